This is an optimization exercise on Yosys and OpenROAD, whose aim is small area and a short achievable clock period, not a production implementation.
At most, simulation tests tie the RTL to the original design; equivalence was not proved.
Order is by start time. A run may have started before the one above it ended, and the first run may already hold edits.
Not every run is shown, and edits may drop behaviour that the tests do not exercise.
Function not checked in runs 9, 15 to 17, 21 to 30, 33, 36, 37, 42, 51, 52, 57 and 58: the RTL went through the layout flow alone.
Power figures rest on the tool's default switching activity, not on a simulated workload.

$ cat flow/config.mk
export PLATFORM = sky130hd
export DESIGN_NAME = desiredDrive_reg
export DESIGN_NICKNAME = desiredDrive_reg
export VERILOG_FILES = /design/flow/design.v
export SDC_FILE = /design/flow/constraint.sdc
export NUM_CORES = 4
export LEC_CHECK = 0
export CAP_MARGIN = 20
export CORE_MARGIN = 2
export CORE_UTILIZATION = 40
export SLEW_MARGIN = 20
$ cat flow/constraint.sdc
create_clock -name core_clock -period 13.0 [get_ports {clk}]
set_input_delay 2.6000 -clock core_clock [delete_from_list [all_inputs] [get_ports {clk}]]
set_output_delay 2.6000 -clock core_clock [all_outputs]
set_load 0.01 [all_outputs]
$ cat flow/design.v
module incline_sat(
    input [12:0] incline,
    output [9:0] incline_sat
);
assign incline_sat = (~incline[12] && |incline[12:9]) ? 10'h1FF : 
                    (incline[12] && ~(&incline[12:9])) ? 10'h200 : incline[9:0];
endmodule
module desiredDrive(
    input [11:0] avg_torque,
    input [4:0] cadence,
    input not_pedaling,
    input [12:0] incline,
    input [2:0] scale,
    output [11:0] target_curr
);
localparam TORQUE_MIN = 12'h380;
localparam TOO_SMALL = 5'h05;
logic [9:0] inc_sat;
incline_sat i1( .incline(incline), .incline_sat(inc_sat));
logic [10:0] incline_factor;
assign incline_factor = {inc_sat[9], inc_sat[9:0]} + 11'd256;
logic [8:0] incline_factor_limit;
assign incline_factor_limit = (incline_factor[10] == 1'b1) ? 9'h000 : (incline_factor[9]) ? 9'h1FF : incline_factor[8:0];
logic [5:0] cadence_factor;
assign cadence_factor = (|cadence[4:1]) ? ({1'b0, cadence} + 6'd32) : 6'h00;
logic [12:0]torque_off;
assign torque_off = {1'b0, avg_torque} - {1'b0, TORQUE_MIN};
logic [12:0] torque_pos;
assign torque_pos = (torque_off[12] == 1'b1) ? 12'h000 : torque_off[11:0];
logic [30:0]assist_prod;
assign assist_prod = not_pedaling ? 30'h00000000 : (torque_pos * incline_factor_limit * cadence_factor * scale);
assign target_curr = (|assist_prod[29:27]) ? 12'hFFF : assist_prod[26:15];
endmodule
module desiredDrive_reg(
    input clk, rst_n,
    input [11:0] avg_torque,
    input [4:0] cadence,
    input not_pedaling,
    input [12:0] incline,
    input [2:0] scale,
    output logic [11:0] target_curr
);
logic [11:0] avg_torque_r;
logic [4:0] cadence_r;
logic not_pedaling_r;
logic [12:0] incline_r;
logic [2:0] scale_r;
logic [11:0] target_curr_nxt;
always_ff @(posedge clk, negedge rst_n) begin
    if (!rst_n) begin
        avg_torque_r <= 12'h000;
        cadence_r <= 5'h00;
        not_pedaling_r <= 1'b0;
        incline_r <= 13'h0000;
        scale_r <= 3'h0;
    end
    else begin
        avg_torque_r <= avg_torque;
        cadence_r <= cadence;
        not_pedaling_r <= not_pedaling;
        incline_r <= incline;
        scale_r <= scale;
    end
end
desiredDrive iDD(.avg_torque(avg_torque_r), .cadence(cadence_r), .not_pedaling(not_pedaling_r),
                 .incline(incline_r), .scale(scale_r), .target_curr(target_curr_nxt));
always_ff @(posedge clk, negedge rst_n) begin
    if (!rst_n)
        target_curr <= 12'h000;
    else
        target_curr <= target_curr_nxt;
end
endmodule
$ cat flow/run.sh
#!/bin/bash
# synth_recipe.tcl (not shown) runs the flow's synth.tcl, then flattens the netlist and writes it again
# the make line also repeats each setting of config.mk as NAME=value (left out here)
make -C /OpenROAD-flow-scripts/flow DESIGN_CONFIG=/design/flow/config.mk WORK_HOME=/design/flow/orfs CLKGATE_MAP_FILE= SYNTH_SCRIPT=/design/flow/synth_recipe.tcl finish
==> summary.md, run 1 <==
| Metric | Value |
|---|---|
| Initial antenna violation count | `0` |
| Crit path time final | `12.11 ns` |
| First-pass GRT wire length | `44500 um` |
| Final HPWL from detailed placement | `20400 um` |
| CP endpoint kind | `flip-flop` |
| Crit path kind | `reg2reg` |
| CTS Root Cell | `clkbuf_16` |
| Worst r2r path cells | `49` |
| Fin crit share | `0.931` |
| Gr usage total | `0.188` |
| Initial Util | `0.409` |
| CP startpoint kind | `flip-flop` |
| Share of cells above drive strength 1 | `0.0376` |
| Final WL | `25000 um` |
| Synth warn | `1` |
| Per-cell routed wire length | `14.5 um` |
| Worst Max-Slew Pin Slew | `0.954 ns` |
| Synth Instances | `1324` |
| Nets | `1675` |
| Crit path required time | `13.18 ns` |
| Pre-antenna DRT Iters | `5` |
| H-tree depth | `2` |
| Pins Over Slew Limit | `0` |
| Global route overflow | `0` |
| Yosys reg bits | `46` |
| Final setup viols | `0` |
| DR vias | `8770` |
| Flop-to-flop setup slack | `0.89 ns` |
| Hold Path End | `target_curr[4]` |
| Number of enable flip-flop cells after synthesis | `0` |
| Critical path's most frequent cell | `fa_1` |
| Final Hold Viols | `0` |
| CTS Buffer Depth | `2` |
| Worst r2r dst | `target_curr[6]` |
| Setup Skew | `0.0172 ns` |
| Max cap viols | `0` |
| Synth area leader | `fa_1` |
| Largest net degree at the start of global routing | `47` |
| Max incr delay on CP | `0.54 ns` |
| Detail Route Antenna Nets | `0` |
| Io pins | `48` |
| Antenna diode count | `0` |
| CTS Buf Count | `5` |
| P&R area growth vs syn | `9.58%` |
| Routability Congestion | `0.860` |
| Vias per inst | `5.07` |
| Worst slew margin relative to its limit | `0.364` |
| Status | `no timing/DRC/antenna violations` |
| CP Max Fanout | `12` |
| # hold bufs at CTS | `0` |
| Residual DRC | `0` |
| RSZ-0062 raised after global routing | `no` |
| Core ar. | `27100 sq um` |
| Port Buffer Count | `47` |
| Syn Area/Cell | `8.38 sq um` |
| Seq/Total Area, Yosys | `0.104` |
| Hold Path Cell Cnt | `1` |
| Max stage delay cell, worst path | `a21oi_1` |
| Synth area leaders | `fa_1 (31%), ha_1 (12%), dfrtp_1 (10%)` |
| Min-delay worst type | `reg2reg` |
| WP data arrival | `12.29 ns` |
| Reg clk slew, reported paths | `0.09 ns` |
| Highest clock rate | `82.6 MHz` |
| DR iter-0 viols | `541` |
| Sinks on the clock net | `46` |
| Setup TNS | `0 ns` |
| Die W | `171 um` |
| Worst R2R Start | `incline_r[11]` |
| Hold_sp | `not_pedaling_r` |
| Rows | `60` |
| Syn Std Cell Area | `11100 sq um` |
| DIE AREA | `29100 sq um` |
| Syn_nets | `1643` |
| Synth top area share | `0.314` |
| Synth Flop Type | `dfrtp_1` |
| Latest clock arrival within the worst-skew pair | `0.32 ns` |
| Die height | `171 um` |
| CTS tree | `built` |
| Post-synth ARST share | `1.00` |
| Netlist cell types | `65` |
| Number of global-route vias before repair | `9185` |
[state kept, by name, summed over array words and instances (netlist names)]
signal and count:
incline_r 13, avg_torque_r 12, target_curr 12, cadence_r 5, scale_r 3, not_pedaling_r 1
[cell usage in the layout, fill, tap and decap left out, drive strengths merged, types with 5 or more instances in the layout]
master         instances
ha                   109
dfrtp                 46
nor3b                  7
and2                  60
nand4                  6
a31oi                  8
mux2i                  5
fa                   174
buf                   17
xor2                  19
nand2b                 9
nand3                 40
nand2                201
nor2b                 13
clkbuf                 5
nor3                  19
inv                  252
a211oi                11
nor2                  81
or2                    7
o2111ai                6
o21ai                 32
a21oi                 51
xnor2                 26
a21o                  31
and3                  13
clkdlybuf4s50         46
[area by class of cell]
| cell class | count | area (sq um) |
|---|---|---|
| fill | 2686 | 14900 |
| clock buffer | 5 | 125 |
| tap | 372 | 465 |
| inverter | 249 | 935 |
| multi-input combinational | 991 | 8870 |
| sequential | 46 | 1150 |
| timing repair buffer | 63 | 586 |
| clock inverter | 3 | 26.3 |
[critical path, delay by kind of cell (launching register included)]
family | cells | cell delay (ns)
flops | 1 | 0.42
fa+ha+maj | 12 | 5.33
simple gates | 8 | 1.20
buf+inv | 10 | 0.87
compound gates | 17 | 3.85
xor+xnor | 2 | 0.34
[stage by stage]
step           utilization  std cells  hold slack [ns]  setup WS, ns  instance area (sq um)
2_1_floorplan            -       1324            0.501          1.58                  11100
3_5_place_dp         0.442       1719            0.757         0.692                  12000
3_3_place_gp         0.442       1719            0.744         0.871                  12000
5_1_grt              0.449       1729            0.820        0.0646                  12200
6_report             0.449       1729            0.770         0.894                  12200
4_1_cts              0.447       1727            0.781         0.607                  12100
[worst max-delay path by stage]
stage	to	start	cells after the start	slack, ns
6_report	target_curr[6]	incline_r[11]	49	0.89
5_1_grt	target_curr[1]	incline_r[11]	52	0.06
4_1_cts	target_curr[9]	incline_r[11]	47	0.61
3_5_place_dp	target_curr[9]	incline_r[11]	47	0.69
3_3_place_gp	target_curr[2]	incline_r[11]	48	0.87
2_1_floorplan	target_curr[10]	incline_r[11]	49	1.58
[routing by layer]
metal | wire length, um | vias to the layer above | track usage
li1 | - | 4267 | -
met1 | 12000 | 4318 | 0.264
met3 | 1220 | 19 | 0.0310
met4 | 259 | 0 | 0.0334
met2 | 11500 | 166 | 0.309
met5 | 0 | - | 0
[what timing repair did]
item                       CTS  global route
setup endpoints to repair    0            12
setup buffers                0             2
gates resized for setup      0             7
[cell families (layout without fill, tap and decap cells)]
group	count (synthesis)	count (layout)	share of synthesized area
XOR/XNOR	45	45	0.0355
AO/OA/AOI/OAI	180	180	0.115
AND/OR/NAND/NOR	477	477	0.205
buffers and inverters	287	320	0.0985
flip-flops	46	46	0.104
adder cells (fa/ha/maj)	283	283	0.437
multiplexers	6	6	0.00553
[synthesized netlist by cell type (19+ instances only)]
library cell	instances
a21o_1	30
a21oi_1	51
and2_1	60
clkbuf_1	35
dfrtp_1	46
fa_1	174
ha_1	109
inv_1	249
nand2_1	201
nand3_1	40
nor2_1	81
nor3_1	19
o21ai_0	32
xnor2_1	26
xor2_1	19
Power of run 1 is not shown: default switching activity piles up to over one toggle a cycle in this logic, so the estimate is an artifact.
==> run 2: too many edits to list; what changed since run 1 <==
flow/design.v: 73 -> 662 lines; modules unchanged: 1
  mul15x15: new, 594 lines, shown in part
  desiredDrive: edited, 26 -> 29 lines, not shown
  desiredDrive_reg: edited, 40 -> 32 lines, not shown
==> module mul15x15 as of run 2, first 43 of 594 lines <==
module mul15x15(input [14:0] a, input [14:0] b, output [29:0] y);
    wire p0_0 = a[0] & b[0];
    wire p0_1 = a[0] & b[1];
    wire p0_2 = a[0] & b[2];
    wire p0_3 = a[0] & b[3];
    wire p0_4 = a[0] & b[4];
    wire p0_5 = a[0] & b[5];
    wire p0_6 = a[0] & b[6];
    wire p0_7 = a[0] & b[7];
    wire p0_8 = a[0] & b[8];
    wire p0_9 = a[0] & b[9];
    wire p0_10 = a[0] & b[10];
    wire p0_11 = a[0] & b[11];
    wire p0_12 = a[0] & b[12];
    wire p0_13 = a[0] & b[13];
    wire p0_14 = a[0] & b[14];
    wire p1_0 = a[1] & b[0];
    wire p1_1 = a[1] & b[1];
    wire p1_2 = a[1] & b[2];
    wire p1_3 = a[1] & b[3];
    wire p1_4 = a[1] & b[4];
    wire p1_5 = a[1] & b[5];
    wire p1_6 = a[1] & b[6];
    wire p1_7 = a[1] & b[7];
    wire p1_8 = a[1] & b[8];
    wire p1_9 = a[1] & b[9];
    wire p1_10 = a[1] & b[10];
    wire p1_11 = a[1] & b[11];
    wire p1_12 = a[1] & b[12];
    wire p1_13 = a[1] & b[13];
    wire p1_14 = a[1] & b[14];
    wire p2_0 = a[2] & b[0];
    wire p2_1 = a[2] & b[1];
    wire p2_2 = a[2] & b[2];
    wire p2_3 = a[2] & b[3];
    wire p2_4 = a[2] & b[4];
    wire p2_5 = a[2] & b[5];
    wire p2_6 = a[2] & b[6];
    wire p2_7 = a[2] & b[7];
    wire p2_8 = a[2] & b[8];
    wire p2_9 = a[2] & b[9];
    wire p2_10 = a[2] & b[10];
    wire p2_11 = a[2] & b[11];
==> summary.md, run 2 <==
| Metric | Value |
|---|---|
| Reg clk slew, reported paths | `0.06 ns` |
| Latest clock arrival within the worst-skew pair | `0.30 ns` |
| Largest net degree at the start of global routing | `43` |
| Max cap viols | `0` |
| Status | `no timing/DRC/antenna violations` |
| Synth warn | `1` |
| Met3 wire length | `1100 um` |
| Min-delay worst type | `reg2reg` |
| Worst r2r path cells | `18` |
| Largest regs | `ic_r (15), ts_r (15), target_curr (12)` |
| Crit path kind | `in2reg` |
| Seq/Total Area, Yosys | `0.102` |
| Post_cts resized | `0` |
| P&R area growth vs syn | `8.81%` |
| Met1 Routed Length | `10600 um` |
| Crit path required time | `13.22 ns` |
| Routability Congestion | `0.828` |
| CP startpoint kind | `input port` |
| Metal2 WL | `10700 um` |
| Final setup viols | `0` |
| Synth top area share | `0.405` |
| Final Hold Viols | `0` |
| Netlist cell types | `44` |
| Setup TNS | `0 ns` |
| Most common cell after layout, fill and taps aside | `inv_1` |
| Residual DRC | `0` |
| CP endpoint kind | `flip-flop` |
| Core ar. | `25200 sq um` |
| Die height | `164 um` |
| Synth Instances | `1170` |
| RSZ-0062 raised after global routing | `no` |
| Antenna diode count | `0` |
| Crit path time final | `7.60 ns` |
| CTS Buf Count | `5` |
| Number of global-route vias before repair | `7962` |
| Initial antenna violation count | `0` |
| Setup Skew | `0.00304 ns` |
| Syn_nets | `1494` |
| Synth area leaders | `fa_1 (41%), dfrtp_1 (10%), ha_1 (9.7%)` |
| Top routing layer in use | `met4` |
| Syn Area/Cell | `8.79 sq um` |
| CTS tree | `built` |
| Pins Over Slew Limit | `0` |
| Synth cell count leaders | `inv_1 (260), fa_1 (208), nand2_1 (162)` |
| Detail Route Antenna Nets | `0` |
| DR iter-0 viols | `339` |
| H-tree depth | `2` |
| # hold bufs at CTS | `0` |
| Nets | `1506` |
| Hold_sp | `ts_r[14]` |
| Gr usage total | `0.185` |
| Flop-to-flop setup slack | `6.79 ns` |
| Synth area leader | `fa_1` |
| Most common cell in the netlist | `inv_1` |
| Worst Max-Slew Pin Slew | `0.711 ns` |
| Worst R2R Start | `ic_r[12]` |
| Global route overflow | `0` |
| Rows | `58` |
| Per-cell routed wire length | `15.0 um` |
| CTS Root Cell | `clkbuf_16` |
| Worst slew margin relative to its limit | `0.519` |
| Fin crit share | `0.584` |
| CP startpoint | `incline[12]` |
| Commonest cells after routing, fill and taps aside | `inv_1 (260), fa_1 (208), nand2_1 (162), and2_1 (147), ha_1 (80)` |
| DIE AREA | `27000 sq um` |
| Final WL | `22700 um` |
| # Post-CTS Setup Buffers | `0` |
| DR vias | `7325` |
| Number of enable flip-flop cells after synthesis | `0` |
| CP Max Fanout | `11` |
| Synth Flop Type | `dfrtp_1` |
| Port Buffer Count | `47` |
| Io pins | `48` |
| CTS Buffer Depth | `2` |
| Vias per inst | `4.84` |
| First-pass GRT wire length | `39400 um` |
| Pre-antenna DRT Iters | `4` |
| Sinks on the clock net | `42` |
| Die W | `164 um` |
| Syn Std Cell Area | `10300 sq um` |
| Share of cells above drive strength 1 | `0.0135` |
| Highest clock rate | `132 MHz` |
| Initial Util | `0.408` |
| Post-synth ARST share | `1.00` |
| Final HPWL from detailed placement | `17900 um` |
| Hold Path Cell Cnt | `4` |
| Yosys reg bits | `42` |
| WP data arrival | `7.82 ns` |
## run 2: cell families after synthesis
family                     share of synthesized area
muxes                                        0.00110
and+or+nand+nor                                0.197
DFF                                            0.102
adders and majority gates                      0.502
xor gates and xnor gates                      0.0264
buffers and inverters                          0.111
AOI/OAI and AO/OA                             0.0600
## run 2: worst max-delay path, stage by stage
cell	delay, ns
clkdlybuf4s50_1	0.68
nand2_1	0.09
a21oi_1	0.18
ha_1	0.25
o21ai_1	0.26
a21oi_1	0.08
nor2_1	0.32
and2_1	0.21
fa_1	0.43
inv_1	0.09
fa_1	0.40
fa_1	0.48
inv_1	0.04
ha_1	0.31
a21o_1	0.20
a21oi_1	0.21
o21bai_1	0.09
a21oi_1	0.23
o21ai_0	0.17
a21o_1	0.20
a21oi_1	0.17
xnor2_1	0.13
## run 2: final cells by class
class / instances / area [sq um]
repair buffers: 48 / 485
well taps: 330 / 413
clock buffers: 6 / 129
flip-flops and latches: 42 / 1050
clock inverters: 2 / 37.5
fillers: 2489 / 14000
multi-input cells: 825 / 8090
inverters: 260 / 976
## run 2: metal layers
| layer | vias to the layer above | GRT usage |
|---|---|---|
| li1 | 3520 | - |
| met1 | 3625 | 0.253 |
| met2 | 163 | 0.314 |
| met3 | 17 | 0.0222 |
| met4 | 0 | 0.0455 |
| met5 | - | 0 |
## run 2: path summary, 6_finish.rpt
path / to
setup / recovery: ic_r[13]
hold / removal: target_curr[7]
setup reg to reg: target_curr[3]
hold reg to reg: target_curr[7]
max in group asynchronous: ic_r[6]
min in group asynchronous: target_curr[0]
## run 2: through the flow
| step | hold slack [ns] | area, sq um | instances | setup WS, ns | util |
|---|---|---|---|---|---|
| global route | 1.33 | 11200 | 1513 | 4.87 | 0.444 |
| CTS | 1.32 | 11200 | 1512 | 5.35 | 0.443 |
| finish | 1.23 | 11200 | 1513 | 5.40 | 0.444 |
| floorplan | 0.752 | 10300 | 1170 | 5.95 | - |
| global placement | 1.31 | 11000 | 1504 | 5.20 | 0.437 |
| detailed placement | 1.32 | 11000 | 1504 | 5.04 | 0.437 |
Power of run 2 is not shown: the default activity estimate is doubtful for this run.
==> run 3: changes to the inputs <==
==> flow/flow/run.sh (new file) <==
#!/bin/bash
# Layout flow: the standard flow, except that Yosys's generic "synth -run fine:"
# step skips its early ABC pass (-noabc), so that extract_fa sees the RTL's full
# adders as written (without the input/output inversions the early ABC pass puts
# around them). Everything else (dfflibmap, the final ABC mapping, flatten,
# renaming, floorplan .. finish) is the standard flow unchanged.
set -euo pipefail
HERE=$(pwd)
# ORFS's synth.tcl with the one change
sed 's/synth -top \$::env(DESIGN_NAME) -run fine: {\*}\$synth_full_args/synth -top $::env(DESIGN_NAME) -run fine: -noabc {*}$synth_full_args/' \
    "$FLOW_HOME/scripts/synth.tcl" > "$HERE/synth_noabc.tcl"
grep -q -- '-run fine: -noabc' "$HERE/synth_noabc.tcl"
# The standard flow's synthesis wrapper, sourcing the changed synth.tcl
sed "s#source \$::env(SCRIPTS_DIR)/synth.tcl#source $HERE/synth_noabc.tcl#" synth_recipe.tcl > "$HERE/flow_synth.tcl"
grep -q "source $HERE/synth_noabc.tcl" "$HERE/flow_synth.tcl"
# standard.sh, pointed at that wrapper
sed "s#SYNTH_SCRIPT=[^ ]*#SYNTH_SCRIPT=$HERE/flow_synth.tcl#" standard.sh > "$HERE/flow_standard.sh"
grep -q "SYNTH_SCRIPT=$HERE/flow_synth.tcl" "$HERE/flow_standard.sh"
bash "$HERE/flow_standard.sh" finish > "$HERE/flow_make.log" 2>&1
==> flow/standard.sh (new file) <==
#!/bin/bash
# synth_recipe.tcl (not shown) runs the flow's synth.tcl, then flattens the netlist and writes it again
# the make line also repeats each setting of config.mk as NAME=value (left out here)
make -C /OpenROAD-flow-scripts/flow DESIGN_CONFIG=/design/flow/config.mk WORK_HOME=/design/flow/orfs CLKGATE_MAP_FILE= SYNTH_SCRIPT=/design/flow/synth_recipe.tcl "${@:-finish}"
removed: flow/run.sh
==> summary.md, run 3 <==
| Metric | Value |
|---|---|
| Status | `no timing/DRC/antenna violations` |
| CTS Root Cell | `clkbuf_16` |
| Crit path kind | `in2reg` |
| Fin crit share | `0.585` |
| Commonest cells after routing, fill and taps aside | `and2_1 (263), fa_1 (208), ha_1 (80), nor2_1 (55), a21oi_1 (48)` |
| # hold bufs at CTS | `0` |
| Die height | `160 um` |
| CP endpoint kind | `flip-flop` |
| Hold Path Cell Cnt | `4` |
| CTS Buffer Depth | `2` |
| Sinks on the clock net | `42` |
| Number of global-route vias before repair | `7191` |
| DR iter-0 viols | `283` |
| Pre-antenna DRT Iters | `5` |
| Highest clock rate | `131 MHz` |
| Post_cts resized | `0` |
| Max cap viols | `0` |
| Residual DRC | `0` |
| Global route overflow | `0` |
| Number of enable flip-flop cells after synthesis | `0` |
| Io pins | `48` |
| Synth area leader | `fa_1` |
| Port Buffer Count | `47` |
| Synth warn | `1` |
| Synth area leaders | `fa_1 (43%), and2_1 (17%), dfrtp_1 (11%)` |
| Setup TNS | `0 ns` |
| Syn Std Cell Area | `9790 sq um` |
| Largest regs | `ic_r (15), ts_r (15), target_curr (12)` |
| Gr usage total | `0.181` |
| Rows | `57` |
| H-tree depth | `2` |
| Die W | `160 um` |
| CP Max Fanout | `8` |
| Yosys reg bits | `42` |
| Worst Max-Slew Pin Slew | `0.940 ns` |
| Reg clk slew, reported paths | `0.06 ns` |
| Final Hold Viols | `0` |
| Setup Skew | `0.00920 ns` |
| Latest clock arrival within the worst-skew pair | `0.30 ns` |
| Synth Instances | `937` |
| Crit path required time | `13.22 ns` |
| Worst r2r path cells | `14` |
| # Post-CTS Setup Buffers | `0` |
| CP startpoint kind | `input port` |
| First-pass GRT wire length | `37200 um` |
| Worst slew margin relative to its limit | `0.374` |
| Final WL | `22100 um` |
| Worst R2R Start | `ts_r[2]` |
| Largest net degree at the start of global routing | `43` |
| Vias per inst | `5.20` |
| DIE AREA | `25700 sq um` |
| Netlist cell types | `52` |
| Synth top area share | `0.426` |
| Seq/Total Area, Yosys | `0.107` |
| Per-cell routed wire length | `17.3 um` |
| Most common cell in the netlist | `and2_1` |
| Min-delay worst type | `reg2reg` |
| Flop-to-flop setup slack | `6.55 ns` |
| Initial Util | `0.405` |
| Synth cell count leaders | `and2_1 (263), fa_1 (208), ha_1 (80)` |
| DR vias | `6637` |
| Final HPWL from detailed placement | `17400 um` |
| Share of cells above drive strength 1 | `0.0273` |
| Hold_sp | `ic_r[14]` |
| Initial antenna violation count | `0` |
| RSZ-0062 raised after global routing | `no` |
| Nets | `1275` |
| P&R area growth vs syn | `9.22%` |
| Syn Area/Cell | `10.4 sq um` |
| Routability Congestion | `0.792` |
| Synth Flop Type | `dfrtp_1` |
| Fin Hold WS | `1.39 ns` |
| Worst r2r dst | `target_curr[6]` |
| Antenna diode count | `0` |
| WP data arrival | `7.83 ns` |
| Pins Over Slew Limit | `0` |
| Crit path time final | `7.61 ns` |
| Final setup viols | `0` |
| Hold Path End | `target_curr[10]` |
| Core ar. | `24200 sq um` |
| Syn_nets | `1261` |
| Post-synth ARST share | `1.00` |
| CTS tree | `built` |
| Most common cell after layout, fill and taps aside | `and2_1` |
| CTS Buf Count | `5` |
| Detail Route Antenna Nets | `0` |
-- run 3: critical path, cell delays in order --
cell and delay (ns):
clkdlybuf4s50_1 0.45, nor3_1 0.20, nor2_1 0.05, a21oi_1 0.18, ha_1 0.16, inv_1 0.04
nor2_1 0.39, a21oi_1 0.27, and2_1 0.25, fa_1 0.58, fa_1 0.45, fa_1 0.48
ha_1 0.33, a21o_1 0.19, a21oi_1 0.21, o21bai_1 0.09, a21oi_1 0.21, o21ai_0 0.18
a21o_1 0.20, a21oi_1 0.18, xnor2_1 0.14
-- run 3: kinds of logic (layout without fill, tap and decap cells) --
logic type,count (synthesis),after routing,synth area share
xor+xnor,33,33,0.0295
simple gates,428,428,0.246
buf+inv,51,66,0.0208
flops,42,42,0.107
mux,2,2,0.00294
compound gates,93,93,0.0651
fa+ha+maj,288,288,0.528
-- run 3: area by class of cell --
class / instances / area (sq um)
clock inverters: 3 / 68.8
well taps: 324 / 405
inverters: 11 / 41.3
repair buffers: 47 / 465
multi-input cells: 844 / 8530
fillers: 2320 / 13500
clock buffers: 5 / 125
flip-flops and latches: 42 / 1050
-- run 3: per-layer routing --
| layer | share of wire | track usage |
|---|---|---|
| met4 | 0.011 | 0.0348 |
| met2 | 0.48 | 0.298 |
| met3 | 0.039 | 0.0279 |
| met1 | 0.47 | 0.257 |
| met5 | 0 | 0 |
-- run 3: through the flow --
step | worst slack [ns] | util | std cells | cell area, sq um
after CTS | 5.41 | 0.442 | 1276 | 10700
final | 5.39 | 0.442 | 1276 | 10700
after floorplan | 6.05 | - | 937 | 9790
after global placement | 5.24 | 0.434 | 1268 | 10500
after detailed placement | 5.11 | 0.434 | 1268 | 10500
after global routing | 4.94 | 0.442 | 1276 | 10700
-- run 3: how the worst max path moves through the flow --
stage,startpoint,to,slack (ns)
global route,incline[10],ic_r[13],4.94
detailed placement,incline[10],ic_r[13],5.11
global placement,incline[10],ic_r[13],5.24
floorplan,incline[10],ic_r[13],6.05
finish,incline[10],ic_r[13],5.39
CTS,incline[10],ic_r[13],5.41
Power of run 3 is not shown: the default activity estimate is doubtful for this run.
## Run 4: large edit since run 3, in outline
flow/design.v: 662 -> 1235 lines; modules unchanged: 1
  desiredDrive: edited, 29 -> 392 lines, not shown
  desiredDrive_reg: edited, 32 -> 836 lines, not shown
  removed: mul15x15
==> summary.md, run 4 <==
| Metric | Value |
|---|---|
| Gr usage total | `0.196` |
| Synth area leaders | `fa_1 (45%), and2_1 (18%), ha_1 (10%)` |
| WP data arrival | `7.18 ns` |
| Fraction of area in multi-input gates | `0.801` |
| Fin crit share | `0.536` |
| Max incr delay on CP | `0.52 ns` |
| Share of cells above drive strength 1 | `0.0193` |
| Global route overflow | `0` |
| Final HPWL from detailed placement | `17000 um` |
| Number of global-route vias before repair | `7041` |
| Signal buffers | `48` |
| CP endpoint kind | `flip-flop` |
| Io pins | `48` |
| Syn Area/Cell | `10.9 sq um` |
| Die height | `157 um` |
| CTS Root Cell | `clkbuf_16` |
| Synth warn | `1` |
| Crit-path cells | `clkdlybuf4s50_1 > nor4_1 > nor2_1 > or2_0 > and2_1 > fa_1 > fa_1 > fa_1 > ha_1 > o21ai_0 > a21oi_1 > o41a_1 > a41o_1 > o31ai_2 > xnor2_1` |
| Synth top area share | `0.454` |
| Nets | `1200` |
| Per-cell routed wire length | `18.1 um` |
| Latest clock arrival within the worst-skew pair | `0.28 ns` |
| Pleak | `5.19 nW` |
| Sinks on the clock net | `42` |
| Synth Flop Type | `dfrtp_1` |
| Worst Max-Slew Pin Slew | `1.02 ns` |
| Crit path kind | `in2reg` |
| Commonest cells after routing, fill and taps aside | `and2_1 (270), fa_1 (211), ha_1 (75), clkdlybuf4s50_1 (47), nor2_1 (33)` |
| Final setup viols | `0` |
| Netlist cell types | `50` |
| Syn Std Cell Area | `9310 sq um` |
| Critical path's top delay family | `adder cells` |
| First-pass GRT wire length | `37100 um` |
| P&R area growth vs syn | `9.77%` |
| Min-delay worst type | `reg2reg` |
| # Post-CTS Setup Buffers | `0` |
| Multi-input logic area | `8190 sq um` |
| Post_cts resized | `0` |
| H-tree depth | `2` |
| Synth Instances | `855` |
| Register Area | `976 sq um` |
| Die W | `157 um` |
| CP Max Fanout | `8` |
| DIE AREA | `24500 sq um` |
| Highest clock rate | `144 MHz` |
| Critical path's most frequent cell | `fa_1` |
| Most common cell in the netlist | `and2_1` |
| Detail Route Antenna Nets | `0` |
| Initial Util | `0.409` |
| Sequential cell count | `42` |
| Power per cell area | `138 nW/um^2` |
| RSZ-0062 raised after global routing | `no` |
| Most common cell after layout, fill and taps aside | `and2_1` |
| Seq/Total Area, Yosys | `0.105` |
| Post-synth ARST share | `0.643` |
| Pins Over Slew Limit | `0` |
| Yosys reg bits | `42` |
| Reg clk slew, reported paths | `0.06 ns` |
| Max stage delay cell, worst path | `fa_1` |
| Antenna diode count | `0` |
| Largest cell class by area | `multi-input gates` |
| Synth area leader | `fa_1` |
| # Taps | `313` |
| CTS Buf Count | `5` |
| Status | `no timing/DRC/antenna violations` |
| Largest regs | `ic_r (15), ts_r (15), target_curr (12)` |
| Final Hold Viols | `0` |
| Clock buffer count | `7` |
| Max cap viols | `0` |
| FILL cells | `2190` |
| Pre-antenna DRT Iters | `4` |
| Largest net degree at the start of global routing | `28` |
| Peak VDD IR | `0.0939 mV` |
| Non-clock buffer share | `0.0468` |
| Number of enable flip-flop cells after synthesis | `0` |
| CP Buf/Inv Count | `1` |
| Fin util | `0.449` |
| CTS Buffer Depth | `2` |
| Port Buffer Count | `47` |
| DR iter-0 viols | `234` |
| Inverter count | `10` |
| Initial antenna violation count | `0` |
| Setup TNS | `0 ns` |
| Final WL | `21600 um` |
| Multi-input gates | `771` |
| Residual DRC | `0` |
| Core ar. | `22800 sq um` |
| CP startpoint kind | `input port` |
| Crit path required time | `13.22 ns` |
| Synth cell count leaders | `and2_1 (270), fa_1 (211), ha_1 (75)` |
| Crit path time final | `6.96 ns` |
| Worst slew margin relative to its limit | `0.322` |
| Fraction of area in registers | `0.0955` |
| # hold bufs at CTS | `0` |
| Rows | `55` |
| CTS tree | `built` |
| Vias per inst | `5.14` |
| Syn_nets | `1177` |
| DR vias | `6128` |
| Clock network area share | `0.0144` |
| Setup Skew | `0.00396 ns` |
| Routability Congestion | `0.804` |
==> run 4: cell count changes in the layout (fill, tap and decap cells not counted), sizes merged, moves of 7 or more <==
cell and delta:
or2 +7, a21o -7, dfrtp -15, dfxtp +15, nand3 -7, a21oi -30
and3 +24, nand4 -14, nand2 -18, nor2 -22
==> run 4: cells by family (layout without fill, tap and decap cells) <==
family / count (synthesis) / in the layout / synth area share
xor gates and xnor gates: 25 / 25 / 0.0235
buffers and inverters: 42 / 66 / 0.0169
and+or+nand+nor: 394 / 394 / 0.248
adders and majority gates: 286 / 286 / 0.554
DFF: 42 / 42 / 0.105
AOI/OAI and AO/OA: 66 / 66 / 0.0521
==> run 4: worst min-delay path, delay by kind of cell (launching register included) <==
family	cells	cell delay (ns)
AND/OR/NAND/NOR	4	0.46
flip-flops	1	0.65
adder cells (fa/ha/maj)	1	0.12
==> run 4: metrics by stage <==
stage	cell area (sq um)	cells	setup WS (ns)	hold WS [ns]	power [mW]
3_5_place_dp	10100	1184	5.73	1.25	1.29
6_report	10200	1192	6.04	1.26	1.41
5_1_grt	10200	1192	5.68	1.39	1.59
4_1_cts	10200	1192	6.01	1.27	1.43
3_3_place_gp	10100	1184	5.79	1.25	1.28
2_1_floorplan	9310	855	6.49	0.951	0.957
==> run 4: final timing paths <==
kind,startpoint,end,slack (ns),cells past startpoint
setup / recovery,incline[8],ic_r[13],6.04,15
hold / removal,ts_r[14],target_curr[11],1.26,5
setup reg to reg,ic_r[14],target_curr[3],7.01,15
hold reg to reg,ts_r[14],target_curr[11],1.26,5
max in group asynchronous,rst_n,ts_r[1],10.00,2
min in group asynchronous,rst_n,target_curr[5],2.71,2
==> run 4: report_power, final <==
group / internal, mW / total (mW) / switching [mW]
Combinational: 0.450 / 0.981 / 0.531
Clock: 0.0762 / 0.126 / 0.0497
Sequential: 0.179 / 0.307 / 0.129
==> run 4: layer usage <==
layer / global-route usage / up-vias / wire length [um]
met1: 0.272 / 3219 / 10100
met2: 0.340 / 79 / 10700
met3: 0.0202 / 16 / 610
met5: 0 / - / 0
met4: 0.0358 / 0 / 265
li1: - / 2814 / -
==> run 5: changes to the inputs <==
--- a/flow/flow/run.sh
+++ b/flow/flow/run.sh
@@ -16,4 +16,4 @@
 # standard.sh, pointed at that wrapper
 sed "s#SYNTH_SCRIPT=[^ ]*#SYNTH_SCRIPT=$HERE/flow_synth.tcl#" standard.sh > "$HERE/flow_standard.sh"
 grep -q "SYNTH_SCRIPT=$HERE/flow_synth.tcl" "$HERE/flow_standard.sh"
-bash "$HERE/flow_standard.sh" finish > "$HERE/flow_make.log" 2>&1
+bash "$HERE/flow_standard.sh" SETUP_SLACK_MARGIN=6.5 finish > "$HERE/flow_make.log" 2>&1
==> summary.md, run 5 <==
| Metric | Value |
|---|---|
| Yosys reg bits | `42` |
| Worst R2R Start | `ic_r[13]` |
| Status | `no timing/DRC/antenna violations` |
| Worst Max-Slew Pin Slew | `0.845 ns` |
| CTS Buffer Depth | `2` |
| Highest clock rate | `158 MHz` |
| CTS tree | `built` |
| Gr usage total | `0.194` |
| Cell Area, Placed | `10100 sq um` |
| Placed cell count | `1185` |
| Nets | `1208` |
| Worst r2r path cells | `15` |
| Io pins | `48` |
| Routability Congestion | `0.815` |
| Syn Area/Cell | `10.9 sq um` |
| Crit path time final | `6.34 ns` |
| Multi-input logic area | `8260 sq um` |
| Antenna diode count | `0` |
| Sinks on the clock net | `42` |
| Most common cell after layout, fill and taps aside | `and2_1` |
| CP startpoint kind | `input port` |
| Worst r2r dst | `target_curr[4]` |
| Rows | `55` |
| Crit path required time | `13.22 ns` |
| Non-filler cells, final | `1200` |
| Max incr delay on CP | `0.57 ns` |
| H-tree depth | `2` |
| Vias per inst | `5.18` |
| Power per cell area | `138 nW/um^2` |
| Number of global-route vias before repair | `7166` |
| Fin crit share | `0.487` |
| Min-delay worst type | `reg2reg` |
| Fin util | `0.454` |
| Setup TNS | `0 ns` |
| Per-cell routed wire length | `17.9 um` |
| Synth warn | `1` |
| Latest clock arrival within the worst-skew pair | `0.29 ns` |
| CTS Root Cell | `clkbuf_16` |
| Crit-path cells | `clkdlybuf4s15_1 > nor4_2 > nor2_2 > or2_4 > and2_4 > fa_1 > fa_1 > fa_1 > ha_4 > o21ai_2 > a21oi_2 > o41a_1 > a41o_1 > o31ai_4 > xnor2_1` |
| DIE AREA | `24500 sq um` |
| Core ar. | `22800 sq um` |
| Initial antenna violation count | `0` |
| Worst slew margin relative to its limit | `0.433` |
| FILL cells | `2167` |
| Synth Instances | `855` |
| First-pass GRT wire length | `37200 um` |
| Top routing layer in use | `met4` |
| Die height | `157 um` |
| Crit path kind | `in2reg` |
| Post-synth ARST share | `0.643` |
| Synth area leader | `fa_1` |
| Synth cell count leaders | `and2_1 (270), fa_1 (211), ha_1 (75)` |
| RSZ-0062 raised after global routing | `no` |
| Critical path's most frequent cell | `fa_1` |
| Number of enable flip-flop cells after synthesis | `0` |
| # hold bufs at CTS | `0` |
| Final setup viols | `0` |
| DR iter-0 viols | `245` |
| Pins Over Slew Limit | `0` |
| Pleak | `5.25 nW` |
| Most common cell in the netlist | `and2_1` |
| Finished Cell Area | `10300 sq um` |
| Global route overflow | `0` |
| Netlist cell types | `50` |
| Register Area | `976 sq um` |
| Commonest cells after routing, fill and taps aside | `and2_1 (268), fa_1 (209), ha_1 (72), clkdlybuf4s50_1 (42), nor2_1 (32)` |
| Synth top area share | `0.454` |
| Final Hold Viols | `0` |
| Met1 Routed Length | `9750 um` |
| Final HPWL from detailed placement | `17000 um` |
| Synth area leaders | `fa_1 (45%), and2_1 (18%), ha_1 (10%)` |
| Initial Util | `0.409` |
| Syn_nets | `1177` |
| CP endpoint kind | `flip-flop` |
| CP Max Fanout | `6` |
| Peak VDD IR | `0.0857 mV` |
| WP data arrival | `6.55 ns` |
| Largest net degree at the start of global routing | `28` |
| Hold Path End | `target_curr[11]` |
| Syn Std Cell Area | `9310 sq um` |
| Reg clk slew, reported paths | `0.07 ns` |
| Setup Skew | `0.0111 ns` |
| Residual DRC | `0` |
| Hold_sp | `ic_r[14]` |
| Flop-to-flop setup slack | `6.89 ns` |
| Largest regs | `ic_r (15), ts_r (15), target_curr (12)` |
| CTS Buf Count | `5` |
| Pre-antenna DRT Iters | `4` |
| Die W | `157 um` |
| P&R area growth vs syn | `11.0%` |
| DR vias | `6211` |
| Met3 wire length | `690 um` |
| Max cap viols | `0` |
| Metal2 WL | `10700 um` |
| Port Buffer Count | `47` |
| Seq/Total Area, Yosys | `0.105` |
| Max stage delay cell, worst path | `fa_1` |
| Share of cells above drive strength 1 | `0.0519` |
| Final WL | `21500 um` |
| Hold Path Cell Cnt | `5` |
| Synth Flop Type | `dfrtp_1` |
| Detail Route Antenna Nets | `0` |
-- run 5: cell counts after synthesis --
Identical to the previous run, type by type.
-- run 5: metal layers --
layer | track usage | up-vias
li1 | - | 2840
met1 | 0.266 | 3245
met2 | 0.338 | 105
met3 | 0.0172 | 21
met4 | 0.0389 | 0
met5 | 0 | -
-- run 5: cell type report --
cell class / instances / area share
flip-flops and latches: 42 / 0.0944
repair buffers: 56 / 0.0508
clock inverters: 3 / 0.00182
multi-input cells: 771 / 0.799
inverters: 10 / 0.00363
clock buffers: 5 / 0.0121
well taps: 313 / 0.0379
-- run 5: power breakdown --
group | internal, mW | switching [mW]
combinational | 0.463 | 0.530
sequential | 0.179 | 0.123
clock | 0.0713 | 0.0555
-- run 5: stage by stage --
stage          hold WS [ns]  setup slack, ns  total power, mW
3_3_place_gp           1.25             5.76             1.27
5_1_grt                1.33             6.49             1.60
6_report               1.23             6.66             1.42
4_1_cts                1.26             6.52             1.43
2_1_floorplan         0.951             6.51            0.957
3_5_place_dp           1.25             5.71             1.28
-- run 5: worst max path at each step --
stage	startpoint	endpoint	cells past startpoint
final	incline[11]	ic_r[13]	15
after global routing	incline[8]	ic_r[13]	15
after CTS	incline[11]	ic_r[13]	15
after detailed placement	incline[8]	ic_r[13]	15
after global placement	incline[8]	ic_r[13]	15
after floorplan	incline[8]	ic_r[13]	14
-- run 5: logic make-up (layout without fill, tap and decap cells) --
kind of cell,after synthesis,after routing,share of synthesized area
compound gates,66,66,0.0521
simple gates,394,394,0.248
flops,42,42,0.105
xor+xnor,25,25,0.0235
buf+inv,42,74,0.0169
fa+ha+maj,286,286,0.554
-- run 5: timing repair --
item / 4_1_cts / 5_1_grt
pin swaps: 13 / 17
setup buffers: 5 / 2
setup endpoints to repair: 7 / 5
resized for setup: 20 / 16
-- run 5: critical path, delay by kind of cell --
kind	cells	cell delay, ns
xor gates and xnor gates	1	0.14
and+or+nand+nor	4	0.78
AOI/OAI and AO/OA	5	1.06
adders and majority gates	4	1.77
buffers and inverters	1	0.19
==> run 6: changes to the inputs <==
--- a/flow/flow/run.sh
+++ b/flow/flow/run.sh
@@ -16,4 +16,4 @@
 # standard.sh, pointed at that wrapper
 sed "s#SYNTH_SCRIPT=[^ ]*#SYNTH_SCRIPT=$HERE/flow_synth.tcl#" standard.sh > "$HERE/flow_standard.sh"
 grep -q "SYNTH_SCRIPT=$HERE/flow_synth.tcl" "$HERE/flow_standard.sh"
-bash "$HERE/flow_standard.sh" SETUP_SLACK_MARGIN=6.5 finish > "$HERE/flow_make.log" 2>&1
+bash "$HERE/flow_standard.sh" SETUP_SLACK_MARGIN=7.5 finish > "$HERE/flow_make.log" 2>&1
==> summary.md, run 6 <==
| Metric | Value |
|---|---|
| Reg clk slew, reported paths | `0.07 ns` |
| Share of cells above drive strength 1 | `0.141` |
| Final HPWL from detailed placement | `16300 um` |
| Post-synth ARST share | `0.643` |
| WP depth | `15` |
| Seq/Total Area, Yosys | `0.105` |
| CP startpoint kind | `input port` |
| Per-cell routed wire length | `17.7 um` |
| Worst slew margin relative to its limit | `0.588` |
| Netlist cell types | `50` |
| Finished Cell Area | `10900 sq um` |
| Min-delay worst type | `reg2reg` |
| CTS Buffer Depth | `2` |
| CP Max Fanout | `8` |
| Core ar. | `22800 sq um` |
| WP data arrival | `6.33 ns` |
| Initial Util | `0.409` |
| Latest clock arrival within the worst-skew pair | `0.30 ns` |
| Setup Skew | `0.00812 ns` |
| Sinks on the clock net | `42` |
| Antenna diode count | `0` |
| Syn_nets | `1177` |
| CTS tree | `built` |
| Final WL | `21700 um` |
| Syn Std Cell Area | `9310 sq um` |
| Crit path required time | `13.19 ns` |
| Die height | `157 um` |
| Final setup viols | `0` |
| Yosys reg bits | `42` |
| Setup TNS | `0 ns` |
| Pins Over Slew Limit | `0` |
| Synth top area share | `0.454` |
| First-pass GRT wire length | `37200 um` |
| Syn Area/Cell | `10.9 sq um` |
| Synth Instances | `855` |
| Critical path's top delay family | `adder cells` |
| Largest regs | `ic_r (15), ts_r (15), target_curr (12)` |
| Synth warn | `1` |
| DIE AREA | `24500 sq um` |
| Most common cell in the netlist | `and2_1` |
| CP Buf/Inv Count | `2` |
| # hold bufs at CTS | `0` |
| Worst Max-Slew Pin Slew | `0.612 ns` |
| Synth area leaders | `fa_1 (45%), and2_1 (18%), ha_1 (10%)` |
| Vias per inst | `5.17` |
| Max stage delay cell, worst path | `fa_1` |
| Nets | `1236` |
| Number of global-route vias before repair | `7206` |
| Max incr delay on CP | `0.55 ns` |
| Critical path's most frequent cell | `fa_1` |
| Pre-antenna DRT Iters | `4` |
| FILL cells | `2105` |
| Most common cell after layout, fill and taps aside | `and2_1` |
| Crit-path cells | `buf_6 > nor4_4 > nor2_4 > or2_4 > and2_4 > fa_1 > fa_1 > fa_1 > ha_4 > o21ai_2 > a21oi_2 > o41a_1 > buf_4 > fa_2 > xor2_1` |
| Fin util | `0.478` |
| Number of enable flip-flop cells after synthesis | `0` |
| Detail Route Antenna Nets | `0` |
| DR vias | `6345` |
| Status | `no timing/DRC/antenna violations` |
| P&R area growth vs syn | `17.0%` |
| Flop-to-flop setup slack | `7.54 ns` |
| Fin crit share | `0.473` |
| Pleak | `5.44 nW` |
| Crit path time final | `6.14 ns` |
| Multi-input logic area | `8540 sq um` |
| Crit path kind | `in2reg` |
| Io pins | `48` |
| Global route overflow | `0` |
| Cell Area, Placed | `10100 sq um` |
| Register Area | `1010 sq um` |
| Largest net degree at the start of global routing | `28` |
| Residual DRC | `0` |
| Worst r2r path cells | `15` |
| Peak VDD IR | `0.104 mV` |
| DR iter-0 viols | `174` |
| Commonest cells after routing, fill and taps aside | `and2_1 (268), fa_1 (208), ha_1 (68), clkdlybuf4s50_1 (32), buf_4 (28)` |
| Synth Flop Type | `dfrtp_1` |
| Hold Path Cell Cnt | `5` |
| Fin Hold WS | `0.999 ns` |
| Die W | `157 um` |
| Highest clock rate | `163 MHz` |
| Routability Congestion | `0.820` |
| CP endpoint kind | `flip-flop` |
| CTS Root Cell | `clkbuf_16` |
| Final Hold Viols | `0` |
| Initial antenna violation count | `0` |
| Synth area leader | `fa_1` |
| Port Buffer Count | `47` |
| Power per cell area | `137 nW/um^2` |
| RSZ-0062 raised after global routing | `yes` |
| Max cap viols | `0` |
| Gr usage total | `0.198` |
| H-tree depth | `2` |
| Synth cell count leaders | `and2_1 (270), fa_1 (211), ha_1 (75)` |
| Rows | `55` |
| CTS Buf Count | `5` |
[run 6: cells by family (layout without fill, tap and decap cells)]
kind of cell    Yosys count  count (layout)  share of synthesized area
compound gates           66              67                     0.0521
xor+xnor                 25              25                     0.0235
fa+ha+maj               286             286                      0.554
buf+inv                  42             101                     0.0169
flops                    42              42                      0.105
simple gates            394             394                      0.248
[run 6: final timing paths]
kind / start / endpoint
worst min register to register: ic_r[14] / target_curr[11]
worst max-delay path: incline[10] / ic_r[9]
min in group asynchronous: rst_n / target_curr[0]
worst min-delay path: ic_r[14] / target_curr[11]
max in group asynchronous: rst_n / ts_r[0]
worst max register to register: ts_r[7] / target_curr[2]
[run 6: final cells by class]
type / count / share of cell area
multi-input combinational: 772 / 0.783
sequential: 42 / 0.0924
timing repair buffer: 83 / 0.0702
tap: 313 / 0.0359
clock buffer: 7 / 0.0141
inverter: 10 / 0.00344
clock inverter: 1 / 0.000574
[run 6: report_power, final]
| group | internal, mW | leakage (nW) | total [mW] | switching, mW |
|---|---|---|---|---|
| Sequential | 0.185 | 0.468 | 0.307 | 0.121 |
| Combinational | 0.505 | 4.90 | 1.04 | 0.535 |
| Clock | 0.0833 | 0.0796 | 0.142 | 0.0590 |
| Total | 0.773 | 5.44 | 1.49 | 0.715 |
[run 6: metal layers]
metal  up-vias  part of all wire  GRT usage
met2       101              0.49      0.341
met3        36             0.027     0.0197
met4         0             0.040     0.0826
met1      3313              0.44      0.255
li1       2895                 -          -
met5         -                 0          0
[run 6: what timing repair did]
item                       4_1_cts  5_1_grt
resized for setup               99       50
setup buffers                   25        9
setup endpoints to repair       34       29
pin swaps                       34       22
cloned                           2        0
[run 6: per-stage QoR]
stage                     setup slack (ns)  instances  total power, mW
final                                 6.86       1228             1.49
after CTS                             6.73       1219             1.44
after global routing                  6.75       1228             1.66
after global placement                6.01       1184             1.23
after floorplan                       6.73        855            0.960
after detailed placement              5.96       1184             1.24
==> run 7: changes to the inputs <==
--- a/flow/flow/run.sh
+++ b/flow/flow/run.sh
@@ -16,4 +16,4 @@
 # standard.sh, pointed at that wrapper
 sed "s#SYNTH_SCRIPT=[^ ]*#SYNTH_SCRIPT=$HERE/flow_synth.tcl#" standard.sh > "$HERE/flow_standard.sh"
 grep -q "SYNTH_SCRIPT=$HERE/flow_synth.tcl" "$HERE/flow_standard.sh"
-bash "$HERE/flow_standard.sh" SETUP_SLACK_MARGIN=7.5 finish > "$HERE/flow_make.log" 2>&1
+bash "$HERE/flow_standard.sh" SETUP_SLACK_MARGIN=7 finish > "$HERE/flow_make.log" 2>&1
==> summary.md, run 7 <==
| Metric | Value |
|---|---|
| Status | `no timing/DRC/antenna violations` |
| Worst r2r path cells | `15` |
| Synth area leader | `fa_1` |
| Pins Over Slew Limit | `0` |
| Setup Skew | `0.00562 ns` |
| CTS Buffer Depth | `2` |
| Hold Path End | `target_curr[11]` |
| Most common cell after layout, fill and taps aside | `and2_1` |
| Share of cells above drive strength 1 | `0.0793` |
| Initial antenna violation count | `1` |
| Peak VDD IR | `0.0717 mV` |
| Worst R2R Start | `ic_r[13]` |
| Largest net degree at the start of global routing | `28` |
| RSZ-0062 raised after global routing | `yes` |
| Synth Instances | `855` |
| Synth warn | `1` |
| Final Hold Viols | `0` |
| CP endpoint kind | `flip-flop` |
| Nets | `1216` |
| Flop-to-flop setup slack | `6.97 ns` |
| Pre-antenna DRT Iters | `5` |
| Per-cell routed wire length | `17.7 um` |
| Crit path kind | `in2reg` |
| Mux share of post-synthesis cell area | `0` |
| Rows | `55` |
| Most common cell in the netlist | `and2_1` |
| Reg clk slew, reported paths | `0.06 ns` |
| Crit path time final | `6.16 ns` |
| Syn Std Cell Area | `9310 sq um` |
| Synth top area share | `0.454` |
| Hold Path Cell Cnt | `5` |
| Number of global-route vias before repair | `7144` |
| CP Buf/Inv Count | `1` |
| First-pass GRT wire length | `36800 um` |
| CTS tree | `built` |
| Crit-path cells | `buf_8 > nor4_4 > nor2_4 > or2_4 > and2_4 > fa_1 > fa_1 > fa_1 > ha_4 > o21ai_2 > a21oi_2 > o41a_1 > a41o_1 > o31ai_4 > xnor2_1` |
| Crit path required time | `13.18 ns` |
| Critical path's most frequent cell | `fa_1` |
| DR vias | `6213` |
| Vias per inst | `5.14` |
| Commonest cells after routing, fill and taps aside | `and2_1 (268), fa_1 (209), ha_1 (70), clkdlybuf4s50_1 (33), nor2_1 (31)` |
| CP startpoint kind | `input port` |
| Fin util | `0.462` |
| Final WL | `21400 um` |
| DR iter-0 viols | `192` |
| Max incr delay on CP | `0.54 ns` |
| CTS Root Cell | `clkbuf_16` |
| Final HPWL from detailed placement | `16800 um` |
| Synth Flop Type | `dfrtp_1` |
| P&R area growth vs syn | `13.0%` |
| Port Buffer Count | `47` |
| Max cap viols | `0` |
| Antenna diode count | `0` |
| Worst slew margin relative to its limit | `0.453` |
| Max stage delay cell, worst path | `fa_1` |
| Die W | `157 um` |
| Latest clock arrival within the worst-skew pair | `0.30 ns` |
| Fin crit share | `0.474` |
| Syn_nets | `1177` |
| Detail Route Antenna Nets | `0` |
| Synth area leaders | `fa_1 (45%), and2_1 (18%), ha_1 (10%)` |
| Yosys reg bits | `42` |
| Pleak | `5.32 nW` |
| Combinational family with the most area after synthesis | `adder cells` |
| DIE AREA | `24500 sq um` |
| Sinks on the clock net | `42` |
| Xor-xnor portion of the synthesized cell area | `0.0235` |
| Syn Area/Cell | `10.9 sq um` |
| Core ar. | `22800 sq um` |
| H-tree depth | `2` |
| WP data arrival | `6.35 ns` |
| CP Max Fanout | `8` |
| Initial Util | `0.409` |
| FILL cells | `2146` |
| Final setup viols | `0` |
| Post-synth ARST share | `0.643` |
| Routability Congestion | `0.819` |
| CP startpoint | `incline[10]` |
| Global route overflow | `0` |
| Netlist cell types | `50` |
| Compound-Gate Fraction of Synth Area | `0.0521` |
| CTS Buf Count | `5` |
| Simple-gate area share of the yosys netlist | `0.248` |
| Die height | `157 um` |
| Synth cell count leaders | `and2_1 (270), fa_1 (211), ha_1 (75)` |
| Tot Pwr | `1.43 mW` |
| Largest regs | `ic_r (15), ts_r (15), target_curr (12)` |
| Setup TNS | `0 ns` |
| Hold_sp | `ts_r[14]` |
| Io pins | `48` |
| Critical path's top delay family | `adder cells` |
| Residual DRC | `0` |
| Gr usage total | `0.195` |
| Seq/Total Area, Yosys | `0.105` |
| Number of enable flip-flop cells after synthesis | `0` |
| Worst r2r dst | `target_curr[3]` |
| Highest clock rate | `162 MHz` |
| Min-delay worst type | `reg2reg` |
| Worst Max-Slew Pin Slew | `0.812 ns` |
| Post-Synth Adder-Cell Area | `0.554` |
| Power per cell area | `136 nW/um^2` |
==> run 7: stage by stage <==
step                      hold WS [ns]  setup WS, ns  instances  area [sq um]
after floorplan                  0.951          6.73        855          9350
after global placement            1.23          6.04       1185         10100
after detailed placement          1.20          5.96       1185         10100
after CTS                         1.22          6.67       1208         10500
after global routing              1.36          6.68       1208         10500
final                             1.23          6.84       1208         10500
==> run 7: layout make-up <==
| class | instances | area [sq um] | area share |
|---|---|---|---|
| clock inverters | 3 | 16.3 | 0.00155 |
| inverters | 10 | 37.5 | 0.00357 |
| multi-input cells | 771 | 8390 | 0.797 |
| clock buffers | 5 | 125 | 0.0119 |
| flip-flops and latches | 42 | 981 | 0.0932 |
| well taps | 313 | 392 | 0.0372 |
| repair buffers | 64 | 581 | 0.0552 |
==> run 7: cells by family after synthesis <==
| family | count (synthesis) |
|---|---|
| AO/OA/AOI/OAI | 66 |
| XOR/XNOR | 25 |
| adder cells (fa/ha/maj) | 286 |
| buffers and inverters | 42 |
| flip-flops | 42 |
| AND/OR/NAND/NOR | 394 |
==> run 7: worst max-delay path by stage <==
stage                    end  slack, ns  cells after the start
floorplan           ic_r[13]       6.73                     14
global placement    ic_r[13]       6.04                     15
detailed placement  ic_r[13]       5.96                     13
CTS                 ic_r[13]       6.67                     15
finish              ic_r[13]       6.84                     15
global route        ic_r[13]       6.68                     15
==> run 7: layer usage <==
metal / track usage / share of wire / vias up
met1: 0.265 / 0.46 / 3219
met2: 0.329 / 0.48 / 112
met3: 0.0296 / 0.041 / 23
met4: 0.0463 / 0.015 / 0
met5: 0 / 0 / -
li1: - / - / 2859
==> run 7: timing repair <==
item | CTS | global route
pin swaps | 22 | 12
buffers inserted | 14 | 0
hold buffers | 0 | 0
endpoints found under the setup margin | 24 | 24
resized for setup | 52 | 22
gates cloned | 1 | 0
==> run 7: power breakdown <==
part	leakage, nW	switching [mW]	internal (mW)
combinational	4.78	0.545	0.462
sequential	0.474	0.123	0.179
clock	0.0672	0.0523	0.0701
total	5.32	0.721	0.711
==> run 8: changes to the inputs <==
--- a/flow/flow/run.sh
+++ b/flow/flow/run.sh
@@ -16,4 +16,4 @@
 # standard.sh, pointed at that wrapper
 sed "s#SYNTH_SCRIPT=[^ ]*#SYNTH_SCRIPT=$HERE/flow_synth.tcl#" standard.sh > "$HERE/flow_standard.sh"
 grep -q "SYNTH_SCRIPT=$HERE/flow_synth.tcl" "$HERE/flow_standard.sh"
-bash "$HERE/flow_standard.sh" SETUP_SLACK_MARGIN=7 finish > "$HERE/flow_make.log" 2>&1
+bash "$HERE/flow_standard.sh" SETUP_SLACK_MARGIN=6.5 "BUFFER_PORTS_ARGS=-buffer_cell sky130_fd_sc_hd__buf_2" finish > "$HERE/flow_make.log" 2>&1
==> summary.md, run 8 <==
| Metric | Value |
|---|---|
| Status | `no timing/DRC/antenna violations` |
| Sw frac | `0.507` |
| Flop-to-flop setup slack | `6.88 ns` |
| CTS tree | `built` |
| Synth area leaders | `fa_1 (45%), and2_1 (18%), ha_1 (10%)` |
| Sequential power share | `0.216` |
| Hold_sp | `ts_r[14]` |
| CTS Root Cell | `clkbuf_16` |
| RSZ-0062 raised after global routing | `no` |
| Crit path kind | `in2reg` |
| Met2 GRT Util | `0.329` |
| Post-synth ARST share | `0.643` |
| Initial antenna violation count | `0` |
| Number of enable flip-flop cells after synthesis | `0` |
| Crit path time final | `6.34 ns` |
| Finished Cell Area | `10100 sq um` |
| Met3 wire length | `815 um` |
| Max incr delay on CP | `0.56 ns` |
| Max stage delay cell, worst path | `fa_1` |
| Initial Util | `0.409` |
| Peak VDD IR | `0.0942 mV` |
| Residual DRC | `0` |
| Nets | `1203` |
| Sinks on the clock net | `42` |
| CTS Buffer Depth | `2` |
| Netlist cell types | `50` |
| Setup Skew | `0.00583 ns` |
| Synth warn | `1` |
| Worst R2R Start | `ic_r[13]` |
| Final setup viols | `0` |
| Comb power frac | `0.694` |
| Clock power frac | `0.090` |
| Per-cell routed wire length | `17.8 um` |
| Syn Area/Cell | `10.9 sq um` |
| Antenna diode count | `0` |
| Syn_nets | `1177` |
| Die W | `157 um` |
| Detail Route Antenna Nets | `0` |
| Most common cell in the netlist | `and2_1` |
| Largest regs | `ic_r (15), ts_r (15), target_curr (12)` |
| Internal | `0.690 mW` |
| Port Buffer Count | `47` |
| Grt met3 use | `0.0241` |
| Hold Path End | `target_curr[11]` |
| Largest net degree at the start of global routing | `28` |
| Pre-antenna DRT Iters | `4` |
| Commonest cells after routing, fill and taps aside | `and2_1 (270), fa_1 (210), ha_1 (73), buf_2 (47), nor2_1 (32)` |
| Final Hold Viols | `0` |
| Io pins | `48` |
| Seq/Total Area, Yosys | `0.105` |
| Top routing layer in use | `met4` |
| Min-delay worst type | `reg2reg` |
| Final HPWL from detailed placement | `16900 um` |
| Max cap viols | `0` |
| DR vias | `6145` |
| DIE AREA | `24500 sq um` |
| Critical path's most frequent cell | `fa_1` |
| Synth cell count leaders | `and2_1 (270), fa_1 (211), ha_1 (75)` |
| Cell Area, Placed | `9830 sq um` |
| CP Buf/Inv Count | `1` |
| Critical path's top delay family | `adder cells` |
| Pins Over Slew Limit | `0` |
| Pre-CTS setup slack | `6.04 ns` |
| Crit-path cells | `buf_2 > nor4_4 > nor2_4 > or2_4 > and2_1 > fa_1 > fa_1 > fa_1 > ha_1 > o41a_1 > a41o_1 > o31ai_4 > o21bai_1` |
| Reg clk slew, reported paths | `0.06 ns` |
| P&R area growth vs syn | `8.15%` |
| Die height | `157 um` |
| Worst Max-Slew Pin Slew | `0.788 ns` |
| Worst r2r path cells | `15` |
| Highest clock rate | `158 MHz` |
| Syn Std Cell Area | `9310 sq um` |
| CTS Buf Count | `5` |
| First-pass GRT wire length | `36300 um` |
| WP data arrival | `6.52 ns` |
| Synth Flop Type | `dfrtp_1` |
| Setup TNS | `0 ns` |
| CP endpoint kind | `flip-flop` |
| Vias per inst | `5.14` |
| Pleak | `5.23 nW` |
| Metal2 WL | `10500 um` |
| Worst slew margin relative to its limit | `0.471` |
| Met1 Routed Length | `9680 um` |
| Synth Instances | `855` |
| Worst r2r dst | `target_curr[3]` |
| H-tree depth | `2` |
| Gr usage total | `0.191` |
| Fin crit share | `0.488` |
| Routability Congestion | `0.782` |
| Rows | `55` |
| Share of cells above drive strength 1 | `0.0907` |
| Synth area leader | `fa_1` |
| GRT Max-Usage Layer | `met2` |
| Hold Path Cell Cnt | `5` |
| Crit path required time | `13.17 ns` |
| Final setup margin | `6.66 ns` |
| Number of global-route vias before repair | `6735` |
| Most common cell after layout, fill and taps aside | `and2_1` |
| Final WL | `21200 um` |
| Tot Pwr | `1.40 mW` |
| Global route overflow | `0` |
| M1 GR Usage | `0.265` |
| Synth top area share | `0.454` |
| Latest clock arrival within the worst-skew pair | `0.29 ns` |
| Yosys reg bits | `42` |
| Core ar. | `22800 sq um` |
| DR iter-0 viols | `245` |
| P_sw | `0.709 mW` |
| CP startpoint kind | `input port` |
| # hold bufs at CTS | `0` |
| CP Max Fanout | `8` |
| Power per cell area | `139 nW/um^2` |
## run 8: cell counts after synthesis
Identical to the previous run, type by type.
## run 8: power groups by stage
stage	registers, mW	logic [mW]	clock network, mW
global placement	0.307	0.948	0
global route	0.312	1.12	0.136
floorplan	0.213	0.744	0
detailed placement	0.305	0.954	0
CTS	0.303	0.968	0.131
finish	0.302	0.971	0.126
## run 8: logic make-up after synthesis
family                   synth area share
AO/OA/AOI/OAI                      0.0521
buffers and inverters              0.0169
adder cells (fa/ha/maj)             0.554
AND/OR/NAND/NOR                     0.248
flip-flops                          0.105
XOR/XNOR                           0.0235
## run 8: repair_timing
action / 4_1_cts / 5_1_grt
pin swaps: 8 / 13
resized for setup: 5 / 16
buffers inserted: 2 / 1
endpoints found under the setup margin: 4 / 5
## run 8: final cells by class
class                   count  area, sq um
fillers                  2173        12700
multi-input cells         771         8260
flip-flops and latches     42          976
well taps                 313          392
repair buffers             51          265
clock buffers               5          125
inverters                  10         37.5
clock inverters             3         18.8
## run 8: worst reg2reg max path: stages (launching register included)
cell      delay, ns
dfxtp_1        0.67
and2_1         0.24
fa_1           0.43
fa_1           0.54
fa_1           0.44
fa_1           0.40
fa_1           0.53
fa_1           0.41
ha_1           0.33
nor2_1         0.06
a311oi_1       0.67
o41ai_1        0.21
a31o_2         0.33
o21ai_2        0.30
a31oi_4        0.19
o21ai_0        0.23
## run 8: worst max-delay path by stage
stage | startpoint | endpoint | slack [ns] | depth (start not counted)
6_report | incline[8] | ic_r[14] | 6.66 | 13
5_1_grt | incline[8] | ic_r[14] | 6.50 | 13
4_1_cts | incline[9] | ic_r[13] | 6.52 | 15
3_5_place_dp | incline[8] | ic_r[13] | 6.04 | 15
3_3_place_gp | incline[8] | ic_r[13] | 6.11 | 15
2_1_floorplan | incline[8] | ic_r[13] | 6.51 | 14
## run 8: stage by stage
stage | cells | utilization | hold WS, ns
global route | 1195 | 0.442 | 1.35
floorplan | 855 | - | 0.951
CTS | 1194 | 0.439 | 1.25
global placement | 1184 | 0.431 | 1.26
finish | 1195 | 0.442 | 1.25
detailed placement | 1184 | 0.431 | 1.24
==> run 9: too many edits to list; what changed since run 8 <==
flow/design.v: 1235 -> 1235 lines; modules unchanged: 1
  desiredDrive: edited, 392 -> 392 lines, not shown
  desiredDrive_reg: edited, 836 -> 836 lines, not shown
==> flow/flow/run.sh (replaced) <==
#!/bin/bash
# Layout flow: the standard flow (standard.sh), with these changes:
#  - synthesis: Yosys's generic "synth -run fine:" step skips its early ABC
#    pass (-noabc), so that extract_fa sees the RTL's full adders as written
#    (without the input/output inversions that pass puts around them), and
#    extract_fa looks for full adders only (EXTRACT_FA_ARGS); the rest of
#    synthesis (dfflibmap, the final ABC mapping, flatten, renaming) is as in
#    the standard flow's synthesis;
#  - the port buffers are PORT_BUF cells;
#  - ORFS's timing repair aims for SETUP_SLACK_MARGIN ns of setup slack.
# The SDC, the clock period and every other step are the standard flow's.
set -euo pipefail
HERE=$(pwd)
EXTRACT_FA_ARGS="-fa"
SETUP_MARGIN=6.5
PORT_BUF=sky130_fd_sc_hd__buf_2
# ORFS's synth.tcl with the changes
sed -e 's/synth -top \$::env(DESIGN_NAME) -run fine: {\*}\$synth_full_args/synth -top $::env(DESIGN_NAME) -run fine: -noabc {*}$synth_full_args/' \
    -e "s/extract_fa {\*}\[dont_use_extract_fa_args\]/extract_fa $EXTRACT_FA_ARGS/" \
    "$FLOW_HOME/scripts/synth.tcl" > "$HERE/synth_changed.tcl"
grep -q -- '-run fine: -noabc' "$HERE/synth_changed.tcl"
grep -q -- "^ *extract_fa $EXTRACT_FA_ARGS\$" "$HERE/synth_changed.tcl"
# The standard flow's synthesis wrapper, sourcing the changed synth.tcl
sed "s#source \$::env(SCRIPTS_DIR)/synth.tcl#source $HERE/synth_changed.tcl#" synth_recipe.tcl > "$HERE/flow_synth.tcl"
grep -q "source $HERE/synth_changed.tcl" "$HERE/flow_synth.tcl"
# standard.sh, pointed at that wrapper
sed "s#SYNTH_SCRIPT=[^ ]*#SYNTH_SCRIPT=$HERE/flow_synth.tcl#" standard.sh > "$HERE/flow_standard.sh"
grep -q "SYNTH_SCRIPT=$HERE/flow_synth.tcl" "$HERE/flow_standard.sh"
bash "$HERE/flow_standard.sh" SETUP_SLACK_MARGIN=$SETUP_MARGIN \
    "BUFFER_PORTS_ARGS=-buffer_cell $PORT_BUF" finish > "$HERE/flow_make.log" 2>&1
==> summary.md, run 9 <==
| Metric | Value |
|---|---|
| Largest net degree at the start of global routing | `28` |
| Cell Area, Placed | `9630 sq um` |
| Synth top area share | `0.457` |
| Pre-CTS setup slack | `5.53 ns` |
| Die W | `156 um` |
| Commonest cells after routing, fill and taps aside | `nand2_1 (305), fa_1 (210), inv_1 (53), xnor2_1 (48), buf_2 (44)` |
| Crit path kind | `in2reg` |
| WP data arrival | `6.72 ns` |
| Max incr delay on CP | `0.56 ns` |
| CTS Root Cell | `clkbuf_16` |
| CTS Buf Count | `5` |
| Status | `no timing/DRC/antenna violations` |
| Flop-to-flop setup slack | `6.89 ns` |
| Syn Area/Cell | `9.02 sq um` |
| Die height | `156 um` |
| Latest clock arrival within the worst-skew pair | `0.31 ns` |
| DR iter-0 viols | `412` |
| Final setup viols | `0` |
| Critical path's most frequent cell | `fa_1` |
| Residual DRC | `0` |
| Core ar. | `22600 sq um` |
| CP Max Fanout | `6` |
| DR vias | `7289` |
| Fin Hold WS | `1.05 ns` |
| CP endpoint kind | `flip-flop` |
| CTS Buffer Depth | `2` |
| Most common cell in the netlist | `nand2_1` |
| Worst slew margin relative to its limit | `0.447` |
| Share of cells above drive strength 1 | `0.118` |
| Most common cell after layout, fill and taps aside | `nand2_1` |
| Rows | `55` |
| Synth cell count leaders | `nand2_1 (310), fa_1 (211), clkbuf_1 (64)` |
| P&R area growth vs syn | `9.17%` |
| Number of global-route vias before repair | `8001` |
| Worst r2r dst | `target_curr[6]` |
| Finished Cell Area | `10100 sq um` |
| Crit-path cells | `buf_8 > nor4_4 > or2_4 > nand2b_4 > nand2_2 > fa_1 > fa_1 > inv_2 > fa_1 > xor2_1 > nand2_1 > a211o_1 > o211ai_1 > buf_4 > a21oi_4 > o41ai_4 > nand2_1 > maj3_2 > xnor2_1` |
| Nets | `1282` |
| Global route overflow | `0` |
| Netlist cell types | `63` |
| Worst r2r path cells | `17` |
| Vias per inst | `5.52` |
| Non-filler cells, final | `1321` |
| Final Hold Viols | `0` |
| Per-cell routed wire length | `17.0 um` |
| Crit path time final | `6.52 ns` |
| Setup Skew | `0.0134 ns` |
| Peak VDD IR | `0.0982 mV` |
| Syn Std Cell Area | `9250 sq um` |
| Max cap viols | `0` |
| CP startpoint | `incline[10]` |
| Synth Flop Type | `dfrtp_1` |
| Synth Instances | `1025` |
| CP Buf/Inv Count | `3` |
| Yosys reg bits | `42` |
| H-tree depth | `2` |
| Post-synth ARST share | `0.643` |
| Sinks on the clock net | `42` |
| CP Capture Point | `ic_r[12]` |
| Pleak | `3.05 nW` |
| Hold_sp | `ic_r[14]` |
| Critical path's top delay family | `adder cells` |
| Final HPWL from detailed placement | `17000 um` |
| Fin crit share | `0.501` |
| First-pass GRT wire length | `39300 um` |
| Initial Util | `0.408` |
| Pins Over Slew Limit | `0` |
| Gr usage total | `0.203` |
| Pre-antenna DRT Iters | `4` |
| WP depth | `19` |
| Fin util | `0.446` |
| Highest clock rate | `153 MHz` |
| Antenna diode count | `0` |
| Number of enable flip-flop cells after synthesis | `0` |
| Final setup margin | `6.48 ns` |
| Tot Pwr | `1.65 mW` |
| DIE AREA | `24300 sq um` |
| Worst Max-Slew Pin Slew | `0.828 ns` |
| Crit path required time | `13.20 ns` |
| Placed cell count | `1290` |
| Initial antenna violation count | `0` |
| Seq/Total Area, Yosys | `0.106` |
| Final WL | `22500 um` |
| Detail Route Antenna Nets | `0` |
| Synth area leaders | `fa_1 (46%), nand2_1 (13%), dfrtp_1 (7.3%)` |
| CP startpoint kind | `input port` |
| Min-delay worst type | `reg2reg` |
| CTS tree | `built` |
| Synth area leader | `fa_1` |
| Power per cell area | `163 nW/um^2` |
| Reg clk slew, reported paths | `0.07 ns` |
| Max stage delay cell, worst path | `fa_1` |
| Syn_nets | `1272` |
| RSZ-0062 raised after global routing | `yes` |
| Setup TNS | `0 ns` |
| Routability Congestion | `0.833` |
| Worst R2R Start | `ic_r[14]` |
| Synth warn | `1` |
| Port Buffer Count | `47` |
| Io pins | `48` |
| Largest regs | `ic_r (15), ts_r (15), target_curr (12)` |
-- run 9: cell types whose count changed in the layout (fill, tap and decap cells not counted), sizes merged, moves of 15 or more --
cell	delta
xnor2	+36
ha	-75
xor2	+22
o21ai	+15
nand2	+283
and3	-16
nand3	+15
inv	+43
buf	+19
and2	-257
-- run 9: area by class of cell --
class / instances / area, sq um
repair buffers: 71 / 438
multi-input cells: 861 / 7970
clock inverters: 3 / 21.3
inverters: 54 / 203
fillers: 2175 / 12500
flip-flops and latches: 42 / 978
well taps: 285 / 357
clock buffers: 5 / 125
-- run 9: repair_timing --
| item | in CTS | in global routing |
|---|---|---|
| endpoints found under the setup margin | 12 | 18 |
| hold endpoints to repair | 0 | 0 |
| gates resized for setup | 13 | 25 |
| setup buffers | 17 | 6 |
| hold buffers | 0 | 0 |
| pin swaps | 14 | 9 |
-- run 9: how the worst min path moves through the flow --
stage / slack, ns / endpoint / cells past startpoint
after floorplan: 0.55 / target_curr[11] / 2
after global placement: 1.05 / target_curr[11] / 2
after detailed placement: 1.05 / target_curr[11] / 2
after CTS: 1.06 / target_curr[11] / 2
after global routing: 1.15 / target_curr[11] / 2
final: 1.05 / target_curr[11] / 2
-- run 9: logic make-up (layout without fill, tap and decap cells) --
kind of cell	Yosys count	count (layout)	synth area share
mux	1	1	0.00108
simple gates	438	438	0.202
flops	42	42	0.106
fa+ha+maj	225	225	0.472
compound gates	114	114	0.0899
buf+inv	122	133	0.0507
xor+xnor	83	83	0.0786
-- run 9: report_power, final --
| part | internal [mW] | switching, mW | total (mW) | leakage [nW] |
|---|---|---|---|---|
| combinational | 0.540 | 0.650 | 1.19 | 2.51 |
| sequential | 0.182 | 0.146 | 0.328 | 0.472 |
| clock | 0.0713 | 0.0605 | 0.132 | 0.0698 |
-- run 9: routing by layer --
layer	GRT usage	up-vias	wire, um
li1	-	3294	-
met1	0.256	3747	9290
met2	0.359	202	11500
met3	0.0264	46	1010
met4	0.0699	0	670
met5	0	-	0
==> run 10: changes to the inputs <==
==> flow/design.v: back to that of run 4 <==
--- a/flow/flow/run.sh
+++ b/flow/flow/run.sh
@@ -11,9 +11,9 @@
 # The SDC, the clock period and every other step are the standard flow's.
 set -euo pipefail
 HERE=$(pwd)
-EXTRACT_FA_ARGS="-fa"
+EXTRACT_FA_ARGS=""
 SETUP_MARGIN=6.5
-PORT_BUF=sky130_fd_sc_hd__buf_2
+PORT_BUF=sky130_fd_sc_hd__buf_1
 # ORFS's synth.tcl with the changes
 sed -e 's/synth -top \$::env(DESIGN_NAME) -run fine: {\*}\$synth_full_args/synth -top $::env(DESIGN_NAME) -run fine: -noabc {*}$synth_full_args/' \
     -e "s/extract_fa {\*}\[dont_use_extract_fa_args\]/extract_fa $EXTRACT_FA_ARGS/" \
==> summary.md, run 10 <==
| Metric | Value |
|---|---|
| CTS Buf Count | `5` |
| Gr usage total | `0.191` |
| Status | `no timing/DRC/antenna violations` |
| Sinks on the clock net | `42` |
| Fin crit share | `0.490` |
| Crit path time final | `6.37 ns` |
| Rows | `55` |
| Final Hold Viols | `0` |
| Multi-input logic area | `8250 sq um` |
| Max stage delay cell, worst path | `fa_1` |
| Max cap viols | `0` |
| Highest clock rate | `157 MHz` |
| Crit-path cells | `buf_6 > nor4_4 > nor2_4 > or2_4 > and2_4 > fa_1 > fa_1 > fa_1 > ha_4 > o21ai_2 > a21oi_2 > o41a_1 > a41o_1 > o31ai_4 > xnor2_1` |
| Synth area leader | `fa_1` |
| Worst slew margin relative to its limit | `0.548` |
| Tot Pwr | `1.41 mW` |
| Yosys reg bits | `42` |
| Combinational family with the most area after synthesis | `adder cells` |
| RSZ-0062 raised after global routing | `no` |
| Latest clock arrival within the worst-skew pair | `0.30 ns` |
| M1 GR Usage | `0.268` |
| CP startpoint kind | `input port` |
| Post-synth ARST share | `0.643` |
| Peak VDD IR | `0.0854 mV` |
| Min-delay worst type | `reg2reg` |
| Syn_nets | `1177` |
| Most common cell in the netlist | `and2_1` |
| FILL cells | `2175` |
| H-tree depth | `2` |
| CP endpoint kind | `flip-flop` |
| Die height | `157 um` |
| Vias per inst | `5.14` |
| Share of cells above drive strength 1 | `0.0375` |
| CTS tree | `built` |
| Simple-gate area share of the yosys netlist | `0.248` |
| Placed cell count | `1185` |
| Met2 GRT Util | `0.331` |
| Pre-CTS setup slack | `6.10 ns` |
| Commonest cells after routing, fill and taps aside | `and2_1 (269), fa_1 (211), ha_1 (74), buf_1 (45), nor2_1 (32)` |
| Final HPWL from detailed placement | `16800 um` |
| Power per cell area | `140 nW/um^2` |
| Port Buffer Count | `47` |
| Fin util | `0.441` |
| Critical path's most frequent cell | `fa_1` |
| Routability Congestion | `0.802` |
| Initial Util | `0.409` |
| Final setup viols | `0` |
| Pre-antenna DRT Iters | `5` |
| Synth cell count leaders | `and2_1 (270), fa_1 (211), ha_1 (75)` |
| Synth top area share | `0.454` |
| DR iter-0 viols | `240` |
| Mux share of post-synthesis cell area | `0` |
| Pins Over Slew Limit | `0` |
| Grt met3 use | `0.0169` |
| Initial antenna violation count | `0` |
| Setup Skew | `0.0110 ns` |
| Fin Hold WS | `1.24 ns` |
| Syn Area/Cell | `10.9 sq um` |
| Residual DRC | `0` |
| Largest net degree at the start of global routing | `28` |
| First-pass GRT wire length | `36400 um` |
| Synth Flop Type | `dfrtp_1` |
| Compound-Gate Fraction of Synth Area | `0.0521` |
| WP data arrival | `6.55 ns` |
| Syn Std Cell Area | `9310 sq um` |
| Final setup margin | `6.63 ns` |
| Seq/Total Area, Yosys | `0.105` |
| Largest regs | `ic_r (15), ts_r (15), target_curr (12)` |
| Register Area | `976 sq um` |
| Most common cell after layout, fill and taps aside | `and2_1` |
| Netlist cell types | `50` |
| Antenna diode count | `0` |
| Number of enable flip-flop cells after synthesis | `0` |
| # hold bufs at CTS | `0` |
| Crit path required time | `13.18 ns` |
| GRT Max-Usage Layer | `met2` |
| Xor-xnor portion of the synthesized cell area | `0.0235` |
| DIE AREA | `24500 sq um` |
| DR vias | `6136` |
| Max incr delay on CP | `0.55 ns` |
| Worst Max-Slew Pin Slew | `0.672 ns` |
| Reg clk slew, reported paths | `0.07 ns` |
| Number of global-route vias before repair | `6828` |
| Synth Instances | `855` |
| Synth warn | `1` |
| Detail Route Antenna Nets | `0` |
| CP Max Fanout | `8` |
| Final WL | `21100 um` |
| CTS Root Cell | `clkbuf_16` |
| Non-filler cells, final | `1194` |
| Per-cell routed wire length | `17.6 um` |
| Pleak | `5.11 nW` |
| Crit path kind | `in2reg` |
| Die W | `157 um` |
| P&R area growth vs syn | `7.78%` |
| Core ar. | `22800 sq um` |
| Cell Area, Placed | `9780 sq um` |
| Finished Cell Area | `10000 sq um` |
| Io pins | `48` |
| Synth area leaders | `fa_1 (45%), and2_1 (18%), ha_1 (10%)` |
| Nets | `1202` |
| Post-Synth Adder-Cell Area | `0.554` |
| Setup TNS | `0 ns` |
| Global route overflow | `0` |
| CTS Buffer Depth | `2` |
-- run 10: cell types whose count changed in the layout (fill, tap and decap cells not counted), moves of 16 or more --
cell     delta
and3_1     +16
xor2_1     -22
ha_1       +74
xnor2_1    -34
buf_1      +45
buf_2      -44
nand2_1   -278
inv_1      -43
and2_1    +259
buf_4      -20
-- run 10: cell families (layout without fill, tap and decap cells) --
logic type / after synthesis / in the layout
xor+xnor: 25 / 25
simple gates: 394 / 394
flops: 42 / 42
compound gates: 66 / 66
fa+ha+maj: 286 / 286
buf+inv: 42 / 68
-- run 10: layer usage --
layer / part of all wire / routed length, um
met1: 0.46 / 9690
met2: 0.50 / 10400
met3: 0.034 / 712
met5: 0 / 0
met4: 0.011 / 237
-- run 10: path summary, 6_finish.rpt --
| check | cells past startpoint | endpoint | slack (ns) | from |
|---|---|---|---|---|
| max | 15 | ic_r[13] | 6.63 | incline[9] |
| max reg2reg | 15 | target_curr[3] | 6.96 | ic_r[13] |
| min reg2reg | 5 | target_curr[11] | 1.24 | ts_r[14] |
| min | 5 | target_curr[11] | 1.24 | ts_r[14] |
| min in group asynchronous | 2 | target_curr[11] | 2.28 | rst_n |
| max in group asynchronous | 2 | ts_r[4] | 10.44 | rst_n |
-- run 10: area by class of cell --
cell class,instances,area share
flip-flops and latches,42,0.0972
repair buffers,50,0.0213
clock inverters,2,0.00187
clock buffers,6,0.0150
multi-input cells,771,0.822
well taps,313,0.0390
inverters,10,0.00374
-- run 10: where the power goes --
part / internal, mW / leakage [nW] / switching (mW)
combinational: 0.426 / 4.55 / 0.535
clock: 0.0843 / 0.0801 / 0.0584
sequential: 0.179 / 0.479 / 0.123
total: 0.689 / 5.11 / 0.717
-- run 10: repair_timing --
action / 4_1_cts / 5_1_grt
pin swaps: 1 / 11
setup endpoints to repair: 2 / 7
gates cloned: 0 / 0
buffers inserted: 0 / 1
gates resized for setup: 4 / 21
-- run 10: critical path: cells and delay by family --
family / cells / cell delay (ns)
buf+inv: 1 / 0.10
simple gates: 4 / 0.89
compound gates: 5 / 1.11
xor+xnor: 1 / 0.10
fa+ha+maj: 4 / 1.74
==> run 11: changes to the inputs <==
--- a/flow/flow/run.sh
+++ b/flow/flow/run.sh
@@ -12,7 +12,7 @@
 set -euo pipefail
 HERE=$(pwd)
 EXTRACT_FA_ARGS=""
-SETUP_MARGIN=6.5
+SETUP_MARGIN=6.0
 PORT_BUF=sky130_fd_sc_hd__buf_1
 # ORFS's synth.tcl with the changes
 sed -e 's/synth -top \$::env(DESIGN_NAME) -run fine: {\*}\$synth_full_args/synth -top $::env(DESIGN_NAME) -run fine: -noabc {*}$synth_full_args/' \
==> summary.md, run 11 <==
| Metric | Value |
|---|---|
| Sinks on the clock net | `42` |
| Per-cell routed wire length | `17.9 um` |
| Die W | `157 um` |
| Setup Skew | `0.00527 ns` |
| DR iter-0 viols | `256` |
| Antenna diode count | `0` |
| Detail Route Antenna Nets | `0` |
| Synth Instances | `855` |
| # hold bufs at CTS | `0` |
| Grt met3 use | `0.0233` |
| H-tree depth | `2` |
| Nets | `1201` |
| Hold_sp | `ts_r[14]` |
| Hold Path Cell Cnt | `5` |
| # Post-CTS Setup Buffers | `0` |
| CTS Buffer Depth | `2` |
| Routability Congestion | `0.805` |
| Vias per inst | `5.18` |
| Syn_nets | `1177` |
| Peak VDD IR | `0.0919 mV` |
| Final HPWL from detailed placement | `16700 um` |
| RSZ-0062 raised after global routing | `no` |
| Seq/Total Area, Yosys | `0.105` |
| Latest clock arrival within the worst-skew pair | `0.30 ns` |
| Gr usage total | `0.196` |
| Crit path required time | `13.23 ns` |
| Syn Std Cell Area | `9310 sq um` |
| Synth Flop Type | `dfrtp_1` |
| Final setup viols | `0` |
| Global route overflow | `0` |
| Worst R2R Start | `ic_r[13]` |
| CP Max Fanout | `8` |
| Pre-antenna DRT Iters | `4` |
| Synth cell count leaders | `and2_1 (270), fa_1 (211), ha_1 (75)` |
| Initial antenna violation count | `0` |
| Crit path kind | `in2reg` |
| WP data arrival | `6.80 ns` |
| Pleak | `5.08 nW` |
| CP endpoint kind | `flip-flop` |
| M1 GR Usage | `0.257` |
| Most common cell in the netlist | `and2_1` |
| Crit path time final | `6.58 ns` |
| Port Buffer Count | `47` |
| Post_cts resized | `0` |
| Commonest cells after routing, fill and taps aside | `and2_1 (270), fa_1 (211), ha_1 (75), buf_1 (47), nor2_1 (33)` |
| Met3 wire length | `697 um` |
| Syn Area/Cell | `10.9 sq um` |
| Met1 Routed Length | `9420 um` |
| Synth top area share | `0.454` |
| Io pins | `48` |
| Die height | `157 um` |
| Yosys reg bits | `42` |
| Final WL | `21300 um` |
| DIE AREA | `24500 sq um` |
| Core ar. | `22800 sq um` |
| CTS Root Cell | `clkbuf_16` |
| P&R area growth vs syn | `6.82%` |
| Largest net degree at the start of global routing | `28` |
| Status | `no timing/DRC/antenna violations` |
| Min-delay worst type | `reg2reg` |
| Top routing layer in use | `met4` |
| Synth area leaders | `fa_1 (45%), and2_1 (18%), ha_1 (10%)` |
| Residual DRC | `0` |
| Worst slew margin relative to its limit | `0.370` |
| Hold Path End | `target_curr[11]` |
| Worst Max-Slew Pin Slew | `0.939 ns` |
| Setup TNS | `0 ns` |
| Worst r2r dst | `target_curr[4]` |
| CP startpoint kind | `input port` |
| Rows | `55` |
| Post-synth ARST share | `0.643` |
| Synth warn | `1` |
| Fin util | `0.437` |
| Initial Util | `0.409` |
| Largest regs | `ic_r (15), ts_r (15), target_curr (12)` |
| Max cap viols | `0` |
| Number of global-route vias before repair | `7126` |
| Most common cell after layout, fill and taps aside | `and2_1` |
| Power per cell area | `140 nW/um^2` |
| First-pass GRT wire length | `37100 um` |
| Worst r2r path cells | `15` |
| CP startpoint | `incline[8]` |
| Netlist cell types | `50` |
| GRT Max-Usage Layer | `met2` |
| CTS Buf Count | `5` |
| Highest clock rate | `152 MHz` |
| Synth area leader | `fa_1` |
| Met2 GRT Util | `0.345` |
| Pins Over Slew Limit | `0` |
| Flop-to-flop setup slack | `6.84 ns` |
| Final Hold Viols | `0` |
| Fin crit share | `0.506` |
| CTS tree | `built` |
| Number of enable flip-flop cells after synthesis | `0` |
| DR vias | `6180` |
| Metal2 WL | `10700 um` |
| Reg clk slew, reported paths | `0.06 ns` |
| Share of cells above drive strength 1 | `0.0205` |
-- run 11: worst max-delay path, stage by stage --
cell and delay (ns):
buf_1 0.10, nor4_1 0.28, nor2_1 0.15, or2_0 0.33
and2_1 0.22, fa_1 0.50, fa_1 0.51, fa_1 0.48
ha_1 0.33, o21ai_0 0.08, a21oi_1 0.09, o41a_1 0.38
a41o_1 0.31, o31ai_2 0.29, xnor2_1 0.14
-- run 11: how the worst max path moves through the flow --
| stage | to | slack (ns) |
|---|---|---|
| 4_1_cts | ic_r[13] | 6.41 |
| 5_1_grt | ic_r[13] | 6.02 |
| 3_3_place_gp | ic_r[13] | 6.16 |
| 2_1_floorplan | ic_r[13] | 6.49 |
| 6_report | ic_r[13] | 6.42 |
| 3_5_place_dp | ic_r[13] | 6.10 |
-- run 11: final cells by class --
class                      count  area, sq um
clock inverter                 1         6.26
fill                        2179        12800
inverter                      10         37.5
multi-input combinational    771         8190
clock buffer                   7          154
tap                          313          392
timing repair buffer          49          191
sequential                    42          976
-- run 11: per-stage QoR --
step           setup slack [ns]  std cells  power (mW)  instance area (sq um)  hold WS [ns]
2_1_floorplan              6.49        855       0.957                   9310         0.951
3_3_place_gp               6.16       1184        1.25                   9780          1.22
3_5_place_dp               6.10       1184        1.26                   9780          1.21
4_1_cts                    6.41       1192        1.41                   9940          1.23
5_1_grt                    6.02       1193        1.56                   9950          1.33
6_report                   6.42       1193        1.40                   9950          1.23
-- run 11: cell families (layout without fill, tap and decap cells) --
family,Yosys count,after routing,share of synthesized area
XOR/XNOR,25,25,0.0235
AND/OR/NAND/NOR,394,394,0.248
flip-flops,42,42,0.105
AO/OA/AOI/OAI,66,66,0.0521
buffers and inverters,42,67,0.0169
adder cells (fa/ha/maj),286,286,0.554
-- run 11: where the power goes --
part           switching, mW  leakage [nW]  total, mW  internal [mW]
Clock                 0.0526        0.0796      0.136         0.0830
Sequential             0.124         0.479      0.303          0.179
Combinational          0.536          4.52      0.958          0.422
Total                  0.713          5.08       1.40          0.684
==> run 12: changes to the inputs <==
--- a/flow/flow/run.sh
+++ b/flow/flow/run.sh
@@ -12,7 +12,7 @@
 set -euo pipefail
 HERE=$(pwd)
 EXTRACT_FA_ARGS=""
-SETUP_MARGIN=6.0
+SETUP_MARGIN=6.8
 PORT_BUF=sky130_fd_sc_hd__buf_1
 # ORFS's synth.tcl with the changes
 sed -e 's/synth -top \$::env(DESIGN_NAME) -run fine: {\*}\$synth_full_args/synth -top $::env(DESIGN_NAME) -run fine: -noabc {*}$synth_full_args/' \
==> summary.md, run 12 <==
| Metric | Value |
|---|---|
| Min-delay worst type | `reg2reg` |
| WP data arrival | `6.36 ns` |
| Core ar. | `22800 sq um` |
| Largest net degree at the start of global routing | `28` |
| Critical path's top delay family | `adder cells` |
| Top routing layer in use | `met4` |
| Sinks on the clock net | `42` |
| Detail Route Antenna Nets | `0` |
| Largest regs | `ic_r (15), ts_r (15), target_curr (12)` |
| Seq/Total Area, Yosys | `0.105` |
| Crit-path cells | `buf_6 > nor4_4 > nor2_4 > or2_4 > and2_4 > fa_1 > fa_1 > fa_1 > ha_4 > o21ai_2 > a21oi_2 > o41a_1 > buf_6 > fa_2 > xor2_1` |
| Setup TNS | `0 ns` |
| Syn Std Cell Area | `9310 sq um` |
| Most common cell in the netlist | `and2_1` |
| Netlist cell types | `50` |
| Nets | `1214` |
| Syn Area/Cell | `10.9 sq um` |
| Synth warn | `1` |
| CP endpoint kind | `flip-flop` |
| Pre-antenna DRT Iters | `4` |
| Synth Flop Type | `dfrtp_1` |
| Final WL | `21700 um` |
| Final setup margin | `6.82 ns` |
| Power per cell area | `141 nW/um^2` |
| CTS Root Cell | `clkbuf_16` |
| Worst R2R Start | `ts_r[0]` |
| Max incr delay on CP | `0.53 ns` |
| Rows | `55` |
| Met1 Routed Length | `9720 um` |
| Latest clock arrival within the worst-skew pair | `0.30 ns` |
| Synth area leaders | `fa_1 (45%), and2_1 (18%), ha_1 (10%)` |
| Pleak | `5.17 nW` |
| CTS tree | `built` |
| Commonest cells after routing, fill and taps aside | `and2_1 (267), fa_1 (210), ha_1 (72), buf_1 (44), nor2_1 (31)` |
| Fin crit share | `0.475` |
| Final setup viols | `0` |
| Routability Congestion | `0.815` |
| Status | `no timing/DRC/antenna violations` |
| Number of enable flip-flop cells after synthesis | `0` |
| Worst r2r dst | `target_curr[1]` |
| Hold Path Cell Cnt | `5` |
| Max stage delay cell, worst path | `fa_1` |
| Residual DRC | `0` |
| Synth area leader | `fa_1` |
| Max cap viols | `0` |
| Die height | `157 um` |
| Fin Hold WS | `1.09 ns` |
| Number of global-route vias before repair | `7084` |
| Hold_sp | `ic_r[14]` |
| Hold Path End | `target_curr[11]` |
| CTS Buf Count | `5` |
| Worst r2r path cells | `16` |
| Die W | `157 um` |
| Per-cell routed wire length | `18.0 um` |
| Port Buffer Count | `47` |
| Syn_nets | `1177` |
| Post-synth ARST share | `0.643` |
| Most common cell after layout, fill and taps aside | `and2_1` |
| CP startpoint kind | `input port` |
| P&R area growth vs syn | `9.23%` |
| DR iter-0 viols | `287` |
| Initial antenna violation count | `0` |
| H-tree depth | `2` |
| Initial Util | `0.409` |
| RSZ-0062 raised after global routing | `yes` |
| Vias per inst | `5.16` |
| Pins Over Slew Limit | `0` |
| Metal2 WL | `11100 um` |
| Highest clock rate | `162 MHz` |
| Yosys reg bits | `42` |
| Crit path kind | `in2reg` |
| Setup Skew | `0.0135 ns` |
| Crit path time final | `6.18 ns` |
| Worst Max-Slew Pin Slew | `0.724 ns` |
| Peak VDD IR | `0.0854 mV` |
| Synth Instances | `855` |
| Global route overflow | `0` |
| Io pins | `48` |
| Synth top area share | `0.454` |
| Critical path's most frequent cell | `fa_1` |
| DIE AREA | `24500 sq um` |
| CP Buf/Inv Count | `2` |
| Fin util | `0.447` |
| Gr usage total | `0.198` |
| CP Max Fanout | `8` |
| Flop-to-flop setup slack | `7.19 ns` |
| Tot Pwr | `1.43 mW` |
| Final Hold Viols | `0` |
| First-pass GRT wire length | `37400 um` |
| Worst slew margin relative to its limit | `0.517` |
| Reg clk slew, reported paths | `0.07 ns` |
| Synth cell count leaders | `and2_1 (270), fa_1 (211), ha_1 (75)` |
| Crit path required time | `13.18 ns` |
| Met3 wire length | `682 um` |
| Pre-CTS setup slack | `6.31 ns` |
| DR vias | `6222` |
| Final HPWL from detailed placement | `16800 um` |
| CTS Buffer Depth | `2` |
| Antenna diode count | `0` |
| Share of cells above drive strength 1 | `0.0649` |
## run 12: layout make-up
cell class	count	area (sq um)
flip-flops and latches	42	983
multi-input cells	771	8290
repair buffers	62	324
fillers	2157	12600
well taps	313	392
inverters	10	37.5
clock buffers	7	143
clock inverters	1	5.00
## run 12: metrics by stage
step,cell area (sq um),std cells
finish,10200,1206
global route,10200,1206
CTS,10100,1202
detailed placement,9800,1184
global placement,9800,1184
floorplan,9350,855
## run 12: what timing repair did
action	CTS	global route
pin swaps	14	15
setup endpoints to repair	6	20
hold buffers	0	0
resized for setup	15	17
buffers inserted	10	4
## run 12: routing by layer
layer,track usage,vias to the layer above
li1,-,2841
met5,0,-
met2,0.346,107
met4,0.0428,0
met1,0.267,3258
met3,0.0219,16
## run 12: how the worst max path moves through the flow
stage | endpoint | startpoint | slack (ns) | depth (start not counted)
2_1_floorplan | ic_r[13] | incline[8] | 6.72 | 14
3_3_place_gp | ic_r[13] | incline[8] | 6.39 | 15
3_5_place_dp | ic_r[13] | incline[8] | 6.31 | 13
4_1_cts | ic_r[13] | incline[9] | 6.77 | 15
5_1_grt | ic_r[9] | incline[10] | 6.69 | 15
6_report | ic_r[9] | incline[10] | 6.82 | 15
## run 12: tightest hold or removal path, stage by stage, from the launching register on
cell,delay [ns]
dfxtp_2,0.50
and2_1,0.18
ha_1,0.12
or4_1,0.09
nor2_1,0.07
nand3b_1,0.09
## run 12: cell families (layout without fill, tap and decap cells)
kind of cell / Yosys count / count (layout) / share of synthesized area
AND/OR/NAND/NOR: 394 / 394 / 0.248
XOR/XNOR: 25 / 25 / 0.0235
buffers and inverters: 42 / 80 / 0.0169
flip-flops: 42 / 42 / 0.105
AO/OA/AOI/OAI: 66 / 66 / 0.0521
adder cells (fa/ha/maj): 286 / 286 / 0.554
## run 12: power by group
group          internal, mW  switching [mW]  total [mW]
Combinational         0.459           0.537       0.996
Clock                0.0763          0.0541       0.130
Sequential            0.180           0.128       0.308
==> run 13: changes to the inputs <==
--- a/flow/flow/run.sh
+++ b/flow/flow/run.sh
@@ -12,7 +12,7 @@
 set -euo pipefail
 HERE=$(pwd)
 EXTRACT_FA_ARGS=""
-SETUP_MARGIN=6.8
+SETUP_MARGIN=7.0
 PORT_BUF=sky130_fd_sc_hd__buf_1
 # ORFS's synth.tcl with the changes
 sed -e 's/synth -top \$::env(DESIGN_NAME) -run fine: {\*}\$synth_full_args/synth -top $::env(DESIGN_NAME) -run fine: -noabc {*}$synth_full_args/' \
==> summary.md, run 13 <==
| Metric | Value |
|---|---|
| Syn Area/Cell | `10.9 sq um` |
| Synth warn | `1` |
| Vias per inst | `5.15` |
| Final setup margin | `6.86 ns` |
| CP endpoint kind | `flip-flop` |
| Max incr delay on CP | `0.54 ns` |
| Pins Over Slew Limit | `0` |
| Routability Congestion | `0.831` |
| Number of global-route vias before repair | `6847` |
| Final setup viols | `0` |
| Nets | `1211` |
| Largest net degree at the start of global routing | `28` |
| Initial Util | `0.409` |
| Combinational family with the most area after synthesis | `adder cells` |
| Crit path kind | `in2reg` |
| P&R area growth vs syn | `9.85%` |
| Tot Pwr | `1.48 mW` |
| Synth area leaders | `fa_1 (45%), and2_1 (18%), ha_1 (10%)` |
| Placed cell count | `1185` |
| Synth cell count leaders | `and2_1 (270), fa_1 (211), ha_1 (75)` |
| Highest clock rate | `163 MHz` |
| Detail Route Antenna Nets | `0` |
| Antenna diode count | `0` |
| Simple-gate area share of the yosys netlist | `0.248` |
| Sinks on the clock net | `42` |
| Netlist cell types | `50` |
| Final WL | `21000 um` |
| Yosys reg bits | `42` |
| Synth area leader | `fa_1` |
| Syn_nets | `1177` |
| Number of enable flip-flop cells after synthesis | `0` |
| Fin Hold WS | `1.09 ns` |
| Synth Flop Type | `dfrtp_1` |
| Synth Instances | `855` |
| Power per cell area | `144 nW/um^2` |
| Crit path required time | `13.18 ns` |
| Per-cell routed wire length | `17.5 um` |
| CTS Buffer Depth | `2` |
| Peak VDD IR | `0.0936 mV` |
| Final Hold Viols | `0` |
| Residual DRC | `0` |
| DIE AREA | `24500 sq um` |
| Worst slew margin relative to its limit | `0.480` |
| Synth top area share | `0.454` |
| Io pins | `48` |
| Final HPWL from detailed placement | `16400 um` |
| Flop-to-flop setup slack | `7.19 ns` |
| CTS tree | `built` |
| Pre-CTS setup slack | `6.35 ns` |
| CP startpoint kind | `input port` |
| Hold_sp | `ic_r[14]` |
| WP data arrival | `6.32 ns` |
| Pleak | `5.18 nW` |
| Max cap viols | `0` |
| Min-delay worst type | `reg2reg` |
| DR iter-0 viols | `291` |
| RSZ-0062 raised after global routing | `yes` |
| Seq/Total Area, Yosys | `0.105` |
| Critical path's most frequent cell | `fa_1` |
| Worst r2r path cells | `15` |
| Post-synth ARST share | `0.643` |
| Worst R2R Start | `ts_r[0]` |
| Worst r2r dst | `target_curr[4]` |
| Syn Std Cell Area | `9310 sq um` |
| Compound-Gate Fraction of Synth Area | `0.0521` |
| CTS Buf Count | `5` |
| Crit path time final | `6.14 ns` |
| H-tree depth | `2` |
| Cell Area, Placed | `9810 sq um` |
| Most common cell after layout, fill and taps aside | `and2_1` |
| Post-Synth Adder-Cell Area | `0.554` |
| Most common cell in the netlist | `and2_1` |
| Non-filler cells, final | `1203` |
| First-pass GRT wire length | `36400 um` |
| Mux share of post-synthesis cell area | `0` |
| Latest clock arrival within the worst-skew pair | `0.30 ns` |
| Hold Path Cell Cnt | `5` |
| Pre-antenna DRT Iters | `5` |
| Global route overflow | `0` |
| Share of cells above drive strength 1 | `0.0899` |
| Core ar. | `22800 sq um` |
| Setup Skew | `0.00799 ns` |
| DR vias | `6195` |
| Largest regs | `ic_r (15), ts_r (15), target_curr (12)` |
| Worst Max-Slew Pin Slew | `0.771 ns` |
| Fin util | `0.449` |
| Port Buffer Count | `47` |
| Max stage delay cell, worst path | `fa_1` |
| Die height | `157 um` |
| Finished Cell Area | `10200 sq um` |
| Crit-path cells | `buf_8 > nor4_4 > nor2_4 > or2_4 > and2_4 > fa_1 > fa_1 > fa_1 > ha_4 > o21ai_2 > a21oi_2 > o41a_1 > a41o_1 > o31ai_4 > xnor2_1` |
| Die W | `157 um` |
| Gr usage total | `0.192` |
| Commonest cells after routing, fill and taps aside | `and2_1 (267), fa_1 (210), ha_1 (72), buf_1 (41), nor2_1 (31)` |
| Rows | `55` |
| Reg clk slew, reported paths | `0.06 ns` |
| CP Max Fanout | `8` |
| Setup TNS | `0 ns` |
| Xor-xnor portion of the synthesized cell area | `0.0235` |
| Status | `no timing/DRC/antenna violations` |
| CTS Root Cell | `clkbuf_16` |
| Hold Path End | `target_curr[11]` |
| Initial antenna violation count | `0` |
| Fin crit share | `0.472` |
==> run 13: cell counts after synthesis <==
No cell type changed its count.
==> run 13: area by class of cell <==
type	instances	area, sq um
Multi-Input combinational cell	771	8310
Fill cell	2148	12500
Clock inverter	3	68.8
Inverter	10	37.5
Tap cell	313	392
Sequential cell	42	1010
Clock buffer	5	125
Timing Repair Buffer	59	290
==> run 13: cell families (layout without fill, tap and decap cells) <==
kind of cell | count (synthesis) | in the layout
AO/OA/AOI/OAI | 66 | 66
XOR/XNOR | 25 | 25
adder cells (fa/ha/maj) | 286 | 286
buffers and inverters | 42 | 77
flip-flops | 42 | 42
AND/OR/NAND/NOR | 394 | 394
==> run 13: where the power goes <==
group,leakage [nW],internal [mW],switching (mW)
clock,0.0940,0.110,0.0554
sequential,0.462,0.184,0.123
combinational,4.62,0.451,0.553
==> run 13: per-layer routing <==
layer | wire length [um] | global-route usage | vias up
li1 | - | - | 2843
met1 | 10000 | 0.277 | 3221
met2 | 9820 | 0.310 | 107
met3 | 699 | 0.0169 | 24
met4 | 452 | 0.0537 | 0
met5 | 0 | 0 | -
==> run 13: critical path, delay by kind of cell <==
kind | cells | cell delay, ns
AOI/OAI and AO/OA | 5 | 0.99
xor gates and xnor gates | 1 | 0.09
adders and majority gates | 4 | 1.69
buffers and inverters | 1 | 0.10
and+or+nand+nor | 4 | 0.84
==> run 13: repair_timing <==
item | 4_1_cts | 5_1_grt
gates resized for setup | 25 | 30
pin swaps | 10 | 7
gates cloned | 0 | 0
hold buffers | 0 | 0
endpoints found under the setup margin | 19 | 20
buffers inserted | 7 | 3
==> run 13: worst max-delay path by stage <==
| stage | start | end | depth (start not counted) |
|---|---|---|---|
| after floorplan | incline[8] | ic_r[13] | 14 |
| after global routing | incline[9] | ic_r[13] | 15 |
| after detailed placement | incline[8] | ic_r[13] | 13 |
| after CTS | incline[9] | ic_r[14] | 15 |
| after global placement | incline[8] | ic_r[13] | 15 |
| final | incline[9] | ic_r[13] | 15 |
==> run 14: changes to the inputs <==
--- a/flow/flow/run.sh
+++ b/flow/flow/run.sh
@@ -12,7 +12,7 @@
 set -euo pipefail
 HERE=$(pwd)
 EXTRACT_FA_ARGS=""
-SETUP_MARGIN=7.0
+SETUP_MARGIN=7.3
 PORT_BUF=sky130_fd_sc_hd__buf_1
 # ORFS's synth.tcl with the changes
 sed -e 's/synth -top \$::env(DESIGN_NAME) -run fine: {\*}\$synth_full_args/synth -top $::env(DESIGN_NAME) -run fine: -noabc {*}$synth_full_args/' \
==> summary.md, run 14 <==
| Metric | Value |
|---|---|
| Critical path's most frequent cell | `fa_1` |
| Largest regs | `ic_r (15), ts_r (15), target_curr (12)` |
| CTS Buf Count | `5` |
| WP data arrival | `6.36 ns` |
| Core ar. | `22800 sq um` |
| Netlist cell types | `50` |
| CTS Buffer Depth | `2` |
| FILL cells | `2154` |
| RSZ-0062 raised after global routing | `yes` |
| Synth area leaders | `fa_1 (45%), and2_1 (18%), ha_1 (10%)` |
| Fin Hold WS | `1.12 ns` |
| First-pass GRT wire length | `36600 um` |
| Critical path's top delay family | `adder cells` |
| Antenna diode count | `0` |
| Die height | `157 um` |
| Synth Flop Type | `dfrtp_1` |
| Post_cts resized | `21` |
| Syn Area/Cell | `10.9 sq um` |
| Final setup viols | `0` |
| Reg clk slew, reported paths | `0.07 ns` |
| Residual DRC | `0` |
| Global route overflow | `0` |
| Initial antenna violation count | `0` |
| Max stage delay cell, worst path | `fa_1` |
| Nets | `1225` |
| Power per cell area | `137 nW/um^2` |
| Pre-CTS setup slack | `6.35 ns` |
| # hold bufs at CTS | `0` |
| Vias per inst | `5.13` |
| Synth Instances | `855` |
| Flop-to-flop setup slack | `7.43 ns` |
| Most common cell in the netlist | `and2_1` |
| Final HPWL from detailed placement | `16500 um` |
| Syn_nets | `1177` |
| Worst R2R Start | `ic_r[9]` |
| # Post-CTS Setup Buffers | `6` |
| Commonest cells after routing, fill and taps aside | `and2_1 (268), fa_1 (209), ha_1 (71), buf_1 (36), nor2_1 (30)` |
| Peak VDD IR | `0.0858 mV` |
| Highest clock rate | `162 MHz` |
| Die W | `157 um` |
| Pins Over Slew Limit | `0` |
| Final WL | `21600 um` |
| Worst Max-Slew Pin Slew | `0.622 ns` |
| Min-delay worst type | `reg2reg` |
| P&R area growth vs syn | `12.3%` |
| Number of global-route vias before repair | `7013` |
| Hold Path Cell Cnt | `5` |
| Routability Congestion | `0.801` |
| Seq/Total Area, Yosys | `0.105` |
| Pre-antenna DRT Iters | `4` |
| Gr usage total | `0.194` |
| Worst slew margin relative to its limit | `0.585` |
| CP Buf/Inv Count | `2` |
| CTS tree | `built` |
| Rows | `55` |
| Syn Std Cell Area | `9310 sq um` |
| CP Max Fanout | `8` |
| Fin util | `0.459` |
| Detail Route Antenna Nets | `0` |
| Port Buffer Count | `47` |
| WP depth | `15` |
| Max cap viols | `0` |
| Crit path required time | `13.18 ns` |
| Hold_sp | `ic_r[14]` |
| Number of enable flip-flop cells after synthesis | `0` |
| Post-synth ARST share | `0.643` |
| Worst r2r dst | `target_curr[7]` |
| Status | `no timing/DRC/antenna violations` |
| Synth area leader | `fa_1` |
| Synth warn | `1` |
| DR iter-0 viols | `240` |
| Worst r2r path cells | `14` |
| CP startpoint kind | `input port` |
| Final setup margin | `6.82 ns` |
| Share of cells above drive strength 1 | `0.118` |
| Io pins | `48` |
| Final Hold Viols | `0` |
| Setup TNS | `0 ns` |
| Sinks on the clock net | `42` |
| Crit path kind | `in2reg` |
| Yosys reg bits | `42` |
| Most common cell after layout, fill and taps aside | `and2_1` |
| Max incr delay on CP | `0.56 ns` |
| Per-cell routed wire length | `17.7 um` |
| Crit path time final | `6.18 ns` |
| Initial Util | `0.409` |
| Pleak | `5.28 nW` |
| Fin crit share | `0.475` |
| Setup Skew | `0.0123 ns` |
| Synth cell count leaders | `and2_1 (270), fa_1 (211), ha_1 (75)` |
| DR vias | `6240` |
| CP endpoint kind | `flip-flop` |
| Synth top area share | `0.454` |
| Crit-path cells | `buf_8 > nor4_4 > nor2_4 > or2_4 > and2_4 > fa_1 > fa_1 > fa_1 > ha_4 > o21ai_2 > a21oi_2 > o41a_1 > buf_4 > fa_2 > xor2_1` |
| Latest clock arrival within the worst-skew pair | `0.30 ns` |
| DIE AREA | `24500 sq um` |
| Hold Path End | `target_curr[11]` |
| CTS Root Cell | `clkbuf_16` |
| H-tree depth | `2` |
| Largest net degree at the start of global routing | `28` |
==> run 14: logic make-up after synthesis <==
| logic type | share of synthesized area |
|---|---|
| AND/OR/NAND/NOR | 0.248 |
| flip-flops | 0.105 |
| adder cells (fa/ha/maj) | 0.554 |
| AO/OA/AOI/OAI | 0.0521 |
| buffers and inverters | 0.0169 |
| XOR/XNOR | 0.0235 |
==> run 14: metal layers <==
metal  up-vias  part of all wire  wire, um  GRT usage
li1       2871                 -         -          -
met1      3277              0.44      9550      0.257
met2        79              0.52     11200      0.348
met3        13             0.027       589     0.0222
met4         0            0.0095       204     0.0328
met5         -                 0         0          0
==> run 14: layout make-up <==
type | instances | area [sq um] | area share
Inverter | 10 | 37.5 | 0.00359
Clock inverter | 3 | 20.0 | 0.00191
Tap cell | 313 | 392 | 0.0374
Clock buffer | 5 | 125 | 0.0120
Sequential cell | 42 | 1000 | 0.0957
Multi-Input combinational cell | 771 | 8430 | 0.806
Timing Repair Buffer | 73 | 454 | 0.0434
==> run 14: per-stage QoR <==
step	instance area, sq um	total power [mW]	std cells
floorplan	9360	0.959	855
global placement	9820	1.21	1184
detailed placement	9820	1.22	1184
CTS	10100	1.40	1198
global route	10500	1.60	1217
finish	10500	1.44	1217
==> run 14: worst max-delay path by stage <==
stage	from	end	slack, ns
2_1_floorplan	incline[8]	ic_r[13]	6.73
3_3_place_gp	incline[8]	ic_r[13]	6.42
4_1_cts	incline[9]	ic_r[13]	6.81
6_report	incline[10]	ic_r[9]	6.82
3_5_place_dp	incline[8]	ic_r[13]	6.35
5_1_grt	incline[10]	ic_r[9]	6.70
==> run 14: tightest hold or removal path, cell delays in order, from the launching register on <==
cell and delay (ns):
dfxtp_2 0.51, and2_1 0.18, ha_1 0.12, or4_1 0.10, nor2_1 0.07, nand3b_1 0.09
==> run 14: power breakdown <==
| part | internal (mW) | leakage [nW] | switching [mW] |
|---|---|---|---|
| sequential | 0.183 | 0.466 | 0.123 |
| combinational | 0.468 | 4.74 | 0.532 |
| clock | 0.0715 | 0.0741 | 0.0601 |
| total | 0.723 | 5.28 | 0.715 |
==> run 15: changes to the inputs <==
--- a/flow/design.v
+++ b/flow/design.v
@@ -407,17 +407,20 @@
     output logic [11:0] target_curr
 );
 logic [14:0] ts_nxt, ic_nxt;
-logic [14:0] ts_r, ic_r;
+logic [14:0] ts_rn, ic_rn;
 desiredDrive iDD(.avg_torque(avg_torque), .cadence(cadence), .not_pedaling(not_pedaling),
                  .incline(incline), .scale(scale), .ts_prod(ts_nxt), .ic_prod(ic_nxt));
 always_ff @(posedge clk, negedge rst_n) begin
     if (!rst_n)
-        ts_r <= 15'h0000;
+        ts_rn <= 15'h7FFF;
     else
-        ts_r <= ts_nxt;
+        ts_rn <= ~ts_nxt;
 end
 always_ff @(posedge clk)
-    ic_r <= ic_nxt;
+    ic_rn <= ~ic_nxt;
+logic [14:0] ts_r, ic_r;
+assign ts_r = ~ts_rn;
+assign ic_r = ~ic_rn;
 wire b_p1 = ts_r[0] & ic_r[0];
 wire b_p2 = ts_r[0] & ic_r[1];
 wire b_p3 = ts_r[0] & ic_r[2];
--- a/flow/flow/run.sh
+++ b/flow/flow/run.sh
@@ -12,7 +12,7 @@
 set -euo pipefail
 HERE=$(pwd)
 EXTRACT_FA_ARGS=""
-SETUP_MARGIN=7.3
+SETUP_MARGIN=6.8
 PORT_BUF=sky130_fd_sc_hd__buf_1
 # ORFS's synth.tcl with the changes
 sed -e 's/synth -top \$::env(DESIGN_NAME) -run fine: {\*}\$synth_full_args/synth -top $::env(DESIGN_NAME) -run fine: -noabc {*}$synth_full_args/' \
==> summary.md, run 15 <==
| Metric | Value |
|---|---|
| Status | `no timing/DRC/antenna violations` |
| Peak VDD IR | `0.101 mV` |
| Most common cell in the netlist | `nor2_1` |
| Die W | `152 um` |
| CP Max Fanout | `7` |
| Highest clock rate | `162 MHz` |
| Routability Congestion | `0.811` |
| Yosys reg bits | `42` |
| GRT Max-Usage Layer | `met2` |
| Io pins | `48` |
| # Post-CTS Setup Buffers | `5` |
| Most common cell after layout, fill and taps aside | `nor2_1` |
| First-pass GRT wire length | `34400 um` |
| Fin Hold WS | `0.976 ns` |
| Share of cells above drive strength 1 | `0.0819` |
| Synth Flop Type | `dfxtp_1` |
| WP data arrival | `6.39 ns` |
| Met1 Routed Length | `8590 um` |
| CTS Buf Count | `5` |
| Initial antenna violation count | `0` |
| Detail Route Antenna Nets | `0` |
| Seq/Total Area, Yosys | `0.113` |
| Synth cell count leaders | `nor2_1 (258), fa_1 (211), ha_1 (75)` |
| Antenna diode count | `0` |
| Crit path time final | `6.18 ns` |
| CTS tree | `built` |
| Pre-antenna DRT Iters | `7` |
| Final setup viols | `0` |
| Vias per inst | `5.37` |
| Flop-to-flop setup slack | `7.25 ns` |
| Worst slew margin relative to its limit | `0.466` |
| CTS Buffer Depth | `2` |
| Metal2 WL | `10700 um` |
| Syn Area/Cell | `10.3 sq um` |
| Gr usage total | `0.185` |
| CP endpoint kind | `flip-flop` |
| Tot Pwr | `1.40 mW` |
| Syn Std Cell Area | `8820 sq um` |
| CP startpoint kind | `input port` |
| FILL cells | `2085` |
| Nets | `1212` |
| Fin crit share | `0.476` |
| Synth warn | `1` |
| Grt met3 use | `0.0219` |
| Port Buffer Count | `47` |
| Power per cell area | `145 nW/um^2` |
| Clock power frac | `0.095` |
| Post-synth ARST share | `0.643` |
| Comb power frac | `0.682` |
| Max cap viols | `0` |
| DIE AREA | `23300 sq um` |
| Netlist cell types | `57` |
| Placed cell count | `1153` |
| Sequential power share | `0.222` |
| Met2 GRT Util | `0.328` |
| Global route overflow | `0` |
| Synth top area share | `0.479` |
| Synth Instances | `858` |
| Min-delay worst type | `reg2reg` |
| Core ar. | `21800 sq um` |
| Final Hold Viols | `0` |
| Largest net degree at the start of global routing | `28` |
| Initial Util | `0.405` |
| Sw frac | `0.497` |
| Syn_nets | `1180` |
| DR iter-0 viols | `362` |
| Residual DRC | `0` |
| Number of enable flip-flop cells after synthesis | `0` |
| RSZ-0062 raised after global routing | `yes` |
| Per-cell routed wire length | `17.4 um` |
| H-tree depth | `2` |
| Setup TNS | `0 ns` |
| Setup Skew | `0.00581 ns` |
| DR vias | `6294` |
| M1 GR Usage | `0.247` |
| # hold bufs at CTS | `0` |
| Final WL | `20300 um` |
| Non-filler cells, final | `1171` |
| Commonest cells after routing, fill and taps aside | `nor2_1 (257), fa_1 (209), ha_1 (70), buf_1 (44), and2_1 (41)` |
| Number of global-route vias before repair | `6733` |
| Internal | `0.705 mW` |
| CTS Root Cell | `clkbuf_16` |
| Pleak | `4.86 nW` |
| Synth area leaders | `fa_1 (48%), nor2_1 (11%), ha_1 (11%)` |
| Sinks on the clock net | `42` |
| P_sw | `0.696 mW` |
| P&R area growth vs syn | `9.27%` |
| Die height | `152 um` |
| Post_cts resized | `14` |
| Crit path kind | `in2reg` |
| Final HPWL from detailed placement | `15700 um` |
| Largest regs | `ic_rn (15), ts_rn (15), target_curr (12)` |
| Worst Max-Slew Pin Slew | `0.799 ns` |
| Rows | `54` |
| Met3 wire length | `834 um` |
| Crit path required time | `13.21 ns` |
| Pins Over Slew Limit | `0` |
| Top routing layer in use | `met4` |
| Reg clk slew, reported paths | `0.07 ns` |
| Synth area leader | `fa_1` |
| Latest clock arrival within the worst-skew pair | `0.30 ns` |
[run 15: cell count changes after synthesis, moves of 3 or more]
cell	before	now
and2_1	270	44
dfrtp_1	27	12
dfstp_2	0	15
inv_1	10	15
nand2_1	27	22
nand3_1	7	10
nor2_1	33	258
o21ai_0	11	6
o21ai_1	0	5
o21bai_1	5	1
xnor2_1	14	19
xor2_1	11	6
[run 15: cell type report]
class	count	area, sq um	area share
tap	280	350	0.0364
sequential	42	995	0.103
clock inverter	3	25.0	0.00260
clock buffer	5	125	0.0130
timing repair buffer	58	275	0.0286
inverter	15	56.3	0.00584
multi-input combinational	768	7810	0.810
[run 15: cell families (layout without fill, tap and decap cells)]
group	Yosys count	count (layout)	synth area share
fa+ha+maj	286	286	0.585
compound gates	59	59	0.0518
buf+inv	48	81	0.0204
xor+xnor	25	25	0.0248
flops	42	42	0.113
mux	1	1	0.00114
simple gates	397	397	0.204
[run 15: metrics by stage]
stage / area (sq um) / utilization / setup slack [ns]
6_report: 9640 / 0.443 / 6.82
5_1_grt: 9640 / 0.443 / 6.68
4_1_cts: 9510 / 0.437 / 6.80
3_5_place_dp: 9270 / 0.426 / 6.36
3_3_place_gp: 9270 / 0.426 / 6.45
2_1_floorplan: 8850 / - / 6.74
[run 15: critical path, cell delays in order]
cell and delay (ns):
buf_6 0.10, nor4_4 0.30, nor2_4 0.10, or2_4 0.28, and2_4 0.16, fa_1 0.52
fa_1 0.43, fa_1 0.53, ha_4 0.21, o21ai_2 0.06, a21oi_2 0.06, o41a_1 0.33
buf_4 0.15, fa_2 0.52, inv_2 0.03
[run 15: final timing paths]
kind,startpoint,endpoint,cells after the start
setup / recovery,incline[9],ic_rn[8],15
hold / removal,ts_rn[14],target_curr[11],4
setup reg to reg,ic_rn[14],target_curr[6],15
hold reg to reg,ts_rn[14],target_curr[11],4
max in group asynchronous,rst_n,target_curr[3],1
min in group asynchronous,rst_n,target_curr[10],1
[run 15: power groups by stage]
stage	registers, mW	clock network, mW	logic, mW
after floorplan	0.222	0	0.760
after global placement	0.312	0	0.896
after detailed placement	0.311	0	0.916
after CTS	0.309	0.139	0.942
after global routing	0.321	0.143	1.11
final	0.312	0.134	0.956
==> run 16: changes to the inputs <==
--- a/flow/config.mk
+++ b/flow/config.mk
@@ -8,4 +8,5 @@
 export CAP_MARGIN = 20
 export CORE_MARGIN = 2
 export CORE_UTILIZATION = 40
+export CTS_BUF_LIST = sky130_fd_sc_hd__clkbuf_4 sky130_fd_sc_hd__clkbuf_8
 export SLEW_MARGIN = 20
==> summary.md, run 16 <==
| Metric | Value |
|---|---|
| Netlist cell types | `57` |
| Cell Area, Placed | `9270 sq um` |
| Most common cell in the netlist | `nor2_1` |
| Die height | `152 um` |
| Gr usage total | `0.184` |
| Max stage delay cell, worst path | `fa_1` |
| Number of enable flip-flop cells after synthesis | `0` |
| Crit path kind | `in2reg` |
| H-tree depth | `2` |
| Power per cell area | `142 nW/um^2` |
| CP Max Fanout | `8` |
| DIE AREA | `23300 sq um` |
| Pins Over Slew Limit | `0` |
| Fin Hold WS | `0.986 ns` |
| Vias per inst | `5.38` |
| Latest clock arrival within the worst-skew pair | `0.33 ns` |
| Rows | `54` |
| Max cap viols | `0` |
| Final Hold Viols | `0` |
| Most common cell after layout, fill and taps aside | `nor2_1` |
| Yosys reg bits | `42` |
| Synth Instances | `858` |
| Synth warn | `1` |
| Pleak | `4.83 nW` |
| Worst r2r path cells | `15` |
| Hold_sp | `ts_rn[14]` |
| Sinks on the clock net | `42` |
| Number of global-route vias before repair | `6710` |
| Fin crit share | `0.474` |
| Final setup margin | `6.84 ns` |
| Register Area | `995 sq um` |
| Synth Flop Type | `dfxtp_1` |
| Residual DRC | `0` |
| Routability Congestion | `0.811` |
| Syn Std Cell Area | `8820 sq um` |
| Setup TNS | `0 ns` |
| # hold bufs at CTS | `0` |
| CP Buf/Inv Count | `3` |
| Critical path's most frequent cell | `fa_1` |
| CTS Root Cell | `clkbuf_8` |
| Fin util | `0.438` |
| FILL cells | `2093` |
| Worst r2r dst | `target_curr[3]` |
| Io pins | `48` |
| Syn_nets | `1180` |
| Setup Skew | `0.0110 ns` |
| Critical path's top delay family | `adder cells` |
| Hold Path End | `target_curr[11]` |
| Hold Path Cell Cnt | `4` |
| Highest clock rate | `162 MHz` |
| CP endpoint kind | `flip-flop` |
| Worst Max-Slew Pin Slew | `0.790 ns` |
| Crit path time final | `6.16 ns` |
| Worst R2R Start | `ts_rn[0]` |
| Pre-antenna DRT Iters | `7` |
| P&R area growth vs syn | `8.14%` |
| Commonest cells after routing, fill and taps aside | `nor2_1 (256), fa_1 (210), ha_1 (72), buf_1 (44), and2_1 (42)` |
| Synth area leaders | `fa_1 (48%), nor2_1 (11%), ha_1 (11%)` |
| Syn Area/Cell | `10.3 sq um` |
| Crit path required time | `13.24 ns` |
| Largest net degree at the start of global routing | `28` |
| CTS Buf Count | `5` |
| Seq/Total Area, Yosys | `0.113` |
| Status | `no timing/DRC/antenna violations` |
| Peak VDD IR | `0.0999 mV` |
| Worst slew margin relative to its limit | `0.474` |
| Final WL | `20200 um` |
| Share of cells above drive strength 1 | `0.0753` |
| Per-cell routed wire length | `17.2 um` |
| Nets | `1211` |
| Detail Route Antenna Nets | `0` |
| Core ar. | `21800 sq um` |
| Tot Pwr | `1.35 mW` |
| Port Buffer Count | `47` |
| Global route overflow | `0` |
| Initial Util | `0.405` |
| Flop-to-flop setup slack | `7.26 ns` |
| Die W | `152 um` |
| Non-filler cells, final | `1170` |
| Placed cell count | `1153` |
| Post-synth ARST share | `0.643` |
| Synth cell count leaders | `nor2_1 (258), fa_1 (211), ha_1 (75)` |
| DR vias | `6289` |
| CTS Buffer Depth | `2` |
| First-pass GRT wire length | `34300 um` |
| WP data arrival | `6.39 ns` |
| Final setup viols | `0` |
| RSZ-0062 raised after global routing | `yes` |
| Reg clk slew, reported paths | `0.10 ns` |
| Crit-path cells | `buf_8 > nor4_4 > nor2_4 > or2_4 > and2_4 > fa_1 > fa_1 > fa_1 > ha_4 > o21ai_2 > a21oi_2 > o41a_1 > buf_4 > fa_2 > inv_2` |
| Min-delay worst type | `reg2reg` |
| CTS tree | `built` |
| Final HPWL from detailed placement | `15700 um` |
| Multi-input logic area | `7770 sq um` |
| Initial antenna violation count | `0` |
| Synth top area share | `0.479` |
| Synth area leader | `fa_1` |
| Max incr delay on CP | `0.54 ns` |
| Finished Cell Area | `9540 sq um` |
| DR iter-0 viols | `389` |
| Largest regs | `ic_rn (15), ts_rn (15), target_curr (12)` |
| Pre-CTS setup slack | `6.36 ns` |
| CP startpoint kind | `input port` |
| Antenna diode count | `0` |
==> run 16: cell counts after synthesis <==
Identical to the previous run, type by type.
==> run 16: worst max path at each step <==
stage | from | to | slack (ns) | depth (start not counted)
CTS | incline[9] | ic_rn[8] | 6.81 | 15
floorplan | incline[8] | ic_rn[8] | 6.74 | 13
detailed placement | incline[8] | ic_rn[14] | 6.36 | 13
global route | incline[8] | ic_rn[8] | 6.71 | 15
global placement | incline[8] | ic_rn[13] | 6.45 | 13
finish | incline[8] | ic_rn[8] | 6.84 | 15
==> run 16: cell families after synthesis <==
family                   Yosys count  share of synthesized area
multiplexers                       1                    0.00114
flip-flops                        42                      0.113
AO/OA/AOI/OAI                     59                     0.0518
XOR/XNOR                          25                     0.0248
AND/OR/NAND/NOR                  397                      0.204
adder cells (fa/ha/maj)          286                      0.585
buffers and inverters             48                     0.0204
==> run 16: metal layers <==
metal  vias up  global-route usage  share of wire
li1       2833                   -              -
met1      3264               0.247           0.42
met2       172               0.322           0.52
met3        20              0.0219          0.051
met4         0              0.0414          0.015
met5         -                   0              0
==> run 16: power by group <==
part           leakage (nW)  switching [mW]  total, mW  internal (mW)
combinational          4.35           0.500      0.943          0.443
clock                0.0447          0.0570     0.0959         0.0389
sequential            0.435           0.130      0.311          0.181
total                  4.83           0.687       1.35          0.663
==> run 16: worst min-delay path, cell delays in order (launching register included) <==
cell and delay, ns:
dfstp_2 0.49, nor2_1 0.16, ha_1 0.15, nor2_1 0.07, nand3b_1 0.08
==> run 16: cell type report <==
type	count	share of cell area
well taps	280	0.0367
clock buffers	5	0.00722
inverters	15	0.00590
flip-flops and latches	42	0.104
multi-input cells	768	0.815
clock inverters	3	0.00262
repair buffers	57	0.0285
==> run 16: what timing repair did <==
item | 4_1_cts | 5_1_grt
resized for setup | 8 | 21
gates cloned | 0 | 0
setup endpoints to repair | 3 | 11
pin swaps | 7 | 14
buffers inserted | 4 | 4
--- run 17: outline of the changes from run 16 ---
flow/design.v: 1238 -> 1253 lines; modules unchanged: 1
  desiredDrive: edited, 392 -> 400 lines, shown in part
  desiredDrive_reg: edited, 839 -> 846 lines
==> module desiredDrive, changes in run 17, first 17 of 199 lines <==
@@ -14,8 +14,10 @@
 logic inc_hi, inc_lo;
 assign inc_hi = ~incline[12] & (|incline[11:8]);
 assign inc_lo = incline[12] & ~(&incline[11:8]);
+logic [8:0] incline_factor_lo;
+assign incline_factor_lo = {~incline[8], incline[7:0]};
 logic [8:0] incline_factor_limit;
-assign incline_factor_limit = {~incline[8], incline[7:0]} | {9{inc_hi}};
+assign incline_factor_limit = incline_factor_lo | {9{inc_hi}};
 logic active;
 assign active = (|cadence[4:1]) & ~not_pedaling & torque_ge & ~inc_lo;
 logic [2:0] scale_g;
@@ -178,75 +180,75 @@
 wire a_o156 = a_h86 ^ a_G137;
 wire a_o157 = a_h87 ^ a_G139;
 wire a_o158 = a_h88 ^ a_G141;
-wire a_p159 = incline_factor_limit[0] & cadence[0];
==> module desiredDrive_reg, changes in run 17 <==
@@ -830,10 +830,17 @@
 wire b_o806 = b_h649 ^ b_G788;
 logic [14:0] prod_hi;
 assign prod_hi = {b_o806, b_o805, b_o804, b_o803, b_o802, b_o801, b_o800, b_o799, b_o798, b_o797, b_o796, b_o795, b_o794, b_o793, b_o792};
+logic [11:0] curr_r;
+logic sat_r;
 always_ff @(posedge clk, negedge rst_n) begin
-    if (!rst_n)
-        target_curr <= 12'h000;
-    else
-        target_curr <= (|prod_hi[14:12]) ? 12'hFFF : prod_hi[11:0];
+    if (!rst_n) begin
+        curr_r <= 12'h000;
+        sat_r <= 1'b0;
+    end
+    else begin
+        curr_r <= prod_hi[11:0];
+        sat_r <= |prod_hi[14:12];
+    end
 end
+assign target_curr = curr_r | {12{sat_r}};
 endmodule
==> summary.md, run 17 <==
| Metric | Value |
|---|---|
| Max cap viols | `0` |
| Seq/Total Area, Yosys | `0.113` |
| Worst r2r path cells | `15` |
| Highest clock rate | `167 MHz` |
| Initial antenna violation count | `0` |
| Pleak | `4.96 nW` |
| Synth top area share | `0.468` |
| Synth Instances | `891` |
| Power per cell area | `127 nW/um^2` |
| Detail Route Antenna Nets | `0` |
| Number of enable flip-flop cells after synthesis | `0` |
| Top power group | `combinational cells` |
| CTS Buf Count | `5` |
| Logic power comb | `0.832 mW` |
| P_sw | `0.616 mW` |
| Io pins | `48` |
| Multi-input gates | `795` |
| Antenna diode count | `0` |
| # Post-CTS Setup Buffers | `0` |
| Per-cell routed wire length | `17.3 um` |
| Final Hold Viols | `0` |
| Gr usage total | `0.184` |
| Synth Flop Type | `dfxtp_1` |
| Seq group | `0.288 mW` |
| FILL cells | `2106` |
| Clk. pwr | `0.0893 mW` |
| Crit path time final | `5.98 ns` |
| Crit path kind | `in2reg` |
| Latest clock arrival within the worst-skew pair | `0.33 ns` |
| Multi-input logic area | `7820 sq um` |
| Syn Std Cell Area | `9020 sq um` |
| Vias per inst | `5.39` |
| Clock power frac | `0.074` |
| DIE AREA | `23800 sq um` |
| CTS Root Cell | `clkbuf_8` |
| Register Area | `1020 sq um` |
| Worst Max-Slew Pin Slew | `0.861 ns` |
| CTS Buffer Depth | `2` |
| Sequential cell count | `43` |
| Clock network area share | `0.00920` |
| Min-delay worst type | `reg2reg` |
| Die height | `154 um` |
| Final setup viols | `0` |
| Inverter count | `15` |
| RSZ-0062 raised after global routing | `yes` |
| DR vias | `6414` |
| Residual DRC | `0` |
| Most common cell in the netlist | `nor2_1` |
| Synth warn | `1` |
| CP Max Fanout | `6` |
| Fin crit share | `0.460` |
| Comb power frac | `0.688` |
| Syn_nets | `1214` |
| Global route overflow | `0` |
| Nets | `1231` |
| Sinks on the clock net | `43` |
| Commonest cells after routing, fill and taps aside | `nor2_1 (253), fa_1 (211), ha_1 (76), buf_1 (42), and2_1 (41)` |
| Worst slew margin relative to its limit | `0.424` |
| Port Buffer Count | `47` |
| Syn Area/Cell | `10.1 sq um` |
| CTS tree | `built` |
| Largest net degree at the start of global routing | `29` |
| Non-clock buffer share | `0.0200` |
| Number of global-route vias before repair | `6692` |
| Largest cell class by area | `multi-input gates` |
| Synth cell count leaders | `nor2_1 (253), fa_1 (211), ha_1 (76)` |
| CP startpoint kind | `input port` |
| Pins Over Slew Limit | `0` |
| H-tree depth | `2` |
| CP endpoint kind | `flip-flop` |
| Signal buffers | `48` |
| Final WL | `20600 um` |
| Largest regs | `ic_rn (15), ts_rn (15), curr_r (12)` |
| Die W | `154 um` |
| Fraction of area in registers | `0.107` |
| Pre-antenna DRT Iters | `5` |
| Sequential power share | `0.238` |
| Most common cell after layout, fill and taps aside | `nor2_1` |
| Peak VDD IR | `0.0732 mV` |
| Post-synth ARST share | `0.651` |
| Internal | `0.593 mW` |
| Rows | `54` |
| DR iter-0 viols | `296` |
| Initial Util | `0.411` |
| Setup TNS | `0 ns` |
| Reg clk slew, reported paths | `0.09 ns` |
| First-pass GRT wire length | `34600 um` |
| Crit path required time | `13.21 ns` |
| Netlist cell types | `51` |
| Share of cells above drive strength 1 | `0.0583` |
| Fin util | `0.434` |
| P&R area growth vs syn | `5.49%` |
| Synth area leaders | `fa_1 (47%), ha_1 (11%), nor2_1 (11%)` |
| Clock buffer count | `5` |
| Setup Skew | `0.00834 ns` |
| Final HPWL from detailed placement | `16300 um` |
| Yosys reg bits | `43` |
| WP data arrival | `6.19 ns` |
| Synth area leader | `fa_1` |
| Fraction of area in multi-input gates | `0.821` |
| # Taps | `280` |
| Core ar. | `22000 sq um` |
| Hold Path Cell Cnt | `4` |
| Status | `no timing/DRC/antenna violations` |
| # hold bufs at CTS | `0` |
| Sw frac | `0.509` |
| Routability Congestion | `0.820` |
[run 17: cell families (layout without fill, tap and decap cells)]
logic type      count (synthesis)  count (layout)  synth area share
simple gates                  395             395             0.196
fa+ha+maj                     287             287             0.573
compound gates                 85              85            0.0679
buf+inv                        53              71            0.0220
flops                          43              43             0.113
xor+xnor                       28              28            0.0272
[run 17: repair_timing]
| action | 4_1_cts | 5_1_grt |
|---|---|---|
| resized for setup | 1 | 7 |
| endpoints found under the setup margin | 1 | 5 |
| hold endpoints to repair | 0 | 0 |
| cloned | 0 | 0 |
| pin swaps | 0 | 0 |
[run 17: metal layers]
metal / global-route usage / wire length, um / share of wire / vias to the layer above
li1: - / - / - / 2922
met5: 0 / 0 / 0 / -
met4: 0.0378 / 276 / 0.013 / 0
met2: 0.306 / 9830 / 0.48 / 165
met1: 0.257 / 9370 / 0.45 / 3306
met3: 0.0277 / 1120 / 0.054 / 21
[run 17: worst max-delay path, stage by stage]
cell      delay, ns
buf_1          0.24
and2_1         0.20
fa_1           0.44
fa_1           0.53
fa_1           0.49
ha_1           0.37
a21o_1         0.18
a21o_1         0.17
a21o_1         0.17
a41o_1         0.28
a311oi_2       0.30
xnor2_1        0.15
a21boi_1       0.08
[run 17: stage by stage]
stage | hold slack (ns) | power [mW] | instance area (sq um) | setup WS (ns) | std cells
floorplan | 0.793 | 0.905 | 9030 | 6.82 | 891
global placement | 0.997 | 1.10 | 9420 | 6.47 | 1181
detailed placement | 0.985 | 1.12 | 9420 | 6.42 | 1181
CTS | 0.994 | 1.22 | 9510 | 6.84 | 1189
global route | 0.962 | 1.36 | 9520 | 6.79 | 1189
finish | 0.900 | 1.21 | 9520 | 7.02 | 1189
[run 17: worst paths after layout]
path	to	slack (ns)	startpoint
min	sat_r	0.90	ic_rn[14]
max reg2reg	sat_r	7.20	ts_rn[0]
max in group asynchronous	sat_r	10.22	rst_n
max	ic_rn[12]	7.02	incline[4]
min reg2reg	sat_r	0.90	ic_rn[14]
min in group asynchronous	curr_r[7]	2.32	rst_n
## Run 18: large edit since run 17, in outline
flow/design.v: 1253 -> 1268 lines; modules unchanged: 1
  cpa_ts: new, 103 lines, not shown
  cpa_ic: new, 103 lines, not shown
  cpa_prod: new, 220 lines, not shown
  desiredDrive: edited, 400 -> 204 lines, shown in part
  desiredDrive_reg: edited, 846 -> 631 lines, not shown
==> module desiredDrive as of run 18, first 33 of 204 lines <==
module desiredDrive(
    input [11:0] avg_torque,
    input [4:0] cadence,
    input not_pedaling,
    input [12:0] incline,
    input [2:0] scale,
    output [14:0] ts_prod,
    output [14:0] ic_prod
);
logic torque_ge;
assign torque_ge = avg_torque[11] | avg_torque[10] | (avg_torque[9] & avg_torque[8] & avg_torque[7]);
logic [11:0] torque_pos;
assign torque_pos = {avg_torque[11:7] - 5'd7, avg_torque[6:0]};
logic inc_hi, inc_lo;
assign inc_hi = ~incline[12] & (|incline[11:8]);
assign inc_lo = incline[12] & ~(&incline[11:8]);
logic [8:0] incline_factor_lo;
assign incline_factor_lo = {~incline[8], incline[7:0]};
logic [8:0] incline_factor_limit;
assign incline_factor_limit = incline_factor_lo | {9{inc_hi}};
logic active;
assign active = (|cadence[4:1]) & ~not_pedaling & torque_ge & ~inc_lo;
logic [2:0] scale_g;
assign scale_g = active ? scale : 3'h0;
wire a_p1 = torque_pos[0] & scale_g[0];
wire a_p2 = torque_pos[0] & scale_g[1];
wire a_p3 = torque_pos[0] & scale_g[2];
wire a_p4 = torque_pos[1] & scale_g[0];
wire a_p5 = torque_pos[1] & scale_g[1];
wire a_p6 = torque_pos[1] & scale_g[2];
wire a_p7 = torque_pos[2] & scale_g[0];
wire a_p8 = torque_pos[2] & scale_g[1];
wire a_p9 = torque_pos[2] & scale_g[2];
==> summary.md, run 18 <==
| Metric | Value |
|---|---|
| Sequential cell count | `43` |
| Worst r2r path cells | `14` |
| Core ar. | `22000 sq um` |
| Nets | `1225` |
| Peak VDD IR | `0.0668 mV` |
| Min-delay worst type | `reg2reg` |
| Fraction of area in multi-input gates | `0.818` |
| Crit-path cells | `clkbuf_2 > or4_1 > nand2b_1 > a221oi_2 > buf_4 > and3_1 > fa_1 > ha_1 > a21o_1 > a21o_1 > a21oi_1 > nor2b_1 > nor2_2 > o21bai_1 > fa_1 > xnor2_1` |
| Residual DRC | `0` |
| Multi-input gates | `785` |
| Flop-to-flop setup slack | `7.29 ns` |
| Io pins | `48` |
| Most common cell in the netlist | `nor2_1` |
| Clock buffer count | `5` |
| CTS tree | `built` |
| CP startpoint kind | `input port` |
| Latest clock arrival within the worst-skew pair | `0.32 ns` |
| Largest regs | `ic_rn (15), ts_rn (15), curr_r (12)` |
| Die height | `154 um` |
| Global route overflow | `0` |
| Status | `no timing/DRC/antenna violations` |
| Die W | `154 um` |
| Register Area | `1020 sq um` |
| Syn_nets | `1209` |
| Gr usage total | `0.186` |
| Seq/Total Area, Yosys | `0.114` |
| Setup Skew | `0.00903 ns` |
| Non-filler cells, final | `1183` |
| First-pass GRT wire length | `35200 um` |
| Pins Over Slew Limit | `0` |
| Routability Congestion | `0.838` |
| Initial Util | `0.409` |
| RSZ-0062 raised after global routing | `no` |
| Inverter count | `18` |
| Crit path required time | `13.25 ns` |
| Setup TNS | `0 ns` |
| Crit path kind | `in2reg` |
| Tot Pwr | `1.23 mW` |
| # Post-CTS Setup Buffers | `0` |
| Max stage delay cell, worst path | `or4_1` |
| Antenna diode count | `0` |
| Worst r2r dst | `curr_r[11]` |
| Commonest cells after routing, fill and taps aside | `nor2_1 (251), fa_1 (211), ha_1 (75), and2_1 (41), buf_1 (41)` |
| Most common cell after layout, fill and taps aside | `nor2_1` |
| Port Buffer Count | `47` |
| Synth area leader | `fa_1` |
| Hold Path End | `sat_r` |
| Max incr delay on CP | `0.57 ns` |
| Initial antenna violation count | `0` |
| Hold Path Cell Cnt | `4` |
| Worst slew margin relative to its limit | `0.409` |
| Fin Hold WS | `0.917 ns` |
| Largest net degree at the start of global routing | `29` |
| Synth top area share | `0.470` |
| Synth warn | `1` |
| Max cap viols | `0` |
| Synth area leaders | `fa_1 (47%), ha_1 (11%), nor2_1 (11%)` |
| Post_cts resized | `0` |
| DR iter-0 viols | `303` |
| Per-cell routed wire length | `17.5 um` |
| CTS Buf Count | `5` |
| Synth Flop Type | `dfxtp_1` |
| Clock network area share | `0.00988` |
| Rows | `54` |
| DR vias | `6417` |
| Highest clock rate | `167 MHz` |
| Share of cells above drive strength 1 | `0.0620` |
| Synth Instances | `886` |
| Final WL | `20700 um` |
| WP data arrival | `6.23 ns` |
| P&R area growth vs syn | `5.81%` |
| H-tree depth | `2` |
| CTS Buffer Depth | `2` |
| Final setup viols | `0` |
| Signal buffers | `49` |
| Number of enable flip-flop cells after synthesis | `0` |
| DIE AREA | `23700 sq um` |
| Post-synth ARST share | `0.651` |
| Detail Route Antenna Nets | `0` |
| Sinks on the clock net | `43` |
| FILL cells | `2109` |
| Pleak | `4.96 nW` |
| Final Hold Viols | `0` |
| # Taps | `280` |
| Netlist cell types | `50` |
| Vias per inst | `5.42` |
| Reg clk slew, reported paths | `0.09 ns` |
| Syn Std Cell Area | `8980 sq um` |
| Syn Area/Cell | `10.1 sq um` |
| CP endpoint kind | `flip-flop` |
| Hold_sp | `ts_rn[14]` |
| Final HPWL from detailed placement | `16100 um` |
| Placed cell count | `1175` |
| CP Max Fanout | `27` |
| # hold bufs at CTS | `0` |
| Non-clock buffer share | `0.0209` |
| Multi-input logic area | `7770 sq um` |
| Fin crit share | `0.460` |
| Yosys reg bits | `43` |
| Number of global-route vias before repair | `6968` |
| Worst Max-Slew Pin Slew | `0.883 ns` |
| Largest cell class by area | `multi-input gates` |
| Pre-antenna DRT Iters | `5` |
| Power per cell area | `129 nW/um^2` |
| Crit path time final | `5.99 ns` |
| Fraction of area in registers | `0.107` |
| Worst R2R Start | `ic_rn[14]` |
| CTS Root Cell | `clkbuf_8` |
| Synth cell count leaders | `nor2_1 (252), fa_1 (211), ha_1 (76)` |
-- run 18: cell types whose count changed in the layout (fill, tap and decap cells not counted), moves of 3 or more --
cell / before / now
a21o_1: 9 / 13
inv_1: 15 / 18
nand2_1: 23 / 19
or4_1: 1 / 4
xor2_1: 12 / 9
-- run 18: worst max-delay path: cells and delay by family --
family                   cells  cell delay [ns]
AO/OA/AOI/OAI                5             0.73
XOR/XNOR                     1             0.14
adder cells (fa/ha/maj)      3             1.23
buffers and inverters        2             0.39
AND/OR/NAND/NOR              5             1.11
-- run 18: worst max path at each step --
stage                from  endpoint  slack (ns)  cells past startpoint
2_1_floorplan  cadence[3]  ic_rn[9]        6.82                     15
3_3_place_gp   cadence[3]  ic_rn[9]        6.52                     15
3_5_place_dp   cadence[3]  ic_rn[9]        6.46                     15
4_1_cts        cadence[3]  ic_rn[9]        6.81                     15
5_1_grt        cadence[3]  ic_rn[9]        6.81                     15
6_report       cadence[2]  ts_rn[9]        7.01                     16
-- run 18: kinds of logic (layout without fill, tap and decap cells) --
logic type | Yosys count | count (layout) | share of synthesized area
flip-flops | 43 | 43 | 0.114
buffers and inverters | 58 | 75 | 0.0242
multiplexers | 1 | 1 | 0.00111
AO/OA/AOI/OAI | 84 | 84 | 0.0642
AND/OR/NAND/NOR | 386 | 386 | 0.194
XOR/XNOR | 27 | 27 | 0.0263
adder cells (fa/ha/maj) | 287 | 287 | 0.576
-- run 18: metal layers --
metal  wire length, um  vias up  track usage
met5                 0        -            0
met4               299        0       0.0432
met3               922       25       0.0214
met2             10400      148        0.324
met1              9100     3339        0.251
li1                  -     2905            -
-- run 18: power by group --
group	total, mW	switching, mW	internal (mW)
clock network	0.0906	0.0521	0.0384
logic	0.843	0.461	0.382
registers	0.292	0.114	0.178
-- run 18: stage by stage --
| stage | setup slack [ns] | utilization | cell area [sq um] |
|---|---|---|---|
| final | 7.01 | 0.433 | 9500 |
| after global placement | 6.52 | 0.427 | 9380 |
| after detailed placement | 6.46 | 0.427 | 9380 |
| after CTS | 6.81 | 0.431 | 9470 |
| after global routing | 6.81 | 0.433 | 9500 |
| after floorplan | 6.82 | - | 8980 |
==> run 19: changes to the inputs <==
--- a/flow/flow/run.sh
+++ b/flow/flow/run.sh
@@ -12,7 +12,7 @@
 set -euo pipefail
 HERE=$(pwd)
 EXTRACT_FA_ARGS=""
-SETUP_MARGIN=6.8
+SETUP_MARGIN=7.5
 PORT_BUF=sky130_fd_sc_hd__buf_1
 # ORFS's synth.tcl with the changes
 sed -e 's/synth -top \$::env(DESIGN_NAME) -run fine: {\*}\$synth_full_args/synth -top $::env(DESIGN_NAME) -run fine: -noabc {*}$synth_full_args/' \
==> summary.md, run 19 <==
| Metric | Value |
|---|---|
| Status | `no timing/DRC/antenna violations` |
| CP endpoint kind | `flip-flop` |
| Max cap viols | `0` |
| Fin crit share | `0.438` |
| Synth cell count leaders | `nor2_1 (252), fa_1 (211), ha_1 (76)` |
| RSZ-0062 raised after global routing | `yes` |
| Residual DRC | `0` |
| Syn Std Cell Area | `8980 sq um` |
| DIE AREA | `23700 sq um` |
| Top routing layer in use | `met4` |
| CTS Buffer Depth | `2` |
| P_sw | `0.649 mW` |
| FILL cells | `2060` |
| Latest clock arrival within the worst-skew pair | `0.33 ns` |
| Setup Skew | `0.0195 ns` |
| Gr usage total | `0.195` |
| First-pass GRT wire length | `36800 um` |
| Per-cell routed wire length | `17.9 um` |
| Final WL | `21800 um` |
| Worst slew margin relative to its limit | `0.354` |
| Met3 wire length | `1240 um` |
| Post-synth ARST share | `0.651` |
| Initial Util | `0.409` |
| Seq group | `0.294 mW` |
| Syn_nets | `1209` |
| Pins Over Slew Limit | `0` |
| Routability Congestion | `0.825` |
| Largest regs | `ic_rn (15), ts_rn (15), curr_r (12)` |
| H-tree depth | `2` |
| Synth Flop Type | `dfxtp_1` |
| Synth Instances | `886` |
| Synth area leader | `fa_1` |
| Finished Cell Area | `10100 sq um` |
| WP data arrival | `5.95 ns` |
| Largest net degree at the start of global routing | `29` |
| Cell Area, Placed | `9450 sq um` |
| Flop-to-flop setup slack | `7.56 ns` |
| Comb power frac | `0.699` |
| Final setup viols | `0` |
| Antenna diode count | `0` |
| Global route overflow | `0` |
| Most common cell after layout, fill and taps aside | `nor2_1` |
| Power per cell area | `128 nW/um^2` |
| Met1 Routed Length | `9260 um` |
| Logic power comb | `0.903 mW` |
| GRT Max-Usage Layer | `met2` |
| DR vias | `6583` |
| Pleak | `5.19 nW` |
| CTS Buf Count | `5` |
| Io pins | `48` |
| Die W | `154 um` |
| Placed cell count | `1173` |
| Crit path time final | `5.69 ns` |
| CP startpoint kind | `input port` |
| Nets | `1259` |
| Number of enable flip-flop cells after synthesis | `0` |
| Metal2 WL | `10900 um` |
| P&R area growth vs syn | `12.9%` |
| Pre-antenna DRT Iters | `4` |
| Syn Area/Cell | `10.1 sq um` |
| M1 GR Usage | `0.256` |
| Share of cells above drive strength 1 | `0.148` |
| Die height | `154 um` |
| Pre-CTS setup slack | `6.48 ns` |
| Final Hold Viols | `0` |
| Final HPWL from detailed placement | `16200 um` |
| Rows | `54` |
| Netlist cell types | `50` |
| Worst Max-Slew Pin Slew | `0.966 ns` |
| Seq/Total Area, Yosys | `0.114` |
| Synth area leaders | `fa_1 (47%), ha_1 (11%), nor2_1 (11%)` |
| Detail Route Antenna Nets | `0` |
| CTS Root Cell | `clkbuf_8` |
| DR iter-0 viols | `350` |
| Clock power frac | `0.074` |
| CP Max Fanout | `8` |
| Tot Pwr | `1.29 mW` |
| Min-delay worst type | `reg2reg` |
| Crit path required time | `13.26 ns` |
| Grt met3 use | `0.0386` |
| Commonest cells after routing, fill and taps aside | `nor2_1 (251), fa_1 (207), ha_1 (68), and2_1 (33), buf_1 (33)` |
| Synth warn | `1` |
| Highest clock rate | `176 MHz` |
| Non-filler cells, final | `1217` |
| Met2 GRT Util | `0.337` |
| Internal | `0.644 mW` |
| Vias per inst | `5.41` |
| Initial antenna violation count | `0` |
| Setup TNS | `0 ns` |
| Yosys reg bits | `43` |
| Most common cell in the netlist | `nor2_1` |
| Number of global-route vias before repair | `7195` |
| Crit path kind | `in2reg` |
| Sinks on the clock net | `43` |
| CTS tree | `built` |
| Peak VDD IR | `0.0748 mV` |
| Sw frac | `0.502` |
| Synth top area share | `0.470` |
| Core ar. | `22000 sq um` |
| Top power group | `combinational cells` |
| Port Buffer Count | `47` |
| Reg clk slew, reported paths | `0.10 ns` |
| Sequential power share | `0.228` |
| Clk. pwr | `0.0953 mW` |
| Final setup margin | `7.31 ns` |
## run 19: changes by cell type in the layout (fill, tap and decap cells not counted), sizes merged
cell and change:
buf +36, inv +3, clkbuf -3, clkinvlp -1
a221oi +1, clkinv -2
## run 19: path summary, 6_finish.rpt
path | from | to | depth (start not counted)
hold / removal | ic_rn[14] | sat_r | 4
setup / recovery | cadence[4] | ts_rn[8] | 16
setup reg to reg | ts_rn[3] | curr_r[10] | 14
min in group asynchronous | rst_n | curr_r[2] | 1
hold reg to reg | ic_rn[14] | sat_r | 4
max in group asynchronous | rst_n | curr_r[5] | 1
## run 19: cell type report
type	instances	area, sq um	area share
flip-flops and latches	43	1040	0.103
clock buffers	5	68.8	0.00679
inverters	18	67.6	0.00666
well taps	280	350	0.0345
multi-input cells	786	8020	0.791
repair buffers	82	567	0.0559
clock inverters	3	26.3	0.00259
## run 19: what timing repair did
action / 4_1_cts / 5_1_grt
gates cloned: 1 / 0
hold buffers: 0 / 0
buffers inserted: 23 / 12
resized for setup: 63 / 21
pin swaps: 41 / 25
endpoints found under the hold margin: 0 / 0
endpoints found under the setup margin: 21 / 20
## run 19: worst max-delay path, stage by stage
cell	delay, ns
buf_12	0.11
or4_4	0.55
nand2b_4	0.10
a221oi_4	0.04
buf_12	0.17
and3_4	0.18
fa_1	0.58
ha_4	0.21
a21o_1	0.21
a21o_1	0.18
a21oi_2	0.13
nor2b_1	0.06
nor2_1	0.15
o21bai_1	0.12
fa_2	0.52
inv_1	0.04
## run 19: stage by stage
step / hold WS (ns) / util
2_1_floorplan: 0.891 / -
3_3_place_gp: 0.919 / 0.430
3_5_place_dp: 0.930 / 0.430
4_1_cts: 0.848 / 0.454
5_1_grt: 0.927 / 0.462
6_report: 0.833 / 0.462
## run 19: cell families (layout without fill, tap and decap cells)
family / Yosys count / after routing / synth area share
and+or+nand+nor: 386 / 386 / 0.194
adders and majority gates: 287 / 287 / 0.576
AOI/OAI and AO/OA: 84 / 85 / 0.0642
buffers and inverters: 58 / 108 / 0.0242
DFF: 43 / 43 / 0.114
xor gates and xnor gates: 27 / 27 / 0.0263
muxes: 1 / 1 / 0.00111
==> run 20: changes to the inputs <==
--- a/flow/flow/run.sh
+++ b/flow/flow/run.sh
@@ -12,7 +12,7 @@
 set -euo pipefail
 HERE=$(pwd)
 EXTRACT_FA_ARGS=""
-SETUP_MARGIN=7.5
+SETUP_MARGIN=7.2
 PORT_BUF=sky130_fd_sc_hd__buf_1
 # ORFS's synth.tcl with the changes
 sed -e 's/synth -top \$::env(DESIGN_NAME) -run fine: {\*}\$synth_full_args/synth -top $::env(DESIGN_NAME) -run fine: -noabc {*}$synth_full_args/' \
==> summary.md, run 20 <==
| Metric | Value |
|---|---|
| Status | `no timing/DRC/antenna violations` |
| P&R area growth vs syn | `9.71%` |
| Final setup margin | `7.27 ns` |
| CP Max Fanout | `11` |
| Final Hold Viols | `0` |
| Fin crit share | `0.441` |
| RSZ-0062 raised after global routing | `yes` |
| Core ar. | `22000 sq um` |
| Pre-CTS setup slack | `6.51 ns` |
| Synth Instances | `886` |
| Met1 Routed Length | `9010 um` |
| Met2 GRT Util | `0.333` |
| Die height | `154 um` |
| Most common cell in the netlist | `nor2_1` |
| Final setup viols | `0` |
| Final WL | `21600 um` |
| Max stage delay cell, worst path | `fa_1` |
| CP startpoint kind | `input port` |
| Min-delay worst type | `reg2reg` |
| Yosys reg bits | `43` |
| CTS Buffer Depth | `2` |
| Post-synth ARST share | `0.651` |
| Crit-path cells | `buf_6 > or4_4 > nand2b_4 > a221oi_4 > buf_12 > and3_4 > fa_1 > ha_4 > a21o_1 > a21o_1 > a21oi_2 > nor2b_1 > nor2_1 > o21bai_1 > fa_2 > inv_1` |
| Simple-gate area share of the yosys netlist | `0.194` |
| Worst slew margin relative to its limit | `0.379` |
| Largest regs | `ic_rn (15), ts_rn (15), curr_r (12)` |
| Mux share of post-synthesis cell area | `0.00111` |
| Antenna diode count | `0` |
| Share of cells above drive strength 1 | `0.110` |
| Max incr delay on CP | `0.59 ns` |
| Port Buffer Count | `47` |
| Nets | `1237` |
| Peak VDD IR | `0.0659 mV` |
| Syn Std Cell Area | `8980 sq um` |
| Crit path required time | `13.27 ns` |
| Syn_nets | `1209` |
| Synth Flop Type | `dfxtp_1` |
| Global route overflow | `0` |
| Met3 wire length | `1140 um` |
| CP endpoint kind | `flip-flop` |
| H-tree depth | `2` |
| Pleak | `5.07 nW` |
| Pre-antenna DRT Iters | `7` |
| WP data arrival | `6.00 ns` |
| DR vias | `6525` |
| Post-Synth Adder-Cell Area | `0.576` |
| Reg clk slew, reported paths | `0.10 ns` |
| Number of global-route vias before repair | `6910` |
| Grt met3 use | `0.0194` |
| First-pass GRT wire length | `35500 um` |
| Compound-Gate Fraction of Synth Area | `0.0642` |
| Critical path's most frequent cell | `a21o_1` |
| Metal2 WL | `11100 um` |
| Power per cell area | `127 nW/um^2` |
| Top routing layer in use | `met4` |
| Worst Max-Slew Pin Slew | `0.928 ns` |
| Tot Pwr | `1.25 mW` |
| CTS Root Cell | `clkbuf_8` |
| Synth warn | `1` |
| Die W | `154 um` |
| M1 GR Usage | `0.251` |
| Pins Over Slew Limit | `0` |
| Finished Cell Area | `9850 sq um` |
| Vias per inst | `5.46` |
| Synth area leader | `fa_1` |
| Number of enable flip-flop cells after synthesis | `0` |
| Initial antenna violation count | `0` |
| DIE AREA | `23700 sq um` |
| Gr usage total | `0.189` |
| Final HPWL from detailed placement | `16500 um` |
| DR iter-0 viols | `451` |
| Commonest cells after routing, fill and taps aside | `nor2_1 (251), fa_1 (208), ha_1 (71), and2_1 (37), buf_1 (33)` |
| Detail Route Antenna Nets | `0` |
| Flop-to-flop setup slack | `7.54 ns` |
| Setup TNS | `0 ns` |
| Largest net degree at the start of global routing | `29` |
| Sinks on the clock net | `43` |
| Io pins | `48` |
| Seq/Total Area, Yosys | `0.114` |
| CTS tree | `built` |
| Synth area leaders | `fa_1 (47%), ha_1 (11%), nor2_1 (11%)` |
| Max cap viols | `0` |
| Initial Util | `0.409` |
| Residual DRC | `0` |
| Netlist cell types | `50` |
| Routability Congestion | `0.846` |
| Crit path time final | `5.73 ns` |
| Per-cell routed wire length | `18.1 um` |
| Synth cell count leaders | `nor2_1 (252), fa_1 (211), ha_1 (76)` |
| Combinational family with the most area after synthesis | `adder cells` |
| Latest clock arrival within the worst-skew pair | `0.33 ns` |
| GRT Max-Usage Layer | `met2` |
| Cell Area, Placed | `9450 sq um` |
| Crit path kind | `in2reg` |
| Setup Skew | `0.0116 ns` |
| FILL cells | `2091` |
| Synth top area share | `0.470` |
| Most common cell after layout, fill and taps aside | `nor2_1` |
| CTS Buf Count | `5` |
| Xor-xnor portion of the synthesized cell area | `0.0263` |
| Highest clock rate | `174 MHz` |
| Syn Area/Cell | `10.1 sq um` |
| Rows | `54` |
[run 20: cell counts after synthesis]
Identical to the previous run, type by type.
[run 20: power by group]
| group | leakage [nW] | internal, mW | switching, mW |
|---|---|---|---|
| clock | 0.0443 | 0.0385 | 0.0561 |
| combinational | 4.58 | 0.395 | 0.466 |
| sequential | 0.445 | 0.179 | 0.112 |
| total | 5.07 | 0.612 | 0.635 |
[run 20: final cells by class]
class / count / area, sq um / share of cell area
clock buffers: 5 / 68.8 / 0.00699
clock inverters: 3 / 25.0 / 0.00254
inverters: 18 / 67.6 / 0.00686
multi-input cells: 786 / 7950 / 0.807
flip-flops and latches: 43 / 1030 / 0.105
well taps: 280 / 350 / 0.0356
repair buffers: 60 / 358 / 0.0363
[run 20: worst paths after layout]
check | from | cells past startpoint | endpoint
min in group asynchronous | rst_n | 1 | curr_r[10]
hold / removal | ic_rn[14] | 4 | sat_r
hold reg to reg | ic_rn[14] | 4 | sat_r
max in group asynchronous | rst_n | 1 | curr_r[8]
setup reg to reg | ts_rn[0] | 14 | curr_r[11]
setup / recovery | cadence[1] | 16 | ts_rn[8]
[run 20: cells by family (layout without fill, tap and decap cells)]
family / Yosys count / after routing
AO/OA/AOI/OAI: 84 / 85
XOR/XNOR: 27 / 27
adder cells (fa/ha/maj): 287 / 287
buffers and inverters: 58 / 86
flip-flops: 43 / 43
multiplexers: 1 / 1
AND/OR/NAND/NOR: 386 / 386
[run 20: repair_timing]
action,4_1_cts,5_1_grt
cloned,1,1
endpoints found under the setup margin,8,15
gates resized for setup,3,52
hold endpoints to repair,0,0
pin swaps,2,24
hold buffers,0,0
buffers inserted,3,9
[run 20: metrics by stage]
stage / hold WS (ns) / std cells / utilization
finish: 0.856 / 1195 / 0.449
detailed placement: 0.930 / 1173 / 0.430
global placement: 0.918 / 1173 / 0.430
global route: 0.890 / 1195 / 0.449
CTS: 0.940 / 1185 / 0.437
floorplan: 0.891 / 886 / -
[run 20: critical path: cells and delay by family]
family	cells	cell delay, ns
and+or+nand+nor	5	1.02
AOI/OAI and AO/OA	5	0.72
adders and majority gates	3	1.33
buffers and inverters	3	0.33
==> run 21: changes to the inputs <==
--- a/flow/design.v
+++ b/flow/design.v
@@ -455,42 +455,42 @@
 assign active = (|cadence[4:1]) & ~not_pedaling & torque_ge & ~inc_lo;
 logic [2:0] scale_g;
 assign scale_g = active ? scale : 3'h0;
-wire a_p1 = torque_pos[0] & scale_g[0];
-wire a_p2 = torque_pos[0] & scale_g[1];
-wire a_p3 = torque_pos[0] & scale_g[2];
-wire a_p4 = torque_pos[1] & scale_g[0];
-wire a_p5 = torque_pos[1] & scale_g[1];
-wire a_p6 = torque_pos[1] & scale_g[2];
-wire a_p7 = torque_pos[2] & scale_g[0];
-wire a_p8 = torque_pos[2] & scale_g[1];
-wire a_p9 = torque_pos[2] & scale_g[2];
-wire a_p10 = torque_pos[3] & scale_g[0];
-wire a_p11 = torque_pos[3] & scale_g[1];
-wire a_p12 = torque_pos[3] & scale_g[2];
-wire a_p13 = torque_pos[4] & scale_g[0];
-wire a_p14 = torque_pos[4] & scale_g[1];
-wire a_p15 = torque_pos[4] & scale_g[2];
-wire a_p16 = torque_pos[5] & scale_g[0];
-wire a_p17 = torque_pos[5] & scale_g[1];
-wire a_p18 = torque_pos[5] & scale_g[2];
-wire a_p19 = torque_pos[6] & scale_g[0];
-wire a_p20 = torque_pos[6] & scale_g[1];
-wire a_p21 = torque_pos[6] & scale_g[2];
-wire a_p22 = torque_pos[7] & scale_g[0];
-wire a_p23 = torque_pos[7] & scale_g[1];
-wire a_p24 = torque_pos[7] & scale_g[2];
-wire a_p25 = torque_pos[8] & scale_g[0];
-wire a_p26 = torque_pos[8] & scale_g[1];
-wire a_p27 = torque_pos[8] & scale_g[2];
-wire a_p28 = torque_pos[9] & scale_g[0];
-wire a_p29 = torque_pos[9] & scale_g[1];
-wire a_p30 = torque_pos[9] & scale_g[2];
-wire a_p31 = torque_pos[10] & scale_g[0];
-wire a_p32 = torque_pos[10] & scale_g[1];
-wire a_p33 = torque_pos[10] & scale_g[2];
-wire a_p34 = torque_pos[11] & scale_g[0];
-wire a_p35 = torque_pos[11] & scale_g[1];
-wire a_p36 = torque_pos[11] & scale_g[2];
+wire a_p1 = torque_pos[0] & scale[0];
+wire a_p2 = torque_pos[0] & scale[1];
+wire a_p3 = torque_pos[0] & scale[2];
+wire a_p4 = torque_pos[1] & scale[0];
+wire a_p5 = torque_pos[1] & scale[1];
+wire a_p6 = torque_pos[1] & scale[2];
+wire a_p7 = torque_pos[2] & scale[0];
+wire a_p8 = torque_pos[2] & scale[1];
+wire a_p9 = torque_pos[2] & scale[2];
+wire a_p10 = torque_pos[3] & scale[0];
+wire a_p11 = torque_pos[3] & scale[1];
+wire a_p12 = torque_pos[3] & scale[2];
+wire a_p13 = torque_pos[4] & scale[0];
+wire a_p14 = torque_pos[4] & scale[1];
+wire a_p15 = torque_pos[4] & scale[2];
+wire a_p16 = torque_pos[5] & scale[0];
+wire a_p17 = torque_pos[5] & scale[1];
+wire a_p18 = torque_pos[5] & scale[2];
+wire a_p19 = torque_pos[6] & scale[0];
+wire a_p20 = torque_pos[6] & scale[1];
+wire a_p21 = torque_pos[6] & scale[2];
+wire a_p22 = torque_pos[7] & scale[0];
+wire a_p23 = torque_pos[7] & scale[1];
+wire a_p24 = torque_pos[7] & scale[2];
+wire a_p25 = torque_pos[8] & scale[0];
+wire a_p26 = torque_pos[8] & scale[1];
+wire a_p27 = torque_pos[8] & scale[2];
+wire a_p28 = torque_pos[9] & scale[0];
+wire a_p29 = torque_pos[9] & scale[1];
+wire a_p30 = torque_pos[9] & scale[2];
+wire a_p31 = torque_pos[10] & scale[0];
+wire a_p32 = torque_pos[10] & scale[1];
+wire a_p33 = torque_pos[10] & scale[2];
+wire a_p34 = torque_pos[11] & scale[0];
+wire a_p35 = torque_pos[11] & scale[1];
+wire a_p36 = torque_pos[11] & scale[2];
 wire a_s37 = a_p3 ^ a_p5;
 wire a_c38 = a_p3 & a_p5;
 wire a_s39 = a_p6 ^ a_p8 ^ a_p10;
@@ -632,7 +632,7 @@
 assign ic_lo_prod = {a_q169[14], a_q169[13], a_q169[12], a_q169[11], a_q169[10], a_q169[9], a_q169[8], a_q169[7], a_q169[6], a_q169[5], a_q169[4], a_q169[3], a_q169[2], a_q169[1], a_q169[0]};
 logic [14:0] ic_sel;
 assign ic_sel = inc_hi ? {cf_m1, 3'b111, ~cf_m1} : ic_lo_prod;
-assign ts_prod = {a_q59[14], a_q59[13], a_q59[12], a_q59[11], a_q59[10], a_q59[9], a_q59[8], a_q59[7], a_q59[6], a_q59[5], a_q59[4], a_q59[3], a_q59[2], a_q59[1], a_q59[0]};
+assign ts_prod = {15{active}} & {a_q59[14], a_q59[13], a_q59[12], a_q59[11], a_q59[10], a_q59[9], a_q59[8], a_q59[7], a_q59[6], a_q59[5], a_q59[4], a_q59[3], a_q59[2], a_q59[1], a_q59[0]};
 assign ic_prod = {ic_sel[14], ic_sel[13], ic_sel[12], ic_sel[11], ic_sel[10], ic_sel[9], ic_sel[8], ic_sel[7], ic_sel[6], ic_sel[5], ic_sel[4], ic_sel[3], ic_sel[2], ic_sel[1], ic_sel[0]};
 endmodule
 module desiredDrive_reg(
--- a/flow/flow/run.sh
+++ b/flow/flow/run.sh
@@ -12,7 +12,7 @@
 set -euo pipefail
 HERE=$(pwd)
 EXTRACT_FA_ARGS=""
-SETUP_MARGIN=7.2
+SETUP_MARGIN=7.0
 PORT_BUF=sky130_fd_sc_hd__buf_1
 # ORFS's synth.tcl with the changes
 sed -e 's/synth -top \$::env(DESIGN_NAME) -run fine: {\*}\$synth_full_args/synth -top $::env(DESIGN_NAME) -run fine: -noabc {*}$synth_full_args/' \
==> summary.md, run 21 <==
| Metric | Value |
|---|---|
| Status | `no timing/DRC/antenna violations` |
| CTS Buf Count | `5` |
| Global route overflow | `0` |
| Synth area leader | `fa_1` |
| Detail Route Antenna Nets | `0` |
| Worst R2R Start | `ts_rn[1]` |
| Antenna diode count | `0` |
| Pleak | `4.96 nW` |
| Fin Hold WS | `0.917 ns` |
| Port Buffer Count | `47` |
| Max cap viols | `0` |
| Post-synth ARST share | `0.651` |
| DR iter-0 viols | `327` |
| P&R area growth vs syn | `6.08%` |
| Comb power frac | `0.640` |
| Sequential power share | `0.271` |
| Synth cell count leaders | `nor2_1 (244), fa_1 (211), ha_1 (76)` |
| Clock power frac | `0.089` |
| Fin crit share | `0.447` |
| DR vias | `6452` |
| Synth area leaders | `fa_1 (46%), ha_1 (10%), nor2_1 (10%)` |
| Crit path kind | `in2reg` |
| Max stage delay cell, worst path | `fa_1` |
| Syn Area/Cell | `10.1 sq um` |
| Gr usage total | `0.192` |
| Worst Max-Slew Pin Slew | `0.782 ns` |
| Final setup viols | `0` |
| H-tree depth | `2` |
| CTS tree | `built` |
| Synth Flop Type | `dfxtp_1` |
| Peak VDD IR | `0.0495 mV` |
| Seq/Total Area, Yosys | `0.112` |
| Number of global-route vias before repair | `6865` |
| Largest net degree at the start of global routing | `29` |
| Rows | `55` |
| Hold Path End | `sat_r` |
| RSZ-0062 raised after global routing | `yes` |
| Routability Congestion | `0.838` |
| Nets | `1238` |
| Sinks on the clock net | `43` |
| Residual DRC | `0` |
| Worst r2r path cells | `14` |
| Syn_nets | `1223` |
| Most common cell after layout, fill and taps aside | `nor2_1` |
| Io pins | `48` |
| Sw frac | `0.504` |
| Internal | `0.527 mW` |
| Pins Over Slew Limit | `0` |
| P_sw | `0.536 mW` |
| Hold_sp | `ic_rn[14]` |
| Initial Util | `0.404` |
| Setup Skew | `0.0176 ns` |
| Per-cell routed wire length | `17.8 um` |
| Final WL | `21400 um` |
| CTS Root Cell | `clkbuf_8` |
| Core ar. | `22500 sq um` |
| Vias per inst | `5.37` |
| Die height | `155 um` |
| Clk. pwr | `0.0949 mW` |
| Commonest cells after routing, fill and taps aside | `nor2_1 (244), fa_1 (210), ha_1 (75), and2_1 (69), buf_1 (37)` |
| DIE AREA | `23900 sq um` |
| Max incr delay on CP | `0.52 ns` |
| Finished Cell Area | `9640 sq um` |
| Synth top area share | `0.465` |
| Highest clock rate | `172 MHz` |
| Yosys reg bits | `43` |
| CP Max Fanout | `11` |
| Synth warn | `1` |
| Final Hold Viols | `0` |
| Fin util | `0.429` |
| Initial antenna violation count | `0` |
| Final HPWL from detailed placement | `16600 um` |
| Number of enable flip-flop cells after synthesis | `0` |
| # hold bufs at CTS | `0` |
| Most common cell in the netlist | `nor2_1` |
| Setup TNS | `0 ns` |
| Worst slew margin relative to its limit | `0.478` |
| Latest clock arrival within the worst-skew pair | `0.32 ns` |
| Reg clk slew, reported paths | `0.10 ns` |
| Share of cells above drive strength 1 | `0.0764` |
| Die W | `155 um` |
| FILL cells | `2188` |
| Power per cell area | `110 nW/um^2` |
| Largest regs | `ic_rn (15), ts_rn (15), curr_r (12)` |
| Min-delay worst type | `reg2reg` |
| Worst r2r dst | `sat_r` |
| Netlist cell types | `55` |
| Cell Area, Placed | `9500 sq um` |
| Crit path required time | `13.22 ns` |
| Flop-to-flop setup slack | `7.29 ns` |
| CP endpoint kind | `flip-flop` |
| Tot Pwr | `1.06 mW` |
| Hold Path Cell Cnt | `3` |
| Seq group | `0.288 mW` |
| CTS Buffer Depth | `2` |
| WP data arrival | `6.04 ns` |
| Crit path time final | `5.82 ns` |
| Pre-antenna DRT Iters | `4` |
| CP startpoint kind | `input port` |
| First-pass GRT wire length | `36200 um` |
| Crit-path cells | `clkbuf_4 > and2_1 > fa_1 > fa_1 > fa_1 > ha_1 > a21o_1 > a21o_1 > a21o_1 > o311ai_4 > a21boi_1 > o31a_1` |
| Logic power comb | `0.681 mW` |
| Synth Instances | `900` |
| Top power group | `combinational cells` |
| Syn Std Cell Area | `9090 sq um` |
run 21: cell count changes after synthesis, moves of 3 or more:
cell,delta
nand2_1,+6
xor2_1,+4
nor2b_1,+5
xnor2_1,-8
o31ai_1,+3
nand3_1,+3
inv_1,-5
and2_1,+30
or4_1,-3
and3_1,-20
nor2_1,-8
run 21: how the worst max path moves through the flow:
stage                     startpoint   endpoint  depth (start not counted)
after floorplan           cadence[3]   ic_rn[9]                         15
after global placement    cadence[3]  ic_rn[13]                         12
after detailed placement  cadence[3]  ic_rn[13]                         12
after CTS                 cadence[0]  ic_rn[13]                         12
after global routing      cadence[3]   ic_rn[9]                         15
final                     cadence[3]  ic_rn[13]                         12
run 21: layer usage:
layer	GRT usage	up-vias	part of all wire	routed length [um]
met5	0	-	0	0
met4	0.0414	0	0.016	346
met3	0.0297	30	0.066	1420
met2	0.307	234	0.46	9850
met1	0.277	3260	0.46	9810
li1	-	2928	-	-
run 21: cells by family after synthesis:
family / share of synthesized area
AO/OA/AOI/OAI: 0.0665
XOR/XNOR: 0.0222
adder cells (fa/ha/maj): 0.569
buffers and inverters: 0.0223
flip-flops: 0.112
multiplexers: 0.00124
AND/OR/NAND/NOR: 0.206
run 21: cell type report:
cell class	count	area (sq um)	area share
clock buffer	7	83.8	0.00869
clock inverter	1	5.00	0.000519
inverter	13	48.8	0.00506
multi-input combinational	803	7920	0.821
sequential	43	1020	0.106
tap	285	357	0.0370
timing repair buffer	49	206	0.0214
run 21: critical path: cells and delay by family:
kind | cells | cell delay [ns]
AO/OA/AOI/OAI | 6 | 1.24
adder cells (fa/ha/maj) | 4 | 1.86
buffers and inverters | 1 | 0.16
AND/OR/NAND/NOR | 1 | 0.17
run 21: per-stage QoR:
stage,setup slack (ns),std cells
after floorplan,7.00,900
after global placement,6.70,1192
after detailed placement,6.62,1192
after CTS,7.10,1200
after global routing,7.00,1201
final,7.18,1201
run 21: timing repair:
item	in CTS	in global routing
hold endpoints to repair	0	0
cloned	0	0
pin swaps	0	4
resized for setup	2	16
setup buffers	0	1
endpoints found under the setup margin	2	5
## Run 22: large edit since run 21, in outline
flow/design.v: 1268 -> 1247 lines; modules unchanged: 4
  cpa_prod: edited, 220 -> 200 lines, not shown
  desiredDrive_reg: edited, 631 -> 630 lines, not shown
==> summary.md, run 22 <==
| Metric | Value |
|---|---|
| WP data arrival | `6.17 ns` |
| Highest clock rate | `169 MHz` |
| Pre-antenna DRT Iters | `4` |
| Crit-path cells | `clkbuf_2 > and2_4 > fa_1 > fa_1 > fa_1 > ha_4 > a21o_1 > a31o_2 > and2_1 > o21ai_1 > nand2b_1 > fa_2 > xnor2_1 > nor2_1 > a21oi_1` |
| Post-synth ARST share | `0.651` |
| P&R area growth vs syn | `5.89%` |
| Final Hold Viols | `0` |
| Detail Route Antenna Nets | `0` |
| Latest clock arrival within the worst-skew pair | `0.33 ns` |
| Core ar. | `21800 sq um` |
| Rows | `54` |
| Share of cells above drive strength 1 | `0.0560` |
| Nets | `1212` |
| Initial antenna violation count | `0` |
| Hold_sp | `ic_rn[14]` |
| Most common cell after layout, fill and taps aside | `nor2_1` |
| Largest regs | `ic_rn (15), ts_rn (15), curr_r (12)` |
| Crit path time final | `5.93 ns` |
| Synth Flop Type | `dfxtp_1` |
| CTS Buf Count | `5` |
| Antenna diode count | `0` |
| Vias per inst | `5.35` |
| Io pins | `48` |
| Commonest cells after routing, fill and taps aside | `nor2_1 (237), fa_1 (209), ha_1 (73), and2_1 (68), buf_1 (43)` |
| First-pass GRT wire length | `36000 um` |
| Sinks on the clock net | `43` |
| Pins Over Slew Limit | `0` |
| DR vias | `6280` |
| CP Max Fanout | `6` |
| Crit path kind | `in2reg` |
| Placed cell count | `1163` |
| DIE AREA | `23500 sq um` |
| CTS Buffer Depth | `2` |
| Setup Skew | `0.0201 ns` |
| Worst slew margin relative to its limit | `0.378` |
| Synth top area share | `0.472` |
| Die W | `153 um` |
| Residual DRC | `0` |
| Synth cell count leaders | `nor2_1 (237), fa_1 (210), ha_1 (74)` |
| Synth area leaders | `fa_1 (47%), ha_1 (10%), nor2_1 (10%)` |
| Final setup viols | `0` |
| FILL cells | `2149` |
| Hold Path Cell Cnt | `2` |
| Syn_nets | `1198` |
| Initial Util | `0.408` |
| Non-filler cells, final | `1173` |
| DR iter-0 viols | `288` |
| Number of global-route vias before repair | `7094` |
| Hold Path End | `sat_r` |
| Number of enable flip-flop cells after synthesis | `0` |
| Synth area leader | `fa_1` |
| CTS Root Cell | `clkbuf_8` |
| Flop-to-flop setup slack | `7.43 ns` |
| Worst r2r path cells | `15` |
| Worst Max-Slew Pin Slew | `0.930 ns` |
| RSZ-0062 raised after global routing | `yes` |
| Fin Hold WS | `0.796 ns` |
| Final WL | `20800 um` |
| Peak VDD IR | `0.0553 mV` |
| Syn Area/Cell | `10.1 sq um` |
| Worst R2R Start | `ic_rn[13]` |
| CP startpoint kind | `input port` |
| Netlist cell types | `44` |
| Min-delay worst type | `reg2reg` |
| Gr usage total | `0.192` |
| H-tree depth | `2` |
| Port Buffer Count | `47` |
| Max stage delay cell, worst path | `fa_1` |
| Largest net degree at the start of global routing | `29` |
| Power per cell area | `114 nW/um^2` |
| Crit path required time | `13.25 ns` |
| Most common cell in the netlist | `nor2_1` |
| Synth warn | `1` |
| Final HPWL from detailed placement | `16200 um` |
| Max incr delay on CP | `0.53 ns` |
| Synth Instances | `878` |
| Pleak | `4.85 nW` |
| # hold bufs at CTS | `0` |
| CP endpoint kind | `flip-flop` |
| Seq/Total Area, Yosys | `0.115` |
| Critical path's most frequent cell | `fa_1` |
| Worst r2r dst | `curr_r[11]` |
| CTS tree | `built` |
| Die height | `153 um` |
| Reg clk slew, reported paths | `0.10 ns` |
| Yosys reg bits | `43` |
| Setup TNS | `0 ns` |
| Global route overflow | `0` |
| Max cap viols | `0` |
| Per-cell routed wire length | `17.7 um` |
| Status | `no timing/DRC/antenna violations` |
| Fin crit share | `0.456` |
| Routability Congestion | `0.845` |
| Syn Std Cell Area | `8900 sq um` |
[run 22: cells by family after synthesis]
family                   synth area share
AND/OR/NAND/NOR                     0.196
adder cells (fa/ha/maj)             0.576
AO/OA/AOI/OAI                      0.0613
buffers and inverters              0.0219
flip-flops                          0.115
XOR/XNOR                           0.0305
[run 22: layout make-up]
type,count,area (sq um),share of cell area
Clock buffer,6,76.3,0.00810
Sequential cell,43,1020,0.108
Timing Repair Buffer,50,204,0.0216
Multi-Input combinational cell,783,7700,0.817
Tap cell,280,350,0.0372
Inverter,9,33.8,0.00358
Clock inverter,2,36.3,0.00385
[run 22: metal layers]
| layer | global-route usage | up-vias | routed length [um] |
|---|---|---|---|
| met3 | 0.0241 | 19 | 923 |
| met1 | 0.254 | 3311 | 8950 |
| met4 | 0.0441 | 0 | 317 |
| met5 | 0 | - | 0 |
| met2 | 0.338 | 122 | 10600 |
| li1 | - | 2828 | - |
[run 22: through the flow]
stage          setup WS [ns]  area, sq um   util  power [mW]
3_3_place_gp            6.64         9290  0.426       0.955
2_1_floorplan           7.01         8930      -       0.774
5_1_grt                 6.91         9430  0.432        1.20
6_report                7.07         9430  0.432        1.08
4_1_cts                 7.02         9410  0.431        1.08
3_5_place_dp            6.59         9290  0.426       0.962
[run 22: worst max-delay path by stage]
stage,startpoint,endpoint,slack (ns)
global route,incline[2],ic_rn[9],6.91
floorplan,cadence[3],ic_rn[9],7.01
CTS,incline[2],ic_rn[9],7.02
detailed placement,cadence[3],ic_rn[9],6.59
global placement,cadence[3],ic_rn[9],6.64
finish,incline[2],ic_rn[9],7.07
[run 22: timing repair]
action                                  4_1_cts  5_1_grt
gates resized for setup                       2        3
setup buffers                                 0        2
pin swaps                                     0        1
endpoints found under the setup margin        4        7
[run 22: critical path: cells and delay by family]
kind | cells | cell delay (ns)
xor+xnor | 1 | 0.16
compound gates | 4 | 0.71
fa+ha+maj | 5 | 2.03
simple gates | 4 | 0.52
buf+inv | 1 | 0.14
[run 22: power breakdown]
part	leakage, nW	internal (mW)	switching, mW
Combinational	4.34	0.313	0.359
Clock	0.0591	0.0597	0.0551
Sequential	0.450	0.175	0.115
Total	4.85	0.548	0.530
==> run 23: changes to the inputs <==
--- a/flow/flow/run.sh
+++ b/flow/flow/run.sh
@@ -12,7 +12,7 @@
 set -euo pipefail
 HERE=$(pwd)
 EXTRACT_FA_ARGS=""
-SETUP_MARGIN=7.0
+SETUP_MARGIN=7.3
 PORT_BUF=sky130_fd_sc_hd__buf_1
 # ORFS's synth.tcl with the changes
 sed -e 's/synth -top \$::env(DESIGN_NAME) -run fine: {\*}\$synth_full_args/synth -top $::env(DESIGN_NAME) -run fine: -noabc {*}$synth_full_args/' \
==> summary.md, run 23 <==
| Metric | Value |
|---|---|
| FILL cells | `2105` |
| Final WL | `21100 um` |
| DR iter-0 viols | `390` |
| Routability Congestion | `0.814` |
| Most common cell in the netlist | `nor2_1` |
| Seq/Total Area, Yosys | `0.115` |
| CP endpoint kind | `flip-flop` |
| CP Buf/Inv Count | `1` |
| Core ar. | `21800 sq um` |
| Setup TNS | `0 ns` |
| First-pass GRT wire length | `36400 um` |
| CTS Buffer Depth | `2` |
| Flop-to-flop setup slack | `7.56 ns` |
| WP data arrival | `5.90 ns` |
| Tot Pwr | `1.11 mW` |
| Power per cell area | `115 nW/um^2` |
| Initial antenna violation count | `0` |
| Final Hold Viols | `0` |
| Post-synth ARST share | `0.651` |
| RSZ-0062 raised after global routing | `yes` |
| Synth area leader | `fa_1` |
| Crit path kind | `in2reg` |
| Final setup viols | `0` |
| Nets | `1224` |
| CTS tree | `built` |
| Port Buffer Count | `47` |
| Worst Max-Slew Pin Slew | `0.876 ns` |
| # hold bufs at CTS | `0` |
| Number of enable flip-flop cells after synthesis | `0` |
| Pre-antenna DRT Iters | `4` |
| P&R area growth vs syn | `8.57%` |
| Die W | `153 um` |
| Status | `no timing/DRC/antenna violations` |
| Syn Std Cell Area | `8900 sq um` |
| DIE AREA | `23500 sq um` |
| Synth top area share | `0.472` |
| Critical path's most frequent cell | `fa_1` |
| Pins Over Slew Limit | `0` |
| Crit-path cells | `buf_12 > and2_4 > fa_1 > fa_1 > fa_1 > ha_4 > a21o_1 > a31o_4 > and2_4 > o21ai_2 > nand2b_1 > fa_2 > xnor2_2 > nor2_1 > a21oi_1` |
| Number of global-route vias before repair | `7269` |
| Yosys reg bits | `43` |
| Post_cts resized | `23` |
| DR vias | `6325` |
| CTS Root Cell | `clkbuf_8` |
| Hold Path Cell Cnt | `2` |
| CP startpoint kind | `input port` |
| Hold Path End | `sat_r` |
| Setup Skew | `0.0144 ns` |
| Gr usage total | `0.194` |
| Largest net degree at the start of global routing | `29` |
| Initial Util | `0.408` |
| Grt met3 use | `0.0244` |
| Crit path time final | `5.73 ns` |
| Min-delay worst type | `reg2reg` |
| Most common cell after layout, fill and taps aside | `nor2_1` |
| Fin crit share | `0.441` |
| Met3 wire length | `987 um` |
| Metal2 WL | `10700 um` |
| Met2 GRT Util | `0.339` |
| Peak VDD IR | `0.0544 mV` |
| Pleak | `4.96 nW` |
| Rows | `54` |
| Reg clk slew, reported paths | `0.09 ns` |
| Per-cell routed wire length | `17.8 um` |
| Max cap viols | `0` |
| Antenna diode count | `0` |
| Share of cells above drive strength 1 | `0.0994` |
| Detail Route Antenna Nets | `0` |
| Final HPWL from detailed placement | `16200 um` |
| GRT Max-Usage Layer | `met2` |
| Die height | `153 um` |
| Synth Flop Type | `dfxtp_1` |
| Worst slew margin relative to its limit | `0.414` |
| Placed cell count | `1163` |
| Top routing layer in use | `met4` |
| Synth warn | `1` |
| Highest clock rate | `175 MHz` |
| Critical path's top delay family | `adder cells` |
| Largest regs | `ic_rn (15), ts_rn (15), curr_r (12)` |
| H-tree depth | `2` |
| M1 GR Usage | `0.257` |
| Latest clock arrival within the worst-skew pair | `0.32 ns` |
| # Post-CTS Setup Buffers | `7` |
| Synth cell count leaders | `nor2_1 (237), fa_1 (210), ha_1 (74)` |
| Netlist cell types | `44` |
| CTS Buf Count | `5` |
| Hold_sp | `ic_rn[14]` |
| Synth Instances | `878` |
| CP Max Fanout | `8` |
| Commonest cells after routing, fill and taps aside | `nor2_1 (237), fa_1 (207), ha_1 (70), and2_1 (64), buf_1 (35)` |
| Worst R2R Start | `ts_rn[0]` |
| Worst r2r dst | `curr_r[11]` |
| Sinks on the clock net | `43` |
| Worst r2r path cells | `15` |
| Crit path required time | `13.17 ns` |
| Syn_nets | `1198` |
| Max stage delay cell, worst path | `fa_1` |
| Vias per inst | `5.34` |
| Max incr delay on CP | `0.53 ns` |
| Global route overflow | `0` |
| Syn Area/Cell | `10.1 sq um` |
| Residual DRC | `0` |
| Synth area leaders | `fa_1 (47%), ha_1 (10%), nor2_1 (10%)` |
| Non-filler cells, final | `1185` |
| Met1 Routed Length | `9000 um` |
| Io pins | `48` |
[run 23: changes by cell type in the layout (fill, tap and decap cells not counted), sizes merged]
cell / change
buf: +11
bufinv: -1
clkbuf: +1
clkinv: +1
[run 23: logic make-up (layout without fill, tap and decap cells)]
family,Yosys count,after routing,synth area share
AO/OA/AOI/OAI,83,83,0.0613
flip-flops,43,43,0.115
buffers and inverters,52,79,0.0219
adder cells (fa/ha/maj),284,284,0.576
XOR/XNOR,31,31,0.0305
AND/OR/NAND/NOR,385,385,0.196
[run 23: worst min-delay path, stage by stage, from the launching register on]
cell and delay (ns):
dfxtp_2 0.44, o21ai_0 0.24, a21o_1 0.09
[run 23: power by group]
group | total, mW | switching, mW | leakage (nW) | internal [mW]
Sequential | 0.290 | 0.114 | 0.450 | 0.176
Combinational | 0.723 | 0.379 | 4.46 | 0.344
Clock | 0.0986 | 0.0549 | 0.0517 | 0.0437
Total | 1.11 | 0.548 | 4.96 | 0.564
[run 23: worst max path at each step]
stage | start | slack, ns | endpoint | depth (start not counted)
2_1_floorplan | cadence[3] | 7.04 | ic_rn[9] | 15
3_3_place_gp | cadence[3] | 6.68 | ic_rn[9] | 15
3_5_place_dp | cadence[3] | 6.57 | ic_rn[12] | 13
4_1_cts | cadence[4] | 7.22 | ic_rn[9] | 15
5_1_grt | cadence[3] | 7.16 | ic_rn[9] | 15
6_report | cadence[3] | 7.27 | ic_rn[9] | 15
[run 23: cell type report]
type	count	area, sq um	share of cell area
Multi-Input combinational cell	783	7800	0.807
Sequential cell	43	1020	0.106
Timing Repair Buffer	62	360	0.0373
Tap cell	280	350	0.0362
Clock buffer	6	82.6	0.00854
Inverter	9	33.8	0.00350
Clock inverter	2	15.0	0.00155
[run 23: metrics by stage]
stage	utilization	worst slack, ns	instance area [sq um]	hold WS (ns)
after floorplan	-	7.04	8940	0.585
after global placement	0.426	6.68	9300	0.834
after detailed placement	0.426	6.57	9300	0.830
after CTS	0.436	7.22	9530	0.850
after global routing	0.443	7.16	9670	0.882
final	0.443	7.27	9670	0.805
==> run 24: changes to the inputs <==
--- a/flow/config.mk
+++ b/flow/config.mk
@@ -10,3 +10,4 @@
 export CORE_UTILIZATION = 40
 export CTS_BUF_LIST = sky130_fd_sc_hd__clkbuf_4 sky130_fd_sc_hd__clkbuf_8
 export SLEW_MARGIN = 20
+export TNS_END_PERCENT = 5
==> summary.md, run 24 <==
| Metric | Value |
|---|---|
| Initial antenna violation count | `0` |
| Hold Path End | `sat_r` |
| WP data arrival | `5.90 ns` |
| Sequential power share | `0.271` |
| Synth area leaders | `fa_1 (47%), ha_1 (10%), nor2_1 (10%)` |
| Synth top area share | `0.472` |
| Placed cell count | `1163` |
| Cell Area, Placed | `9300 sq um` |
| Setup TNS | `0 ns` |
| Crit path time final | `5.71 ns` |
| Hold_sp | `ic_rn[14]` |
| DIE AREA | `23500 sq um` |
| Die W | `153 um` |
| CP startpoint kind | `input port` |
| Netlist cell types | `44` |
| Critical path's most frequent cell | `fa_1` |
| Crit path kind | `in2reg` |
| Commonest cells after routing, fill and taps aside | `nor2_1 (237), fa_1 (207), ha_1 (72), and2_1 (66), buf_1 (36)` |
| Syn Area/Cell | `10.1 sq um` |
| Worst r2r path cells | `15` |
| Port Buffer Count | `47` |
| Flop-to-flop setup slack | `7.52 ns` |
| Crit-path cells | `buf_12 > and2_4 > fa_1 > fa_1 > fa_1 > ha_4 > a21o_1 > a31o_4 > and2_4 > o21ai_4 > nand2b_1 > fa_2 > xnor2_1 > nor2_1 > a21oi_1` |
| Final Hold Viols | `0` |
| Max cap viols | `0` |
| P&R area growth vs syn | `7.58%` |
| Max incr delay on CP | `0.54 ns` |
| Per-cell routed wire length | `17.2 um` |
| Number of enable flip-flop cells after synthesis | `0` |
| Die height | `153 um` |
| Io pins | `48` |
| Synth Instances | `878` |
| Yosys reg bits | `43` |
| CTS Root Cell | `clkbuf_8` |
| Pins Over Slew Limit | `0` |
| Most common cell in the netlist | `nor2_1` |
| Reg clk slew, reported paths | `0.09 ns` |
| Initial Util | `0.408` |
| # hold bufs at CTS | `0` |
| CTS Buffer Depth | `2` |
| CTS tree | `built` |
| Nets | `1219` |
| Comb power frac | `0.638` |
| Status | `no timing/DRC/antenna violations` |
| Number of global-route vias before repair | `7165` |
| First-pass GRT wire length | `35900 um` |
| Seq/Total Area, Yosys | `0.115` |
| Residual DRC | `0` |
| DR vias | `6257` |
| Worst slew margin relative to its limit | `0.409` |
| Clock power frac | `0.091` |
| Largest net degree at the start of global routing | `29` |
| Peak VDD IR | `0.0552 mV` |
| Finished Cell Area | `9580 sq um` |
| Final setup viols | `0` |
| Latest clock arrival within the worst-skew pair | `0.32 ns` |
| Pre-CTS setup slack | `6.55 ns` |
| Power per cell area | `112 nW/um^2` |
| Gr usage total | `0.191` |
| Tot Pwr | `1.08 mW` |
| Fin crit share | `0.440` |
| Worst r2r dst | `curr_r[11]` |
| P_sw | `0.532 mW` |
| CP Max Fanout | `6` |
| Global route overflow | `0` |
| H-tree depth | `2` |
| Final HPWL from detailed placement | `15800 um` |
| Highest clock rate | `175 MHz` |
| Rows | `54` |
| Largest regs | `ic_rn (15), ts_rn (15), curr_r (12)` |
| Internal | `0.543 mW` |
| Share of cells above drive strength 1 | `0.0811` |
| Antenna diode count | `0` |
| Vias per inst | `5.30` |
| Hold Path Cell Cnt | `2` |
| DR iter-0 viols | `363` |
| Pre-antenna DRT Iters | `4` |
| Syn Std Cell Area | `8900 sq um` |
| Sinks on the clock net | `43` |
| FILL cells | `2127` |
| CP endpoint kind | `flip-flop` |
| Sw frac | `0.495` |
| Non-filler cells, final | `1180` |
| Synth Flop Type | `dfxtp_1` |
| Setup Skew | `0.0127 ns` |
| Core ar. | `21800 sq um` |
| Routability Congestion | `0.816` |
| Final setup margin | `7.29 ns` |
| Worst Max-Slew Pin Slew | `0.883 ns` |
| Min-delay worst type | `reg2reg` |
| Synth warn | `1` |
| Fin util | `0.439` |
| Fin Hold WS | `0.800 ns` |
| Crit path required time | `13.18 ns` |
| Most common cell after layout, fill and taps aside | `nor2_1` |
| Worst R2R Start | `ts_rn[0]` |
| Detail Route Antenna Nets | `0` |
| RSZ-0062 raised after global routing | `yes` |
| Final WL | `20300 um` |
| CTS Buf Count | `5` |
| Syn_nets | `1198` |
| Pleak | `4.92 nW` |
| Synth cell count leaders | `nor2_1 (237), fa_1 (210), ha_1 (74)` |
| Max stage delay cell, worst path | `fa_1` |
| Synth area leader | `fa_1` |
| Post-synth ARST share | `0.651` |
run 24: area by class of cell:
class	instances	area (sq um)	share of cell area
timing repair buffer	57	320	0.0334
multi-input combinational	783	7750	0.809
clock buffer	6	82.6	0.00862
tap	280	350	0.0366
sequential	43	1020	0.107
clock inverter	2	15.0	0.00157
inverter	9	33.8	0.00353
run 24: timing repair:
item	CTS	global route
gates resized for setup	16	17
setup buffers	6	3
pin swaps	11	11
hold endpoints to repair	0	0
endpoints found under the setup margin	7	10
run 24: cells by family (layout without fill, tap and decap cells):
logic type / Yosys count / count (layout) / share of synthesized area
AOI/OAI and AO/OA: 83 / 83 / 0.0613
xor gates and xnor gates: 31 / 31 / 0.0305
adders and majority gates: 284 / 284 / 0.576
buffers and inverters: 52 / 74 / 0.0219
DFF: 43 / 43 / 0.115
and+or+nand+nor: 385 / 385 / 0.196
run 24: power by group through the flow:
stage	clock [mW]	sequential (mW)	combinational [mW]
global route	0.107	0.299	0.801
CTS	0.102	0.289	0.687
finish	0.0976	0.292	0.686
global placement	0	0.293	0.666
detailed placement	0	0.292	0.672
floorplan	0	0.200	0.576
run 24: how the worst max path moves through the flow:
stage	start	endpoint	slack [ns]	depth (start not counted)
after detailed placement	cadence[3]	ic_rn[14]	6.55	13
after global placement	cadence[3]	ic_rn[12]	6.64	13
after global routing	cadence[3]	ic_rn[9]	7.14	15
after CTS	cadence[4]	ic_rn[9]	7.18	15
after floorplan	cadence[3]	ic_rn[9]	7.04	15
final	cadence[3]	ic_rn[9]	7.29	15
run 24: critical path: cells and delay by family:
kind            cells  cell delay, ns
fa+ha+maj           5            2.03
xor+xnor            1            0.13
simple gates        4            0.48
buf+inv             1            0.11
compound gates      4            0.57
run 24: routing by layer:
| layer | track usage | routed length, um | vias to the layer above |
|---|---|---|---|
| met4 | 0.0520 | 438 | 0 |
| met1 | 0.260 | 8740 | 3247 |
| li1 | - | - | 2848 |
| met2 | 0.327 | 10200 | 137 |
| met3 | 0.0218 | 966 | 25 |
| met5 | 0 | 0 | - |
==> run 25: changes to the inputs <==
--- a/flow/config.mk
+++ b/flow/config.mk
@@ -7,7 +7,7 @@
 export LEC_CHECK = 0
 export CAP_MARGIN = 20
 export CORE_MARGIN = 2
-export CORE_UTILIZATION = 40
+export CORE_UTILIZATION = 60
 export CTS_BUF_LIST = sky130_fd_sc_hd__clkbuf_4 sky130_fd_sc_hd__clkbuf_8
+export PLACE_DENSITY = 0.75
 export SLEW_MARGIN = 20
-export TNS_END_PERCENT = 5
==> summary.md, run 25 <==
| Metric | Value |
|---|---|
| Syn Area/Cell | `10.1 sq um` |
| DR vias | `6458` |
| Crit path time final | `5.77 ns` |
| Pre-antenna DRT Iters | `6` |
| Xor-xnor portion of the synthesized cell area | `0.0305` |
| Power per cell area | `118 nW/um^2` |
| Simple-gate area share of the yosys netlist | `0.196` |
| Min-delay worst type | `reg2reg` |
| Final HPWL from detailed placement | `15400 um` |
| Largest regs | `ic_rn (15), ts_rn (15), curr_r (12)` |
| First-pass GRT wire length | `34500 um` |
| DR iter-0 viols | `346` |
| Fin util | `0.658` |
| CP endpoint kind | `flip-flop` |
| Largest net degree at the start of global routing | `29` |
| Global route overflow | `0` |
| Pins Over Slew Limit | `0` |
| Number of enable flip-flop cells after synthesis | `0` |
| RSZ-0062 raised after global routing | `yes` |
| Final setup margin | `7.23 ns` |
| Mux share of post-synthesis cell area | `0` |
| Number of global-route vias before repair | `7018` |
| Syn_nets | `1198` |
| Latest clock arrival within the worst-skew pair | `0.32 ns` |
| Clock power frac | `0.098` |
| Crit path kind | `in2reg` |
| Combinational family with the most area after synthesis | `adder cells` |
| Worst Max-Slew Pin Slew | `0.824 ns` |
| Post-synth ARST share | `0.651` |
| Status | `no timing/DRC/antenna violations` |
| Final setup viols | `0` |
| Reg clk slew, reported paths | `0.09 ns` |
| Setup Skew | `0.00716 ns` |
| Port Buffer Count | `47` |
| Highest clock rate | `173 MHz` |
| Synth Instances | `878` |
| Die W | `126 um` |
| Synth warn | `1` |
| Per-cell routed wire length | `18.6 um` |
| Worst slew margin relative to its limit | `0.449` |
| CTS Buf Count | `5` |
| FILL cells | `1167` |
| Routability Congestion | `0.872` |
| Synth area leader | `fa_1` |
| Peak VDD IR | `0.0740 mV` |
| Fin crit share | `0.444` |
| Crit path required time | `13.19 ns` |
| Core ar. | `14500 sq um` |
| Most common cell in the netlist | `nor2_1` |
| Rows | `44` |
| DIE AREA | `15800 sq um` |
| Sequential power share | `0.257` |
| Gr usage total | `0.275` |
| Detail Route Antenna Nets | `0` |
| Sw frac | `0.487` |
| Placed cell count | `1067` |
| Register Area | `1030 sq um` |
| Residual DRC | `0` |
| Synth top area share | `0.472` |
| Seq/Total Area, Yosys | `0.115` |
| P&R area growth vs syn | `7.48%` |
| Sinks on the clock net | `43` |
| H-tree depth | `2` |
| Comb power frac | `0.645` |
| Post-Synth Adder-Cell Area | `0.576` |
| Nets | `1225` |
| Antenna diode count | `0` |
| Internal | `0.577 mW` |
| Share of cells above drive strength 1 | `0.0938` |
| Netlist cell types | `44` |
| Initial Util | `0.613` |
| CP Max Fanout | `4` |
| CTS Buffer Depth | `2` |
| Tot Pwr | `1.13 mW` |
| Yosys reg bits | `43` |
| Commonest cells after routing, fill and taps aside | `nor2_1 (237), fa_1 (208), ha_1 (70), and2_1 (66), buf_1 (35)` |
| Most common cell after layout, fill and taps aside | `nor2_1` |
| CTS tree | `built` |
| Synth area leaders | `fa_1 (47%), ha_1 (10%), nor2_1 (10%)` |
| P_sw | `0.549 mW` |
| Synth cell count leaders | `nor2_1 (237), fa_1 (210), ha_1 (74)` |
| Multi-input logic area | `7790 sq um` |
| Setup TNS | `0 ns` |
| CTS Root Cell | `clkbuf_8` |
| Io pins | `48` |
| Syn Std Cell Area | `8900 sq um` |
| Fin Hold WS | `0.778 ns` |
| Cell Area, Placed | `9180 sq um` |
| Final WL | `20300 um` |
| Pre-CTS setup slack | `6.62 ns` |
| Non-filler cells, final | `1090` |
| Vias per inst | `5.92` |
| Max cap viols | `0` |
| # hold bufs at CTS | `0` |
| CP startpoint kind | `input port` |
| Finished Cell Area | `9570 sq um` |
| Die height | `126 um` |
| Pleak | `4.97 nW` |
| Initial antenna violation count | `0` |
| Compound-Gate Fraction of Synth Area | `0.0613` |
| Final Hold Viols | `0` |
| WP data arrival | `5.95 ns` |
| Synth Flop Type | `dfxtp_1` |
==> run 25: cell counts after synthesis <==
Identical to the previous run, type by type.
==> run 25: cell type report <==
cell class / count / share of cell area
Multi-Input combinational cell: 783 / 0.814
Timing Repair Buffer: 63 / 0.0387
Clock buffer: 6 / 0.00798
Sequential cell: 43 / 0.108
Tap cell: 184 / 0.0241
Inverter: 9 / 0.00353
Clock inverter: 2 / 0.00379
==> run 25: final timing paths <==
check / depth (start not counted) / from / endpoint / slack, ns
max reg2reg: 15 / ts_rn[0] / curr_r[11] / 7.54
min reg2reg: 2 / ic_rn[14] / sat_r / 0.78
max in group asynchronous: 2 / rst_n / ts_rn[4] / 10.41
min: 2 / ic_rn[14] / sat_r / 0.78
min in group asynchronous: 2 / rst_n / curr_r[2] / 2.26
max: 15 / incline[2] / ic_rn[9] / 7.23
==> run 25: what timing repair did <==
item                                    CTS  global route
gates resized for setup                  21            23
endpoints found under the setup margin    7             9
pin swaps                                12            16
buffers inserted                          9             6
==> run 25: logic make-up after synthesis <==
family / count (synthesis)
adders and majority gates: 284
DFF: 43
and+or+nand+nor: 385
AOI/OAI and AO/OA: 83
xor gates and xnor gates: 31
buffers and inverters: 52
==> run 25: power groups by stage <==
stage,clock network (mW),registers (mW),logic (mW)
after floorplan,0,0.200,0.576
after global placement,0,0.285,0.652
after detailed placement,0,0.285,0.674
after CTS,0.114,0.282,0.698
after global routing,0.120,0.294,0.826
final,0.111,0.289,0.726
==> run 25: per-layer routing <==
layer / routed length [um] / global-route usage / vias to the layer above / part of all wire
met1: 8300 / 0.375 / 3296 / 0.41
met5: 0 / 0 / - / 0
li1: - / - / 2858 / -
met2: 9920 / 0.461 / 257 / 0.49
met3: 1600 / 0.0527 / 47 / 0.079
met4: 500 / 0.0698 / 0 / 0.025
==> run 25: critical path: stages <==
cell and delay [ns]:
buf_8 0.10, and2_4 0.15, fa_1 0.51, fa_1 0.44, fa_1 0.55, ha_4 0.22
a21o_1 0.17, a31o_4 0.21, and2_4 0.14, o21ai_2 0.16, nand2b_1 0.11, fa_2 0.34
xnor2_1 0.13, nor2_1 0.08, a21oi_1 0.05
==> run 26: changes to the inputs <==
--- a/flow/config.mk
+++ b/flow/config.mk
@@ -5,9 +5,10 @@
 export SDC_FILE = /design/flow/constraint.sdc
 export NUM_CORES = 4
 export LEC_CHECK = 0
+export ABC_AREA = 1
 export CAP_MARGIN = 20
 export CORE_MARGIN = 2
-export CORE_UTILIZATION = 60
+export CORE_UTILIZATION = 40
 export CTS_BUF_LIST = sky130_fd_sc_hd__clkbuf_4 sky130_fd_sc_hd__clkbuf_8
-export PLACE_DENSITY = 0.75
 export SLEW_MARGIN = 20
+export TNS_END_PERCENT = 5
==> summary.md, run 26 <==
| Metric | Value |
|---|---|
| Status | `no timing/DRC/antenna violations` |
| CP Buf/Inv Count | `2` |
| GRT Max-Usage Layer | `met2` |
| CP endpoint kind | `flip-flop` |
| Global route overflow | `0` |
| Detail Route Antenna Nets | `0` |
| Sequential power share | `0.258` |
| Crit path required time | `13.20 ns` |
| Final setup margin | `7.53 ns` |
| P&R area growth vs syn | `6.15%` |
| Fin crit share | `0.421` |
| Netlist cell types | `38` |
| Max stage delay cell, worst path | `fa_1` |
| Io pins | `48` |
| DIE AREA | `24600 sq um` |
| Syn Area/Cell | `8.67 sq um` |
| M1 GR Usage | `0.272` |
| Max incr delay on CP | `0.49 ns` |
| Port Buffer Count | `47` |
| Synth Instances | `1078` |
| CTS Buf Count | `5` |
| Number of enable flip-flop cells after synthesis | `0` |
| Antenna diode count | `0` |
| Cell Area, Placed | `9780 sq um` |
| Per-cell routed wire length | `15.0 um` |
| Pre-antenna DRT Iters | `5` |
| Top power group | `combinational cells` |
| Pre-CTS setup slack | `6.87 ns` |
| Max cap viols | `0` |
| Largest regs | `ic_rn (15), ts_rn (15), curr_r (12)` |
| Most common cell after layout, fill and taps aside | `nor2_1` |
| Fin util | `0.435` |
| Share of cells above drive strength 1 | `0.0621` |
| Gr usage total | `0.194` |
| Syn_nets | `1398` |
| Syn Std Cell Area | `9340 sq um` |
| Synth top area share | `0.450` |
| Rows | `55` |
| Worst slew margin relative to its limit | `0.460` |
| Pleak | `5.68 nW` |
| H-tree depth | `2` |
| Latest clock arrival within the worst-skew pair | `0.32 ns` |
| Core ar. | `22800 sq um` |
| Grt met3 use | `0.0199` |
| Synth area leader | `fa_1` |
| Yosys reg bits | `43` |
| Setup Skew | `0.00718 ns` |
| Met3 wire length | `847 um` |
| Met2 GRT Util | `0.326` |
| Number of global-route vias before repair | `7630` |
| Residual DRC | `0` |
| Post-Synth Adder-Cell Area | `0.549` |
| Synth cell count leaders | `nor2_1 (275), fa_1 (210), nand2_1 (173)` |
| Mux share of post-synthesis cell area | `0` |
| CTS Root Cell | `clkbuf_8` |
| Synth area leaders | `fa_1 (45%), nor2_1 (11%), ha_1 (9.9%)` |
| Multi-input logic area | `7730 sq um` |
| Die W | `157 um` |
| Metal2 WL | `10100 um` |
| Xor-xnor portion of the synthesized cell area | `0.0112` |
| Clock power frac | `0.100` |
| Die height | `157 um` |
| Commonest cells after routing, fill and taps aside | `nor2_1 (275), fa_1 (209), nand2_1 (172), inv_1 (112), ha_1 (72)` |
| Initial antenna violation count | `0` |
| CP Max Fanout | `10` |
| Finished Cell Area | `9920 sq um` |
| DR iter-0 viols | `390` |
| Seq group | `0.282 mW` |
| Largest net degree at the start of global routing | `29` |
| CTS tree | `built` |
| WP data arrival | `5.67 ns` |
| Post-synth ARST share | `0.651` |
| Sw frac | `0.510` |
| Sinks on the clock net | `43` |
| Placed cell count | `1399` |
| Nets | `1414` |
| Crit path kind | `in2reg` |
| Synth warn | `1` |
| Simple-gate area share of the yosys netlist | `0.225` |
| Comb power frac | `0.642` |
| Initial Util | `0.410` |
| First-pass GRT wire length | `37700 um` |
| Final WL | `21200 um` |
| Final Hold Viols | `0` |
| Setup TNS | `0 ns` |
| Vias per inst | `4.99` |
| P_sw | `0.558 mW` |
| Register Area | `1020 sq um` |
| Clk. pwr | `0.109 mW` |
| # hold bufs at CTS | `0` |
| Highest clock rate | `183 MHz` |
| Synth Flop Type | `dfxtp_1` |
| Final HPWL from detailed placement | `16600 um` |
| Critical path's most frequent cell | `fa_1` |
| Compound-Gate Fraction of Synth Area | `0.0380` |
| Peak VDD IR | `0.0488 mV` |
| Internal | `0.537 mW` |
| Routability Congestion | `0.845` |
| Worst Max-Slew Pin Slew | `0.809 ns` |
| Seq/Total Area, Yosys | `0.109` |
| Power per cell area | `110 nW/um^2` |
| Crit-path cells | `buf_1 > inv_1 > nor2_1 > fa_1 > fa_1 > fa_1 > ha_1 > a21oi_1 > o21ai_0 > a21oi_1 > nand3_1 > nand3_1 > nand2_1` |
[run 26: cell count changes after synthesis, moves of 6 or more]
| cell | previous run | this run |
|---|---|---|
| clkbuf_1 | 43 | 36 |
| xor2_1 | 15 | 8 |
| nor2b_1 | 11 | 0 |
| o21ai_0 | 16 | 10 |
| nor2_1 | 237 | 275 |
| nand3_1 | 7 | 42 |
| xnor2_1 | 16 | 4 |
| and2_1 | 69 | 0 |
| a21oi_1 | 27 | 34 |
| inv_1 | 9 | 112 |
| nand2_1 | 28 | 173 |
| a21o_1 | 12 | 3 |
[run 26: what timing repair did]
item,CTS,global route
cloned,0,0
setup endpoints to repair,1,6
resized for setup,2,11
pin swaps,0,1
endpoints found under the hold margin,0,0
setup buffers,0,1
[run 26: cell type report]
| type | count | share of cell area |
|---|---|---|
| multi-input cells | 877 | 0.779 |
| flip-flops and latches | 43 | 0.103 |
| inverters | 117 | 0.0453 |
| well taps | 313 | 0.0395 |
| repair buffers | 50 | 0.0216 |
| clock buffers | 6 | 0.00770 |
| clock inverters | 2 | 0.00366 |
[run 26: through the flow]
step	hold slack (ns)	power, mW
floorplan	0.538	0.794
global route	0.820	1.24
finish	0.751	1.09
detailed placement	0.725	0.992
CTS	0.748	1.11
global placement	0.739	0.982
[run 26: cell families (layout without fill, tap and decap cells)]
kind of cell               Yosys count  after routing
AOI/OAI and AO/OA                   60             60
xor gates and xnor gates            12             12
adders and majority gates          284            284
buffers and inverters              158            175
DFF                                 43             43
and+or+nand+nor                    521            521
[run 26: path summary, 6_finish.rpt]
| path | endpoint | cells past startpoint | slack, ns | start |
|---|---|---|---|---|
| worst max-delay path | ic_rn[13] | 13 | 7.53 | cadence[0] |
| worst min register to register | sat_r | 3 | 0.75 | ts_rn[14] |
| worst min-delay path | sat_r | 3 | 0.75 | ts_rn[14] |
| max in group asynchronous | sat_r | 1 | 10.23 | rst_n |
| worst max register to register | curr_r[2] | 14 | 7.54 | ic_rn[13] |
| min in group asynchronous | curr_r[1] | 1 | 2.31 | rst_n |
==> run 27: changes to the inputs <==
--- a/flow/flow/run.sh
+++ b/flow/flow/run.sh
@@ -12,7 +12,7 @@
 set -euo pipefail
 HERE=$(pwd)
 EXTRACT_FA_ARGS=""
-SETUP_MARGIN=7.3
+SETUP_MARGIN=7.6
 PORT_BUF=sky130_fd_sc_hd__buf_1
 # ORFS's synth.tcl with the changes
 sed -e 's/synth -top \$::env(DESIGN_NAME) -run fine: {\*}\$synth_full_args/synth -top $::env(DESIGN_NAME) -run fine: -noabc {*}$synth_full_args/' \
==> summary.md, run 27 <==
| Metric | Value |
|---|---|
| Worst R2R Start | `ts_rn[0]` |
| CP Buf/Inv Count | `3` |
| Netlist cell types | `38` |
| Hold Path Cell Cnt | `3` |
| Die W | `157 um` |
| Min-delay worst type | `reg2reg` |
| Synth cell count leaders | `nor2_1 (275), fa_1 (210), nand2_1 (173)` |
| Worst Max-Slew Pin Slew | `0.787 ns` |
| Flop-to-flop setup slack | `7.77 ns` |
| Setup Skew | `0.0116 ns` |
| Largest net degree at the start of global routing | `29` |
| Yosys reg bits | `43` |
| Gr usage total | `0.194` |
| Syn Area/Cell | `8.67 sq um` |
| Io pins | `48` |
| Most common cell after layout, fill and taps aside | `nor2_1` |
| RSZ-0062 raised after global routing | `yes` |
| Crit path time final | `5.33 ns` |
| DR iter-0 viols | `409` |
| P&R area growth vs syn | `8.89%` |
| Share of cells above drive strength 1 | `0.0986` |
| Pins Over Slew Limit | `0` |
| Max stage delay cell, worst path | `fa_1` |
| Number of global-route vias before repair | `7769` |
| Post-synth ARST share | `0.651` |
| Critical path's top delay family | `adder cells` |
| CTS tree | `built` |
| Final setup margin | `7.67 ns` |
| Initial Util | `0.410` |
| Fin crit share | `0.410` |
| Final HPWL from detailed placement | `16800 um` |
| Max cap viols | `0` |
| Pleak | `5.77 nW` |
| DIE AREA | `24600 sq um` |
| Reg clk slew, reported paths | `0.10 ns` |
| CTS Buffer Depth | `2` |
| Critical path's most frequent cell | `nand2_2` |
| Latest clock arrival within the worst-skew pair | `0.33 ns` |
| H-tree depth | `2` |
| Largest regs | `ic_rn (15), ts_rn (15), curr_r (12)` |
| Synth warn | `1` |
| Syn_nets | `1398` |
| Syn Std Cell Area | `9340 sq um` |
| Worst r2r dst | `curr_r[2]` |
| Seq/Total Area, Yosys | `0.109` |
| Peak VDD IR | `0.0546 mV` |
| CP startpoint kind | `input port` |
| CP Max Fanout | `6` |
| Placed cell count | `1398` |
| Final WL | `21700 um` |
| CP startpoint | `cadence[4]` |
| Nets | `1424` |
| CTS Buf Count | `5` |
| Worst slew margin relative to its limit | `0.475` |
| Highest clock rate | `188 MHz` |
| Pre-CTS setup slack | `6.97 ns` |
| Routability Congestion | `0.834` |
| Non-filler cells, final | `1418` |
| Per-cell routed wire length | `15.3 um` |
| Worst r2r path cells | `14` |
| Status | `no timing/DRC/antenna violations` |
| Core ar. | `22800 sq um` |
| Detail Route Antenna Nets | `0` |
| Residual DRC | `0` |
| Power per cell area | `112 nW/um^2` |
| Synth Flop Type | `dfxtp_1` |
| Synth Instances | `1078` |
| Hold_sp | `ic_rn[13]` |
| First-pass GRT wire length | `38000 um` |
| CTS Root Cell | `clkbuf_8` |
| Fin util | `0.447` |
| Die height | `157 um` |
| Max incr delay on CP | `0.57 ns` |
| Vias per inst | `5.00` |
| Sinks on the clock net | `43` |
| Synth area leaders | `fa_1 (45%), nor2_1 (11%), ha_1 (9.9%)` |
| Port Buffer Count | `47` |
| Synth area leader | `fa_1` |
| Final Hold Viols | `0` |
| Antenna diode count | `0` |
| Commonest cells after routing, fill and taps aside | `nor2_1 (275), fa_1 (206), nand2_1 (162), inv_1 (106), ha_1 (70)` |
| WP data arrival | `5.55 ns` |
| Initial antenna violation count | `0` |
| DR vias | `7091` |
| Fin Hold WS | `0.708 ns` |
| Pre-antenna DRT Iters | `4` |
| Most common cell in the netlist | `nor2_1` |
| Crit-path cells | `buf_12 > nand2_2 > inv_2 > fa_2 > fa_1 > fa_1 > ha_4 > nand2_2 > nand2_2 > a21oi_2 > nand2_2 > fa_2 > xnor2_1 > o21ai_1 > inv_1` |
| Global route overflow | `0` |
| Rows | `55` |
| Crit path kind | `in2reg` |
| Hold Path End | `sat_r` |
| Setup TNS | `0 ns` |
| CP endpoint kind | `flip-flop` |
| Final setup viols | `0` |
| Synth top area share | `0.450` |
| Crit path required time | `13.22 ns` |
| Number of enable flip-flop cells after synthesis | `0` |
| # hold bufs at CTS | `0` |
==> run 27: cell count changes in the layout (fill, tap and decap cells not counted), moves of 6 or more <==
cell     change
buf_4        +9
buf_1        -6
nand2_1     -10
inv_1        -6
nand2_2      +8
inv_2        +6
==> run 27: area by class of cell <==
class                   count  area, sq um
fillers                  2222        12600
multi-input cells         877         7800
well taps                 313          392
inverters                 117          449
clock buffers               6         82.6
repair buffers             60          373
clock inverters             2         38.8
flip-flops and latches     43         1030
==> run 27: what timing repair did <==
action / in CTS / in global routing
resized for setup: 11 / 59
pin swaps: 1 / 17
endpoints found under the setup margin: 8 / 10
setup buffers: 1 / 10
gates cloned: 0 / 1
==> run 27: cell families after synthesis <==
group	Yosys count	synth area share
buffers and inverters	158	0.0672
adder cells (fa/ha/maj)	284	0.549
XOR/XNOR	12	0.0112
AO/OA/AOI/OAI	60	0.0380
AND/OR/NAND/NOR	521	0.225
flip-flops	43	0.109
==> run 27: through the flow <==
stage                     power [mW]  cell area (sq um)
after floorplan                0.795               9400
after global placement         0.982               9770
after detailed placement       0.993               9770
after CTS                       1.12               9920
after global routing            1.28              10200
final                           1.14              10200
==> run 27: worst max path at each step <==
stage / endpoint / slack (ns) / cells past startpoint
3_5_place_dp: ic_rn[9] / 6.97 / 15
4_1_cts: ic_rn[13] / 7.58 / 13
6_report: ic_rn[9] / 7.67 / 15
2_1_floorplan: ic_rn[9] / 7.43 / 15
3_3_place_gp: ic_rn[9] / 7.00 / 15
5_1_grt: ic_rn[9] / 7.57 / 15
==> run 27: where the power goes <==
| group | internal (mW) | total, mW | switching (mW) |
|---|---|---|---|
| clock | 0.0633 | 0.120 | 0.0563 |
| combinational | 0.324 | 0.738 | 0.414 |
| sequential | 0.175 | 0.280 | 0.105 |
==> run 27: layer usage <==
layer  share of wire  track usage  wire, um
met1            0.45        0.263      9750
met2            0.49        0.335     10600
met3           0.046       0.0227       998
met4           0.015       0.0441       317
met5               0            0         0
==> run 28: changes to the inputs <==
--- a/flow/flow/run.sh
+++ b/flow/flow/run.sh
@@ -12,7 +12,7 @@
 set -euo pipefail
 HERE=$(pwd)
 EXTRACT_FA_ARGS=""
-SETUP_MARGIN=7.6
+SETUP_MARGIN=7.9
 PORT_BUF=sky130_fd_sc_hd__buf_1
 # ORFS's synth.tcl with the changes
 sed -e 's/synth -top \$::env(DESIGN_NAME) -run fine: {\*}\$synth_full_args/synth -top $::env(DESIGN_NAME) -run fine: -noabc {*}$synth_full_args/' \
==> summary.md, run 28 <==
| Metric | Value |
|---|---|
| Pre-antenna DRT Iters | `7` |
| Pre-CTS setup slack | `6.97 ns` |
| Core ar. | `22800 sq um` |
| Pins Over Slew Limit | `0` |
| Synth warn | `1` |
| Initial Util | `0.410` |
| Antenna diode count | `0` |
| Fin crit share | `0.411` |
| Non-filler cells, final | `1413` |
| Fin util | `0.445` |
| Syn_nets | `1398` |
| Synth Flop Type | `dfxtp_1` |
| Xor-xnor portion of the synthesized cell area | `0.0112` |
| Largest net degree at the start of global routing | `29` |
| Pleak | `5.75 nW` |
| Share of cells above drive strength 1 | `0.0936` |
| CP endpoint kind | `flip-flop` |
| H-tree depth | `2` |
| Seq/Total Area, Yosys | `0.109` |
| # hold bufs at CTS | `0` |
| Cell Area, Placed | `9770 sq um` |
| Synth cell count leaders | `nor2_1 (275), fa_1 (210), nand2_1 (173)` |
| CTS tree | `built` |
| CTS Root Cell | `clkbuf_8` |
| Sw frac | `0.506` |
| Global route overflow | `0` |
| Status | `no timing/DRC/antenna violations` |
| Latest clock arrival within the worst-skew pair | `0.33 ns` |
| Compound-Gate Fraction of Synth Area | `0.0380` |
| Syn Std Cell Area | `9340 sq um` |
| Synth Instances | `1078` |
| Synth area leaders | `fa_1 (45%), nor2_1 (11%), ha_1 (9.9%)` |
| Highest clock rate | `187 MHz` |
| Netlist cell types | `38` |
| Finished Cell Area | `10100 sq um` |
| DIE AREA | `24600 sq um` |
| Setup Skew | `0.0123 ns` |
| Combinational family with the most area after synthesis | `adder cells` |
| Crit path time final | `5.35 ns` |
| Port Buffer Count | `47` |
| Most common cell after layout, fill and taps aside | `nor2_1` |
| Max cap viols | `0` |
| P_sw | `0.576 mW` |
| Clock power frac | `0.105` |
| Rows | `55` |
| Number of global-route vias before repair | `7799` |
| Reg clk slew, reported paths | `0.10 ns` |
| Crit path kind | `in2reg` |
| Residual DRC | `0` |
| CP Max Fanout | `6` |
| Largest regs | `ic_rn (15), ts_rn (15), curr_r (12)` |
| Tot Pwr | `1.14 mW` |
| Crit-path cells | `buf_12 > nand2_4 > inv_2 > fa_2 > fa_1 > fa_1 > ha_4 > nand2_2 > nand2_2 > a21oi_2 > nand2_2 > fa_2 > xnor2_1 > o21ai_1 > inv_1` |
| Max stage delay cell, worst path | `fa_1` |
| Min-delay worst type | `reg2reg` |
| Synth top area share | `0.450` |
| Commonest cells after routing, fill and taps aside | `nor2_1 (275), fa_1 (206), nand2_1 (162), inv_1 (106), ha_1 (70)` |
| Final HPWL from detailed placement | `16800 um` |
| Nets | `1419` |
| Simple-gate area share of the yosys netlist | `0.225` |
| CTS Buffer Depth | `2` |
| Mux share of post-synthesis cell area | `0` |
| Detail Route Antenna Nets | `0` |
| Internal | `0.561 mW` |
| DR iter-0 viols | `402` |
| Placed cell count | `1398` |
| Worst Max-Slew Pin Slew | `0.771 ns` |
| Die height | `157 um` |
| Vias per inst | `5.04` |
| CTS Buf Count | `5` |
| Peak VDD IR | `0.0543 mV` |
| Post-Synth Adder-Cell Area | `0.549` |
| Syn Area/Cell | `8.67 sq um` |
| Comb power frac | `0.650` |
| DR vias | `7119` |
| P&R area growth vs syn | `8.45%` |
| First-pass GRT wire length | `38300 um` |
| Post-synth ARST share | `0.651` |
| Final setup margin | `7.65 ns` |
| Sequential power share | `0.245` |
| Setup TNS | `0 ns` |
| Routability Congestion | `0.834` |
| Max incr delay on CP | `0.57 ns` |
| WP data arrival | `5.57 ns` |
| Initial antenna violation count | `0` |
| RSZ-0062 raised after global routing | `yes` |
| Crit path required time | `13.22 ns` |
| Worst slew margin relative to its limit | `0.485` |
| Number of enable flip-flop cells after synthesis | `0` |
| Per-cell routed wire length | `15.4 um` |
| Power per cell area | `112 nW/um^2` |
| Final Hold Viols | `0` |
| Final setup viols | `0` |
| Die W | `157 um` |
| Io pins | `48` |
| Fin Hold WS | `0.706 ns` |
| Synth area leader | `fa_1` |
| CP Buf/Inv Count | `3` |
| CP startpoint kind | `input port` |
| Critical path's top delay family | `adder cells` |
| Most common cell in the netlist | `nor2_1` |
| Gr usage total | `0.196` |
| Sinks on the clock net | `43` |
| Yosys reg bits | `43` |
| Final WL | `21800 um` |
| Critical path's most frequent cell | `nand2_2` |
-- run 28: cells by family (layout without fill, tap and decap cells) --
logic type               after synthesis  count (layout)
adder cells (fa/ha/maj)              284             284
AND/OR/NAND/NOR                      521             521
buffers and inverters                158             180
XOR/XNOR                              12              12
flip-flops                            43              43
AO/OA/AOI/OAI                         60              60
-- run 28: worst paths after layout --
| check | from | endpoint | slack [ns] | cells after the start |
|---|---|---|---|---|
| setup / recovery | cadence[4] | ic_rn[9] | 7.65 | 15 |
| min in group asynchronous | rst_n | curr_r[0] | 2.31 | 1 |
| hold reg to reg | ic_rn[14] | sat_r | 0.71 | 3 |
| max in group asynchronous | rst_n | curr_r[6] | 10.23 | 1 |
| hold / removal | ic_rn[14] | sat_r | 0.71 | 3 |
| setup reg to reg | ic_rn[13] | curr_r[2] | 7.78 | 14 |
-- run 28: per-layer routing --
layer  wire length (um)  track usage  up-vias
li1                   -            -     3337
met1               9740        0.263     3585
met2              10800        0.341      173
met3               1000       0.0230       24
met4                288       0.0441        0
met5                  0            0        -
-- run 28: layout make-up --
type	instances	area (sq um)
clock inverter	2	38.8
tap	313	392
multi-input combinational	877	7800
sequential	43	1030
timing repair buffer	55	335
inverter	117	449
clock buffer	6	82.6
fill	2222	12600
-- run 28: what timing repair did --
| item | in CTS | in global routing |
|---|---|---|
| setup endpoints to repair | 23 | 26 |
| gates resized for setup | 20 | 46 |
| buffers inserted | 4 | 2 |
| pin swaps | 1 | 18 |
| gates cloned | 0 | 1 |
-- run 28: power by group through the flow --
stage	logic (mW)	registers (mW)	clock network [mW]
2_1_floorplan	0.596	0.198	0
3_3_place_gp	0.698	0.284	0
3_5_place_dp	0.713	0.281	0
4_1_cts	0.727	0.278	0.124
5_1_grt	0.860	0.287	0.128
6_report	0.738	0.279	0.120
-- run 28: worst register-to-register path: cells and delay by family (launching register included) --
family                     cells  cell delay, ns
xor gates and xnor gates       1            0.15
adders and majority gates      8            3.63
AOI/OAI and AO/OA              3            0.47
and+or+nand+nor                2            0.30
DFF                            1            0.57
==> run 29: changes to the inputs <==
--- a/flow/flow/run.sh
+++ b/flow/flow/run.sh
@@ -6,20 +6,24 @@
 #    extract_fa looks for full adders only (EXTRACT_FA_ARGS); the rest of
 #    synthesis (dfflibmap, the final ABC mapping, flatten, renaming) is as in
 #    the standard flow's synthesis;
+#    the final ABC mapping runs flow/map.abc (a delay-oriented mapping without
+#    ABC's own buffering and sizing, which OpenROAD's repair does later);
 #  - the port buffers are PORT_BUF cells;
 #  - ORFS's timing repair aims for SETUP_SLACK_MARGIN ns of setup slack.
 # The SDC, the clock period and every other step are the standard flow's.
 set -euo pipefail
 HERE=$(pwd)
 EXTRACT_FA_ARGS=""
-SETUP_MARGIN=7.9
+SETUP_MARGIN=7.6
 PORT_BUF=sky130_fd_sc_hd__buf_1
 # ORFS's synth.tcl with the changes
 sed -e 's/synth -top \$::env(DESIGN_NAME) -run fine: {\*}\$synth_full_args/synth -top $::env(DESIGN_NAME) -run fine: -noabc {*}$synth_full_args/' \
     -e "s/extract_fa {\*}\[dont_use_extract_fa_args\]/extract_fa $EXTRACT_FA_ARGS/" \
+    -e "s#^  log_cmd abc {\*}\$abc_args#  log_cmd abc {*}[lreplace \$abc_args 1 1 $HERE/flow/map.abc]#" \
     "$FLOW_HOME/scripts/synth.tcl" > "$HERE/synth_changed.tcl"
 grep -q -- '-run fine: -noabc' "$HERE/synth_changed.tcl"
 grep -q -- "^ *extract_fa $EXTRACT_FA_ARGS\$" "$HERE/synth_changed.tcl"
+grep -q -- "lreplace \$abc_args 1 1 $HERE/flow/map.abc" "$HERE/synth_changed.tcl"
 # The standard flow's synthesis wrapper, sourcing the changed synth.tcl
 sed "s#source \$::env(SCRIPTS_DIR)/synth.tcl#source $HERE/synth_changed.tcl#" synth_recipe.tcl > "$HERE/flow_synth.tcl"
 grep -q "source $HERE/synth_changed.tcl" "$HERE/flow_synth.tcl"
==> flow/flow/map.abc (new file) <==
strash
&get -n
&st
&dch
&nf
&put
topo
stime -c
--- a/flow/config.mk
+++ b/flow/config.mk
@@ -5,7 +5,6 @@
 export SDC_FILE = /design/flow/constraint.sdc
 export NUM_CORES = 4
 export LEC_CHECK = 0
-export ABC_AREA = 1
 export CAP_MARGIN = 20
 export CORE_MARGIN = 2
 export CORE_UTILIZATION = 40
==> summary.md, run 29 <==
| Metric | Value |
|---|---|
| Crit path kind | `in2reg` |
| Post-synth ARST share | `0.651` |
| DIE AREA | `23100 sq um` |
| Crit path required time | `13.19 ns` |
| Crit-path cells | `buf_12 > and2_4 > fa_1 > fa_1 > fa_1 > ha_4 > a21oi_2 > o21ai_1 > a31oi_2 > clkinv_2 > fa_2 > xor2_1 > a21oi_1` |
| Final HPWL from detailed placement | `16100 um` |
| H-tree depth | `2` |
| Yosys reg bits | `43` |
| Global route overflow | `0` |
| Comb power frac | `0.638` |
| Max cap viols | `0` |
| Synth Flop Type | `dfxtp_1` |
| CTS Buf Count | `5` |
| Crit path time final | `5.64 ns` |
| CTS Root Cell | `clkbuf_8` |
| Syn Area/Cell | `10.4 sq um` |
| Initial antenna violation count | `0` |
| Final WL | `20500 um` |
| M1 GR Usage | `0.269` |
| Netlist cell types | `40` |
| Synth cell count leaders | `nor2_1 (235), fa_1 (210), ha_1 (74)` |
| Final setup margin | `7.36 ns` |
| Highest clock rate | `177 MHz` |
| Synth area leader | `fa_1` |
| Max stage delay cell, worst path | `fa_1` |
| Metal2 WL | `9780 um` |
| Core ar. | `21600 sq um` |
| Sinks on the clock net | `43` |
| Setup TNS | `0 ns` |
| Final Hold Viols | `0` |
| Logic power comb | `0.701 mW` |
| Sw frac | `0.493` |
| P&R area growth vs syn | `9.68%` |
| Multi-input logic area | `7770 sq um` |
| Detail Route Antenna Nets | `0` |
| Peak VDD IR | `0.0537 mV` |
| CP Max Fanout | `6` |
| Hold Path Cell Cnt | `3` |
| Rows | `54` |
| Syn_nets | `1162` |
| CP startpoint kind | `input port` |
| Antenna diode count | `0` |
| Met3 wire length | `986 um` |
| Final setup viols | `0` |
| Reg clk slew, reported paths | `0.09 ns` |
| Top power group | `combinational cells` |
| Tot Pwr | `1.10 mW` |
| Io pins | `48` |
| Seq group | `0.290 mW` |
| Synth Instances | `842` |
| Gr usage total | `0.185` |
| Power per cell area | `115 nW/um^2` |
| Pre-antenna DRT Iters | `5` |
| Synth top area share | `0.481` |
| Synth warn | `1` |
| Internal | `0.557 mW` |
| Vias per inst | `5.30` |
| Largest net degree at the start of global routing | `29` |
| Top routing layer in use | `met4` |
| Setup Skew | `0.00665 ns` |
| FILL cells | `2089` |
| Port Buffer Count | `47` |
| Register Area | `1030 sq um` |
| Sequential power share | `0.264` |
| Clk. pwr | `0.108 mW` |
| Routability Congestion | `0.816` |
| Most common cell after layout, fill and taps aside | `nor2_1` |
| Number of enable flip-flop cells after synthesis | `0` |
| Grt met3 use | `0.0145` |
| Met2 GRT Util | `0.306` |
| Pre-CTS setup slack | `6.76 ns` |
| Synth area leaders | `fa_1 (48%), ha_1 (11%), nor2_1 (10%)` |
| RSZ-0062 raised after global routing | `yes` |
| Fin crit share | `0.434` |
| Syn Std Cell Area | `8750 sq um` |
| Number of global-route vias before repair | `6604` |
| Worst Max-Slew Pin Slew | `0.783 ns` |
| DR iter-0 viols | `299` |
| Largest regs | `ic_rn (15), ts_rn (15), curr_r (12)` |
| Clock power frac | `0.098` |
| Residual DRC | `0` |
| CTS tree | `built` |
| CTS Buffer Depth | `2` |
| Commonest cells after routing, fill and taps aside | `nor2_1 (234), fa_1 (207), ha_1 (71), and2_0 (66), buf_1 (34)` |
| Die W | `152 um` |
| Most common cell in the netlist | `nor2_1` |
| Met1 Routed Length | `9470 um` |
| Die height | `152 um` |
| GRT Max-Usage Layer | `met2` |
| Latest clock arrival within the worst-skew pair | `0.32 ns` |
| # hold bufs at CTS | `0` |
| Fin util | `0.444` |
| Per-cell routed wire length | `17.3 um` |
| Status | `no timing/DRC/antenna violations` |
| Worst slew margin relative to its limit | `0.477` |
| Worst r2r path cells | `14` |
| Pleak | `4.78 nW` |
| Pins Over Slew Limit | `0` |
| Critical path's most frequent cell | `fa_1` |
| P_sw | `0.542 mW` |
| First-pass GRT wire length | `34700 um` |
| Nets | `1224` |
| Seq/Total Area, Yosys | `0.117` |
| CP endpoint kind | `flip-flop` |
| Initial Util | `0.405` |
| Min-delay worst type | `reg2reg` |
| DR vias | `6284` |
| Share of cells above drive strength 1 | `0.0707` |
| WP data arrival | `5.83 ns` |
| Max incr delay on CP | `0.59 ns` |
run 29: cell count changes after synthesis, sizes merged, moves of 34 or more:
cell,before,now
nand2,176,29
inv,116,0
and2,0,69
nor2,277,235
clkbuf,36,0
nand3,42,8
run 29: worst paths after layout:
path                       startpoint  slack [ns]         end
setup reg to reg             ts_rn[3]        7.68  curr_r[10]
setup / recovery           cadence[4]        7.36    ic_rn[9]
hold / removal              ic_rn[14]        0.79       sat_r
max in group asynchronous       rst_n       10.22   curr_r[4]
hold reg to reg             ic_rn[14]        0.79       sat_r
min in group asynchronous       rst_n        2.33   curr_r[2]
run 29: layout make-up:
| cell class | instances | area share |
|---|---|---|
| Sequential cell | 43 | 0.108 |
| Tap cell | 280 | 0.0365 |
| Clock buffer | 5 | 0.00717 |
| Timing Repair Buffer | 55 | 0.0292 |
| Inverter | 12 | 0.00482 |
| Multi-Input combinational cell | 787 | 0.810 |
| Clock inverter | 3 | 0.00456 |
run 29: cell families (layout without fill, tap and decap cells):
family	after synthesis	count (layout)	share of synthesized area
buffers and inverters	12	75	0.00515
adder cells (fa/ha/maj)	284	284	0.586
flip-flops	43	43	0.117
AND/OR/NAND/NOR	383	383	0.198
AO/OA/AOI/OAI	89	89	0.0631
XOR/XNOR	31	31	0.0310
run 29: critical path, delay by kind of cell:
kind	cells	cell delay, ns
and+or+nand+nor	1	0.15
xor gates and xnor gates	1	0.14
buffers and inverters	2	0.26
adders and majority gates	5	2.18
AOI/OAI and AO/OA	4	0.48
run 29: what timing repair did:
action                                  CTS  global route
pin swaps                                 0             9
endpoints found under the hold margin     0             0
resized for setup                        11            34
buffers inserted                          0             6
endpoints found under the setup margin   11            18
run 29: stage by stage:
stage / area [sq um] / instances / hold slack, ns
after global placement: 9340 / 1170 / 0.807
after global routing: 9600 / 1185 / 0.860
after detailed placement: 9340 / 1170 / 0.855
after CTS: 9470 / 1178 / 0.798
after floorplan: 8800 / 842 / 0.669
final: 9600 / 1185 / 0.790
==> run 30: changes to the inputs <==
==> flow/flow/map.abc (replaced) <==
strash
dc2
dch
map -B 0.9
topo
stime -c
==> summary.md, run 30 <==
| Metric | Value |
|---|---|
| Global route overflow | `0` |
| Final setup viols | `0` |
| CP endpoint kind | `flip-flop` |
| CTS Root Cell | `clkbuf_8` |
| CTS tree | `built` |
| Number of global-route vias before repair | `6929` |
| Fin crit share | `0.436` |
| Placed cell count | `1273` |
| Detail Route Antenna Nets | `0` |
| Per-cell routed wire length | `15.1 um` |
| DR vias | `6400` |
| Non-filler cells, final | `1285` |
| Vias per inst | `4.98` |
| Port Buffer Count | `47` |
| Setup Skew | `0.0123 ns` |
| Final Hold Viols | `0` |
| H-tree depth | `2` |
| Hold_sp | `ic_rn[14]` |
| Pre-antenna DRT Iters | `5` |
| Pleak | `5.04 nW` |
| Hold Path End | `sat_r` |
| Largest net degree at the start of global routing | `29` |
| Largest regs | `ic_rn (15), ts_rn (15), curr_r (12)` |
| Sw frac | `0.489` |
| CP Max Fanout | `11` |
| Core ar. | `21600 sq um` |
| Peak VDD IR | `0.0710 mV` |
| Worst Max-Slew Pin Slew | `0.749 ns` |
| Clk. pwr | `0.111 mW` |
| Post_cts resized | `4` |
| Comb power frac | `0.617` |
| Syn Area/Cell | `9.27 sq um` |
| Synth warn | `1` |
| Final HPWL from detailed placement | `15200 um` |
| Synth Flop Type | `dfxtp_1` |
| Netlist cell types | `28` |
| WP data arrival | `5.88 ns` |
| RSZ-0062 raised after global routing | `yes` |
| Synth Instances | `944` |
| Initial antenna violation count | `0` |
| Seq/Total Area, Yosys | `0.117` |
| First-pass GRT wire length | `33900 um` |
| Yosys reg bits | `43` |
| Syn_nets | `1264` |
| Worst r2r path cells | `27` |
| # Post-CTS Setup Buffers | `0` |
| Residual DRC | `0` |
| Clock power frac | `0.107` |
| Highest clock rate | `176 MHz` |
| Max cap viols | `0` |
| Worst R2R Start | `ts_rn[0]` |
| Pins Over Slew Limit | `0` |
| Logic power comb | `0.640 mW` |
| Tot Pwr | `1.04 mW` |
| Crit path required time | `13.21 ns` |
| Sequential power share | `0.275` |
| # hold bufs at CTS | `0` |
| Final WL | `19300 um` |
| Commonest cells after routing, fill and taps aside | `nor2_1 (254), fa_1 (209), nand2_1 (127), clkinv_1 (119), ha_1 (73)` |
| Die W | `152 um` |
| Internal | `0.530 mW` |
| CTS Buf Count | `5` |
| Syn Std Cell Area | `8750 sq um` |
| Most common cell after layout, fill and taps aside | `nor2_1` |
| Number of enable flip-flop cells after synthesis | `0` |
| Top power group | `combinational cells` |
| Most common cell in the netlist | `nor2_1` |
| Status | `no timing/DRC/antenna violations` |
| CTS Buffer Depth | `2` |
| CP startpoint kind | `input port` |
| Die height | `152 um` |
| Routability Congestion | `0.807` |
| Worst r2r dst | `sat_r` |
| Crit path kind | `in2reg` |
| Synth area leaders | `fa_1 (48%), nor2_1 (11%), ha_1 (11%)` |
| Fin util | `0.444` |
| Initial Util | `0.405` |
| Power per cell area | `108 nW/um^2` |
| Antenna diode count | `0` |
| Synth cell count leaders | `nor2_1 (254), fa_1 (210), nand2_1 (139)` |
| P_sw | `0.506 mW` |
| Flop-to-flop setup slack | `7.64 ns` |
| Io pins | `48` |
| DR iter-0 viols | `370` |
| Worst slew margin relative to its limit | `0.500` |
| Setup TNS | `0 ns` |
| Synth top area share | `0.480` |
| Rows | `54` |
| Sinks on the clock net | `43` |
| FILL cells | `2147` |
| P&R area growth vs syn | `9.58%` |
| Gr usage total | `0.180` |
| Hold Path Cell Cnt | `3` |
| DIE AREA | `23100 sq um` |
| Nets | `1324` |
| Fin Hold WS | `0.764 ns` |
| Crit path time final | `5.67 ns` |
| Latest clock arrival within the worst-skew pair | `0.32 ns` |
| Reg clk slew, reported paths | `0.10 ns` |
| Min-delay worst type | `reg2reg` |
| Share of cells above drive strength 1 | `0.0935` |
| Post-synth ARST share | `0.651` |
| Synth area leader | `fa_1` |
| Seq group | `0.285 mW` |
run 30: changes by cell type after synthesis, moves of 7 or more:
cell / previous run / this run
nor2_1: 235 / 254
and3_1: 9 / 0
nor2b_1: 7 / 0
o21ai_0: 19 / 9
and2_0: 69 / 0
or2_2: 0 / 19
xor2_1: 16 / 9
or2_0: 14 / 0
clkinv_1: 12 / 122
a21o_1: 9 / 0
nand2_1: 29 / 139
a21oi_1: 33 / 18
run 30: metrics by stage:
step / setup slack, ns / instance area [sq um]
after CTS: 7.25 / 9440
after floorplan: 7.27 / 8770
after global routing: 7.13 / 9590
after global placement: 6.80 / 9320
final: 7.33 / 9590
after detailed placement: 6.73 / 9320
run 30: critical path, cell delays in order:
cell	delay, ns
buf_6	0.12
nand2_2	0.06
inv_2	0.03
fa_1	0.46
fa_1	0.51
fa_1	0.61
ha_4	0.23
inv_4	0.06
o21bai_4	0.07
nand2_2	0.08
nand2_2	0.06
nand2_2	0.07
nand2_2	0.07
buf_4	0.14
fa_2	0.38
xor2_1	0.13
nand2_1	0.06
o21ai_1	0.08
clkinv_1	0.07
run 30: logic make-up (layout without fill, tap and decap cells):
logic type                 Yosys count  after routing  synth area share
buffers and inverters              122            183            0.0523
adders and majority gates          284            284             0.586
muxes                                1              1           0.00114
and+or+nand+nor                    432            432             0.195
AOI/OAI and AO/OA                   43             43            0.0302
DFF                                 43             43             0.117
xor gates and xnor gates            19             19            0.0190
run 30: final cells by class:
cell class	instances	area (sq um)	share of cell area
clock buffers	5	68.8	0.00718
clock inverters	3	45.0	0.00470
inverters	122	460	0.0480
multi-input cells	779	7360	0.768
flip-flops and latches	43	1030	0.107
well taps	280	350	0.0365
repair buffers	53	275	0.0287
run 30: how the worst max path moves through the flow:
stage | start | endpoint
finish | cadence[3] | ic_rn[9]
CTS | cadence[3] | ic_rn[14]
global route | cadence[2] | ic_rn[14]
global placement | cadence[4] | ic_rn[14]
floorplan | incline[2] | ic_rn[14]
detailed placement | cadence[4] | ic_rn[14]
run 30: per-layer routing:
layer	share of wire	global-route usage
met3	0.044	0.0191
met4	0.012	0.0338
met2	0.51	0.319
met5	0	0
met1	0.44	0.243
==> run 31: changes to the inputs <==
--- a/flow/design.v
+++ b/flow/design.v
@@ -628,14 +628,17 @@
 logic [14:0] ts_rn, ic_rn;
 desiredDrive iDD(.avg_torque(avg_torque), .cadence(cadence), .not_pedaling(not_pedaling),
                  .incline(incline), .scale(scale), .ts_prod(ts_nxt), .ic_prod(ic_nxt));
+always_ff @(posedge clk) begin
+    ts_rn <= ~ts_nxt;
+    ic_rn <= ~ic_nxt;
+end
+logic valid;
 always_ff @(posedge clk, negedge rst_n) begin
     if (!rst_n)
-        ts_rn <= 15'h7FFF;
+        valid <= 1'b0;
     else
-        ts_rn <= ~ts_nxt;
+        valid <= 1'b1;
 end
-always_ff @(posedge clk)
-    ic_rn <= ~ic_nxt;
 logic [14:0] ts_r, ic_r;
 assign ts_r = ~ts_rn;
 assign ic_r = ~ic_rn;
@@ -1239,8 +1242,8 @@
         sat_r <= 1'b0;
     end
     else begin
-        curr_r <= prod_hi[11:0];
-        sat_r <= |prod_hi[14:12];
+        curr_r <= prod_hi[11:0] & {12{valid}};
+        sat_r <= (|prod_hi[14:12]) & valid;
     end
 end
 assign target_curr = curr_r | {12{sat_r}};
==> flow/flow/map.abc (replaced) <==
strash
&get -n
&st
&dch
&nf
&put
topo
stime -c
==> summary.md, run 31 <==
| Metric | Value |
|---|---|
| Status | `no timing/DRC/antenna violations` |
| Fin util | `0.443` |
| Crit path required time | `13.17 ns` |
| Die height | `152 um` |
| Mux share of post-synthesis cell area | `0` |
| Worst slew margin relative to its limit | `0.475` |
| Die W | `152 um` |
| Post-Synth Adder-Cell Area | `0.588` |
| Clock power frac | `0.117` |
| Synth warn | `1` |
| Cell Area, Placed | `9300 sq um` |
| Antenna diode count | `0` |
| Critical path's top delay family | `adder cells` |
| Pleak | `4.69 nW` |
| Setup Skew | `0.00962 ns` |
| Crit path time final | `5.57 ns` |
| Comb power frac | `0.625` |
| RSZ-0062 raised after global routing | `yes` |
| Combinational family with the most area after synthesis | `adder cells` |
| Reg clk slew, reported paths | `0.09 ns` |
| Initial antenna violation count | `0` |
| Final setup viols | `0` |
| Detail Route Antenna Nets | `0` |
| Syn_nets | `1184` |
| Post-synth ARST share | `0.318` |
| Most common cell in the netlist | `nor2_1` |
| Gr usage total | `0.198` |
| Max cap viols | `0` |
| Sw frac | `0.491` |
| Power per cell area | `114 nW/um^2` |
| Final Hold Viols | `0` |
| # hold bufs at CTS | `0` |
| CP endpoint kind | `flip-flop` |
| Latest clock arrival within the worst-skew pair | `0.31 ns` |
| Fin crit share | `0.428` |
| Tot Pwr | `1.09 mW` |
| CTS Buffer Depth | `2` |
| DR vias | `6471` |
| Syn Area/Cell | `10.1 sq um` |
| Internal | `0.555 mW` |
| P_sw | `0.535 mW` |
| Synth area leaders | `fa_1 (48%), ha_1 (11%), nor2_1 (10%)` |
| DIE AREA | `23000 sq um` |
| Pins Over Slew Limit | `0` |
| Critical path's most frequent cell | `fa_1` |
| Synth cell count leaders | `nor2_1 (241), fa_1 (210), ha_1 (74)` |
| CP Buf/Inv Count | `2` |
| Finished Cell Area | `9580 sq um` |
| Routability Congestion | `0.810` |
| Number of global-route vias before repair | `7080` |
| Yosys reg bits | `44` |
| H-tree depth | `2` |
| Port Buffer Count | `47` |
| CTS Root Cell | `clkbuf_8` |
| Worst Max-Slew Pin Slew | `0.788 ns` |
| Compound-Gate Fraction of Synth Area | `0.0708` |
| Core ar. | `21600 sq um` |
| Seq/Total Area, Yosys | `0.109` |
| CP Max Fanout | `6` |
| Final HPWL from detailed placement | `16200 um` |
| First-pass GRT wire length | `35600 um` |
| CP startpoint kind | `input port` |
| Io pins | `48` |
| DR iter-0 viols | `339` |
| Largest regs | `ic_rn (15), ts_rn (15), curr_r (12)` |
| Share of cells above drive strength 1 | `0.0681` |
| Pre-antenna DRT Iters | `5` |
| Nets | `1245` |
| Commonest cells after routing, fill and taps aside | `nor2_1 (241), fa_1 (209), ha_1 (72), and2_0 (71), a21oi_1 (39)` |
| Rows | `54` |
| P&R area growth vs syn | `9.69%` |
| Max incr delay on CP | `0.55 ns` |
| Residual DRC | `0` |
| Largest net degree at the start of global routing | `16` |
| Per-cell routed wire length | `17.0 um` |
| Peak VDD IR | `0.0743 mV` |
| Max stage delay cell, worst path | `fa_1` |
| Final setup margin | `7.43 ns` |
| Placed cell count | `1193` |
| Pre-CTS setup slack | `6.70 ns` |
| WP data arrival | `5.74 ns` |
| Most common cell after layout, fill and taps aside | `nor2_1` |
| Xor-xnor portion of the synthesized cell area | `0.0231` |
| CTS tree | `built` |
| Global route overflow | `0` |
| Synth area leader | `fa_1` |
| FILL cells | `2096` |
| Sinks on the clock net | `44` |
| Non-filler cells, final | `1205` |
| Synth Flop Type | `dfxtp_1` |
| Syn Std Cell Area | `8730 sq um` |
| Highest clock rate | `180 MHz` |
| Sequential power share | `0.258` |
| CTS Buf Count | `5` |
| Synth top area share | `0.482` |
| Crit path kind | `in2reg` |
| Synth Instances | `864` |
| Final WL | `20500 um` |
| Vias per inst | `5.37` |
| Setup TNS | `0 ns` |
| Crit-path cells | `buf_6 > and2_4 > fa_1 > fa_1 > fa_1 > ha_4 > a21o_1 > a31oi_4 > o21a_2 > clkinv_2 > fa_2 > nor2_1` |
| Netlist cell types | `40` |
| Initial Util | `0.404` |
| Simple-gate area share of the yosys netlist | `0.201` |
| Fin Hold WS | `0.693 ns` |
| Number of enable flip-flop cells after synthesis | `0` |
| Min-delay worst type | `reg2reg` |
run 31: cell count changes in the layout (fill, tap and decap cells not counted), sizes merged, moves of 6 or more:
| cell | change |
|---|---|
| nand2 | -110 |
| clkinv | -100 |
| and2 | +73 |
| a21oi | +22 |
| o21ai | +19 |
| dfstp | -15 |
| dfxtp | +15 |
| nor2 | -13 |
| nand3 | -6 |
| nand4 | +6 |
run 31: power by group through the flow:
stage | logic (mW) | clock network [mW] | registers, mW
detailed placement | 0.671 | 0 | 0.279
finish | 0.681 | 0.127 | 0.282
CTS | 0.683 | 0.132 | 0.277
global placement | 0.654 | 0 | 0.278
floorplan | 0.519 | 0 | 0.226
global route | 0.799 | 0.135 | 0.288
run 31: repair_timing:
item,4_1_cts,5_1_grt
buffers inserted,3,2
pin swaps,7,4
resized for setup,27,33
setup endpoints to repair,19,20
run 31: kinds of logic (layout without fill, tap and decap cells):
kind of cell    after synthesis  after routing
compound gates              103            103
xor+xnor                     23             23
fa+ha+maj                   284            284
buf+inv                      20             81
flops                        44             44
other cells                   1              1
simple gates                389            389
run 31: metal layers:
metal	vias up	share of wire	track usage
met5	-	0	0
met4	0	0.017	0.0454
met3	31	0.043	0.0186
met2	157	0.51	0.350
met1	3331	0.43	0.264
li1	2952	-	-
run 31: final cells by class:
class	count	area, sq um	share of cell area
well taps	280	350	0.0366
clock inverters	2	60.1	0.00627
flip-flops and latches	44	1000	0.104
inverters	20	76.3	0.00797
clock buffers	5	68.8	0.00719
repair buffers	54	258	0.0269
multi-input cells	800	7760	0.811
run 31: final timing paths:
check                      depth (start not counted)    endpoint       start  slack (ns)
min in group asynchronous                          1   curr_r[7]       rst_n        2.31
min                                                2   curr_r[2]       valid        0.69
max reg2reg                                       15  curr_r[10]    ts_rn[3]        7.79
min reg2reg                                        2   curr_r[2]       valid        0.69
max                                               12    ic_rn[8]  incline[1]        7.43
max in group asynchronous                          1   curr_r[5]       rst_n       10.22
==> run 32: changes to the inputs <==
--- a/flow/flow/run.sh
+++ b/flow/flow/run.sh
@@ -6,8 +6,6 @@
 #    extract_fa looks for full adders only (EXTRACT_FA_ARGS); the rest of
 #    synthesis (dfflibmap, the final ABC mapping, flatten, renaming) is as in
 #    the standard flow's synthesis;
-#    the final ABC mapping runs flow/map.abc (a delay-oriented mapping without
-#    ABC's own buffering and sizing, which OpenROAD's repair does later);
 #  - the port buffers are PORT_BUF cells;
 #  - ORFS's timing repair aims for SETUP_SLACK_MARGIN ns of setup slack.
 # The SDC, the clock period and every other step are the standard flow's.
@@ -19,11 +17,9 @@
 # ORFS's synth.tcl with the changes
 sed -e 's/synth -top \$::env(DESIGN_NAME) -run fine: {\*}\$synth_full_args/synth -top $::env(DESIGN_NAME) -run fine: -noabc {*}$synth_full_args/' \
     -e "s/extract_fa {\*}\[dont_use_extract_fa_args\]/extract_fa $EXTRACT_FA_ARGS/" \
-    -e "s#^  log_cmd abc {\*}\$abc_args#  log_cmd abc {*}[lreplace \$abc_args 1 1 $HERE/flow/map.abc]#" \
     "$FLOW_HOME/scripts/synth.tcl" > "$HERE/synth_changed.tcl"
 grep -q -- '-run fine: -noabc' "$HERE/synth_changed.tcl"
 grep -q -- "^ *extract_fa $EXTRACT_FA_ARGS\$" "$HERE/synth_changed.tcl"
-grep -q -- "lreplace \$abc_args 1 1 $HERE/flow/map.abc" "$HERE/synth_changed.tcl"
 # The standard flow's synthesis wrapper, sourcing the changed synth.tcl
 sed "s#source \$::env(SCRIPTS_DIR)/synth.tcl#source $HERE/synth_changed.tcl#" synth_recipe.tcl > "$HERE/flow_synth.tcl"
 grep -q "source $HERE/synth_changed.tcl" "$HERE/flow_synth.tcl"
--- a/flow/config.mk
+++ b/flow/config.mk
@@ -5,6 +5,7 @@
 export SDC_FILE = /design/flow/constraint.sdc
 export NUM_CORES = 4
 export LEC_CHECK = 0
+export ABC_AREA = 1
 export CAP_MARGIN = 20
 export CORE_MARGIN = 2
 export CORE_UTILIZATION = 40
removed: flow/flow/map.abc
==> summary.md, run 32 <==
| Metric | Value |
|---|---|
| Status | `no timing/DRC/antenna violations` |
| Pre-antenna DRT Iters | `6` |
| Share of cells above drive strength 1 | `0.0544` |
| Reg clk slew, reported paths | `0.09 ns` |
| Per-cell routed wire length | `15.8 um` |
| Commonest cells after routing, fill and taps aside | `nor2_1 (285), fa_1 (209), nand2_1 (158), inv_1 (118), ha_1 (71)` |
| Crit path required time | `13.23 ns` |
| Yosys reg bits | `44` |
| Mux share of post-synthesis cell area | `0` |
| Xor-xnor portion of the synthesized cell area | `0.0104` |
| Fin util | `0.435` |
| Max incr delay on CP | `0.58 ns` |
| Worst R2R Start | `ts_rn[0]` |
| Sinks on the clock net | `44` |
| Setup TNS | `0 ns` |
| RSZ-0062 raised after global routing | `yes` |
| H-tree depth | `2` |
| CP Capture Point | `ic_rn[9]` |
| Nets | `1421` |
| Seq/Total Area, Yosys | `0.103` |
| Placed cell count | `1378` |
| Syn Area/Cell | `8.52 sq um` |
| Netlist cell types | `36` |
| Number of enable flip-flop cells after synthesis | `0` |
| # hold bufs at CTS | `0` |
| Latest clock arrival within the worst-skew pair | `0.33 ns` |
| Worst Max-Slew Pin Slew | `0.863 ns` |
| DR iter-0 viols | `442` |
| Port Buffer Count | `47` |
| Pleak | `5.69 nW` |
| Antenna diode count | `0` |
| Detail Route Antenna Nets | `0` |
| CTS Root Cell | `clkbuf_8` |
| Post-Synth Adder-Cell Area | `0.554` |
| Crit-path cells | `buf_8 > nand2_1 > inv_1 > fa_1 > fa_1 > fa_1 > ha_4 > nand2_2 > inv_1 > nand2_1 > nand3_2 > fa_2 > xor2_1 > nand2_1 > o21ai_1 > inv_1` |
| Combinational family with the most area after synthesis | `adder cells` |
| Peak VDD IR | `0.0583 mV` |
| Initial Util | `0.408` |
| Final setup viols | `0` |
| Syn_nets | `1407` |
| CP startpoint kind | `input port` |
| Synth area leaders | `fa_1 (45%), nor2_1 (12%), ha_1 (10%)` |
| CP endpoint kind | `flip-flop` |
| Gr usage total | `0.199` |
| Largest regs | `ic_rn (15), ts_rn (15), curr_r (12)` |
| Syn Std Cell Area | `9260 sq um` |
| Final HPWL from detailed placement | `17400 um` |
| P&R area growth vs syn | `6.73%` |
| Final Hold Viols | `0` |
| Worst slew margin relative to its limit | `0.424` |
| Simple-gate area share of the yosys netlist | `0.221` |
| Hold_sp | `valid` |
| Residual DRC | `0` |
| Routability Congestion | `0.820` |
| Pins Over Slew Limit | `0` |
| CP Max Fanout | `11` |
| Hold Path Cell Cnt | `2` |
| Most common cell in the netlist | `nor2_1` |
| Hold Path End | `curr_r[0]` |
| DIE AREA | `24400 sq um` |
| Non-filler cells, final | `1387` |
| CTS tree | `built` |
| Min-delay worst type | `reg2reg` |
| CTS Buf Count | `5` |
| Synth cell count leaders | `nor2_1 (286), fa_1 (210), nand2_1 (161)` |
| Die W | `156 um` |
| Crit path time final | `5.37 ns` |
| # Post-CTS Setup Buffers | `0` |
| Initial antenna violation count | `0` |
| First-pass GRT wire length | `38300 um` |
| Flop-to-flop setup slack | `7.77 ns` |
| Synth warn | `1` |
| Compound-Gate Fraction of Synth Area | `0.0447` |
| Worst r2r dst | `curr_r[1]` |
| Synth Flop Type | `dfxtp_1` |
| Worst r2r path cells | `15` |
| Synth Instances | `1087` |
| Post_cts resized | `12` |
| Fin crit share | `0.413` |
| Core ar. | `22700 sq um` |
| WP data arrival | `5.59 ns` |
| Power per cell area | `111 nW/um^2` |
| Synth top area share | `0.454` |
| Synth area leader | `fa_1` |
| Max cap viols | `0` |
| Highest clock rate | `186 MHz` |
| Number of global-route vias before repair | `7699` |
| Final WL | `21900 um` |
| DR vias | `7130` |
| Io pins | `48` |
| Global route overflow | `0` |
| Setup Skew | `0.00433 ns` |
| Crit path kind | `in2reg` |
| CTS Buffer Depth | `2` |
| Largest net degree at the start of global routing | `16` |
| Vias per inst | `5.14` |
| CP startpoint | `cadence[4]` |
| Post-synth ARST share | `0.318` |
| Max stage delay cell, worst path | `fa_1` |
| Die height | `156 um` |
| Most common cell after layout, fill and taps aside | `nor2_1` |
| Rows | `55` |
-- run 32: cell count changes after synthesis, moves of 5 or more --
cell	delta
o21ai_0	-16
inv_1	+118
clkinv_1	-18
clkbuf_1	+38
nand3_1	+29
or2_2	+13
nor2_1	+45
nand2_2	+5
and3_1	-5
xnor2_1	-9
nand2_1	+132
or2_0	-14
and2_0	-73
nand4_1	-5
-- run 32: critical path, delay by kind of cell --
family	cells	cell delay [ns]
simple gates	5	0.36
fa+ha+maj	5	2.16
buf+inv	4	0.26
compound gates	1	0.09
xor+xnor	1	0.13
-- run 32: stage by stage --
| step | cell area [sq um] | hold slack (ns) | power (mW) | setup slack, ns |
|---|---|---|---|---|
| after global routing | 9880 | 0.806 | 1.23 | 7.46 |
| after CTS | 9810 | 0.764 | 1.10 | 7.54 |
| after floorplan | 9310 | 0.532 | 0.774 | 7.42 |
| after detailed placement | 9680 | 0.755 | 0.971 | 7.01 |
| final | 9880 | 0.767 | 1.09 | 7.63 |
| after global placement | 9680 | 0.747 | 0.957 | 7.07 |
-- run 32: cell families (layout without fill, tap and decap cells) --
logic type,Yosys count,after routing
and+or+nand+nor,512,512
adders and majority gates,284,284
buffers and inverters,162,177
AOI/OAI and AO/OA,73,73
DFF,44,44
xor gates and xnor gates,11,11
other,1,1
-- run 32: final cells by class --
cell class                      count  area [sq um]
Tap cell                          285           357
Timing Repair Buffer               49           236
Inverter                          120           450
Fill cell                        2265         12800
Sequential cell                    44           963
Clock buffer                        6          82.6
Multi-Input combinational cell    881          7760
Clock inverter                      2          38.8
-- run 32: layer usage --
| layer | GRT usage | vias to the layer above | part of all wire |
|---|---|---|---|
| li1 | - | 3338 | - |
| met4 | 0.0398 | 0 | 0.014 |
| met2 | 0.347 | 170 | 0.49 |
| met3 | 0.0253 | 25 | 0.046 |
| met1 | 0.267 | 3597 | 0.45 |
| met5 | 0 | - | 0 |
-- run 32: report_power, final --
part	switching, mW	internal, mW
registers	0.104	0.167
clock network	0.0528	0.0629
logic	0.405	0.301
==> run 33: changes to the inputs <==
--- a/flow/design.v
+++ b/flow/design.v
@@ -36,77 +36,111 @@
 wire h28 = a[12] ^ b[12];
 wire h29 = a[13] ^ b[13];
 wire h30 = a[14] ^ b[14];
-wire G31 = g2 | (h17 & g1);
-wire P32 = h17 & h16;
-wire G33 = g4 | (h19 & g3);
-wire P34 = h19 & h18;
-wire G35 = g6 | (h21 & g5);
-wire P36 = h21 & h20;
-wire G37 = g8 | (h23 & g7);
-wire P38 = h23 & h22;
-wire G39 = g10 | (h25 & g9);
-wire P40 = h25 & h24;
-wire G41 = g12 | (h27 & g11);
-wire P42 = h27 & h26;
-wire G43 = g14 | (h29 & g13);
-wire P44 = h29 & h28;
-wire G45 = g3 | (h18 & G31);
-wire P46 = h18 & P32;
-wire G47 = G33 | (P34 & G31);
-wire P48 = P34 & P32;
-wire G49 = g7 | (h22 & G35);
-wire P50 = h22 & P36;
-wire G51 = G37 | (P38 & G35);
-wire P52 = P38 & P36;
-wire G53 = g11 | (h26 & G39);
-wire P54 = h26 & P40;
-wire G55 = G41 | (P42 & G39);
-wire P56 = P42 & P40;
-wire G57 = g15 | (h30 & G43);
-wire P58 = h30 & P44;
-wire G59 = g5 | (h20 & G47);
-wire P60 = h20 & P48;
-wire G61 = G35 | (P36 & G47);
-wire P62 = P36 & P48;
-wire G63 = G49 | (P50 & G47);
-wire P64 = P50 & P48;
-wire G65 = G51 | (P52 & G47);
-wire P66 = P52 & P48;
-wire G67 = g13 | (h28 & G55);
-wire P68 = h28 & P56;
-wire G69 = G43 | (P44 & G55);
-wire P70 = P44 & P56;
-wire G71 = G57 | (P58 & G55);
-wire P72 = P58 & P56;
-wire G73 = g9 | (h24 & G65);
-wire P74 = h24 & P66;
-wire G75 = G39 | (P40 & G65);
-wire P76 = P40 & P66;
-wire G77 = G53 | (P54 & G65);
-wire P78 = P54 & P66;
-wire G79 = G55 | (P56 & G65);
-wire P80 = P56 & P66;
-wire G81 = G67 | (P68 & G65);
-wire P82 = P68 & P66;
-wire G83 = G69 | (P70 & G65);
-wire P84 = P70 & P66;
-wire G85 = G71 | (P72 & G65);
-wire P86 = P72 & P66;
-wire o87 = h17 ^ g1;
-wire o88 = h18 ^ G31;
-wire o89 = h19 ^ G45;
-wire o90 = h20 ^ G47;
-wire o91 = h21 ^ G59;
-wire o92 = h22 ^ G61;
-wire o93 = h23 ^ G63;
-wire o94 = h24 ^ G65;
-wire o95 = h25 ^ G73;
-wire o96 = h26 ^ G75;
-wire o97 = h27 ^ G77;
-wire o98 = h28 ^ G79;
-wire o99 = h29 ^ G81;
-wire o100 = h30 ^ G83;
-assign s = {o100, o99, o98, o97, o96, o95, o94, o93, o92, o91, o90, o89, o88, o87, h16};
+wire G31 = g15 | (h30 & g14);
+wire P32 = h30 & h29;
+wire G33 = g14 | (h29 & g13);
+wire P34 = h29 & h28;
+wire G35 = g13 | (h28 & g12);
+wire P36 = h28 & h27;
+wire G37 = g12 | (h27 & g11);
+wire P38 = h27 & h26;
+wire G39 = g11 | (h26 & g10);
+wire P40 = h26 & h25;
+wire G41 = g10 | (h25 & g9);
+wire P42 = h25 & h24;
+wire G43 = g9 | (h24 & g8);
+wire P44 = h24 & h23;
+wire G45 = g8 | (h23 & g7);
+wire P46 = h23 & h22;
+wire G47 = g7 | (h22 & g6);
+wire P48 = h22 & h21;
+wire G49 = g6 | (h21 & g5);
+wire P50 = h21 & h20;
+wire G51 = g5 | (h20 & g4);
+wire P52 = h20 & h19;
+wire G53 = g4 | (h19 & g3);
+wire P54 = h19 & h18;
+wire G55 = g3 | (h18 & g2);
+wire P56 = h18 & h17;
+wire G57 = g2 | (h17 & g1);
+wire P58 = h17 & h16;
+wire G59 = G31 | (P32 & G35);
+wire P60 = P32 & P36;
+wire G61 = G33 | (P34 & G37);
+wire P62 = P34 & P38;
+wire G63 = G35 | (P36 & G39);
+wire P64 = P36 & P40;
+wire G65 = G37 | (P38 & G41);
+wire P66 = P38 & P42;
+wire G67 = G39 | (P40 & G43);
+wire P68 = P40 & P44;
+wire G69 = G41 | (P42 & G45);
+wire P70 = P42 & P46;
+wire G71 = G43 | (P44 & G47);
+wire P72 = P44 & P48;
+wire G73 = G45 | (P46 & G49);
+wire P74 = P46 & P50;
+wire G75 = G47 | (P48 & G51);
+wire P76 = P48 & P52;
+wire G77 = G49 | (P50 & G53);
+wire P78 = P50 & P54;
+wire G79 = G51 | (P52 & G55);
+wire P80 = P52 & P56;
+wire G81 = G53 | (P54 & G57);
+wire P82 = P54 & P58;
+wire G83 = G55 | (P56 & g1);
+wire P84 = P56 & h16;
+wire G85 = G59 | (P60 & G67);
+wire P86 = P60 & P68;
+wire G87 = G61 | (P62 & G69);
+wire P88 = P62 & P70;
+wire G89 = G63 | (P64 & G71);
+wire P90 = P64 & P72;
+wire G91 = G65 | (P66 & G73);
+wire P92 = P66 & P74;
+wire G93 = G67 | (P68 & G75);
+wire P94 = P68 & P76;
+wire G95 = G69 | (P70 & G77);
+wire P96 = P70 & P78;
+wire G97 = G71 | (P72 & G79);
+wire P98 = P72 & P80;
+wire G99 = G73 | (P74 & G81);
+wire P100 = P74 & P82;
+wire G101 = G75 | (P76 & G83);
+wire P102 = P76 & P84;
+wire G103 = G77 | (P78 & G57);
+wire P104 = P78 & P58;
+wire G105 = G79 | (P80 & g1);
+wire P106 = P80 & h16;
+wire G107 = G85 | (P86 & G101);
+wire P108 = P86 & P102;
+wire G109 = G87 | (P88 & G103);
+wire P110 = P88 & P104;
+wire G111 = G89 | (P90 & G105);
+wire P112 = P90 & P106;
+wire G113 = G91 | (P92 & G81);
+wire P114 = P92 & P82;
+wire G115 = G93 | (P94 & G83);
+wire P116 = P94 & P84;
+wire G117 = G95 | (P96 & G57);
+wire P118 = P96 & P58;
+wire G119 = G97 | (P98 & g1);
+wire P120 = P98 & h16;
+wire o121 = h17 ^ g1;
+wire o122 = h18 ^ G57;
+wire o123 = h19 ^ G83;
+wire o124 = h20 ^ G81;
+wire o125 = h21 ^ G105;
+wire o126 = h22 ^ G103;
+wire o127 = h23 ^ G101;
+wire o128 = h24 ^ G99;
+wire o129 = h25 ^ G119;
+wire o130 = h26 ^ G117;
+wire o131 = h27 ^ G115;
+wire o132 = h28 ^ G113;
+wire o133 = h29 ^ G111;
+wire o134 = h30 ^ G109;
+assign s = {o134, o133, o132, o131, o130, o129, o128, o127, o126, o125, o124, o123, o122, o121, h16};
 endmodule
 module cpa_ic(input [14:0] a, input [14:0] b, output [14:0] s);
 wire g1 = a[0] & b[0];
@@ -139,77 +173,111 @@
 wire h28 = a[12] ^ b[12];
 wire h29 = a[13] ^ b[13];
 wire h30 = a[14] ^ b[14];
-wire G31 = g2 | (h17 & g1);
-wire P32 = h17 & h16;
-wire G33 = g4 | (h19 & g3);
-wire P34 = h19 & h18;
-wire G35 = g6 | (h21 & g5);
-wire P36 = h21 & h20;
-wire G37 = g8 | (h23 & g7);
-wire P38 = h23 & h22;
-wire G39 = g10 | (h25 & g9);
-wire P40 = h25 & h24;
-wire G41 = g12 | (h27 & g11);
-wire P42 = h27 & h26;
-wire G43 = g14 | (h29 & g13);
-wire P44 = h29 & h28;
-wire G45 = g3 | (h18 & G31);
-wire P46 = h18 & P32;
-wire G47 = G33 | (P34 & G31);
-wire P48 = P34 & P32;
-wire G49 = g7 | (h22 & G35);
-wire P50 = h22 & P36;
-wire G51 = G37 | (P38 & G35);
-wire P52 = P38 & P36;
-wire G53 = g11 | (h26 & G39);
-wire P54 = h26 & P40;
-wire G55 = G41 | (P42 & G39);
-wire P56 = P42 & P40;
-wire G57 = g15 | (h30 & G43);
-wire P58 = h30 & P44;
-wire G59 = g5 | (h20 & G47);
-wire P60 = h20 & P48;
-wire G61 = G35 | (P36 & G47);
-wire P62 = P36 & P48;
-wire G63 = G49 | (P50 & G47);
-wire P64 = P50 & P48;
-wire G65 = G51 | (P52 & G47);
-wire P66 = P52 & P48;
-wire G67 = g13 | (h28 & G55);
-wire P68 = h28 & P56;
-wire G69 = G43 | (P44 & G55);
-wire P70 = P44 & P56;
-wire G71 = G57 | (P58 & G55);
-wire P72 = P58 & P56;
-wire G73 = g9 | (h24 & G65);
-wire P74 = h24 & P66;
-wire G75 = G39 | (P40 & G65);
-wire P76 = P40 & P66;
-wire G77 = G53 | (P54 & G65);
-wire P78 = P54 & P66;
-wire G79 = G55 | (P56 & G65);
-wire P80 = P56 & P66;
-wire G81 = G67 | (P68 & G65);
-wire P82 = P68 & P66;
-wire G83 = G69 | (P70 & G65);
-wire P84 = P70 & P66;
-wire G85 = G71 | (P72 & G65);
-wire P86 = P72 & P66;
-wire o87 = h17 ^ g1;
-wire o88 = h18 ^ G31;
-wire o89 = h19 ^ G45;
-wire o90 = h20 ^ G47;
-wire o91 = h21 ^ G59;
-wire o92 = h22 ^ G61;
-wire o93 = h23 ^ G63;
-wire o94 = h24 ^ G65;
-wire o95 = h25 ^ G73;
-wire o96 = h26 ^ G75;
-wire o97 = h27 ^ G77;
-wire o98 = h28 ^ G79;
-wire o99 = h29 ^ G81;
-wire o100 = h30 ^ G83;
-assign s = {o100, o99, o98, o97, o96, o95, o94, o93, o92, o91, o90, o89, o88, o87, h16};
+wire G31 = g15 | (h30 & g14);
+wire P32 = h30 & h29;
+wire G33 = g14 | (h29 & g13);
+wire P34 = h29 & h28;
+wire G35 = g13 | (h28 & g12);
+wire P36 = h28 & h27;
+wire G37 = g12 | (h27 & g11);
+wire P38 = h27 & h26;
+wire G39 = g11 | (h26 & g10);
+wire P40 = h26 & h25;
+wire G41 = g10 | (h25 & g9);
+wire P42 = h25 & h24;
+wire G43 = g9 | (h24 & g8);
+wire P44 = h24 & h23;
+wire G45 = g8 | (h23 & g7);
+wire P46 = h23 & h22;
+wire G47 = g7 | (h22 & g6);
+wire P48 = h22 & h21;
+wire G49 = g6 | (h21 & g5);
+wire P50 = h21 & h20;
+wire G51 = g5 | (h20 & g4);
+wire P52 = h20 & h19;
+wire G53 = g4 | (h19 & g3);
+wire P54 = h19 & h18;
+wire G55 = g3 | (h18 & g2);
+wire P56 = h18 & h17;
+wire G57 = g2 | (h17 & g1);
+wire P58 = h17 & h16;
+wire G59 = G31 | (P32 & G35);
+wire P60 = P32 & P36;
+wire G61 = G33 | (P34 & G37);
+wire P62 = P34 & P38;
+wire G63 = G35 | (P36 & G39);
+wire P64 = P36 & P40;
+wire G65 = G37 | (P38 & G41);
+wire P66 = P38 & P42;
+wire G67 = G39 | (P40 & G43);
+wire P68 = P40 & P44;
+wire G69 = G41 | (P42 & G45);
+wire P70 = P42 & P46;
+wire G71 = G43 | (P44 & G47);
+wire P72 = P44 & P48;
+wire G73 = G45 | (P46 & G49);
+wire P74 = P46 & P50;
+wire G75 = G47 | (P48 & G51);
+wire P76 = P48 & P52;
+wire G77 = G49 | (P50 & G53);
+wire P78 = P50 & P54;
+wire G79 = G51 | (P52 & G55);
+wire P80 = P52 & P56;
+wire G81 = G53 | (P54 & G57);
+wire P82 = P54 & P58;
+wire G83 = G55 | (P56 & g1);
+wire P84 = P56 & h16;
+wire G85 = G59 | (P60 & G67);
+wire P86 = P60 & P68;
+wire G87 = G61 | (P62 & G69);
+wire P88 = P62 & P70;
+wire G89 = G63 | (P64 & G71);
+wire P90 = P64 & P72;
+wire G91 = G65 | (P66 & G73);
+wire P92 = P66 & P74;
+wire G93 = G67 | (P68 & G75);
+wire P94 = P68 & P76;
+wire G95 = G69 | (P70 & G77);
+wire P96 = P70 & P78;
+wire G97 = G71 | (P72 & G79);
+wire P98 = P72 & P80;
+wire G99 = G73 | (P74 & G81);
+wire P100 = P74 & P82;
+wire G101 = G75 | (P76 & G83);
+wire P102 = P76 & P84;
+wire G103 = G77 | (P78 & G57);
+wire P104 = P78 & P58;
+wire G105 = G79 | (P80 & g1);
+wire P106 = P80 & h16;
+wire G107 = G85 | (P86 & G101);
+wire P108 = P86 & P102;
+wire G109 = G87 | (P88 & G103);
+wire P110 = P88 & P104;
+wire G111 = G89 | (P90 & G105);
+wire P112 = P90 & P106;
+wire G113 = G91 | (P92 & G81);
+wire P114 = P92 & P82;
+wire G115 = G93 | (P94 & G83);
+wire P116 = P94 & P84;
+wire G117 = G95 | (P96 & G57);
+wire P118 = P96 & P58;
+wire G119 = G97 | (P98 & g1);
+wire P120 = P98 & h16;
+wire o121 = h17 ^ g1;
+wire o122 = h18 ^ G57;
+wire o123 = h19 ^ G83;
+wire o124 = h20 ^ G81;
+wire o125 = h21 ^ G105;
+wire o126 = h22 ^ G103;
+wire o127 = h23 ^ G101;
+wire o128 = h24 ^ G99;
+wire o129 = h25 ^ G119;
+wire o130 = h26 ^ G117;
+wire o131 = h27 ^ G115;
+wire o132 = h28 ^ G113;
+wire o133 = h29 ^ G111;
+wire o134 = h30 ^ G109;
+assign s = {o134, o133, o132, o131, o130, o129, o128, o127, o126, o125, o124, o123, o122, o121, h16};
 endmodule
 module cpa_prod(input [27:0] a, input [27:0] b, output [12:0] s);
 wire g1 = a[0] & b[0];
==> summary.md, run 33 <==
| Metric | Value |
|---|---|
| Status | `no timing/DRC/antenna violations` |
| Synth Flop Type | `dfxtp_1` |
| Pleak | `5.75 nW` |
| M1 GR Usage | `0.265` |
| Yosys reg bits | `44` |
| Multi-input logic area | `7960 sq um` |
| Global route overflow | `0` |
| Crit path required time | `13.21 ns` |
| CTS Buf Count | `5` |
| Worst R2R Start | `ic_rn[9]` |
| Pins Over Slew Limit | `0` |
| Synth top area share | `0.434` |
| Highest clock rate | `190 MHz` |
| CTS Root Cell | `clkbuf_8` |
| # hold bufs at CTS | `0` |
| DR iter-0 viols | `558` |
| Max cap viols | `0` |
| Syn Area/Cell | `8.30 sq um` |
| Per-cell routed wire length | `15.4 um` |
| Syn_nets | `1460` |
| Max incr delay on CP | `0.52 ns` |
| Most common cell in the netlist | `nor2_1` |
| GRT Max-Usage Layer | `met2` |
| Largest regs | `ic_rn (15), ts_rn (15), curr_r (12)` |
| Pre-antenna DRT Iters | `5` |
| Min-delay worst type | `reg2reg` |
| Crit-path cells | `buf_4 > nand2_1 > inv_1 > fa_1 > fa_1 > fa_1 > ha_1 > nand2_1 > nor2_1 > nor2_1 > nand2_1 > a21oi_1 > nand2_1 > nand3_1 > nand2_1` |
| Synth warn | `1` |
| Hold Path Cell Cnt | `2` |
| Port Buffer Count | `47` |
| DIE AREA | `25000 sq um` |
| Core ar. | `23400 sq um` |
| Reg clk slew, reported paths | `0.08 ns` |
| Synth cell count leaders | `nor2_1 (294), fa_1 (206), nand2_1 (177)` |
| Antenna diode count | `0` |
| Peak VDD IR | `0.0486 mV` |
| P&R area growth vs syn | `6.09%` |
| CTS Buffer Depth | `2` |
| Final WL | `22700 um` |
| Crit path kind | `in2reg` |
| CTS tree | `built` |
| CP startpoint kind | `input port` |
| Residual DRC | `0` |
| Sinks on the clock net | `44` |
| Fin crit share | `0.405` |
| Grt met3 use | `0.0186` |
| Worst r2r dst | `curr_r[2]` |
| Commonest cells after routing, fill and taps aside | `nor2_1 (294), fa_1 (206), nand2_1 (177), inv_1 (119), ha_1 (71)` |
| Routability Congestion | `0.873` |
| Detail Route Antenna Nets | `0` |
| Setup TNS | `0 ns` |
| Register Area | `975 sq um` |
| Number of enable flip-flop cells after synthesis | `0` |
| DR vias | `7446` |
| Synth area leaders | `fa_1 (43%), nor2_1 (12%), ha_1 (9.7%)` |
| Io pins | `48` |
| Gr usage total | `0.197` |
| Hold Path End | `curr_r[1]` |
| Synth Instances | `1144` |
| Hold_sp | `valid` |
| Syn Std Cell Area | `9500 sq um` |
| Latest clock arrival within the worst-skew pair | `0.32 ns` |
| Max stage delay cell, worst path | `fa_1` |
| Tot Pwr | `1.10 mW` |
| Setup Skew | `0.00583 ns` |
| Most common cell after layout, fill and taps aside | `nor2_1` |
| Nets | `1472` |
| Die W | `158 um` |
| Share of cells above drive strength 1 | `0.0502` |
| Worst r2r path cells | `14` |
| Final setup viols | `0` |
| Number of global-route vias before repair | `7681` |
| Critical path's top delay family | `adder cells` |
| H-tree depth | `2` |
| Final setup margin | `7.73 ns` |
| Met2 GRT Util | `0.349` |
| Final HPWL from detailed placement | `18000 um` |
| Vias per inst | `5.05` |
| Rows | `56` |
| CP endpoint kind | `flip-flop` |
| Largest net degree at the start of global routing | `16` |
| CP Max Fanout | `13` |
| Critical path's most frequent cell | `nand2_1` |
| RSZ-0062 raised after global routing | `yes` |
| Crit path time final | `5.27 ns` |
| WP data arrival | `5.47 ns` |
| Power per cell area | `109 nW/um^2` |
| First-pass GRT wire length | `38700 um` |
| CP Buf/Inv Count | `2` |
| Worst Max-Slew Pin Slew | `0.845 ns` |
| Worst slew margin relative to its limit | `0.436` |
| Final Hold Viols | `0` |
| Synth area leader | `fa_1` |
| # Post-CTS Setup Buffers | `0` |
| Initial Util | `0.406` |
| Initial antenna violation count | `0` |
| Netlist cell types | `36` |
| Pre-CTS setup slack | `7.08 ns` |
| FILL cells | `2408` |
| Post-synth ARST share | `0.318` |
| Flop-to-flop setup slack | `7.88 ns` |
| Seq/Total Area, Yosys | `0.100` |
| Die height | `158 um` |
run 33: tightest hold or removal path: cells and delay by family, from the launching register on:
kind,cells,cell delay (ns)
simple gates,1,0.11
flops,1,0.53
buf+inv,1,0.03
run 33: power by group:
group | switching [mW] | internal (mW)
clock network | 0.0509 | 0.0366
registers | 0.110 | 0.168
logic | 0.426 | 0.309
run 33: repair_timing:
action | 4_1_cts | 5_1_grt
hold endpoints to repair | 0 | 0
gates resized for setup | 4 | 30
pin swaps | 0 | 2
setup endpoints to repair | 9 | 20
run 33: worst max-delay path by stage:
| stage | cells after the start | end | startpoint |
|---|---|---|---|
| after floorplan | 15 | ic_rn[12] | cadence[3] |
| after global placement | 12 | ic_rn[10] | cadence[3] |
| after global routing | 15 | ic_rn[12] | cadence[4] |
| after detailed placement | 12 | ic_rn[10] | cadence[3] |
| after CTS | 15 | curr_r[2] | ic_rn[12] |
| final | 15 | ic_rn[12] | cadence[3] |
run 33: metal layers:
layer / up-vias / routed length [um]
li1: 3537 / -
met1: 3713 / 10300
met2: 178 / 11200
met3: 18 / 904
met4: 0 / 251
met5: - / 0
run 33: area by class of cell:
cell class | instances | area share
clock buffers | 5 | 0.00683
clock inverters | 2 | 0.00112
flip-flops and latches | 44 | 0.0967
inverters | 122 | 0.0454
well taps | 319 | 0.0396
repair buffers | 48 | 0.0202
multi-input cells | 935 | 0.790
run 33: logic make-up (layout without fill, tap and decap cells):
family | count (synthesis) | count (layout) | share of synthesized area
xor+xnor | 18 | 18 | 0.0166
simple gates | 539 | 539 | 0.227
other cells | 1 | 1 | 0.000395
compound gates | 97 | 97 | 0.0572
buf+inv | 165 | 177 | 0.0670
flops | 44 | 44 | 0.100
fa+ha+maj | 280 | 280 | 0.532
run 33: metrics by stage:
stage	cell area [sq um]	utilization	cells	hold slack, ns
floorplan	9530	-	1144	0.585
global placement	9940	0.425	1468	0.693
detailed placement	9940	0.425	1468	0.694
CTS	10000	0.428	1475	0.708
global route	10100	0.431	1475	0.755
finish	10100	0.431	1475	0.707
==> run 34: changes to the inputs <==
==> flow/design.v: back to that of run 31 <==
--- a/flow/config.mk
+++ b/flow/config.mk
@@ -7,6 +7,8 @@
 export LEC_CHECK = 0
 export ABC_AREA = 1
 export CAP_MARGIN = 20
+export CELL_PAD_IN_SITES_DETAIL_PLACEMENT = 0
+export CELL_PAD_IN_SITES_GLOBAL_PLACEMENT = 0
 export CORE_MARGIN = 2
 export CORE_UTILIZATION = 40
 export CTS_BUF_LIST = sky130_fd_sc_hd__clkbuf_4 sky130_fd_sc_hd__clkbuf_8
==> summary.md, run 34 <==
| Metric | Value |
|---|---|
| Status | `no timing/DRC/antenna violations` |
| CP Max Fanout | `11` |
| Initial Util | `0.408` |
| Number of global-route vias before repair | `7699` |
| Die height | `156 um` |
| Comb power frac | `0.646` |
| Final HPWL from detailed placement | `17400 um` |
| Worst Max-Slew Pin Slew | `0.863 ns` |
| Most common cell in the netlist | `nor2_1` |
| Sw frac | `0.514` |
| Synth warn | `1` |
| Top power group | `combinational cells` |
| Seq group | `0.271 mW` |
| H-tree depth | `2` |
| Crit path kind | `in2reg` |
| Port Buffer Count | `47` |
| WP data arrival | `5.59 ns` |
| Clock power frac | `0.106` |
| Critical path's top delay family | `adder cells` |
| Setup TNS | `0 ns` |
| Die W | `156 um` |
| Max stage delay cell, worst path | `fa_1` |
| Synth top area share | `0.454` |
| Synth area leader | `fa_1` |
| Netlist cell types | `36` |
| Routability Congestion | `0.820` |
| DR iter-0 viols | `442` |
| Most common cell after layout, fill and taps aside | `nor2_1` |
| Detail Route Antenna Nets | `0` |
| CTS tree | `built` |
| DR vias | `7130` |
| Synth Flop Type | `dfxtp_1` |
| First-pass GRT wire length | `38300 um` |
| CP endpoint kind | `flip-flop` |
| Number of enable flip-flop cells after synthesis | `0` |
| # hold bufs at CTS | `0` |
| Largest net degree at the start of global routing | `16` |
| Final setup viols | `0` |
| Hold_sp | `valid` |
| DIE AREA | `24400 sq um` |
| Rows | `55` |
| Clk. pwr | `0.116 mW` |
| Fin util | `0.435` |
| Internal | `0.530 mW` |
| Power per cell area | `111 nW/um^2` |
| Latest clock arrival within the worst-skew pair | `0.33 ns` |
| Max incr delay on CP | `0.58 ns` |
| Synth cell count leaders | `nor2_1 (286), fa_1 (210), nand2_1 (161)` |
| Crit path time final | `5.37 ns` |
| Yosys reg bits | `44` |
| Max cap viols | `0` |
| Synth Instances | `1087` |
| CP Buf/Inv Count | `4` |
| Largest regs | `ic_rn (15), ts_rn (15), curr_r (12)` |
| RSZ-0062 raised after global routing | `yes` |
| Synth area leaders | `fa_1 (45%), nor2_1 (12%), ha_1 (10%)` |
| Io pins | `48` |
| CP startpoint | `cadence[4]` |
| CTS Buffer Depth | `2` |
| CTS Root Cell | `clkbuf_8` |
| Antenna diode count | `0` |
| Multi-input logic area | `7760 sq um` |
| Min-delay worst type | `reg2reg` |
| Worst slew margin relative to its limit | `0.424` |
| Final WL | `21900 um` |
| Global route overflow | `0` |
| Worst R2R Start | `ts_rn[0]` |
| Vias per inst | `5.14` |
| Core ar. | `22700 sq um` |
| Highest clock rate | `186 MHz` |
| Reg clk slew, reported paths | `0.09 ns` |
| Peak VDD IR | `0.0583 mV` |
| Initial antenna violation count | `0` |
| Sequential power share | `0.248` |
| Fin Hold WS | `0.767 ns` |
| Share of cells above drive strength 1 | `0.0544` |
| CTS Buf Count | `5` |
| Post-synth ARST share | `0.318` |
| FILL cells | `2265` |
| Commonest cells after routing, fill and taps aside | `nor2_1 (285), fa_1 (209), nand2_1 (158), inv_1 (118), ha_1 (71)` |
| Final Hold Viols | `0` |
| Setup Skew | `0.00433 ns` |
| Pleak | `5.69 nW` |
| Gr usage total | `0.199` |
| Crit-path cells | `buf_8 > nand2_1 > inv_1 > fa_1 > fa_1 > fa_1 > ha_4 > nand2_2 > inv_1 > nand2_1 > nand3_2 > fa_2 > xor2_1 > nand2_1 > o21ai_1 > inv_1` |
| Sinks on the clock net | `44` |
| Syn_nets | `1407` |
| Crit path required time | `13.23 ns` |
| Pre-antenna DRT Iters | `6` |
| Seq/Total Area, Yosys | `0.103` |
| Pins Over Slew Limit | `0` |
| Syn Std Cell Area | `9260 sq um` |
| P&R area growth vs syn | `6.73%` |
| Syn Area/Cell | `8.52 sq um` |
| Register Area | `963 sq um` |
| Fin crit share | `0.413` |
| Per-cell routed wire length | `15.8 um` |
| Logic power comb | `0.705 mW` |
| Nets | `1421` |
| Residual DRC | `0` |
| CP startpoint kind | `input port` |
| P_sw | `0.562 mW` |
==> run 34: cell types whose count changed after synthesis, moves of 4 or more <==
cell	before	now
xnor2_1	7	3
a21oi_1	54	41
fa_1	206	210
nand3_1	33	37
nor2_1	294	286
nand4_1	5	1
o21ai_0	25	12
nand2_1	177	161
==> run 34: layout make-up <==
class	count	area share
clock buffers	6	0.00835
clock inverters	2	0.00392
inverters	120	0.0456
multi-input cells	881	0.785
flip-flops and latches	44	0.0975
well taps	285	0.0361
repair buffers	49	0.0239
==> run 34: through the flow <==
stage / power [mW] / setup slack (ns) / instance area [sq um] / instances
floorplan: 0.774 / 7.42 / 9310 / 1087
global placement: 0.957 / 7.07 / 9680 / 1378
detailed placement: 0.971 / 7.01 / 9680 / 1378
CTS: 1.10 / 7.54 / 9810 / 1386
global route: 1.23 / 7.46 / 9880 / 1387
finish: 1.09 / 7.63 / 9880 / 1387
==> run 34: what timing repair did <==
action | in CTS | in global routing
gates resized for setup | 12 | 33
endpoints found under the hold margin | 0 | 0
pin swaps | 0 | 12
setup buffers | 0 | 1
setup endpoints to repair | 7 | 13
==> run 34: cell families (layout without fill, tap and decap cells) <==
group | Yosys count | after routing | share of synthesized area
simple gates | 512 | 512 | 0.221
fa+ha+maj | 284 | 284 | 0.554
buf+inv | 162 | 177 | 0.0671
compound gates | 73 | 73 | 0.0447
flops | 44 | 44 | 0.103
xor+xnor | 11 | 11 | 0.0104
other cells | 1 | 1 | 0.000405
==> run 34: final timing paths <==
check | cells after the start | end | slack (ns)
min reg2reg | 2 | curr_r[0] | 0.77
min | 2 | curr_r[0] | 0.77
min in group asynchronous | 1 | valid | 2.31
max reg2reg | 15 | curr_r[1] | 7.77
max in group asynchronous | 1 | curr_r[8] | 10.22
max | 16 | ic_rn[9] | 7.63
==> run 34: metal layers <==
metal | share of wire | GRT usage
met1 | 0.45 | 0.267
met2 | 0.49 | 0.347
met3 | 0.046 | 0.0253
met4 | 0.014 | 0.0398
met5 | 0 | 0
==> run 35: changes to the inputs <==
--- a/flow/config.mk
+++ b/flow/config.mk
@@ -7,10 +7,9 @@
 export LEC_CHECK = 0
 export ABC_AREA = 1
 export CAP_MARGIN = 20
-export CELL_PAD_IN_SITES_DETAIL_PLACEMENT = 0
-export CELL_PAD_IN_SITES_GLOBAL_PLACEMENT = 0
 export CORE_MARGIN = 2
 export CORE_UTILIZATION = 40
 export CTS_BUF_LIST = sky130_fd_sc_hd__clkbuf_4 sky130_fd_sc_hd__clkbuf_8
+export PLACE_DENSITY = 0.8
 export SLEW_MARGIN = 20
 export TNS_END_PERCENT = 5
==> summary.md, run 35 <==
| Metric | Value |
|---|---|
| Largest net degree at the start of global routing | `16` |
| Port Buffer Count | `47` |
| Rows | `55` |
| First-pass GRT wire length | `37300 um` |
| Initial antenna violation count | `0` |
| Synth warn | `1` |
| Synth area leaders | `fa_1 (45%), nor2_1 (12%), ha_1 (10%)` |
| Die W | `156 um` |
| Synth cell count leaders | `nor2_1 (286), fa_1 (210), nand2_1 (161)` |
| Min-delay worst type | `reg2reg` |
| Final HPWL from detailed placement | `17200 um` |
| Pre-antenna DRT Iters | `5` |
| Syn Std Cell Area | `9260 sq um` |
| Cell Area, Placed | `9670 sq um` |
| Crit path required time | `13.21 ns` |
| Setup TNS | `0 ns` |
| Crit path kind | `in2reg` |
| RSZ-0062 raised after global routing | `yes` |
| Reg clk slew, reported paths | `0.09 ns` |
| Netlist cell types | `36` |
| Finished Cell Area | `9850 sq um` |
| Status | `no timing/DRC/antenna violations` |
| Placed cell count | `1377` |
| Power per cell area | `111 nW/um^2` |
| CP endpoint kind | `flip-flop` |
| Global route overflow | `0` |
| Core ar. | `22700 sq um` |
| Worst slew margin relative to its limit | `0.452` |
| Routability Congestion | `0.886` |
| Sinks on the clock net | `44` |
| Tot Pwr | `1.09 mW` |
| Syn Area/Cell | `8.52 sq um` |
| Pleak | `5.68 nW` |
| CTS tree | `built` |
| Largest regs | `ic_rn (15), ts_rn (15), curr_r (12)` |
| Post-synth ARST share | `0.318` |
| CP startpoint kind | `input port` |
| Syn_nets | `1407` |
| Fin Hold WS | `0.740 ns` |
| Final setup viols | `0` |
| H-tree depth | `2` |
| CTS Buffer Depth | `2` |
| Commonest cells after routing, fill and taps aside | `nor2_1 (286), fa_1 (209), nand2_1 (157), inv_1 (118), ha_1 (71)` |
| Number of global-route vias before repair | `7964` |
| Detail Route Antenna Nets | `0` |
| Vias per inst | `5.28` |
| Peak VDD IR | `0.0557 mV` |
| Latest clock arrival within the worst-skew pair | `0.32 ns` |
| P&R area growth vs syn | `6.40%` |
| Crit path time final | `5.44 ns` |
| FILL cells | `2163` |
| Share of cells above drive strength 1 | `0.0535` |
| Per-cell routed wire length | `15.5 um` |
| Io pins | `48` |
| DR vias | `7322` |
| Seq/Total Area, Yosys | `0.103` |
| Pre-CTS setup slack | `7.00 ns` |
| Most common cell after layout, fill and taps aside | `nor2_1` |
| Gr usage total | `0.190` |
| Initial Util | `0.408` |
| Most common cell in the netlist | `nor2_1` |
| CP Max Fanout | `11` |
| Max cap viols | `0` |
| Final setup margin | `7.56 ns` |
| DR iter-0 viols | `512` |
| Synth Flop Type | `dfxtp_1` |
| Fin util | `0.434` |
| Yosys reg bits | `44` |
| Die height | `156 um` |
| Pins Over Slew Limit | `0` |
| Nets | `1422` |
| Antenna diode count | `0` |
| Residual DRC | `0` |
| # hold bufs at CTS | `0` |
| Final WL | `21500 um` |
| Fin crit share | `0.419` |
| Synth area leader | `fa_1` |
| Synth Instances | `1087` |
| Non-filler cells, final | `1388` |
| Flop-to-flop setup slack | `7.69 ns` |
| WP data arrival | `5.65 ns` |
| Number of enable flip-flop cells after synthesis | `0` |
| DIE AREA | `24400 sq um` |
| CTS Buf Count | `5` |
| Final Hold Viols | `0` |
| Synth top area share | `0.454` |
| Worst Max-Slew Pin Slew | `0.821 ns` |
| Setup Skew | `0.00961 ns` |
| CTS Root Cell | `clkbuf_8` |
| Highest clock rate | `184 MHz` |
-- run 35: cell types whose count changed in the layout (fill, tap and decap cells not counted), moves of 2 or more --
cell,previous run,this run
buf_4,2,5
buf_6,3,1
dfxtp_2,4,6
dfxtp_4,2,0
nand2_2,7,9
-- run 35: per-layer routing --
layer  up-vias  track usage  part of all wire
li1       3341            -                 -
met1      3609        0.240              0.40
met2       303        0.337              0.50
met3        69       0.0219             0.073
met4         0       0.0682             0.032
met5         -            0                 0
-- run 35: cell type report --
cell class	count	area, sq um	area share
multi-input cells	881	7750	0.786
repair buffers	50	225	0.0229
inverters	120	450	0.0457
clock inverters	3	47.5	0.00482
well taps	285	357	0.0362
flip-flops and latches	44	958	0.0973
clock buffers	5	68.8	0.00698
-- run 35: path summary, 6_finish.rpt --
check	end	from	depth (start not counted)
max	ic_rn[9]	cadence[3]	15
min	curr_r[10]	valid	2
max reg2reg	curr_r[1]	ts_rn[0]	15
min reg2reg	curr_r[10]	valid	2
max in group asynchronous	curr_r[7]	rst_n	1
min in group asynchronous	curr_r[8]	rst_n	1
-- run 35: timing repair --
action,4_1_cts,5_1_grt
endpoints found under the setup margin,8,10
pin swaps,0,6
buffers inserted,0,3
hold endpoints to repair,0,0
gates resized for setup,17,12
gates cloned,0,0
-- run 35: worst max-delay path, cell delays in order --
cell,delay (ns)
buf_4,0.16
nand2_1,0.06
inv_1,0.05
fa_1,0.51
fa_1,0.44
fa_1,0.56
ha_4,0.23
a21o_1,0.18
nand2_2,0.06
nand3_2,0.11
fa_2,0.37
xor2_1,0.14
nand2_1,0.06
o21ai_1,0.08
inv_1,0.04
-- run 35: cell families after synthesis --
logic type / Yosys count / share of synthesized area
flops: 44 / 0.103
xor+xnor: 11 / 0.0104
simple gates: 512 / 0.221
fa+ha+maj: 284 / 0.554
other cells: 1 / 0.000405
compound gates: 73 / 0.0447
buf+inv: 162 / 0.0671
-- run 35: report_power, final --
group | internal [mW] | switching, mW | total [mW]
Clock | 0.0579 | 0.0526 | 0.111
Sequential | 0.167 | 0.107 | 0.273
Combinational | 0.303 | 0.404 | 0.707
## Run 36: large edit since run 35, in outline
flow/design.v: 1250 -> 1250 lines; modules unchanged: 4
  desiredDrive: edited, 204 -> 204 lines, not shown
  desiredDrive_reg: edited, 633 -> 633 lines, shown in part
==> module desiredDrive_reg as of run 36, first 38 of 633 lines <==
module desiredDrive_reg(
    input clk, rst_n,
    input [11:0] avg_torque,
    input [4:0] cadence,
    input not_pedaling,
    input [12:0] incline,
    input [2:0] scale,
    output logic [11:0] target_curr
);
logic [14:0] ts_nxt, ic_nxt;
logic [14:0] ts_rn, ic_rn;
desiredDrive iDD(.avg_torque(avg_torque), .cadence(cadence), .not_pedaling(not_pedaling),
                 .incline(incline), .scale(scale), .ts_prod(ts_nxt), .ic_prod(ic_nxt));
always_ff @(posedge clk) begin
    ts_rn <= ~ts_nxt;
    ic_rn <= ~ic_nxt;
end
logic valid;
always_ff @(posedge clk, negedge rst_n) begin
    if (!rst_n)
        valid <= 1'b0;
    else
        valid <= 1'b1;
end
logic [14:0] ts_r, ic_r;
assign ts_r = ~ts_rn;
assign ic_r = ~ic_rn;
wire b_p1 = ts_r[0] & ic_r[0];
wire b_p2 = ts_r[0] & ic_r[1];
wire b_p3 = ts_r[0] & ic_r[2];
wire b_p4 = ts_r[0] & ic_r[3];
wire b_p5 = ts_r[0] & ic_r[4];
wire b_p6 = ts_r[0] & ic_r[5];
wire b_p7 = ts_r[0] & ic_r[6];
wire b_p8 = ts_r[0] & ic_r[7];
wire b_p9 = ts_r[0] & ic_r[8];
wire b_p10 = ts_r[0] & ic_r[9];
wire b_p11 = ts_r[0] & ic_r[10];
--- a/flow/config.mk
+++ b/flow/config.mk
@@ -10,6 +10,5 @@
 export CORE_MARGIN = 2
 export CORE_UTILIZATION = 40
 export CTS_BUF_LIST = sky130_fd_sc_hd__clkbuf_4 sky130_fd_sc_hd__clkbuf_8
-export PLACE_DENSITY = 0.8
 export SLEW_MARGIN = 20
 export TNS_END_PERCENT = 5
==> summary.md, run 36 <==
| Metric | Value |
|---|---|
| Placed cell count | `1378` |
| Routability Congestion | `0.893` |
| DIE AREA | `24400 sq um` |
| Signal buffers | `51` |
| Final WL | `21300 um` |
| First-pass GRT wire length | `37600 um` |
| Worst slew margin relative to its limit | `0.472` |
| Most common cell in the netlist | `nor2_1` |
| Antenna diode count | `0` |
| Port Buffer Count | `47` |
| Syn Std Cell Area | `9270 sq um` |
| Clock buffer count | `5` |
| Non-clock buffer share | `0.0278` |
| Synth warn | `1` |
| Final Hold Viols | `0` |
| Crit path required time | `13.24 ns` |
| Fraction of area in registers | `0.102` |
| Share of cells above drive strength 1 | `0.0960` |
| Combinational family with the most area after synthesis | `adder cells` |
| Synth area leaders | `fa_1 (45%), nor2_1 (12%), ha_1 (10%)` |
| CTS Root Cell | `clkbuf_8` |
| RSZ-0062 raised after global routing | `yes` |
| Power per cell area | `112 nW/um^2` |
| Rows | `55` |
| Synth area leader | `fa_1` |
| DR vias | `7187` |
| Syn Area/Cell | `8.52 sq um` |
| CP endpoint kind | `flip-flop` |
| Core ar. | `22700 sq um` |
| H-tree depth | `2` |
| Final setup viols | `0` |
| Setup TNS | `0 ns` |
| Syn_nets | `1407` |
| Initial antenna violation count | `0` |
| Pre-antenna DRT Iters | `5` |
| DR iter-0 viols | `385` |
| Commonest cells after routing, fill and taps aside | `nor2_1 (285), fa_1 (198), nand2_1 (154), inv_1 (116), ha_1 (68)` |
| # hold bufs at CTS | `0` |
| CP Max Fanout | `6` |
| Register Area | `1030 sq um` |
| Fin crit share | `0.410` |
| CTS tree | `built` |
| Multi-input logic area | `7840 sq um` |
| Most common cell after layout, fill and taps aside | `nor2_1` |
| Crit path kind | `in2reg` |
| Finished Cell Area | `10100 sq um` |
| Latest clock arrival within the worst-skew pair | `0.33 ns` |
| Largest net degree at the start of global routing | `16` |
| Final HPWL from detailed placement | `16800 um` |
| Multi-input gates | `881` |
| # Taps | `285` |
| Pleak | `5.70 nW` |
| Synth Flop Type | `dfxtp_1` |
| Xor-xnor portion of the synthesized cell area | `0.0113` |
| FILL cells | `2273` |
| Nets | `1423` |
| CTS Buffer Depth | `2` |
| Initial Util | `0.408` |
| Highest clock rate | `188 MHz` |
| Non-filler cells, final | `1389` |
| Pre-CTS setup slack | `7.10 ns` |
| CP startpoint kind | `input port` |
| Io pins | `48` |
| Status | `no timing/DRC/antenna violations` |
| Clock network area share | `0.0116` |
| Post-Synth Adder-Cell Area | `0.554` |
| Sequential cell count | `44` |
| Die W | `156 um` |
| Per-cell routed wire length | `15.3 um` |
| Reg clk slew, reported paths | `0.10 ns` |
| Vias per inst | `5.17` |
| CTS Buf Count | `5` |
| Largest regs | `ic_rn (15), ts_rn (15), curr_r (12)` |
| Number of global-route vias before repair | `7739` |
| Detail Route Antenna Nets | `0` |
| Crit path time final | `5.33 ns` |
| Mux share of post-synthesis cell area | `0` |
| Sinks on the clock net | `44` |
| Synth Instances | `1087` |
| Final setup margin | `7.67 ns` |
| Synth top area share | `0.454` |
| Synth cell count leaders | `nor2_1 (285), fa_1 (210), nand2_1 (158)` |
| Number of enable flip-flop cells after synthesis | `0` |
| Setup Skew | `0.0125 ns` |
| Die height | `156 um` |
| Min-delay worst type | `reg2reg` |
| Cell Area, Placed | `9720 sq um` |
| Compound-Gate Fraction of Synth Area | `0.0467` |
| Tot Pwr | `1.13 mW` |
| Seq/Total Area, Yosys | `0.103` |
| Simple-gate area share of the yosys netlist | `0.218` |
| Residual DRC | `0` |
| Gr usage total | `0.194` |
| Pins Over Slew Limit | `0` |
| Yosys reg bits | `44` |
| Post-synth ARST share | `0.318` |
| Fraction of area in multi-input gates | `0.778` |
| Inverter count | `120` |
| P&R area growth vs syn | `8.67%` |
| Global route overflow | `0` |
| Max cap viols | `0` |
| Peak VDD IR | `0.0843 mV` |
| Worst Max-Slew Pin Slew | `0.793 ns` |
| Largest cell class by area | `multi-input gates` |
| Netlist cell types | `33` |
| WP data arrival | `5.57 ns` |
-- run 36: changes by cell type in the layout (fill, tap and decap cells not counted), sizes merged, moves of 2 or more --
cell | previous run | this run
a21oi | 41 | 48
buf | 49 | 45
nand2 | 166 | 163
nand3 | 38 | 36
clkbuf | 6 | 11
-- run 36: power by group --
part	internal (mW)	switching, mW
Sequential	0.177	0.116
Combinational	0.318	0.409
Clock	0.0579	0.0555
Total	0.553	0.580
-- run 36: stage by stage --
step	hold slack [ns]	utilization
after floorplan	0.490	-
after global placement	0.724	0.428
after detailed placement	0.723	0.428
after CTS	0.732	0.434
after global routing	0.793	0.443
final	0.722	0.443
-- run 36: timing repair --
| action | in CTS | in global routing |
|---|---|---|
| buffers inserted | 0 | 3 |
| gates resized for setup | 25 | 77 |
| pin swaps | 0 | 16 |
| setup endpoints to repair | 9 | 15 |
-- run 36: logic make-up after synthesis --
family | Yosys count
xor gates and xnor gates | 12
adders and majority gates | 284
AOI/OAI and AO/OA | 77
and+or+nand+nor | 507
buffers and inverters | 162
other | 1
DFF | 44
-- run 36: final timing paths --
kind	end	start	depth (start not counted)	slack, ns
min reg2reg	curr_r[0]	valid	2	0.72
max	ic_rn[9]	cadence[4]	15	7.67
min	curr_r[0]	valid	2	0.72
max in group asynchronous	curr_r[7]	rst_n	1	10.19
min in group asynchronous	curr_r[1]	rst_n	1	2.32
max reg2reg	curr_r[2]	ic_rn[2]	15	7.86
-- run 36: worst max-delay path, cell delays in order --
cell and delay (ns):
buf_12 0.11, nand2_4 0.06, inv_2 0.03, fa_2 0.57, fa_1 0.42, fa_1 0.60, ha_4 0.23, nand2_2 0.07
inv_2 0.04, nand3_2 0.08, nand3_4 0.09, fa_2 0.38, xnor2_2 0.14, o21ai_1 0.11, inv_1 0.04
-- run 36: layer usage --
layer / vias to the layer above / routed length, um / GRT usage
met1: 3627 / 9420 / 0.259
met2: 186 / 10600 / 0.338
li1: 3350 / - / -
met3: 24 / 935 / 0.0236
met5: - / 0 / 0
met4: 0 / 326 / 0.0476
==> run 37: changes to the inputs <==
--- a/flow/design.v
+++ b/flow/design.v
@@ -36,77 +36,111 @@
 wire h28 = a[12] ^ b[12];
 wire h29 = a[13] ^ b[13];
 wire h30 = a[14] ^ b[14];
-wire G31 = g2 | (h17 & g1);
-wire P32 = h17 & h16;
-wire G33 = g4 | (h19 & g3);
-wire P34 = h19 & h18;
-wire G35 = g6 | (h21 & g5);
-wire P36 = h21 & h20;
-wire G37 = g8 | (h23 & g7);
-wire P38 = h23 & h22;
-wire G39 = g10 | (h25 & g9);
-wire P40 = h25 & h24;
-wire G41 = g12 | (h27 & g11);
-wire P42 = h27 & h26;
-wire G43 = g14 | (h29 & g13);
-wire P44 = h29 & h28;
-wire G45 = g3 | (h18 & G31);
-wire P46 = h18 & P32;
-wire G47 = G33 | (P34 & G31);
-wire P48 = P34 & P32;
-wire G49 = g7 | (h22 & G35);
-wire P50 = h22 & P36;
-wire G51 = G37 | (P38 & G35);
-wire P52 = P38 & P36;
-wire G53 = g11 | (h26 & G39);
-wire P54 = h26 & P40;
-wire G55 = G41 | (P42 & G39);
-wire P56 = P42 & P40;
-wire G57 = g15 | (h30 & G43);
-wire P58 = h30 & P44;
-wire G59 = g5 | (h20 & G47);
-wire P60 = h20 & P48;
-wire G61 = G35 | (P36 & G47);
-wire P62 = P36 & P48;
-wire G63 = G49 | (P50 & G47);
-wire P64 = P50 & P48;
-wire G65 = G51 | (P52 & G47);
-wire P66 = P52 & P48;
-wire G67 = g13 | (h28 & G55);
-wire P68 = h28 & P56;
-wire G69 = G43 | (P44 & G55);
-wire P70 = P44 & P56;
-wire G71 = G57 | (P58 & G55);
-wire P72 = P58 & P56;
-wire G73 = g9 | (h24 & G65);
-wire P74 = h24 & P66;
-wire G75 = G39 | (P40 & G65);
-wire P76 = P40 & P66;
-wire G77 = G53 | (P54 & G65);
-wire P78 = P54 & P66;
-wire G79 = G55 | (P56 & G65);
-wire P80 = P56 & P66;
-wire G81 = G67 | (P68 & G65);
-wire P82 = P68 & P66;
-wire G83 = G69 | (P70 & G65);
-wire P84 = P70 & P66;
-wire G85 = G71 | (P72 & G65);
-wire P86 = P72 & P66;
-wire o87 = h17 ^ g1;
-wire o88 = h18 ^ G31;
-wire o89 = h19 ^ G45;
-wire o90 = h20 ^ G47;
-wire o91 = h21 ^ G59;
-wire o92 = h22 ^ G61;
-wire o93 = h23 ^ G63;
-wire o94 = h24 ^ G65;
-wire o95 = h25 ^ G73;
-wire o96 = h26 ^ G75;
-wire o97 = h27 ^ G77;
-wire o98 = h28 ^ G79;
-wire o99 = h29 ^ G81;
-wire o100 = h30 ^ G83;
-assign s = {o100, o99, o98, o97, o96, o95, o94, o93, o92, o91, o90, o89, o88, o87, h16};
+wire G31 = g15 | (h30 & g14);
+wire P32 = h30 & h29;
+wire G33 = g14 | (h29 & g13);
+wire P34 = h29 & h28;
+wire G35 = g13 | (h28 & g12);
+wire P36 = h28 & h27;
+wire G37 = g12 | (h27 & g11);
+wire P38 = h27 & h26;
+wire G39 = g11 | (h26 & g10);
+wire P40 = h26 & h25;
+wire G41 = g10 | (h25 & g9);
+wire P42 = h25 & h24;
+wire G43 = g9 | (h24 & g8);
+wire P44 = h24 & h23;
+wire G45 = g8 | (h23 & g7);
+wire P46 = h23 & h22;
+wire G47 = g7 | (h22 & g6);
+wire P48 = h22 & h21;
+wire G49 = g6 | (h21 & g5);
+wire P50 = h21 & h20;
+wire G51 = g5 | (h20 & g4);
+wire P52 = h20 & h19;
+wire G53 = g4 | (h19 & g3);
+wire P54 = h19 & h18;
+wire G55 = g3 | (h18 & g2);
+wire P56 = h18 & h17;
+wire G57 = g2 | (h17 & g1);
+wire P58 = h17 & h16;
+wire G59 = G31 | (P32 & G35);
+wire P60 = P32 & P36;
+wire G61 = G33 | (P34 & G37);
+wire P62 = P34 & P38;
+wire G63 = G35 | (P36 & G39);
+wire P64 = P36 & P40;
+wire G65 = G37 | (P38 & G41);
+wire P66 = P38 & P42;
+wire G67 = G39 | (P40 & G43);
+wire P68 = P40 & P44;
+wire G69 = G41 | (P42 & G45);
+wire P70 = P42 & P46;
+wire G71 = G43 | (P44 & G47);
+wire P72 = P44 & P48;
+wire G73 = G45 | (P46 & G49);
+wire P74 = P46 & P50;
+wire G75 = G47 | (P48 & G51);
+wire P76 = P48 & P52;
+wire G77 = G49 | (P50 & G53);
+wire P78 = P50 & P54;
+wire G79 = G51 | (P52 & G55);
+wire P80 = P52 & P56;
+wire G81 = G53 | (P54 & G57);
+wire P82 = P54 & P58;
+wire G83 = G55 | (P56 & g1);
+wire P84 = P56 & h16;
+wire G85 = G59 | (P60 & G67);
+wire P86 = P60 & P68;
+wire G87 = G61 | (P62 & G69);
+wire P88 = P62 & P70;
+wire G89 = G63 | (P64 & G71);
+wire P90 = P64 & P72;
+wire G91 = G65 | (P66 & G73);
+wire P92 = P66 & P74;
+wire G93 = G67 | (P68 & G75);
+wire P94 = P68 & P76;
+wire G95 = G69 | (P70 & G77);
+wire P96 = P70 & P78;
+wire G97 = G71 | (P72 & G79);
+wire P98 = P72 & P80;
+wire G99 = G73 | (P74 & G81);
+wire P100 = P74 & P82;
+wire G101 = G75 | (P76 & G83);
+wire P102 = P76 & P84;
+wire G103 = G77 | (P78 & G57);
+wire P104 = P78 & P58;
+wire G105 = G79 | (P80 & g1);
+wire P106 = P80 & h16;
+wire G107 = G85 | (P86 & G101);
+wire P108 = P86 & P102;
+wire G109 = G87 | (P88 & G103);
+wire P110 = P88 & P104;
+wire G111 = G89 | (P90 & G105);
+wire P112 = P90 & P106;
+wire G113 = G91 | (P92 & G81);
+wire P114 = P92 & P82;
+wire G115 = G93 | (P94 & G83);
+wire P116 = P94 & P84;
+wire G117 = G95 | (P96 & G57);
+wire P118 = P96 & P58;
+wire G119 = G97 | (P98 & g1);
+wire P120 = P98 & h16;
+wire o121 = h17 ^ g1;
+wire o122 = h18 ^ G57;
+wire o123 = h19 ^ G83;
+wire o124 = h20 ^ G81;
+wire o125 = h21 ^ G105;
+wire o126 = h22 ^ G103;
+wire o127 = h23 ^ G101;
+wire o128 = h24 ^ G99;
+wire o129 = h25 ^ G119;
+wire o130 = h26 ^ G117;
+wire o131 = h27 ^ G115;
+wire o132 = h28 ^ G113;
+wire o133 = h29 ^ G111;
+wire o134 = h30 ^ G109;
+assign s = {o134, o133, o132, o131, o130, o129, o128, o127, o126, o125, o124, o123, o122, o121, h16};
 endmodule
 module cpa_ic(input [14:0] a, input [14:0] b, output [14:0] s);
 wire g1 = a[0] & b[0];
@@ -139,77 +173,111 @@
 wire h28 = a[12] ^ b[12];
 wire h29 = a[13] ^ b[13];
 wire h30 = a[14] ^ b[14];
-wire G31 = g2 | (h17 & g1);
-wire P32 = h17 & h16;
-wire G33 = g4 | (h19 & g3);
-wire P34 = h19 & h18;
-wire G35 = g6 | (h21 & g5);
-wire P36 = h21 & h20;
-wire G37 = g8 | (h23 & g7);
-wire P38 = h23 & h22;
-wire G39 = g10 | (h25 & g9);
-wire P40 = h25 & h24;
-wire G41 = g12 | (h27 & g11);
-wire P42 = h27 & h26;
-wire G43 = g14 | (h29 & g13);
-wire P44 = h29 & h28;
-wire G45 = g3 | (h18 & G31);
-wire P46 = h18 & P32;
-wire G47 = G33 | (P34 & G31);
-wire P48 = P34 & P32;
-wire G49 = g7 | (h22 & G35);
-wire P50 = h22 & P36;
-wire G51 = G37 | (P38 & G35);
-wire P52 = P38 & P36;
-wire G53 = g11 | (h26 & G39);
-wire P54 = h26 & P40;
-wire G55 = G41 | (P42 & G39);
-wire P56 = P42 & P40;
-wire G57 = g15 | (h30 & G43);
-wire P58 = h30 & P44;
-wire G59 = g5 | (h20 & G47);
-wire P60 = h20 & P48;
-wire G61 = G35 | (P36 & G47);
-wire P62 = P36 & P48;
-wire G63 = G49 | (P50 & G47);
-wire P64 = P50 & P48;
-wire G65 = G51 | (P52 & G47);
-wire P66 = P52 & P48;
-wire G67 = g13 | (h28 & G55);
-wire P68 = h28 & P56;
-wire G69 = G43 | (P44 & G55);
-wire P70 = P44 & P56;
-wire G71 = G57 | (P58 & G55);
-wire P72 = P58 & P56;
-wire G73 = g9 | (h24 & G65);
-wire P74 = h24 & P66;
-wire G75 = G39 | (P40 & G65);
-wire P76 = P40 & P66;
-wire G77 = G53 | (P54 & G65);
-wire P78 = P54 & P66;
-wire G79 = G55 | (P56 & G65);
-wire P80 = P56 & P66;
-wire G81 = G67 | (P68 & G65);
-wire P82 = P68 & P66;
-wire G83 = G69 | (P70 & G65);
-wire P84 = P70 & P66;
-wire G85 = G71 | (P72 & G65);
-wire P86 = P72 & P66;
-wire o87 = h17 ^ g1;
-wire o88 = h18 ^ G31;
-wire o89 = h19 ^ G45;
-wire o90 = h20 ^ G47;
-wire o91 = h21 ^ G59;
-wire o92 = h22 ^ G61;
-wire o93 = h23 ^ G63;
-wire o94 = h24 ^ G65;
-wire o95 = h25 ^ G73;
-wire o96 = h26 ^ G75;
-wire o97 = h27 ^ G77;
-wire o98 = h28 ^ G79;
-wire o99 = h29 ^ G81;
-wire o100 = h30 ^ G83;
-assign s = {o100, o99, o98, o97, o96, o95, o94, o93, o92, o91, o90, o89, o88, o87, h16};
+wire G31 = g15 | (h30 & g14);
+wire P32 = h30 & h29;
+wire G33 = g14 | (h29 & g13);
+wire P34 = h29 & h28;
+wire G35 = g13 | (h28 & g12);
+wire P36 = h28 & h27;
+wire G37 = g12 | (h27 & g11);
+wire P38 = h27 & h26;
+wire G39 = g11 | (h26 & g10);
+wire P40 = h26 & h25;
+wire G41 = g10 | (h25 & g9);
+wire P42 = h25 & h24;
+wire G43 = g9 | (h24 & g8);
+wire P44 = h24 & h23;
+wire G45 = g8 | (h23 & g7);
+wire P46 = h23 & h22;
+wire G47 = g7 | (h22 & g6);
+wire P48 = h22 & h21;
+wire G49 = g6 | (h21 & g5);
+wire P50 = h21 & h20;
+wire G51 = g5 | (h20 & g4);
+wire P52 = h20 & h19;
+wire G53 = g4 | (h19 & g3);
+wire P54 = h19 & h18;
+wire G55 = g3 | (h18 & g2);
+wire P56 = h18 & h17;
+wire G57 = g2 | (h17 & g1);
+wire P58 = h17 & h16;
+wire G59 = G31 | (P32 & G35);
+wire P60 = P32 & P36;
+wire G61 = G33 | (P34 & G37);
+wire P62 = P34 & P38;
+wire G63 = G35 | (P36 & G39);
+wire P64 = P36 & P40;
+wire G65 = G37 | (P38 & G41);
+wire P66 = P38 & P42;
+wire G67 = G39 | (P40 & G43);
+wire P68 = P40 & P44;
+wire G69 = G41 | (P42 & G45);
+wire P70 = P42 & P46;
+wire G71 = G43 | (P44 & G47);
+wire P72 = P44 & P48;
+wire G73 = G45 | (P46 & G49);
+wire P74 = P46 & P50;
+wire G75 = G47 | (P48 & G51);
+wire P76 = P48 & P52;
+wire G77 = G49 | (P50 & G53);
+wire P78 = P50 & P54;
+wire G79 = G51 | (P52 & G55);
+wire P80 = P52 & P56;
+wire G81 = G53 | (P54 & G57);
+wire P82 = P54 & P58;
+wire G83 = G55 | (P56 & g1);
+wire P84 = P56 & h16;
+wire G85 = G59 | (P60 & G67);
+wire P86 = P60 & P68;
+wire G87 = G61 | (P62 & G69);
+wire P88 = P62 & P70;
+wire G89 = G63 | (P64 & G71);
+wire P90 = P64 & P72;
+wire G91 = G65 | (P66 & G73);
+wire P92 = P66 & P74;
+wire G93 = G67 | (P68 & G75);
+wire P94 = P68 & P76;
+wire G95 = G69 | (P70 & G77);
+wire P96 = P70 & P78;
+wire G97 = G71 | (P72 & G79);
+wire P98 = P72 & P80;
+wire G99 = G73 | (P74 & G81);
+wire P100 = P74 & P82;
+wire G101 = G75 | (P76 & G83);
+wire P102 = P76 & P84;
+wire G103 = G77 | (P78 & G57);
+wire P104 = P78 & P58;
+wire G105 = G79 | (P80 & g1);
+wire P106 = P80 & h16;
+wire G107 = G85 | (P86 & G101);
+wire P108 = P86 & P102;
+wire G109 = G87 | (P88 & G103);
+wire P110 = P88 & P104;
+wire G111 = G89 | (P90 & G105);
+wire P112 = P90 & P106;
+wire G113 = G91 | (P92 & G81);
+wire P114 = P92 & P82;
+wire G115 = G93 | (P94 & G83);
+wire P116 = P94 & P84;
+wire G117 = G95 | (P96 & G57);
+wire P118 = P96 & P58;
+wire G119 = G97 | (P98 & g1);
+wire P120 = P98 & h16;
+wire o121 = h17 ^ g1;
+wire o122 = h18 ^ G57;
+wire o123 = h19 ^ G83;
+wire o124 = h20 ^ G81;
+wire o125 = h21 ^ G105;
+wire o126 = h22 ^ G103;
+wire o127 = h23 ^ G101;
+wire o128 = h24 ^ G99;
+wire o129 = h25 ^ G119;
+wire o130 = h26 ^ G117;
+wire o131 = h27 ^ G115;
+wire o132 = h28 ^ G113;
+wire o133 = h29 ^ G111;
+wire o134 = h30 ^ G109;
+assign s = {o134, o133, o132, o131, o130, o129, o128, o127, o126, o125, o124, o123, o122, o121, h16};
 endmodule
 module cpa_prod(input [27:0] a, input [27:0] b, output [12:0] s);
 wire g1 = a[0] & b[0];
==> summary.md, run 37 <==
| Metric | Value |
|---|---|
| Routability Congestion | `0.895` |
| FILL cells | `2295` |
| Setup Skew | `0.00874 ns` |
| Setup TNS | `0 ns` |
| Hold_sp | `valid` |
| Pins Over Slew Limit | `0` |
| Synth top area share | `0.435` |
| Synth area leader | `fa_1` |
| Initial antenna violation count | `0` |
| Max stage delay cell, worst path | `fa_1` |
| WP data arrival | `5.59 ns` |
| Vias per inst | `5.10` |
| CP Max Fanout | `6` |
| Final WL | `22600 um` |
| Core ar. | `23300 sq um` |
| Nets | `1467` |
| CTS Buffer Depth | `2` |
| Gr usage total | `0.198` |
| Yosys reg bits | `44` |
| Post-synth ARST share | `0.318` |
| Hold Path Cell Cnt | `2` |
| Global route overflow | `0` |
| Fin crit share | `0.409` |
| Largest regs | `ic_rn (15), ts_rn (15), curr_r (12)` |
| Crit path required time | `13.27 ns` |
| Grt met3 use | `0.0183` |
| DR vias | `7498` |
| Io pins | `48` |
| DR iter-0 viols | `392` |
| Commonest cells after routing, fill and taps aside | `nor2_1 (291), fa_1 (202), nand2_1 (181), inv_1 (117), ha_1 (69)` |
| Most common cell in the netlist | `nor2_1` |
| Placed cell count | `1463` |
| Crit-path cells | `buf_1 > nand2_1 > inv_1 > fa_2 > fa_1 > ha_1 > fa_1 > ha_4 > a21oi_2 > nor2_1 > nor2_1 > nand2_1 > or2_2 > nand3_1 > o21ai_0 > inv_1` |
| # hold bufs at CTS | `0` |
| Share of cells above drive strength 1 | `0.0729` |
| P&R area growth vs syn | `7.04%` |
| Pre-CTS setup slack | `7.14 ns` |
| Final HPWL from detailed placement | `17900 um` |
| Worst R2R Start | `ts_rn[6]` |
| Antenna diode count | `0` |
| DIE AREA | `24900 sq um` |
| Worst r2r dst | `curr_r[2]` |
| Reg clk slew, reported paths | `0.09 ns` |
| Synth area leaders | `fa_1 (44%), nor2_1 (12%), ha_1 (9.8%)` |
| Max cap viols | `0` |
| Port Buffer Count | `47` |
| Die height | `158 um` |
| Final Hold Viols | `0` |
| CP startpoint kind | `input port` |
| H-tree depth | `2` |
| RSZ-0062 raised after global routing | `yes` |
| Met2 GRT Util | `0.336` |
| Final setup margin | `7.69 ns` |
| Largest net degree at the start of global routing | `16` |
| Synth cell count leaders | `nor2_1 (291), fa_1 (206), nand2_1 (181)` |
| Max incr delay on CP | `0.52 ns` |
| Synth warn | `1` |
| Worst Max-Slew Pin Slew | `0.758 ns` |
| Flop-to-flop setup slack | `7.79 ns` |
| Final setup viols | `0` |
| Pleak | `5.74 nW` |
| Rows | `56` |
| CTS tree | `built` |
| First-pass GRT wire length | `38800 um` |
| Syn Std Cell Area | `9480 sq um` |
| Status | `no timing/DRC/antenna violations` |
| Highest clock rate | `188 MHz` |
| Fin util | `0.435` |
| M1 GR Usage | `0.278` |
| Netlist cell types | `34` |
| Seq/Total Area, Yosys | `0.100` |
| Sinks on the clock net | `44` |
| Latest clock arrival within the worst-skew pair | `0.33 ns` |
| Most common cell after layout, fill and taps aside | `nor2_1` |
| Cell Area, Placed | `9960 sq um` |
| Peak VDD IR | `0.0519 mV` |
| GRT Max-Usage Layer | `met2` |
| Non-filler cells, final | `1471` |
| CTS Root Cell | `clkbuf_8` |
| Worst slew margin relative to its limit | `0.495` |
| Finished Cell Area | `10100 sq um` |
| Syn Area/Cell | `8.33 sq um` |
| Power per cell area | `114 nW/um^2` |
| CP endpoint kind | `flip-flop` |
| Number of global-route vias before repair | `7632` |
| Per-cell routed wire length | `15.4 um` |
| Worst r2r path cells | `15` |
| Min-delay worst type | `reg2reg` |
| Number of enable flip-flop cells after synthesis | `0` |
| Tot Pwr | `1.16 mW` |
| Fin Hold WS | `0.725 ns` |
| Crit path kind | `in2reg` |
| CTS Buf Count | `5` |
| Die W | `158 um` |
| Initial Util | `0.406` |
| Detail Route Antenna Nets | `0` |
| Crit path time final | `5.31 ns` |
| Pre-antenna DRT Iters | `5` |
| Synth Instances | `1138` |
| Hold Path End | `curr_r[1]` |
| Syn_nets | `1454` |
| Synth Flop Type | `dfxtp_1` |
| Residual DRC | `0` |
==> run 37: cell types whose count changed in the layout (fill, tap and decap cells not counted), sizes merged, moves of 4 or more <==
| cell | delta |
|---|---|
| fa | -4 |
| nor2 | +6 |
| buf | -4 |
| xor2 | +4 |
| a21oi | +4 |
| nand2 | +23 |
| o21ai | +10 |
==> run 37: power by group <==
part	leakage, nW	internal, mW	total [mW]	switching, mW
registers	0.431	0.172	0.284	0.113
clock network	0.0591	0.0581	0.112	0.0541
logic	5.25	0.327	0.764	0.437
total	5.74	0.557	1.16	0.604
==> run 37: kinds of logic after synthesis <==
logic type      synth area share
compound gates            0.0565
other cells             0.000396
buf+inv                   0.0656
xor+xnor                  0.0176
fa+ha+maj                  0.533
simple gates               0.227
flops                      0.100
==> run 37: what timing repair did <==
action,4_1_cts,5_1_grt
gates resized for setup,25,22
setup endpoints to repair,8,17
setup buffers,0,0
cloned,0,0
==> run 37: final cells by class <==
| cell class | count | area (sq um) | share of cell area |
|---|---|---|---|
| clock inverters | 3 | 45.0 | 0.00444 |
| inverters | 118 | 443 | 0.0437 |
| flip-flops and latches | 44 | 993 | 0.0980 |
| clock buffers | 5 | 68.8 | 0.00679 |
| repair buffers | 49 | 210 | 0.0207 |
| well taps | 319 | 399 | 0.0394 |
| multi-input cells | 933 | 7980 | 0.787 |
==> run 37: how the worst max path moves through the flow <==
stage	start	cells after the start	end	slack, ns
finish	incline[1]	16	ic_rn[9]	7.69
global route	incline[7]	15	ic_rn[13]	7.51
CTS	ts_rn[0]	15	curr_r[2]	7.60
detailed placement	cadence[3]	15	ic_rn[9]	7.14
global placement	cadence[3]	15	ic_rn[9]	7.18
floorplan	cadence[3]	15	ic_rn[11]	7.57
==> run 37: worst max-delay path: cells and delay by family <==
kind,cells,cell delay (ns)
AOI/OAI and AO/OA,2,0.26
buffers and inverters,3,0.29
and+or+nand+nor,6,0.66
adders and majority gates,5,1.78
==> run 37: routing by layer <==
layer | vias up | share of wire
met5 | - | 0
met2 | 199 | 0.48
met1 | 3760 | 0.46
met4 | 0 | 0.012
met3 | 22 | 0.045
li1 | 3517 | -
==> run 38: changes to the inputs <==
==> flow/design.v: back to that of run 31 <==
--- a/flow/flow/run.sh
+++ b/flow/flow/run.sh
@@ -12,7 +12,7 @@
 set -euo pipefail
 HERE=$(pwd)
 EXTRACT_FA_ARGS=""
-SETUP_MARGIN=7.6
+SETUP_MARGIN=7.8
 PORT_BUF=sky130_fd_sc_hd__buf_1
 # ORFS's synth.tcl with the changes
 sed -e 's/synth -top \$::env(DESIGN_NAME) -run fine: {\*}\$synth_full_args/synth -top $::env(DESIGN_NAME) -run fine: -noabc {*}$synth_full_args/' \
==> summary.md, run 38 <==
| Metric | Value |
|---|---|
| Antenna diode count | `0` |
| Final Hold Viols | `0` |
| RSZ-0062 raised after global routing | `yes` |
| Initial Util | `0.408` |
| Synth warn | `1` |
| Pre-CTS setup slack | `7.01 ns` |
| Highest clock rate | `185 MHz` |
| DIE AREA | `24400 sq um` |
| DR vias | `7109` |
| Final setup viols | `0` |
| Number of global-route vias before repair | `7717` |
| Die height | `156 um` |
| Post-synth ARST share | `0.318` |
| Crit path required time | `13.23 ns` |
| Gr usage total | `0.199` |
| Netlist cell types | `36` |
| Max stage delay cell, worst path | `fa_1` |
| Die W | `156 um` |
| Yosys reg bits | `44` |
| Residual DRC | `0` |
| Status | `no timing/DRC/antenna violations` |
| Share of cells above drive strength 1 | `0.0579` |
| First-pass GRT wire length | `38400 um` |
| Per-cell routed wire length | `15.8 um` |
| CTS Buffer Depth | `2` |
| Synth cell count leaders | `nor2_1 (286), fa_1 (210), nand2_1 (161)` |
| CTS Buf Count | `5` |
| Final setup margin | `7.59 ns` |
| Fin crit share | `0.416` |
| Critical path's most frequent cell | `fa_1` |
| CP startpoint | `cadence[4]` |
| Sinks on the clock net | `44` |
| Pins Over Slew Limit | `0` |
| Final WL | `22000 um` |
| Max cap viols | `0` |
| H-tree depth | `2` |
| Port Buffer Count | `47` |
| Initial antenna violation count | `0` |
| # hold bufs at CTS | `0` |
| Worst R2R Start | `ts_rn[0]` |
| Pre-antenna DRT Iters | `6` |
| CTS tree | `built` |
| Largest regs | `ic_rn (15), ts_rn (15), curr_r (12)` |
| Nets | `1424` |
| Worst slew margin relative to its limit | `0.428` |
| CP endpoint kind | `flip-flop` |
| Number of enable flip-flop cells after synthesis | `0` |
| Setup Skew | `0.00428 ns` |
| Detail Route Antenna Nets | `0` |
| Non-filler cells, final | `1390` |
| Final HPWL from detailed placement | `17400 um` |
| Most common cell after layout, fill and taps aside | `nor2_1` |
| CP startpoint kind | `input port` |
| Latest clock arrival within the worst-skew pair | `0.33 ns` |
| Post_cts resized | `18` |
| Reg clk slew, reported paths | `0.09 ns` |
| Power per cell area | `110 nW/um^2` |
| Worst Max-Slew Pin Slew | `0.857 ns` |
| Routability Congestion | `0.820` |
| Setup TNS | `0 ns` |
| Core ar. | `22700 sq um` |
| Commonest cells after routing, fill and taps aside | `nor2_1 (285), fa_1 (209), nand2_1 (157), inv_1 (117), ha_1 (71)` |
| Synth area leader | `fa_1` |
| # Post-CTS Setup Buffers | `1` |
| Placed cell count | `1378` |
| Syn Std Cell Area | `9260 sq um` |
| CP Max Fanout | `7` |
| P&R area growth vs syn | `7.03%` |
| Synth area leaders | `fa_1 (45%), nor2_1 (12%), ha_1 (10%)` |
| Vias per inst | `5.11` |
| Synth top area share | `0.454` |
| Crit-path cells | `buf_12 > nand2_4 > inv_2 > fa_1 > fa_1 > fa_1 > ha_4 > a21o_1 > nand2_1 > nand3_2 > fa_2 > xor2_1 > nand2_1 > o21ai_1 > inv_1` |
| Min-delay worst type | `reg2reg` |
| Crit path time final | `5.41 ns` |
| Most common cell in the netlist | `nor2_1` |
| DR iter-0 viols | `400` |
| Seq/Total Area, Yosys | `0.103` |
| Syn Area/Cell | `8.52 sq um` |
| Pleak | `5.71 nW` |
| Hold_sp | `valid` |
| WP data arrival | `5.63 ns` |
| Crit path kind | `in2reg` |
| Synth Flop Type | `dfxtp_1` |
| Syn_nets | `1407` |
| Synth Instances | `1087` |
| Max incr delay on CP | `0.56 ns` |
| Peak VDD IR | `0.0582 mV` |
| CTS Root Cell | `clkbuf_8` |
| Largest net degree at the start of global routing | `16` |
| Io pins | `48` |
| Global route overflow | `0` |
| Rows | `55` |
## run 38: cell types whose count changed after synthesis, sizes merged, moves of 5 or more
| cell | change |
|---|---|
| nand2 | -20 |
| nor2 | -5 |
| o21ai | -9 |
| a21oi | -11 |
## run 38: power by group
group / switching [mW] / internal (mW)
clock: 0.0528 / 0.0629
sequential: 0.104 / 0.167
combinational: 0.404 / 0.303
total: 0.560 / 0.532
## run 38: layout make-up
type	instances	area, sq um
fill	2265	12800
inverter	120	450
clock buffer	6	82.6
clock inverter	2	38.8
multi-input combinational	881	7750
tap	285	357
sequential	44	963
timing repair buffer	52	269
## run 38: worst max-delay path: cells and delay by family
kind / cells / cell delay, ns
adders and majority gates: 5 / 2.13
buffers and inverters: 3 / 0.19
and+or+nand+nor: 4 / 0.30
xor gates and xnor gates: 1 / 0.13
AOI/OAI and AO/OA: 2 / 0.27
## run 38: path summary, 6_finish.rpt
path | end | slack, ns | cells past startpoint
setup / recovery | ic_rn[9] | 7.59 | 15
hold / removal | curr_r[0] | 0.77 | 2
setup reg to reg | curr_r[1] | 7.75 | 15
hold reg to reg | curr_r[0] | 0.77 | 2
max in group asynchronous | curr_r[8] | 10.22 | 1
min in group asynchronous | valid | 2.31 | 1
## run 38: cell families (layout without fill, tap and decap cells)
kind of cell / count (synthesis) / count (layout) / share of synthesized area
AND/OR/NAND/NOR: 512 / 512 / 0.221
AO/OA/AOI/OAI: 73 / 73 / 0.0447
flip-flops: 44 / 44 / 0.103
XOR/XNOR: 11 / 11 / 0.0104
adder cells (fa/ha/maj): 284 / 284 / 0.554
buffers and inverters: 162 / 180 / 0.0671
other: 1 / 1 / 0.000405
## run 38: metrics by stage
step                hold slack [ns]  power (mW)  instance area (sq um)  utilization
detailed placement            0.755       0.971                   9680        0.426
CTS                           0.764        1.10                   9830        0.433
global route                  0.806        1.23                   9910        0.436
global placement              0.747       0.957                   9680        0.426
floorplan                     0.532       0.774                   9310            -
finish                        0.768        1.09                   9910        0.436
## run 38: layer usage
metal	GRT usage	part of all wire
met3	0.0253	0.040
met1	0.267	0.45
met4	0.0398	0.013
met2	0.347	0.49
met5	0	0
==> run 39: changes to the inputs <==
--- a/flow/flow/run.sh
+++ b/flow/flow/run.sh
@@ -12,7 +12,7 @@
 set -euo pipefail
 HERE=$(pwd)
 EXTRACT_FA_ARGS=""
-SETUP_MARGIN=7.8
+SETUP_MARGIN=8.0
 PORT_BUF=sky130_fd_sc_hd__buf_1
 # ORFS's synth.tcl with the changes
 sed -e 's/synth -top \$::env(DESIGN_NAME) -run fine: {\*}\$synth_full_args/synth -top $::env(DESIGN_NAME) -run fine: -noabc {*}$synth_full_args/' \
==> summary.md, run 39 <==
| Metric | Value |
|---|---|
| Status | `no timing/DRC/antenna violations` |
| Residual DRC | `0` |
| Synth area leaders | `fa_1 (45%), nor2_1 (12%), ha_1 (10%)` |
| Most common cell after layout, fill and taps aside | `nor2_1` |
| Die W | `156 um` |
| Syn Std Cell Area | `9260 sq um` |
| Worst r2r path cells | `15` |
| Peak VDD IR | `0.0582 mV` |
| Post-Synth Adder-Cell Area | `0.554` |
| Routability Congestion | `0.820` |
| Flop-to-flop setup slack | `7.75 ns` |
| Gr usage total | `0.199` |
| DR iter-0 viols | `400` |
| CTS Buf Count | `5` |
| Port Buffer Count | `47` |
| Netlist cell types | `36` |
| Commonest cells after routing, fill and taps aside | `nor2_1 (285), fa_1 (209), nand2_1 (157), inv_1 (117), ha_1 (71)` |
| Worst slew margin relative to its limit | `0.428` |
| Final setup margin | `7.59 ns` |
| Cell Area, Placed | `9680 sq um` |
| Finished Cell Area | `9910 sq um` |
| Crit path time final | `5.41 ns` |
| CTS tree | `built` |
| Synth Instances | `1087` |
| FILL cells | `2265` |
| CP Max Fanout | `7` |
| Initial Util | `0.408` |
| First-pass GRT wire length | `38400 um` |
| Crit path required time | `13.23 ns` |
| Die height | `156 um` |
| CP startpoint | `cadence[4]` |
| WP data arrival | `5.63 ns` |
| Worst r2r dst | `curr_r[1]` |
| CTS Root Cell | `clkbuf_8` |
| Placed cell count | `1378` |
| DIE AREA | `24400 sq um` |
| Hold Path End | `curr_r[0]` |
| Highest clock rate | `185 MHz` |
| Seq/Total Area, Yosys | `0.103` |
| CP endpoint kind | `flip-flop` |
| Share of cells above drive strength 1 | `0.0579` |
| P&R area growth vs syn | `7.03%` |
| Rows | `55` |
| Final HPWL from detailed placement | `17400 um` |
| Pins Over Slew Limit | `0` |
| Max cap viols | `0` |
| Final Hold Viols | `0` |
| Most common cell in the netlist | `nor2_1` |
| Synth area leader | `fa_1` |
| Antenna diode count | `0` |
| Synth warn | `1` |
| Core ar. | `22700 sq um` |
| Nets | `1424` |
| Global route overflow | `0` |
| Crit path kind | `in2reg` |
| Pleak | `5.71 nW` |
| RSZ-0062 raised after global routing | `yes` |
| Yosys reg bits | `44` |
| Hold_sp | `valid` |
| Number of enable flip-flop cells after synthesis | `0` |
| Syn_nets | `1407` |
| Setup TNS | `0 ns` |
| Initial antenna violation count | `0` |
| Number of global-route vias before repair | `7717` |
| Synth cell count leaders | `nor2_1 (286), fa_1 (210), nand2_1 (161)` |
| CP startpoint kind | `input port` |
| Largest net degree at the start of global routing | `16` |
| Hold Path Cell Cnt | `2` |
| Latest clock arrival within the worst-skew pair | `0.33 ns` |
| Detail Route Antenna Nets | `0` |
| Min-delay worst type | `reg2reg` |
| Post-synth ARST share | `0.318` |
| Multi-input logic area | `7750 sq um` |
| Reg clk slew, reported paths | `0.09 ns` |
| Power per cell area | `110 nW/um^2` |
| CTS Buffer Depth | `2` |
| Synth Flop Type | `dfxtp_1` |
| Fin Hold WS | `0.768 ns` |
| Per-cell routed wire length | `15.8 um` |
| Worst R2R Start | `ts_rn[0]` |
| Final setup viols | `0` |
| Final WL | `22000 um` |
| Non-filler cells, final | `1390` |
| Register Area | `963 sq um` |
| Vias per inst | `5.11` |
| Tot Pwr | `1.09 mW` |
| Compound-Gate Fraction of Synth Area | `0.0447` |
| Pre-CTS setup slack | `7.01 ns` |
| Setup Skew | `0.00428 ns` |
| Fin crit share | `0.416` |
| Sinks on the clock net | `44` |
| Synth top area share | `0.454` |
| DR vias | `7109` |
| Largest regs | `ic_rn (15), ts_rn (15), curr_r (12)` |
| Syn Area/Cell | `8.52 sq um` |
| Worst Max-Slew Pin Slew | `0.857 ns` |
| Mux share of post-synthesis cell area | `0` |
| Io pins | `48` |
| Simple-gate area share of the yosys netlist | `0.221` |
| Fin util | `0.436` |
| H-tree depth | `2` |
| Combinational family with the most area after synthesis | `adder cells` |
| Xor-xnor portion of the synthesized cell area | `0.0104` |
| Pre-antenna DRT Iters | `6` |
[run 39: cell counts after synthesis]
No cell type changed its count.
[run 39: cells by family (layout without fill, tap and decap cells)]
group | after synthesis | in the layout
AO/OA/AOI/OAI | 73 | 73
XOR/XNOR | 11 | 11
adder cells (fa/ha/maj) | 284 | 284
buffers and inverters | 162 | 180
flip-flops | 44 | 44
other | 1 | 1
AND/OR/NAND/NOR | 512 | 512
[run 39: final cells by class]
type,instances,share of cell area
Multi-Input combinational cell,881,0.782
Sequential cell,44,0.0972
Inverter,120,0.0454
Tap cell,285,0.0360
Timing Repair Buffer,52,0.0271
Clock buffer,6,0.00833
Clock inverter,2,0.00391
[run 39: worst max-delay path by stage]
stage	to	slack [ns]
finish	ic_rn[9]	7.59
global route	ic_rn[9]	7.44
CTS	ic_rn[9]	7.58
detailed placement	ic_rn[9]	7.01
global placement	ic_rn[9]	7.07
floorplan	ic_rn[9]	7.42
[run 39: what timing repair did]
action | in CTS | in global routing
pin swaps | 1 | 14
buffers inserted | 1 | 3
resized for setup | 18 | 25
hold buffers | 0 | 0
endpoints found under the setup margin | 23 | 27
cloned | 0 | 0
[run 39: critical path, stage by stage]
cell,delay [ns]
buf_12,0.11
nand2_4,0.06
inv_2,0.03
fa_1,0.49
fa_1,0.56
fa_1,0.45
ha_4,0.27
a21o_1,0.18
nand2_1,0.07
nand3_2,0.10
fa_2,0.36
xor2_1,0.13
nand2_1,0.07
o21ai_1,0.09
inv_1,0.05
[run 39: report_power, final]
group          switching, mW  total (mW)  internal, mW
logic                  0.404       0.706         0.303
clock network         0.0528       0.116        0.0629
registers              0.104       0.271         0.167
[run 39: per-layer routing]
metal / up-vias / GRT usage / part of all wire
li1: 3347 / - / -
met1: 3592 / 0.267 / 0.45
met2: 147 / 0.347 / 0.49
met3: 23 / 0.0253 / 0.040
met4: 0 / 0.0398 / 0.013
met5: - / 0 / 0
==> run 40: changes to the inputs <==
==> flow/flow/run.sh (replaced) <==
#!/bin/bash
# Layout flow: the standard flow (standard.sh), with these changes:
#  - synthesis: Yosys's generic "synth -run fine:" step skips its early ABC
#    pass (-noabc), so that extract_fa sees the RTL's full adders as written
#    (without the input/output inversions that pass puts around them), and
#    extract_fa leaves the carry-propagate adders (instances u_cpa_*) to the
#    final ABC mapping instead of building them from adder cells; the rest of
#    synthesis (dfflibmap, the final ABC mapping, flatten, renaming) is as in
#    the standard flow's synthesis;
#  - the port buffers are PORT_BUF cells;
#  - ORFS's timing repair aims for SETUP_MARGIN ns of setup slack.
# The SDC, the clock period and every other step are the standard flow's.
set -euo pipefail
HERE=$(pwd)
SETUP_MARGIN=7.6
PORT_BUF=sky130_fd_sc_hd__buf_1
# ORFS's synth.tcl with the changes
sed -e 's/synth -top \$::env(DESIGN_NAME) -run fine: {\*}\$synth_full_args/synth -top $::env(DESIGN_NAME) -run fine: -noabc {*}$synth_full_args/' \
    -e 's/extract_fa {\*}\[dont_use_extract_fa_args\]/extract_fa {*}[dont_use_extract_fa_args] c:* c:*u_cpa_* %d/' \
    "$FLOW_HOME/scripts/synth.tcl" > "$HERE/synth_changed.tcl"
grep -q -F -- '-run fine: -noabc' "$HERE/synth_changed.tcl"
grep -q -F -- 'extract_fa {*}[dont_use_extract_fa_args] c:* c:*u_cpa_* %d' "$HERE/synth_changed.tcl"
# The standard flow's synthesis wrapper, sourcing the changed synth.tcl
sed "s#source \$::env(SCRIPTS_DIR)/synth.tcl#source $HERE/synth_changed.tcl#" synth_recipe.tcl > "$HERE/flow_synth.tcl"
grep -q -F "source $HERE/synth_changed.tcl" "$HERE/flow_synth.tcl"
# standard.sh, pointed at that wrapper
sed "s#SYNTH_SCRIPT=[^ ]*#SYNTH_SCRIPT=$HERE/flow_synth.tcl#" standard.sh > "$HERE/flow_standard.sh"
grep -q -F "SYNTH_SCRIPT=$HERE/flow_synth.tcl" "$HERE/flow_standard.sh"
bash "$HERE/flow_standard.sh" SETUP_SLACK_MARGIN=$SETUP_MARGIN \
    "BUFFER_PORTS_ARGS=-buffer_cell $PORT_BUF" finish > "$HERE/flow_make.log" 2>&1
==> summary.md, run 40 <==
| Metric | Value |
|---|---|
| RSZ-0062 raised after global routing | `yes` |
| Fin crit share | `0.405` |
| Seq/Total Area, Yosys | `0.101` |
| Syn Area/Cell | `7.49 sq um` |
| Number of enable flip-flop cells after synthesis | `0` |
| Initial antenna violation count | `0` |
| H-tree depth | `2` |
| Crit-path cells | `clkbuf_2 > nand2_1 > inv_1 > fa_1 > fa_1 > fa_1 > nor2_1 > nor2_1 > nand2_1 > nor2_1 > nand2_1 > nand2_2 > nand2_1 > nand2_1 > nand2_1 > nand2_1 > o21ai_1` |
| Non-filler cells, final | `1589` |
| P&R area growth vs syn | `5.68%` |
| Final Hold Viols | `0` |
| Final WL | `22400 um` |
| Largest regs | `ic_rn (15), ts_rn (15), curr_r (12)` |
| CTS Buffer Depth | `2` |
| Placed cell count | `1580` |
| Netlist cell types | `37` |
| Synth cell count leaders | `nor2_1 (352), nand2_1 (258), fa_1 (203)` |
| Rows | `56` |
| CP endpoint kind | `flip-flop` |
| Initial Util | `0.404` |
| CTS tree | `built` |
| CTS Buf Count | `5` |
| Crit path kind | `in2reg` |
| CP startpoint kind | `input port` |
| # hold bufs at CTS | `0` |
| Share of cells above drive strength 1 | `0.0433` |
| Post-synth ARST share | `0.318` |
| Critical path's most frequent cell | `nand2_1` |
| Most common cell in the netlist | `nor2_1` |
| Die W | `157 um` |
| Die height | `157 um` |
| Syn_nets | `1520` |
| Yosys reg bits | `44` |
| DIE AREA | `24800 sq um` |
| Io pins | `48` |
| CTS Root Cell | `clkbuf_8` |
| Crit path required time | `13.20 ns` |
| Pleak | `5.78 nW` |
| Worst slew margin relative to its limit | `0.316` |
| Residual DRC | `0` |
| Setup Skew | `0.00617 ns` |
| Synth warn | `1` |
| First-pass GRT wire length | `38400 um` |
| Port Buffer Count | `47` |
| Final setup viols | `0` |
| Power per cell area | `109 nW/um^2` |
| Synth Flop Type | `dfxtp_1` |
| Peak VDD IR | `0.0474 mV` |
| Max stage delay cell, worst path | `fa_1` |
| Routability Congestion | `0.853` |
| Fin Hold WS | `0.769 ns` |
| Per-cell routed wire length | `14.1 um` |
| Commonest cells after routing, fill and taps aside | `nor2_1 (351), nand2_1 (258), fa_1 (203), inv_1 (163), nand3_1 (42)` |
| Synth Instances | `1258` |
| Pins Over Slew Limit | `0` |
| Latest clock arrival within the worst-skew pair | `0.34 ns` |
| Pre-CTS setup slack | `7.13 ns` |
| Crit path time final | `5.26 ns` |
| Global route overflow | `0` |
| Setup TNS | `0 ns` |
| Min-delay worst type | `reg2reg` |
| Synth area leader | `fa_1` |
| Max incr delay on CP | `0.57 ns` |
| Sinks on the clock net | `44` |
| Pre-antenna DRT Iters | `5` |
| Highest clock rate | `190 MHz` |
| Nets | `1531` |
| Flop-to-flop setup slack | `8.05 ns` |
| Synth area leaders | `fa_1 (43%), nor2_1 (14%), nand2_1 (10%)` |
| Status | `no timing/DRC/antenna violations` |
| Most common cell after layout, fill and taps aside | `nor2_1` |
| DR iter-0 viols | `413` |
| Detail Route Antenna Nets | `0` |
| Vias per inst | `4.86` |
| FILL cells | `2376` |
| Worst Max-Slew Pin Slew | `1.03 ns` |
| CP Max Fanout | `9` |
| Syn Std Cell Area | `9420 sq um` |
| Reg clk slew, reported paths | `0.09 ns` |
| DR vias | `7717` |
| WP data arrival | `5.46 ns` |
| Gr usage total | `0.196` |
| Largest net degree at the start of global routing | `16` |
| Synth top area share | `0.431` |
| Core ar. | `23300 sq um` |
| Final setup margin | `7.74 ns` |
| Tot Pwr | `1.09 mW` |
| Final HPWL from detailed placement | `17900 um` |
| Antenna diode count | `0` |
| Number of global-route vias before repair | `7972` |
| Max cap viols | `0` |
[run 40: final timing paths]
path	start	endpoint	cells after the start
worst max-delay path	cadence[3]	ic_rn[12]	17
max in group asynchronous	rst_n	curr_r[8]	1
worst min register to register	valid	curr_r[9]	2
min in group asynchronous	rst_n	curr_r[9]	1
worst max register to register	ic_rn[14]	curr_r[2]	19
worst min-delay path	valid	curr_r[9]	2
[run 40: what timing repair did]
action	in CTS	in global routing
pin swaps	0	2
setup endpoints to repair	6	19
endpoints found under the hold margin	0	0
resized for setup	1	18
buffers inserted	0	1
[run 40: critical path, delay by kind of cell]
family | cells | cell delay, ns
adders and majority gates | 3 | 1.56
and+or+nand+nor | 11 | 1.02
AOI/OAI and AO/OA | 1 | 0.07
buffers and inverters | 2 | 0.21
[run 40: cells by family (layout without fill, tap and decap cells)]
kind of cell | after synthesis | count (layout) | synth area share
flops | 44 | 44 | 0.101
buf+inv | 207 | 219 | 0.0855
xor+xnor | 17 | 17 | 0.0158
simple gates | 694 | 694 | 0.293
other cells | 1 | 1 | 0.000398
compound gates | 68 | 68 | 0.0410
fa+ha+maj | 227 | 227 | 0.463
[run 40: cell type report]
class | instances | area (sq um) | area share
Multi-Input combinational cell | 1007 | 7680 | 0.771
Inverter | 163 | 612 | 0.0614
Clock inverter | 3 | 45.0 | 0.00452
Sequential cell | 44 | 960 | 0.0964
Clock buffer | 5 | 68.8 | 0.00691
Timing Repair Buffer | 48 | 198 | 0.0199
Tap cell | 319 | 399 | 0.0401
[run 40: power by group]
group / switching, mW / internal [mW] / total [mW]
logic: 0.420 / 0.288 / 0.708
registers: 0.102 / 0.165 / 0.267
clock network: 0.0555 / 0.0581 / 0.114
[run 40: metrics by stage]
step                      utilization  instance area, sq um
after floorplan                     -                  9420
after global placement          0.420                  9800
after detailed placement        0.420                  9800
after CTS                       0.425                  9920
after global routing            0.427                  9960
final                           0.427                  9960
[run 40: layer usage]
layer	global-route usage	up-vias	part of all wire
met1	0.260	3791	0.45
met5	0	-	0
met4	0.0494	0	0.017
met2	0.346	139	0.49
met3	0.0190	20	0.037
li1	-	3767	-
==> run 41: changes to the inputs <==
--- a/flow/flow/run.sh
+++ b/flow/flow/run.sh
@@ -12,7 +12,7 @@
 # The SDC, the clock period and every other step are the standard flow's.
 set -euo pipefail
 HERE=$(pwd)
-SETUP_MARGIN=7.6
+SETUP_MARGIN=8.0
 PORT_BUF=sky130_fd_sc_hd__buf_1
 # ORFS's synth.tcl with the changes
 sed -e 's/synth -top \$::env(DESIGN_NAME) -run fine: {\*}\$synth_full_args/synth -top $::env(DESIGN_NAME) -run fine: -noabc {*}$synth_full_args/' \
==> summary.md, run 41 <==
| Metric | Value |
|---|---|
| Status | `no timing/DRC/antenna violations` |
| Io pins | `48` |
| Post-synth ARST share | `0.318` |
| Worst slew margin relative to its limit | `0.312` |
| Synth warn | `1` |
| Comb power frac | `0.677` |
| Fin crit share | `0.392` |
| Worst r2r path cells | `18` |
| Largest cell class by area | `multi-input gates` |
| Pre-antenna DRT Iters | `5` |
| Syn_nets | `1520` |
| Flop-to-flop setup slack | `8.24 ns` |
| Signal buffers | `60` |
| Hold Path End | `curr_r[9]` |
| FILL cells | `2326` |
| DIE AREA | `24800 sq um` |
| Crit path required time | `13.21 ns` |
| Max incr delay on CP | `0.58 ns` |
| Most common cell in the netlist | `nor2_1` |
| Internal | `0.546 mW` |
| Commonest cells after routing, fill and taps aside | `nor2_1 (342), nand2_1 (247), fa_1 (199), inv_1 (156), nand3_1 (39)` |
| Sequential power share | `0.224` |
| Power per cell area | `112 nW/um^2` |
| GRT Max-Usage Layer | `met2` |
| Largest regs | `ic_rn (15), ts_rn (15), curr_r (12)` |
| Crit path time final | `5.09 ns` |
| Rows | `56` |
| Non-clock buffer share | `0.0330` |
| Crit path kind | `in2reg` |
| Min-delay worst type | `reg2reg` |
| Pins Over Slew Limit | `0` |
| Vias per inst | `4.85` |
| Setup Skew | `0.0127 ns` |
| Sinks on the clock net | `44` |
| Clock power frac | `0.098` |
| Final WL | `22600 um` |
| Grt met3 use | `0.0182` |
| Seq/Total Area, Yosys | `0.101` |
| Gr usage total | `0.200` |
| Syn Std Cell Area | `9420 sq um` |
| CTS Buffer Depth | `2` |
| Netlist cell types | `37` |
| Pleak | `5.88 nW` |
| Final setup viols | `0` |
| Number of enable flip-flop cells after synthesis | `0` |
| Synth top area share | `0.431` |
| Highest clock rate | `196 MHz` |
| Synth Instances | `1258` |
| Latest clock arrival within the worst-skew pair | `0.33 ns` |
| CP startpoint kind | `input port` |
| Global route overflow | `0` |
| Multi-input gates | `1007` |
| Worst Max-Slew Pin Slew | `1.03 ns` |
| DR iter-0 viols | `397` |
| Sw frac | `0.526` |
| Die W | `157 um` |
| Clock network area share | `0.0111` |
| CTS tree | `built` |
| Setup TNS | `0 ns` |
| Inverter count | `163` |
| Final HPWL from detailed placement | `17700 um` |
| Synth cell count leaders | `nor2_1 (352), nand2_1 (258), fa_1 (203)` |
| CTS Root Cell | `clkbuf_8` |
| P_sw | `0.606 mW` |
| RSZ-0062 raised after global routing | `yes` |
| Peak VDD IR | `0.0574 mV` |
| Hold Path Cell Cnt | `2` |
| Die height | `157 um` |
| Residual DRC | `0` |
| M1 GR Usage | `0.257` |
| Fin util | `0.441` |
| Max stage delay cell, worst path | `fa_1` |
| Core ar. | `23300 sq um` |
| Worst R2R Start | `ts_rn[9]` |
| Fraction of area in registers | `0.0958` |
| Syn Area/Cell | `7.49 sq um` |
| Largest net degree at the start of global routing | `16` |
| Worst r2r dst | `curr_r[7]` |
| Antenna diode count | `0` |
| Port Buffer Count | `47` |
| Crit-path cells | `buf_4 > nand2_2 > inv_2 > fa_2 > fa_1 > fa_1 > nor2_2 > nor2_4 > nand2_1 > nor2_1 > nand2_1 > nand2_4 > nand2_4 > nand3_2 > nand2_2 > nor2_2 > nor2_1` |
| Per-cell routed wire length | `14.1 um` |
| Max cap viols | `0` |
| Share of cells above drive strength 1 | `0.0920` |
| CTS Buf Count | `5` |
| CP Max Fanout | `6` |
| Hold_sp | `valid` |
| Initial antenna violation count | `0` |
| Initial Util | `0.404` |
| Yosys reg bits | `44` |
| Finished Cell Area | `10300 sq um` |
| Register Area | `985 sq um` |
| WP data arrival | `5.31 ns` |
| Sequential cell count | `44` |
| Fraction of area in multi-input gates | `0.762` |
| CP endpoint kind | `flip-flop` |
| Tot Pwr | `1.15 mW` |
| Clock buffer count | `5` |
| Synth area leader | `fa_1` |
| Routability Congestion | `0.843` |
| Met2 GRT Util | `0.366` |
| Final Hold Viols | `0` |
| First-pass GRT wire length | `39200 um` |
| Detail Route Antenna Nets | `0` |
| H-tree depth | `2` |
| Synth area leaders | `fa_1 (43%), nor2_1 (14%), nand2_1 (10%)` |
| Cell Area, Placed | `9850 sq um` |
| Most common cell after layout, fill and taps aside | `nor2_1` |
| # Taps | `319` |
| Multi-input logic area | `7830 sq um` |
| Reg clk slew, reported paths | `0.10 ns` |
| Number of global-route vias before repair | `8119` |
| P&R area growth vs syn | `9.10%` |
| Nets | `1543` |
| Synth Flop Type | `dfxtp_1` |
| DR vias | `7772` |
==> run 41: power groups by stage <==
stage | sequential, mW | clock, mW | combinational, mW
global placement | 0.261 | 0 | 0.707
CTS | 0.259 | 0.117 | 0.737
global route | 0.264 | 0.121 | 0.908
finish | 0.258 | 0.113 | 0.780
detailed placement | 0.262 | 0 | 0.726
floorplan | 0.188 | 0 | 0.620
==> run 41: cells by family (layout without fill, tap and decap cells) <==
family,Yosys count,after routing,share of synthesized area
compound gates,68,68,0.0410
xor+xnor,17,17,0.0158
fa+ha+maj,227,227,0.463
buf+inv,207,231,0.0855
flops,44,44,0.101
other cells,1,1,0.000398
simple gates,694,694,0.293
==> run 41: per-stage QoR <==
step / instances / worst slack [ns] / hold WS, ns
3_5_place_dp: 1583 / 7.34 / 0.751
3_3_place_gp: 1583 / 7.38 / 0.754
6_report: 1601 / 7.91 / 0.749
4_1_cts: 1592 / 7.91 / 0.760
5_1_grt: 1601 / 7.79 / 0.815
2_1_floorplan: 1258 / 7.76 / 0.514
==> run 41: how the worst max path moves through the flow <==
stage	depth (start not counted)	end	start	slack, ns
after global routing	14	ic_rn[13]	incline[5]	7.79
after global placement	14	ic_rn[12]	cadence[4]	7.38
after detailed placement	14	ic_rn[13]	cadence[4]	7.34
after CTS	16	ic_rn[12]	cadence[4]	7.91
after floorplan	16	ic_rn[14]	cadence[3]	7.76
final	17	ic_rn[9]	incline[1]	7.91
==> run 41: repair_timing <==
action                     CTS  global route
buffers inserted             1             9
pin swaps                    9            29
setup endpoints to repair   20            19
hold buffers                 0             0
gates resized for setup     31            68
==> run 41: worst max-delay path: cells and delay by family <==
family        cells  cell delay (ns)
fa+ha+maj         3             1.53
simple gates     12             1.00
buf+inv           2             0.18
==> run 41: per-layer routing <==
layer / share of wire / vias up
met4: 0.011 / 0
met3: 0.035 / 20
met2: 0.51 / 146
met1: 0.44 / 3818
li1: - / 3788
met5: 0 / -
==> run 42: too many edits to list; what changed since run 41 <==
flow/design.v: 1250 -> 1217 lines; modules unchanged: 3
  cpa_ts: edited, 103 -> 137 lines, not shown
  cpa_ic: edited, 103 -> 137 lines, not shown
  cpa_prod: edited, 200 -> 99 lines, not shown
==> summary.md, run 42 <==
| Metric | Value |
|---|---|
| Status | `no timing/DRC/antenna violations` |
| Synth area leaders | `fa_1 (46%), nor2_1 (13%), dfxtp_1 (6.8%)` |
| Final Hold Viols | `0` |
| Fin Hold WS | `0.716 ns` |
| Pins Over Slew Limit | `0` |
| Final setup viols | `0` |
| Crit path required time | `13.21 ns` |
| Non-filler cells, final | `1398` |
| CP Max Fanout | `6` |
| Internal | `0.508 mW` |
| Nets | `1379` |
| Sw frac | `0.503` |
| CP startpoint kind | `input port` |
| Peak VDD IR | `0.0531 mV` |
| Final HPWL from detailed placement | `16000 um` |
| Syn Std Cell Area | `8790 sq um` |
| Synth cell count leaders | `nor2_1 (293), fa_1 (203), nand2_1 (147)` |
| Synth area leader | `fa_1` |
| Synth Instances | `1076` |
| Most common cell after layout, fill and taps aside | `nor2_1` |
| DR vias | `7014` |
| Worst Max-Slew Pin Slew | `0.922 ns` |
| Seq/Total Area, Yosys | `0.108` |
| Share of cells above drive strength 1 | `0.131` |
| Fin crit share | `0.420` |
| Yosys reg bits | `44` |
| Comb power frac | `0.637` |
| P_sw | `0.513 mW` |
| Port Buffer Count | `47` |
| Syn Area/Cell | `8.17 sq um` |
| Largest net degree at the start of global routing | `16` |
| Core ar. | `21700 sq um` |
| Worst slew margin relative to its limit | `0.384` |
| Residual DRC | `0` |
| CTS Buffer Depth | `2` |
| Min-delay worst type | `reg2reg` |
| Io pins | `48` |
| Pre-CTS setup slack | `6.97 ns` |
| RSZ-0062 raised after global routing | `yes` |
| Rows | `54` |
| Highest clock rate | `183 MHz` |
| # hold bufs at CTS | `0` |
| Gr usage total | `0.192` |
| Pleak | `5.46 nW` |
| WP depth | `18` |
| Global route overflow | `0` |
| Crit path time final | `5.46 ns` |
| Largest regs | `ic_rn (15), ts_rn (15), curr_r (12)` |
| Reg clk slew, reported paths | `0.09 ns` |
| Number of enable flip-flop cells after synthesis | `0` |
| Critical path's top delay family | `adder cells` |
| Detail Route Antenna Nets | `0` |
| CTS tree | `built` |
| Fin util | `0.445` |
| DIE AREA | `23200 sq um` |
| Most common cell in the netlist | `nor2_1` |
| Netlist cell types | `38` |
| P&R area growth vs syn | `9.94%` |
| Critical path's most frequent cell | `buf_4` |
| Commonest cells after routing, fill and taps aside | `nor2_1 (291), fa_1 (203), nand2_1 (145), inv_1 (131), buf_1 (32)` |
| Initial antenna violation count | `0` |
| WP data arrival | `5.67 ns` |
| Pre-antenna DRT Iters | `5` |
| Synth Flop Type | `dfxtp_1` |
| Tot Pwr | `1.02 mW` |
| Placed cell count | `1363` |
| Power per cell area | `106 nW/um^2` |
| CTS Root Cell | `clkbuf_8` |
| Max cap viols | `0` |
| CTS Buf Count | `5` |
| Max stage delay cell, worst path | `fa_1` |
| Initial Util | `0.405` |
| CP endpoint kind | `flip-flop` |
| Worst r2r path cells | `32` |
| DR iter-0 viols | `426` |
| Die height | `152 um` |
| Max incr delay on CP | `0.52 ns` |
| Cell Area, Placed | `9190 sq um` |
| Routability Congestion | `0.859` |
| Vias per inst | `5.02` |
| Die W | `152 um` |
| Sinks on the clock net | `44` |
| Crit path kind | `in2reg` |
| FILL cells | `2112` |
| Final WL | `20800 um` |
| Antenna diode count | `0` |
| Clock power frac | `0.110` |
| Per-cell routed wire length | `14.9 um` |
| Post-synth ARST share | `0.318` |
| Crit-path cells | `buf_12 > buf_4 > nand2_1 > inv_1 > fa_1 > fa_1 > fa_1 > nor2_1 > o21ai_4 > inv_2 > o21ai_2 > buf_4 > buf_4 > buf_4 > buf_4 > buf_4 > o21ai_0 > a21oi_1` |
| Synth top area share | `0.462` |
| Number of global-route vias before repair | `7465` |
| Latest clock arrival within the worst-skew pair | `0.32 ns` |
| Hold Path Cell Cnt | `2` |
| First-pass GRT wire length | `36200 um` |
| Sequential power share | `0.253` |
| H-tree depth | `2` |
| CP Buf/Inv Count | `9` |
| Final setup margin | `7.54 ns` |
| Synth warn | `1` |
| Setup Skew | `0.00718 ns` |
| Setup TNS | `0 ns` |
| Finished Cell Area | `9660 sq um` |
| Syn_nets | `1338` |
run 42: changes by cell type after synthesis, moves of 16 or more:
cell / previous run / this run
inv_1: 163 / 133
inv_2: 0 / 17
nand2_1: 258 / 147
nand3_1: 42 / 12
nor2_1: 352 / 293
xor2_1: 13 / 29
run 42: area by class of cell:
type / count / area, sq um / area share
flip-flops and latches: 44 / 1000 / 0.104
clock buffers: 5 / 68.8 / 0.00712
inverters: 150 / 563 / 0.0583
repair buffers: 77 / 467 / 0.0483
clock inverters: 3 / 45.0 / 0.00466
multi-input cells: 839 / 7160 / 0.742
well taps: 280 / 350 / 0.0363
run 42: metal layers:
layer | global-route usage | vias up | routed length [um]
met5 | 0 | - | 0
met4 | 0.0521 | 0 | 487
met3 | 0.0247 | 36 | 1230
met2 | 0.340 | 209 | 10400
met1 | 0.249 | 3483 | 8730
li1 | - | 3286 | -
run 42: worst paths after layout:
check	startpoint	end	slack, ns
worst min-delay path	valid	curr_r[11]	0.72
min in group asynchronous	rst_n	curr_r[7]	2.32
worst min register to register	valid	curr_r[11]	0.72
max in group asynchronous	rst_n	curr_r[6]	10.21
worst max register to register	ts_rn[2]	curr_r[11]	7.66
worst max-delay path	cadence[4]	ic_rn[8]	7.54
run 42: power by group through the flow:
stage / Combinational [mW] / Sequential (mW) / Clock (mW)
finish: 0.650 / 0.259 / 0.112
global route: 0.753 / 0.263 / 0.122
CTS: 0.646 / 0.257 / 0.116
detailed placement: 0.607 / 0.262 / 0
global placement: 0.591 / 0.261 / 0
floorplan: 0.521 / 0.189 / 0
run 42: kinds of logic (layout without fill, tap and decap cells):
logic type / count (synthesis) / count (layout) / synth area share
and+or+nand+nor: 494 / 494 / 0.225
adders and majority gates: 227 / 227 / 0.496
buffers and inverters: 193 / 235 / 0.0831
AOI/OAI and AO/OA: 85 / 85 / 0.0548
DFF: 44 / 44 / 0.108
xor gates and xnor gates: 32 / 32 / 0.0319
other: 1 / 1 / 0.000427
run 42: what timing repair did:
item	CTS	global route
setup buffers	20	6
setup endpoints to repair	21	23
pin swaps	14	0
resized for setup	61	12
==> run 43: changes to the inputs <==
==> flow/design.v: back to that of run 31 <==
--- a/flow/flow/run.sh
+++ b/flow/flow/run.sh
@@ -5,8 +5,9 @@
 #    (without the input/output inversions that pass puts around them), and
 #    extract_fa leaves the carry-propagate adders (instances u_cpa_*) to the
 #    final ABC mapping instead of building them from adder cells; the rest of
-#    synthesis (dfflibmap, the final ABC mapping, flatten, renaming) is as in
-#    the standard flow's synthesis;
+#    synthesis (dfflibmap, flatten, renaming) is as in the standard flow's synthesis, but
+#    the final ABC mapping runs flow/map.abc, a delay-oriented mapping without
+#    ABC's own buffering and sizing (OpenROAD's repair sizes the cells later);
 #  - the port buffers are PORT_BUF cells;
 #  - ORFS's timing repair aims for SETUP_MARGIN ns of setup slack.
 # The SDC, the clock period and every other step are the standard flow's.
@@ -17,9 +18,11 @@
 # ORFS's synth.tcl with the changes
 sed -e 's/synth -top \$::env(DESIGN_NAME) -run fine: {\*}\$synth_full_args/synth -top $::env(DESIGN_NAME) -run fine: -noabc {*}$synth_full_args/' \
     -e 's/extract_fa {\*}\[dont_use_extract_fa_args\]/extract_fa {*}[dont_use_extract_fa_args] c:* c:*u_cpa_* %d/' \
+    -e "s#^  log_cmd abc {\*}\\\$abc_args\$#  log_cmd abc {*}[lreplace \$abc_args 1 1 $HERE/flow/map.abc]#" \
     "$FLOW_HOME/scripts/synth.tcl" > "$HERE/synth_changed.tcl"
 grep -q -F -- '-run fine: -noabc' "$HERE/synth_changed.tcl"
 grep -q -F -- 'extract_fa {*}[dont_use_extract_fa_args] c:* c:*u_cpa_* %d' "$HERE/synth_changed.tcl"
+grep -q -F -- "log_cmd abc {*}[lreplace \$abc_args 1 1 $HERE/flow/map.abc]" "$HERE/synth_changed.tcl"
 # The standard flow's synthesis wrapper, sourcing the changed synth.tcl
 sed "s#source \$::env(SCRIPTS_DIR)/synth.tcl#source $HERE/synth_changed.tcl#" synth_recipe.tcl > "$HERE/flow_synth.tcl"
 grep -q -F "source $HERE/synth_changed.tcl" "$HERE/flow_synth.tcl"
==> flow/flow/map.abc (new file) <==
strash
dch
map -B 0.9
topo
stime -c
--- a/flow/config.mk
+++ b/flow/config.mk
@@ -5,7 +5,6 @@
 export SDC_FILE = /design/flow/constraint.sdc
 export NUM_CORES = 4
 export LEC_CHECK = 0
-export ABC_AREA = 1
 export CAP_MARGIN = 20
 export CORE_MARGIN = 2
 export CORE_UTILIZATION = 40
==> summary.md, run 43 <==
| Metric | Value |
|---|---|
| Status | `no timing/DRC/antenna violations` |
| Nets | `1543` |
| Initial Util | `0.407` |
| Post-synth ARST share | `0.318` |
| Final WL | `22400 um` |
| Final HPWL from detailed placement | `17700 um` |
| First-pass GRT wire length | `39200 um` |
| Syn Std Cell Area | `9190 sq um` |
| Max stage delay cell, worst path | `fa_1` |
| Crit-path cells | `buf_12 > nand2_4 > inv_2 > fa_1 > fa_1 > fa_1 > xor2_2 > nand3_2 > nor2_4 > nand2_2 > nand2_2 > nand2_1 > nand2_1 > o21bai_1` |
| Io pins | `48` |
| Rows | `55` |
| GRT Max-Usage Layer | `met2` |
| Netlist cell types | `27` |
| Pre-antenna DRT Iters | `5` |
| WP data arrival | `5.35 ns` |
| DR iter-0 viols | `395` |
| Internal | `0.544 mW` |
| Per-cell routed wire length | `14.3 um` |
| Pre-CTS setup slack | `7.21 ns` |
| Worst slew margin relative to its limit | `0.458` |
| Synth top area share | `0.442` |
| RSZ-0062 raised after global routing | `yes` |
| Final setup margin | `7.85 ns` |
| Antenna diode count | `0` |
| Sinks on the clock net | `44` |
| Synth Instances | `1214` |
| Setup TNS | `0 ns` |
| Final setup viols | `0` |
| Clk. pwr | `0.112 mW` |
| Power per cell area | `113 nW/um^2` |
| CTS Buffer Depth | `2` |
| Gr usage total | `0.200` |
| CP Buf/Inv Count | `2` |
| Synth area leader | `fa_1` |
| Cell Area, Placed | `9790 sq um` |
| Vias per inst | `5.02` |
| Share of cells above drive strength 1 | `0.0936` |
| Largest regs | `ic_rn (15), ts_rn (15), curr_r (12)` |
| Met2 GRT Util | `0.362` |
| Core ar. | `22600 sq um` |
| Sequential power share | `0.232` |
| Latest clock arrival within the worst-skew pair | `0.32 ns` |
| Synth cell count leaders | `nor2_1 (356), nand2_1 (264), fa_1 (203)` |
| Critical path's top delay family | `adder cells` |
| Clock power frac | `0.097` |
| Seq group | `0.268 mW` |
| Grt met3 use | `0.0192` |
| # Post-CTS Setup Buffers | `5` |
| Logic power comb | `0.776 mW` |
| Worst r2r path cells | `19` |
| DR vias | `7864` |
| Hold Path Cell Cnt | `2` |
| Reg clk slew, reported paths | `0.10 ns` |
| Most common cell in the netlist | `nor2_1` |
| M1 GR Usage | `0.259` |
| Critical path's most frequent cell | `fa_1` |
| FILL cells | `2232` |
| CTS Buf Count | `5` |
| Initial antenna violation count | `0` |
| Max cap viols | `0` |
| Residual DRC | `0` |
| Finished Cell Area | `10300 sq um` |
| Setup Skew | `0.0189 ns` |
| Final Hold Viols | `0` |
| P_sw | `0.612 mW` |
| WP depth | `14` |
| DIE AREA | `24200 sq um` |
| Routability Congestion | `0.860` |
| Pleak | `5.22 nW` |
| Worst Max-Slew Pin Slew | `0.813 ns` |
| # hold bufs at CTS | `0` |
| Global route overflow | `0` |
| CP endpoint kind | `flip-flop` |
| Synth warn | `1` |
| Peak VDD IR | `0.0675 mV` |
| Post_cts resized | `45` |
| CTS Root Cell | `clkbuf_8` |
| CTS tree | `built` |
| Min-delay worst type | `reg2reg` |
| Top power group | `combinational cells` |
| Max incr delay on CP | `0.63 ns` |
| H-tree depth | `2` |
| Crit path time final | `5.15 ns` |
| Synth Flop Type | `dfxtp_1` |
| Sw frac | `0.530` |
| Detail Route Antenna Nets | `0` |
| Die height | `156 um` |
| Seq/Total Area, Yosys | `0.103` |
| Syn_nets | `1476` |
| Fin crit share | `0.396` |
| Synth area leaders | `fa_1 (44%), nor2_1 (15%), nand2_1 (11%)` |
| CP startpoint kind | `input port` |
| Crit path kind | `in2reg` |
| CP Max Fanout | `7` |
| Number of enable flip-flop cells after synthesis | `0` |
| Largest net degree at the start of global routing | `16` |
| Highest clock rate | `194 MHz` |
| Most common cell after layout, fill and taps aside | `nor2_1` |
| Port Buffer Count | `47` |
| Yosys reg bits | `44` |
| Number of global-route vias before repair | `8271` |
| Pins Over Slew Limit | `0` |
| Crit path required time | `13.20 ns` |
| P&R area growth vs syn | `11.7%` |
| Syn Area/Cell | `7.57 sq um` |
| Die W | `156 um` |
| Commonest cells after routing, fill and taps aside | `nor2_1 (348), nand2_1 (245), fa_1 (196), clkinv_1 (149), nand3_1 (39)` |
| Comb power frac | `0.672` |
## run 43: cell types whose count changed after synthesis, moves of 6 or more
cell / before / now
o21ai_1: 6 / 0
a21oi_1: 28 / 36
nor2_1: 293 / 356
nand2_2: 20 / 0
clkbuf_1: 38 / 0
inv_1: 133 / 0
inv_2: 17 / 0
clkinv_1: 0 / 163
or2_2: 12 / 18
o21ai_0: 26 / 16
nand3_1: 12 / 42
nand2_1: 147 / 264
xor2_1: 29 / 13
## run 43: area by class of cell
class,instances,area (sq um),area share
clock buffers,5,68.8,0.00670
clock inverters,3,45.0,0.00439
inverters,163,624,0.0608
multi-input cells,1007,7820,0.762
flip-flops and latches,44,978,0.0953
well taps,285,357,0.0347
repair buffers,60,373,0.0363
## run 43: path summary, 6_finish.rpt
check / start / end / slack [ns]
max: cadence[4] / ic_rn[14] / 7.85
min: valid / curr_r[9] / 0.74
max reg2reg: ic_rn[14] / curr_r[2] / 8.11
min reg2reg: valid / curr_r[9] / 0.74
max in group asynchronous: rst_n / curr_r[6] / 10.14
min in group asynchronous: rst_n / curr_r[8] / 2.34
## run 43: through the flow
| step | util | cells | hold WS, ns | power [mW] |
|---|---|---|---|---|
| after floorplan | - | 1214 | 0.626 | 0.798 |
| after global placement | 0.434 | 1549 | 0.742 | 0.972 |
| after detailed placement | 0.434 | 1549 | 0.747 | 0.988 |
| after CTS | 0.445 | 1562 | 0.740 | 1.12 |
| after global routing | 0.455 | 1567 | 0.797 | 1.30 |
| final | 0.455 | 1567 | 0.738 | 1.16 |
## run 43: layer usage
metal	up-vias	share of wire
met3	35	0.042
met5	-	0
met4	0	0.021
li1	3803	-
met2	169	0.51
met1	3857	0.42
## run 43: kinds of logic (layout without fill, tap and decap cells)
| group | after synthesis | in the layout | share of synthesized area |
|---|---|---|---|
| simple gates | 694 | 694 | 0.298 |
| fa+ha+maj | 227 | 227 | 0.475 |
| buf+inv | 163 | 231 | 0.0666 |
| compound gates | 68 | 68 | 0.0407 |
| flops | 44 | 44 | 0.104 |
| xor+xnor | 17 | 17 | 0.0162 |
| other cells | 1 | 1 | 0.000408 |
--- run 44: outline of the changes from run 43 ---
flow/design.v: 1250 -> 1194 lines; modules unchanged: 3
  cpa_ts: edited, 103 -> 91 lines, not shown
  cpa_ic: edited, 103 -> 91 lines, not shown
  cpa_prod: edited, 200 -> 168 lines, not shown
==> summary.md, run 44 <==
| Metric | Value |
|---|---|
| CTS Root Cell | `clkbuf_8` |
| First-pass GRT wire length | `37200 um` |
| Hold Path End | `curr_r[0]` |
| Most common cell after layout, fill and taps aside | `nor2_1` |
| Setup Skew | `0.00334 ns` |
| Worst R2R Start | `ts_rn[3]` |
| Vias per inst | `4.94` |
| CP Max Fanout | `6` |
| Residual DRC | `0` |
| Synth area leader | `fa_1` |
| Finished Cell Area | `9860 sq um` |
| Antenna diode count | `0` |
| Fin crit share | `0.405` |
| Synth Flop Type | `dfxtp_1` |
| Pleak | `5.03 nW` |
| CP endpoint kind | `flip-flop` |
| # hold bufs at CTS | `0` |
| Clock network area share | `0.0115` |
| Die height | `153 um` |
| Per-cell routed wire length | `14.8 um` |
| Clock buffer count | `5` |
| Min-delay worst type | `reg2reg` |
| Global route overflow | `0` |
| Inverter count | `144` |
| Initial Util | `0.406` |
| Port Buffer Count | `47` |
| Signal buffers | `53` |
| H-tree depth | `2` |
| Power per cell area | `113 nW/um^2` |
| FILL cells | `2174` |
| Synth area leaders | `fa_1 (46%), nor2_1 (14%), nand2_1 (9.5%)` |
| Rows | `54` |
| Die W | `153 um` |
| RSZ-0062 raised after global routing | `yes` |
| Syn_nets | `1394` |
| Final setup viols | `0` |
| Multi-input logic area | `7570 sq um` |
| Detail Route Antenna Nets | `0` |
| Nets | `1454` |
| Syn Area/Cell | `7.83 sq um` |
| Cell Area, Placed | `9440 sq um` |
| Final WL | `21800 um` |
| Synth cell count leaders | `nor2_1 (339), nand2_1 (224), fa_1 (203)` |
| Number of global-route vias before repair | `7609` |
| Crit path time final | `5.27 ns` |
| Worst Max-Slew Pin Slew | `0.827 ns` |
| Final HPWL from detailed placement | `17100 um` |
| CTS Buffer Depth | `2` |
| Setup TNS | `0 ns` |
| Non-clock buffer share | `0.0310` |
| Synth Instances | `1132` |
| Core ar. | `21800 sq um` |
| Syn Std Cell Area | `8870 sq um` |
| Multi-input gates | `944` |
| Hold_sp | `valid` |
| Netlist cell types | `28` |
| Final Hold Viols | `0` |
| Share of cells above drive strength 1 | `0.103` |
| Gr usage total | `0.197` |
| CTS tree | `built` |
| Max cap viols | `0` |
| Seq/Total Area, Yosys | `0.107` |
| Largest regs | `ic_rn (15), ts_rn (15), curr_r (12)` |
| Crit path kind | `in2reg` |
| Crit path required time | `13.22 ns` |
| Worst r2r dst | `curr_r[11]` |
| DR vias | `7277` |
| Sinks on the clock net | `44` |
| Number of enable flip-flop cells after synthesis | `0` |
| Highest clock rate | `190 MHz` |
| Flop-to-flop setup slack | `8.00 ns` |
| Latest clock arrival within the worst-skew pair | `0.32 ns` |
| Worst r2r path cells | `19` |
| Io pins | `48` |
| Post-synth ARST share | `0.318` |
| Register Area | `980 sq um` |
| Hold Path Cell Cnt | `2` |
| Pre-antenna DRT Iters | `4` |
| Sequential cell count | `44` |
| Synth warn | `1` |
| # Taps | `280` |
| Status | `no timing/DRC/antenna violations` |
| CTS Buf Count | `5` |
| P&R area growth vs syn | `11.2%` |
| CP Capture Point | `ic_rn[13]` |
| Largest cell class by area | `multi-input gates` |
| CP startpoint kind | `input port` |
| Pins Over Slew Limit | `0` |
| Peak VDD IR | `0.0510 mV` |
| Yosys reg bits | `44` |
| Synth top area share | `0.458` |
| Routability Congestion | `0.865` |
| Worst slew margin relative to its limit | `0.446` |
| DIE AREA | `23400 sq um` |
| Most common cell in the netlist | `nor2_1` |
| DR iter-0 viols | `336` |
| Commonest cells after routing, fill and taps aside | `nor2_1 (325), nand2_1 (207), fa_1 (198), clkinv_1 (130), buf_1 (33)` |
| Fraction of area in multi-input gates | `0.767` |
| Initial antenna violation count | `0` |
| Reg clk slew, reported paths | `0.09 ns` |
| Fraction of area in registers | `0.0993` |
| WP data arrival | `5.49 ns` |
| CP startpoint | `incline[3]` |
| Largest net degree at the start of global routing | `16` |
[run 44: cell types whose count changed in the layout (fill, tap and decap cells not counted), sizes merged, moves of 3 or more]
cell,before,now
a21oi,36,33
nand3,42,30
buf,59,51
nor2,356,339
clkinv,153,131
o21bai,4,0
inv,12,15
nand2,264,224
nand3b,4,1
o21ai,16,28
[run 44: timing repair]
item / CTS / global route
endpoints found under the setup margin: 22 / 27
resized for setup: 32 / 88
endpoints found under the hold margin: 0 / 0
pin swaps: 8 / 32
buffers inserted: 1 / 3
[run 44: routing by layer]
| metal | up-vias | global-route usage | wire [um] |
|---|---|---|---|
| met5 | - | 0 | 0 |
| met1 | 3522 | 0.262 | 9600 |
| li1 | 3561 | - | - |
| met4 | 0 | 0.0538 | 417 |
| met3 | 33 | 0.0187 | 819 |
| met2 | 161 | 0.346 | 11000 |
[run 44: worst max-delay path, cell delays in order]
cell,delay (ns)
buf_6,0.12
nand2_2,0.08
inv_4,0.03
fa_2,0.56
fa_1,0.42
fa_1,0.56
xor2_2,0.22
nand2_2,0.08
nor2_2,0.10
nand2_1,0.07
nand2_2,0.11
nand2_2,0.07
nand2_2,0.09
nand2_4,0.07
nand3_2,0.07
nand2_1,0.05
o21a_1,0.19
[run 44: stage by stage]
step / utilization / setup WS, ns / instances / hold slack (ns) / power (mW)
after floorplan: - / 7.73 / 1132 / 0.597 / 0.772
after global placement: 0.433 / 7.30 / 1461 / 0.711 / 0.944
after detailed placement: 0.433 / 7.24 / 1461 / 0.729 / 0.959
after CTS: 0.441 / 7.77 / 1470 / 0.740 / 1.08
after global routing: 0.452 / 7.61 / 1473 / 0.787 / 1.25
final: 0.452 / 7.73 / 1473 / 0.730 / 1.12
[run 44: cells by family after synthesis]
family                   share of synthesized area
other                                     0.000423
AND/OR/NAND/NOR                              0.277
adder cells (fa/ha/maj)                      0.491
buffers and inverters                       0.0609
XOR/XNOR                                    0.0188
AO/OA/AOI/OAI                               0.0450
flip-flops                                   0.107
[run 44: where the power goes]
part	switching [mW]	leakage (nW)	internal, mW
logic	0.427	4.53	0.310
clock network	0.0553	0.0591	0.0581
registers	0.100	0.434	0.167
total	0.583	5.03	0.535
==> run 45: changes to the inputs <==
--- a/flow/flow/run.sh
+++ b/flow/flow/run.sh
@@ -5,9 +5,8 @@
 #    (without the input/output inversions that pass puts around them), and
 #    extract_fa leaves the carry-propagate adders (instances u_cpa_*) to the
 #    final ABC mapping instead of building them from adder cells; the rest of
-#    synthesis (dfflibmap, flatten, renaming) is as in the standard flow's synthesis, but
-#    the final ABC mapping runs flow/map.abc, a delay-oriented mapping without
-#    ABC's own buffering and sizing (OpenROAD's repair sizes the cells later);
+#    synthesis (dfflibmap, the final ABC mapping, flatten, renaming) is as in
+#    the standard flow's synthesis;
 #  - the port buffers are PORT_BUF cells;
 #  - ORFS's timing repair aims for SETUP_MARGIN ns of setup slack.
 # The SDC, the clock period and every other step are the standard flow's.
@@ -18,11 +17,9 @@
 # ORFS's synth.tcl with the changes
 sed -e 's/synth -top \$::env(DESIGN_NAME) -run fine: {\*}\$synth_full_args/synth -top $::env(DESIGN_NAME) -run fine: -noabc {*}$synth_full_args/' \
     -e 's/extract_fa {\*}\[dont_use_extract_fa_args\]/extract_fa {*}[dont_use_extract_fa_args] c:* c:*u_cpa_* %d/' \
-    -e "s#^  log_cmd abc {\*}\\\$abc_args\$#  log_cmd abc {*}[lreplace \$abc_args 1 1 $HERE/flow/map.abc]#" \
     "$FLOW_HOME/scripts/synth.tcl" > "$HERE/synth_changed.tcl"
 grep -q -F -- '-run fine: -noabc' "$HERE/synth_changed.tcl"
 grep -q -F -- 'extract_fa {*}[dont_use_extract_fa_args] c:* c:*u_cpa_* %d' "$HERE/synth_changed.tcl"
-grep -q -F -- "log_cmd abc {*}[lreplace \$abc_args 1 1 $HERE/flow/map.abc]" "$HERE/synth_changed.tcl"
 # The standard flow's synthesis wrapper, sourcing the changed synth.tcl
 sed "s#source \$::env(SCRIPTS_DIR)/synth.tcl#source $HERE/synth_changed.tcl#" synth_recipe.tcl > "$HERE/flow_synth.tcl"
 grep -q -F "source $HERE/synth_changed.tcl" "$HERE/flow_synth.tcl"
--- a/flow/config.mk
+++ b/flow/config.mk
@@ -5,6 +5,7 @@
 export SDC_FILE = /design/flow/constraint.sdc
 export NUM_CORES = 4
 export LEC_CHECK = 0
+export ABC_AREA = 1
 export CAP_MARGIN = 20
 export CORE_MARGIN = 2
 export CORE_UTILIZATION = 40
removed: flow/flow/map.abc
==> summary.md, run 45 <==
| Metric | Value |
|---|---|
| Status | `no timing/DRC/antenna violations` |
| # hold bufs at CTS | `0` |
| Min-delay worst type | `reg2reg` |
| Sinks on the clock net | `44` |
| Seq/Total Area, Yosys | `0.104` |
| DR vias | `7411` |
| # Post-CTS Setup Buffers | `3` |
| Highest clock rate | `192 MHz` |
| CP Max Fanout | `6` |
| Most common cell after layout, fill and taps aside | `nor2_1` |
| Most common cell in the netlist | `nor2_1` |
| Syn_nets | `1436` |
| Max cap viols | `0` |
| Rows | `55` |
| Comb power frac | `0.654` |
| Pins Over Slew Limit | `0` |
| Worst slew margin relative to its limit | `0.384` |
| Power per cell area | `112 nW/um^2` |
| Yosys reg bits | `44` |
| CP endpoint kind | `flip-flop` |
| Vias per inst | `5.00` |
| Synth cell count leaders | `nor2_1 (335), nand2_1 (209), fa_1 (203)` |
| Residual DRC | `0` |
| Port Buffer Count | `47` |
| Die W | `155 um` |
| Critical path's top delay family | `adder cells` |
| Grt met3 use | `0.0198` |
| P_sw | `0.578 mW` |
| CTS tree | `built` |
| CTS Buf Count | `5` |
| First-pass GRT wire length | `37900 um` |
| Sw frac | `0.522` |
| Nets | `1458` |
| Sequential power share | `0.244` |
| Clock power frac | `0.102` |
| Syn Area/Cell | `7.80 sq um` |
| Per-cell routed wire length | `14.9 um` |
| Synth warn | `1` |
| DIE AREA | `24100 sq um` |
| P&R area growth vs syn | `8.00%` |
| Met2 GRT Util | `0.359` |
| Finished Cell Area | `9880 sq um` |
| Crit-path cells | `buf_12 > nand2_4 > inv_2 > fa_1 > fa_1 > fa_1 > nand2_1 > inv_2 > nor2_4 > nand2_2 > nor2_2 > nand2_2 > nand2_4 > nand2_2 > nand2_2 > nand2_4 > nand3_2 > nand2_1 > o21a_1` |
| Detail Route Antenna Nets | `0` |
| Latest clock arrival within the worst-skew pair | `0.32 ns` |
| Share of cells above drive strength 1 | `0.0977` |
| Max incr delay on CP | `0.53 ns` |
| Final WL | `22000 um` |
| Number of enable flip-flop cells after synthesis | `0` |
| Reg clk slew, reported paths | `0.10 ns` |
| Crit path time final | `5.21 ns` |
| Post-synth ARST share | `0.318` |
| DR iter-0 viols | `392` |
| Initial antenna violation count | `0` |
| Internal | `0.529 mW` |
| CP startpoint kind | `input port` |
| Synth top area share | `0.444` |
| Largest net degree at the start of global routing | `16` |
| Antenna diode count | `0` |
| Crit path required time | `13.22 ns` |
| Synth area leaders | `fa_1 (44%), nor2_1 (14%), nand2_1 (8.6%)` |
| Synth area leader | `fa_1` |
| Placed cell count | `1465` |
| Pre-antenna DRT Iters | `5` |
| CTS Root Cell | `clkbuf_8` |
| Number of global-route vias before repair | `7729` |
| Gr usage total | `0.196` |
| Fin crit share | `0.401` |
| GRT Max-Usage Layer | `met2` |
| Critical path's most frequent cell | `nand2_2` |
| Setup TNS | `0 ns` |
| CTS Buffer Depth | `2` |
| Commonest cells after routing, fill and taps aside | `nor2_1 (327), nand2_1 (201), fa_1 (199), inv_1 (137), buf_1 (33)` |
| H-tree depth | `2` |
| Worst Max-Slew Pin Slew | `0.923 ns` |
| RSZ-0062 raised after global routing | `yes` |
| Pleak | `5.63 nW` |
| Synth Flop Type | `dfxtp_1` |
| Syn Std Cell Area | `9150 sq um` |
| Final HPWL from detailed placement | `17200 um` |
| Fin util | `0.438` |
| Global route overflow | `0` |
| Cell Area, Placed | `9530 sq um` |
| M1 GR Usage | `0.254` |
| Die height | `155 um` |
| Largest regs | `ic_rn (15), ts_rn (15), curr_r (12)` |
| Final setup viols | `0` |
| Io pins | `48` |
| Initial Util | `0.405` |
| Crit path kind | `in2reg` |
| WP data arrival | `5.43 ns` |
| Non-filler cells, final | `1482` |
| Routability Congestion | `0.825` |
| Core ar. | `22600 sq um` |
| Synth Instances | `1174` |
| Post_cts resized | `32` |
| CP Buf/Inv Count | `3` |
| Netlist cell types | `42` |
| Max stage delay cell, worst path | `fa_1` |
| Peak VDD IR | `0.0559 mV` |
| Final Hold Viols | `0` |
| Setup Skew | `0.0123 ns` |
run 45: changes by cell type in the layout (fill, tap and decap cells not counted), sizes merged:
cell	delta
inv	+131
buf	+5
clkbuf	-1
clkinv	-131
run 45: per-layer routing:
| layer | part of all wire | routed length (um) | vias up |
|---|---|---|---|
| li1 | - | - | 3546 |
| met1 | 0.43 | 9420 | 3691 |
| met2 | 0.52 | 11400 | 146 |
| met3 | 0.041 | 909 | 28 |
| met4 | 0.016 | 354 | 0 |
| met5 | 0 | 0 | - |
run 45: final cells by class:
cell class	count	area (sq um)
timing repair buffer	57	325
multi-input combinational	944	7570
clock inverter	3	45.0
clock buffer	5	68.8
sequential	44	973
inverter	144	541
tap	285	357
fill	2280	12700
run 45: path summary, 6_finish.rpt:
check | startpoint | end | slack, ns | cells after the start
max | cadence[4] | ic_rn[13] | 7.79 | 19
min | valid | curr_r[10] | 0.71 | 2
max reg2reg | ic_rn[11] | curr_r[6] | 8.01 | 17
min reg2reg | valid | curr_r[10] | 0.71 | 2
max in group asynchronous | rst_n | curr_r[5] | 10.21 | 1
min in group asynchronous | rst_n | curr_r[10] | 2.32 | 1
run 45: metrics by stage:
stage	setup WS [ns]	hold slack (ns)	power [mW]
after floorplan	7.66	0.503	0.785
after global placement	7.30	0.695	0.948
after CTS	7.81	0.702	1.10
final	7.79	0.713	1.11
after global routing	7.67	0.769	1.24
after detailed placement	7.22	0.704	0.964
run 45: logic make-up after synthesis:
kind of cell,count (synthesis),share of synthesized area
and+or+nand+nor,624,0.275
buffers and inverters,186,0.0796
other,1,0.000410
adders and majority gates,226,0.475
AOI/OAI and AO/OA,74,0.0466
DFF,44,0.104
xor gates and xnor gates,19,0.0190
run 45: power by group through the flow:
stage / Combinational (mW) / Sequential (mW) / Clock, mW
after floorplan: 0.597 / 0.189 / 0
after global placement: 0.679 / 0.268 / 0
after detailed placement: 0.696 / 0.269 / 0
after CTS: 0.714 / 0.266 / 0.115
after global routing: 0.841 / 0.276 / 0.122
final: 0.723 / 0.270 / 0.113
run 45: tightest hold or removal path, delay by kind of cell, from the launching register on:
kind,cells,cell delay [ns]
DFF,1,0.54
and+or+nand+nor,2,0.16
==> run 46: changes to the inputs <==
--- a/flow/flow/run.sh
+++ b/flow/flow/run.sh
@@ -12,7 +12,7 @@
 # The SDC, the clock period and every other step are the standard flow's.
 set -euo pipefail
 HERE=$(pwd)
-SETUP_MARGIN=8.0
+SETUP_MARGIN=8.3
 PORT_BUF=sky130_fd_sc_hd__buf_1
 # ORFS's synth.tcl with the changes
 sed -e 's/synth -top \$::env(DESIGN_NAME) -run fine: {\*}\$synth_full_args/synth -top $::env(DESIGN_NAME) -run fine: -noabc {*}$synth_full_args/' \
==> summary.md, run 46 <==
| Metric | Value |
|---|---|
| Residual DRC | `0` |
| Non-filler cells, final | `1482` |
| Number of enable flip-flop cells after synthesis | `0` |
| Initial antenna violation count | `0` |
| Setup TNS | `0 ns` |
| CTS Buffer Depth | `2` |
| Placed cell count | `1465` |
| Vias per inst | `5.00` |
| Initial Util | `0.405` |
| M1 GR Usage | `0.254` |
| Cell Area, Placed | `9530 sq um` |
| Worst Max-Slew Pin Slew | `0.923 ns` |
| CP Buf/Inv Count | `3` |
| Synth Flop Type | `dfxtp_1` |
| Max stage delay cell, worst path | `fa_1` |
| Critical path's top delay family | `adder cells` |
| Number of global-route vias before repair | `7729` |
| Synth warn | `1` |
| Antenna diode count | `0` |
| Syn Std Cell Area | `9150 sq um` |
| Syn_nets | `1436` |
| Detail Route Antenna Nets | `0` |
| CP endpoint kind | `flip-flop` |
| Crit-path cells | `buf_12 > nand2_4 > inv_2 > fa_1 > fa_1 > fa_1 > nand2_1 > inv_2 > nor2_4 > nand2_2 > nor2_2 > nand2_2 > nand2_4 > nand2_2 > nand2_2 > nand2_4 > nand3_2 > nand2_1 > o21a_1` |
| Yosys reg bits | `44` |
| Seq/Total Area, Yosys | `0.104` |
| Pre-antenna DRT Iters | `5` |
| Met2 GRT Util | `0.359` |
| Die W | `155 um` |
| Most common cell after layout, fill and taps aside | `nor2_1` |
| Pins Over Slew Limit | `0` |
| Max incr delay on CP | `0.53 ns` |
| Latest clock arrival within the worst-skew pair | `0.32 ns` |
| Largest net degree at the start of global routing | `16` |
| Min-delay worst type | `reg2reg` |
| Final WL | `22000 um` |
| Global route overflow | `0` |
| GRT Max-Usage Layer | `met2` |
| Synth area leader | `fa_1` |
| Final HPWL from detailed placement | `17200 um` |
| Peak VDD IR | `0.0559 mV` |
| Setup Skew | `0.0123 ns` |
| Sinks on the clock net | `44` |
| CTS Root Cell | `clkbuf_8` |
| Post-synth ARST share | `0.318` |
| Max cap viols | `0` |
| Pre-CTS setup slack | `7.22 ns` |
| CP startpoint | `cadence[4]` |
| CTS Buf Count | `5` |
| Flop-to-flop setup slack | `8.01 ns` |
| Status | `no timing/DRC/antenna violations` |
| DR iter-0 viols | `392` |
| Core ar. | `22600 sq um` |
| Final setup viols | `0` |
| Most common cell in the netlist | `nor2_1` |
| Synth Instances | `1174` |
| CP Max Fanout | `6` |
| Fin util | `0.438` |
| Gr usage total | `0.196` |
| Commonest cells after routing, fill and taps aside | `nor2_1 (327), nand2_1 (201), fa_1 (199), inv_1 (137), buf_1 (33)` |
| Final Hold Viols | `0` |
| Die height | `155 um` |
| Hold_sp | `valid` |
| Nets | `1458` |
| Pleak | `5.63 nW` |
| Rows | `55` |
| P&R area growth vs syn | `8.00%` |
| Crit path kind | `in2reg` |
| Netlist cell types | `42` |
| CP startpoint kind | `input port` |
| Worst R2R Start | `ic_rn[11]` |
| Power per cell area | `112 nW/um^2` |
| Worst slew margin relative to its limit | `0.384` |
| Crit path required time | `13.22 ns` |
| CTS tree | `built` |
| DIE AREA | `24100 sq um` |
| Crit path time final | `5.21 ns` |
| First-pass GRT wire length | `37900 um` |
| H-tree depth | `2` |
| Highest clock rate | `192 MHz` |
| Share of cells above drive strength 1 | `0.0977` |
| Synth area leaders | `fa_1 (44%), nor2_1 (14%), nand2_1 (8.6%)` |
| Critical path's most frequent cell | `nand2_2` |
| Per-cell routed wire length | `14.9 um` |
| Largest regs | `ic_rn (15), ts_rn (15), curr_r (12)` |
| Port Buffer Count | `47` |
| Finished Cell Area | `9880 sq um` |
| WP data arrival | `5.43 ns` |
| Synth cell count leaders | `nor2_1 (335), nand2_1 (209), fa_1 (203)` |
| Final setup margin | `7.79 ns` |
| RSZ-0062 raised after global routing | `yes` |
| Io pins | `48` |
| Grt met3 use | `0.0198` |
| Syn Area/Cell | `7.80 sq um` |
| Fin crit share | `0.401` |
| Routability Congestion | `0.825` |
| Synth top area share | `0.444` |
| DR vias | `7411` |
| Reg clk slew, reported paths | `0.10 ns` |
## run 46: final timing paths
check,to,cells after the start
worst max-delay path,ic_rn[13],19
worst min-delay path,curr_r[10],2
worst max register to register,curr_r[6],17
worst min register to register,curr_r[10],2
max in group asynchronous,curr_r[5],1
min in group asynchronous,curr_r[10],1
## run 46: through the flow
| stage | hold slack (ns) | power [mW] |
|---|---|---|
| finish | 0.713 | 1.11 |
| global route | 0.769 | 1.24 |
| CTS | 0.702 | 1.10 |
| detailed placement | 0.704 | 0.964 |
| global placement | 0.695 | 0.948 |
| floorplan | 0.503 | 0.785 |
## run 46: power by group
| group | internal, mW | total [mW] | switching, mW |
|---|---|---|---|
| Sequential | 0.167 | 0.270 | 0.104 |
| Combinational | 0.304 | 0.723 | 0.419 |
| Clock | 0.0582 | 0.113 | 0.0548 |
| Total | 0.529 | 1.11 | 0.578 |
## run 46: what timing repair did
action	in CTS	in global routing
resized for setup	32	49
setup buffers	3	5
hold buffers	0	0
pin swaps	11	25
setup endpoints to repair	26	31
## run 46: layer usage
layer	share of wire	vias to the layer above	routed length (um)
met4	0.016	0	354
li1	-	3546	-
met2	0.52	146	11400
met1	0.43	3691	9420
met3	0.041	28	909
met5	0	-	0
## run 46: tightest hold or removal path, delay by kind of cell (launching register included)
kind / cells / cell delay (ns)
simple gates: 2 / 0.16
flops: 1 / 0.54
## run 46: logic make-up (layout without fill, tap and decap cells)
family / count (synthesis) / in the layout / synth area share
AOI/OAI and AO/OA: 74 / 74 / 0.0466
xor gates and xnor gates: 19 / 19 / 0.0190
adders and majority gates: 226 / 226 / 0.475
buffers and inverters: 186 / 209 / 0.0796
DFF: 44 / 44 / 0.104
other: 1 / 1 / 0.000410
and+or+nand+nor: 624 / 624 / 0.275
## run 46: final cells by class
class                      instances  area, sq um
clock buffer                       5         68.8
clock inverter                     3         45.0
fill                            2280        12700
inverter                         144          541
multi-input combinational        944         7570
sequential                        44          973
tap                              285          357
timing repair buffer              57          325
==> run 47: changes to the inputs <==
==> flow/flow/run.sh (replaced) <==
#!/bin/bash
# Layout flow: the standard flow (standard.sh), with these changes:
#  - synthesis: Yosys's generic "synth -run fine:" step skips its early ABC
#    pass (-noabc), so that extract_fa sees the RTL's full adders as written
#    (without the input/output inversions that pass puts around them), and
#    extract_fa leaves the carry-propagate adders (instances u_cpa_*) and the
#    whole input stage (instance iDD) to the
#    final ABC mapping instead of building them from adder cells; the rest of
#    synthesis (dfflibmap, flatten, renaming) is as in the standard flow's synthesis, but
#    the final ABC mapping runs flow/map.abc, a delay-oriented mapping without
#    ABC's own buffering and sizing (OpenROAD's repair sizes the cells later);
#  - the port buffers are PORT_BUF cells;
#  - ORFS's timing repair aims for SETUP_MARGIN ns of setup slack.
# The SDC, the clock period and every other step are the standard flow's.
set -euo pipefail
HERE=$(pwd)
SETUP_MARGIN=8.0
PORT_BUF=sky130_fd_sc_hd__buf_1
# ORFS's synth.tcl with the changes
sed -e 's/synth -top \$::env(DESIGN_NAME) -run fine: {\*}\$synth_full_args/synth -top $::env(DESIGN_NAME) -run fine: -noabc {*}$synth_full_args/' \
    -e 's/extract_fa {\*}\[dont_use_extract_fa_args\]/extract_fa {*}[dont_use_extract_fa_args] c:* c:*u_cpa_* %d c:iDD.* %d/' \
    -e "s#^  log_cmd abc {\*}\\\$abc_args\$#  log_cmd abc {*}[lreplace \$abc_args 1 1 $HERE/flow/map.abc]#" \
    "$FLOW_HOME/scripts/synth.tcl" > "$HERE/synth_changed.tcl"
grep -q -F -- '-run fine: -noabc' "$HERE/synth_changed.tcl"
grep -q -F -- 'extract_fa {*}[dont_use_extract_fa_args] c:* c:*u_cpa_* %d c:iDD.* %d' "$HERE/synth_changed.tcl"
grep -q -F -- "log_cmd abc {*}[lreplace \$abc_args 1 1 $HERE/flow/map.abc]" "$HERE/synth_changed.tcl"
# The standard flow's synthesis wrapper, sourcing the changed synth.tcl
sed "s#source \$::env(SCRIPTS_DIR)/synth.tcl#source $HERE/synth_changed.tcl#" synth_recipe.tcl > "$HERE/flow_synth.tcl"
grep -q -F "source $HERE/synth_changed.tcl" "$HERE/flow_synth.tcl"
# standard.sh, pointed at that wrapper
sed "s#SYNTH_SCRIPT=[^ ]*#SYNTH_SCRIPT=$HERE/flow_synth.tcl#" standard.sh > "$HERE/flow_standard.sh"
grep -q -F "SYNTH_SCRIPT=$HERE/flow_synth.tcl" "$HERE/flow_standard.sh"
bash "$HERE/flow_standard.sh" SETUP_SLACK_MARGIN=$SETUP_MARGIN \
    "BUFFER_PORTS_ARGS=-buffer_cell $PORT_BUF" finish > "$HERE/flow_make.log" 2>&1
==> flow/flow/map.abc (new file) <==
strash
dch
map -B 0.9
topo
stime -c
--- a/flow/config.mk
+++ b/flow/config.mk
@@ -5,7 +5,6 @@
 export SDC_FILE = /design/flow/constraint.sdc
 export NUM_CORES = 4
 export LEC_CHECK = 0
-export ABC_AREA = 1
 export CAP_MARGIN = 20
 export CORE_MARGIN = 2
 export CORE_UTILIZATION = 40
==> summary.md, run 47 <==
| Metric | Value |
|---|---|
| Die height | `159 um` |
| Status | `no timing/DRC/antenna violations` |
| Clock power frac | `0.089` |
| Detail Route Antenna Nets | `0` |
| Vias per inst | `4.97` |
| RSZ-0062 raised after global routing | `yes` |
| Power per cell area | `97.6 nW/um^2` |
| Die W | `159 um` |
| P&R area growth vs syn | `13.6%` |
| Comb power frac | `0.686` |
| Peak VDD IR | `0.0435 mV` |
| DR iter-0 viols | `459` |
| Reg clk slew, reported paths | `0.09 ns` |
| CP endpoint kind | `flip-flop` |
| Syn Area/Cell | `7.13 sq um` |
| Synth area leader | `fa_1` |
| H-tree depth | `2` |
| Io pins | `48` |
| Grt met3 use | `0.0207` |
| Internal | `0.505 mW` |
| Global route overflow | `0` |
| # Post-CTS Setup Buffers | `0` |
| Initial Util | `0.408` |
| Met2 GRT Util | `0.359` |
| Pleak | `5.63 nW` |
| Residual DRC | `0` |
| Critical path's top delay family | `simple AND/OR/NAND/NOR gates` |
| CP Buf/Inv Count | `5` |
| Final HPWL from detailed placement | `19300 um` |
| Crit path kind | `in2reg` |
| Crit path time final | `4.84 ns` |
| Post-synth ARST share | `0.318` |
| CP startpoint kind | `input port` |
| Seq group | `0.239 mW` |
| Synth Instances | `1341` |
| Most common cell in the netlist | `nand2_1` |
| Critical path's most frequent cell | `nand2_2` |
| Sw frac | `0.523` |
| Final setup viols | `0` |
| Max incr delay on CP | `0.35 ns` |
| First-pass GRT wire length | `40800 um` |
| DIE AREA | `25200 sq um` |
| Worst slew margin relative to its limit | `0.494` |
| Non-filler cells, final | `1749` |
| Number of enable flip-flop cells after synthesis | `0` |
| Min-delay worst type | `reg2reg` |
| Netlist cell types | `31` |
| Latest clock arrival within the worst-skew pair | `0.32 ns` |
| CTS Buffer Depth | `2` |
| Synth warn | `1` |
| Max stage delay cell, worst path | `ha_4` |
| Synth cell count leaders | `nand2_1 (345), nor2_1 (301), clkinv_1 (171)` |
| Crit path required time | `13.22 ns` |
| CTS Buf Count | `5` |
| Nets | `1682` |
| Pins Over Slew Limit | `0` |
| DR vias | `8692` |
| CTS Root Cell | `clkbuf_8` |
| Syn Std Cell Area | `9570 sq um` |
| Flop-to-flop setup slack | `8.24 ns` |
| Pre-antenna DRT Iters | `5` |
| Seq/Total Area, Yosys | `0.0994` |
| Sinks on the clock net | `44` |
| Top power group | `combinational cells` |
| P_sw | `0.555 mW` |
| Commonest cells after routing, fill and taps aside | `nand2_1 (314), nor2_1 (292), clkinv_1 (166), fa_1 (165), nand3_1 (74)` |
| Post_cts resized | `21` |
| Syn_nets | `1594` |
| Initial antenna violation count | `0` |
| Antenna diode count | `0` |
| CP Max Fanout | `13` |
| Placed cell count | `1713` |
| Synth Flop Type | `dfxtp_1` |
| Setup Skew | `0.00842 ns` |
| Synth top area share | `0.350` |
| Share of cells above drive strength 1 | `0.115` |
| M1 GR Usage | `0.272` |
| Worst Max-Slew Pin Slew | `0.759 ns` |
| Number of global-route vias before repair | `8507` |
| Rows | `56` |
| # hold bufs at CTS | `0` |
| GRT Max-Usage Layer | `met2` |
| Logic power comb | `0.727 mW` |
| Synth area leaders | `fa_1 (35%), nand2_1 (14%), nor2_1 (12%)` |
| Max cap viols | `0` |
| Final WL | `24300 um` |
| WP data arrival | `5.05 ns` |
| Yosys reg bits | `44` |
| Routability Congestion | `0.810` |
| Port Buffer Count | `47` |
| Gr usage total | `0.205` |
| Crit-path cells | `buf_4 > nand2_2 > clkinv_1 > ha_1 > clkinv_1 > nand2_1 > ha_1 > nand3b_1 > ha_4 > xor2_4 > clkinv_1 > nand2_1 > nand2_2 > nand2_2 > nor2_1 > nor2_1 > nand2_2 > nand2_2 > nand2_1 > o21ai_2 > clkinv_1` |
| Core ar. | `23500 sq um` |
| Most common cell after layout, fill and taps aside | `nand2_1` |
| Per-cell routed wire length | `13.9 um` |
| Setup TNS | `0 ns` |
| Largest net degree at the start of global routing | `17` |
| Clk. pwr | `0.0944 mW` |
| Highest clock rate | `207 MHz` |
| Largest regs | `ic_rn (15), ts_rn (15), curr_r (12)` |
| Final Hold Viols | `0` |
| Sequential power share | `0.225` |
| CTS tree | `built` |
| Fin crit share | `0.372` |
## run 47: cell types whose count changed after synthesis, sizes merged, moves of 13 or more
cell	change
nor2	-38
fa	-36
o21ai	+13
nand3	+46
inv	-144
ha	+27
clkinv	+171
clkbuf	-34
nand2	+121
xnor2	+15
## run 47: logic make-up (layout without fill, tap and decap cells)
logic type / Yosys count / count (layout) / share of synthesized area
adders and majority gates: 217 / 217 / 0.415
and+or+nand+nor: 759 / 759 / 0.318
xor gates and xnor gates: 40 / 40 / 0.0366
other: 1 / 1 / 0.000392
AOI/OAI and AO/OA: 109 / 109 / 0.0636
DFF: 44 / 44 / 0.0994
buffers and inverters: 171 / 260 / 0.0671
## run 47: stage by stage
| stage | setup slack (ns) | total power [mW] | utilization | hold slack (ns) | cell area (sq um) |
|---|---|---|---|---|---|
| after global placement | 7.45 | 0.882 | 0.435 | 0.714 | 10200 |
| after floorplan | 8.01 | 0.719 | - | 0.584 | 9570 |
| final | 8.16 | 1.06 | 0.463 | 0.722 | 10900 |
| after global routing | 7.98 | 1.18 | 0.463 | 0.780 | 10900 |
| after CTS | 7.98 | 0.998 | 0.440 | 0.719 | 10300 |
| after detailed placement | 7.36 | 0.898 | 0.435 | 0.715 | 10200 |
## run 47: cell type report
class	instances	area (sq um)
clock buffers	6	82.6
clock inverters	2	13.8
fillers	2397	12600
inverters	171	642
multi-input cells	1126	8250
flip-flops and latches	44	1000
well taps	319	399
repair buffers	81	472
## run 47: routing by layer
metal	share of wire	routed length, um	vias to the layer above
li1	-	-	4333
met1	0.46	11200	4174
met2	0.49	11900	163
met3	0.030	738	22
met4	0.017	419	0
met5	0	0	-
## run 47: path summary, 6_finish.rpt
| check | startpoint | endpoint | depth (start not counted) |
|---|---|---|---|
| setup reg to reg | ic_rn[13] | curr_r[11] | 18 |
| setup / recovery | cadence[1] | ic_rn[12] | 21 |
| max in group asynchronous | rst_n | curr_r[7] | 1 |
| hold reg to reg | valid | sat_r | 2 |
| hold / removal | valid | sat_r | 2 |
| min in group asynchronous | rst_n | curr_r[8] | 1 |
==> run 48: changes to the inputs <==
--- a/flow/flow/run.sh
+++ b/flow/flow/run.sh
@@ -14,7 +14,7 @@
 # The SDC, the clock period and every other step are the standard flow's.
 set -euo pipefail
 HERE=$(pwd)
-SETUP_MARGIN=8.0
+SETUP_MARGIN=8.4
 PORT_BUF=sky130_fd_sc_hd__buf_1
 # ORFS's synth.tcl with the changes
 sed -e 's/synth -top \$::env(DESIGN_NAME) -run fine: {\*}\$synth_full_args/synth -top $::env(DESIGN_NAME) -run fine: -noabc {*}$synth_full_args/' \
==> summary.md, run 48 <==
| Metric | Value |
|---|---|
| Sequential power share | `0.217` |
| Per-cell routed wire length | `14.0 um` |
| First-pass GRT wire length | `42200 um` |
| Peak VDD IR | `0.0597 mV` |
| Largest regs | `ic_rn (15), ts_rn (15), curr_r (12)` |
| Setup TNS | `0 ns` |
| Power per cell area | `95.5 nW/um^2` |
| Largest net degree at the start of global routing | `17` |
| Mux share of post-synthesis cell area | `0` |
| Crit path kind | `in2reg` |
| CP Buf/Inv Count | `5` |
| Netlist cell types | `31` |
| Fin crit share | `0.364` |
| Number of enable flip-flop cells after synthesis | `0` |
| Final setup viols | `0` |
| Fin util | `0.475` |
| Final HPWL from detailed placement | `19100 um` |
| Gr usage total | `0.211` |
| Core ar. | `23500 sq um` |
| Syn Area/Cell | `7.13 sq um` |
| Nets | `1690` |
| H-tree depth | `2` |
| Combinational family with the most area after synthesis | `adder cells` |
| Non-filler cells, final | `1757` |
| Worst Max-Slew Pin Slew | `0.797 ns` |
| Die W | `159 um` |
| Port Buffer Count | `47` |
| Synth Flop Type | `dfxtp_1` |
| RSZ-0062 raised after global routing | `yes` |
| Flop-to-flop setup slack | `8.31 ns` |
| Min-delay worst type | `reg2reg` |
| Rows | `56` |
| Worst r2r dst | `curr_r[11]` |
| Compound-Gate Fraction of Synth Area | `0.0636` |
| Synth Instances | `1341` |
| Detail Route Antenna Nets | `0` |
| Status | `no timing/DRC/antenna violations` |
| # hold bufs at CTS | `0` |
| Crit path required time | `13.21 ns` |
| Crit path time final | `4.73 ns` |
| Simple-gate area share of the yosys netlist | `0.318` |
| Pleak | `5.75 nW` |
| Max stage delay cell, worst path | `ha_1` |
| DR iter-0 viols | `499` |
| Final setup margin | `8.27 ns` |
| Commonest cells after routing, fill and taps aside | `nand2_1 (306), nor2_1 (291), fa_1 (165), clkinv_1 (158), nand3_1 (72)` |
| Synth cell count leaders | `nand2_1 (345), nor2_1 (301), clkinv_1 (171)` |
| Critical path's top delay family | `simple AND/OR/NAND/NOR gates` |
| Most common cell in the netlist | `nand2_1` |
| Synth area leader | `fa_1` |
| DIE AREA | `25200 sq um` |
| Synth warn | `1` |
| Internal | `0.507 mW` |
| Tot Pwr | `1.06 mW` |
| CP endpoint kind | `flip-flop` |
| Die height | `159 um` |
| Share of cells above drive strength 1 | `0.141` |
| Worst R2R Start | `ic_rn[14]` |
| Io pins | `48` |
| Hold Path End | `sat_r` |
| Finished Cell Area | `11100 sq um` |
| Hold_sp | `valid` |
| Sw frac | `0.523` |
| CP Max Fanout | `13` |
| Yosys reg bits | `44` |
| GRT Max-Usage Layer | `met2` |
| Initial Util | `0.408` |
| Vias per inst | `4.92` |
| Placed cell count | `1715` |
| Synth area leaders | `fa_1 (35%), nand2_1 (14%), nor2_1 (12%)` |
| Setup Skew | `0.0123 ns` |
| Worst r2r path cells | `18` |
| Worst slew margin relative to its limit | `0.469` |
| Latest clock arrival within the worst-skew pair | `0.32 ns` |
| Post-synth ARST share | `0.318` |
| Final Hold Viols | `0` |
| Hold Path Cell Cnt | `2` |
| Pre-antenna DRT Iters | `4` |
| Synth top area share | `0.350` |
| Number of global-route vias before repair | `8698` |
| CTS Buffer Depth | `2` |
| Max cap viols | `0` |
| Global route overflow | `0` |
| Routability Congestion | `0.834` |
| Sinks on the clock net | `44` |
| Pre-CTS setup slack | `7.41 ns` |
| Met2 GRT Util | `0.373` |
| M1 GR Usage | `0.281` |
| CTS Root Cell | `clkbuf_8` |
| Clock power frac | `0.083` |
| Cell Area, Placed | `10300 sq um` |
| CP startpoint kind | `input port` |
| Crit-path cells | `buf_6 > nand2_2 > clkinv_1 > ha_1 > clkinv_1 > nand2_1 > ha_1 > nand3b_1 > ha_1 > clkinv_1 > nand2_1 > nand2_2 > clkinv_1 > nand3_1 > nand2_2 > nand2_1 > nor2_2 > nand2_2 > nand2_2 > nand2_2 > nand2_1 > nand2_1 > nand3_1 > nand2_1` |
| Highest clock rate | `212 MHz` |
| Max incr delay on CP | `0.33 ns` |
| Xor-xnor portion of the synthesized cell area | `0.0366` |
| Syn Std Cell Area | `9570 sq um` |
| Residual DRC | `0` |
| Seq/Total Area, Yosys | `0.0994` |
| Reg clk slew, reported paths | `0.09 ns` |
| DR vias | `8645` |
| Fin Hold WS | `0.717 ns` |
## run 48: changes by cell type in the layout (fill, tap and decap cells not counted), moves of 3 or more
| cell | change |
|---|---|
| nand2_1 | -8 |
| clkinv_1 | -8 |
| clkinv_2 | +6 |
| nand2_4 | +4 |
| buf_6 | +4 |
| clkinv_4 | +3 |
| a21oi_2 | +3 |
| buf_4 | +9 |
| ha_4 | +3 |
| ha_1 | -5 |
| a21oi_1 | -3 |
## run 48: how the worst max path moves through the flow
| stage | from | to | slack [ns] | cells past startpoint |
|---|---|---|---|---|
| floorplan | cadence[4] | ic_rn[12] | 8.23 | 19 |
| global placement | cadence[4] | ic_rn[13] | 7.49 | 25 |
| detailed placement | cadence[4] | ic_rn[13] | 7.41 | 25 |
| CTS | cadence[4] | ic_rn[11] | 8.29 | 25 |
| global route | cadence[3] | ic_rn[13] | 8.04 | 24 |
| finish | cadence[1] | ic_rn[13] | 8.27 | 24 |
## run 48: final cells by class
| type | instances | area, sq um |
|---|---|---|
| clock buffers | 6 | 76.3 |
| inverters | 171 | 663 |
| multi-input cells | 1126 | 8400 |
| well taps | 319 | 399 |
| fillers | 2321 | 12300 |
| clock inverters | 2 | 11.3 |
| flip-flops and latches | 44 | 1010 |
| repair buffers | 89 | 582 |
## run 48: worst reg2reg max path, delay by kind of cell, from the launching register on
family          cells  cell delay [ns]
compound gates      5             0.72
simple gates        7             0.65
fa+ha+maj           6             2.86
flops               1             0.39
## run 48: what timing repair did
item / in CTS / in global routing
setup endpoints to repair: 25 / 29
buffers inserted: 29 / 5
gates resized for setup: 119 / 40
pin swaps: 30 / 30
gates cloned: 0 / 0
## run 48: power groups by stage
stage / combinational, mW / sequential [mW] / clock, mW
2_1_floorplan: 0.514 / 0.210 / 0
3_3_place_gp: 0.656 / 0.232 / 0
3_5_place_dp: 0.668 / 0.233 / 0
4_1_cts: 0.719 / 0.228 / 0.0917
5_1_grt: 0.860 / 0.235 / 0.0974
6_report: 0.744 / 0.231 / 0.0885
## run 48: per-layer routing
metal,part of all wire,vias to the layer above
met5,0,-
li1,-,4354
met1,0.45,4113
met3,0.032,28
met2,0.50,150
met4,0.016,0
==> run 49: changes to the inputs <==
--- a/flow/flow/run.sh
+++ b/flow/flow/run.sh
@@ -14,7 +14,7 @@
 # The SDC, the clock period and every other step are the standard flow's.
 set -euo pipefail
 HERE=$(pwd)
-SETUP_MARGIN=8.4
+SETUP_MARGIN=7.6
 PORT_BUF=sky130_fd_sc_hd__buf_1
 # ORFS's synth.tcl with the changes
 sed -e 's/synth -top \$::env(DESIGN_NAME) -run fine: {\*}\$synth_full_args/synth -top $::env(DESIGN_NAME) -run fine: -noabc {*}$synth_full_args/' \
==> summary.md, run 49 <==
| Metric | Value |
|---|---|
| CTS Root Cell | `clkbuf_8` |
| Clock power frac | `0.095` |
| Synth Flop Type | `dfxtp_1` |
| Worst r2r dst | `curr_r[8]` |
| Most common cell in the netlist | `nand2_1` |
| First-pass GRT wire length | `40900 um` |
| CP Capture Point | `ic_rn[13]` |
| Sw frac | `0.528` |
| Max cap viols | `0` |
| Fin Hold WS | `0.699 ns` |
| CP Max Fanout | `11` |
| Port Buffer Count | `47` |
| Non-filler cells, final | `1721` |
| Worst R2R Start | `ts_rn[8]` |
| Crit path required time | `13.21 ns` |
| Post-synth ARST share | `0.318` |
| CTS Buffer Depth | `2` |
| Initial antenna violation count | `0` |
| Number of enable flip-flop cells after synthesis | `0` |
| Global route overflow | `0` |
| Simple-gate area share of the yosys netlist | `0.318` |
| Synth cell count leaders | `nand2_1 (345), nor2_1 (301), clkinv_1 (171)` |
| Multi-input logic area | `8010 sq um` |
| Yosys reg bits | `44` |
| Seq/Total Area, Yosys | `0.0994` |
| Comb power frac | `0.665` |
| Post-Synth Adder-Cell Area | `0.415` |
| CP endpoint kind | `flip-flop` |
| Sequential power share | `0.241` |
| Pins Over Slew Limit | `0` |
| Synth warn | `1` |
| Per-cell routed wire length | `13.7 um` |
| Syn_nets | `1594` |
| Placed cell count | `1713` |
| # Post-CTS Setup Buffers | `0` |
| Gr usage total | `0.206` |
| Vias per inst | `4.94` |
| Core ar. | `23500 sq um` |
| Pre-CTS setup slack | `7.39 ns` |
| Synth top area share | `0.350` |
| Min-delay worst type | `reg2reg` |
| Crit path kind | `in2reg` |
| CP startpoint kind | `input port` |
| Routability Congestion | `0.839` |
| Worst Max-Slew Pin Slew | `0.783 ns` |
| DR vias | `8503` |
| FILL cells | `2452` |
| RSZ-0062 raised after global routing | `yes` |
| Highest clock rate | `198 MHz` |
| Status | `no timing/DRC/antenna violations` |
| Internal | `0.466 mW` |
| Reg clk slew, reported paths | `0.09 ns` |
| Worst r2r path cells | `22` |
| Syn Area/Cell | `7.13 sq um` |
| Crit path time final | `5.04 ns` |
| Io pins | `48` |
| Flop-to-flop setup slack | `8.02 ns` |
| Number of global-route vias before repair | `8589` |
| P&R area growth vs syn | `8.31%` |
| Residual DRC | `0` |
| Final Hold Viols | `0` |
| Detail Route Antenna Nets | `0` |
| Combinational family with the most area after synthesis | `adder cells` |
| # hold bufs at CTS | `0` |
| Final HPWL from detailed placement | `19100 um` |
| Synth area leader | `fa_1` |
| Largest net degree at the start of global routing | `17` |
| Peak VDD IR | `0.0483 mV` |
| Synth Instances | `1341` |
| Syn Std Cell Area | `9570 sq um` |
| Initial Util | `0.408` |
| Die height | `159 um` |
| WP data arrival | `5.25 ns` |
| Setup TNS | `0 ns` |
| Final WL | `23600 um` |
| Final setup margin | `7.96 ns` |
| Final setup viols | `0` |
| CTS tree | `built` |
| DR iter-0 viols | `500` |
| Nets | `1654` |
| Sinks on the clock net | `44` |
| Most common cell after layout, fill and taps aside | `nand2_1` |
| DIE AREA | `25200 sq um` |
| Worst slew margin relative to its limit | `0.478` |
| P_sw | `0.521 mW` |
| Max stage delay cell, worst path | `ha_1` |
| Critical path's most frequent cell | `nand2_1` |
| CTS Buf Count | `5` |
| Xor-xnor portion of the synthesized cell area | `0.0366` |
| Share of cells above drive strength 1 | `0.0428` |
| Max incr delay on CP | `0.31 ns` |
| Register Area | `976 sq um` |
| Commonest cells after routing, fill and taps aside | `nand2_1 (343), nor2_1 (301), clkinv_1 (171), fa_1 (167), nand3_1 (76)` |
| Power per cell area | `95.2 nW/um^2` |
| H-tree depth | `2` |
| Mux share of post-synthesis cell area | `0` |
| Pre-antenna DRT Iters | `5` |
| Die W | `159 um` |
| Antenna diode count | `0` |
| CP startpoint | `cadence[4]` |
| Rows | `56` |
| Compound-Gate Fraction of Synth Area | `0.0636` |
| Latest clock arrival within the worst-skew pair | `0.32 ns` |
| Fin crit share | `0.388` |
| Pleak | `5.44 nW` |
| Netlist cell types | `31` |
| Setup Skew | `0.00800 ns` |
| Post_cts resized | `0` |
| Synth area leaders | `fa_1 (35%), nand2_1 (14%), nor2_1 (12%)` |
| Largest regs | `ic_rn (15), ts_rn (15), curr_r (12)` |
==> run 49: power groups by stage <==
stage	clock, mW	sequential (mW)	combinational [mW]
detailed placement	0	0.237	0.660
finish	0.0935	0.237	0.656
global placement	0	0.236	0.647
CTS	0.0977	0.234	0.661
floorplan	0	0.210	0.509
global route	0.103	0.244	0.772
==> run 49: per-stage QoR <==
| step | utilization | cell area (sq um) | power [mW] |
|---|---|---|---|
| floorplan | - | 9570 | 0.718 |
| global placement | 0.434 | 10200 | 0.883 |
| detailed placement | 0.434 | 10200 | 0.897 |
| CTS | 0.438 | 10300 | 0.993 |
| global route | 0.441 | 10400 | 1.12 |
| finish | 0.441 | 10400 | 0.987 |
==> run 49: logic make-up after synthesis <==
| logic type | count (synthesis) |
|---|---|
| buffers and inverters | 171 |
| other | 1 |
| adder cells (fa/ha/maj) | 217 |
| AO/OA/AOI/OAI | 109 |
| AND/OR/NAND/NOR | 759 |
| flip-flops | 44 |
| XOR/XNOR | 40 |
==> run 49: layout make-up <==
class / count / area share
Inverter: 171 / 0.0620
Multi-Input combinational cell: 1126 / 0.773
Clock inverter: 2 / 0.00133
Clock buffer: 6 / 0.00797
Timing Repair Buffer: 53 / 0.0226
Tap cell: 319 / 0.0385
Sequential cell: 44 / 0.0942
==> run 49: routing by layer <==
| layer | GRT usage | part of all wire | vias up | routed length [um] |
|---|---|---|---|---|
| met5 | 0 | 0 | - | 0 |
| met4 | 0.0485 | 0.012 | 0 | 284 |
| met3 | 0.0193 | 0.034 | 20 | 799 |
| met2 | 0.362 | 0.49 | 150 | 11600 |
| met1 | 0.273 | 0.46 | 4035 | 10800 |
| li1 | - | - | 4298 | - |
==> run 49: critical path: cells and delay by family <==
family	cells	cell delay (ns)
fa+ha+maj	2	0.60
buf+inv	4	0.43
simple gates	19	1.60
==> run 49: worst min path at each step <==
stage	start	end	slack (ns)	cells past startpoint
after detailed placement	valid	sat_r	0.70	2
after floorplan	valid	sat_r	0.58	2
after global routing	valid	curr_r[8]	0.76	2
after CTS	valid	sat_r	0.71	2
final	valid	sat_r	0.70	2
after global placement	valid	sat_r	0.71	2
==> run 50: changes to the inputs <==
--- a/flow/flow/run.sh
+++ b/flow/flow/run.sh
@@ -6,24 +6,21 @@
 #    extract_fa leaves the carry-propagate adders (instances u_cpa_*) and the
 #    whole input stage (instance iDD) to the
 #    final ABC mapping instead of building them from adder cells; the rest of
-#    synthesis (dfflibmap, flatten, renaming) is as in the standard flow's synthesis, but
-#    the final ABC mapping runs flow/map.abc, a delay-oriented mapping without
-#    ABC's own buffering and sizing (OpenROAD's repair sizes the cells later);
+#    synthesis (dfflibmap, the final ABC mapping, flatten, renaming) is as in
+#    the standard flow's synthesis;
 #  - the port buffers are PORT_BUF cells;
 #  - ORFS's timing repair aims for SETUP_MARGIN ns of setup slack.
 # The SDC, the clock period and every other step are the standard flow's.
 set -euo pipefail
 HERE=$(pwd)
-SETUP_MARGIN=7.6
+SETUP_MARGIN=8.0
 PORT_BUF=sky130_fd_sc_hd__buf_1
 # ORFS's synth.tcl with the changes
 sed -e 's/synth -top \$::env(DESIGN_NAME) -run fine: {\*}\$synth_full_args/synth -top $::env(DESIGN_NAME) -run fine: -noabc {*}$synth_full_args/' \
     -e 's/extract_fa {\*}\[dont_use_extract_fa_args\]/extract_fa {*}[dont_use_extract_fa_args] c:* c:*u_cpa_* %d c:iDD.* %d/' \
-    -e "s#^  log_cmd abc {\*}\\\$abc_args\$#  log_cmd abc {*}[lreplace \$abc_args 1 1 $HERE/flow/map.abc]#" \
     "$FLOW_HOME/scripts/synth.tcl" > "$HERE/synth_changed.tcl"
 grep -q -F -- '-run fine: -noabc' "$HERE/synth_changed.tcl"
 grep -q -F -- 'extract_fa {*}[dont_use_extract_fa_args] c:* c:*u_cpa_* %d c:iDD.* %d' "$HERE/synth_changed.tcl"
-grep -q -F -- "log_cmd abc {*}[lreplace \$abc_args 1 1 $HERE/flow/map.abc]" "$HERE/synth_changed.tcl"
 # The standard flow's synthesis wrapper, sourcing the changed synth.tcl
 sed "s#source \$::env(SCRIPTS_DIR)/synth.tcl#source $HERE/synth_changed.tcl#" synth_recipe.tcl > "$HERE/flow_synth.tcl"
 grep -q -F "source $HERE/synth_changed.tcl" "$HERE/flow_synth.tcl"
--- a/flow/config.mk
+++ b/flow/config.mk
@@ -5,6 +5,7 @@
 export SDC_FILE = /design/flow/constraint.sdc
 export NUM_CORES = 4
 export LEC_CHECK = 0
+export ABC_AREA = 1
 export CAP_MARGIN = 20
 export CORE_MARGIN = 2
 export CORE_UTILIZATION = 40
removed: flow/flow/map.abc
==> summary.md, run 50 <==
| Metric | Value |
|---|---|
| WP data arrival | `5.01 ns` |
| Status | `no timing/DRC/antenna violations` |
| Reg clk slew, reported paths | `0.09 ns` |
| Initial Util | `0.410` |
| CP Buf/Inv Count | `2` |
| Met3 wire length | `1060 um` |
| Core ar. | `24400 sq um` |
| Seq/Total Area, Yosys | `0.0952` |
| Tot Pwr | `1.07 mW` |
| Most common cell in the netlist | `nand2_1` |
| Synth area leaders | `fa_1 (33%), nand2_1 (12%), nor2_1 (11%)` |
| Initial antenna violation count | `0` |
| Latest clock arrival within the worst-skew pair | `0.32 ns` |
| Number of enable flip-flop cells after synthesis | `0` |
| First-pass GRT wire length | `41800 um` |
| Vias per inst | `4.99` |
| Largest net degree at the start of global routing | `17` |
| Synth cell count leaders | `nand2_1 (316), nor2_1 (298), fa_1 (167)` |
| Global route overflow | `0` |
| Crit path required time | `13.21 ns` |
| Gr usage total | `0.195` |
| Synth Flop Type | `dfxtp_1` |
| Syn Std Cell Area | `9990 sq um` |
| # hold bufs at CTS | `0` |
| DR vias | `8718` |
| Sequential power share | `0.213` |
| Sinks on the clock net | `44` |
| Crit-path cells | `clkbuf_2 > nand2_1 > inv_1 > ha_1 > o21bai_1 > ha_1 > or2_1 > ha_1 > xor2_2 > nand3_1 > nand2_2 > nand2_2 > nor2_1 > nand2_1 > nand2_2 > nand2_2 > nand2_1 > nand2_1 > nand3_1 > nand2_1` |
| Max cap viols | `0` |
| Top routing layer in use | `met4` |
| Highest clock rate | `208 MHz` |
| RSZ-0062 raised after global routing | `yes` |
| Synth area leader | `fa_1` |
| Yosys reg bits | `44` |
| Final setup viols | `0` |
| Critical path's top delay family | `simple AND/OR/NAND/NOR gates` |
| Final Hold Viols | `0` |
| Fin crit share | `0.370` |
| CTS Buffer Depth | `2` |
| Residual DRC | `0` |
| Share of cells above drive strength 1 | `0.122` |
| Metal2 WL | `11800 um` |
| Clock power frac | `0.111` |
| Fin Hold WS | `0.701 ns` |
| H-tree depth | `2` |
| Power per cell area | `98.4 nW/um^2` |
| DR iter-0 viols | `435` |
| Sw frac | `0.511` |
| P&R area growth vs syn | `9.28%` |
| Synth top area share | `0.335` |
| Peak VDD IR | `0.0491 mV` |
| Io pins | `48` |
| Setup TNS | `0 ns` |
| Placed cell count | `1719` |
| P_sw | `0.549 mW` |
| Finished Cell Area | `10900 sq um` |
| Routability Congestion | `0.856` |
| Syn Area/Cell | `7.21 sq um` |
| Met1 Routed Length | `10800 um` |
| Max stage delay cell, worst path | `ha_1` |
| CP endpoint kind | `flip-flop` |
| Internal | `0.526 mW` |
| Min-delay worst type | `reg2reg` |
| Final setup margin | `8.20 ns` |
| DIE AREA | `26300 sq um` |
| Port Buffer Count | `47` |
| Synth Instances | `1386` |
| Final WL | `24200 um` |
| Crit path time final | `4.80 ns` |
| Nets | `1674` |
| Setup Skew | `0.00786 ns` |
| Largest regs | `ic_rn (15), ts_rn (15), curr_r (12)` |
| FILL cells | `2482` |
| Pleak | `6.27 nW` |
| Antenna diode count | `0` |
| CP Max Fanout | `7` |
| Worst Max-Slew Pin Slew | `0.778 ns` |
| Pre-antenna DRT Iters | `5` |
| Final HPWL from detailed placement | `19200 um` |
| Number of global-route vias before repair | `8815` |
| Detail Route Antenna Nets | `0` |
| CP startpoint kind | `input port` |
| Netlist cell types | `53` |
| CTS tree | `built` |
| Post-synth ARST share | `0.318` |
| Comb power frac | `0.676` |
| Crit path kind | `in2reg` |
| Syn_nets | `1639` |
| Rows | `57` |
| Synth warn | `1` |
| Worst slew margin relative to its limit | `0.481` |
| Critical path's most frequent cell | `nand2_1` |
| Die height | `162 um` |
| Non-filler cells, final | `1746` |
| Max incr delay on CP | `0.33 ns` |
| Most common cell after layout, fill and taps aside | `nand2_1` |
| Commonest cells after routing, fill and taps aside | `nand2_1 (305), nor2_1 (291), fa_1 (165), inv_1 (164), nand3_1 (69)` |
| Die W | `162 um` |
| Per-cell routed wire length | `13.8 um` |
| CTS Buf Count | `5` |
| CTS Root Cell | `clkbuf_8` |
| Pins Over Slew Limit | `0` |
| Fin util | `0.448` |
| Pre-CTS setup slack | `7.43 ns` |
| Cell Area, Placed | `10400 sq um` |
-- run 50: worst paths after layout --
path	depth (start not counted)	startpoint	slack, ns	end
hold / removal	2	valid	0.70	curr_r[8]
setup / recovery	20	incline[5]	8.20	ic_rn[13]
setup reg to reg	23	ic_rn[14]	8.25	curr_r[8]
max in group asynchronous	1	rst_n	10.19	sat_r
min in group asynchronous	1	rst_n	2.32	curr_r[1]
hold reg to reg	2	valid	0.70	curr_r[8]
-- run 50: routing by layer --
layer / GRT usage / vias to the layer above
met3: 0.0207 / 40
met2: 0.348 / 206
met5: 0 / -
met4: 0.0487 / 0
li1: - / 4309
met1: 0.253 / 4163
-- run 50: repair_timing --
action / 4_1_cts / 5_1_grt
endpoints found under the setup margin: 15 / 20
hold endpoints to repair: 0 / 0
resized for setup: 12 / 87
pin swaps: 0 / 16
setup buffers: 0 / 19
-- run 50: cells by family after synthesis --
| group | after synthesis | share of synthesized area |
|---|---|---|
| AOI/OAI and AO/OA | 109 | 0.0622 |
| xor gates and xnor gates | 40 | 0.0414 |
| adders and majority gates | 217 | 0.397 |
| buffers and inverters | 216 | 0.0872 |
| DFF | 44 | 0.0952 |
| other | 1 | 0.000375 |
| and+or+nand+nor | 759 | 0.316 |
-- run 50: cell type report --
| class | count | area [sq um] | share of cell area |
|---|---|---|---|
| Multi-Input combinational cell | 1126 | 8340 | 0.763 |
| Timing Repair Buffer | 73 | 407 | 0.0372 |
| Sequential cell | 44 | 1000 | 0.0919 |
| Clock inverter | 1 | 30.0 | 0.00275 |
| Tap cell | 324 | 405 | 0.0371 |
| Inverter | 171 | 642 | 0.0588 |
| Clock buffer | 7 | 96.3 | 0.00882 |
-- run 50: power groups by stage --
stage	sequential [mW]	clock [mW]	combinational [mW]
after detailed placement	0.232	0	0.679
after floorplan	0.183	0	0.559
after CTS	0.230	0.122	0.681
after global placement	0.232	0	0.668
final	0.229	0.120	0.726
after global routing	0.234	0.127	0.837
-- run 50: tightest hold or removal path: stages (launching register included) --
cell and delay (ns):
dfrtp_1 0.51, nand2_1 0.12, nor2_1 0.04
--- run 51: outline of the changes from run 50 ---
flow/design.v: 1194 -> 1248 lines; modules unchanged: 4
  cpa_ic: edited, 91 -> 209 lines, not shown
  desiredDrive: edited, 204 -> 140 lines, not shown
changed, not shown: flow/flow/run.sh
==> flow/flow/map.abc (new file) <==
strash
dch
map -B 0.9
topo
stime -c
--- a/flow/config.mk
+++ b/flow/config.mk
@@ -5,7 +5,6 @@
 export SDC_FILE = /design/flow/constraint.sdc
 export NUM_CORES = 4
 export LEC_CHECK = 0
-export ABC_AREA = 1
 export CAP_MARGIN = 20
 export CORE_MARGIN = 2
 export CORE_UTILIZATION = 40
==> summary.md, run 51 <==
| Metric | Value |
|---|---|
| P&R area growth vs syn | `10.6%` |
| Worst r2r dst | `sat_r` |
| Largest net degree at the start of global routing | `18` |
| Hold Path End | `curr_r[8]` |
| Most common cell in the netlist | `nand2_1` |
| Setup TNS | `0 ns` |
| Global route overflow | `0` |
| Synth cell count leaders | `nand2_1 (324), nor2_1 (299), clkinv_1 (187)` |
| Die W | `158 um` |
| DIE AREA | `25100 sq um` |
| WP depth | `24` |
| Syn Std Cell Area | `9530 sq um` |
| DR iter-0 viols | `422` |
| Highest clock rate | `199 MHz` |
| Pins Over Slew Limit | `0` |
| CTS Root Cell | `clkbuf_8` |
| Largest regs | `ic_rn (15), ts_rn (15), curr_r (12)` |
| Sw frac | `0.528` |
| Cell Area, Placed | `10100 sq um` |
| Final HPWL from detailed placement | `18500 um` |
| Netlist cell types | `33` |
| Final setup viols | `0` |
| Placed cell count | `1680` |
| Grt met3 use | `0.0199` |
| Fin util | `0.450` |
| Fin crit share | `0.387` |
| Vias per inst | `4.90` |
| Final WL | `23000 um` |
| Worst r2r path cells | `20` |
| Number of global-route vias before repair | `8442` |
| CP Max Fanout | `13` |
| Synth top area share | `0.370` |
| Synth warn | `1` |
| Yosys reg bits | `44` |
| Routability Congestion | `0.840` |
| Crit path time final | `5.03 ns` |
| Gr usage total | `0.201` |
| Flop-to-flop setup slack | `8.13 ns` |
| Worst slew margin relative to its limit | `0.468` |
| Met2 GRT Util | `0.348` |
| Hold Path Cell Cnt | `2` |
| P_sw | `0.548 mW` |
| Critical path's top delay family | `simple AND/OR/NAND/NOR gates` |
| Initial Util | `0.407` |
| Synth Flop Type | `dfxtp_1` |
| Crit path required time | `13.23 ns` |
| Crit path kind | `in2reg` |
| Final setup margin | `7.97 ns` |
| Final Hold Viols | `0` |
| Sinks on the clock net | `44` |
| Commonest cells after routing, fill and taps aside | `nand2_1 (312), nor2_1 (295), clkinv_1 (185), fa_1 (176), nand3_1 (63)` |
| M1 GR Usage | `0.275` |
| Seq/Total Area, Yosys | `0.0998` |
| Detail Route Antenna Nets | `0` |
| Post-synth ARST share | `0.318` |
| First-pass GRT wire length | `40200 um` |
| Max stage delay cell, worst path | `ha_1` |
| Port Buffer Count | `47` |
| RSZ-0062 raised after global routing | `yes` |
| Tot Pwr | `1.04 mW` |
| Syn_nets | `1570` |
| Crit-path cells | `clkbuf_4 > nand2_2 > clkinv_1 > ha_1 > clkinv_1 > nand2_1 > ha_1 > nand3b_1 > ha_1 > nand3b_1 > nand2_2 > clkinv_1 > nand2_2 > nand2_2 > nor2_2 > nand2_1 > nand2_2 > nand2_1 > nand2_1 > nand2_2 > nand3_1 > nand3_1 > nand2_1 > clkinv_1` |
| Critical path's most frequent cell | `nand2_2` |
| Max cap viols | `0` |
| Worst R2R Start | `ts_rn[1]` |
| Finished Cell Area | `10500 sq um` |
| Synth area leader | `fa_1` |
| Status | `no timing/DRC/antenna violations` |
| Pre-CTS setup slack | `7.31 ns` |
| Reg clk slew, reported paths | `0.10 ns` |
| Syn Area/Cell | `7.26 sq um` |
| Core ar. | `23400 sq um` |
| CTS tree | `built` |
| Sequential power share | `0.247` |
| Per-cell routed wire length | `13.5 um` |
| Number of enable flip-flop cells after synthesis | `0` |
| CTS Buf Count | `5` |
| Die height | `158 um` |
| WP data arrival | `5.26 ns` |
| DR vias | `8353` |
| CP endpoint kind | `flip-flop` |
| Synth Instances | `1312` |
| Io pins | `48` |
| CP startpoint kind | `input port` |
| Internal | `0.490 mW` |
| Initial antenna violation count | `1` |
| Peak VDD IR | `0.0447 mV` |
| Most common cell after layout, fill and taps aside | `nand2_1` |
| Latest clock arrival within the worst-skew pair | `0.33 ns` |
| Rows | `56` |
| Comb power frac | `0.663` |
| Pleak | `5.44 nW` |
| Share of cells above drive strength 1 | `0.0816` |
| Setup Skew | `0.0163 ns` |
| Pre-antenna DRT Iters | `7` |
| Fin Hold WS | `0.724 ns` |
| CP Buf/Inv Count | `5` |
| Residual DRC | `0` |
| Synth area leaders | `fa_1 (37%), nand2_1 (13%), nor2_1 (12%)` |
| Non-filler cells, final | `1705` |
| Hold_sp | `valid` |
| Clock power frac | `0.089` |
## run 51: changes by cell type after synthesis, moves of 6 or more
cell / delta
clkinv_1: +186
inv_1: -164
clkbuf_1: -33
nand2_2: -28
fa_1: +9
nand2_1: +8
o21ai_1: -8
inv_2: -6
nand3_1: -6
nand3_2: -6
## run 51: how the worst max path moves through the flow
stage,startpoint,to,slack [ns]
after floorplan,avg_torque[7],ts_rn[13],8.00
after global placement,cadence[2],ic_rn[13],7.39
after detailed placement,cadence[2],ic_rn[13],7.31
after CTS,ts_rn[0],sat_r,7.74
after global routing,cadence[4],ic_rn[11],7.72
final,cadence[1],ic_rn[11],7.97
## run 51: cells by family (layout without fill, tap and decap cells)
logic type,Yosys count,count (layout),share of synthesized area
other cells,1,2,0.000394
buf+inv,187,260,0.0737
xor+xnor,36,36,0.0331
fa+ha+maj,222,222,0.430
simple gates,726,726,0.305
compound gates,96,96,0.0577
flops,44,44,0.0998
## run 51: final cells by class
class / instances / area, sq um
well taps: 319 / 399
fillers: 2393 / 12900
repair buffers: 65 / 337
multi-input cells: 1081 / 8000
flip-flops and latches: 44 / 1010
clock inverters: 2 / 11.3
inverters: 187 / 702
diodes: 1 / 2.50
clock buffers: 6 / 76.3
## run 51: power groups by stage
stage	logic [mW]	clock network (mW)	registers, mW
finish	0.689	0.0928	0.257
global route	0.806	0.101	0.264
CTS	0.655	0.0968	0.258
detailed placement	0.653	0	0.260
global placement	0.639	0	0.262
floorplan	0.524	0	0.215
## run 51: per-layer routing
metal | vias up | wire length (um) | share of wire
met5 | - | 0 | 0
met4 | 0 | 312 | 0.014
met3 | 22 | 887 | 0.039
met2 | 149 | 11200 | 0.48
met1 | 3991 | 10700 | 0.46
li1 | 4191 | - | -
## run 51: worst min-delay path: cells and delay by family (launching register included)
| family | cells | cell delay, ns |
|---|---|---|
| DFF | 1 | 0.54 |
| and+or+nand+nor | 2 | 0.16 |
## run 51: repair_timing
item,in CTS,in global routing
pin swaps,0,3
hold buffers,0,0
buffers inserted,0,16
resized for setup,11,76
gates cloned,0,0
setup endpoints to repair,13,22
==> run 52: changes to the inputs <==
--- a/flow/flow/run.sh
+++ b/flow/flow/run.sh
@@ -5,24 +5,21 @@
 #    (without the input/output inversions that pass puts around them), and
 #    extract_fa leaves the carry-propagate adders (instances u_cpa_*) to the
 #    final ABC mapping instead of building them from adder cells; the rest of
-#    synthesis (dfflibmap, flatten, renaming) is as in the standard flow's synthesis, but
-#    the final ABC mapping runs flow/map.abc, a delay-oriented mapping without
-#    ABC's own buffering and sizing (OpenROAD's repair sizes the cells later);
+#    synthesis (dfflibmap, the final ABC mapping, flatten, renaming) is as in
+#    the standard flow's synthesis;
 #  - the port buffers are PORT_BUF cells;
 #  - ORFS's timing repair aims for SETUP_MARGIN ns of setup slack.
 # The SDC, the clock period and every other step are the standard flow's.
 set -euo pipefail
 HERE=$(pwd)
-SETUP_MARGIN=7.8
+SETUP_MARGIN=8.0
 PORT_BUF=sky130_fd_sc_hd__buf_1
 # ORFS's synth.tcl with the changes
 sed -e 's/synth -top \$::env(DESIGN_NAME) -run fine: {\*}\$synth_full_args/synth -top $::env(DESIGN_NAME) -run fine: -noabc {*}$synth_full_args/' \
     -e 's/extract_fa {\*}\[dont_use_extract_fa_args\]/extract_fa {*}[dont_use_extract_fa_args] c:* c:*u_cpa_* %d/' \
-    -e "s#^  log_cmd abc {\*}\\\$abc_args\$#  log_cmd abc {*}[lreplace \$abc_args 1 1 $HERE/flow/map.abc]#" \
     "$FLOW_HOME/scripts/synth.tcl" > "$HERE/synth_changed.tcl"
 grep -q -F -- '-run fine: -noabc' "$HERE/synth_changed.tcl"
 grep -q -F -- 'extract_fa {*}[dont_use_extract_fa_args] c:* c:*u_cpa_* %d' "$HERE/synth_changed.tcl"
-grep -q -F -- "log_cmd abc {*}[lreplace \$abc_args 1 1 $HERE/flow/map.abc]" "$HERE/synth_changed.tcl"
 # The standard flow's synthesis wrapper, sourcing the changed synth.tcl
 sed "s#source \$::env(SCRIPTS_DIR)/synth.tcl#source $HERE/synth_changed.tcl#" synth_recipe.tcl > "$HERE/flow_synth.tcl"
 grep -q -F "source $HERE/synth_changed.tcl" "$HERE/flow_synth.tcl"
--- a/flow/config.mk
+++ b/flow/config.mk
@@ -5,6 +5,7 @@
 export SDC_FILE = /design/flow/constraint.sdc
 export NUM_CORES = 4
 export LEC_CHECK = 0
+export ABC_AREA = 1
 export CAP_MARGIN = 20
 export CORE_MARGIN = 2
 export CORE_UTILIZATION = 40
removed: flow/flow/map.abc
==> summary.md, run 52 <==
| Metric | Value |
|---|---|
| Status | `no timing/DRC/antenna violations` |
| # hold bufs at CTS | `0` |
| Final WL | `24200 um` |
| Die height | `162 um` |
| Final setup margin | `8.14 ns` |
| First-pass GRT wire length | `41600 um` |
| Netlist cell types | `52` |
| Detail Route Antenna Nets | `0` |
| CTS Buf Count | `5` |
| Peak VDD IR | `0.0454 mV` |
| P&R area growth vs syn | `9.10%` |
| Vias per inst | `4.99` |
| Max incr delay on CP | `0.36 ns` |
| Placed cell count | `1686` |
| Pleak | `6.26 nW` |
| Yosys reg bits | `44` |
| Internal | `0.529 mW` |
| Setup TNS | `0 ns` |
| RSZ-0062 raised after global routing | `yes` |
| Die W | `162 um` |
| Final Hold Viols | `0` |
| Mux share of post-synthesis cell area | `0` |
| Io pins | `48` |
| Pins Over Slew Limit | `0` |
| Commonest cells after routing, fill and taps aside | `nand2_1 (290), nor2_1 (289), inv_1 (178), fa_1 (174), nand3_1 (59)` |
| WP data arrival | `5.07 ns` |
| Sw frac | `0.518` |
| Pre-CTS setup slack | `7.37 ns` |
| DR iter-0 viols | `512` |
| Per-cell routed wire length | `14.1 um` |
| Antenna diode count | `0` |
| P_sw | `0.567 mW` |
| Largest net degree at the start of global routing | `18` |
| Finished Cell Area | `10900 sq um` |
| Worst Max-Slew Pin Slew | `0.766 ns` |
| Rows | `57` |
| H-tree depth | `2` |
| Post-Synth Adder-Cell Area | `0.411` |
| Post-synth ARST share | `0.318` |
| Post_cts resized | `22` |
| Most common cell in the netlist | `nand2_1` |
| Share of cells above drive strength 1 | `0.127` |
| Crit path time final | `4.86 ns` |
| Crit path kind | `in2reg` |
| Final HPWL from detailed placement | `18800 um` |
| Number of global-route vias before repair | `8691` |
| Non-filler cells, final | `1720` |
| Synth top area share | `0.353` |
| CTS Buffer Depth | `2` |
| Initial Util | `0.409` |
| Most common cell after layout, fill and taps aside | `nand2_1` |
| Synth Flop Type | `dfxtp_1` |
| Max stage delay cell, worst path | `ha_1` |
| FILL cells | `2489` |
| Initial antenna violation count | `0` |
| Final setup viols | `0` |
| Synth Instances | `1356` |
| CP endpoint kind | `flip-flop` |
| Syn Area/Cell | `7.36 sq um` |
| Largest regs | `ic_rn (15), ts_rn (15), curr_r (12)` |
| Gr usage total | `0.196` |
| Routability Congestion | `0.823` |
| Core ar. | `24400 sq um` |
| DR vias | `8586` |
| Synth warn | `1` |
| Reg clk slew, reported paths | `0.10 ns` |
| Syn_nets | `1614` |
| Sequential power share | `0.235` |
| Fin Hold WS | `0.728 ns` |
| Synth area leader | `fa_1` |
| Global route overflow | `0` |
| Syn Std Cell Area | `9980 sq um` |
| Combinational family with the most area after synthesis | `adder cells` |
| Synth area leaders | `fa_1 (35%), nand2_1 (11%), nor2_1 (11%)` |
| DIE AREA | `26200 sq um` |
| Worst slew margin relative to its limit | `0.489` |
| Nets | `1653` |
| Sinks on the clock net | `44` |
| Pre-antenna DRT Iters | `5` |
| Residual DRC | `0` |
| Max cap viols | `0` |
| Number of enable flip-flop cells after synthesis | `0` |
| CTS Root Cell | `clkbuf_8` |
| CP Max Fanout | `7` |
| Critical path's most frequent cell | `nand2_1` |
| Cell Area, Placed | `10400 sq um` |
| CTS tree | `built` |
| Port Buffer Count | `47` |
| Crit-path cells | `buf_1 > nand2_1 > inv_1 > ha_1 > o21bai_4 > ha_1 > nand3b_2 > ha_1 > xnor2_2 > nand3_1 > nand2_1 > nand2_1 > nor2_1 > nand2_1 > nand2_2 > nand2_2 > nand2_1 > nand2_1 > nand3_1 > nand2_1` |
| Setup Skew | `0.0103 ns` |
| Synth cell count leaders | `nand2_1 (297), nor2_1 (296), inv_1 (178)` |
| Fin crit share | `0.374` |
| Xor-xnor portion of the synthesized cell area | `0.0399` |
| Simple-gate area share of the yosys netlist | `0.303` |
| Clock power frac | `0.107` |
| Highest clock rate | `206 MHz` |
| Seq/Total Area, Yosys | `0.0953` |
| Comb power frac | `0.658` |
| Crit path required time | `13.21 ns` |
| # Post-CTS Setup Buffers | `0` |
| Min-delay worst type | `reg2reg` |
| Latest clock arrival within the worst-skew pair | `0.32 ns` |
| CP startpoint kind | `input port` |
| Power per cell area | `101 nW/um^2` |
| Compound-Gate Fraction of Synth Area | `0.0602` |
[run 52: changes by cell type after synthesis, sizes merged]
cell    change
clkinv    -187
inv       +187
clkbuf     +35
buf         +9
[run 52: layout make-up]
class | instances | area, sq um | area share
sequential | 44 | 1010 | 0.0926
multi-input combinational | 1081 | 8240 | 0.757
inverter | 187 | 702 | 0.0645
timing repair buffer | 76 | 413 | 0.0379
clock buffer | 6 | 82.6 | 0.00758
clock inverter | 2 | 38.8 | 0.00356
tap | 324 | 405 | 0.0372
[run 52: final timing paths]
| kind | from | to | slack, ns | cells past startpoint |
|---|---|---|---|---|
| worst min register to register | valid | curr_r[11] | 0.73 | 2 |
| min in group asynchronous | rst_n | curr_r[0] | 2.31 | 1 |
| worst min-delay path | valid | curr_r[11] | 0.73 | 2 |
| worst max-delay path | incline[6] | ic_rn[13] | 8.14 | 20 |
| worst max register to register | ts_rn[14] | sat_r | 8.22 | 19 |
| max in group asynchronous | rst_n | valid | 10.21 | 1 |
[run 52: power by group through the flow]
stage          logic [mW]  registers, mW  clock network [mW]
6_report            0.721          0.257               0.118
4_1_cts             0.678          0.258               0.121
3_3_place_gp        0.659          0.258                   0
2_1_floorplan       0.580          0.186                   0
3_5_place_dp        0.676          0.258                   0
5_1_grt             0.844          0.263               0.124
[run 52: cell families after synthesis]
kind of cell / after synthesis
simple gates: 726
flops: 44
compound gates: 96
xor+xnor: 36
buf+inv: 231
other cells: 1
fa+ha+maj: 222
[run 52: critical path: cells and delay by family]
kind	cells	cell delay (ns)
XOR/XNOR	1	0.18
adder cells (fa/ha/maj)	3	0.72
AO/OA/AOI/OAI	1	0.17
AND/OR/NAND/NOR	13	1.11
buffers and inverters	2	0.27
[run 52: per-stage QoR]
step,power [mW],utilization
CTS,1.06,0.432
finish,1.10,0.446
global placement,0.917,0.426
detailed placement,0.934,0.426
global route,1.23,0.446
floorplan,0.766,-
[run 52: metal layers]
layer,vias to the layer above,global-route usage,share of wire
met1,4171,0.254,0.44
met3,31,0.0163,0.034
met5,-,0,0
li1,4204,-,-
met4,0,0.0471,0.019
met2,180,0.356,0.51
==> run 53: changes to the inputs <==
==> flow/design.v: back to that of run 44 <==
--- a/flow/flow/run.sh
+++ b/flow/flow/run.sh
@@ -12,7 +12,7 @@
 # The SDC, the clock period and every other step are the standard flow's.
 set -euo pipefail
 HERE=$(pwd)
-SETUP_MARGIN=8.0
+SETUP_MARGIN=7.8
 PORT_BUF=sky130_fd_sc_hd__buf_1
 # ORFS's synth.tcl with the changes
 sed -e 's/synth -top \$::env(DESIGN_NAME) -run fine: {\*}\$synth_full_args/synth -top $::env(DESIGN_NAME) -run fine: -noabc {*}$synth_full_args/' \
==> summary.md, run 53 <==
| Metric | Value |
|---|---|
| Vias per inst | `5.01` |
| Setup Skew | `0.0120 ns` |
| Worst r2r dst | `curr_r[6]` |
| Largest net degree at the start of global routing | `16` |
| CP Capture Point | `ic_rn[13]` |
| CTS tree | `built` |
| Routability Congestion | `0.825` |
| DR vias | `7406` |
| CTS Buffer Depth | `2` |
| Worst R2R Start | `ic_rn[11]` |
| CP startpoint | `incline[2]` |
| Latest clock arrival within the worst-skew pair | `0.32 ns` |
| CP endpoint kind | `flip-flop` |
| Nets | `1454` |
| Final setup viols | `0` |
| CP startpoint kind | `input port` |
| Worst r2r path cells | `17` |
| DR iter-0 viols | `374` |
| Clock power frac | `0.101` |
| First-pass GRT wire length | `37800 um` |
| Status | `no timing/DRC/antenna violations` |
| Initial Util | `0.405` |
| Multi-input logic area | `7580 sq um` |
| Commonest cells after routing, fill and taps aside | `nor2_1 (326), nand2_1 (202), fa_1 (198), inv_1 (139), buf_1 (33)` |
| Max cap viols | `0` |
| CTS Buf Count | `5` |
| CTS Root Cell | `clkbuf_8` |
| Seq/Total Area, Yosys | `0.104` |
| Hold Path Cell Cnt | `2` |
| Initial antenna violation count | `0` |
| Global route overflow | `0` |
| Core ar. | `22600 sq um` |
| # hold bufs at CTS | `0` |
| H-tree depth | `2` |
| Die height | `155 um` |
| Sw frac | `0.524` |
| Final setup margin | `7.72 ns` |
| Highest clock rate | `189 MHz` |
| Synth Instances | `1174` |
| FILL cells | `2286` |
| Synth cell count leaders | `nor2_1 (335), nand2_1 (209), fa_1 (203)` |
| Worst slew margin relative to its limit | `0.414` |
| Largest regs | `ic_rn (15), ts_rn (15), curr_r (12)` |
| Synth Flop Type | `dfxtp_1` |
| Residual DRC | `0` |
| Detail Route Antenna Nets | `0` |
| Setup TNS | `0 ns` |
| Internal | `0.528 mW` |
| Syn Std Cell Area | `9150 sq um` |
| Rows | `55` |
| Most common cell in the netlist | `nor2_1` |
| Min-delay worst type | `reg2reg` |
| Worst Max-Slew Pin Slew | `0.878 ns` |
| Syn_nets | `1436` |
| Gr usage total | `0.196` |
| Number of global-route vias before repair | `7715` |
| Tot Pwr | `1.11 mW` |
| Syn Area/Cell | `7.80 sq um` |
| Comb power frac | `0.655` |
| Per-cell routed wire length | `14.9 um` |
| Hold_sp | `valid` |
| Peak VDD IR | `0.0545 mV` |
| Sinks on the clock net | `44` |
| Crit path kind | `in2reg` |
| Final HPWL from detailed placement | `17200 um` |
| CP Max Fanout | `7` |
| Pleak | `5.60 nW` |
| Synth top area share | `0.444` |
| Pre-CTS setup slack | `7.22 ns` |
| Final WL | `22100 um` |
| Share of cells above drive strength 1 | `0.0947` |
| RSZ-0062 raised after global routing | `yes` |
| Flop-to-flop setup slack | `8.05 ns` |
| Reg clk slew, reported paths | `0.10 ns` |
| Pre-antenna DRT Iters | `5` |
| Io pins | `48` |
| Port Buffer Count | `47` |
| Sequential power share | `0.244` |
| Hold Path End | `curr_r[10]` |
| Number of enable flip-flop cells after synthesis | `0` |
| Register Area | `971 sq um` |
| DIE AREA | `24100 sq um` |
| Pins Over Slew Limit | `0` |
| Crit path time final | `5.28 ns` |
| Synth area leader | `fa_1` |
| Crit path required time | `13.21 ns` |
| Fin crit share | `0.406` |
| Post-synth ARST share | `0.318` |
| Netlist cell types | `42` |
| Die W | `155 um` |
| P&R area growth vs syn | `7.52%` |
| Antenna diode count | `0` |
| Yosys reg bits | `44` |
| Power per cell area | `113 nW/um^2` |
| Most common cell after layout, fill and taps aside | `nor2_1` |
| WP data arrival | `5.50 ns` |
| Fin util | `0.436` |
| Synth warn | `1` |
| Final Hold Viols | `0` |
| P_sw | `0.582 mW` |
| Synth area leaders | `fa_1 (44%), nor2_1 (14%), nand2_1 (8.6%)` |
==> run 53: logic make-up (layout without fill, tap and decap cells) <==
family / Yosys count / count (layout) / synth area share
other cells: 1 / 1 / 0.000410
flops: 44 / 44 / 0.104
fa+ha+maj: 226 / 226 / 0.475
simple gates: 624 / 624 / 0.275
compound gates: 74 / 74 / 0.0466
xor+xnor: 19 / 19 / 0.0190
buf+inv: 186 / 205 / 0.0796
==> run 53: layout make-up <==
| class | instances | area share |
|---|---|---|
| repair buffers | 53 | 0.0280 |
| inverters | 144 | 0.0549 |
| clock buffers | 5 | 0.00699 |
| multi-input cells | 944 | 0.771 |
| flip-flops and latches | 44 | 0.0987 |
| clock inverters | 3 | 0.00458 |
| well taps | 285 | 0.0362 |
==> run 53: power by group through the flow <==
stage	clock, mW	sequential (mW)	combinational, mW
global route	0.122	0.276	0.843
finish	0.112	0.271	0.726
CTS	0.115	0.266	0.700
floorplan	0	0.189	0.597
detailed placement	0	0.269	0.696
global placement	0	0.268	0.679
==> run 53: repair_timing <==
action                     in CTS  in global routing
setup endpoints to repair      14                 18
setup buffers                   1                  3
pin swaps                       1                 19
gates resized for setup        16                 61
==> run 53: routing by layer <==
layer  part of all wire  wire length, um  up-vias  track usage
met5                  0                0        -            0
met4              0.014              307        0       0.0402
met3              0.045              991       20       0.0198
met2               0.52            11400      155        0.357
met1               0.42             9370     3696        0.254
li1                   -                -     3535            -
==> run 53: critical path, stage by stage <==
cell and delay [ns]:
clkbuf_4 0.16, nand2_1 0.07, inv_1 0.05, fa_2 0.53
fa_1 0.42, fa_1 0.56, xor2_2 0.26, nand2_2 0.10
nor2_2 0.10, nand2_2 0.07, nand2_4 0.07, nand2_2 0.05
nand2_2 0.10, nand2_4 0.07, nand3_2 0.06, nand2_1 0.05
o21a_1 0.17
==> run 53: stage by stage <==
stage	cell area [sq um]	std cells	hold slack (ns)
after floorplan	9180	1174	0.503
after global placement	9530	1465	0.695
after detailed placement	9530	1465	0.704
after CTS	9670	1474	0.702
after global routing	9840	1478	0.767
final	9840	1478	0.721
==> run 54: changes to the inputs <==
--- a/flow/flow/run.sh
+++ b/flow/flow/run.sh
@@ -12,8 +12,8 @@
 # The SDC, the clock period and every other step are the standard flow's.
 set -euo pipefail
 HERE=$(pwd)
-SETUP_MARGIN=7.8
-PORT_BUF=sky130_fd_sc_hd__buf_1
+SETUP_MARGIN=8.0
+PORT_BUF=sky130_fd_sc_hd__buf_2
 # ORFS's synth.tcl with the changes
 sed -e 's/synth -top \$::env(DESIGN_NAME) -run fine: {\*}\$synth_full_args/synth -top $::env(DESIGN_NAME) -run fine: -noabc {*}$synth_full_args/' \
     -e 's/extract_fa {\*}\[dont_use_extract_fa_args\]/extract_fa {*}[dont_use_extract_fa_args] c:* c:*u_cpa_* %d/' \
==> summary.md, run 54 <==
| Metric | Value |
|---|---|
| Status | `no timing/DRC/antenna violations` |
| Number of global-route vias before repair | `7724` |
| CTS tree | `built` |
| Min-delay worst type | `reg2reg` |
| Synth area leaders | `fa_1 (44%), nor2_1 (14%), nand2_1 (8.6%)` |
| Pre-CTS setup slack | `7.43 ns` |
| Pins Over Slew Limit | `0` |
| Per-cell routed wire length | `14.8 um` |
| Crit path kind | `in2reg` |
| Syn_nets | `1436` |
| Final WL | `21900 um` |
| Initial Util | `0.405` |
| Crit-path cells | `buf_12 > nand2_2 > inv_2 > fa_1 > fa_1 > fa_1 > xor2_2 > nand2_1 > nor2_1 > nand2_2 > nand2_4 > nand2_2 > nand2_2 > nand2_4 > nand3_2 > nand2_1 > o21a_1` |
| Fin util | `0.435` |
| Pleak | `5.70 nW` |
| Placed cell count | `1466` |
| Most common cell after layout, fill and taps aside | `nor2_1` |
| DR iter-0 viols | `345` |
| Setup Skew | `0.0167 ns` |
| Reg clk slew, reported paths | `0.10 ns` |
| Largest net degree at the start of global routing | `16` |
| Max cap viols | `0` |
| Io pins | `48` |
| Power per cell area | `111 nW/um^2` |
| Largest regs | `ic_rn (15), ts_rn (15), curr_r (12)` |
| Most common cell in the netlist | `nor2_1` |
| Setup TNS | `0 ns` |
| Synth top area share | `0.444` |
| P&R area growth vs syn | `7.37%` |
| Detail Route Antenna Nets | `0` |
| Synth Flop Type | `dfxtp_1` |
| Port Buffer Count | `47` |
| RSZ-0062 raised after global routing | `yes` |
| Sinks on the clock net | `44` |
| FILL cells | `2255` |
| DR vias | `7313` |
| Yosys reg bits | `44` |
| Share of cells above drive strength 1 | `0.108` |
| Commonest cells after routing, fill and taps aside | `nor2_1 (330), nand2_1 (205), fa_1 (202), inv_1 (139), buf_2 (41)` |
| Routability Congestion | `0.835` |
| Synth Instances | `1174` |
| Register Area | `971 sq um` |
| Synth warn | `1` |
| Final setup viols | `0` |
| Metal2 WL | `11000 um` |
| CTS Buffer Depth | `2` |
| Vias per inst | `4.95` |
| Synth area leader | `fa_1` |
| Seq/Total Area, Yosys | `0.104` |
| Max incr delay on CP | `0.58 ns` |
| Residual DRC | `0` |
| Syn Area/Cell | `7.80 sq um` |
| CP startpoint kind | `input port` |
| Pre-antenna DRT Iters | `5` |
| Final HPWL from detailed placement | `17200 um` |
| Number of enable flip-flop cells after synthesis | `0` |
| CP Max Fanout | `7` |
| Crit path time final | `5.21 ns` |
| Synth cell count leaders | `nor2_1 (335), nand2_1 (209), fa_1 (203)` |
| Cell Area, Placed | `9590 sq um` |
| Critical path's most frequent cell | `nand2_2` |
| Initial antenna violation count | `0` |
| WP data arrival | `5.43 ns` |
| Netlist cell types | `42` |
| Top routing layer in use | `met4` |
| Fin crit share | `0.401` |
| Antenna diode count | `0` |
| Crit path required time | `13.23 ns` |
| Die W | `155 um` |
| Die height | `155 um` |
| H-tree depth | `2` |
| Final setup margin | `7.79 ns` |
| Fin Hold WS | `0.720 ns` |
| Max stage delay cell, worst path | `fa_1` |
| Gr usage total | `0.197` |
| Peak VDD IR | `0.0425 mV` |
| Highest clock rate | `192 MHz` |
| Tot Pwr | `1.09 mW` |
| Met1 Routed Length | `9460 um` |
| Core ar. | `22600 sq um` |
| Worst Max-Slew Pin Slew | `0.800 ns` |
| First-pass GRT wire length | `38000 um` |
| Syn Std Cell Area | `9150 sq um` |
| Finished Cell Area | `9830 sq um` |
| Multi-input logic area | `7530 sq um` |
| # hold bufs at CTS | `0` |
| Rows | `55` |
| CTS Buf Count | `5` |
| Final Hold Viols | `0` |
| Non-filler cells, final | `1476` |
| Met3 wire length | `1050 um` |
| CTS Root Cell | `clkbuf_8` |
| Global route overflow | `0` |
| Nets | `1452` |
| DIE AREA | `24100 sq um` |
| Worst slew margin relative to its limit | `0.466` |
| Latest clock arrival within the worst-skew pair | `0.33 ns` |
| CP endpoint kind | `flip-flop` |
| Post-synth ARST share | `0.318` |
[run 54: cell types whose count changed in the layout (fill, tap and decap cells not counted), sizes merged]
cell    before  now
clkinv       0    2
clkbuf       8    5
buf         50   51
inv        146  144
[run 54: layer usage]
layer | vias up | GRT usage
met5 | - | 0
li1 | 3534 | -
met2 | 151 | 0.347
met1 | 3605 | 0.258
met4 | 0 | 0.0502
met3 | 23 | 0.0248
[run 54: what timing repair did]
item,4_1_cts,5_1_grt
gates resized for setup,14,30
endpoints found under the setup margin,18,21
endpoints found under the hold margin,0,0
setup buffers,2,0
pin swaps,11,10
[run 54: worst max-delay path, delay by kind of cell]
| kind | cells | cell delay, ns |
|---|---|---|
| fa+ha+maj | 3 | 1.58 |
| simple gates | 10 | 0.71 |
| xor+xnor | 1 | 0.20 |
| compound gates | 1 | 0.18 |
| buf+inv | 2 | 0.15 |
[run 54: layout make-up]
type,instances,share of cell area
inverters,144,0.0550
multi-input cells,944,0.767
flip-flops and latches,44,0.0988
clock buffers,5,0.00700
clock inverters,3,0.00484
well taps,285,0.0363
repair buffers,51,0.0313
[run 54: worst paths after layout]
| check | from | to | slack [ns] | cells after the start |
|---|---|---|---|---|
| setup / recovery | cadence[4] | ic_rn[13] | 7.79 | 17 |
| hold / removal | valid | curr_r[0] | 0.72 | 2 |
| setup reg to reg | ic_rn[12] | curr_r[8] | 8.05 | 24 |
| hold reg to reg | valid | curr_r[0] | 0.72 | 2 |
| max in group asynchronous | rst_n | sat_r | 10.60 | 1 |
| min in group asynchronous | rst_n | curr_r[0] | 2.15 | 1 |
[run 54: where the power goes]
group          internal, mW  total [mW]  switching, mW
registers             0.165       0.267          0.102
logic                 0.297       0.708          0.411
clock network        0.0580       0.115         0.0568
[run 54: logic make-up after synthesis]
group	after synthesis	synth area share
buf+inv	186	0.0796
fa+ha+maj	226	0.475
simple gates	624	0.275
xor+xnor	19	0.0190
flops	44	0.104
other cells	1	0.000410
compound gates	74	0.0466
==> run 55: changes to the inputs <==
--- a/flow/flow/run.sh
+++ b/flow/flow/run.sh
@@ -13,7 +13,7 @@
 set -euo pipefail
 HERE=$(pwd)
 SETUP_MARGIN=8.0
-PORT_BUF=sky130_fd_sc_hd__buf_2
+PORT_BUF=sky130_fd_sc_hd__buf_1
 # ORFS's synth.tcl with the changes
 sed -e 's/synth -top \$::env(DESIGN_NAME) -run fine: {\*}\$synth_full_args/synth -top $::env(DESIGN_NAME) -run fine: -noabc {*}$synth_full_args/' \
     -e 's/extract_fa {\*}\[dont_use_extract_fa_args\]/extract_fa {*}[dont_use_extract_fa_args] c:* c:*u_cpa_* %d/' \
--- a/flow/config.mk
+++ b/flow/config.mk
@@ -6,9 +6,9 @@
 export NUM_CORES = 4
 export LEC_CHECK = 0
 export ABC_AREA = 1
-export CAP_MARGIN = 20
+export CAP_MARGIN = 0
 export CORE_MARGIN = 2
 export CORE_UTILIZATION = 40
 export CTS_BUF_LIST = sky130_fd_sc_hd__clkbuf_4 sky130_fd_sc_hd__clkbuf_8
-export SLEW_MARGIN = 20
+export SLEW_MARGIN = 0
 export TNS_END_PERCENT = 5
==> summary.md, run 55 <==
| Metric | Value |
|---|---|
| Sequential power share | `0.244` |
| Register Area | `973 sq um` |
| Reg clk slew, reported paths | `0.10 ns` |
| Nets | `1457` |
| Sinks on the clock net | `44` |
| Synth top area share | `0.444` |
| P_sw | `0.578 mW` |
| DR iter-0 viols | `420` |
| Syn Std Cell Area | `9150 sq um` |
| Most common cell in the netlist | `nor2_1` |
| Sw frac | `0.522` |
| CP endpoint kind | `flip-flop` |
| Io pins | `48` |
| Final WL | `22100 um` |
| Gr usage total | `0.196` |
| Internal | `0.529 mW` |
| CP Buf/Inv Count | `3` |
| P&R area growth vs syn | `7.92%` |
| Comb power frac | `0.654` |
| Die W | `155 um` |
| Multi-input logic area | `7570 sq um` |
| Hold_sp | `valid` |
| Pleak | `5.62 nW` |
| Initial Util | `0.405` |
| Yosys reg bits | `44` |
| Post_cts resized | `32` |
| Rows | `55` |
| Status | `no timing/DRC/antenna violations` |
| Worst slew margin relative to its limit | `0.275` |
| Synth Instances | `1174` |
| Pre-antenna DRT Iters | `4` |
| Final Hold Viols | `0` |
| Min-delay worst type | `reg2reg` |
| Core ar. | `22600 sq um` |
| Final HPWL from detailed placement | `17200 um` |
| Share of cells above drive strength 1 | `0.0970` |
| Crit path kind | `in2reg` |
| CTS Buf Count | `5` |
| Netlist cell types | `42` |
| Routability Congestion | `0.825` |
| Residual DRC | `0` |
| Crit path required time | `13.22 ns` |
| CP Max Fanout | `6` |
| Seq/Total Area, Yosys | `0.104` |
| Tot Pwr | `1.11 mW` |
| DIE AREA | `24100 sq um` |
| Setup TNS | `0 ns` |
| Largest net degree at the start of global routing | `16` |
| Synth warn | `1` |
| Die height | `155 um` |
| CTS Buffer Depth | `2` |
| Fin util | `0.438` |
| WP data arrival | `5.43 ns` |
| Max stage delay cell, worst path | `fa_1` |
| CTS tree | `built` |
| Peak VDD IR | `0.0558 mV` |
| Fin Hold WS | `0.719 ns` |
| Number of enable flip-flop cells after synthesis | `0` |
| Crit path time final | `5.21 ns` |
| Cell Area, Placed | `9530 sq um` |
| CP startpoint | `cadence[4]` |
| Detail Route Antenna Nets | `0` |
| First-pass GRT wire length | `37900 um` |
| Antenna diode count | `0` |
| Synth area leader | `fa_1` |
| Syn_nets | `1436` |
| # hold bufs at CTS | `0` |
| Setup Skew | `0.0126 ns` |
| DR vias | `7415` |
| RSZ-0062 raised after global routing | `yes` |
| Max cap viols | `0` |
| Post-synth ARST share | `0.318` |
| Max incr delay on CP | `0.53 ns` |
| Critical path's most frequent cell | `nand2_2` |
| Worst Max-Slew Pin Slew | `1.09 ns` |
| CP startpoint kind | `input port` |
| Vias per inst | `5.01` |
| Latest clock arrival within the worst-skew pair | `0.32 ns` |
| Synth area leaders | `fa_1 (44%), nor2_1 (14%), nand2_1 (8.6%)` |
| Crit-path cells | `buf_12 > nand2_4 > inv_2 > fa_1 > fa_1 > fa_1 > nand2_1 > inv_2 > nor2_4 > nand2_2 > nor2_2 > nand2_2 > nand2_4 > nand2_2 > nand2_2 > nand2_4 > nand3_2 > nand2_1 > o21a_1` |
| Final setup viols | `0` |
| Highest clock rate | `192 MHz` |
| Syn Area/Cell | `7.80 sq um` |
| H-tree depth | `2` |
| Clock power frac | `0.102` |
| Per-cell routed wire length | `14.9 um` |
| Most common cell after layout, fill and taps aside | `nor2_1` |
| Synth cell count leaders | `nor2_1 (335), nand2_1 (209), fa_1 (203)` |
| Finished Cell Area | `9880 sq um` |
| Commonest cells after routing, fill and taps aside | `nor2_1 (327), nand2_1 (201), fa_1 (199), inv_1 (137), buf_1 (33)` |
| FILL cells | `2280` |
| Largest regs | `ic_rn (15), ts_rn (15), curr_r (12)` |
| Port Buffer Count | `47` |
| Fin crit share | `0.401` |
| # Post-CTS Setup Buffers | `3` |
| Power per cell area | `112 nW/um^2` |
| Global route overflow | `0` |
| Synth Flop Type | `dfxtp_1` |
| Initial antenna violation count | `0` |
| Number of global-route vias before repair | `7729` |
| Critical path's top delay family | `adder cells` |
| Worst R2R Start | `ic_rn[11]` |
| Pins Over Slew Limit | `0` |
| CTS Root Cell | `clkbuf_8` |
[run 55: cell counts after synthesis]
No cell type changed its count.
[run 55: layer usage]
layer	GRT usage	up-vias	wire (um)
met5	0	-	0
met4	0.0402	0	321
met3	0.0198	24	873
met2	0.359	150	11500
met1	0.254	3698	9420
li1	-	3543	-
[run 55: logic make-up after synthesis]
| group | Yosys count | synth area share |
|---|---|---|
| AND/OR/NAND/NOR | 624 | 0.275 |
| adder cells (fa/ha/maj) | 226 | 0.475 |
| flip-flops | 44 | 0.104 |
| other | 1 | 0.000410 |
| buffers and inverters | 186 | 0.0796 |
| AO/OA/AOI/OAI | 74 | 0.0466 |
| XOR/XNOR | 19 | 0.0190 |
[run 55: cell type report]
type | instances | area share
multi-input combinational | 944 | 0.767
sequential | 44 | 0.0986
clock inverter | 3 | 0.00456
tap | 285 | 0.0361
timing repair buffer | 56 | 0.0322
inverter | 144 | 0.0547
clock buffer | 5 | 0.00697
[run 55: per-stage QoR]
step,cells,setup WS (ns)
after detailed placement,1465,7.22
after global routing,1481,7.67
final,1481,7.79
after CTS,1476,7.81
after global placement,1465,7.30
after floorplan,1174,7.66
[run 55: power by group through the flow]
| stage | Sequential, mW | Clock [mW] | Combinational, mW |
|---|---|---|---|
| 2_1_floorplan | 0.189 | 0 | 0.597 |
| 3_3_place_gp | 0.268 | 0 | 0.679 |
| 3_5_place_dp | 0.269 | 0 | 0.696 |
| 4_1_cts | 0.266 | 0.115 | 0.714 |
| 5_1_grt | 0.276 | 0.122 | 0.841 |
| 6_report | 0.270 | 0.113 | 0.724 |
[run 55: path summary, 6_finish.rpt]
| kind | endpoint | slack (ns) | depth (start not counted) |
|---|---|---|---|
| hold reg to reg | curr_r[10] | 0.72 | 2 |
| setup reg to reg | curr_r[6] | 8.05 | 17 |
| max in group asynchronous | curr_r[5] | 10.21 | 1 |
| min in group asynchronous | curr_r[10] | 2.32 | 1 |
| setup / recovery | ic_rn[13] | 7.79 | 19 |
| hold / removal | curr_r[10] | 0.72 | 2 |
==> run 56: changes to the inputs <==
--- a/flow/flow/run.sh
+++ b/flow/flow/run.sh
@@ -26,5 +26,5 @@
 # standard.sh, pointed at that wrapper
 sed "s#SYNTH_SCRIPT=[^ ]*#SYNTH_SCRIPT=$HERE/flow_synth.tcl#" standard.sh > "$HERE/flow_standard.sh"
 grep -q -F "SYNTH_SCRIPT=$HERE/flow_synth.tcl" "$HERE/flow_standard.sh"
-bash "$HERE/flow_standard.sh" SETUP_SLACK_MARGIN=$SETUP_MARGIN \
+bash "$HERE/flow_standard.sh" SETUP_SLACK_MARGIN=$SETUP_MARGIN RECOVER_POWER=50 \
     "BUFFER_PORTS_ARGS=-buffer_cell $PORT_BUF" finish > "$HERE/flow_make.log" 2>&1
--- a/flow/config.mk
+++ b/flow/config.mk
@@ -6,9 +6,9 @@
 export NUM_CORES = 4
 export LEC_CHECK = 0
 export ABC_AREA = 1
-export CAP_MARGIN = 0
+export CAP_MARGIN = 20
 export CORE_MARGIN = 2
 export CORE_UTILIZATION = 40
 export CTS_BUF_LIST = sky130_fd_sc_hd__clkbuf_4 sky130_fd_sc_hd__clkbuf_8
-export SLEW_MARGIN = 0
+export SLEW_MARGIN = 20
 export TNS_END_PERCENT = 5
==> summary.md, run 56 <==
| Metric | Value |
|---|---|
| Status | `no timing/DRC/antenna violations` |
| Setup TNS | `0 ns` |
| Fin crit share | `0.405` |
| Core ar. | `22600 sq um` |
| Seq/Total Area, Yosys | `0.104` |
| Number of global-route vias before repair | `7729` |
| Clk. pwr | `0.113 mW` |
| Final Hold Viols | `0` |
| DR iter-0 viols | `402` |
| Syn_nets | `1436` |
| Latest clock arrival within the worst-skew pair | `0.32 ns` |
| Setup Skew | `0.0121 ns` |
| Crit path required time | `13.22 ns` |
| Syn Std Cell Area | `9150 sq um` |
| Logic power comb | `0.723 mW` |
| Synth warn | `1` |
| Reg clk slew, reported paths | `0.10 ns` |
| CP endpoint kind | `flip-flop` |
| Syn Area/Cell | `7.80 sq um` |
| CTS Root Cell | `clkbuf_8` |
| Rows | `55` |
| Register Area | `973 sq um` |
| Seq group | `0.270 mW` |
| DIE AREA | `24100 sq um` |
| Min-delay worst type | `reg2reg` |
| H-tree depth | `2` |
| Synth Flop Type | `dfxtp_1` |
| CP Max Fanout | `7` |
| Crit path kind | `in2reg` |
| DR vias | `7417` |
| Commonest cells after routing, fill and taps aside | `nor2_1 (327), nand2_1 (201), fa_1 (199), inv_1 (137), buf_1 (32)` |
| Pleak | `5.61 nW` |
| Die W | `155 um` |
| Worst R2R Start | `ic_rn[11]` |
| Synth cell count leaders | `nor2_1 (335), nand2_1 (209), fa_1 (203)` |
| Final setup viols | `0` |
| Netlist cell types | `42` |
| Worst Max-Slew Pin Slew | `1.07 ns` |
| Internal | `0.529 mW` |
| Top power group | `combinational cells` |
| Antenna diode count | `0` |
| CP Buf/Inv Count | `3` |
| Initial Util | `0.405` |
| Sinks on the clock net | `44` |
| Most common cell in the netlist | `nor2_1` |
| Nets | `1458` |
| FILL cells | `2286` |
| First-pass GRT wire length | `37900 um` |
| Final setup margin | `7.73 ns` |
| Post-synth ARST share | `0.318` |
| Max cap viols | `0` |
| Pins Over Slew Limit | `0` |
| Residual DRC | `0` |
| CTS Buf Count | `5` |
| CP startpoint | `incline[8]` |
| Multi-input logic area | `7560 sq um` |
| Global route overflow | `0` |
| Number of enable flip-flop cells after synthesis | `0` |
| RSZ-0062 raised after global routing | `yes` |
| Max incr delay on CP | `0.53 ns` |
| Port Buffer Count | `47` |
| Most common cell after layout, fill and taps aside | `nor2_1` |
| Initial antenna violation count | `0` |
| Critical path's top delay family | `adder cells` |
| Pre-CTS setup slack | `7.22 ns` |
| Synth Instances | `1174` |
| Largest regs | `ic_rn (15), ts_rn (15), curr_r (12)` |
| Peak VDD IR | `0.0556 mV` |
| CP startpoint kind | `input port` |
| Synth area leader | `fa_1` |
| Critical path's most frequent cell | `fa_1` |
| P_sw | `0.578 mW` |
| P&R area growth vs syn | `7.75%` |
| Largest net degree at the start of global routing | `16` |
| Hold_sp | `valid` |
| Comb power frac | `0.654` |
| Worst slew margin relative to its limit | `0.288` |
| Share of cells above drive strength 1 | `0.0927` |
| Clock power frac | `0.102` |
| CTS Buffer Depth | `2` |
| Sw frac | `0.522` |
| Crit-path cells | `clkbuf_1 > nor2_1 > fa_1 > fa_1 > fa_1 > nand2_1 > inv_2 > nor2_2 > a21oi_2 > nor2_2 > a211oi_2 > nand2_2 > nand2_4 > nand2_2 > o21ai_1 > inv_1` |
| Io pins | `48` |
| Routability Congestion | `0.825` |
| Die height | `155 um` |
| CTS tree | `built` |
| Final HPWL from detailed placement | `17200 um` |
| Vias per inst | `5.00` |
| Highest clock rate | `190 MHz` |
| Gr usage total | `0.196` |
| Detail Route Antenna Nets | `0` |
| Per-cell routed wire length | `14.9 um` |
| Crit path time final | `5.27 ns` |
| Synth area leaders | `fa_1 (44%), nor2_1 (14%), nand2_1 (8.6%)` |
| Power per cell area | `112 nW/um^2` |
| Yosys reg bits | `44` |
| Pre-antenna DRT Iters | `5` |
| Synth top area share | `0.444` |
| WP data arrival | `5.49 ns` |
| Max stage delay cell, worst path | `fa_1` |
| Final WL | `22100 um` |
| Sequential power share | `0.244` |
-- run 56: cell count changes in the layout (fill, tap and decap cells not counted), sizes merged --
cell | before | now
buf | 55 | 52
clkbuf | 6 | 10
-- run 56: final cells by class --
cell class,count,area share
Timing Repair Buffer,57,0.0320
Sequential cell,44,0.0987
Inverter,144,0.0548
Clock inverter,3,0.00457
Tap cell,285,0.0362
Clock buffer,5,0.00698
Multi-Input combinational cell,944,0.767
-- run 56: path summary, 6_finish.rpt --
| path | slack [ns] | cells past startpoint | end |
|---|---|---|---|
| max | 7.73 | 16 | ic_rn[12] |
| min | 0.72 | 2 | curr_r[10] |
| max reg2reg | 8.04 | 17 | curr_r[6] |
| min reg2reg | 0.72 | 2 | curr_r[10] |
| max in group asynchronous | 10.21 | 1 | curr_r[5] |
| min in group asynchronous | 2.32 | 1 | curr_r[10] |
-- run 56: cells by family after synthesis --
kind of cell / count (synthesis) / synth area share
buffers and inverters: 186 / 0.0796
other: 1 / 0.000410
and+or+nand+nor: 624 / 0.275
xor gates and xnor gates: 19 / 0.0190
adders and majority gates: 226 / 0.475
DFF: 44 / 0.104
AOI/OAI and AO/OA: 74 / 0.0466
-- run 56: metal layers --
metal	track usage	wire (um)
met1	0.254	9390
met2	0.359	11400
met3	0.0198	901
met4	0.0402	349
met5	0	0
-- run 56: worst min-delay path, cell delays in order, from the launching register on --
cell     delay (ns)
dfrtp_1        0.54
nand2_1        0.13
nor2_1         0.03
-- run 56: through the flow --
step	area, sq um	cells	hold WS (ns)	util	power [mW]
final	9860	1482	0.721	0.437	1.11
after global routing	9860	1482	0.769	0.437	1.24
after CTS	9730	1476	0.702	0.431	1.10
after detailed placement	9530	1465	0.704	0.422	0.964
after global placement	9530	1465	0.695	0.422	0.948
after floorplan	9180	1174	0.503	-	0.785
-- run 56: what timing repair did --
action	in CTS	in global routing
pin swaps	11	25
endpoints found under the setup margin	21	26
gates cloned	0	0
resized for setup	32	49
hold buffers	0	0
buffers inserted	3	5
==> run 57: changes to the inputs <==
--- a/flow/design.v
+++ b/flow/design.v
@@ -362,7 +362,8 @@
     input [12:0] incline,
     input [2:0] scale,
     output [14:0] ts_prod,
-    output [14:0] ic_prod
+    output [14:0] ic_prod,
+    output ic_hi
 );
 logic torque_ge;
 assign torque_ge = avg_torque[11] | avg_torque[10] | (avg_torque[9] & avg_torque[8] & avg_torque[7]);
@@ -373,12 +374,8 @@
 assign inc_lo = incline[12] & ~(&incline[11:8]);
 logic [8:0] incline_factor_lo;
 assign incline_factor_lo = {~incline[8], incline[7:0]};
-logic [8:0] incline_factor_limit;
-assign incline_factor_limit = incline_factor_lo | {9{inc_hi}};
 logic active;
 assign active = (|cadence[4:1]) & ~not_pedaling & torque_ge & ~inc_lo;
-logic [2:0] scale_g;
-assign scale_g = active ? scale : 3'h0;
 wire a_p1 = torque_pos[0] & scale[0];
 wire a_p2 = torque_pos[0] & scale[1];
 wire a_p3 = torque_pos[0] & scale[2];
@@ -550,14 +547,9 @@
 wire a_c168 = (incline_factor_lo[7] & a_p104) | (incline_factor_lo[7] & a_c146) | (a_p104 & a_c146);
 wire [14:0] a_q169;
 cpa_ic u_cpa_ic(.a({1'b0, incline_factor_lo[8], a_c166, a_c164, a_c162, a_c160, a_c158, a_c156, a_c154, a_c152, a_c150, a_c148, a_p70, a_p61, a_p60}), .b({1'b0, a_c168, a_s167, a_s165, a_s163, a_s161, a_s159, a_s157, a_s155, a_s153, a_s151, a_s149, a_s147, a_p65, 1'b0}), .s(a_q169));
-logic [5:0] cf_m1;
-assign cf_m1 = {1'b1, cadence} - 6'd1;
-logic [14:0] ic_lo_prod;
-assign ic_lo_prod = {a_q169[14], a_q169[13], a_q169[12], a_q169[11], a_q169[10], a_q169[9], a_q169[8], a_q169[7], a_q169[6], a_q169[5], a_q169[4], a_q169[3], a_q169[2], a_q169[1], a_q169[0]};
-logic [14:0] ic_sel;
-assign ic_sel = inc_hi ? {cf_m1, 3'b111, ~cf_m1} : ic_lo_prod;
 assign ts_prod = {15{active}} & {a_q59[14], a_q59[13], a_q59[12], a_q59[11], a_q59[10], a_q59[9], a_q59[8], a_q59[7], a_q59[6], a_q59[5], a_q59[4], a_q59[3], a_q59[2], a_q59[1], a_q59[0]};
-assign ic_prod = {ic_sel[14], ic_sel[13], ic_sel[12], ic_sel[11], ic_sel[10], ic_sel[9], ic_sel[8], ic_sel[7], ic_sel[6], ic_sel[5], ic_sel[4], ic_sel[3], ic_sel[2], ic_sel[1], ic_sel[0]};
+assign ic_prod = {a_q169[14], a_q169[13], a_q169[12], a_q169[11], a_q169[10], a_q169[9], a_q169[8], a_q169[7], a_q169[6], a_q169[5], a_q169[4], a_q169[3], a_q169[2], a_q169[1], a_q169[0]};
+assign ic_hi = inc_hi;
 endmodule
 module desiredDrive_reg(
     input clk, rst_n,
@@ -569,12 +561,18 @@
     output logic [11:0] target_curr
 );
 logic [14:0] ts_nxt, ic_nxt;
+logic ic_hi;
 logic [14:0] ts_rn, ic_rn;
 desiredDrive iDD(.avg_torque(avg_torque), .cadence(cadence), .not_pedaling(not_pedaling),
-                 .incline(incline), .scale(scale), .ts_prod(ts_nxt), .ic_prod(ic_nxt));
+                 .incline(incline), .scale(scale), .ts_prod(ts_nxt), .ic_prod(ic_nxt),
+                 .ic_hi(ic_hi));
+logic ic_hi_r;
+logic [4:0] cad_r;
 always_ff @(posedge clk) begin
     ts_rn <= ~ts_nxt;
     ic_rn <= ~ic_nxt;
+    ic_hi_r <= ic_hi;
+    cad_r <= cadence;
 end
 logic valid;
 always_ff @(posedge clk, negedge rst_n) begin
@@ -583,9 +581,11 @@
     else
         valid <= 1'b1;
 end
+logic [5:0] cf_m1;
+assign cf_m1 = {1'b1, cad_r} - 6'd1;
 logic [14:0] ts_r, ic_r;
 assign ts_r = ~ts_rn;
-assign ic_r = ~ic_rn;
+assign ic_r = ic_hi_r ? {cf_m1, 3'b111, ~cf_m1} : ~ic_rn;
 wire b_p1 = ts_r[0] & ic_r[0];
 wire b_p2 = ts_r[0] & ic_r[1];
 wire b_p3 = ts_r[0] & ic_r[2];
--- a/flow/flow/run.sh
+++ b/flow/flow/run.sh
@@ -26,5 +26,5 @@
 # standard.sh, pointed at that wrapper
 sed "s#SYNTH_SCRIPT=[^ ]*#SYNTH_SCRIPT=$HERE/flow_synth.tcl#" standard.sh > "$HERE/flow_standard.sh"
 grep -q -F "SYNTH_SCRIPT=$HERE/flow_synth.tcl" "$HERE/flow_standard.sh"
-bash "$HERE/flow_standard.sh" SETUP_SLACK_MARGIN=$SETUP_MARGIN RECOVER_POWER=50 \
+bash "$HERE/flow_standard.sh" SETUP_SLACK_MARGIN=$SETUP_MARGIN \
     "BUFFER_PORTS_ARGS=-buffer_cell $PORT_BUF" finish > "$HERE/flow_make.log" 2>&1
==> summary.md, run 57 <==
| Metric | Value |
|---|---|
| Highest clock rate | `187 MHz` |
| Nets | `1446` |
| Power per cell area | `111 nW/um^2` |
| CTS tree | `built` |
| Final Hold Viols | `0` |
| RSZ-0062 raised after global routing | `yes` |
| Crit path kind | `reg2reg` |
| Critical path's most frequent cell | `fa_2` |
| Crit path time final | `5.36 ns` |
| Most common cell in the netlist | `nor2_1` |
| DIE AREA | `24400 sq um` |
| DR iter-0 viols | `430` |
| Latest clock arrival within the worst-skew pair | `0.33 ns` |
| Comb power frac | `0.718` |
| Seq/Total Area, Yosys | `0.116` |
| Port Buffer Count | `47` |
| CP startpoint kind | `flip-flop` |
| Number of enable flip-flop cells after synthesis | `0` |
| Tot Pwr | `1.12 mW` |
| Max cap viols | `0` |
| P&R area growth vs syn | `9.19%` |
| Cell Area, Placed | `9660 sq um` |
| Sw frac | `0.515` |
| CP startpoint | `cad_r[0]` |
| Initial Util | `0.408` |
| Grt met3 use | `0.0264` |
| Min-delay worst type | `reg2reg` |
| M1 GR Usage | `0.248` |
| Final setup margin | `7.64 ns` |
| First-pass GRT wire length | `37000 um` |
| Pins Over Slew Limit | `0` |
| Synth cell count leaders | `nor2_1 (318), fa_1 (203), nand2_1 (190)` |
| Share of cells above drive strength 1 | `0.126` |
| WP depth | `27` |
| Netlist cell types | `41` |
| Commonest cells after routing, fill and taps aside | `nor2_1 (306), fa_1 (192), nand2_1 (182), inv_1 (128), buf_1 (44)` |
| Largest net degree at the start of global routing | `17` |
| P_sw | `0.577 mW` |
| Routability Congestion | `0.821` |
| Gr usage total | `0.190` |
| Placed cell count | `1447` |
| Post-synth ARST share | `0.280` |
| Syn Area/Cell | `8.03 sq um` |
| Internal | `0.543 mW` |
| Reg clk slew, reported paths | `0.09 ns` |
| CTS Buf Count | `5` |
| Sequential power share | `0.198` |
| Detail Route Antenna Nets | `0` |
| Hold_sp | `valid` |
| Synth Instances | `1153` |
| Fin crit share | `0.412` |
| GRT Max-Usage Layer | `met2` |
| Setup TNS | `0 ns` |
| Pre-CTS setup slack | `7.15 ns` |
| Synth top area share | `0.439` |
| Peak VDD IR | `0.0465 mV` |
| Die W | `156 um` |
| WP data arrival | `5.59 ns` |
| Finished Cell Area | `10100 sq um` |
| Synth area leaders | `fa_1 (44%), nor2_1 (13%), dfxtp_1 (7.8%)` |
| Worst R2R Start | `cad_r[0]` |
| Final WL | `21400 um` |
| Hold Path Cell Cnt | `2` |
| Initial antenna violation count | `0` |
| Syn_nets | `1415` |
| Fin util | `0.445` |
| Sinks on the clock net | `50` |
| Number of global-route vias before repair | `7698` |
| Core ar. | `22700 sq um` |
| Crit path required time | `13.23 ns` |
| Max incr delay on CP | `0.56 ns` |
| DR vias | `7288` |
| Per-cell routed wire length | `14.5 um` |
| Yosys reg bits | `50` |
| CTS Buffer Depth | `2` |
| Synth area leader | `fa_1` |
| Worst Max-Slew Pin Slew | `0.828 ns` |
| Non-filler cells, final | `1470` |
| Antenna diode count | `0` |
| CTS Root Cell | `clkbuf_8` |
| Pleak | `5.63 nW` |
| Status | `no timing/DRC/antenna violations` |
| Worst r2r path cells | `27` |
| Clock power frac | `0.084` |
| Vias per inst | `4.96` |
| # hold bufs at CTS | `0` |
| Most common cell after layout, fill and taps aside | `nor2_1` |
| Largest regs | `ic_rn (15), ts_rn (15), curr_r (12)` |
| Final HPWL from detailed placement | `16800 um` |
| Synth Flop Type | `dfxtp_1` |
| Fin Hold WS | `0.743 ns` |
| Residual DRC | `0` |
| Critical path's top delay family | `adder cells` |
| Die height | `156 um` |
| Met2 GRT Util | `0.332` |
| Global route overflow | `0` |
| Synth warn | `1` |
| Pre-antenna DRT Iters | `5` |
| Io pins | `48` |
| Setup Skew | `0.00534 ns` |
| CP Buf/Inv Count | `5` |
| Rows | `55` |
| CP Max Fanout | `3` |
| Final setup viols | `0` |
| Max stage delay cell, worst path | `fa_2` |
| H-tree depth | `2` |
| Worst slew margin relative to its limit | `0.447` |
| CP endpoint kind | `flip-flop` |
| Syn Std Cell Area | `9260 sq um` |
-- run 57: cell count changes after synthesis, moves of 7 or more --
cell	delta
xor2_1	+9
o21ai_0	-7
a21oi_1	-10
inv_1	-9
nand2_1	-19
nor2_1	-17
-- run 57: layer usage --
metal | share of wire | wire (um)
met5 | 0 | 0
met2 | 0.49 | 10500
met4 | 0.013 | 274
met3 | 0.061 | 1300
met1 | 0.43 | 9280
-- run 57: final timing paths --
check,end,slack [ns]
max reg2reg,curr_r[8],7.64
min reg2reg,curr_r[10],0.74
max,curr_r[8],7.64
min,curr_r[10],0.74
min in group asynchronous,curr_r[11],2.31
max in group asynchronous,curr_r[8],10.21
-- run 57: repair_timing --
action                                  in CTS  in global routing
buffers inserted                            11                  4
gates resized for setup                     49                 28
pin swaps                                   24                 23
endpoints found under the setup margin      21                 23
-- run 57: cells by family (layout without fill, tap and decap cells) --
| logic type | Yosys count | after routing | synth area share |
|---|---|---|---|
| other | 1 | 1 | 0.000405 |
| AO/OA/AOI/OAI | 61 | 61 | 0.0407 |
| adder cells (fa/ha/maj) | 226 | 226 | 0.470 |
| AND/OR/NAND/NOR | 607 | 607 | 0.271 |
| buffers and inverters | 180 | 212 | 0.0756 |
| flip-flops | 50 | 50 | 0.116 |
| XOR/XNOR | 28 | 28 | 0.0265 |
-- run 57: power groups by stage --
| stage | clock, mW | sequential, mW | combinational [mW] |
|---|---|---|---|
| 2_1_floorplan | 0 | 0.203 | 0.577 |
| 3_3_place_gp | 0 | 0.226 | 0.706 |
| 3_5_place_dp | 0 | 0.225 | 0.720 |
| 4_1_cts | 0.0984 | 0.222 | 0.770 |
| 5_1_grt | 0.104 | 0.226 | 0.918 |
| 6_report | 0.0942 | 0.222 | 0.804 |
-- run 57: area by class of cell --
type / instances / area [sq um]
clock inverters: 3 / 21.3
repair buffers: 66 / 327
well taps: 285 / 357
multi-input cells: 923 / 7730
inverters: 138 / 520
clock buffers: 5 / 68.8
fillers: 2270 / 12600
flip-flops and latches: 50 / 1080
==> run 58: changes to the inputs <==
--- a/flow/flow/run.sh
+++ b/flow/flow/run.sh
@@ -5,8 +5,9 @@
 #    (without the input/output inversions that pass puts around them), and
 #    extract_fa leaves the carry-propagate adders (instances u_cpa_*) to the
 #    final ABC mapping instead of building them from adder cells; the rest of
-#    synthesis (dfflibmap, the final ABC mapping, flatten, renaming) is as in
-#    the standard flow's synthesis;
+#    synthesis (dfflibmap, flatten, renaming) is as in the standard flow's synthesis, but
+#    the final ABC mapping runs flow/map.abc, a delay-oriented mapping without
+#    ABC's own buffering and sizing (OpenROAD's repair sizes the cells later);
 #  - the port buffers are PORT_BUF cells;
 #  - ORFS's timing repair aims for SETUP_MARGIN ns of setup slack.
 # The SDC, the clock period and every other step are the standard flow's.
@@ -17,9 +18,11 @@
 # ORFS's synth.tcl with the changes
 sed -e 's/synth -top \$::env(DESIGN_NAME) -run fine: {\*}\$synth_full_args/synth -top $::env(DESIGN_NAME) -run fine: -noabc {*}$synth_full_args/' \
     -e 's/extract_fa {\*}\[dont_use_extract_fa_args\]/extract_fa {*}[dont_use_extract_fa_args] c:* c:*u_cpa_* %d/' \
+    -e "s#^  log_cmd abc {\*}\\\$abc_args\$#  log_cmd abc {*}[lreplace \$abc_args 1 1 $HERE/flow/map.abc]#" \
     "$FLOW_HOME/scripts/synth.tcl" > "$HERE/synth_changed.tcl"
 grep -q -F -- '-run fine: -noabc' "$HERE/synth_changed.tcl"
 grep -q -F -- 'extract_fa {*}[dont_use_extract_fa_args] c:* c:*u_cpa_* %d' "$HERE/synth_changed.tcl"
+grep -q -F -- "log_cmd abc {*}[lreplace \$abc_args 1 1 $HERE/flow/map.abc]" "$HERE/synth_changed.tcl"
 # The standard flow's synthesis wrapper, sourcing the changed synth.tcl
 sed "s#source \$::env(SCRIPTS_DIR)/synth.tcl#source $HERE/synth_changed.tcl#" synth_recipe.tcl > "$HERE/flow_synth.tcl"
 grep -q -F "source $HERE/synth_changed.tcl" "$HERE/flow_synth.tcl"
==> flow/flow/map.abc (new file) <==
strash
dch
map -B 0.9
topo
stime -c
--- a/flow/config.mk
+++ b/flow/config.mk
@@ -5,7 +5,6 @@
 export SDC_FILE = /design/flow/constraint.sdc
 export NUM_CORES = 4
 export LEC_CHECK = 0
-export ABC_AREA = 1
 export CAP_MARGIN = 20
 export CORE_MARGIN = 2
 export CORE_UTILIZATION = 40
==> summary.md, run 58 <==
| Metric | Value |
|---|---|
| Status | `no timing/DRC/antenna violations` |
| Die W | `154 um` |
| Largest net degree at the start of global routing | `17` |
| Post-synth ARST share | `0.280` |
| Crit path time final | `5.37 ns` |
| Peak VDD IR | `0.0439 mV` |
| Number of enable flip-flop cells after synthesis | `0` |
| WP data arrival | `5.64 ns` |
| Syn Area/Cell | `8.05 sq um` |
| Synth warn | `1` |
| Synth top area share | `0.454` |
| Gr usage total | `0.193` |
| Mux share of post-synthesis cell area | `0` |
| Synth area leader | `fa_1` |
| Commonest cells after routing, fill and taps aside | `nor2_1 (311), fa_1 (199), nand2_1 (195), clkinv_1 (129), buf_1 (35)` |
| CTS Buf Count | `5` |
| Power per cell area | `113 nW/um^2` |
| Crit path required time | `13.28 ns` |
| H-tree depth | `2` |
| Cell Area, Placed | `9560 sq um` |
| CTS tree | `built` |
| Critical path's most frequent cell | `nand2_2` |
| Max incr delay on CP | `0.54 ns` |
| Initial Util | `0.408` |
| Synth cell count leaders | `nor2_1 (322), nand2_1 (210), fa_1 (203)` |
| Syn Std Cell Area | `8940 sq um` |
| Fin crit share | `0.413` |
| Pre-CTS setup slack | `7.10 ns` |
| Netlist cell types | `25` |
| Die height | `154 um` |
| Synth Instances | `1111` |
| Final HPWL from detailed placement | `16700 um` |
| Combinational family with the most area after synthesis | `adder cells` |
| Residual DRC | `0` |
| Fin Hold WS | `0.745 ns` |
| Setup Skew | `0.0145 ns` |
| Synth Flop Type | `dfxtp_1` |
| Number of global-route vias before repair | `7608` |
| Worst R2R Start | `cad_r[0]` |
| Worst Max-Slew Pin Slew | `0.775 ns` |
| Syn_nets | `1373` |
| Flop-to-flop setup slack | `7.63 ns` |
| Non-filler cells, final | `1462` |
| Worst r2r dst | `curr_r[8]` |
| Hold Path Cell Cnt | `2` |
| Max cap viols | `0` |
| Per-cell routed wire length | `14.5 um` |
| Latest clock arrival within the worst-skew pair | `0.34 ns` |
| Pre-antenna DRT Iters | `5` |
| Share of cells above drive strength 1 | `0.105` |
| CP endpoint kind | `flip-flop` |
| Xor-xnor portion of the synthesized cell area | `0.0274` |
| CTS Root Cell | `clkbuf_8` |
| Min-delay worst type | `reg2reg` |
| DR iter-0 viols | `326` |
| # hold bufs at CTS | `0` |
| Largest regs | `ic_rn (15), ts_rn (15), curr_r (12)` |
| RSZ-0062 raised after global routing | `yes` |
| Seq/Total Area, Yosys | `0.120` |
| Sinks on the clock net | `50` |
| Highest clock rate | `186 MHz` |
| Final setup margin | `7.63 ns` |
| Routability Congestion | `0.819` |
| Initial antenna violation count | `0` |
| First-pass GRT wire length | `36900 um` |
| Io pins | `48` |
| Pleak | `5.02 nW` |
| DR vias | `7213` |
| Core ar. | `21900 sq um` |
| Port Buffer Count | `47` |
| Worst r2r path cells | `31` |
| P&R area growth vs syn | `11.8%` |
| Final Hold Viols | `0` |
| Setup TNS | `0 ns` |
| Rows | `54` |
| Vias per inst | `4.93` |
| Detail Route Antenna Nets | `0` |
| Yosys reg bits | `50` |
| CP Buf/Inv Count | `4` |
| CP startpoint | `cad_r[0]` |
| Finished Cell Area | `10000 sq um` |
| DIE AREA | `23600 sq um` |
| Compound-Gate Fraction of Synth Area | `0.0382` |
| Final setup viols | `0` |
| Crit path kind | `reg2reg` |
| Placed cell count | `1442` |
| Fin util | `0.457` |
| Tot Pwr | `1.13 mW` |
| CTS Buffer Depth | `2` |
| Critical path's top delay family | `adder cells` |
| Final WL | `21200 um` |
| Most common cell after layout, fill and taps aside | `nor2_1` |
| Max stage delay cell, worst path | `fa_1` |
| Global route overflow | `0` |
| Hold_sp | `valid` |
| Hold Path End | `curr_r[8]` |
| Synth area leaders | `fa_1 (45%), nor2_1 (14%), nand2_1 (8.8%)` |
| Post-Synth Adder-Cell Area | `0.487` |
| FILL cells | `2188` |
| Worst slew margin relative to its limit | `0.483` |
| CP startpoint kind | `flip-flop` |
| Nets | `1443` |
| Antenna diode count | `0` |
| Simple-gate area share of the yosys netlist | `0.270` |
| CP Max Fanout | `5` |
| Reg clk slew, reported paths | `0.10 ns` |
| Pins Over Slew Limit | `0` |
| Most common cell in the netlist | `nor2_1` |
==> run 58: logic make-up (layout without fill, tap and decap cells) <==
logic type	after synthesis	count (layout)
AOI/OAI and AO/OA	61	61
xor gates and xnor gates	28	28
adders and majority gates	226	226
buffers and inverters	138	209
DFF	50	50
other	1	1
and+or+nand+nor	607	607
==> run 58: where the power goes <==
group          switching (mW)  internal (mW)  leakage (nW)  total, mW
sequential             0.0333          0.190         0.486      0.224
combinational           0.482          0.307          4.48      0.789
clock                  0.0583         0.0578        0.0585      0.116
==> run 58: layer usage <==
layer,vias up,GRT usage,share of wire
met3,17,0.0321,0.057
met4,0,0.0415,0.012
met1,3506,0.265,0.46
met5,-,0,0
met2,185,0.325,0.47
li1,3505,-,-
==> run 58: area by class of cell <==
class | instances | area, sq um | share of cell area
well taps | 280 | 350 | 0.0350
clock buffers | 5 | 68.8 | 0.00688
flip-flops and latches | 50 | 1080 | 0.108
inverters | 138 | 536 | 0.0535
repair buffers | 63 | 312 | 0.0312
clock inverters | 3 | 43.8 | 0.00438
multi-input cells | 923 | 7610 | 0.761
==> run 58: how the worst max path moves through the flow <==
| stage | end | slack [ns] | depth (start not counted) |
|---|---|---|---|
| finish | curr_r[8] | 7.63 | 31 |
| global route | curr_r[11] | 7.28 | 30 |
| CTS | curr_r[11] | 7.69 | 29 |
| detailed placement | ic_rn[14] | 7.10 | 18 |
| global placement | ic_rn[14] | 7.22 | 18 |
| floorplan | ic_rn[14] | 7.72 | 17 |
==> run 58: worst reg2reg max path, delay by kind of cell (launching register included) <==
family                     cells  cell delay, ns
adders and majority gates      7            2.96
and+or+nand+nor               18            1.53
AOI/OAI and AO/OA              1            0.08
buffers and inverters          4            0.30
DFF                            1            0.35
xor gates and xnor gates       1            0.10
==> run 58: what timing repair did <==
item,CTS,global route
setup buffers,8,4
pin swaps,14,17
gates resized for setup,49,26
setup endpoints to repair,22,25
==> run 59: changes to the inputs <==
--- a/flow/design.v
+++ b/flow/design.v
@@ -362,8 +362,7 @@
     input [12:0] incline,
     input [2:0] scale,
     output [14:0] ts_prod,
-    output [14:0] ic_prod,
-    output ic_hi
+    output [14:0] ic_prod
 );
 logic torque_ge;
 assign torque_ge = avg_torque[11] | avg_torque[10] | (avg_torque[9] & avg_torque[8] & avg_torque[7]);
@@ -547,9 +546,14 @@
 wire a_c168 = (incline_factor_lo[7] & a_p104) | (incline_factor_lo[7] & a_c146) | (a_p104 & a_c146);
 wire [14:0] a_q169;
 cpa_ic u_cpa_ic(.a({1'b0, incline_factor_lo[8], a_c166, a_c164, a_c162, a_c160, a_c158, a_c156, a_c154, a_c152, a_c150, a_c148, a_p70, a_p61, a_p60}), .b({1'b0, a_c168, a_s167, a_s165, a_s163, a_s161, a_s159, a_s157, a_s155, a_s153, a_s151, a_s149, a_s147, a_p65, 1'b0}), .s(a_q169));
+logic [5:0] cf_m1;
+assign cf_m1 = {1'b1, cadence} - 6'd1;
+logic [14:0] ic_lo_prod;
+assign ic_lo_prod = {a_q169[14], a_q169[13], a_q169[12], a_q169[11], a_q169[10], a_q169[9], a_q169[8], a_q169[7], a_q169[6], a_q169[5], a_q169[4], a_q169[3], a_q169[2], a_q169[1], a_q169[0]};
+logic [14:0] ic_sel;
+assign ic_sel = inc_hi ? {cf_m1, 3'b111, ~cf_m1} : ic_lo_prod;
 assign ts_prod = {15{active}} & {a_q59[14], a_q59[13], a_q59[12], a_q59[11], a_q59[10], a_q59[9], a_q59[8], a_q59[7], a_q59[6], a_q59[5], a_q59[4], a_q59[3], a_q59[2], a_q59[1], a_q59[0]};
-assign ic_prod = {a_q169[14], a_q169[13], a_q169[12], a_q169[11], a_q169[10], a_q169[9], a_q169[8], a_q169[7], a_q169[6], a_q169[5], a_q169[4], a_q169[3], a_q169[2], a_q169[1], a_q169[0]};
-assign ic_hi = inc_hi;
+assign ic_prod = {ic_sel[14], ic_sel[13], ic_sel[12], ic_sel[11], ic_sel[10], ic_sel[9], ic_sel[8], ic_sel[7], ic_sel[6], ic_sel[5], ic_sel[4], ic_sel[3], ic_sel[2], ic_sel[1], ic_sel[0]};
 endmodule
 module desiredDrive_reg(
     input clk, rst_n,
@@ -561,18 +565,12 @@
     output logic [11:0] target_curr
 );
 logic [14:0] ts_nxt, ic_nxt;
-logic ic_hi;
 logic [14:0] ts_rn, ic_rn;
 desiredDrive iDD(.avg_torque(avg_torque), .cadence(cadence), .not_pedaling(not_pedaling),
-                 .incline(incline), .scale(scale), .ts_prod(ts_nxt), .ic_prod(ic_nxt),
-                 .ic_hi(ic_hi));
-logic ic_hi_r;
-logic [4:0] cad_r;
+                 .incline(incline), .scale(scale), .ts_prod(ts_nxt), .ic_prod(ic_nxt));
 always_ff @(posedge clk) begin
     ts_rn <= ~ts_nxt;
     ic_rn <= ~ic_nxt;
-    ic_hi_r <= ic_hi;
-    cad_r <= cadence;
 end
 logic valid;
 always_ff @(posedge clk, negedge rst_n) begin
@@ -581,11 +579,9 @@
     else
         valid <= 1'b1;
 end
-logic [5:0] cf_m1;
-assign cf_m1 = {1'b1, cad_r} - 6'd1;
 logic [14:0] ts_r, ic_r;
 assign ts_r = ~ts_rn;
-assign ic_r = ic_hi_r ? {cf_m1, 3'b111, ~cf_m1} : ~ic_rn;
+assign ic_r = ~ic_rn;
 wire b_p1 = ts_r[0] & ic_r[0];
 wire b_p2 = ts_r[0] & ic_r[1];
 wire b_p3 = ts_r[0] & ic_r[2];
--- a/flow/flow/run.sh
+++ b/flow/flow/run.sh
@@ -5,24 +5,21 @@
 #    (without the input/output inversions that pass puts around them), and
 #    extract_fa leaves the carry-propagate adders (instances u_cpa_*) to the
 #    final ABC mapping instead of building them from adder cells; the rest of
-#    synthesis (dfflibmap, flatten, renaming) is as in the standard flow's synthesis, but
-#    the final ABC mapping runs flow/map.abc, a delay-oriented mapping without
-#    ABC's own buffering and sizing (OpenROAD's repair sizes the cells later);
+#    synthesis (dfflibmap, the final ABC mapping, flatten, renaming) is as in
+#    the standard flow's synthesis;
 #  - the port buffers are PORT_BUF cells;
 #  - ORFS's timing repair aims for SETUP_MARGIN ns of setup slack.
 # The SDC, the clock period and every other step are the standard flow's.
 set -euo pipefail
 HERE=$(pwd)
 SETUP_MARGIN=8.0
-PORT_BUF=sky130_fd_sc_hd__buf_1
+PORT_BUF=sky130_fd_sc_hd__buf_2
 # ORFS's synth.tcl with the changes
 sed -e 's/synth -top \$::env(DESIGN_NAME) -run fine: {\*}\$synth_full_args/synth -top $::env(DESIGN_NAME) -run fine: -noabc {*}$synth_full_args/' \
     -e 's/extract_fa {\*}\[dont_use_extract_fa_args\]/extract_fa {*}[dont_use_extract_fa_args] c:* c:*u_cpa_* %d/' \
-    -e "s#^  log_cmd abc {\*}\\\$abc_args\$#  log_cmd abc {*}[lreplace \$abc_args 1 1 $HERE/flow/map.abc]#" \
     "$FLOW_HOME/scripts/synth.tcl" > "$HERE/synth_changed.tcl"
 grep -q -F -- '-run fine: -noabc' "$HERE/synth_changed.tcl"
 grep -q -F -- 'extract_fa {*}[dont_use_extract_fa_args] c:* c:*u_cpa_* %d' "$HERE/synth_changed.tcl"
-grep -q -F -- "log_cmd abc {*}[lreplace \$abc_args 1 1 $HERE/flow/map.abc]" "$HERE/synth_changed.tcl"
 # The standard flow's synthesis wrapper, sourcing the changed synth.tcl
 sed "s#source \$::env(SCRIPTS_DIR)/synth.tcl#source $HERE/synth_changed.tcl#" synth_recipe.tcl > "$HERE/flow_synth.tcl"
 grep -q -F "source $HERE/synth_changed.tcl" "$HERE/flow_synth.tcl"
--- a/flow/config.mk
+++ b/flow/config.mk
@@ -5,6 +5,7 @@
 export SDC_FILE = /design/flow/constraint.sdc
 export NUM_CORES = 4
 export LEC_CHECK = 0
+export ABC_AREA = 1
 export CAP_MARGIN = 20
 export CORE_MARGIN = 2
 export CORE_UTILIZATION = 40
removed: flow/flow/map.abc
==> summary.md, run 59 <==
| Metric | Value |
|---|---|
| Pins Over Slew Limit | `0` |
| Hold_sp | `valid` |
| Gr usage total | `0.193` |
| Final setup margin | `7.78 ns` |
| Die W | `155 um` |
| Crit path kind | `in2reg` |
| Highest clock rate | `192 MHz` |
| Syn Area/Cell | `7.76 sq um` |
| Routability Congestion | `0.853` |
| Fin Hold WS | `0.688 ns` |
| Post-synth ARST share | `0.318` |
| Fin crit share | `0.402` |
| Synth Instances | `1182` |
| Syn_nets | `1444` |
| Synth cell count leaders | `nor2_1 (338), nand2_1 (207), fa_1 (203)` |
| Synth Flop Type | `dfxtp_1` |
| Antenna diode count | `0` |
| Cell Area, Placed | `9610 sq um` |
| DR vias | `7514` |
| Synth top area share | `0.443` |
| Fin util | `0.445` |
| Yosys reg bits | `44` |
| Non-filler cells, final | `1498` |
| Setup TNS | `0 ns` |
| Netlist cell types | `41` |
| CP startpoint | `incline[3]` |
| WP data arrival | `5.43 ns` |
| Core ar. | `22600 sq um` |
| Seq/Total Area, Yosys | `0.104` |
| Worst slew margin relative to its limit | `0.301` |
| Worst R2R Start | `ts_rn[0]` |
| P&R area growth vs syn | `9.58%` |
| Number of global-route vias before repair | `7934` |
| Crit path time final | `5.22 ns` |
| Port Buffer Count | `47` |
| Worst Max-Slew Pin Slew | `1.05 ns` |
| CTS Root Cell | `clkbuf_8` |
| CP Max Fanout | `5` |
| Synth area leaders | `fa_1 (44%), nor2_1 (14%), nand2_1 (8.5%)` |
| Peak VDD IR | `0.0580 mV` |
| First-pass GRT wire length | `37700 um` |
| RSZ-0062 raised after global routing | `yes` |
| CTS Buffer Depth | `2` |
| CP startpoint kind | `input port` |
| Most common cell after layout, fill and taps aside | `nor2_1` |
| Final Hold Viols | `0` |
| Crit path required time | `13.21 ns` |
| Io pins | `48` |
| H-tree depth | `2` |
| Setup Skew | `0.00796 ns` |
| Initial Util | `0.406` |
| Pleak | `5.83 nW` |
| Synth warn | `1` |
| Number of enable flip-flop cells after synthesis | `0` |
| DR iter-0 viols | `440` |
| Initial antenna violation count | `0` |
| Most common cell in the netlist | `nor2_1` |
| CTS tree | `built` |
| Commonest cells after routing, fill and taps aside | `nor2_1 (331), fa_1 (198), nand2_1 (196), inv_1 (144), buf_2 (38)` |
| Pre-antenna DRT Iters | `4` |
| Min-delay worst type | `reg2reg` |
| Pre-CTS setup slack | `7.30 ns` |
| CP endpoint kind | `flip-flop` |
| Final HPWL from detailed placement | `17100 um` |
| Syn Std Cell Area | `9170 sq um` |
| Status | `no timing/DRC/antenna violations` |
| Residual DRC | `0` |
| Share of cells above drive strength 1 | `0.126` |
| Rows | `55` |
| Synth area leader | `fa_1` |
| Nets | `1474` |
| Die height | `155 um` |
| Final setup viols | `0` |
| Sinks on the clock net | `44` |
| Latest clock arrival within the worst-skew pair | `0.31 ns` |
| Final WL | `21800 um` |
| Per-cell routed wire length | `14.5 um` |
| Reg clk slew, reported paths | `0.09 ns` |
| Finished Cell Area | `10000 sq um` |
| # hold bufs at CTS | `0` |
| Power per cell area | `112 nW/um^2` |
| Largest net degree at the start of global routing | `18` |
| Max cap viols | `0` |
| Tot Pwr | `1.12 mW` |
| Detail Route Antenna Nets | `0` |
| Placed cell count | `1472` |
| Largest regs | `ic_rn (15), ts_rn (15), curr_r (12)` |
| CTS Buf Count | `5` |
| Global route overflow | `0` |
| DIE AREA | `24100 sq um` |
| Vias per inst | `5.02` |
==> run 59: where the power goes <==
group          switching [mW]  internal [mW]  total [mW]
Combinational           0.413          0.320       0.733
Sequential              0.106          0.167       0.273
Clock                  0.0515         0.0629       0.114
Total                   0.570          0.550        1.12
==> run 59: kinds of logic after synthesis <==
group,synth area share
AND/OR/NAND/NOR,0.277
adder cells (fa/ha/maj),0.475
buffers and inverters,0.0816
AO/OA/AOI/OAI,0.0472
flip-flops,0.104
XOR/XNOR,0.0153
other,0.000409
==> run 59: timing repair <==
item	4_1_cts	5_1_grt
gates cloned	0	1
setup buffers	13	4
gates resized for setup	28	33
setup endpoints to repair	18	22
pin swaps	29	21
==> run 59: layout make-up <==
cell class	instances	area, sq um
sequential	44	971
tap	285	357
multi-input combinational	946	7570
clock inverter	2	38.8
fill	2273	12500
inverter	150	566
timing repair buffer	65	459
clock buffer	6	82.6
==> run 59: critical path, stage by stage <==
cell and delay, ns:
buf_12 0.11, nand2_4 0.06, inv_4 0.03, fa_2 0.56, fa_1 0.43, fa_1 0.61
xor2_2 0.17, nand2_1 0.08, nor2_2 0.15, nand2_4 0.07, nand2_4 0.07, nand2_2 0.05
nand2_2 0.07, nand2_2 0.07, nand3_2 0.07, nand2_1 0.04, o21a_1 0.17
==> run 59: final timing paths <==
path                                   end  slack (ns)  cells after the start
worst min register to register  curr_r[10]        0.69                      2
worst max-delay path             ic_rn[13]        7.78                     17
worst min-delay path            curr_r[10]        0.69                      2
min in group asynchronous        curr_r[0]        2.16                      1
max in group asynchronous            valid       10.60                      1
worst max register to register   curr_r[8]        8.07                     23
==> run 59: layer usage <==
| metal | wire, um | vias to the layer above | GRT usage |
|---|---|---|---|
| met5 | 0 | - | 0 |
| met4 | 377 | 0 | 0.0498 |
| met3 | 779 | 30 | 0.0192 |
| met2 | 11300 | 133 | 0.355 |
| met1 | 9380 | 3765 | 0.244 |
| li1 | - | 3586 | - |

==> re-timing with driven ports <==
In the flow no input, the clock included, has a driving cell. The finished layouts below were timed again as built, in two steps.
Step 1 (the two cells are an assumption about what drives the block):
set clk [get_ports {clk}]
set_driving_cell -lib_cell sky130_fd_sc_hd__clkbuf_16 $clk
set_driving_cell -lib_cell sky130_fd_sc_hd__buf_2 [delete_from_list [all_inputs] $clk]
Step 2 adds t to the input delays and takes it off the output delays; t is the mean of the earliest and latest rising clock arrival at the registers after step 1. Input paths then give back, and output paths get back, about the clock's delay inside the block.
Three values: ideal ports, drivers, drivers and shift; two values: the first two.
run	shift t [ns]	setup slack, ns	pins driven straight from the clock port
run 1	0.367	0.894 / 0.894 / 0.894	1
run 2	0.337	5.402 / 5.422 / 5.085	1
run 3	0.338	5.390 / 5.414 / 5.076	1
run 4	0.329	6.038 / 6.058 / 5.729	1
run 5	0.318	6.664 / 6.673 / 6.356	1
run 6	0.345	6.856 / 6.870 / 6.525	1
run 7	0.344	6.835 / 6.845 / 6.501	1
run 8	0.318	6.656 / 6.665 / 6.347	1
run 9	0.344	6.481 / 6.487 / 6.143	1
run 10	0.325	6.635 / 6.633 / 6.308	1
run 11	0.339	6.422 / 6.446 / 6.108	1
run 12	0.342	6.823 / 6.839 / 6.497	1
run 13	0.341	6.861 / 6.867 / 6.526	1
run 14	0.336	6.820 / 6.818 / 6.482	1
run 15	0.346	6.816 / 6.829 / 6.484	1
run 16	0.364	6.843 / 6.846 / 6.482	1
run 17	0.361	7.024 / 7.040 / 6.679	1
run 18	0.348	7.015 / 7.031 / 6.682	1
run 19	0.348	7.312 / 7.298 / 6.950	1
run 20	0.362	7.267 / 7.271 / 6.909	1
run 21	0.352	7.183 / 7.199 / 6.847	1
run 22	0.361	7.072 / 7.086 / 6.725	1
run 23	0.351	7.270 / 7.260 / 6.908	1
run 24	0.353	7.286 / 7.277 / 6.924	1
run 25	0.357	7.233 / 7.229 / 6.872	1
run 26	0.352	7.526 / 7.539 / 7.192	1
run 27	0.362	7.670 / 7.636 / 7.274	1
run 28	0.361	7.653 / 7.617 / 7.256	1
run 29	0.350	7.361 / 7.347 / 6.996	1
run 30	0.352	7.330 / 7.313 / 6.961	1
run 31	0.347	7.434 / 7.443 / 7.096	1
run 32	0.364	7.634 / 7.632 / 7.268	1
run 33	0.360	7.732 / 7.749 / 7.388	1
run 34	0.364	7.634 / 7.632 / 7.268	1
run 35	0.349	7.559 / 7.575 / 7.226	1
run 36	0.362	7.672 / 7.661 / 7.298	1
run 37	0.361	7.688 / 7.704 / 7.343	1
run 38	0.364	7.594 / 7.586 / 7.222	1
run 39	0.364	7.594 / 7.586 / 7.222	1
run 40	0.370	7.741 / 7.757 / 7.387	1
run 41	0.360	7.908 / 7.908 / 7.548	1
run 42	0.360	7.542 / 7.531 / 7.171	1
run 43	0.347	7.850 / 7.835 / 7.489	1
run 44	0.360	7.734 / 7.719 / 7.359	1
run 45	0.347	7.792 / 7.783 / 7.436	1
run 46	0.347	7.792 / 7.783 / 7.436	1
run 47	0.356	8.165 / 8.183 / 7.826	1
run 48	0.357	8.273 / 8.270 / 7.912	1
run 49	0.358	7.958 / 7.975 / 7.617	1
run 50	0.352	8.195 / 8.206 / 7.854	1
run 51	0.364	7.966 / 7.985 / 7.621	1
run 52	0.354	8.140 / 8.159 / 7.805	1
run 53	0.346	7.718 / 7.733 / 7.387	1
run 54	0.359	7.793 / 7.785 / 7.425	1
run 55	0.346	7.790 / 7.781 / 7.435	1
run 56	0.346	7.729 / 7.744 / 7.398	1
run 57	0.362	7.642 / 7.642 / 7.366	1
run 58	0.369	7.634 / 7.634 / 7.349	1
run 59	0.343	7.779 / 7.742 / 7.399	1
After both steps every run listed still meets setup and hold. The setup slack of run 28, which loses most, moves by -0.036 ns with the drivers and by -0.397 ns with both steps.
